This design comes from an exercise in tuning for small area on the open sky130 flow, not from production work. At most, simulation tests tie the RTL to the original design; equivalence was not proved. The runs stand in the order in which they began. Some may have run side by side, so a run need not build on the results above it, and the first need not be the original design. Not every run is shown, and edits may drop behaviour that the tests do not exercise. Function not checked in runs 13 to 18, 21, 22 and 24: the RTL went through the layout flow alone.

==> flow/design.v <==
module multiplier (
    input wire A_flag,
    input wire U_flag,
    input wire LongMul,
    input wire [31:0] Rm_data,
    input wire [31:0] Rs_data,
    input wire [31:0] Rn_data,
    input wire [31:0] RdHi_data,  
    input wire [31:0] RdLo_data,
    input wire [3:0] cpsr_flags,
    output wire [31:0] result_lo,
    output wire [31:0] result_hi,
    output wire [3:0] flags_out
);
wire [31:0] productHi, productLo;
wire N, Z, C, V;
assign N = LongMul ? result_hi[31] : result_lo[31];
assign Z = LongMul ? ~|{result_hi, result_lo} : ~|result_lo;
assign C = productHi[0];  
assign V = cpsr_flags[0];  
assign flags_out = {N, Z, C, V};
wire signed [63:0] productSigned;
wire [63:0] productUnsigned;
assign productSigned = $signed(Rm_data) * $signed(Rs_data);
assign productUnsigned = $unsigned(Rm_data) * $unsigned(Rs_data);
assign {productHi, productLo} = (U_flag & LongMul) ? productSigned : productUnsigned;
assign {result_hi, result_lo} = A_flag   ?
                                (LongMul ? ({productHi, productLo} + {RdHi_data, RdLo_data}) :
                                ({productHi, productLo} + Rn_data)) :
                                {productHi, productLo};
endmodule
module mul_unit (
    input wire clk,
    input wire A_flag,
    input wire U_flag,
    input wire LongMul,
    input wire [31:0] Rm_data,
    input wire [31:0] Rs_data,
    input wire [31:0] Rn_data,
    input wire [31:0] RdHi_data,
    input wire [31:0] RdLo_data,
    input wire [3:0] cpsr_flags,
    output reg [31:0] result_lo,
    output reg [31:0] result_hi,
    output reg [3:0] flags_out
);
reg A_q, U_q, L_q;
reg [31:0] Rm_q, Rs_q, Rn_q, RdHi_q, RdLo_q;
reg [3:0] flags_q;
wire [31:0] lo_w, hi_w;
wire [3:0] flags_w;
always @(posedge clk) begin
    A_q <= A_flag;
    U_q <= U_flag;
    L_q <= LongMul;
    Rm_q <= Rm_data;
    Rs_q <= Rs_data;
    Rn_q <= Rn_data;
    RdHi_q <= RdHi_data;
    RdLo_q <= RdLo_data;
    flags_q <= cpsr_flags;
end
multiplier u_mul (
    .A_flag(A_q),
    .U_flag(U_q),
    .LongMul(L_q),
    .Rm_data(Rm_q),
    .Rs_data(Rs_q),
    .Rn_data(Rn_q),
    .RdHi_data(RdHi_q),
    .RdLo_data(RdLo_q),
    .cpsr_flags(flags_q),
    .result_lo(lo_w),
    .result_hi(hi_w),
    .flags_out(flags_w)
);
always @(posedge clk) begin
    result_lo <= lo_w;
    result_hi <= hi_w;
    flags_out <= flags_w;
end
endmodule
==> flow/run.sh <==
#!/bin/bash
# synth_recipe.tcl (not shown) runs the flow's synth.tcl, then flattens the netlist and writes it again
# the make line also repeats each setting of config.mk as NAME=value (left out here)
make -C /OpenROAD-flow-scripts/flow DESIGN_CONFIG=/design/flow/config.mk WORK_HOME=/design/flow/orfs CLKGATE_MAP_FILE= SYNTH_SCRIPT=/design/flow/synth_recipe.tcl finish
==> flow/config.mk <==
export PLATFORM = sky130hd
export DESIGN_NAME = mul_unit
export DESIGN_NICKNAME = mul_unit
export VERILOG_FILES = /design/flow/design.v
export SDC_FILE = /design/flow/constraint.sdc
export NUM_CORES = 4
export LEC_CHECK = 0
export CAP_MARGIN = 20
export CORE_MARGIN = 2
export CORE_UTILIZATION = 40
export SLEW_MARGIN = 20
==> flow/constraint.sdc <==
create_clock -name core_clock -period 14.0 [get_ports {clk}]
set_input_delay 2.8000 -clock core_clock [delete_from_list [all_inputs] [get_ports {clk}]]
set_output_delay 2.8000 -clock core_clock [all_outputs]
set_load 0.01 [all_outputs]
==> results of run 1 <==
cell usage after synthesis (12+ instances only):
cell type and number:
a211o_1 12, a211oi_1 27, a21o_1 108, a21oi_1 215
a31oi_1 23, and2_1 526, and3_1 28, clkbuf_1 277
dfxtp_1 232, fa_1 1473, ha_1 454, inv_1 1637
mux2_2 49, mux2i_1 16, nand2_1 775, nand2b_1 26
nand3_1 43, nand4_1 57, nor2_1 139, nor2b_1 45
nor3_1 34, o211ai_1 37, o21a_1 30, o21ai_0 130
o21ai_1 17, o21bai_1 25, o31ai_1 12, or3_1 14
xnor2_1 102, xor2_1 70
final timing paths:
path / startpoint / to / cells past startpoint
hold / removal: flags_q / flags_out[0] / 0
hold reg to reg: flags_q / flags_out[0] / 0
setup reg to reg: Rm_q[9] / flags_out[2] / 38
setup / recovery: Rm_q[9] / flags_out[2] / 38
critical path, delay by kind of cell, from the launching register on:
family	cells	cell delay [ns]
multiplexers	1	0.44
flip-flops	1	1.01
adder cells (fa/ha/maj)	10	4.83
XOR/XNOR	2	0.22
AND/OR/NAND/NOR	10	2.29
AO/OA/AOI/OAI	10	3.12
buffers and inverters	5	0.67
stage by stage:
stage	instance area [um^2]	cells	utilization (%)	hold slack, ns	setup slack, ns
floorplan	63300	6863	-	0.310	3.69
global placement	67600	8932	43.1	0.317	1.35
detailed placement	67600	8932	43.1	0.313	1.37
CTS	68700	8986	43.8	0.344	1.28
global route	68700	8986	43.8	0.354	0.647
finish	68700	8987	43.8	0.341	1.26
per-layer routing:
| layer | up-vias | global-route usage [%] | share of wire [%] |
|---|---|---|---|
| li1 | 20800 | - | - |
| met1 | 24000 | 34.4 | 47 |
| met2 | 1313 | 35.7 | 44 |
| met3 | 168 | 3.32 | 6.1 |
| met4 | 0 | 5.01 | 2.3 |
| met5 | - | 0 | 0 |
final cells by class:
type	count	area share, %
Sequential cell	232	6.79
Clock inverter	18	0.363
Timing Repair Buffer	314	4.28
Antenna cell	1	0.00364
Multi-Input combinational cell	4690	74.7
Tap cell	2058	3.75
Inverter	1638	8.95
Clock buffer	36	1.17
state kept, by name (all words and copies together) (netlist names):
name / flops
U_q: 1
Rs_q: 32
result_hi: 32
Rn_q: 32
L_q: 1
A_q: 1
Rm_q: 32
flags_q: 1
RdLo_q: 32
flags_out: 4
result_lo: 32
RdHi_q: 32
logic make-up after synthesis:
group,synth area share (%)
AOI/OAI and AO/OA,8.32
xor gates and xnor gates,2.38
adders and majority gates,55.6
buffers and inverters,11.6
DFF,7.34
muxes,1.12
and+or+nand+nor,13.6
==> flow_summary.json, run 1 <==
{
  "dr.pass1.iters": 7,
  "cp_data_arrival_time_ns": 13.25,
  "crit_type": "flop to flop",
  "gp_congestion": 0.915,
  "hold_violations": 0,
  "ant_nets": 0,
  "via_per_inst": 5.15,
  "cts_sinks": 232,
  "num-fill-cells": 15400,
  "antenna_found_initial": 2,
  "wl_mm": 181,
  "ys_seq_area_share_pct": 7.34,
  "cap_viol_max_count": 0,
  "die_area_um2": 161000,
  "synth_seq_cells": 232,
  "mostFrequentLayoutCell": "inv_1",
  "ctsHoldBuffers": 0,
  "numCtsBuffers": 30,
  "root_buffer": "clkbuf_16",
  "synth.distinct_cells": 98,
  "cp_slowest_stage_delay_ns": 1.01,
  "drc": 0,
  "syn_to_final_growth_pct": 8.52,
  "synth.area.top_cells": "fa_1, inv_1, ha_1",
  "clock.fmax_mhz": 78.5,
  "r2r_setup_slack_ns": 1.26,
  "die_x_um": 402,
  "async_reset_ff_share_pct": 0,
  "synth.top_cell.area_share_pct": 46.6,
  "synthFlopType": "dfxtp_1",
  "clk_latency_ns": 0.69,
  "initial_core_util_pct": 40.4,
  "cp-end-kind": "flop",
  "ff_latch_area_um2": 4660,
  "synthCells": 6863,
  "core.rowCount": 145,
  "syn_area_um2": 63300,
  "htree_levels": 1,
  "critPathRequiredTime_ns": 14.52,
  "dp_hpwl_mm": 159,
  "path_clk_slew_ns": 0.06,
  "yosysTopAreaCell": "fa_1",
  "fin_crit_sh_pct": 91.0,
  "cts_setup_buffers": 0,
  "rsz0062_at_grt": "no",
  "hold_class": "flop to flop",
  "multi_input_area_um2": 51300,
  "cp_max_fo": 20,
  "grt-ovfl-total": 0,
  "layout_common_cells": "inv_1, fa_1, nand2_1",
  "grt_pass1_vias": 50200,
  "crit_slowest_cell": "dfxtp_1",
  "ctsResizeCount": 0,
  "avgRoutedWirePerCell_um": 20.1,
  "vias": 46300,
  "synth_warnings": 1,
  "avgSynthCellArea_um2": 9.22,
  "fin_skew_ns": 0.0524,
  "final_nets": 9001,
  "grt_max_degree": 72,
  "pin_count": 236,
  "worst_slew_pin_slew_ns": 1.11,
  "drive_gt1_share_pct": 3.59,
  "drt_iter0_drc": 3002,
  "track_usage_pct": 23.1,
  "slew_headroom_pct": 25.9,
  "fin_crit_ns": 12.74,
  "slew_viol_final": 0,
  "die_h_um": 402,
  "portBuffers": 232,
  "tns_ns": 0,
  "cts_tree": "built",
  "core-area_um2": 157000,
  "synth-edff-count": 0,
  "finalSetupViolCount": 0,
  "status": "complete, no violations",
  "crit_top_cell": "fa_1",
  "start_kind": "flop",
  "cts_max_path_buffers": 3,
  "grt_pass1_wl_mm": 292
}
Power of run 1 is left out: the tool's default activity adds up to more than one toggle a clock period on the data nets, which glitch-free logic cannot reach.
## Run 2: large edit since run 1, in outline
flow/design.v: 82 -> 4938 lines; modules unchanged: 0
  multiplier: edited, 31 -> 4882 lines, shown in part
  fa_cell: new, 4 lines
  ha_cell: new, 4 lines
  mul_unit: edited, 51 -> 48 lines
==> module multiplier, changes in run 2, first 51 of 4900 lines <==
@@ -5,27 +5,4878 @@
     input wire [31:0] Rm_data,
     input wire [31:0] Rs_data,
     input wire [31:0] Rn_data,
-    input wire [31:0] RdHi_data,  
+    input wire [31:0] RdHi_data,
     input wire [31:0] RdLo_data,
-    input wire [3:0] cpsr_flags,
-    output wire [31:0] result_lo,
-    output wire [31:0] result_hi,
-    output wire [3:0] flags_out
+    output wire [63:0] res,
+    output wire prod32
 );
-wire [31:0] productHi, productLo;
-wire N, Z, C, V;
-assign N = LongMul ? result_hi[31] : result_lo[31];
-assign Z = LongMul ? ~|{result_hi, result_lo} : ~|result_lo;
-assign C = productHi[0];  
-assign V = cpsr_flags[0];  
-assign flags_out = {N, Z, C, V};
-wire signed [63:0] productSigned;
-wire [63:0] productUnsigned;
-assign productSigned = $signed(Rm_data) * $signed(Rs_data);
-assign productUnsigned = $unsigned(Rm_data) * $unsigned(Rs_data);
-assign {productHi, productLo} = (U_flag & LongMul) ? productSigned : productUnsigned;
-assign {result_hi, result_lo} = A_flag   ?
-                                (LongMul ? ({productHi, productLo} + {RdHi_data, RdLo_data}) :
-                                ({productHi, productLo} + Rn_data)) :
-                                {productHi, productLo};
+wire n0 = U_flag & LongMul;
+wire n1 = A_flag & LongMul;
+wire n2 = ~LongMul;
+wire n3 = A_flag & n2;
+wire n4 = n1 & RdLo_data[0];
+wire n5 = n3 & Rn_data[0];
+wire n6 = n4 | n5;
+wire n7 = n1 & RdLo_data[1];
+wire n8 = n3 & Rn_data[1];
+wire n9 = n7 | n8;
+wire n10 = n1 & RdLo_data[2];
+wire n11 = n3 & Rn_data[2];
+wire n12 = n10 | n11;
+wire n13 = n1 & RdLo_data[3];
+wire n14 = n3 & Rn_data[3];
+wire n15 = n13 | n14;
+wire n16 = n1 & RdLo_data[4];
+wire n17 = n3 & Rn_data[4];
+wire n18 = n16 | n17;
+wire n19 = n1 & RdLo_data[5];
+wire n20 = n3 & Rn_data[5];
==> module fa_cell as of run 2 <==
module fa_cell (input wire a, input wire b, input wire c, output wire s, output wire co);
assign s = a ^ b ^ c;
assign co = (a & b) | (c & (a ^ b));
endmodule
==> module ha_cell as of run 2 <==
module ha_cell (input wire a, input wire b, output wire s, output wire co);
assign s = a ^ b;
assign co = a & b;
endmodule
==> module mul_unit as of run 2 <==
module mul_unit (
    input wire clk,
    input wire A_flag,
    input wire U_flag,
    input wire LongMul,
    input wire [31:0] Rm_data,
    input wire [31:0] Rs_data,
    input wire [31:0] Rn_data,
    input wire [31:0] RdHi_data,
    input wire [31:0] RdLo_data,
    input wire [3:0] cpsr_flags,
    output wire [31:0] result_lo,
    output wire [31:0] result_hi,
    output wire [3:0] flags_out
);
wire [63:0] res_w;
wire c_w;
multiplier u_mul (
    .A_flag(A_flag),
    .U_flag(U_flag),
    .LongMul(LongMul),
    .Rm_data(Rm_data),
    .Rs_data(Rs_data),
    .Rn_data(Rn_data),
    .RdHi_data(RdHi_data),
    .RdLo_data(RdLo_data),
    .res(res_w),
    .prod32(c_w)
);
reg [63:0] res_q, res_qq;
reg c_q, c_qq, v_q, v_qq, l_q, l_qq;
always @(posedge clk) begin
    res_q <= res_w;
    c_q <= c_w;
    v_q <= cpsr_flags[0];
    l_q <= LongMul;
    res_qq <= res_q;
    c_qq <= c_q;
    v_qq <= v_q;
    l_qq <= l_q;
end
assign result_lo = res_qq[31:0];
assign result_hi = res_qq[63:32];
assign flags_out = {l_qq ? res_qq[63] : res_qq[31],
                    ~|res_qq[31:0] & (~l_qq | ~|res_qq[63:32]),
                    c_qq,
                    v_qq};
endmodule
--- a/flow/config.mk
+++ b/flow/config.mk
@@ -5,7 +5,10 @@
 export SDC_FILE = /design/flow/constraint.sdc
 export NUM_CORES = 4
 export LEC_CHECK = 0
+export ABC_AREA = 1
 export CAP_MARGIN = 20
 export CORE_MARGIN = 2
 export CORE_UTILIZATION = 40
 export SLEW_MARGIN = 20
+export SYNTH_HIERARCHICAL = 1
+export SYNTH_MINIMUM_KEEP_SIZE = 0
==> flow_summary.json, run 2 <==
{
  "synth.distinct_cells": 23,
  "slew_viol_final": 0,
  "async_reset_ff_share_pct": 0,
  "worst_slew_pin_slew_ns": 0.887,
  "finalSetupViolCount": 0,
  "num-fill-cells": 6629,
  "pin_count": 236,
  "cp-end-kind": "flop",
  "cts_setup_buffers": 0,
  "track_usage_pct": 27.1,
  "grt_pass1_vias": 25200,
  "clk_latency_ns": 0.49,
  "via_per_inst": 5.95,
  "avgRoutedWirePerCell_um": 25.1,
  "hold_violations": 0,
  "dp_cells": 3908,
  "portBuffers": 232,
  "gp_congestion": 0.968,
  "start_kind": "input port",
  "met3_length_mm": 10.7,
  "clock.fmax_mhz": 78.9,
  "cp_max_fo": 17,
  "path_clk_slew_ns": 0.06,
  "syn_to_final_growth_pct": 12.4,
  "cts_tree": "built",
  "grt-ovfl-total": 0,
  "antenna_found_initial": 1,
  "cp_data_arrival_time_ns": 13.09,
  "synthFlopType": "dfxtp_1",
  "syn_area_um2": 28300,
  "drt_iter0_drc": 2716,
  "yosysTopAreaCell": "fa_1",
  "core-area_um2": 70000,
  "topRoutingLayerUsed": "met5",
  "synth.area.top_cells": "fa_1, xor2_1, o22ai_1",
  "grt_max_degree": 66,
  "reg.largest.list": "res_q x64, res_qq x64",
  "slew_headroom_pct": 39.7,
  "final_nets": 3870,
  "die_area_um2": 72800,
  "synthCells": 2959,
  "fin_crit_ns": 12.67,
  "die_x_um": 270,
  "tns_ns": 0,
  "ctsHoldBuffers": 0,
  "min_from": "res_q[41]",
  "synth.most_common_cell": "xor2_1",
  "layout_common_cells": "xor2_1, fa_1, o22ai_1",
  "die_h_um": 270,
  "synthTopCellsByCount": "xor2_1, fa_1, o22ai_1",
  "rr_startpoint": "c_q",
  "crit_slowest_cell": "fa_1",
  "cts_sinks": 134,
  "path_buf_inv": 3,
  "numCtsBuffers": 17,
  "cts_max_path_buffers": 2,
  "avgSynthCellArea_um2": 9.56,
  "fin_crit_sh_pct": 90.5,
  "synth.top_cell.area_share_pct": 36.4,
  "timing.hold.ws_ns": 0.321,
  "wl_met2_mm": 46.0,
  "worstSetupStartpoint": "Rs_data[7]",
  "cap_viol_max_count": 0,
  "final_core_util_pct": 45.4,
  "fin_skew_ns": 0.00828,
  "synth-edff-count": 0,
  "root_buffer": "clkbuf_16",
  "rsz0062_at_grt": "no",
  "drc": 0,
  "ant_nets": 0,
  "core.rowCount": 97,
  "dr.pass1.iters": 6,
  "stdcell_count": 3942,
  "crit_top_cell": "nand2_1",
  "initial_core_util_pct": 40.4,
  "status": "complete, no violations",
  "grt_pass1_wl_mm": 151,
  "vias": 23400,
  "drt-met1-wl_mm": 36.8,
  "dp_hpwl_mm": 73.9,
  "hold_class": "flop to flop",
  "htree_levels": 4,
  "wl_mm": 99.0,
  "synth_seq_cells": 134,
  "synth_warnings": 7,
  "cp_slowest_stage_delay_ns": 0.48,
  "drive_gt1_share_pct": 8.10,
  "crit_type": "input port to flop",
  "critPathRequiredTime_ns": 14.42,
  "crit_family": "adder cells",
  "ctsResizeCount": 0,
  "ys_seq_area_share_pct": 9.49,
  "mostFrequentLayoutCell": "xor2_1"
}
run 2: cell count changes after synthesis, sizes merged, moves of 148 or more:
cell	delta
inv	-1464
fa	-959
a21oi	-166
o21ai	-148
nand2	-582
and2	-526
xor2	+473
ha	-254
o22ai	+508
run 2: through the flow:
step / cell area [um^2] / setup slack, ns
2_1_floorplan: 28300 / 2.36
3_3_place_gp: 31100 / 0.852
3_5_place_dp: 31100 / 0.767
4_1_cts: 31800 / 1.29
5_1_grt: 31800 / 0.657
6_report: 31800 / 1.33
run 2: area by class of cell:
| class | instances | area [um^2] | area share, % |
|---|---|---|---|
| Multi-Input combinational cell | 2305 | 23500 | 73.8 |
| Timing Repair Buffer | 355 | 3200 | 10.1 |
| Sequential cell | 134 | 2680 | 8.44 |
| Tap cell | 940 | 1180 | 3.70 |
| Inverter | 175 | 657 | 2.07 |
| Clock buffer | 17 | 425 | 1.34 |
| Clock inverter | 15 | 199 | 0.626 |
| Antenna cell | 1 | 2.50 | 0.00787 |
run 2: path summary, 6_finish.rpt:
path	to	slack [ns]	depth (start not counted)
hold / removal	res_qq[41]	0.32	0
setup reg to reg	c_qq	13.58	0
setup / recovery	res_q[63]	1.33	62
hold reg to reg	res_qq[41]	0.32	0
run 2: logic make-up (layout without fill, tap and decap cells):
kind of cell	Yosys count	after routing	share of synthesized area, %
adder cells (fa/ha/maj)	714	714	45.2
multiplexers	15	15	0.531
XOR/XNOR	587	587	18.2
buffers and inverters	520	562	7.78
AND/OR/NAND/NOR	414	414	6.32
flip-flops	134	134	9.49
AO/OA/AOI/OAI	575	575	12.5
other	0	1	0
run 2: per-module statistics from Yosys, one instance, submodules excluded:
module | area (um^2) | cells inside | flops+latches | times used
fa_cell | 20.0 | 1 | 0 | 514
ha_cell | 12.5 | 1 | 0 | 123
mul_unit | 2940 | 196 | 134 | 1
multiplier | 13500 | 2126 | 0 | 1
run 2: routing by layer:
metal | vias to the layer above | global-route usage [%]
met5 | - | 0
met4 | 2 | 14.2
met3 | 390 | 7.70
met2 | 1604 | 43.4
met1 | 11600 | 33.2
li1 | 9843 | -
Power of run 2 is left out for the same reason.
==> inputs of run 3 (changes only) <==
--- a/flow/config.mk
+++ b/flow/config.mk
@@ -8,7 +8,7 @@
 export ABC_AREA = 1
 export CAP_MARGIN = 20
 export CORE_MARGIN = 2
-export CORE_UTILIZATION = 40
+export CORE_UTILIZATION = 75
 export SLEW_MARGIN = 20
 export SYNTH_HIERARCHICAL = 1
 export SYNTH_MINIMUM_KEEP_SIZE = 0
==> flow_summary.json, run 3 <==
{
  "gp_congestion": 1.00,
  "r2r-end": "res_qq[20]",
  "cts_max_path_buffers": 2,
  "syn_to_final_growth_pct": 10.5,
  "holdPathEnd": "res_qq[30]",
  "drc": 0,
  "ys_seq_area_share_pct": 9.49,
  "grt_pass1_vias": 27600,
  "layout_common_cells": "xor2_1, fa_1, o22ai_1",
  "portBuffers": 232,
  "min_from": "res_q[30]",
  "cp_max_fo": 17,
  "grt_max_degree": 64,
  "reg.largest.list": "res_q x64, res_qq x64",
  "synth_warnings": 7,
  "avgRoutedWirePerCell_um": 28.2,
  "syn_area_um2": 28300,
  "wl_mm": 98.9,
  "fin_crit_sh_pct": 94.5,
  "drive_gt1_share_pct": 7.88,
  "fin_skew_ns": 0.0153,
  "cp-end-kind": "flop",
  "rr_startpoint": "res_q[20]",
  "synth_mux_area_share_pct": 0.531,
  "avgSynthCellArea_um2": 9.56,
  "die_area_um2": 39300,
  "synth-edff-count": 0,
  "ctsResizeCount": 0,
  "crit_top_cell": "nand2_1",
  "final_nets": 3863,
  "tns_ns": 0,
  "hold_violations": 0,
  "cts_sinks": 134,
  "critPathRequiredTime_ns": 14.40,
  "antenna_found_initial": 1,
  "via_per_inst": 7.26,
  "pin_count": 236,
  "ctsHoldBuffers": 0,
  "synthTopCellsByCount": "xor2_1, fa_1, o22ai_1",
  "fin_crit_ns": 13.24,
  "synthFlopType": "dfxtp_1",
  "finalSetupViolCount": 0,
  "core.rowCount": 71,
  "synthCells": 2959,
  "rsz0062_at_grt": "no",
  "synth.area.top_cells": "fa_1, xor2_1, o22ai_1",
  "clk_latency_ns": 0.49,
  "hold_depth": 0,
  "synth_top_family_by_area": "adder cells",
  "crit_slowest_cell": "inv_1",
  "track_usage_pct": 51.8,
  "synth.top_cell.area_share_pct": 36.4,
  "synth.distinct_cells": 23,
  "initial_core_util_pct": 75.6,
  "grt_pass1_wl_mm": 150,
  "mostFrequentLayoutCell": "xor2_1",
  "dp_hpwl_mm": 68.8,
  "worst_slew_pin_slew_ns": 1.06,
  "cts_setup_buffers": 0,
  "clock.fmax_mhz": 75.6,
  "synth_xor_area_share_pct": 18.2,
  "die_x_um": 198,
  "r2r_setup_slack_ns": 13.56,
  "synth_seq_cells": 134,
  "cp_slowest_stage_delay_ns": 0.69,
  "slew_viol_final": 0,
  "synth_compound_area_share_pct": 12.5,
  "vias": 25500,
  "status": "complete, no violations",
  "ant_nets": 0,
  "cp_data_arrival_time_ns": 13.64,
  "slew_headroom_pct": 29.4,
  "synth-adder-area-share_pct": 45.2,
  "grt-ovfl-total": 0,
  "dr.pass1.iters": 9,
  "numCtsBuffers": 17,
  "start_kind": "input port",
  "r2r.worst_path.cells": 0,
  "root_buffer": "clkbuf_16",
  "die_h_um": 198,
  "crit_type": "input port to flop",
  "synth.most_common_cell": "xor2_1",
  "path_clk_slew_ns": 0.06,
  "drt_iter0_drc": 3836,
  "htree_levels": 4,
  "cap_viol_max_count": 0,
  "async_reset_ff_share_pct": 0,
  "cts_tree": "built",
  "core-area_um2": 37400,
  "hold_class": "flop to flop",
  "yosysTopAreaCell": "fa_1",
  "synth-simple-area-share_pct": 6.32
}
run 3: per-stage QoR:
step	worst slack, ns	hold WS [ns]	instance area, um^2	util (%)	instances
floorplan	2.36	0.310	28300	-	2959
global route	0.322	0.332	31200	83.5	3505
detailed placement	0.628	0.312	30600	81.8	3473
global placement	0.810	0.310	30600	81.8	3473
CTS	1.07	0.325	31200	83.5	3505
finish	0.765	0.325	31200	83.5	3507
run 3: how the worst max path moves through the flow:
| stage | startpoint | endpoint | slack [ns] | depth (start not counted) |
|---|---|---|---|---|
| 4_1_cts | Rs_data[5] | res_q[63] | 1.07 | 56 |
| 3_5_place_dp | Rs_data[9] | res_q[63] | 0.63 | 62 |
| 2_1_floorplan | Rs_data[9] | res_q[63] | 2.36 | 64 |
| 5_1_grt | Rs_data[9] | res_q[63] | 0.32 | 62 |
| 3_3_place_gp | Rs_data[9] | res_q[63] | 0.81 | 62 |
| 6_report | Rs_data[7] | res_q[63] | 0.76 | 56 |
run 3: cells by family after synthesis:
kind of cell | Yosys count
adder cells (fa/ha/maj) | 714
XOR/XNOR | 587
AO/OA/AOI/OAI | 575
buffers and inverters | 520
AND/OR/NAND/NOR | 414
flip-flops | 134
multiplexers | 15
run 3: Yosys stat by module (local to each module, per instance):
module | cells inside | area [um^2] | copies in the design
ha_cell | 1 | 12.5 | 123
multiplier | 2126 | 13500 | 1
fa_cell | 1 | 20.0 | 514
mul_unit | 196 | 2940 | 1
run 3: cell type report:
class / count / area, um^2
well taps: 511 / 639
flip-flops and latches: 134 / 2680
fillers: 2192 / 6160
clock inverters: 15 / 215
multi-input cells: 2305 / 23500
repair buffers: 348 / 3160
diodes: 2 / 5.00
inverters: 175 / 657
clock buffers: 17 / 425
run 3: layer usage:
layer	global-route usage (%)	vias to the layer above	part of all wire, %
met4	42.1	2	10
met2	78.9	2628	44
met5	1.02	-	0.056
li1	-	9834	-
met1	57.0	12000	31
met3	21.5	1003	15
run 3: critical path, delay by kind of cell:
kind	cells	cell delay [ns]
AOI/OAI and AO/OA	5	0.90
and+or+nand+nor	30	2.57
adders and majority gates	14	5.32
xor gates and xnor gates	3	0.47
buffers and inverters	4	1.57
Power of run 3 is left out for the same reason.
--- run 4: outline of the changes from run 3 ---
flow/design.v: 4938 -> 4734 lines; modules unchanged: 3
  multiplier: edited, 4882 -> 4674 lines, shown in part
  fa1_cell: new, 4 lines
==> module multiplier, changes in run 4, first 58 of 3378 lines <==
@@ -2475,1910 +2475,1912 @@
 wire n2462 = Rm_data[29] & n2432;
 wire n2463 = Rm_data[30] & n2432;
 wire n2464 = Rm_data[31] & n2432;
-wire n2465 = ~n2434;
-wire n2466 = ~n2435;
-wire n2467 = ~n2437;
-wire n2468 = ~n2439;
-wire n2469 = ~n2441;
-wire n2470 = ~n2443;
-wire n2471 = ~n2445;
-wire n2472 = ~n2447;
-wire n2473 = ~n2449;
-wire n2474 = ~n2451;
-wire n2475 = ~n2453;
-wire n2476 = ~n2455;
-wire n2477 = ~n2457;
-wire n2478 = ~n2459;
-wire n2479 = ~n2461;
-wire n2480 = ~n2463;
+wire n2465;
+wire n2466;
+fa_cell u0 (.a(Rs_data[3]), .b(n145), .c(n281), .s(n2465), .co(n2466));
+wire n2467;
+wire n2468;
+fa_cell u1 (.a(n149), .b(n285), .c(n2466), .s(n2467), .co(n2468));
+wire n2469;
+wire n2470;
+fa_cell u2 (.a(Rs_data[5]), .b(n153), .c(n289), .s(n2469), .co(n2470));
+wire n2471;
+wire n2472;
+fa_cell u3 (.a(n425), .b(n2469), .c(n2468), .s(n2471), .co(n2472));
+wire n2473;
+wire n2474;
+fa_cell u4 (.a(n157), .b(n293), .c(n429), .s(n2473), .co(n2474));
+wire n2475;
+wire n2476;
+fa_cell u5 (.a(n2470), .b(n2473), .c(n2472), .s(n2475), .co(n2476));
+wire n2477;
+wire n2478;
+fa_cell u6 (.a(Rs_data[7]), .b(n161), .c(n297), .s(n2477), .co(n2478));
+wire n2479;
+wire n2480;
+fa_cell u7 (.a(n433), .b(n569), .c(n2474), .s(n2479), .co(n2480));
 wire n2481;
 wire n2482;
-ha_cell u0 (.a(Rs_data[3]), .b(n145), .s(n2481), .co(n2482));
+fa_cell u8 (.a(n2477), .b(n2479), .c(n2476), .s(n2481), .co(n2482));
 wire n2483;
 wire n2484;
-ha_cell u1 (.a(n149), .b(n285), .s(n2483), .co(n2484));
+fa_cell u9 (.a(n165), .b(n301), .c(n437), .s(n2483), .co(n2484));
 wire n2485;
 wire n2486;
-fa_cell u2 (.a(Rs_data[5]), .b(n153), .c(n289), .s(n2485), .co(n2486));
+fa_cell u10 (.a(n573), .b(n2478), .c(n2483), .s(n2485), .co(n2486));
 wire n2487;
 wire n2488;
==> module fa1_cell as of run 4 <==
module fa1_cell (input wire a, input wire b, output wire s, output wire co);
assign s = ~(a ^ b);
assign co = a | b;
endmodule
removed: flow/run.sh
==> flow/flow/run.sh (new file) <==
#!/bin/bash
# Standard layout, except that the port buffers are the smallest buffer cell.
set -euo pipefail
bash standard.sh "BUFFER_PORTS_ARGS=-buffer_cell sky130_fd_sc_hd__buf_1" finish > standard_flow.log 2>&1
==> flow/standard.sh (new file) <==
#!/bin/bash
# synth_recipe.tcl (not shown) runs the flow's synth.tcl, then flattens the netlist and writes it again
# the make line also repeats each setting of config.mk as NAME=value (left out here)
make -C /OpenROAD-flow-scripts/flow DESIGN_CONFIG=/design/flow/config.mk WORK_HOME=/design/flow/orfs CLKGATE_MAP_FILE= SYNTH_SCRIPT=/design/flow/synth_recipe.tcl "${@:-finish}"
--- a/flow/config.mk
+++ b/flow/config.mk
@@ -8,7 +8,7 @@
 export ABC_AREA = 1
 export CAP_MARGIN = 20
 export CORE_MARGIN = 2
-export CORE_UTILIZATION = 75
+export CORE_UTILIZATION = 40
 export SLEW_MARGIN = 20
 export SYNTH_HIERARCHICAL = 1
 export SYNTH_MINIMUM_KEEP_SIZE = 0
==> flow_summary.json, run 4 <==
{
  "rsz0062_at_grt": "yes",
  "cap_viol_max_count": 0,
  "setup_ws_ns": -3.31,
  "slew_viol_final": 0,
  "diodes": 0,
  "hold_class": "flop to flop",
  "place_area_um2": 30500,
  "wl_mm": 96.1,
  "check-failures": "negative setup slack",
  "crit_slowest_cell": "fa_1",
  "grt_max_degree": 66,
  "dp_hpwl_mm": 71.7,
  "avgRoutedWirePerCell_um": 24.3,
  "pin_count": 236,
  "cp_max_fo": 4,
  "synth.distinct_cells": 29,
  "clk_latency_ns": 0.49,
  "crit_family": "adder cells",
  "cts_max_path_buffers": 2,
  "final_nets": 3856,
  "grt_pass1_wl_mm": 147,
  "drive_gt1_share_pct": 15.0,
  "grt_pass1_vias": 24900,
  "core.rowCount": 96,
  "hold_violations": 0,
  "synth_warnings": 7,
  "cts_tree": "built",
  "drc": 0,
  "path_buf_inv": 3,
  "synth.top_cell.area_share_pct": 40.1,
  "crit_top_cell": "fa_2",
  "die_h_um": 268,
  "portBuffers": 232,
  "cp_data_arrival_time_ns": 17.68,
  "finalSetupViolCount": 36,
  "stdcell_count": 3947,
  "root_buffer": "clkbuf_16",
  "synthFlopType": "dfxtp_1",
  "gp_congestion": 0.982,
  "ys_seq_area_share_pct": 9.62,
  "fin_skew_ns": 0.0175,
  "cp-end-kind": "flop",
  "track_usage_pct": 27.1,
  "mostFrequentLayoutCell": "xor2_1",
  "syn_to_final_growth_pct": 13.1,
  "worst_slew_pin_slew_ns": 0.975,
  "critPathRequiredTime_ns": 14.37,
  "via_per_inst": 5.87,
  "core-area_um2": 68800,
  "ctsHoldBuffers": 0,
  "vias": 23200,
  "die_x_um": 268,
  "htree_levels": 4,
  "clock.fmax_mhz": 57.8,
  "async_reset_ff_share_pct": 0,
  "ant_nets": 0,
  "synthTopCellsByCount": "xor2_1, fa_1, o22ai_1",
  "die_area_um2": 71800,
  "initial_core_util_pct": 40.5,
  "slew_headroom_pct": 34.9,
  "grt-ovfl-total": 0,
  "layout_common_cells": "xor2_1, fa_1, o22ai_1",
  "status": "complete, but fails checks",
  "place_ws_ns": -4.18,
  "fin_crit_ns": 17.31,
  "synth.most_common_cell": "xor2_1",
  "yosysTopAreaCell": "fa_1",
  "postLayoutCellArea_um2": 31500,
  "synth-edff-count": 0,
  "drt_iter0_drc": 2340,
  "dr.pass1.iters": 8,
  "reg.largest.list": "res_q x64, res_qq x64",
  "numCtsBuffers": 17,
  "path_clk_slew_ns": 0.08,
  "start_kind": "input port",
  "synth_seq_cells": 134,
  "crit_type": "input port to flop",
  "antenna_found_initial": 0,
  "avgSynthCellArea_um2": 9.85,
  "synth.area.top_cells": "fa_1, xor2_1, o22ai_1",
  "syn_area_um2": 27900,
  "dp_cells": 3901,
  "synthCells": 2832,
  "cts_sinks": 134,
  "cp_slowest_stage_delay_ns": 0.52,
  "fin_crit_sh_pct": 124
}
## run 4: changes by cell type in the layout (fill, tap and decap cells not counted), moves of 16 or more
cell / previous run / this run
a21oi_1: 60 / 29
buf_1: 0 / 213
buf_2: 17 / 0
buf_4: 112 / 238
clkbuf_2: 0 / 17
clkdlybuf4s50_1: 215 / 0
conb_1: 0 / 16
fa_2: 0 / 31
ha_1: 200 / 109
inv_1: 172 / 153
nand2_1: 141 / 101
nor2_1: 149 / 117
xnor2_1: 44 / 13
xor2_1: 543 / 571
## run 4: metal layers
layer / vias up / global-route usage (%) / wire length [um]
met1: 11700 / 34.3 / 37000
met3: 279 / 6.82 / 10000
li1: 9664 / - / -
met5: - / 0 / 0
met2: 1523 / 44.0 / 45200
met4: 0 / 11.8 / 3810
## run 4: what timing repair did
| item | in CTS | in global routing |
|---|---|---|
| resized for setup | 50 | 24 |
| setup buffers | 9 | 11 |
| pin swaps | 11 | 14 |
| hold endpoints to repair | 0 | 0 |
| setup endpoints to repair | 36 | 37 |
## run 4: cell type report
type,count,area (um^2)
Inverter,161,609
Fill cell,6490,37300
Clock inverter,14,181
Clock buffer,18,439
Timing Repair Buffer,482,2840
Multi-Input combinational cell,2207,23600
Tap cell,931,1160
Sequential cell,134,2680
## run 4: kinds of logic after synthesis
logic type / Yosys count / share of synthesized area, %
muxes: 15 / 0.538
buffers and inverters: 506 / 7.70
and+or+nand+nor: 360 / 5.86
DFF: 134 / 9.62
xor gates and xnor gates: 587 / 18.4
other: 1 / 0.0134
AOI/OAI and AO/OA: 544 / 12.1
adders and majority gates: 685 / 45.8
## run 4: stage by stage
step | hold WS [ns] | util [%] | setup TNS [ns]
6_report | 0.309 | 45.8 | -82.62
5_1_grt | 0.329 | 45.8 | -96.92
4_1_cts | 0.315 | 45.6 | -83.46
3_5_place_dp | 0.312 | 44.2 | -107.87
3_3_place_gp | 0.311 | 44.2 | -108.09
2_1_floorplan | 0.310 | - | -84.16
## run 4: path summary, 6_finish.rpt
check | start | endpoint | slack, ns | cells after the start
hold / removal | res_q[32] | res_qq[32] | 0.31 | 0
setup reg to reg | res_q[48] | res_qq[48] | 13.56 | 0
hold reg to reg | res_q[32] | res_qq[32] | 0.31 | 0
setup / recovery | Rs_data[1] | res_q[63] | -3.31 | 73
## run 4: modules after synthesis (local to each module, per instance)
| module | cells | cell area (um^2) |
|---|---|---|
| ha_cell | 1 | 12.5 |
| fa_cell | 1 | 20.0 |
| mul_unit | 196 | 2940 |
| multiplier | 2028 | 13100 |
Power of run 4 is left out for the same reason.
==> inputs of run 5 (changes only) <==
--- a/flow/config.mk
+++ b/flow/config.mk
@@ -9,6 +9,7 @@
 export CAP_MARGIN = 20
 export CORE_MARGIN = 2
 export CORE_UTILIZATION = 40
+export CTS_BUF_LIST = sky130_fd_sc_hd__clkbuf_8
 export SLEW_MARGIN = 20
 export SYNTH_HIERARCHICAL = 1
 export SYNTH_MINIMUM_KEEP_SIZE = 0
==> flow_summary.json, run 5 <==
{
  "root_buffer": "clkbuf_8",
  "clk_latency_ns": 0.58,
  "synth-edff-count": 0,
  "synthFlopType": "dfxtp_1",
  "drc": 0,
  "numCtsBuffers": 17,
  "cp_max_fo": 4,
  "syn_area_um2": 27900,
  "grt_max_degree": 66,
  "synth.distinct_cells": 29,
  "clock.fmax_mhz": 58.1,
  "hold_class": "flop to flop",
  "timing.hold.ws_ns": 0.300,
  "mostFrequentLayoutCell": "xor2_1",
  "ant_nets": 0,
  "fin_skew_ns": 0.0296,
  "grt_pass1_vias": 24900,
  "status": "complete, but fails checks",
  "synth_warnings": 7,
  "setup_ws_ns": -3.22,
  "final_core_util_pct": 45.5,
  "cp-end-kind": "flop",
  "cts_tree": "built",
  "start_kind": "input port",
  "synthTopCellsByCount": "xor2_1, fa_1, o22ai_1",
  "fin_crit_sh_pct": 123,
  "synth_seq_cells": 134,
  "synth.top_cell.area_share_pct": 40.1,
  "finalSetupViolCount": 35,
  "drt_iter0_drc": 2216,
  "ys_seq_area_share_pct": 9.62,
  "ctsHoldBuffers": 0,
  "yosysTopAreaCell": "fa_1",
  "path_clk_slew_ns": 0.12,
  "hold_violations": 0,
  "async_reset_ff_share_pct": 0,
  "synth.most_common_cell": "xor2_1",
  "place_area_um2": 30500,
  "postLayoutCellArea_um2": 31300,
  "wl_mm": 95.8,
  "die_x_um": 268,
  "initial_core_util_pct": 40.5,
  "dr.pass1.iters": 6,
  "avgRoutedWirePerCell_um": 24.3,
  "portBuffers": 232,
  "avgSynthCellArea_um2": 9.85,
  "check-failures": "negative setup slack",
  "vias": 23000,
  "slew_headroom_pct": 35.5,
  "reg.largest.list": "res_q x64, res_qq x64",
  "pin_count": 236,
  "antenna_found_initial": 0,
  "syn_to_final_growth_pct": 12.4,
  "layout_common_cells": "xor2_1, fa_1, o22ai_1",
  "die_area_um2": 71800,
  "core-area_um2": 68800,
  "synthCells": 2832,
  "htree_levels": 4,
  "gp_congestion": 0.982,
  "crit_top_cell": "fa_2",
  "fin_crit_ns": 17.22,
  "crit_type": "input port to flop",
  "drive_gt1_share_pct": 15.0,
  "core.rowCount": 96,
  "cts_max_path_buffers": 2,
  "final_nets": 3856,
  "cp_slowest_stage_delay_ns": 0.47,
  "cp_data_arrival_time_ns": 17.66,
  "track_usage_pct": 27.2,
  "grt-ovfl-total": 0,
  "cap_viol_max_count": 0,
  "slew_viol_final": 0,
  "via_per_inst": 5.81,
  "die_h_um": 268,
  "dp_hpwl_mm": 71.7,
  "grt_pass1_wl_mm": 147,
  "rsz0062_at_grt": "yes",
  "worst_slew_pin_slew_ns": 0.966,
  "cts_sinks": 134,
  "synth.area.top_cells": "fa_1, xor2_1, o22ai_1",
  "critPathRequiredTime_ns": 14.45,
  "crit_slowest_cell": "fa_1"
}
[run 5: cell count changes in the layout (fill, tap and decap cells not counted), sizes merged]
cell	previous run	this run
diode	0	1
[run 5: critical path, delay by kind of cell]
| family | cells | cell delay [ns] |
|---|---|---|
| fa+ha+maj | 35 | 12.17 |
| xor+xnor | 3 | 0.46 |
| simple gates | 32 | 2.00 |
| buf+inv | 3 | 0.19 |
[run 5: kinds of logic after synthesis]
family / Yosys count / synth area share (%)
other: 1 / 0.0134
AOI/OAI and AO/OA: 544 / 12.1
muxes: 15 / 0.538
adders and majority gates: 685 / 45.8
DFF: 134 / 9.62
and+or+nand+nor: 360 / 5.86
xor gates and xnor gates: 587 / 18.4
buffers and inverters: 506 / 7.70
[run 5: worst paths after layout]
kind         startpoint          to  slack, ns  depth (start not counted)
max          Rs_data[1]   res_q[63]      -3.22                         73
min           res_q[32]  res_qq[32]       0.30                          0
max reg2reg   res_q[48]  res_qq[48]      13.55                          0
min reg2reg   res_q[32]  res_qq[32]       0.30                          0
[run 5: Yosys stat by module (local to each module, per instance)]
module / cell area, um^2 / flip-flops and latches / cells inside / copies in the design
fa_cell: 20.0 / 0 / 1 / 559
ha_cell: 12.5 / 0 / 1 / 49
mul_unit: 2940 / 134 / 196 / 1
multiplier: 13100 / 0 / 2028 / 1
[run 5: metrics by stage]
stage                     setup slack (ns)  cells  setup TNS [ns]
after floorplan                      -3.42   2847          -84.16
after global placement               -4.21   3901         -108.09
after detailed placement             -4.18   3901         -107.87
after CTS                            -3.31   3941          -80.25
after global routing                 -3.78   3947          -93.98
final                                -3.22   3948          -79.45
[run 5: what timing repair did]
action | CTS | global route
hold endpoints to repair | 0 | 0
gates resized for setup | 50 | 24
pin swaps | 11 | 16
endpoints found under the setup margin | 36 | 36
setup buffers | 9 | 11
[run 5: layer usage]
metal	part of all wire, %	up-vias	GRT usage, %
li1	-	9666	-
met1	39	11500	34.1
met2	47	1493	44.1
met3	10	286	7.04
met4	4.1	0	12.0
met5	0	-	0
[run 5: final cells by class]
cell class | count | area (um^2)
sequential | 134 | 2680
fill | 6517 | 37500
multi-input combinational | 2207 | 23600
tap | 931 | 1160
timing repair buffer | 482 | 2840
clock inverter | 14 | 181
inverter | 161 | 609
antenna | 1 | 2.50
clock buffer | 18 | 248
Power of run 5 is left out for the same reason.
==> inputs of run 6 (changes only) <==
--- a/flow/design.v
+++ b/flow/design.v
@@ -2582,7 +2582,7 @@
 fa_cell u34 (.a(n2520), .b(n2529), .c(n2531), .s(n2533), .co(n2534));
 wire n2535;
 wire n2536;
-fa_cell u35 (.a(n2522), .b(n2533), .c(n2524), .s(n2535), .co(n2536));
+ha_cell u35 (.a(n2522), .b(n2533), .s(n2535), .co(n2536));
 wire n2537;
 wire n2538;
 fa_cell u36 (.a(n189), .b(n325), .c(n461), .s(n2537), .co(n2538));
@@ -2600,7 +2600,7 @@
 fa_cell u40 (.a(n2532), .b(n2541), .c(n2543), .s(n2545), .co(n2546));
 wire n2547;
 wire n2548;
-fa_cell u41 (.a(n2534), .b(n2545), .c(n2536), .s(n2547), .co(n2548));
+fa_cell u41 (.a(n2534), .b(n2536), .c(n2545), .s(n2547), .co(n2548));
 wire n2549;
 wire n2550;
 fa_cell u42 (.a(Rs_data[15]), .b(n193), .c(n329), .s(n2549), .co(n2550));
@@ -2744,7 +2744,7 @@
 fa_cell u88 (.a(n2622), .b(n2637), .c(n2639), .s(n2641), .co(n2642));
 wire n2643;
 wire n2644;
-fa_cell u89 (.a(n2624), .b(n2641), .c(n2626), .s(n2643), .co(n2644));
+ha_cell u89 (.a(n2624), .b(n2641), .s(n2643), .co(n2644));
 wire n2645;
 wire n2646;
 fa_cell u90 (.a(Rs_data[21]), .b(n217), .c(n353), .s(n2645), .co(n2646));
@@ -2906,7 +2906,7 @@
 fa_cell u142 (.a(n2745), .b(n2724), .c(n2747), .s(n2749), .co(n2750));
 wire n2751;
 wire n2752;
-fa_cell u143 (.a(n2726), .b(n2749), .c(n2728), .s(n2751), .co(n2752));
+ha_cell u143 (.a(n2726), .b(n2749), .s(n2751), .co(n2752));
 wire n2753;
 wire n2754;
 fa_cell u144 (.a(n237), .b(n373), .c(n509), .s(n2753), .co(n2754));
@@ -3104,7 +3104,7 @@
 fa_cell u208 (.a(n2877), .b(n2852), .c(n2879), .s(n2881), .co(n2882));
 wire n2883;
 wire n2884;
-fa_cell u209 (.a(n2854), .b(n2881), .c(n2856), .s(n2883), .co(n2884));
+ha_cell u209 (.a(n2854), .b(n2881), .s(n2883), .co(n2884));
 wire n2885;
 wire n2886;
 fa_cell u210 (.a(Rs_data[31]), .b(n257), .c(n393), .s(n2885), .co(n2886));
@@ -4177,500 +4177,562 @@
 wire n3606 = n2523 ^ n3605;
 wire n3607 = n2523 & n2513;
 wire n3608 = n3607 & n3603;
-wire n3609 = n2535 ^ n3608;
-wire n3610 = n2535 & n3608;
-wire n3611 = n2547 ^ n3610;
-wire n3612 = n2547 & n2535;
-wire n3613 = n3612 & n3608;
-wire n3614 = n2561 ^ n3613;
-wire n3615 = n2561 & n3613;
-wire n3616 = n2575 ^ n3615;
-wire n3617 = n2575 & n2561;
-wire n3618 = n3617 & n3613;
-wire n3619 = n2591 ^ n3618;
-wire n3620 = n2591 & n3618;
-wire n3621 = n2607 ^ n3620;
-wire n3622 = n2607 & n2591;
+wire n3609;
+wire n3610;
+ha_cell u558 (.a(n2524), .b(n2535), .s(n3609), .co(n3610));
+wire n3611 = n3609 ^ n3608;
+wire n3612 = n3609 & n3608;
+wire n3613 = n3610 | n3612;
+wire n3614 = n2547 ^ n3613;
+wire n3615 = n2547 & n3610;
+wire n3616 = n2547 & n3609;
+wire n3617 = n3616 & n3608;
+wire n3618 = n3615 | n3617;
+wire n3619 = n2561 ^ n3618;
+wire n3620 = n2561 & n3618;
+wire n3621 = n2575 ^ n3620;
+wire n3622 = n2575 & n2561;
 wire n3623 = n3622 & n3618;
-wire n3624 = n2625 ^ n3623;
-wire n3625 = n2625 & n3623;
-wire n3626 = n2643 ^ n3625;
-wire n3627 = n2643 & n2625;
+wire n3624 = n2591 ^ n3623;
+wire n3625 = n2591 & n3623;
+wire n3626 = n2607 ^ n3625;
+wire n3627 = n2607 & n2591;
 wire n3628 = n3627 & n3623;
-wire n3629 = n2663 ^ n3628;
-wire n3630 = n2663 & n3628;
-wire n3631 = n2683 ^ n3630;
-wire n3632 = n2683 & n2663;
-wire n3633 = n3632 & n3628;
-wire n3634 = n2705 ^ n3633;
-wire n3635 = n2705 & n3633;
-wire n3636 = n2727 ^ n3635;
-wire n3637 = n2727 & n2705;
-wire n3638 = n3637 & n3633;
-wire n3639 = n2751 ^ n3638;
-wire n3640 = n2751 & n3638;
-wire n3641 = n2775 ^ n3640;
-wire n3642 = n2775 & n2751;
-wire n3643 = n3642 & n3638;
-wire n3644 = n2801 ^ n3643;
-wire n3645 = n2801 & n3643;
-wire n3646 = n2827 ^ n3645;
-wire n3647 = n2827 & n2801;
-wire n3648 = n3647 & n3643;
-wire n3649 = n2855 ^ n3648;
-wire n3650 = n2855 & n3648;
-wire n3651 = n2883 ^ n3650;
-wire n3652 = n2883 & n2855;
-wire n3653 = n3652 & n3648;
-wire n3654 = n2913 ^ n3653;
-wire n3655 = n2913 & n3653;
-wire n3656 = n2943 ^ n3655;
-wire n3657 = n2943 & n2913;
-wire n3658 = n3657 & n3653;
-wire n3659;
-wire n3660;
-fa_cell u558 (.a(n2944), .b(n2973), .c(n3658), .s(n3659), .co(n3660));
-wire n3661;
+wire n3629;
+wire n3630;
+ha_cell u559 (.a(n2626), .b(n2643), .s(n3629), .co(n3630));
+wire n3631 = n2625 ^ n3628;
+wire n3632 = n2625 & n3628;
+wire n3633 = n3629 ^ n3632;
+wire n3634 = n3629 & n2625;
+wire n3635 = n3634 & n3628;
+wire n3636 = n3630 | n3635;
+wire n3637 = n2663 ^ n3636;
+wire n3638 = n2663 & n3636;
+wire n3639 = n2683 ^ n3638;
+wire n3640 = n2683 & n2663;
+wire n3641 = n3640 & n3636;
+wire n3642 = n2705 ^ n3641;
+wire n3643 = n2705 & n3641;
+wire n3644 = n2727 ^ n3643;
+wire n3645 = n2727 & n2705;
+wire n3646 = n3645 & n3641;
+wire n3647;
+wire n3648;
+ha_cell u560 (.a(n2728), .b(n2751), .s(n3647), .co(n3648));
+wire n3649 = n3647 ^ n3646;
+wire n3650 = n3647 & n3646;
+wire n3651 = n3648 | n3650;
+wire n3652 = n2775 ^ n3651;
+wire n3653 = n2775 & n3648;
+wire n3654 = n2775 & n3647;
+wire n3655 = n3654 & n3646;
+wire n3656 = n3653 | n3655;
+wire n3657 = n2801 ^ n3656;
+wire n3658 = n2801 & n3656;
+wire n3659 = n2827 ^ n3658;
+wire n3660 = n2827 & n2801;
+wire n3661 = n3660 & n3656;
 wire n3662;
-ha_cell u559 (.a(n3579), .b(n6), .s(n3661), .co(n3662));
 wire n3663;
-wire n3664;
-ha_cell u560 (.a(n3581), .b(n9), .s(n3663), .co(n3664));
-wire n3665 = n3663 ^ n3662;
-wire n3666 = n3663 & n3662;
-wire n3667 = n3664 | n3666;
-wire n3668 = n3663 & n3661;
-wire n3669;
-wire n3670;
-ha_cell u561 (.a(n3584), .b(n12), .s(n3669), .co(n3670));
-wire n3671;
-wire n3672;
-ha_cell u562 (.a(n3586), .b(n15), .s(n3671), .co(n3672));
-wire n3673 = n3669 ^ n3667;
-wire n3674 = n3669 & n3667;
-wire n3675 = n3670 | n3674;
-wire n3676 = n3671 ^ n3675;
-wire n3677 = n3671 & n3670;
-wire n3678 = n3672 | n3677;
-wire n3679 = n3671 & n3669;
-wire n3680 = n3679 & n3667;
-wire n3681 = n3678 | n3680;
-wire n3682;
-wire n3683;
-ha_cell u563 (.a(n3589), .b(n18), .s(n3682), .co(n3683));
-wire n3684;
+ha_cell u561 (.a(n2856), .b(n2883), .s(n3662), .co(n3663));
+wire n3664 = n2855 ^ n3661;
+wire n3665 = n2855 & n3661;
+wire n3666 = n3662 ^ n3665;
+wire n3667 = n3662 & n2855;
+wire n3668 = n3667 & n3661;
+wire n3669 = n3663 | n3668;
+wire n3670 = n2913 ^ n3669;
+wire n3671 = n2913 & n3669;
+wire n3672 = n2943 ^ n3671;
+wire n3673 = n2943 & n2913;
+wire n3674 = n3673 & n3669;
+wire n3675;
+wire n3676;
+fa_cell u562 (.a(n2944), .b(n2973), .c(n3674), .s(n3675), .co(n3676));
+wire n3677;
+wire n3678;
+ha_cell u563 (.a(n3579), .b(n6), .s(n3677), .co(n3678));
+wire n3679;
+wire n3680;
+ha_cell u564 (.a(n3581), .b(n9), .s(n3679), .co(n3680));
+wire n3681 = n3679 ^ n3678;
+wire n3682 = n3679 & n3678;
+wire n3683 = n3680 | n3682;
+wire n3684 = n3679 & n3677;
 wire n3685;
-ha_cell u564 (.a(n3591), .b(n21), .s(n3684), .co(n3685));
-wire n3686 = n3682 ^ n3681;
-wire n3687 = n3682 & n3681;
-wire n3688 = n3683 | n3687;
-wire n3689 = n3684 ^ n3688;
-wire n3690 = n3684 & n3683;
-wire n3691 = n3685 | n3690;
-wire n3692 = n3684 & n3682;
-wire n3693 = n3692 & n3681;
-wire n3694 = n3691 | n3693;
-wire n3695;
-wire n3696;
-ha_cell u565 (.a(n3594), .b(n24), .s(n3695), .co(n3696));
-wire n3697;
+wire n3686;
+ha_cell u565 (.a(n3584), .b(n12), .s(n3685), .co(n3686));
+wire n3687;
+wire n3688;
+ha_cell u566 (.a(n3586), .b(n15), .s(n3687), .co(n3688));
+wire n3689 = n3685 ^ n3683;
+wire n3690 = n3685 & n3683;
+wire n3691 = n3686 | n3690;
+wire n3692 = n3687 ^ n3691;
+wire n3693 = n3687 & n3686;
+wire n3694 = n3688 | n3693;
+wire n3695 = n3687 & n3685;
+wire n3696 = n3695 & n3683;
+wire n3697 = n3694 | n3696;
 wire n3698;
-ha_cell u566 (.a(n3596), .b(n27), .s(n3697), .co(n3698));
-wire n3699 = n3695 ^ n3694;
-wire n3700 = n3695 & n3694;
-wire n3701 = n3696 | n3700;
-wire n3702 = n3697 ^ n3701;
-wire n3703 = n3697 & n3696;
-wire n3704 = n3698 | n3703;
-wire n3705 = n3697 & n3695;
-wire n3706 = n3705 & n3694;
-wire n3707 = n3704 | n3706;
-wire n3708;
-wire n3709;
-ha_cell u567 (.a(n3599), .b(n30), .s(n3708), .co(n3709));
-wire n3710;
+wire n3699;
+ha_cell u567 (.a(n3589), .b(n18), .s(n3698), .co(n3699));
+wire n3700;
+wire n3701;
+ha_cell u568 (.a(n3591), .b(n21), .s(n3700), .co(n3701));
+wire n3702 = n3698 ^ n3697;
+wire n3703 = n3698 & n3697;
+wire n3704 = n3699 | n3703;
+wire n3705 = n3700 ^ n3704;
+wire n3706 = n3700 & n3699;
+wire n3707 = n3701 | n3706;
+wire n3708 = n3700 & n3698;
+wire n3709 = n3708 & n3697;
+wire n3710 = n3707 | n3709;
 wire n3711;
-ha_cell u568 (.a(n3601), .b(n33), .s(n3710), .co(n3711));
-wire n3712 = n3708 ^ n3707;
-wire n3713 = n3708 & n3707;
-wire n3714 = n3709 | n3713;
-wire n3715 = n3710 ^ n3714;
-wire n3716 = n3710 & n3709;
-wire n3717 = n3711 | n3716;
-wire n3718 = n3710 & n3708;
-wire n3719 = n3718 & n3707;
-wire n3720 = n3717 | n3719;
-wire n3721;
-wire n3722;
-ha_cell u569 (.a(n3604), .b(n36), .s(n3721), .co(n3722));
-wire n3723;
+wire n3712;
+ha_cell u569 (.a(n3594), .b(n24), .s(n3711), .co(n3712));
+wire n3713;
+wire n3714;
+ha_cell u570 (.a(n3596), .b(n27), .s(n3713), .co(n3714));
+wire n3715 = n3711 ^ n3710;
+wire n3716 = n3711 & n3710;
+wire n3717 = n3712 | n3716;
+wire n3718 = n3713 ^ n3717;
+wire n3719 = n3713 & n3712;
+wire n3720 = n3714 | n3719;
+wire n3721 = n3713 & n3711;
+wire n3722 = n3721 & n3710;
+wire n3723 = n3720 | n3722;
 wire n3724;
-ha_cell u570 (.a(n3606), .b(n39), .s(n3723), .co(n3724));
-wire n3725 = n3721 ^ n3720;
-wire n3726 = n3721 & n3720;
-wire n3727 = n3722 | n3726;
-wire n3728 = n3723 ^ n3727;
-wire n3729 = n3723 & n3722;
-wire n3730 = n3724 | n3729;
-wire n3731 = n3723 & n3721;
-wire n3732 = n3731 & n3720;
-wire n3733 = n3730 | n3732;
-wire n3734;
-wire n3735;
-ha_cell u571 (.a(n3609), .b(n42), .s(n3734), .co(n3735));
-wire n3736;
+wire n3725;
+ha_cell u571 (.a(n3599), .b(n30), .s(n3724), .co(n3725));
+wire n3726;
+wire n3727;
+ha_cell u572 (.a(n3601), .b(n33), .s(n3726), .co(n3727));
+wire n3728 = n3724 ^ n3723;
+wire n3729 = n3724 & n3723;
+wire n3730 = n3725 | n3729;
+wire n3731 = n3726 ^ n3730;
+wire n3732 = n3726 & n3725;
+wire n3733 = n3727 | n3732;
+wire n3734 = n3726 & n3724;
+wire n3735 = n3734 & n3723;
+wire n3736 = n3733 | n3735;
 wire n3737;
-ha_cell u572 (.a(n3611), .b(n45), .s(n3736), .co(n3737));
-wire n3738 = n3734 ^ n3733;
-wire n3739 = n3734 & n3733;
-wire n3740 = n3735 | n3739;
-wire n3741 = n3736 ^ n3740;
-wire n3742 = n3736 & n3735;
-wire n3743 = n3737 | n3742;
-wire n3744 = n3736 & n3734;
-wire n3745 = n3744 & n3733;
-wire n3746 = n3743 | n3745;
-wire n3747;
-wire n3748;
-ha_cell u573 (.a(n3614), .b(n48), .s(n3747), .co(n3748));
-wire n3749;
+wire n3738;
+ha_cell u573 (.a(n3604), .b(n36), .s(n3737), .co(n3738));
+wire n3739;
+wire n3740;
+ha_cell u574 (.a(n3606), .b(n39), .s(n3739), .co(n3740));
+wire n3741 = n3737 ^ n3736;
+wire n3742 = n3737 & n3736;
+wire n3743 = n3738 | n3742;
+wire n3744 = n3739 ^ n3743;
+wire n3745 = n3739 & n3738;
+wire n3746 = n3740 | n3745;
+wire n3747 = n3739 & n3737;
+wire n3748 = n3747 & n3736;
+wire n3749 = n3746 | n3748;
 wire n3750;
-ha_cell u574 (.a(n3616), .b(n51), .s(n3749), .co(n3750));
-wire n3751 = n3747 ^ n3746;
-wire n3752 = n3747 & n3746;
-wire n3753 = n3748 | n3752;
-wire n3754 = n3749 ^ n3753;
-wire n3755 = n3749 & n3748;
-wire n3756 = n3750 | n3755;
-wire n3757 = n3749 & n3747;
-wire n3758 = n3757 & n3746;
-wire n3759 = n3756 | n3758;
-wire n3760;
-wire n3761;
-ha_cell u575 (.a(n3619), .b(n54), .s(n3760), .co(n3761));
-wire n3762;
+wire n3751;
+ha_cell u575 (.a(n3611), .b(n42), .s(n3750), .co(n3751));
+wire n3752;
+wire n3753;
+ha_cell u576 (.a(n3614), .b(n45), .s(n3752), .co(n3753));
+wire n3754 = n3750 ^ n3749;
+wire n3755 = n3750 & n3749;
+wire n3756 = n3751 | n3755;
+wire n3757 = n3752 ^ n3756;
+wire n3758 = n3752 & n3751;
+wire n3759 = n3753 | n3758;
+wire n3760 = n3752 & n3750;
+wire n3761 = n3760 & n3749;
+wire n3762 = n3759 | n3761;
 wire n3763;
-ha_cell u576 (.a(n3621), .b(n57), .s(n3762), .co(n3763));
-wire n3764 = n3760 ^ n3759;
-wire n3765 = n3760 & n3759;
-wire n3766 = n3761 | n3765;
-wire n3767 = n3762 ^ n3766;
-wire n3768 = n3762 & n3761;
-wire n3769 = n3763 | n3768;
-wire n3770 = n3762 & n3760;
-wire n3771 = n3770 & n3759;
-wire n3772 = n3769 | n3771;
-wire n3773;
-wire n3774;
-ha_cell u577 (.a(n3624), .b(n60), .s(n3773), .co(n3774));
-wire n3775;
+wire n3764;
+ha_cell u577 (.a(n3619), .b(n48), .s(n3763), .co(n3764));
+wire n3765;
+wire n3766;
+ha_cell u578 (.a(n3621), .b(n51), .s(n3765), .co(n3766));
+wire n3767 = n3763 ^ n3762;
+wire n3768 = n3763 & n3762;
+wire n3769 = n3764 | n3768;
+wire n3770 = n3765 ^ n3769;
+wire n3771 = n3765 & n3764;
+wire n3772 = n3766 | n3771;
+wire n3773 = n3765 & n3763;
+wire n3774 = n3773 & n3762;
+wire n3775 = n3772 | n3774;
 wire n3776;
-ha_cell u578 (.a(n3626), .b(n63), .s(n3775), .co(n3776));
-wire n3777 = n3773 ^ n3772;
-wire n3778 = n3773 & n3772;
-wire n3779 = n3774 | n3778;
-wire n3780 = n3775 ^ n3779;
-wire n3781 = n3775 & n3774;
-wire n3782 = n3776 | n3781;
-wire n3783 = n3775 & n3773;
-wire n3784 = n3783 & n3772;
-wire n3785 = n3782 | n3784;
-wire n3786;
-wire n3787;
-ha_cell u579 (.a(n3629), .b(n66), .s(n3786), .co(n3787));
-wire n3788;
+wire n3777;
+ha_cell u579 (.a(n3624), .b(n54), .s(n3776), .co(n3777));
+wire n3778;
+wire n3779;
+ha_cell u580 (.a(n3626), .b(n57), .s(n3778), .co(n3779));
+wire n3780 = n3776 ^ n3775;
+wire n3781 = n3776 & n3775;
+wire n3782 = n3777 | n3781;
+wire n3783 = n3778 ^ n3782;
+wire n3784 = n3778 & n3777;
+wire n3785 = n3779 | n3784;
+wire n3786 = n3778 & n3776;
+wire n3787 = n3786 & n3775;
+wire n3788 = n3785 | n3787;
 wire n3789;
-ha_cell u580 (.a(n3631), .b(n69), .s(n3788), .co(n3789));
-wire n3790 = n3786 ^ n3785;
-wire n3791 = n3786 & n3785;
-wire n3792 = n3787 | n3791;
-wire n3793 = n3788 ^ n3792;
-wire n3794 = n3788 & n3787;
-wire n3795 = n3789 | n3794;
-wire n3796 = n3788 & n3786;
-wire n3797 = n3796 & n3785;
-wire n3798 = n3795 | n3797;
-wire n3799;
-wire n3800;
-ha_cell u581 (.a(n3634), .b(n72), .s(n3799), .co(n3800));
-wire n3801;
+wire n3790;
+ha_cell u581 (.a(n3631), .b(n60), .s(n3789), .co(n3790));
+wire n3791;
+wire n3792;
+ha_cell u582 (.a(n3633), .b(n63), .s(n3791), .co(n3792));
+wire n3793 = n3789 ^ n3788;
+wire n3794 = n3789 & n3788;
+wire n3795 = n3790 | n3794;
+wire n3796 = n3791 ^ n3795;
+wire n3797 = n3791 & n3790;
+wire n3798 = n3792 | n3797;
+wire n3799 = n3791 & n3789;
+wire n3800 = n3799 & n3788;
+wire n3801 = n3798 | n3800;
 wire n3802;
-ha_cell u582 (.a(n3636), .b(n75), .s(n3801), .co(n3802));
-wire n3803 = n3799 ^ n3798;
-wire n3804 = n3799 & n3798;
-wire n3805 = n3800 | n3804;
-wire n3806 = n3801 ^ n3805;
-wire n3807 = n3801 & n3800;
-wire n3808 = n3802 | n3807;
-wire n3809 = n3801 & n3799;
-wire n3810 = n3809 & n3798;
-wire n3811 = n3808 | n3810;
-wire n3812;
-wire n3813;
-ha_cell u583 (.a(n3639), .b(n78), .s(n3812), .co(n3813));
-wire n3814;
+wire n3803;
+ha_cell u583 (.a(n3637), .b(n66), .s(n3802), .co(n3803));
+wire n3804;
+wire n3805;
+ha_cell u584 (.a(n3639), .b(n69), .s(n3804), .co(n3805));
+wire n3806 = n3802 ^ n3801;
+wire n3807 = n3802 & n3801;
+wire n3808 = n3803 | n3807;
+wire n3809 = n3804 ^ n3808;
+wire n3810 = n3804 & n3803;
+wire n3811 = n3805 | n3810;
+wire n3812 = n3804 & n3802;
+wire n3813 = n3812 & n3801;
+wire n3814 = n3811 | n3813;
 wire n3815;
-ha_cell u584 (.a(n3641), .b(n81), .s(n3814), .co(n3815));
-wire n3816 = n3812 ^ n3811;
-wire n3817 = n3812 & n3811;
-wire n3818 = n3813 | n3817;
-wire n3819 = n3814 ^ n3818;
-wire n3820 = n3814 & n3813;
-wire n3821 = n3815 | n3820;
-wire n3822 = n3814 & n3812;
-wire n3823 = n3822 & n3811;
-wire n3824 = n3821 | n3823;
-wire n3825;
-wire n3826;
-ha_cell u585 (.a(n3644), .b(n84), .s(n3825), .co(n3826));
-wire n3827;
+wire n3816;
+ha_cell u585 (.a(n3642), .b(n72), .s(n3815), .co(n3816));
+wire n3817;
+wire n3818;
+ha_cell u586 (.a(n3644), .b(n75), .s(n3817), .co(n3818));
+wire n3819 = n3815 ^ n3814;
+wire n3820 = n3815 & n3814;
+wire n3821 = n3816 | n3820;
+wire n3822 = n3817 ^ n3821;
+wire n3823 = n3817 & n3816;
+wire n3824 = n3818 | n3823;
+wire n3825 = n3817 & n3815;
+wire n3826 = n3825 & n3814;
+wire n3827 = n3824 | n3826;
 wire n3828;
-ha_cell u586 (.a(n3646), .b(n87), .s(n3827), .co(n3828));
-wire n3829 = n3825 ^ n3824;
-wire n3830 = n3825 & n3824;
-wire n3831 = n3826 | n3830;
-wire n3832 = n3827 ^ n3831;
-wire n3833 = n3827 & n3826;
-wire n3834 = n3828 | n3833;
-wire n3835 = n3827 & n3825;
-wire n3836 = n3835 & n3824;
-wire n3837 = n3834 | n3836;
-wire n3838;
-wire n3839;
-ha_cell u587 (.a(n3649), .b(n90), .s(n3838), .co(n3839));
-wire n3840;
+wire n3829;
+ha_cell u587 (.a(n3649), .b(n78), .s(n3828), .co(n3829));
+wire n3830;
+wire n3831;
+ha_cell u588 (.a(n3652), .b(n81), .s(n3830), .co(n3831));
+wire n3832 = n3828 ^ n3827;
+wire n3833 = n3828 & n3827;
+wire n3834 = n3829 | n3833;
+wire n3835 = n3830 ^ n3834;
+wire n3836 = n3830 & n3829;
+wire n3837 = n3831 | n3836;
+wire n3838 = n3830 & n3828;
+wire n3839 = n3838 & n3827;
+wire n3840 = n3837 | n3839;
 wire n3841;
-ha_cell u588 (.a(n3651), .b(n93), .s(n3840), .co(n3841));
-wire n3842 = n3838 ^ n3837;
-wire n3843 = n3838 & n3837;
-wire n3844 = n3839 | n3843;
-wire n3845 = n3840 ^ n3844;
-wire n3846 = n3840 & n3839;
-wire n3847 = n3841 | n3846;
-wire n3848 = n3840 & n3838;
-wire n3849 = n3848 & n3837;
-wire n3850 = n3847 | n3849;
-wire n3851;
-wire n3852;
-ha_cell u589 (.a(n3654), .b(n96), .s(n3851), .co(n3852));
-wire n3853;
+wire n3842;
+ha_cell u589 (.a(n3657), .b(n84), .s(n3841), .co(n3842));
+wire n3843;
+wire n3844;
+ha_cell u590 (.a(n3659), .b(n87), .s(n3843), .co(n3844));
+wire n3845 = n3841 ^ n3840;
+wire n3846 = n3841 & n3840;
+wire n3847 = n3842 | n3846;
+wire n3848 = n3843 ^ n3847;
+wire n3849 = n3843 & n3842;
+wire n3850 = n3844 | n3849;
+wire n3851 = n3843 & n3841;
+wire n3852 = n3851 & n3840;
+wire n3853 = n3850 | n3852;
 wire n3854;
-ha_cell u590 (.a(n3656), .b(n99), .s(n3853), .co(n3854));
-wire n3855 = n3851 ^ n3850;
-wire n3856 = n3851 & n3850;
-wire n3857 = n3852 | n3856;
-wire n3858 = n3853 ^ n3857;
-wire n3859 = n3853 & n3852;
-wire n3860 = n3854 | n3859;
-wire n3861 = n3853 & n3851;
-wire n3862 = n3861 & n3850;
-wire n3863 = n3860 | n3862;
-wire n3864;
-wire n3865;
-fa_cell u591 (.a(n3659), .b(n100), .c(n3863), .s(n3864), .co(n3865));
-wire n3866;
+wire n3855;
+ha_cell u591 (.a(n3664), .b(n90), .s(n3854), .co(n3855));
+wire n3856;
+wire n3857;
+ha_cell u592 (.a(n3666), .b(n93), .s(n3856), .co(n3857));
+wire n3858 = n3854 ^ n3853;
+wire n3859 = n3854 & n3853;
+wire n3860 = n3855 | n3859;
+wire n3861 = n3856 ^ n3860;
+wire n3862 = n3856 & n3855;
+wire n3863 = n3857 | n3862;
+wire n3864 = n3856 & n3854;
+wire n3865 = n3864 & n3853;
+wire n3866 = n3863 | n3865;
 wire n3867;
-fa_cell u592 (.a(n3007), .b(n3660), .c(n3865), .s(n3866), .co(n3867));
 wire n3868;
+ha_cell u593 (.a(n3670), .b(n96), .s(n3867), .co(n3868));
 wire n3869;
-ha_cell u593 (.a(n3042), .b(n3073), .s(n3868), .co(n3869));
-wire n3870 = n3041 ^ n3867;
-wire n3871 = n3041 & n3867;
-wire n3872 = n3868 ^ n3871;
-wire n3873 = n3868 & n3041;
-wire n3874 = n3873 & n3867;
-wire n3875 = n3869 | n3874;
-wire n3876;
-wire n3877;
-ha_cell u594 (.a(n3106), .b(n3135), .s(n3876), .co(n3877));
-wire n3878 = n3105 ^ n3875;
-wire n3879 = n3105 & n3875;
-wire n3880 = n3876 ^ n3879;
-wire n3881 = n3876 & n3105;
-wire n3882 = n3881 & n3875;
-wire n3883 = n3877 | n3882;
+wire n3870;
+ha_cell u594 (.a(n3672), .b(n99), .s(n3869), .co(n3870));
+wire n3871 = n3867 ^ n3866;
+wire n3872 = n3867 & n3866;
+wire n3873 = n3868 | n3872;
+wire n3874 = n3869 ^ n3873;
+wire n3875 = n3869 & n3868;
+wire n3876 = n3870 | n3875;
+wire n3877 = n3869 & n3867;
+wire n3878 = n3877 & n3866;
+wire n3879 = n3876 | n3878;
+wire n3880;
+wire n3881;
+fa_cell u595 (.a(n3675), .b(n100), .c(n3879), .s(n3880), .co(n3881));
+wire n3882;
+wire n3883;
+fa_cell u596 (.a(n3007), .b(n3676), .c(n3881), .s(n3882), .co(n3883));
 wire n3884;
 wire n3885;
-ha_cell u595 (.a(n3166), .b(n3193), .s(n3884), .co(n3885));
-wire n3886 = n3165 ^ n3883;
-wire n3887 = n3165 & n3883;
+ha_cell u597 (.a(n3042), .b(n3073), .s(n3884), .co(n3885));
+wire n3886 = n3041 ^ n3883;
+wire n3887 = n3041 & n3883;
 wire n3888 = n3884 ^ n3887;
-wire n3889 = n3884 & n3165;
+wire n3889 = n3884 & n3041;
 wire n3890 = n3889 & n3883;
 wire n3891 = n3885 | n3890;
 wire n3892;
 wire n3893;
-ha_cell u596 (.a(n3222), .b(n3247), .s(n3892), .co(n3893));
-wire n3894 = n3221 ^ n3891;
-wire n3895 = n3221 & n3891;
+ha_cell u598 (.a(n3106), .b(n3135), .s(n3892), .co(n3893));
+wire n3894 = n3105 ^ n3891;
+wire n3895 = n3105 & n3891;
 wire n3896 = n3892 ^ n3895;
-wire n3897 = n3892 & n3221;
-wire n3898 = n3897 & n3891;
+wire n3897 = n3892 & n3105;
+wire n3898 = n3897 & n3885;
 wire n3899 = n3893 | n3898;
-wire n3900;
-wire n3901;
-ha_cell u597 (.a(n3274), .b(n3297), .s(n3900), .co(n3901));
-wire n3902 = n3273 ^ n3899;
-wire n3903 = n3273 & n3899;
-wire n3904 = n3900 ^ n3903;
-wire n3905 = n3900 & n3273;
-wire n3906 = n3905 & n3899;
-wire n3907 = n3901 | n3906;
-wire n3908;
-wire n3909;
-ha_cell u598 (.a(n3322), .b(n3343), .s(n3908), .co(n3909));
-wire n3910 = n3321 ^ n3907;
-wire n3911 = n3321 & n3907;
-wire n3912 = n3908 ^ n3911;
-wire n3913 = n3908 & n3321;
-wire n3914 = n3913 & n3907;
-wire n3915 = n3909 | n3914;
-wire n3916;
-wire n3917;
-ha_cell u599 (.a(n3366), .b(n3385), .s(n3916), .co(n3917));
-wire n3918 = n3365 ^ n3915;
-wire n3919 = n3365 & n3915;
-wire n3920 = n3916 ^ n3919;
-wire n3921 = n3916 & n3365;
-wire n3922 = n3921 & n3915;
-wire n3923 = n3917 | n3922;
-wire n3924;
+wire n3900 = n3897 & n3889;
+wire n3901 = n3900 & n3883;
+wire n3902 = n3899 | n3901;
+wire n3903;
+wire n3904;
+ha_cell u599 (.a(n3166), .b(n3193), .s(n3903), .co(n3904));
+wire n3905 = n3165 ^ n3902;
+wire n3906 = n3165 & n3902;
+wire n3907 = n3903 ^ n3906;
+wire n3908 = n3903 & n3165;
+wire n3909 = n3908 & n3899;
+wire n3910 = n3904 | n3909;
+wire n3911 = n3908 & n3900;
+wire n3912 = n3911 & n3883;
+wire n3913 = n3910 | n3912;
+wire n3914;
+wire n3915;
+ha_cell u600 (.a(n3222), .b(n3247), .s(n3914), .co(n3915));
+wire n3916 = n3221 ^ n3913;
+wire n3917 = n3221 & n3913;
+wire n3918 = n3914 ^ n3917;
+wire n3919 = n3914 & n3221;
+wire n3920 = n3919 & n3910;
+wire n3921 = n3915 | n3920;
+wire n3922 = n3919 & n3911;
+wire n3923 = n3922 & n3883;
+wire n3924 = n3921 | n3923;
 wire n3925;
-ha_cell u600 (.a(n3406), .b(n3423), .s(n3924), .co(n3925));
-wire n3926 = n3405 ^ n3923;
-wire n3927 = n3405 & n3923;
-wire n3928 = n3924 ^ n3927;
-wire n3929 = n3924 & n3405;
-wire n3930 = n3929 & n3923;
-wire n3931 = n3925 | n3930;
-wire n3932;
-wire n3933;
-ha_cell u601 (.a(n3442), .b(n3457), .s(n3932), .co(n3933));
-wire n3934 = n3441 ^ n3931;
-wire n3935 = n3441 & n3931;
-wire n3936 = n3932 ^ n3935;
-wire n3937 = n3932 & n3441;
-wire n3938 = n3937 & n3931;
-wire n3939 = n3933 | n3938;
-wire n3940;
-wire n3941;
-ha_cell u602 (.a(n3474), .b(n3487), .s(n3940), .co(n3941));
-wire n3942 = n3473 ^ n3939;
-wire n3943 = n3473 & n3939;
-wire n3944 = n3940 ^ n3943;
-wire n3945 = n3940 & n3473;
-wire n3946 = n3945 & n3939;
-wire n3947 = n3941 | n3946;
+wire n3926;
+ha_cell u601 (.a(n3274), .b(n3297), .s(n3925), .co(n3926));
+wire n3927 = n3273 ^ n3924;
+wire n3928 = n3273 & n3924;
+wire n3929 = n3925 ^ n3928;
+wire n3930 = n3925 & n3273;
+wire n3931 = n3930 & n3921;
+wire n3932 = n3926 | n3931;
+wire n3933 = n3930 & n3922;
+wire n3934 = n3933 & n3883;
+wire n3935 = n3932 | n3934;
+wire n3936;
+wire n3937;
+ha_cell u602 (.a(n3322), .b(n3343), .s(n3936), .co(n3937));
+wire n3938 = n3321 ^ n3935;
+wire n3939 = n3321 & n3935;
+wire n3940 = n3936 ^ n3939;
+wire n3941 = n3936 & n3321;
+wire n3942 = n3941 & n3932;
+wire n3943 = n3937 | n3942;
+wire n3944 = n3941 & n3933;
+wire n3945 = n3944 & n3883;
+wire n3946 = n3943 | n3945;
+wire n3947;
 wire n3948;
-wire n3949;
-ha_cell u603 (.a(n3502), .b(n3513), .s(n3948), .co(n3949));
-wire n3950 = n3501 ^ n3947;
-wire n3951 = n3501 & n3947;
-wire n3952 = n3948 ^ n3951;
-wire n3953 = n3948 & n3501;
-wire n3954 = n3953 & n3947;
-wire n3955 = n3949 | n3954;
-wire n3956;
-wire n3957;
-ha_cell u604 (.a(n3526), .b(n3535), .s(n3956), .co(n3957));
-wire n3958 = n3525 ^ n3955;
-wire n3959 = n3525 & n3955;
-wire n3960 = n3956 ^ n3959;
-wire n3961 = n3956 & n3525;
-wire n3962 = n3961 & n3955;
-wire n3963 = n3957 | n3962;
-wire n3964;
-wire n3965;
-ha_cell u605 (.a(n3546), .b(n3553), .s(n3964), .co(n3965));
-wire n3966 = n3545 ^ n3963;
-wire n3967 = n3545 & n3963;
-wire n3968 = n3964 ^ n3967;
-wire n3969 = n3964 & n3545;
-wire n3970 = n3969 & n3963;
-wire n3971 = n3965 | n3970;
-wire n3972;
-wire n3973;
-ha_cell u606 (.a(n3562), .b(n3567), .s(n3972), .co(n3973));
-wire n3974 = n3561 ^ n3971;
-wire n3975 = n3561 & n3971;
-wire n3976 = n3972 ^ n3975;
-wire n3977 = n3972 & n3561;
-wire n3978 = n3977 & n3971;
-wire n3979 = n3973 | n3978;
+ha_cell u603 (.a(n3366), .b(n3385), .s(n3947), .co(n3948));
+wire n3949 = n3365 ^ n3946;
+wire n3950 = n3365 & n3946;
+wire n3951 = n3947 ^ n3950;
+wire n3952 = n3947 & n3365;
+wire n3953 = n3952 & n3943;
+wire n3954 = n3948 | n3953;
+wire n3955 = n3952 & n3944;
+wire n3956 = n3955 & n3883;
+wire n3957 = n3954 | n3956;
+wire n3958;
+wire n3959;
+ha_cell u604 (.a(n3406), .b(n3423), .s(n3958), .co(n3959));
+wire n3960 = n3405 ^ n3957;
+wire n3961 = n3405 & n3957;
+wire n3962 = n3958 ^ n3961;
+wire n3963 = n3958 & n3405;
+wire n3964 = n3963 & n3954;
+wire n3965 = n3959 | n3964;
+wire n3966 = n3963 & n3955;
+wire n3967 = n3966 & n3883;
+wire n3968 = n3965 | n3967;
+wire n3969;
+wire n3970;
+ha_cell u605 (.a(n3442), .b(n3457), .s(n3969), .co(n3970));
+wire n3971 = n3441 ^ n3968;
+wire n3972 = n3441 & n3968;
+wire n3973 = n3969 ^ n3972;
+wire n3974 = n3969 & n3441;
+wire n3975 = n3974 & n3965;
+wire n3976 = n3970 | n3975;
+wire n3977 = n3974 & n3966;
+wire n3978 = n3977 & n3883;
+wire n3979 = n3976 | n3978;
 wire n3980;
 wire n3981;
-ha_cell u607 (.a(n3574), .b(n3577), .s(n3980), .co(n3981));
-wire n3982 = n3573 ^ n3979;
-wire n3983 = n3573 & n3979;
+ha_cell u606 (.a(n3474), .b(n3487), .s(n3980), .co(n3981));
+wire n3982 = n3473 ^ n3979;
+wire n3983 = n3473 & n3979;
 wire n3984 = n3980 ^ n3983;
-wire n3985 = n3980 & n3573;
-wire n3986 = n3985 & n3979;
+wire n3985 = n3980 & n3473;
+wire n3986 = n3985 & n3976;
 wire n3987 = n3981 | n3986;
-assign res[0] = n3661;
-assign res[1] = n3665;
-assign res[2] = n3673;
-assign res[3] = n3676;
-assign res[4] = n3686;
-assign res[5] = n3689;
-assign res[6] = n3699;
-assign res[7] = n3702;
-assign res[8] = n3712;
-assign res[9] = n3715;
-assign res[10] = n3725;
-assign res[11] = n3728;
-assign res[12] = n3738;
-assign res[13] = n3741;
-assign res[14] = n3751;
-assign res[15] = n3754;
-assign res[16] = n3764;
-assign res[17] = n3767;
-assign res[18] = n3777;
-assign res[19] = n3780;
-assign res[20] = n3790;
-assign res[21] = n3793;
-assign res[22] = n3803;
-assign res[23] = n3806;
-assign res[24] = n3816;
-assign res[25] = n3819;
-assign res[26] = n3829;
-assign res[27] = n3832;
-assign res[28] = n3842;
-assign res[29] = n3845;
-assign res[30] = n3855;
-assign res[31] = n3858;
-assign res[32] = n3864;
-assign res[33] = n3866;
-assign res[34] = n3870;
-assign res[35] = n3872;
-assign res[36] = n3878;
-assign res[37] = n3880;
-assign res[38] = n3886;
-assign res[39] = n3888;
-assign res[40] = n3894;
-assign res[41] = n3896;
-assign res[42] = n3902;
-assign res[43] = n3904;
-assign res[44] = n3910;
-assign res[45] = n3912;
-assign res[46] = n3918;
-assign res[47] = n3920;
-assign res[48] = n3926;
-assign res[49] = n3928;
-assign res[50] = n3934;
-assign res[51] = n3936;
-assign res[52] = n3942;
-assign res[53] = n3944;
-assign res[54] = n3950;
-assign res[55] = n3952;
-assign res[56] = n3958;
-assign res[57] = n3960;
-assign res[58] = n3966;
-assign res[59] = n3968;
-assign res[60] = n3974;
-assign res[61] = n3976;
-assign res[62] = n3982;
-assign res[63] = n3984;
-assign prod32 = n3659;
+wire n3988 = n3985 & n3977;
+wire n3989 = n3988 & n3883;
+wire n3990 = n3987 | n3989;
+wire n3991;
+wire n3992;
+ha_cell u607 (.a(n3502), .b(n3513), .s(n3991), .co(n3992));
+wire n3993 = n3501 ^ n3990;
+wire n3994 = n3501 & n3990;
+wire n3995 = n3991 ^ n3994;
+wire n3996 = n3991 & n3501;
+wire n3997 = n3996 & n3987;
+wire n3998 = n3992 | n3997;
+wire n3999 = n3996 & n3988;
+wire n4000 = n3999 & n3883;
+wire n4001 = n3998 | n4000;
+wire n4002;
+wire n4003;
+ha_cell u608 (.a(n3526), .b(n3535), .s(n4002), .co(n4003));
+wire n4004 = n3525 ^ n4001;
+wire n4005 = n3525 & n4001;
+wire n4006 = n4002 ^ n4005;
+wire n4007 = n4002 & n3525;
+wire n4008 = n4007 & n3998;
+wire n4009 = n4003 | n4008;
+wire n4010 = n4007 & n3999;
+wire n4011 = n4010 & n3883;
+wire n4012 = n4009 | n4011;
+wire n4013;
+wire n4014;
+ha_cell u609 (.a(n3546), .b(n3553), .s(n4013), .co(n4014));
+wire n4015 = n3545 ^ n4012;
+wire n4016 = n3545 & n4012;
+wire n4017 = n4013 ^ n4016;
+wire n4018 = n4013 & n3545;
+wire n4019 = n4018 & n4009;
+wire n4020 = n4014 | n4019;
+wire n4021 = n4018 & n4010;
+wire n4022 = n4021 & n3883;
+wire n4023 = n4020 | n4022;
+wire n4024;
+wire n4025;
+ha_cell u610 (.a(n3562), .b(n3567), .s(n4024), .co(n4025));
+wire n4026 = n3561 ^ n4023;
+wire n4027 = n3561 & n4023;
+wire n4028 = n4024 ^ n4027;
+wire n4029 = n4024 & n3561;
+wire n4030 = n4029 & n4020;
+wire n4031 = n4025 | n4030;
+wire n4032 = n4029 & n4021;
+wire n4033 = n4032 & n3883;
+wire n4034 = n4031 | n4033;
+wire n4035;
+wire n4036;
+ha_cell u611 (.a(n3574), .b(n3577), .s(n4035), .co(n4036));
+wire n4037 = n3573 ^ n4034;
+wire n4038 = n3573 & n4034;
+wire n4039 = n4035 ^ n4038;
+wire n4040 = n4035 & n3573;
+wire n4041 = n4040 & n4031;
+wire n4042 = n4036 | n4041;
+wire n4043 = n4040 & n4032;
+wire n4044 = n4043 & n3883;
+wire n4045 = n4042 | n4044;
+assign res[0] = n3677;
+assign res[1] = n3681;
+assign res[2] = n3689;
+assign res[3] = n3692;
+assign res[4] = n3702;
+assign res[5] = n3705;
+assign res[6] = n3715;
+assign res[7] = n3718;
+assign res[8] = n3728;
+assign res[9] = n3731;
+assign res[10] = n3741;
+assign res[11] = n3744;
+assign res[12] = n3754;
+assign res[13] = n3757;
+assign res[14] = n3767;
+assign res[15] = n3770;
+assign res[16] = n3780;
+assign res[17] = n3783;
+assign res[18] = n3793;
+assign res[19] = n3796;
+assign res[20] = n3806;
+assign res[21] = n3809;
+assign res[22] = n3819;
+assign res[23] = n3822;
+assign res[24] = n3832;
+assign res[25] = n3835;
+assign res[26] = n3845;
+assign res[27] = n3848;
+assign res[28] = n3858;
+assign res[29] = n3861;
+assign res[30] = n3871;
+assign res[31] = n3874;
+assign res[32] = n3880;
+assign res[33] = n3882;
+assign res[34] = n3886;
+assign res[35] = n3888;
+assign res[36] = n3894;
+assign res[37] = n3896;
+assign res[38] = n3905;
+assign res[39] = n3907;
+assign res[40] = n3916;
+assign res[41] = n3918;
+assign res[42] = n3927;
+assign res[43] = n3929;
+assign res[44] = n3938;
+assign res[45] = n3940;
+assign res[46] = n3949;
+assign res[47] = n3951;
+assign res[48] = n3960;
+assign res[49] = n3962;
+assign res[50] = n3971;
+assign res[51] = n3973;
+assign res[52] = n3982;
+assign res[53] = n3984;
+assign res[54] = n3993;
+assign res[55] = n3995;
+assign res[56] = n4004;
+assign res[57] = n4006;
+assign res[58] = n4015;
+assign res[59] = n4017;
+assign res[60] = n4026;
+assign res[61] = n4028;
+assign res[62] = n4037;
+assign res[63] = n4039;
+assign prod32 = n3675;
 endmodule
 module fa_cell (input wire a, input wire b, input wire c, output wire s, output wire co);
 assign s = a ^ b ^ c;
==> flow/run.sh (new file) <==
#!/bin/bash
# synth_recipe.tcl (not shown) runs the flow's synth.tcl, then flattens the netlist and writes it again
# the make line also repeats each setting of config.mk as NAME=value (left out here)
make -C /OpenROAD-flow-scripts/flow DESIGN_CONFIG=/design/flow/config.mk WORK_HOME=/design/flow/orfs CLKGATE_MAP_FILE= SYNTH_SCRIPT=/design/flow/synth_recipe.tcl finish
--- a/flow/config.mk
+++ b/flow/config.mk
@@ -9,7 +9,6 @@
 export CAP_MARGIN = 20
 export CORE_MARGIN = 2
 export CORE_UTILIZATION = 40
-export CTS_BUF_LIST = sky130_fd_sc_hd__clkbuf_8
 export SLEW_MARGIN = 20
 export SYNTH_HIERARCHICAL = 1
 export SYNTH_MINIMUM_KEEP_SIZE = 0
removed: flow/flow/run.sh
removed: flow/standard.sh
==> flow_summary.json, run 6 <==
{
  "status": "complete, no violations",
  "root_buffer": "clkbuf_16",
  "synth-adder-area-share_pct": 45.7,
  "via_per_inst": 5.99,
  "ys_seq_area_share_pct": 9.58,
  "slew_viol_final": 0,
  "finalSetupViolCount": 0,
  "dr.pass1.iters": 7,
  "final_nets": 3745,
  "antenna_found_initial": 0,
  "clock.fmax_mhz": 78.4,
  "synthTopCellsByCount": "xor2_1, fa_1, o22ai_1",
  "initial_core_util_pct": 40.2,
  "avgRoutedWirePerCell_um": 25.5,
  "synth.top_cell.area_share_pct": 39.7,
  "avgSynthCellArea_um2": 9.81,
  "fin_skew_ns": 0.00745,
  "drt_iter0_drc": 2466,
  "synth_warnings": 7,
  "r2r.worst_path.cells": 0,
  "wl_mm": 97.8,
  "fin_crit_sh_pct": 91.1,
  "layout_common_cells": "xor2_1, fa_1, o22ai_1",
  "track_usage_pct": 27.4,
  "critPathRequiredTime_ns": 14.38,
  "r2r_setup_slack_ns": 13.59,
  "rr_startpoint": "res_q[46]",
  "diodes": 0,
  "hold_violations": 0,
  "synth.area.top_cells": "fa_1, xor2_1, o22ai_1",
  "worst_slew_pin_slew_ns": 1.10,
  "synth_top_family_by_area": "adder cells",
  "hold_class": "flop to flop",
  "synth_compound_area_share_pct": 12.4,
  "gp_congestion": 0.957,
  "rsz0062_at_grt": "no",
  "die_h_um": 269,
  "crit_top_cell": "nand2_1",
  "num-fill-cells": 6606,
  "reg.largest.list": "res_q x64, res_qq x64",
  "cts_max_path_buffers": 2,
  "crit_family": "adder cells",
  "cp_slowest_stage_delay_ns": 0.55,
  "r2r-end": "res_qq[46]",
  "grt-ovfl-total": 0,
  "holdPathEnd": "res_qq[37]",
  "grt_pass1_vias": 24600,
  "drc": 0,
  "synth-simple-area-share_pct": 5.84,
  "syn_to_final_growth_pct": 12.2,
  "ctsResizeCount": 0,
  "numCtsBuffers": 17,
  "min_from": "res_q[37]",
  "synth_xor_area_share_pct": 18.4,
  "cp_max_fo": 14,
  "tns_ns": 0,
  "pin_count": 236,
  "yosysTopAreaCell": "fa_1",
  "fin_crit_ns": 12.75,
  "htree_levels": 4,
  "dp_hpwl_mm": 72.5,
  "grt_pass1_wl_mm": 148,
  "slew_headroom_pct": 25.6,
  "core-area_um2": 69700,
  "synth.distinct_cells": 30,
  "synth_seq_cells": 134,
  "cts_sinks": 134,
  "start_kind": "input port",
  "die_x_um": 269,
  "clk_latency_ns": 0.50,
  "syn_area_um2": 28000,
  "drive_gt1_share_pct": 7.58,
  "core.rowCount": 97,
  "synth_mux_area_share_pct": 0.536,
  "path_buf_inv": 4,
  "cts_setup_buffers": 0,
  "path_clk_slew_ns": 0.07,
  "cp-end-kind": "flop",
  "synthCells": 2855,
  "synth-edff-count": 0,
  "crit_type": "input port to flop",
  "vias": 23000,
  "ant_nets": 0,
  "portBuffers": 232,
  "crit_slowest_cell": "fa_1",
  "synthFlopType": "dfxtp_1",
  "cap_viol_max_count": 0,
  "cts_tree": "built",
  "synth.most_common_cell": "xor2_1",
  "mostFrequentLayoutCell": "xor2_1",
  "die_area_um2": 72100,
  "grt_max_degree": 66,
  "hold_depth": 0,
  "async_reset_ff_share_pct": 0,
  "cp_data_arrival_time_ns": 13.13,
  "ctsHoldBuffers": 0
}
==> run 6: kinds of logic (layout without fill, tap and decap cells) <==
logic type / after synthesis / in the layout
buffers and inverters: 503 / 534
XOR/XNOR: 587 / 587
other: 1 / 16
flip-flops: 134 / 134
AO/OA/AOI/OAI: 559 / 559
adder cells (fa/ha/maj): 689 / 689
AND/OR/NAND/NOR: 367 / 367
multiplexers: 15 / 15
==> run 6: Yosys stat by module (local to each module, per instance) <==
module      flops+latches  area (um^2)
ha_cell                 0         12.5
multiplier              0        13200
mul_unit              134         2940
fa_cell                 0         20.0
==> run 6: metrics by stage <==
| stage | setup WS, ns | instances | instance area, um^2 | util (%) | hold WS, ns |
|---|---|---|---|---|---|
| 5_1_grt | 0.675 | 3841 | 31400 | 45.1 | 0.329 |
| 3_5_place_dp | 0.731 | 3809 | 30800 | 44.2 | 0.312 |
| 4_1_cts | 1.27 | 3841 | 31400 | 45.1 | 0.325 |
| 3_3_place_gp | 0.764 | 3809 | 30800 | 44.2 | 0.310 |
| 2_1_floorplan | 1.86 | 2870 | 28100 | - | 0.310 |
| 6_report | 1.25 | 3841 | 31400 | 45.1 | 0.322 |
==> run 6: metal layers <==
metal | vias up | track usage, % | wire [um] | share of wire [%]
li1 | 9461 | - | - | -
met5 | - | 0 | 0 | 0
met3 | 354 | 7.31 | 10800 | 11
met4 | 0 | 13.1 | 4760 | 4.9
met1 | 11500 | 34.3 | 37100 | 38
met2 | 1681 | 44.1 | 45200 | 46
==> run 6: worst max-delay path by stage <==
stage          depth (start not counted)         to  startpoint  slack, ns
2_1_floorplan                         52  res_q[63]  Rs_data[1]       1.86
3_3_place_gp                          50  res_q[63]  Rs_data[6]       0.76
3_5_place_dp                          51  res_q[63]  Rs_data[2]       0.73
4_1_cts                               48  res_q[63]  Rs_data[6]       1.27
5_1_grt                               52  res_q[63]  Rs_data[0]       0.67
6_report                              50  res_q[63]  Rs_data[6]       1.25
==> run 6: cell type report <==
type / instances / area, um^2 / area share, %
timing repair buffer: 344 / 3080 / 9.79
inverter: 158 / 593 / 1.89
multi-input combinational: 2233 / 23300 / 74.1
sequential: 134 / 2680 / 8.54
clock buffer: 18 / 439 / 1.40
tap: 940 / 1180 / 3.74
clock inverter: 14 / 161 / 0.514
Power of run 6 is left out for the same reason.
==> inputs of run 7 (changes only) <==
==> flow/flow/run.sh (new file) <==
#!/bin/bash
# Standard layout, except that the port buffers are the smallest buffer cell.
set -euo pipefail
bash standard.sh "BUFFER_PORTS_ARGS=-buffer_cell sky130_fd_sc_hd__buf_1" finish > standard_flow.log 2>&1
==> flow/standard.sh (new file) <==
#!/bin/bash
# synth_recipe.tcl (not shown) runs the flow's synth.tcl, then flattens the netlist and writes it again
# the make line also repeats each setting of config.mk as NAME=value (left out here)
make -C /OpenROAD-flow-scripts/flow DESIGN_CONFIG=/design/flow/config.mk WORK_HOME=/design/flow/orfs CLKGATE_MAP_FILE= SYNTH_SCRIPT=/design/flow/synth_recipe.tcl "${@:-finish}"
removed: flow/run.sh
==> flow_summary.json, run 7 <==
{
  "synth_warnings": 7,
  "mostFrequentLayoutCell": "xor2_1",
  "fin_skew_ns": 0.00543,
  "avgSynthCellArea_um2": 9.81,
  "grt-ovfl-total": 0,
  "final_nets": 3738,
  "crit_slowest_cell": "fa_1",
  "reg.largest.list": "res_q x64, res_qq x64",
  "portBuffers": 232,
  "path_clk_slew_ns": 0.06,
  "critPathRequiredTime_ns": 14.38,
  "vias": 22300,
  "layout_common_cells": "xor2_1, fa_1, o22ai_1",
  "ant_nets": 0,
  "async_reset_ff_share_pct": 0,
  "diodes": 0,
  "fin_crit_ns": 12.56,
  "ctsResizeCount": 0,
  "syn_area_um2": 28000,
  "core-area_um2": 69700,
  "cap_viol_max_count": 0,
  "grt_pass1_vias": 22800,
  "rsz0062_at_grt": "no",
  "die_x_um": 269,
  "worst_slew_pin_slew_ns": 0.922,
  "slew_headroom_pct": 38.5,
  "pin_count": 236,
  "cts_setup_buffers": 0,
  "status": "complete, no violations",
  "drc": 0,
  "syn_to_final_growth_pct": 7.31,
  "cts_tree": "built",
  "dr.pass1.iters": 6,
  "cp_data_arrival_time_ns": 12.95,
  "crit_type": "input port to flop",
  "synth_seq_cells": 134,
  "ctsHoldBuffers": 0,
  "die_area_um2": 72100,
  "start_kind": "input port",
  "synth.most_common_cell": "xor2_1",
  "synth.top_cell.area_share_pct": 39.7,
  "cp_slowest_stage_delay_ns": 0.57,
  "synthTopCellsByCount": "xor2_1, fa_1, o22ai_1",
  "grt_max_degree": 66,
  "htree_levels": 4,
  "root_buffer": "clkbuf_16",
  "crit_top_cell": "nand2_1",
  "num-fill-cells": 6799,
  "core.rowCount": 97,
  "via_per_inst": 5.82,
  "dp_hpwl_mm": 68.0,
  "yosysTopAreaCell": "fa_1",
  "slew_viol_final": 0,
  "cp_max_fo": 19,
  "place_area_um2": 29400,
  "cts_sinks": 134,
  "numCtsBuffers": 17,
  "synth.area.top_cells": "fa_1, xor2_1, o22ai_1",
  "gp_congestion": 0.961,
  "clk_latency_ns": 0.49,
  "synthFlopType": "dfxtp_1",
  "synth.distinct_cells": 30,
  "initial_core_util_pct": 40.2,
  "tns_ns": 0,
  "grt_pass1_wl_mm": 141,
  "die_h_um": 269,
  "cts_max_path_buffers": 2,
  "cp-end-kind": "flop",
  "postLayoutCellArea_um2": 30000,
  "hold_class": "flop to flop",
  "drive_gt1_share_pct": 7.50,
  "drt_iter0_drc": 2448,
  "wl_mm": 92.9,
  "fin_crit_sh_pct": 89.7,
  "hold_violations": 0,
  "synth-edff-count": 0,
  "antenna_found_initial": 3,
  "clock.fmax_mhz": 79.6,
  "track_usage_pct": 26.1,
  "avgRoutedWirePerCell_um": 24.2,
  "synthCells": 2855,
  "finalSetupViolCount": 0,
  "ys_seq_area_share_pct": 9.58
}
run 7: cell counts after synthesis:
Identical to the previous run, type by type.
run 7: final timing paths:
path	slack, ns	cells after the start	to	start
min	0.32	0	res_qq[26]	res_q[26]
min reg2reg	0.32	0	res_qq[26]	res_q[26]
max	1.44	50	res_q[63]	Rs_data[3]
max reg2reg	13.59	0	res_qq[45]	res_q[45]
run 7: worst max-delay path, delay by kind of cell:
family,cells,cell delay [ns]
buffers and inverters,5,1.25
XOR/XNOR,3,0.49
adder cells (fa/ha/maj),16,6.22
AND/OR/NAND/NOR,24,1.84
AO/OA/AOI/OAI,2,0.32
run 7: final cells by class:
type	count	area, um^2	area share (%)
multi-input cells	2233	23300	77.5
flip-flops and latches	134	2680	8.93
clock buffers	17	425	1.42
repair buffers	337	1690	5.63
clock inverters	15	183	0.608
well taps	940	1180	3.91
inverters	158	593	1.97
run 7: routing by layer:
layer  vias to the layer above  GRT usage, %  wire length [um]
met4                         6          10.2              3570
li1                       9458             -                 -
met5                         -             0                40
met3                       262          7.69             10900
met1                     11100          33.8             36000
met2                      1476          41.3             42500
run 7: per-stage QoR:
step / hold WS (ns) / cells / util (%) / setup WS [ns]
floorplan: 0.310 / 2870 / - / 1.86
global placement: 0.310 / 3801 / 42.2 / 1.02
detailed placement: 0.312 / 3801 / 42.2 / 0.948
CTS: 0.324 / 3833 / 43.1 / 1.47
global route: 0.328 / 3834 / 43.1 / 0.829
finish: 0.324 / 3834 / 43.1 / 1.44
run 7: logic make-up after synthesis:
group                    count (synthesis)  synth area share, %
flip-flops                             134                 9.58
AND/OR/NAND/NOR                        367                 5.84
XOR/XNOR                               587                 18.4
AO/OA/AOI/OAI                          559                 12.4
multiplexers                            15                0.536
adder cells (fa/ha/maj)                689                 45.7
other                                    1               0.0134
buffers and inverters                  503                 7.63
run 7: modules after synthesis (local to each module, per instance):
| module | cell area, um^2 | cells | flip-flops and latches | copies in the design |
|---|---|---|---|---|
| ha_cell | 12.5 | 1 | 0 | 57 |
| multiplier | 13200 | 2047 | 0 | 1 |
| fa_cell | 20.0 | 1 | 0 | 555 |
| mul_unit | 2940 | 196 | 134 | 1 |
Power of run 7 is left out for the same reason.
==> inputs of run 8 (changes only) <==
==> flow/flow/run.sh (replaced) <==
#!/bin/bash
set -euo pipefail
bash standard.sh "BUFFER_PORTS_ARGS=-buffer_cell sky130_fd_sc_hd__buf_1" "CTS_ARGS=-sink_clustering_enable -repair_clock_nets -dont_use_dummy_load -buf_list sky130_fd_sc_hd__clkbuf_8 -sink_clustering_size 30" finish > standard_flow.log 2>&1
--- a/flow/config.mk
+++ b/flow/config.mk
@@ -6,9 +6,9 @@
 export NUM_CORES = 4
 export LEC_CHECK = 0
 export ABC_AREA = 1
-export CAP_MARGIN = 20
+export CAP_MARGIN = 0
 export CORE_MARGIN = 2
 export CORE_UTILIZATION = 40
-export SLEW_MARGIN = 20
+export SLEW_MARGIN = 0
 export SYNTH_HIERARCHICAL = 1
 export SYNTH_MINIMUM_KEEP_SIZE = 0
==> flow_summary.json, run 8 <==
{
  "synth.top_cell.area_share_pct": 39.7,
  "ctsHoldBuffers": 0,
  "tns_ns": 0,
  "die_area_um2": 72100,
  "core-area_um2": 69700,
  "clock.fmax_mhz": 79.5,
  "numCtsBuffers": 17,
  "cap_viol_max_count": 0,
  "dr.pass1.iters": 6,
  "via_per_inst": 5.82,
  "die_h_um": 269,
  "dp_hpwl_mm": 68.1,
  "drc": 0,
  "syn_to_final_growth_pct": 5.92,
  "reg.largest.list": "res_q x64, res_qq x64",
  "initial_core_util_pct": 40.2,
  "synth-edff-count": 0,
  "cts_setup_buffers": 0,
  "status": "complete, no violations",
  "hold_class": "flop to flop",
  "synth.most_common_cell": "xor2_1",
  "stdcell_count": 3819,
  "htree_levels": 4,
  "avgSynthCellArea_um2": 9.81,
  "ant_nets": 0,
  "synthFlopType": "dfxtp_1",
  "synthCells": 2855,
  "portBuffers": 232,
  "cp_max_fo": 19,
  "crit_family": "adder cells",
  "grt_pass1_vias": 22700,
  "grt_max_degree": 66,
  "cts_sinks": 134,
  "clk_latency_ns": 0.55,
  "fin_skew_ns": 0.0187,
  "crit_type": "input port to flop",
  "cp-end-kind": "flop",
  "mostFrequentLayoutCell": "xor2_1",
  "drt_iter0_drc": 2287,
  "crit_top_cell": "nand2_1",
  "cp_data_arrival_time_ns": 13.00,
  "grt-ovfl-total": 0,
  "worst_slew_pin_slew_ns": 1.24,
  "track_usage_pct": 26.2,
  "synthTopCellsByCount": "xor2_1, fa_1, o22ai_1",
  "vias": 22200,
  "finalSetupViolCount": 0,
  "gp_congestion": 0.961,
  "synth_seq_cells": 134,
  "yosysTopAreaCell": "fa_1",
  "fin_crit_sh_pct": 89.9,
  "synth.distinct_cells": 30,
  "critPathRequiredTime_ns": 14.41,
  "path_clk_slew_ns": 0.08,
  "dp_cells": 3801,
  "start_kind": "input port",
  "async_reset_ff_share_pct": 0,
  "synth.area.top_cells": "fa_1, xor2_1, o22ai_1",
  "final_core_util_pct": 42.6,
  "slew_viol_final": 0,
  "antenna_found_initial": 3,
  "die_x_um": 269,
  "crit_slowest_cell": "fa_1",
  "cts_tree": "built",
  "wl_mm": 93.2,
  "ys_seq_area_share_pct": 9.58,
  "root_buffer": "clkbuf_8",
  "ctsResizeCount": 0,
  "synth_warnings": 7,
  "cp_slowest_stage_delay_ns": 0.57,
  "num-fill-cells": 6860,
  "pin_count": 236,
  "slew_headroom_pct": 17.3,
  "fin_crit_ns": 12.59,
  "final_nets": 3737,
  "rsz0062_at_grt": "no",
  "core.rowCount": 97,
  "layout_common_cells": "xor2_1, fa_1, o22ai_1",
  "cts_max_path_buffers": 2,
  "path_buf_inv": 5,
  "grt_pass1_wl_mm": 141,
  "drive_gt1_share_pct": 6.98,
  "syn_area_um2": 28000,
  "avgRoutedWirePerCell_um": 24.4,
  "hold_violations": 0
}
[run 8: cell count changes in the layout (fill, tap and decap cells not counted), moves of 2 or more]
cell / before / now
clkbuf_8: 1 / 17
clkinvlp_4: 2 / 0
clkinv_8: 3 / 0
clkbuf_16: 17 / 0
inv_8: 4 / 0
inv_6: 4 / 0
[run 8: worst paths after layout]
| check | end | start | slack [ns] | cells past startpoint |
|---|---|---|---|---|
| setup / recovery | res_q[63] | Rs_data[3] | 1.41 | 50 |
| hold / removal | res_qq[36] | res_q[36] | 0.30 | 0 |
| setup reg to reg | res_qq[33] | res_q[33] | 13.60 | 0 |
| hold reg to reg | res_qq[36] | res_q[36] | 0.30 | 0 |
[run 8: metrics by stage]
step | setup WS (ns) | instance area (um^2) | hold slack [ns]
2_1_floorplan | 1.86 | 28100 | 0.310
3_3_place_gp | 1.02 | 29400 | 0.310
3_5_place_dp | 0.939 | 29400 | 0.312
4_1_cts | 1.52 | 29700 | 0.307
5_1_grt | 0.862 | 29700 | 0.306
6_report | 1.41 | 29700 | 0.304
[run 8: layout make-up]
cell class,count,area [um^2],share of cell area [%]
multi-input combinational,2233,23300,78.5
tap,940,1180,3.97
inverter,158,593,2.00
sequential,134,2680,9.04
clock buffer,17,234,0.789
timing repair buffer,336,1670,5.64
antenna,1,2.50,0.00844
[run 8: cell families (layout without fill, tap and decap cells)]
group,after synthesis,in the layout,synth area share [%]
adders and majority gates,689,689,45.7
xor gates and xnor gates,587,587,18.4
AOI/OAI and AO/OA,559,559,12.4
buffers and inverters,503,511,7.63
and+or+nand+nor,367,367,5.84
DFF,134,134,9.58
muxes,15,15,0.536
other,1,17,0.0134
[run 8: modules after synthesis, one instance, submodules excluded]
module,cells,times used,area (um^2),flops+latches
multiplier,2047,1,13200,0
mul_unit,196,1,2940,134
fa_cell,1,555,20.0,0
ha_cell,1,57,12.5,0
[run 8: layer usage]
metal	part of all wire [%]	track usage, %	vias to the layer above
li1	-	-	9451
met5	0.024	0	-
met4	3.7	10.2	4
met1	39	33.9	11000
met3	12	7.86	238
met2	46	41.1	1477
Power of run 8 is left out for the same reason.
==> inputs of run 9 (changes only) <==
==> flow/flow/run.sh (replaced) <==
#!/bin/bash
set -euo pipefail
bash standard.sh "BUFFER_PORTS_ARGS=-buffer_cell sky130_fd_sc_hd__buf_1" "CTS_ARGS=-sink_clustering_enable -repair_clock_nets -dont_use_dummy_load -buf_list sky130_fd_sc_hd__clkbuf_8" finish > standard_flow.log 2>&1
--- a/flow/config.mk
+++ b/flow/config.mk
@@ -6,9 +6,9 @@
 export NUM_CORES = 4
 export LEC_CHECK = 0
 export ABC_AREA = 1
-export CAP_MARGIN = 0
+export CAP_MARGIN = 20
 export CORE_MARGIN = 2
 export CORE_UTILIZATION = 40
-export SLEW_MARGIN = 0
+export SLEW_MARGIN = 20
 export SYNTH_HIERARCHICAL = 1
 export SYNTH_MINIMUM_KEEP_SIZE = 0
==> flow_summary.json, run 9 <==
{
  "status": "complete, no violations",
  "async_reset_ff_share_pct": 0,
  "synth-simple-area-share_pct": 5.84,
  "synth_top_family_by_area": "adder cells",
  "drc": 0,
  "r2r_setup_slack_ns": 13.60,
  "worst_slew_pin_slew_ns": 0.969,
  "cp_data_arrival_time_ns": 12.94,
  "start_kind": "input port",
  "core.rowCount": 97,
  "postLayoutCellArea_um2": 29700,
  "cts_sinks": 134,
  "final_nets": 3738,
  "stdcell_count": 3819,
  "hold_class": "flop to flop",
  "clock.fmax_mhz": 79.8,
  "die_area_um2": 72100,
  "synth_warnings": 7,
  "wl_mm": 92.9,
  "r2r-end": "res_qq[41]",
  "synthCells": 2855,
  "final_core_util_pct": 42.6,
  "avgSynthCellArea_um2": 9.81,
  "synth-adder-area-share_pct": 45.7,
  "mostFrequentLayoutCell": "xor2_1",
  "synth-edff-count": 0,
  "synth_compound_area_share_pct": 12.4,
  "synthTopCellsByCount": "xor2_1, fa_1, o22ai_1",
  "dr.pass1.iters": 5,
  "fin_crit_sh_pct": 89.5,
  "diodes": 0,
  "finalSetupViolCount": 0,
  "tns_ns": 0,
  "ctsResizeCount": 0,
  "drt_iter0_drc": 2429,
  "drive_gt1_share_pct": 7.02,
  "ys_seq_area_share_pct": 9.58,
  "dp_hpwl_mm": 68.0,
  "synthFlopType": "dfxtp_1",
  "place_area_um2": 29400,
  "min_from": "res_q[29]",
  "multi_input_area_um2": 23300,
  "hold_depth": 0,
  "synth.top_cell.area_share_pct": 39.7,
  "syn_to_final_growth_pct": 5.97,
  "ant_nets": 0,
  "synth.distinct_cells": 30,
  "crit_slowest_cell": "fa_1",
  "cap_viol_max_count": 0,
  "avgRoutedWirePerCell_um": 24.3,
  "hold_violations": 0,
  "synth.most_common_cell": "xor2_1",
  "grt_pass1_vias": 22700,
  "cts_setup_buffers": 0,
  "track_usage_pct": 26.2,
  "path_buf_inv": 5,
  "cts_tree": "built",
  "synth.area.top_cells": "fa_1, xor2_1, o22ai_1",
  "vias": 22200,
  "cts_max_path_buffers": 2,
  "yosysTopAreaCell": "fa_1",
  "grt_max_degree": 66,
  "slew_viol_final": 0,
  "via_per_inst": 5.80,
  "ctsHoldBuffers": 0,
  "reg.largest.list": "res_q x64, res_qq x64",
  "die_h_um": 269,
  "cp_slowest_stage_delay_ns": 0.57,
  "antenna_found_initial": 3,
  "grt-ovfl-total": 0,
  "clk_latency_ns": 0.56,
  "ff_latch_area_um2": 2680,
  "initial_core_util_pct": 40.2,
  "htree_levels": 4,
  "r2r.worst_path.cells": 0,
  "crit_top_cell": "nand2_1",
  "grt_pass1_wl_mm": 141,
  "cp-end-kind": "flop",
  "rr_startpoint": "res_q[41]",
  "layout_common_cells": "xor2_1, fa_1, o22ai_1",
  "crit_family": "adder cells",
  "portBuffers": 232,
  "synth_xor_area_share_pct": 18.4,
  "core-area_um2": 69700,
  "gp_congestion": 0.961,
  "holdPathEnd": "res_qq[29]",
  "fin_crit_ns": 12.52,
  "synth_mux_area_share_pct": 0.536,
  "synth_seq_cells": 134,
  "rsz0062_at_grt": "no",
  "syn_area_um2": 28000,
  "root_buffer": "clkbuf_8",
  "slew_headroom_pct": 35.2,
  "cp_max_fo": 19,
  "num-fill-cells": 6838,
  "path_clk_slew_ns": 0.08,
  "pin_count": 236,
  "die_x_um": 269,
  "fin_skew_ns": 0.0278,
  "critPathRequiredTime_ns": 14.42,
  "crit_type": "input port to flop",
  "numCtsBuffers": 17,
  "dp_cells": 3801
}
==> run 9: cell counts after synthesis <==
No cell type changed its count.
==> run 9: routing by layer <==
| metal | global-route usage [%] | vias up | part of all wire [%] |
|---|---|---|---|
| li1 | - | 9442 | - |
| met1 | 33.9 | 11000 | 39 |
| met2 | 41.3 | 1477 | 46 |
| met3 | 7.86 | 221 | 12 |
| met4 | 9.71 | 6 | 3.5 |
| met5 | 0 | - | 0.058 |
==> run 9: Yosys stat by module, one instance, submodules excluded <==
module      flops+latches  cell area (um^2)  cells inside
fa_cell                 0              20.0             1
ha_cell                 0              12.5             1
mul_unit              134              2940           196
multiplier              0             13200          2047
==> run 9: stage by stage <==
stage / worst slack, ns / hold WS, ns
after CTS: 1.52 / 0.303
final: 1.48 / 0.300
after global placement: 1.02 / 0.310
after floorplan: 1.86 / 0.310
after detailed placement: 0.948 / 0.312
after global routing: 0.875 / 0.295
==> run 9: cell families after synthesis <==
kind of cell	count (synthesis)
adders and majority gates	689
xor gates and xnor gates	587
AOI/OAI and AO/OA	559
buffers and inverters	503
and+or+nand+nor	367
DFF	134
muxes	15
other	1
==> run 9: how the worst max path moves through the flow <==
stage	from	end	slack, ns	cells after the start
after floorplan	Rs_data[1]	res_q[63]	1.86	52
after global placement	Rs_data[3]	res_q[63]	1.02	50
after detailed placement	Rs_data[3]	res_q[63]	0.95	50
after CTS	Rs_data[3]	res_q[63]	1.52	50
after global routing	Rs_data[3]	res_q[63]	0.88	48
final	Rs_data[3]	res_q[63]	1.48	50
==> run 9: layout make-up <==
type                       instances  share of cell area [%]
inverter                         158                    2.00
timing repair buffer             337                    5.70
tap                              940                    3.96
sequential                       134                    9.04
clock buffer                      17                   0.788
multi-input combinational       2233                    78.5
Power of run 9 is left out for the same reason.
==> inputs of run 10 (changes only) <==
--- a/flow/config.mk
+++ b/flow/config.mk
@@ -6,9 +6,11 @@
 export NUM_CORES = 4
 export LEC_CHECK = 0
 export ABC_AREA = 1
-export CAP_MARGIN = 20
+export CAP_MARGIN = 0
 export CORE_MARGIN = 2
 export CORE_UTILIZATION = 40
-export SLEW_MARGIN = 20
+export GPL_ROUTABILITY_DRIVEN = 0
+export GPL_TIMING_DRIVEN = 0
+export SLEW_MARGIN = 0
 export SYNTH_HIERARCHICAL = 1
 export SYNTH_MINIMUM_KEEP_SIZE = 0
==> flow_summary.json, run 10 <==
{
  "antenna_found_initial": 7,
  "die_x_um": 269,
  "cts_sinks": 134,
  "avgSynthCellArea_um2": 9.81,
  "cp-end-kind": "flop",
  "avgRoutedWirePerCell_um": 26.4,
  "worst_slew_pin_slew_ns": 1.35,
  "core.rowCount": 97,
  "grt_pass1_vias": 24100,
  "grt_max_degree": 17,
  "hold_class": "flop to flop",
  "cts_tree": "built",
  "synth_xor_area_share_pct": 18.4,
  "path_clk_slew_ns": 0.09,
  "grt-ovfl-total": 0,
  "grt_pass1_wl_mm": 155,
  "start_kind": "input port",
  "track_usage_pct": 29.9,
  "critPathRequiredTime_ns": 14.44,
  "async_reset_ff_share_pct": 0,
  "slew_headroom_pct": 10.3,
  "slew_viol_final": 0,
  "synth.top_cell.area_share_pct": 39.7,
  "yosysTopAreaCell": "fa_1",
  "synthTopCellsByCount": "xor2_1, fa_1, o22ai_1",
  "cp.depth": 48,
  "multi_input_area_um2": 23300,
  "r2r_setup_slack_ns": 13.57,
  "vias": 24100,
  "r2r.worst_path.cells": 0,
  "ant_nets": 0,
  "finalSetupViolCount": 0,
  "status": "complete, no violations",
  "wl_mm": 107,
  "drc": 0,
  "fin_skew_ns": 0.0306,
  "cp_data_arrival_time_ns": 14.04,
  "via_per_inst": 5.94,
  "cts_max_path_buffers": 2,
  "die_area_um2": 72100,
  "mostFrequentLayoutCell": "xor2_1",
  "r2r-end": "res_qq[28]",
  "synth.distinct_cells": 30,
  "reg.largest.list": "res_q x64, res_qq x64",
  "ctsResizeCount": 0,
  "final_nets": 3976,
  "synth_compound_area_share_pct": 12.4,
  "synth_top_family_by_area": "adder cells",
  "synth.area.top_cells": "fa_1, xor2_1, o22ai_1",
  "syn_to_final_growth_pct": 8.51,
  "die_h_um": 269,
  "dp_cells": 4041,
  "synthFlopType": "dfxtp_1",
  "root_buffer": "clkbuf_8",
  "synth-adder-area-share_pct": 45.7,
  "cap_viol_max_count": 0,
  "core-area_um2": 69700,
  "cp_max_fo": 10,
  "hold_violations": 0,
  "cp_slowest_stage_delay_ns": 0.66,
  "cts_setup_buffers": 0,
  "synth.most_common_cell": "xor2_1",
  "cp-endpoint": "res_q[63]",
  "synthCells": 2855,
  "synth_mux_area_share_pct": 0.536,
  "final_core_util_pct": 43.6,
  "layout_common_cells": "xor2_1, fa_1, o22ai_1",
  "num-fill-cells": 7021,
  "syn_area_um2": 28000,
  "crit_slowest_cell": "mux2i_1",
  "numCtsBuffers": 17,
  "ctsHoldBuffers": 0,
  "fin_crit_ns": 13.60,
  "portBuffers": 231,
  "dr.pass1.iters": 7,
  "stdcell_count": 4059,
  "crit_type": "input port to flop",
  "initial_core_util_pct": 40.2,
  "crit_top_cell": "nand2_1",
  "path_buf_inv": 5,
  "clk_latency_ns": 0.57,
  "crit_family": "adder cells",
  "dp_hpwl_mm": 85.9,
  "rr_startpoint": "res_q[28]",
  "drive_gt1_share_pct": 4.56,
  "clock.fmax_mhz": 73.5,
  "fin_crit_sh_pct": 97.2,
  "ff_latch_area_um2": 2680,
  "ys_seq_area_share_pct": 9.58,
  "worstSetupStartpoint": "Rs_data[11]",
  "synth-simple-area-share_pct": 5.84,
  "rsz0062_at_grt": "no",
  "synth_seq_cells": 134,
  "drt_iter0_drc": 3492,
  "htree_levels": 4,
  "pin_count": 236,
  "synth_warnings": 7,
  "synth-edff-count": 0
}
## run 10: final cells by class
type	instances	share of cell area [%]
Clock buffer	17	0.770
Tap cell	940	3.87
Multi-Input combinational cell	2233	76.6
Buffer	344	5.11
Inverter	158	1.95
Timing Repair Buffer	231	2.85
Sequential cell	134	8.83
Antenna cell	2	0.0165
## run 10: worst min path at each step
stage / startpoint / end / cells past startpoint
6_report: res_q[26] / res_qq[26] / 0
5_1_grt: res_q[26] / res_qq[26] / 0
4_1_cts: res_q[26] / res_qq[26] / 0
3_5_place_dp: res_q[36] / res_qq[36] / 0
3_3_place_gp: res_q[16] / res_qq[16] / 0
2_1_floorplan: c_q / c_qq / 0
## run 10: cells by family (layout without fill, tap and decap cells)
kind of cell | after synthesis | after routing
AO/OA/AOI/OAI | 559 | 559
XOR/XNOR | 587 | 587
adder cells (fa/ha/maj) | 689 | 689
buffers and inverters | 503 | 750
flip-flops | 134 | 134
multiplexers | 15 | 15
other | 1 | 18
AND/OR/NAND/NOR | 367 | 367
## run 10: metal layers
| layer | routed length (um) | vias to the layer above | track usage (%) |
|---|---|---|---|
| met3 | 13900 | 487 | 10.2 |
| li1 | - | 9935 | - |
| met4 | 7400 | 12 | 17.1 |
| met2 | 46100 | 1897 | 45.0 |
| met1 | 39500 | 11800 | 37.6 |
| met5 | 66 | - | 0 |
## run 10: stage by stage
stage,setup slack (ns),TNS (ns),hold slack (ns),cell area (um^2)
floorplan,1.86,0,0.310,28100
global placement,-0.458,-2.11,0.310,30100
detailed placement,-0.525,-3.01,0.312,30100
CTS,0.0529,0,0.308,30300
global route,0.0234,0,0.312,30400
finish,0.398,0,0.310,30400
## run 10: Yosys stat by module (local to each module, per instance)
module | times used | flops+latches
mul_unit | 1 | 134
fa_cell | 555 | 0
multiplier | 1 | 0
ha_cell | 57 | 0
Power of run 10 is left out for the same reason.
==> inputs of run 11 (changes only) <==
--- a/flow/config.mk
+++ b/flow/config.mk
@@ -6,11 +6,10 @@
 export NUM_CORES = 4
 export LEC_CHECK = 0
 export ABC_AREA = 1
-export CAP_MARGIN = 0
+export CAP_MARGIN = 20
 export CORE_MARGIN = 2
 export CORE_UTILIZATION = 40
-export GPL_ROUTABILITY_DRIVEN = 0
 export GPL_TIMING_DRIVEN = 0
-export SLEW_MARGIN = 0
+export SLEW_MARGIN = 20
 export SYNTH_HIERARCHICAL = 1
 export SYNTH_MINIMUM_KEEP_SIZE = 0
==> flow_summary.json, run 11 <==
{
  "status": "complete, no violations",
  "grt-ovfl-total": 0,
  "htree_levels": 4,
  "crit_family": "adder cells",
  "core.rowCount": 97,
  "cp_slowest_stage_delay_ns": 0.61,
  "syn_area_um2": 28000,
  "layout_common_cells": "xor2_1, fa_1, o22ai_1",
  "dp_hpwl_mm": 91.0,
  "grt_pass1_vias": 24500,
  "pin_count": 236,
  "met3_length_mm": 13.0,
  "root_buffer": "clkbuf_8",
  "synthFlopType": "dfxtp_1",
  "crit_top_cell": "nand2_1",
  "postLayoutCellArea_um2": 30400,
  "yosysTopAreaCell": "fa_1",
  "ys_seq_area_share_pct": 9.58,
  "cts_max_path_buffers": 2,
  "synth.most_common_cell": "xor2_1",
  "cp_max_fo": 10,
  "cp_data_arrival_time_ns": 14.02,
  "drt_iter0_drc": 2859,
  "numCtsBuffers": 17,
  "grt_max_degree": 17,
  "place_area_um2": 30100,
  "cp-end-kind": "flop",
  "critPathRequiredTime_ns": 14.44,
  "synth-edff-count": 0,
  "grt_pass1_wl_mm": 162,
  "clk_latency_ns": 0.56,
  "hold_class": "flop to flop",
  "synthTopCellsByCount": "xor2_1, fa_1, o22ai_1",
  "clock.fmax_mhz": 73.6,
  "fin_crit_ns": 13.59,
  "syn_to_final_growth_pct": 8.57,
  "core-area_um2": 69700,
  "synth.top_cell.area_share_pct": 39.7,
  "portBuffers": 231,
  "crit_slowest_cell": "fa_1",
  "initial_core_util_pct": 40.2,
  "start_kind": "input port",
  "die_area_um2": 72100,
  "via_per_inst": 5.87,
  "synth.distinct_cells": 30,
  "ant_nets": 0,
  "vias": 23800,
  "fin_skew_ns": 0.0253,
  "antenna_found_initial": 6,
  "tns_ns": 0,
  "timing.hold.ws_ns": 0.306,
  "track_usage_pct": 31.8,
  "topRoutingLayerUsed": "met5",
  "drt-met1-wl_mm": 42.1,
  "cts_sinks": 134,
  "synth_seq_cells": 134,
  "finalSetupViolCount": 0,
  "slew_viol_final": 0,
  "avgSynthCellArea_um2": 9.81,
  "cts_setup_buffers": 0,
  "crit_type": "input port to flop",
  "dr.pass1.iters": 6,
  "wl_mm": 113,
  "path_clk_slew_ns": 0.08,
  "synthCells": 2855,
  "synth_warnings": 7,
  "ctsHoldBuffers": 0,
  "worst_slew_pin_slew_ns": 1.19,
  "reg.largest.list": "res_q x64, res_qq x64",
  "mostFrequentLayoutCell": "xor2_1",
  "hold_violations": 0,
  "avgRoutedWirePerCell_um": 27.9,
  "die_x_um": 269,
  "final_nets": 3975,
  "cap_viol_max_count": 0,
  "final_core_util_pct": 43.6,
  "drc": 0,
  "fin_crit_sh_pct": 97.0,
  "path_buf_inv": 6,
  "ctsResizeCount": 1,
  "gp_congestion": 1.04,
  "wl_met2_mm": 50.2,
  "synth.area.top_cells": "fa_1, xor2_1, o22ai_1",
  "slew_headroom_pct": 21.0,
  "async_reset_ff_share_pct": 0,
  "die_h_um": 269,
  "rsz0062_at_grt": "no",
  "drive_gt1_share_pct": 4.75,
  "cts_tree": "built"
}
run 11: changes by cell type in the layout (fill, tap and decap cells not counted), sizes merged:
cell,previous run,this run
buf,378,377
diode,2,1
run 11: cell type report:
type / instances / area, um^2
diodes: 1 / 2.50
plain buffers: 343 / 1550
clock buffers: 17 / 234
fillers: 7081 / 39300
inverters: 158 / 593
multi-input cells: 2233 / 23300
flip-flops and latches: 134 / 2680
well taps: 940 / 1180
repair buffers: 231 / 867
run 11: metrics by stage:
step	instances	setup slack [ns]
after floorplan	2870	1.86
after global placement	4041	-0.490
after detailed placement	4041	-0.578
after CTS	4058	0.0154
after global routing	4057	0.00942
final	4057	0.413
run 11: cells by family after synthesis:
logic type / synth area share, %
and+or+nand+nor: 5.84
muxes: 0.536
AOI/OAI and AO/OA: 12.4
adders and majority gates: 45.7
other: 0.0134
DFF: 9.58
buffers and inverters: 7.63
xor gates and xnor gates: 18.4
run 11: worst paths after layout:
kind	start	to	slack, ns	cells after the start
setup / recovery	Rs_data[17]	res_q[63]	0.41	43
hold / removal	res_q[16]	res_qq[16]	0.31	0
setup reg to reg	res_q[59]	res_qq[59]	13.57	0
hold reg to reg	res_q[16]	res_qq[16]	0.31	0
run 11: layer usage:
layer | global-route usage [%] | up-vias
met1 | 39.4 | 11800
met2 | 49.1 | 1666
met3 | 9.01 | 389
li1 | - | 9932
met5 | 0 | -
met4 | 19.4 | 8
run 11: per-module statistics from Yosys, one instance, submodules excluded:
module / cells / flops+latches
multiplier: 2047 / 0
ha_cell: 1 / 0
fa_cell: 1 / 0
mul_unit: 196 / 134
Power of run 11 is left out for the same reason.
==> inputs of run 12 (changes only) <==
--- a/flow/design.v
+++ b/flow/design.v
@@ -4146,593 +4146,536 @@
 wire n3577;
 wire n3578;
 fa_cell u556 (.a(n3570), .b(n3575), .c(n3572), .s(n3577), .co(n3578));
-wire n3579;
-wire n3580;
-ha_cell u557 (.a(n137), .b(Rs_data[1]), .s(n3579), .co(n3580));
+wire n3579 = n137 ^ Rs_data[1];
+wire n3580 = n137 & Rs_data[1];
 wire n3581 = n141 ^ n3580;
-wire n3582 = n141 & n3580;
-wire n3583 = n141 & n3579;
-wire n3584 = n2465 ^ n3582;
-wire n3585 = n2465 & n3582;
-wire n3586 = n2467 ^ n3585;
-wire n3587 = n2467 & n2465;
-wire n3588 = n3587 & n3582;
-wire n3589 = n2471 ^ n3588;
-wire n3590 = n2471 & n3588;
-wire n3591 = n2475 ^ n3590;
-wire n3592 = n2475 & n2471;
-wire n3593 = n3592 & n3588;
-wire n3594 = n2481 ^ n3593;
-wire n3595 = n2481 & n3593;
-wire n3596 = n2487 ^ n3595;
-wire n3597 = n2487 & n2481;
-wire n3598 = n3597 & n3593;
-wire n3599 = n2495 ^ n3598;
-wire n3600 = n2495 & n3598;
-wire n3601 = n2503 ^ n3600;
-wire n3602 = n2503 & n2495;
-wire n3603 = n3602 & n3598;
-wire n3604 = n2513 ^ n3603;
-wire n3605 = n2513 & n3603;
-wire n3606 = n2523 ^ n3605;
-wire n3607 = n2523 & n2513;
-wire n3608 = n3607 & n3603;
-wire n3609;
-wire n3610;
-ha_cell u558 (.a(n2524), .b(n2535), .s(n3609), .co(n3610));
-wire n3611 = n3609 ^ n3608;
-wire n3612 = n3609 & n3608;
-wire n3613 = n3610 | n3612;
-wire n3614 = n2547 ^ n3613;
-wire n3615 = n2547 & n3610;
-wire n3616 = n2547 & n3609;
-wire n3617 = n3616 & n3608;
-wire n3618 = n3615 | n3617;
-wire n3619 = n2561 ^ n3618;
-wire n3620 = n2561 & n3618;
-wire n3621 = n2575 ^ n3620;
-wire n3622 = n2575 & n2561;
-wire n3623 = n3622 & n3618;
-wire n3624 = n2591 ^ n3623;
-wire n3625 = n2591 & n3623;
-wire n3626 = n2607 ^ n3625;
-wire n3627 = n2607 & n2591;
-wire n3628 = n3627 & n3623;
-wire n3629;
-wire n3630;
-ha_cell u559 (.a(n2626), .b(n2643), .s(n3629), .co(n3630));
-wire n3631 = n2625 ^ n3628;
-wire n3632 = n2625 & n3628;
-wire n3633 = n3629 ^ n3632;
-wire n3634 = n3629 & n2625;
-wire n3635 = n3634 & n3628;
-wire n3636 = n3630 | n3635;
-wire n3637 = n2663 ^ n3636;
-wire n3638 = n2663 & n3636;
-wire n3639 = n2683 ^ n3638;
-wire n3640 = n2683 & n2663;
-wire n3641 = n3640 & n3636;
-wire n3642 = n2705 ^ n3641;
-wire n3643 = n2705 & n3641;
-wire n3644 = n2727 ^ n3643;
-wire n3645 = n2727 & n2705;
-wire n3646 = n3645 & n3641;
-wire n3647;
-wire n3648;
-ha_cell u560 (.a(n2728), .b(n2751), .s(n3647), .co(n3648));
-wire n3649 = n3647 ^ n3646;
-wire n3650 = n3647 & n3646;
-wire n3651 = n3648 | n3650;
-wire n3652 = n2775 ^ n3651;
-wire n3653 = n2775 & n3648;
-wire n3654 = n2775 & n3647;
-wire n3655 = n3654 & n3646;
-wire n3656 = n3653 | n3655;
-wire n3657 = n2801 ^ n3656;
-wire n3658 = n2801 & n3656;
-wire n3659 = n2827 ^ n3658;
-wire n3660 = n2827 & n2801;
-wire n3661 = n3660 & n3656;
-wire n3662;
-wire n3663;
-ha_cell u561 (.a(n2856), .b(n2883), .s(n3662), .co(n3663));
-wire n3664 = n2855 ^ n3661;
-wire n3665 = n2855 & n3661;
-wire n3666 = n3662 ^ n3665;
-wire n3667 = n3662 & n2855;
-wire n3668 = n3667 & n3661;
-wire n3669 = n3663 | n3668;
-wire n3670 = n2913 ^ n3669;
-wire n3671 = n2913 & n3669;
-wire n3672 = n2943 ^ n3671;
-wire n3673 = n2943 & n2913;
-wire n3674 = n3673 & n3669;
+wire n3582 = n3580 & n141;
+wire n3583 = n2465 ^ n3582;
+wire n3584 = n3582 & n2465;
+wire n3585 = n2467 ^ n3584;
+wire n3586 = n3584 & n2467;
+wire n3587 = n2471 ^ n3586;
+wire n3588 = n3586 & n2471;
+wire n3589 = n2475 ^ n3588;
+wire n3590 = n3588 & n2475;
+wire n3591 = n2481 ^ n3590;
+wire n3592 = n3590 & n2481;
+wire n3593 = n2487 ^ n3592;
+wire n3594 = n3592 & n2487;
+wire n3595 = n2495 ^ n3594;
+wire n3596 = n3594 & n2495;
+wire n3597 = n2503 ^ n3596;
+wire n3598 = n3596 & n2503;
+wire n3599 = n2513 ^ n3598;
+wire n3600 = n3598 & n2513;
+wire n3601 = n2523 ^ n3600;
+wire n3602 = n3600 & n2523;
+wire n3603;
+wire n3604;
+ha_cell u557 (.a(n2524), .b(n2535), .s(n3603), .co(n3604));
+wire n3605 = n3603 ^ n3602;
+wire n3606 = n3603 & n3602;
+wire n3607 = n3604 | n3606;
+wire n3608 = n2547 ^ n3607;
+wire n3609 = n2547 & n3604;
+wire n3610 = n2547 & n3603;
+wire n3611 = n3610 & n3602;
+wire n3612 = n3609 | n3611;
+wire n3613 = n2561 ^ n3612;
+wire n3614 = n2561 & n3612;
+wire n3615 = n2575 ^ n3614;
+wire n3616 = n2575 & n2561;
+wire n3617 = n3616 & n3612;
+wire n3618 = n2591 ^ n3617;
+wire n3619 = n2591 & n3617;
+wire n3620 = n2607 ^ n3619;
+wire n3621 = n2607 & n2591;
+wire n3622 = n3621 & n3617;
+wire n3623;
+wire n3624;
+ha_cell u558 (.a(n2626), .b(n2643), .s(n3623), .co(n3624));
+wire n3625 = n2625 ^ n3622;
+wire n3626 = n2625 & n3622;
+wire n3627 = n3623 ^ n3626;
+wire n3628 = n3623 & n2625;
+wire n3629 = n3628 & n3622;
+wire n3630 = n3624 | n3629;
+wire n3631 = n2663 ^ n3630;
+wire n3632 = n2663 & n3630;
+wire n3633 = n2683 ^ n3632;
+wire n3634 = n2683 & n2663;
+wire n3635 = n3634 & n3630;
+wire n3636 = n2705 ^ n3635;
+wire n3637 = n2705 & n3635;
+wire n3638 = n2727 ^ n3637;
+wire n3639 = n2727 & n2705;
+wire n3640 = n3639 & n3635;
+wire n3641;
+wire n3642;
+ha_cell u559 (.a(n2728), .b(n2751), .s(n3641), .co(n3642));
+wire n3643 = n3641 ^ n3640;
+wire n3644 = n3641 & n3640;
+wire n3645 = n3642 | n3644;
+wire n3646 = n2775 ^ n3645;
+wire n3647 = n2775 & n3642;
+wire n3648 = n2775 & n3641;
+wire n3649 = n3648 & n3640;
+wire n3650 = n3647 | n3649;
+wire n3651 = n2801 ^ n3650;
+wire n3652 = n2801 & n3650;
+wire n3653 = n2827 ^ n3652;
+wire n3654 = n2827 & n2801;
+wire n3655 = n3654 & n3650;
+wire n3656;
+wire n3657;
+ha_cell u560 (.a(n2856), .b(n2883), .s(n3656), .co(n3657));
+wire n3658 = n2855 ^ n3655;
+wire n3659 = n2855 & n3655;
+wire n3660 = n3656 ^ n3659;
+wire n3661 = n3656 & n2855;
+wire n3662 = n3661 & n3655;
+wire n3663 = n3657 | n3662;
+wire n3664 = n2913 ^ n3663;
+wire n3665 = n2913 & n3663;
+wire n3666 = n2943 ^ n3665;
+wire n3667 = n2943 & n2913;
+wire n3668 = n3667 & n3663;
+wire n3669;
+wire n3670;
+fa_cell u561 (.a(n2944), .b(n2973), .c(n3668), .s(n3669), .co(n3670));
+wire n3671 = n3579 ^ n6;
+wire n3672 = n3579 & n6;
+wire n3673;
+wire n3674;
+fa_cell u562 (.a(n3581), .b(n9), .c(n3672), .s(n3673), .co(n3674));
 wire n3675;
 wire n3676;
-fa_cell u562 (.a(n2944), .b(n2973), .c(n3674), .s(n3675), .co(n3676));
+fa_cell u563 (.a(n3583), .b(n12), .c(n3674), .s(n3675), .co(n3676));
 wire n3677;
 wire n3678;
-ha_cell u563 (.a(n3579), .b(n6), .s(n3677), .co(n3678));
+fa_cell u564 (.a(n3585), .b(n15), .c(n3676), .s(n3677), .co(n3678));
 wire n3679;
 wire n3680;
-ha_cell u564 (.a(n3581), .b(n9), .s(n3679), .co(n3680));
-wire n3681 = n3679 ^ n3678;
-wire n3682 = n3679 & n3678;
-wire n3683 = n3680 | n3682;
-wire n3684 = n3679 & n3677;
+fa_cell u565 (.a(n3587), .b(n18), .c(n3678), .s(n3679), .co(n3680));
+wire n3681;
+wire n3682;
+fa_cell u566 (.a(n3589), .b(n21), .c(n3680), .s(n3681), .co(n3682));
+wire n3683;
+wire n3684;
+fa_cell u567 (.a(n3591), .b(n24), .c(n3682), .s(n3683), .co(n3684));
 wire n3685;
 wire n3686;
-ha_cell u565 (.a(n3584), .b(n12), .s(n3685), .co(n3686));
+fa_cell u568 (.a(n3593), .b(n27), .c(n3684), .s(n3685), .co(n3686));
 wire n3687;
 wire n3688;
-ha_cell u566 (.a(n3586), .b(n15), .s(n3687), .co(n3688));
-wire n3689 = n3685 ^ n3683;
-wire n3690 = n3685 & n3683;
-wire n3691 = n3686 | n3690;
-wire n3692 = n3687 ^ n3691;
-wire n3693 = n3687 & n3686;
-wire n3694 = n3688 | n3693;
-wire n3695 = n3687 & n3685;
-wire n3696 = n3695 & n3683;
-wire n3697 = n3694 | n3696;
+fa_cell u569 (.a(n3595), .b(n30), .c(n3686), .s(n3687), .co(n3688));
+wire n3689;
+wire n3690;
+fa_cell u570 (.a(n3597), .b(n33), .c(n3688), .s(n3689), .co(n3690));
+wire n3691;
+wire n3692;
+fa_cell u571 (.a(n3599), .b(n36), .c(n3690), .s(n3691), .co(n3692));
+wire n3693;
+wire n3694;
+fa_cell u572 (.a(n3601), .b(n39), .c(n3692), .s(n3693), .co(n3694));
+wire n3695;
+wire n3696;
+ha_cell u573 (.a(n3605), .b(n42), .s(n3695), .co(n3696));
+wire n3697;
 wire n3698;
-wire n3699;
-ha_cell u567 (.a(n3589), .b(n18), .s(n3698), .co(n3699));
-wire n3700;
-wire n3701;
-ha_cell u568 (.a(n3591), .b(n21), .s(n3700), .co(n3701));
-wire n3702 = n3698 ^ n3697;
-wire n3703 = n3698 & n3697;
-wire n3704 = n3699 | n3703;
-wire n3705 = n3700 ^ n3704;
-wire n3706 = n3700 & n3699;
-wire n3707 = n3701 | n3706;
-wire n3708 = n3700 & n3698;
-wire n3709 = n3708 & n3697;
-wire n3710 = n3707 | n3709;
+ha_cell u574 (.a(n3608), .b(n45), .s(n3697), .co(n3698));
+wire n3699 = n3695 ^ n3694;
+wire n3700 = n3695 & n3694;
+wire n3701 = n3696 | n3700;
+wire n3702 = n3697 ^ n3701;
+wire n3703 = n3697 & n3696;
+wire n3704 = n3698 | n3703;
+wire n3705 = n3697 & n3695;
+wire n3706 = n3705 & n3694;
+wire n3707 = n3704 | n3706;
+wire n3708;
+wire n3709;
+ha_cell u575 (.a(n3613), .b(n48), .s(n3708), .co(n3709));
+wire n3710;
 wire n3711;
-wire n3712;
-ha_cell u569 (.a(n3594), .b(n24), .s(n3711), .co(n3712));
-wire n3713;
-wire n3714;
-ha_cell u570 (.a(n3596), .b(n27), .s(n3713), .co(n3714));
-wire n3715 = n3711 ^ n3710;
-wire n3716 = n3711 & n3710;
-wire n3717 = n3712 | n3716;
-wire n3718 = n3713 ^ n3717;
-wire n3719 = n3713 & n3712;
-wire n3720 = n3714 | n3719;
-wire n3721 = n3713 & n3711;
-wire n3722 = n3721 & n3710;
-wire n3723 = n3720 | n3722;
+ha_cell u576 (.a(n3615), .b(n51), .s(n3710), .co(n3711));
+wire n3712 = n3708 ^ n3707;
+wire n3713 = n3708 & n3707;
+wire n3714 = n3709 | n3713;
+wire n3715 = n3710 ^ n3714;
+wire n3716 = n3710 & n3709;
+wire n3717 = n3711 | n3716;
+wire n3718 = n3710 & n3708;
+wire n3719 = n3718 & n3707;
+wire n3720 = n3717 | n3719;
+wire n3721;
+wire n3722;
+ha_cell u577 (.a(n3618), .b(n54), .s(n3721), .co(n3722));
+wire n3723;
 wire n3724;
-wire n3725;
-ha_cell u571 (.a(n3599), .b(n30), .s(n3724), .co(n3725));
-wire n3726;
-wire n3727;
-ha_cell u572 (.a(n3601), .b(n33), .s(n3726), .co(n3727));
-wire n3728 = n3724 ^ n3723;
-wire n3729 = n3724 & n3723;
-wire n3730 = n3725 | n3729;
-wire n3731 = n3726 ^ n3730;
-wire n3732 = n3726 & n3725;
-wire n3733 = n3727 | n3732;
-wire n3734 = n3726 & n3724;
-wire n3735 = n3734 & n3723;
-wire n3736 = n3733 | n3735;
+ha_cell u578 (.a(n3620), .b(n57), .s(n3723), .co(n3724));
+wire n3725 = n3721 ^ n3720;
+wire n3726 = n3721 & n3720;
+wire n3727 = n3722 | n3726;
+wire n3728 = n3723 ^ n3727;
+wire n3729 = n3723 & n3722;
+wire n3730 = n3724 | n3729;
+wire n3731 = n3723 & n3721;
+wire n3732 = n3731 & n3720;
+wire n3733 = n3730 | n3732;
+wire n3734;
+wire n3735;
+ha_cell u579 (.a(n3625), .b(n60), .s(n3734), .co(n3735));
+wire n3736;
 wire n3737;
-wire n3738;
-ha_cell u573 (.a(n3604), .b(n36), .s(n3737), .co(n3738));
-wire n3739;
-wire n3740;
-ha_cell u574 (.a(n3606), .b(n39), .s(n3739), .co(n3740));
-wire n3741 = n3737 ^ n3736;
-wire n3742 = n3737 & n3736;
-wire n3743 = n3738 | n3742;
-wire n3744 = n3739 ^ n3743;
-wire n3745 = n3739 & n3738;
-wire n3746 = n3740 | n3745;
-wire n3747 = n3739 & n3737;
-wire n3748 = n3747 & n3736;
-wire n3749 = n3746 | n3748;
+ha_cell u580 (.a(n3627), .b(n63), .s(n3736), .co(n3737));
+wire n3738 = n3734 ^ n3733;
+wire n3739 = n3734 & n3733;
+wire n3740 = n3735 | n3739;
+wire n3741 = n3736 ^ n3740;
+wire n3742 = n3736 & n3735;
+wire n3743 = n3737 | n3742;
+wire n3744 = n3736 & n3734;
+wire n3745 = n3744 & n3733;
+wire n3746 = n3743 | n3745;
+wire n3747;
+wire n3748;
+ha_cell u581 (.a(n3631), .b(n66), .s(n3747), .co(n3748));
+wire n3749;
 wire n3750;
-wire n3751;
-ha_cell u575 (.a(n3611), .b(n42), .s(n3750), .co(n3751));
-wire n3752;
-wire n3753;
-ha_cell u576 (.a(n3614), .b(n45), .s(n3752), .co(n3753));
-wire n3754 = n3750 ^ n3749;
-wire n3755 = n3750 & n3749;
-wire n3756 = n3751 | n3755;
-wire n3757 = n3752 ^ n3756;
-wire n3758 = n3752 & n3751;
-wire n3759 = n3753 | n3758;
-wire n3760 = n3752 & n3750;
-wire n3761 = n3760 & n3749;
-wire n3762 = n3759 | n3761;
+ha_cell u582 (.a(n3633), .b(n69), .s(n3749), .co(n3750));
+wire n3751 = n3747 ^ n3746;
+wire n3752 = n3747 & n3746;
+wire n3753 = n3748 | n3752;
+wire n3754 = n3749 ^ n3753;
+wire n3755 = n3749 & n3748;
+wire n3756 = n3750 | n3755;
+wire n3757 = n3749 & n3747;
+wire n3758 = n3757 & n3746;
+wire n3759 = n3756 | n3758;
+wire n3760;
+wire n3761;
+ha_cell u583 (.a(n3636), .b(n72), .s(n3760), .co(n3761));
+wire n3762;
 wire n3763;
-wire n3764;
-ha_cell u577 (.a(n3619), .b(n48), .s(n3763), .co(n3764));
-wire n3765;
-wire n3766;
-ha_cell u578 (.a(n3621), .b(n51), .s(n3765), .co(n3766));
-wire n3767 = n3763 ^ n3762;
-wire n3768 = n3763 & n3762;
-wire n3769 = n3764 | n3768;
-wire n3770 = n3765 ^ n3769;
-wire n3771 = n3765 & n3764;
-wire n3772 = n3766 | n3771;
-wire n3773 = n3765 & n3763;
-wire n3774 = n3773 & n3762;
-wire n3775 = n3772 | n3774;
+ha_cell u584 (.a(n3638), .b(n75), .s(n3762), .co(n3763));
+wire n3764 = n3760 ^ n3759;
+wire n3765 = n3760 & n3759;
+wire n3766 = n3761 | n3765;
+wire n3767 = n3762 ^ n3766;
+wire n3768 = n3762 & n3761;
+wire n3769 = n3763 | n3768;
+wire n3770 = n3762 & n3760;
+wire n3771 = n3770 & n3759;
+wire n3772 = n3769 | n3771;
+wire n3773;
+wire n3774;
+ha_cell u585 (.a(n3643), .b(n78), .s(n3773), .co(n3774));
+wire n3775;
 wire n3776;
-wire n3777;
-ha_cell u579 (.a(n3624), .b(n54), .s(n3776), .co(n3777));
-wire n3778;
-wire n3779;
-ha_cell u580 (.a(n3626), .b(n57), .s(n3778), .co(n3779));
-wire n3780 = n3776 ^ n3775;
-wire n3781 = n3776 & n3775;
-wire n3782 = n3777 | n3781;
-wire n3783 = n3778 ^ n3782;
-wire n3784 = n3778 & n3777;
-wire n3785 = n3779 | n3784;
-wire n3786 = n3778 & n3776;
-wire n3787 = n3786 & n3775;
-wire n3788 = n3785 | n3787;
+ha_cell u586 (.a(n3646), .b(n81), .s(n3775), .co(n3776));
+wire n3777 = n3773 ^ n3772;
+wire n3778 = n3773 & n3772;
+wire n3779 = n3774 | n3778;
+wire n3780 = n3775 ^ n3779;
+wire n3781 = n3775 & n3774;
+wire n3782 = n3776 | n3781;
+wire n3783 = n3775 & n3773;
+wire n3784 = n3783 & n3772;
+wire n3785 = n3782 | n3784;
+wire n3786;
+wire n3787;
+ha_cell u587 (.a(n3651), .b(n84), .s(n3786), .co(n3787));
+wire n3788;
 wire n3789;
-wire n3790;
-ha_cell u581 (.a(n3631), .b(n60), .s(n3789), .co(n3790));
-wire n3791;
-wire n3792;
-ha_cell u582 (.a(n3633), .b(n63), .s(n3791), .co(n3792));
-wire n3793 = n3789 ^ n3788;
-wire n3794 = n3789 & n3788;
-wire n3795 = n3790 | n3794;
-wire n3796 = n3791 ^ n3795;
-wire n3797 = n3791 & n3790;
-wire n3798 = n3792 | n3797;
-wire n3799 = n3791 & n3789;
-wire n3800 = n3799 & n3788;
-wire n3801 = n3798 | n3800;
+ha_cell u588 (.a(n3653), .b(n87), .s(n3788), .co(n3789));
+wire n3790 = n3786 ^ n3785;
+wire n3791 = n3786 & n3785;
+wire n3792 = n3787 | n3791;
+wire n3793 = n3788 ^ n3792;
+wire n3794 = n3788 & n3787;
+wire n3795 = n3789 | n3794;
+wire n3796 = n3788 & n3786;
+wire n3797 = n3796 & n3785;
+wire n3798 = n3795 | n3797;
+wire n3799;
+wire n3800;
+ha_cell u589 (.a(n3658), .b(n90), .s(n3799), .co(n3800));
+wire n3801;
 wire n3802;
-wire n3803;
-ha_cell u583 (.a(n3637), .b(n66), .s(n3802), .co(n3803));
-wire n3804;
-wire n3805;
-ha_cell u584 (.a(n3639), .b(n69), .s(n3804), .co(n3805));
-wire n3806 = n3802 ^ n3801;
-wire n3807 = n3802 & n3801;
-wire n3808 = n3803 | n3807;
-wire n3809 = n3804 ^ n3808;
-wire n3810 = n3804 & n3803;
-wire n3811 = n3805 | n3810;
-wire n3812 = n3804 & n3802;
-wire n3813 = n3812 & n3801;
-wire n3814 = n3811 | n3813;
+ha_cell u590 (.a(n3660), .b(n93), .s(n3801), .co(n3802));
+wire n3803 = n3799 ^ n3798;
+wire n3804 = n3799 & n3798;
+wire n3805 = n3800 | n3804;
+wire n3806 = n3801 ^ n3805;
+wire n3807 = n3801 & n3800;
+wire n3808 = n3802 | n3807;
+wire n3809 = n3801 & n3799;
+wire n3810 = n3809 & n3798;
+wire n3811 = n3808 | n3810;
+wire n3812;
+wire n3813;
+ha_cell u591 (.a(n3664), .b(n96), .s(n3812), .co(n3813));
+wire n3814;
 wire n3815;
-wire n3816;
-ha_cell u585 (.a(n3642), .b(n72), .s(n3815), .co(n3816));
-wire n3817;
-wire n3818;
-ha_cell u586 (.a(n3644), .b(n75), .s(n3817), .co(n3818));
-wire n3819 = n3815 ^ n3814;
-wire n3820 = n3815 & n3814;
-wire n3821 = n3816 | n3820;
-wire n3822 = n3817 ^ n3821;
-wire n3823 = n3817 & n3816;
-wire n3824 = n3818 | n3823;
-wire n3825 = n3817 & n3815;
-wire n3826 = n3825 & n3814;
-wire n3827 = n3824 | n3826;
+ha_cell u592 (.a(n3666), .b(n99), .s(n3814), .co(n3815));
+wire n3816 = n3812 ^ n3811;
+wire n3817 = n3812 & n3811;
+wire n3818 = n3813 | n3817;
+wire n3819 = n3814 ^ n3818;
+wire n3820 = n3814 & n3813;
+wire n3821 = n3815 | n3820;
+wire n3822 = n3814 & n3812;
+wire n3823 = n3822 & n3811;
+wire n3824 = n3821 | n3823;
+wire n3825;
+wire n3826;
+fa_cell u593 (.a(n3669), .b(n100), .c(n3824), .s(n3825), .co(n3826));
+wire n3827;
 wire n3828;
+fa_cell u594 (.a(n3007), .b(n3670), .c(n3826), .s(n3827), .co(n3828));
 wire n3829;
-ha_cell u587 (.a(n3649), .b(n78), .s(n3828), .co(n3829));
 wire n3830;
-wire n3831;
-ha_cell u588 (.a(n3652), .b(n81), .s(n3830), .co(n3831));
-wire n3832 = n3828 ^ n3827;
-wire n3833 = n3828 & n3827;
-wire n3834 = n3829 | n3833;
-wire n3835 = n3830 ^ n3834;
-wire n3836 = n3830 & n3829;
-wire n3837 = n3831 | n3836;
-wire n3838 = n3830 & n3828;
-wire n3839 = n3838 & n3827;
-wire n3840 = n3837 | n3839;
-wire n3841;
-wire n3842;
-ha_cell u589 (.a(n3657), .b(n84), .s(n3841), .co(n3842));
-wire n3843;
-wire n3844;
-ha_cell u590 (.a(n3659), .b(n87), .s(n3843), .co(n3844));
-wire n3845 = n3841 ^ n3840;
-wire n3846 = n3841 & n3840;
-wire n3847 = n3842 | n3846;
-wire n3848 = n3843 ^ n3847;
-wire n3849 = n3843 & n3842;
-wire n3850 = n3844 | n3849;
-wire n3851 = n3843 & n3841;
-wire n3852 = n3851 & n3840;
-wire n3853 = n3850 | n3852;
-wire n3854;
-wire n3855;
-ha_cell u591 (.a(n3664), .b(n90), .s(n3854), .co(n3855));
-wire n3856;
-wire n3857;
-ha_cell u592 (.a(n3666), .b(n93), .s(n3856), .co(n3857));
-wire n3858 = n3854 ^ n3853;
-wire n3859 = n3854 & n3853;
-wire n3860 = n3855 | n3859;
-wire n3861 = n3856 ^ n3860;
-wire n3862 = n3856 & n3855;
-wire n3863 = n3857 | n3862;
-wire n3864 = n3856 & n3854;
-wire n3865 = n3864 & n3853;
-wire n3866 = n3863 | n3865;
-wire n3867;
-wire n3868;
-ha_cell u593 (.a(n3670), .b(n96), .s(n3867), .co(n3868));
-wire n3869;
+ha_cell u595 (.a(n3042), .b(n3073), .s(n3829), .co(n3830));
+wire n3831 = n3041 ^ n3828;
+wire n3832 = n3041 & n3828;
+wire n3833 = n3829 ^ n3832;
+wire n3834 = n3829 & n3041;
+wire n3835 = n3834 & n3828;
+wire n3836 = n3830 | n3835;
+wire n3837;
+wire n3838;
+ha_cell u596 (.a(n3106), .b(n3135), .s(n3837), .co(n3838));
+wire n3839 = n3105 ^ n3836;
+wire n3840 = n3105 & n3836;
+wire n3841 = n3837 ^ n3840;
+wire n3842 = n3837 & n3105;
+wire n3843 = n3842 & n3830;
+wire n3844 = n3838 | n3843;
+wire n3845 = n3842 & n3834;
+wire n3846 = n3845 & n3828;
+wire n3847 = n3844 | n3846;
+wire n3848;
+wire n3849;
+ha_cell u597 (.a(n3166), .b(n3193), .s(n3848), .co(n3849));
+wire n3850 = n3165 ^ n3847;
+wire n3851 = n3165 & n3847;
+wire n3852 = n3848 ^ n3851;
+wire n3853 = n3848 & n3165;
+wire n3854 = n3853 & n3844;
+wire n3855 = n3849 | n3854;
+wire n3856 = n3853 & n3845;
+wire n3857 = n3856 & n3828;
+wire n3858 = n3855 | n3857;
+wire n3859;
+wire n3860;
+ha_cell u598 (.a(n3222), .b(n3247), .s(n3859), .co(n3860));
+wire n3861 = n3221 ^ n3858;
+wire n3862 = n3221 & n3858;
+wire n3863 = n3859 ^ n3862;
+wire n3864 = n3859 & n3221;
+wire n3865 = n3864 & n3855;
+wire n3866 = n3860 | n3865;
+wire n3867 = n3864 & n3856;
+wire n3868 = n3867 & n3828;
+wire n3869 = n3866 | n3868;
 wire n3870;
-ha_cell u594 (.a(n3672), .b(n99), .s(n3869), .co(n3870));
-wire n3871 = n3867 ^ n3866;
-wire n3872 = n3867 & n3866;
-wire n3873 = n3868 | n3872;
-wire n3874 = n3869 ^ n3873;
-wire n3875 = n3869 & n3868;
-wire n3876 = n3870 | n3875;
-wire n3877 = n3869 & n3867;
-wire n3878 = n3877 & n3866;
-wire n3879 = n3876 | n3878;
-wire n3880;
+wire n3871;
+ha_cell u599 (.a(n3274), .b(n3297), .s(n3870), .co(n3871));
+wire n3872 = n3273 ^ n3869;
+wire n3873 = n3273 & n3869;
+wire n3874 = n3870 ^ n3873;
+wire n3875 = n3870 & n3273;
+wire n3876 = n3875 & n3866;
+wire n3877 = n3871 | n3876;
+wire n3878 = n3875 & n3867;
+wire n3879 = n3878 & n3828;
+wire n3880 = n3877 | n3879;
 wire n3881;
-fa_cell u595 (.a(n3675), .b(n100), .c(n3879), .s(n3880), .co(n3881));
 wire n3882;
-wire n3883;
-fa_cell u596 (.a(n3007), .b(n3676), .c(n3881), .s(n3882), .co(n3883));
-wire n3884;
-wire n3885;
-ha_cell u597 (.a(n3042), .b(n3073), .s(n3884), .co(n3885));
-wire n3886 = n3041 ^ n3883;
-wire n3887 = n3041 & n3883;
-wire n3888 = n3884 ^ n3887;
-wire n3889 = n3884 & n3041;
-wire n3890 = n3889 & n3883;
-wire n3891 = n3885 | n3890;
+ha_cell u600 (.a(n3322), .b(n3343), .s(n3881), .co(n3882));
+wire n3883 = n3321 ^ n3880;
+wire n3884 = n3321 & n3880;
+wire n3885 = n3881 ^ n3884;
+wire n3886 = n3881 & n3321;
+wire n3887 = n3886 & n3877;
+wire n3888 = n3882 | n3887;
+wire n3889 = n3886 & n3878;
+wire n3890 = n3889 & n3828;
+wire n3891 = n3888 | n3890;
 wire n3892;
 wire n3893;
-ha_cell u598 (.a(n3106), .b(n3135), .s(n3892), .co(n3893));
-wire n3894 = n3105 ^ n3891;
-wire n3895 = n3105 & n3891;
+ha_cell u601 (.a(n3366), .b(n3385), .s(n3892), .co(n3893));
+wire n3894 = n3365 ^ n3891;
+wire n3895 = n3365 & n3891;
 wire n3896 = n3892 ^ n3895;
-wire n3897 = n3892 & n3105;
-wire n3898 = n3897 & n3885;
+wire n3897 = n3892 & n3365;
+wire n3898 = n3897 & n3888;
 wire n3899 = n3893 | n3898;
 wire n3900 = n3897 & n3889;
-wire n3901 = n3900 & n3883;
+wire n3901 = n3900 & n3828;
 wire n3902 = n3899 | n3901;
 wire n3903;
 wire n3904;
-ha_cell u599 (.a(n3166), .b(n3193), .s(n3903), .co(n3904));
-wire n3905 = n3165 ^ n3902;
-wire n3906 = n3165 & n3902;
+ha_cell u602 (.a(n3406), .b(n3423), .s(n3903), .co(n3904));
+wire n3905 = n3405 ^ n3902;
+wire n3906 = n3405 & n3902;
 wire n3907 = n3903 ^ n3906;
-wire n3908 = n3903 & n3165;
+wire n3908 = n3903 & n3405;
 wire n3909 = n3908 & n3899;
 wire n3910 = n3904 | n3909;
 wire n3911 = n3908 & n3900;
-wire n3912 = n3911 & n3883;
+wire n3912 = n3911 & n3828;
 wire n3913 = n3910 | n3912;
 wire n3914;
 wire n3915;
-ha_cell u600 (.a(n3222), .b(n3247), .s(n3914), .co(n3915));
-wire n3916 = n3221 ^ n3913;
-wire n3917 = n3221 & n3913;
+ha_cell u603 (.a(n3442), .b(n3457), .s(n3914), .co(n3915));
+wire n3916 = n3441 ^ n3913;
+wire n3917 = n3441 & n3913;
 wire n3918 = n3914 ^ n3917;
-wire n3919 = n3914 & n3221;
+wire n3919 = n3914 & n3441;
 wire n3920 = n3919 & n3910;
 wire n3921 = n3915 | n3920;
 wire n3922 = n3919 & n3911;
-wire n3923 = n3922 & n3883;
+wire n3923 = n3922 & n3828;
 wire n3924 = n3921 | n3923;
 wire n3925;
 wire n3926;
-ha_cell u601 (.a(n3274), .b(n3297), .s(n3925), .co(n3926));
-wire n3927 = n3273 ^ n3924;
-wire n3928 = n3273 & n3924;
+ha_cell u604 (.a(n3474), .b(n3487), .s(n3925), .co(n3926));
+wire n3927 = n3473 ^ n3924;
+wire n3928 = n3473 & n3924;
 wire n3929 = n3925 ^ n3928;
-wire n3930 = n3925 & n3273;
+wire n3930 = n3925 & n3473;
 wire n3931 = n3930 & n3921;
 wire n3932 = n3926 | n3931;
 wire n3933 = n3930 & n3922;
-wire n3934 = n3933 & n3883;
+wire n3934 = n3933 & n3828;
 wire n3935 = n3932 | n3934;
 wire n3936;
 wire n3937;
-ha_cell u602 (.a(n3322), .b(n3343), .s(n3936), .co(n3937));
-wire n3938 = n3321 ^ n3935;
-wire n3939 = n3321 & n3935;
+ha_cell u605 (.a(n3502), .b(n3513), .s(n3936), .co(n3937));
+wire n3938 = n3501 ^ n3935;
+wire n3939 = n3501 & n3935;
 wire n3940 = n3936 ^ n3939;
-wire n3941 = n3936 & n3321;
+wire n3941 = n3936 & n3501;
 wire n3942 = n3941 & n3932;
 wire n3943 = n3937 | n3942;
 wire n3944 = n3941 & n3933;
-wire n3945 = n3944 & n3883;
+wire n3945 = n3944 & n3828;
 wire n3946 = n3943 | n3945;
 wire n3947;
 wire n3948;
-ha_cell u603 (.a(n3366), .b(n3385), .s(n3947), .co(n3948));
-wire n3949 = n3365 ^ n3946;
-wire n3950 = n3365 & n3946;
+ha_cell u606 (.a(n3526), .b(n3535), .s(n3947), .co(n3948));
+wire n3949 = n3525 ^ n3946;
+wire n3950 = n3525 & n3946;
 wire n3951 = n3947 ^ n3950;
-wire n3952 = n3947 & n3365;
+wire n3952 = n3947 & n3525;
 wire n3953 = n3952 & n3943;
 wire n3954 = n3948 | n3953;
 wire n3955 = n3952 & n3944;
-wire n3956 = n3955 & n3883;
+wire n3956 = n3955 & n3828;
 wire n3957 = n3954 | n3956;
 wire n3958;
 wire n3959;
-ha_cell u604 (.a(n3406), .b(n3423), .s(n3958), .co(n3959));
-wire n3960 = n3405 ^ n3957;
-wire n3961 = n3405 & n3957;
+ha_cell u607 (.a(n3546), .b(n3553), .s(n3958), .co(n3959));
+wire n3960 = n3545 ^ n3957;
+wire n3961 = n3545 & n3957;
 wire n3962 = n3958 ^ n3961;
-wire n3963 = n3958 & n3405;
+wire n3963 = n3958 & n3545;
 wire n3964 = n3963 & n3954;
 wire n3965 = n3959 | n3964;
 wire n3966 = n3963 & n3955;
-wire n3967 = n3966 & n3883;
+wire n3967 = n3966 & n3828;
 wire n3968 = n3965 | n3967;
 wire n3969;
 wire n3970;
-ha_cell u605 (.a(n3442), .b(n3457), .s(n3969), .co(n3970));
-wire n3971 = n3441 ^ n3968;
-wire n3972 = n3441 & n3968;
+ha_cell u608 (.a(n3562), .b(n3567), .s(n3969), .co(n3970));
+wire n3971 = n3561 ^ n3968;
+wire n3972 = n3561 & n3968;
 wire n3973 = n3969 ^ n3972;
-wire n3974 = n3969 & n3441;
+wire n3974 = n3969 & n3561;
 wire n3975 = n3974 & n3965;
 wire n3976 = n3970 | n3975;
 wire n3977 = n3974 & n3966;
-wire n3978 = n3977 & n3883;
+wire n3978 = n3977 & n3828;
 wire n3979 = n3976 | n3978;
 wire n3980;
 wire n3981;
-ha_cell u606 (.a(n3474), .b(n3487), .s(n3980), .co(n3981));
-wire n3982 = n3473 ^ n3979;
-wire n3983 = n3473 & n3979;
+ha_cell u609 (.a(n3574), .b(n3577), .s(n3980), .co(n3981));
+wire n3982 = n3573 ^ n3979;
+wire n3983 = n3573 & n3979;
 wire n3984 = n3980 ^ n3983;
-wire n3985 = n3980 & n3473;
+wire n3985 = n3980 & n3573;
 wire n3986 = n3985 & n3976;
 wire n3987 = n3981 | n3986;
 wire n3988 = n3985 & n3977;
-wire n3989 = n3988 & n3883;
+wire n3989 = n3988 & n3828;
 wire n3990 = n3987 | n3989;
-wire n3991;
-wire n3992;
-ha_cell u607 (.a(n3502), .b(n3513), .s(n3991), .co(n3992));
-wire n3993 = n3501 ^ n3990;
-wire n3994 = n3501 & n3990;
-wire n3995 = n3991 ^ n3994;
-wire n3996 = n3991 & n3501;
-wire n3997 = n3996 & n3987;
-wire n3998 = n3992 | n3997;
-wire n3999 = n3996 & n3988;
-wire n4000 = n3999 & n3883;
-wire n4001 = n3998 | n4000;
-wire n4002;
-wire n4003;
-ha_cell u608 (.a(n3526), .b(n3535), .s(n4002), .co(n4003));
-wire n4004 = n3525 ^ n4001;
-wire n4005 = n3525 & n4001;
-wire n4006 = n4002 ^ n4005;
-wire n4007 = n4002 & n3525;
-wire n4008 = n4007 & n3998;
-wire n4009 = n4003 | n4008;
-wire n4010 = n4007 & n3999;
-wire n4011 = n4010 & n3883;
-wire n4012 = n4009 | n4011;
-wire n4013;
-wire n4014;
-ha_cell u609 (.a(n3546), .b(n3553), .s(n4013), .co(n4014));
-wire n4015 = n3545 ^ n4012;
-wire n4016 = n3545 & n4012;
-wire n4017 = n4013 ^ n4016;
-wire n4018 = n4013 & n3545;
-wire n4019 = n4018 & n4009;
-wire n4020 = n4014 | n4019;
-wire n4021 = n4018 & n4010;
-wire n4022 = n4021 & n3883;
-wire n4023 = n4020 | n4022;
-wire n4024;
-wire n4025;
-ha_cell u610 (.a(n3562), .b(n3567), .s(n4024), .co(n4025));
-wire n4026 = n3561 ^ n4023;
-wire n4027 = n3561 & n4023;
-wire n4028 = n4024 ^ n4027;
-wire n4029 = n4024 & n3561;
-wire n4030 = n4029 & n4020;
-wire n4031 = n4025 | n4030;
-wire n4032 = n4029 & n4021;
-wire n4033 = n4032 & n3883;
-wire n4034 = n4031 | n4033;
-wire n4035;
-wire n4036;
-ha_cell u611 (.a(n3574), .b(n3577), .s(n4035), .co(n4036));
-wire n4037 = n3573 ^ n4034;
-wire n4038 = n3573 & n4034;
-wire n4039 = n4035 ^ n4038;
-wire n4040 = n4035 & n3573;
-wire n4041 = n4040 & n4031;
-wire n4042 = n4036 | n4041;
-wire n4043 = n4040 & n4032;
-wire n4044 = n4043 & n3883;
-wire n4045 = n4042 | n4044;
-assign res[0] = n3677;
-assign res[1] = n3681;
-assign res[2] = n3689;
-assign res[3] = n3692;
-assign res[4] = n3702;
-assign res[5] = n3705;
-assign res[6] = n3715;
-assign res[7] = n3718;
-assign res[8] = n3728;
-assign res[9] = n3731;
-assign res[10] = n3741;
-assign res[11] = n3744;
-assign res[12] = n3754;
-assign res[13] = n3757;
-assign res[14] = n3767;
-assign res[15] = n3770;
-assign res[16] = n3780;
-assign res[17] = n3783;
-assign res[18] = n3793;
-assign res[19] = n3796;
-assign res[20] = n3806;
-assign res[21] = n3809;
-assign res[22] = n3819;
-assign res[23] = n3822;
-assign res[24] = n3832;
-assign res[25] = n3835;
-assign res[26] = n3845;
-assign res[27] = n3848;
-assign res[28] = n3858;
-assign res[29] = n3861;
-assign res[30] = n3871;
-assign res[31] = n3874;
-assign res[32] = n3880;
-assign res[33] = n3882;
-assign res[34] = n3886;
-assign res[35] = n3888;
-assign res[36] = n3894;
-assign res[37] = n3896;
-assign res[38] = n3905;
-assign res[39] = n3907;
-assign res[40] = n3916;
-assign res[41] = n3918;
-assign res[42] = n3927;
-assign res[43] = n3929;
-assign res[44] = n3938;
-assign res[45] = n3940;
-assign res[46] = n3949;
-assign res[47] = n3951;
-assign res[48] = n3960;
-assign res[49] = n3962;
-assign res[50] = n3971;
-assign res[51] = n3973;
-assign res[52] = n3982;
-assign res[53] = n3984;
-assign res[54] = n3993;
-assign res[55] = n3995;
-assign res[56] = n4004;
-assign res[57] = n4006;
-assign res[58] = n4015;
-assign res[59] = n4017;
-assign res[60] = n4026;
-assign res[61] = n4028;
-assign res[62] = n4037;
-assign res[63] = n4039;
-assign prod32 = n3675;
+assign res[0] = n3671;
+assign res[1] = n3673;
+assign res[2] = n3675;
+assign res[3] = n3677;
+assign res[4] = n3679;
+assign res[5] = n3681;
+assign res[6] = n3683;
+assign res[7] = n3685;
+assign res[8] = n3687;
+assign res[9] = n3689;
+assign res[10] = n3691;
+assign res[11] = n3693;
+assign res[12] = n3699;
+assign res[13] = n3702;
+assign res[14] = n3712;
+assign res[15] = n3715;
+assign res[16] = n3725;
+assign res[17] = n3728;
+assign res[18] = n3738;
+assign res[19] = n3741;
+assign res[20] = n3751;
+assign res[21] = n3754;
+assign res[22] = n3764;
+assign res[23] = n3767;
+assign res[24] = n3777;
+assign res[25] = n3780;
+assign res[26] = n3790;
+assign res[27] = n3793;
+assign res[28] = n3803;
+assign res[29] = n3806;
+assign res[30] = n3816;
+assign res[31] = n3819;
+assign res[32] = n3825;
+assign res[33] = n3827;
+assign res[34] = n3831;
+assign res[35] = n3833;
+assign res[36] = n3839;
+assign res[37] = n3841;
+assign res[38] = n3850;
+assign res[39] = n3852;
+assign res[40] = n3861;
+assign res[41] = n3863;
+assign res[42] = n3872;
+assign res[43] = n3874;
+assign res[44] = n3883;
+assign res[45] = n3885;
+assign res[46] = n3894;
+assign res[47] = n3896;
+assign res[48] = n3905;
+assign res[49] = n3907;
+assign res[50] = n3916;
+assign res[51] = n3918;
+assign res[52] = n3927;
+assign res[53] = n3929;
+assign res[54] = n3938;
+assign res[55] = n3940;
+assign res[56] = n3949;
+assign res[57] = n3951;
+assign res[58] = n3960;
+assign res[59] = n3962;
+assign res[60] = n3971;
+assign res[61] = n3973;
+assign res[62] = n3982;
+assign res[63] = n3984;
+assign prod32 = n3669;
 endmodule
 module fa_cell (input wire a, input wire b, input wire c, output wire s, output wire co);
 assign s = a ^ b ^ c;
--- a/flow/config.mk
+++ b/flow/config.mk
@@ -9,7 +9,6 @@
 export CAP_MARGIN = 20
 export CORE_MARGIN = 2
 export CORE_UTILIZATION = 40
-export GPL_TIMING_DRIVEN = 0
 export SLEW_MARGIN = 20
 export SYNTH_HIERARCHICAL = 1
 export SYNTH_MINIMUM_KEEP_SIZE = 0
==> flow_summary.json, run 12 <==
{
  "fin_crit_ns": 12.51,
  "ys_seq_area_share_pct": 9.63,
  "via_per_inst": 5.85,
  "ctsHoldBuffers": 0,
  "synthCells": 2822,
  "ant_nets": 0,
  "hold_class": "flop to flop",
  "die_h_um": 268,
  "cts_sinks": 134,
  "synth-edff-count": 0,
  "portBuffers": 232,
  "slew_viol_final": 0,
  "cp_max_fo": 13,
  "worst_slew_pin_slew_ns": 1.11,
  "ff_latch_area_um2": 2680,
  "cp_slowest_stage_delay_ns": 0.67,
  "cp-end-kind": "flop",
  "num-fill-cells": 6783,
  "synth_warnings": 7,
  "grt_max_degree": 43,
  "cts_setup_buffers": 0,
  "place_area_um2": 29200,
  "vias": 22100,
  "mostFrequentLayoutCell": "xor2_1",
  "synthFlopType": "dfxtp_1",
  "pin_count": 236,
  "htree_levels": 4,
  "cts_tree": "built",
  "status": "complete, no violations",
  "finalSetupViolCount": 0,
  "core-area_um2": 68700,
  "grt_pass1_wl_mm": 142,
  "avgSynthCellArea_um2": 9.87,
  "drc": 0,
  "cp_data_arrival_time_ns": 12.95,
  "drt_iter0_drc": 2281,
  "dp_hpwl_mm": 68.2,
  "crit_type": "input port to flop",
  "start_kind": "input port",
  "synthTopCellsByCount": "xor2_1, fa_1, o22ai_1",
  "layout_common_cells": "xor2_1, fa_1, o22ai_1",
  "syn_area_um2": 27900,
  "synth_seq_cells": 134,
  "initial_core_util_pct": 40.5,
  "synth.distinct_cells": 34,
  "critPathRequiredTime_ns": 14.44,
  "drive_gt1_share_pct": 6.40,
  "synth.most_common_cell": "xor2_1",
  "fin_crit_sh_pct": 89.3,
  "rsz0062_at_grt": "no",
  "grt_pass1_vias": 22700,
  "syn_to_final_growth_pct": 5.85,
  "wl_mm": 94.1,
  "cap_viol_max_count": 0,
  "final_nets": 3701,
  "crit_top_cell": "fa_1",
  "yosysTopAreaCell": "fa_1",
  "path_clk_slew_ns": 0.08,
  "hold_violations": 0,
  "async_reset_ff_share_pct": 0,
  "die_area_um2": 71800,
  "slew_headroom_pct": 24.6,
  "die_x_um": 268,
  "ctsResizeCount": 0,
  "gp_congestion": 0.969,
  "reg.largest.list": "res_q x64, res_qq x64",
  "synth.area.top_cells": "fa_1, xor2_1, o22ai_1",
  "dr.pass1.iters": 5,
  "grt-ovfl-total": 0,
  "postLayoutCellArea_um2": 29500,
  "numCtsBuffers": 17,
  "fin_skew_ns": 0.0218,
  "cts_max_path_buffers": 2,
  "tns_ns": 0,
  "core.rowCount": 96,
  "avgRoutedWirePerCell_um": 24.9,
  "track_usage_pct": 26.6,
  "synth.top_cell.area_share_pct": 40.7,
  "crit_slowest_cell": "fa_1",
  "root_buffer": "clkbuf_8",
  "antenna_found_initial": 3,
  "clock.fmax_mhz": 79.9,
  "clk_latency_ns": 0.54,
  "multi_input_area_um2": 23100
}
-- run 12: logic make-up after synthesis --
logic type	synth area share [%]
other cells	0.0135
buf+inv	7.66
flops	9.63
mux	0.539
xor+xnor	18.2
compound gates	12.3
fa+ha+maj	46.2
simple gates	5.53
-- run 12: per-layer routing --
layer,GRT usage [%],wire length (um),up-vias
met3,6.97,10300,221
met5,0,23,-
li1,-,-,9315
met1,34.1,35900,11200
met2,42.5,44000,1372
met4,11.3,3760,4
-- run 12: worst max-delay path, delay by kind of cell --
kind | cells | cell delay, ns
AOI/OAI and AO/OA | 3 | 0.54
xor gates and xnor gates | 3 | 0.48
adders and majority gates | 17 | 6.58
buffers and inverters | 4 | 1.36
and+or+nand+nor | 17 | 1.17
-- run 12: final timing paths --
| check | from | cells past startpoint | endpoint | slack (ns) |
|---|---|---|---|---|
| worst max-delay path | Rs_data[5] | 44 | res_q[61] | 1.49 |
| worst min-delay path | v_q | 0 | v_qq | 0.30 |
| worst max register to register | res_q[51] | 0 | res_qq[51] | 13.57 |
| worst min register to register | v_q | 0 | v_qq | 0.30 |
-- run 12: cell type report --
cell class	instances	share of cell area, %
Antenna cell	1	0.00849
Clock buffer	17	0.794
Inverter	157	2.00
Multi-Input combinational cell	2201	78.5
Sequential cell	134	9.10
Tap cell	931	3.95
Timing Repair Buffer	334	5.63
-- run 12: per-module statistics from Yosys (local to each module, per instance) --
module	times used	flip-flops and latches	cell area, um^2
mul_unit	1	134	2940
fa_cell	566	0	20.0
multiplier	1	0	13000
ha_cell	44	0	12.5
-- run 12: per-stage QoR --
stage          setup WS (ns)  utilization, %  hold slack, ns  cells
3_3_place_gp            1.05            42.6           0.310   3757
3_5_place_dp           0.976            42.6           0.312   3757
4_1_cts                 1.59            42.9           0.309   3774
5_1_grt                 1.03            42.9           0.305   3775
6_report                1.49            42.9           0.305   3775
2_1_floorplan           1.88               -           0.310   2837
Power of run 12 is left out for the same reason.
==> inputs of run 13 (changes only) <==
--- a/flow/design.v
+++ b/flow/design.v
@@ -4172,510 +4172,495 @@
 wire n3602 = n3600 & n2523;
 wire n3603;
 wire n3604;
-ha_cell u557 (.a(n2524), .b(n2535), .s(n3603), .co(n3604));
-wire n3605 = n3603 ^ n3602;
-wire n3606 = n3603 & n3602;
-wire n3607 = n3604 | n3606;
-wire n3608 = n2547 ^ n3607;
-wire n3609 = n2547 & n3604;
-wire n3610 = n2547 & n3603;
-wire n3611 = n3610 & n3602;
-wire n3612 = n3609 | n3611;
-wire n3613 = n2561 ^ n3612;
-wire n3614 = n2561 & n3612;
-wire n3615 = n2575 ^ n3614;
-wire n3616 = n2575 & n2561;
-wire n3617 = n3616 & n3612;
-wire n3618 = n2591 ^ n3617;
-wire n3619 = n2591 & n3617;
-wire n3620 = n2607 ^ n3619;
-wire n3621 = n2607 & n2591;
-wire n3622 = n3621 & n3617;
-wire n3623;
-wire n3624;
-ha_cell u558 (.a(n2626), .b(n2643), .s(n3623), .co(n3624));
-wire n3625 = n2625 ^ n3622;
-wire n3626 = n2625 & n3622;
-wire n3627 = n3623 ^ n3626;
-wire n3628 = n3623 & n2625;
-wire n3629 = n3628 & n3622;
-wire n3630 = n3624 | n3629;
-wire n3631 = n2663 ^ n3630;
-wire n3632 = n2663 & n3630;
-wire n3633 = n2683 ^ n3632;
-wire n3634 = n2683 & n2663;
-wire n3635 = n3634 & n3630;
-wire n3636 = n2705 ^ n3635;
-wire n3637 = n2705 & n3635;
-wire n3638 = n2727 ^ n3637;
-wire n3639 = n2727 & n2705;
-wire n3640 = n3639 & n3635;
-wire n3641;
-wire n3642;
-ha_cell u559 (.a(n2728), .b(n2751), .s(n3641), .co(n3642));
-wire n3643 = n3641 ^ n3640;
-wire n3644 = n3641 & n3640;
-wire n3645 = n3642 | n3644;
-wire n3646 = n2775 ^ n3645;
-wire n3647 = n2775 & n3642;
-wire n3648 = n2775 & n3641;
-wire n3649 = n3648 & n3640;
-wire n3650 = n3647 | n3649;
-wire n3651 = n2801 ^ n3650;
-wire n3652 = n2801 & n3650;
-wire n3653 = n2827 ^ n3652;
-wire n3654 = n2827 & n2801;
-wire n3655 = n3654 & n3650;
-wire n3656;
-wire n3657;
-ha_cell u560 (.a(n2856), .b(n2883), .s(n3656), .co(n3657));
-wire n3658 = n2855 ^ n3655;
-wire n3659 = n2855 & n3655;
-wire n3660 = n3656 ^ n3659;
-wire n3661 = n3656 & n2855;
-wire n3662 = n3661 & n3655;
-wire n3663 = n3657 | n3662;
-wire n3664 = n2913 ^ n3663;
-wire n3665 = n2913 & n3663;
-wire n3666 = n2943 ^ n3665;
-wire n3667 = n2943 & n2913;
-wire n3668 = n3667 & n3663;
+fa_cell u557 (.a(n2524), .b(n2535), .c(n3602), .s(n3603), .co(n3604));
+wire n3605 = n2547 ^ n3604;
+wire n3606 = n3604 & n2547;
+wire n3607 = n2561 ^ n3606;
+wire n3608 = n2561 & n3606;
+wire n3609 = n2575 ^ n3608;
+wire n3610 = n2575 & n2561;
+wire n3611 = n3610 & n3606;
+wire n3612 = n2591 ^ n3611;
+wire n3613 = n2591 & n3611;
+wire n3614 = n2607 ^ n3613;
+wire n3615 = n2607 & n2591;
+wire n3616 = n3615 & n3611;
+wire n3617;
+wire n3618;
+ha_cell u558 (.a(n2626), .b(n2643), .s(n3617), .co(n3618));
+wire n3619 = n2625 ^ n3616;
+wire n3620 = n2625 & n3616;
+wire n3621 = n3617 ^ n3620;
+wire n3622 = n3617 & n2625;
+wire n3623 = n3622 & n3616;
+wire n3624 = n3618 | n3623;
+wire n3625 = n2663 ^ n3624;
+wire n3626 = n2663 & n3624;
+wire n3627 = n2683 ^ n3626;
+wire n3628 = n2683 & n2663;
+wire n3629 = n3628 & n3624;
+wire n3630 = n2705 ^ n3629;
+wire n3631 = n2705 & n3629;
+wire n3632 = n2727 ^ n3631;
+wire n3633 = n2727 & n2705;
+wire n3634 = n3633 & n3629;
+wire n3635;
+wire n3636;
+ha_cell u559 (.a(n2728), .b(n2751), .s(n3635), .co(n3636));
+wire n3637 = n3635 ^ n3634;
+wire n3638 = n3635 & n3634;
+wire n3639 = n3636 | n3638;
+wire n3640 = n2775 ^ n3639;
+wire n3641 = n2775 & n3636;
+wire n3642 = n2775 & n3635;
+wire n3643 = n3642 & n3634;
+wire n3644 = n3641 | n3643;
+wire n3645 = n2801 ^ n3644;
+wire n3646 = n2801 & n3644;
+wire n3647 = n2827 ^ n3646;
+wire n3648 = n2827 & n2801;
+wire n3649 = n3648 & n3644;
+wire n3650;
+wire n3651;
+ha_cell u560 (.a(n2856), .b(n2883), .s(n3650), .co(n3651));
+wire n3652 = n2855 ^ n3649;
+wire n3653 = n2855 & n3649;
+wire n3654 = n3650 ^ n3653;
+wire n3655 = n3650 & n2855;
+wire n3656 = n3655 & n3649;
+wire n3657 = n3651 | n3656;
+wire n3658 = n2913 ^ n3657;
+wire n3659 = n2913 & n3657;
+wire n3660 = n2943 ^ n3659;
+wire n3661 = n2943 & n2913;
+wire n3662 = n3661 & n3657;
+wire n3663;
+wire n3664;
+fa_cell u561 (.a(n2944), .b(n2973), .c(n3662), .s(n3663), .co(n3664));
+wire n3665 = n3579 ^ n6;
+wire n3666 = n3579 & n6;
+wire n3667;
+wire n3668;
+fa_cell u562 (.a(n3581), .b(n9), .c(n3666), .s(n3667), .co(n3668));
 wire n3669;
 wire n3670;
-fa_cell u561 (.a(n2944), .b(n2973), .c(n3668), .s(n3669), .co(n3670));
-wire n3671 = n3579 ^ n6;
-wire n3672 = n3579 & n6;
+fa_cell u563 (.a(n3583), .b(n12), .c(n3668), .s(n3669), .co(n3670));
+wire n3671;
+wire n3672;
+fa_cell u564 (.a(n3585), .b(n15), .c(n3670), .s(n3671), .co(n3672));
 wire n3673;
 wire n3674;
-fa_cell u562 (.a(n3581), .b(n9), .c(n3672), .s(n3673), .co(n3674));
+fa_cell u565 (.a(n3587), .b(n18), .c(n3672), .s(n3673), .co(n3674));
 wire n3675;
 wire n3676;
-fa_cell u563 (.a(n3583), .b(n12), .c(n3674), .s(n3675), .co(n3676));
+fa_cell u566 (.a(n3589), .b(n21), .c(n3674), .s(n3675), .co(n3676));
 wire n3677;
 wire n3678;
-fa_cell u564 (.a(n3585), .b(n15), .c(n3676), .s(n3677), .co(n3678));
+fa_cell u567 (.a(n3591), .b(n24), .c(n3676), .s(n3677), .co(n3678));
 wire n3679;
 wire n3680;
-fa_cell u565 (.a(n3587), .b(n18), .c(n3678), .s(n3679), .co(n3680));
+fa_cell u568 (.a(n3593), .b(n27), .c(n3678), .s(n3679), .co(n3680));
 wire n3681;
 wire n3682;
-fa_cell u566 (.a(n3589), .b(n21), .c(n3680), .s(n3681), .co(n3682));
+fa_cell u569 (.a(n3595), .b(n30), .c(n3680), .s(n3681), .co(n3682));
 wire n3683;
 wire n3684;
-fa_cell u567 (.a(n3591), .b(n24), .c(n3682), .s(n3683), .co(n3684));
+fa_cell u570 (.a(n3597), .b(n33), .c(n3682), .s(n3683), .co(n3684));
 wire n3685;
 wire n3686;
-fa_cell u568 (.a(n3593), .b(n27), .c(n3684), .s(n3685), .co(n3686));
+fa_cell u571 (.a(n3599), .b(n36), .c(n3684), .s(n3685), .co(n3686));
 wire n3687;
 wire n3688;
-fa_cell u569 (.a(n3595), .b(n30), .c(n3686), .s(n3687), .co(n3688));
+fa_cell u572 (.a(n3601), .b(n39), .c(n3686), .s(n3687), .co(n3688));
 wire n3689;
 wire n3690;
-fa_cell u570 (.a(n3597), .b(n33), .c(n3688), .s(n3689), .co(n3690));
+fa_cell u573 (.a(n3603), .b(n42), .c(n3688), .s(n3689), .co(n3690));
 wire n3691;
 wire n3692;
-fa_cell u571 (.a(n3599), .b(n36), .c(n3690), .s(n3691), .co(n3692));
+fa_cell u574 (.a(n3605), .b(n45), .c(n3690), .s(n3691), .co(n3692));
 wire n3693;
 wire n3694;
-fa_cell u572 (.a(n3601), .b(n39), .c(n3692), .s(n3693), .co(n3694));
+ha_cell u575 (.a(n3607), .b(n48), .s(n3693), .co(n3694));
 wire n3695;
 wire n3696;
-ha_cell u573 (.a(n3605), .b(n42), .s(n3695), .co(n3696));
-wire n3697;
-wire n3698;
-ha_cell u574 (.a(n3608), .b(n45), .s(n3697), .co(n3698));
-wire n3699 = n3695 ^ n3694;
-wire n3700 = n3695 & n3694;
-wire n3701 = n3696 | n3700;
-wire n3702 = n3697 ^ n3701;
-wire n3703 = n3697 & n3696;
-wire n3704 = n3698 | n3703;
-wire n3705 = n3697 & n3695;
-wire n3706 = n3705 & n3694;
-wire n3707 = n3704 | n3706;
+ha_cell u576 (.a(n3609), .b(n51), .s(n3695), .co(n3696));
+wire n3697 = n3693 ^ n3692;
+wire n3698 = n3693 & n3692;
+wire n3699 = n3694 | n3698;
+wire n3700 = n3695 ^ n3699;
+wire n3701 = n3695 & n3694;
+wire n3702 = n3696 | n3701;
+wire n3703 = n3695 & n3693;
+wire n3704 = n3703 & n3692;
+wire n3705 = n3702 | n3704;
+wire n3706;
+wire n3707;
+ha_cell u577 (.a(n3612), .b(n54), .s(n3706), .co(n3707));
 wire n3708;
 wire n3709;
-ha_cell u575 (.a(n3613), .b(n48), .s(n3708), .co(n3709));
-wire n3710;
-wire n3711;
-ha_cell u576 (.a(n3615), .b(n51), .s(n3710), .co(n3711));
-wire n3712 = n3708 ^ n3707;
-wire n3713 = n3708 & n3707;
-wire n3714 = n3709 | n3713;
-wire n3715 = n3710 ^ n3714;
-wire n3716 = n3710 & n3709;
-wire n3717 = n3711 | n3716;
-wire n3718 = n3710 & n3708;
-wire n3719 = n3718 & n3707;
-wire n3720 = n3717 | n3719;
+ha_cell u578 (.a(n3614), .b(n57), .s(n3708), .co(n3709));
+wire n3710 = n3706 ^ n3705;
+wire n3711 = n3706 & n3705;
+wire n3712 = n3707 | n3711;
+wire n3713 = n3708 ^ n3712;
+wire n3714 = n3708 & n3707;
+wire n3715 = n3709 | n3714;
+wire n3716 = n3708 & n3706;
+wire n3717 = n3716 & n3705;
+wire n3718 = n3715 | n3717;
+wire n3719;
+wire n3720;
+ha_cell u579 (.a(n3619), .b(n60), .s(n3719), .co(n3720));
 wire n3721;
 wire n3722;
-ha_cell u577 (.a(n3618), .b(n54), .s(n3721), .co(n3722));
-wire n3723;
-wire n3724;
-ha_cell u578 (.a(n3620), .b(n57), .s(n3723), .co(n3724));
-wire n3725 = n3721 ^ n3720;
-wire n3726 = n3721 & n3720;
-wire n3727 = n3722 | n3726;
-wire n3728 = n3723 ^ n3727;
-wire n3729 = n3723 & n3722;
-wire n3730 = n3724 | n3729;
-wire n3731 = n3723 & n3721;
-wire n3732 = n3731 & n3720;
-wire n3733 = n3730 | n3732;
+ha_cell u580 (.a(n3621), .b(n63), .s(n3721), .co(n3722));
+wire n3723 = n3719 ^ n3718;
+wire n3724 = n3719 & n3718;
+wire n3725 = n3720 | n3724;
+wire n3726 = n3721 ^ n3725;
+wire n3727 = n3721 & n3720;
+wire n3728 = n3722 | n3727;
+wire n3729 = n3721 & n3719;
+wire n3730 = n3729 & n3718;
+wire n3731 = n3728 | n3730;
+wire n3732;
+wire n3733;
+ha_cell u581 (.a(n3625), .b(n66), .s(n3732), .co(n3733));
 wire n3734;
 wire n3735;
-ha_cell u579 (.a(n3625), .b(n60), .s(n3734), .co(n3735));
-wire n3736;
-wire n3737;
-ha_cell u580 (.a(n3627), .b(n63), .s(n3736), .co(n3737));
-wire n3738 = n3734 ^ n3733;
-wire n3739 = n3734 & n3733;
-wire n3740 = n3735 | n3739;
-wire n3741 = n3736 ^ n3740;
-wire n3742 = n3736 & n3735;
-wire n3743 = n3737 | n3742;
-wire n3744 = n3736 & n3734;
-wire n3745 = n3744 & n3733;
-wire n3746 = n3743 | n3745;
+ha_cell u582 (.a(n3627), .b(n69), .s(n3734), .co(n3735));
+wire n3736 = n3732 ^ n3731;
+wire n3737 = n3732 & n3731;
+wire n3738 = n3733 | n3737;
+wire n3739 = n3734 ^ n3738;
+wire n3740 = n3734 & n3733;
+wire n3741 = n3735 | n3740;
+wire n3742 = n3734 & n3732;
+wire n3743 = n3742 & n3731;
+wire n3744 = n3741 | n3743;
+wire n3745;
+wire n3746;
+ha_cell u583 (.a(n3630), .b(n72), .s(n3745), .co(n3746));
 wire n3747;
 wire n3748;
-ha_cell u581 (.a(n3631), .b(n66), .s(n3747), .co(n3748));
-wire n3749;
-wire n3750;
-ha_cell u582 (.a(n3633), .b(n69), .s(n3749), .co(n3750));
-wire n3751 = n3747 ^ n3746;
-wire n3752 = n3747 & n3746;
-wire n3753 = n3748 | n3752;
-wire n3754 = n3749 ^ n3753;
-wire n3755 = n3749 & n3748;
-wire n3756 = n3750 | n3755;
-wire n3757 = n3749 & n3747;
-wire n3758 = n3757 & n3746;
-wire n3759 = n3756 | n3758;
+ha_cell u584 (.a(n3632), .b(n75), .s(n3747), .co(n3748));
+wire n3749 = n3745 ^ n3744;
+wire n3750 = n3745 & n3744;
+wire n3751 = n3746 | n3750;
+wire n3752 = n3747 ^ n3751;
+wire n3753 = n3747 & n3746;
+wire n3754 = n3748 | n3753;
+wire n3755 = n3747 & n3745;
+wire n3756 = n3755 & n3744;
+wire n3757 = n3754 | n3756;
+wire n3758;
+wire n3759;
+ha_cell u585 (.a(n3637), .b(n78), .s(n3758), .co(n3759));
 wire n3760;
 wire n3761;
-ha_cell u583 (.a(n3636), .b(n72), .s(n3760), .co(n3761));
-wire n3762;
-wire n3763;
-ha_cell u584 (.a(n3638), .b(n75), .s(n3762), .co(n3763));
-wire n3764 = n3760 ^ n3759;
-wire n3765 = n3760 & n3759;
-wire n3766 = n3761 | n3765;
-wire n3767 = n3762 ^ n3766;
-wire n3768 = n3762 & n3761;
-wire n3769 = n3763 | n3768;
-wire n3770 = n3762 & n3760;
-wire n3771 = n3770 & n3759;
-wire n3772 = n3769 | n3771;
+ha_cell u586 (.a(n3640), .b(n81), .s(n3760), .co(n3761));
+wire n3762 = n3758 ^ n3757;
+wire n3763 = n3758 & n3757;
+wire n3764 = n3759 | n3763;
+wire n3765 = n3760 ^ n3764;
+wire n3766 = n3760 & n3759;
+wire n3767 = n3761 | n3766;
+wire n3768 = n3760 & n3758;
+wire n3769 = n3768 & n3757;
+wire n3770 = n3767 | n3769;
+wire n3771;
+wire n3772;
+ha_cell u587 (.a(n3645), .b(n84), .s(n3771), .co(n3772));
 wire n3773;
 wire n3774;
-ha_cell u585 (.a(n3643), .b(n78), .s(n3773), .co(n3774));
-wire n3775;
-wire n3776;
-ha_cell u586 (.a(n3646), .b(n81), .s(n3775), .co(n3776));
-wire n3777 = n3773 ^ n3772;
-wire n3778 = n3773 & n3772;
-wire n3779 = n3774 | n3778;
-wire n3780 = n3775 ^ n3779;
-wire n3781 = n3775 & n3774;
-wire n3782 = n3776 | n3781;
-wire n3783 = n3775 & n3773;
-wire n3784 = n3783 & n3772;
-wire n3785 = n3782 | n3784;
+ha_cell u588 (.a(n3647), .b(n87), .s(n3773), .co(n3774));
+wire n3775 = n3771 ^ n3770;
+wire n3776 = n3771 & n3770;
+wire n3777 = n3772 | n3776;
+wire n3778 = n3773 ^ n3777;
+wire n3779 = n3773 & n3772;
+wire n3780 = n3774 | n3779;
+wire n3781 = n3773 & n3771;
+wire n3782 = n3781 & n3770;
+wire n3783 = n3780 | n3782;
+wire n3784;
+wire n3785;
+ha_cell u589 (.a(n3652), .b(n90), .s(n3784), .co(n3785));
 wire n3786;
 wire n3787;
-ha_cell u587 (.a(n3651), .b(n84), .s(n3786), .co(n3787));
-wire n3788;
-wire n3789;
-ha_cell u588 (.a(n3653), .b(n87), .s(n3788), .co(n3789));
-wire n3790 = n3786 ^ n3785;
-wire n3791 = n3786 & n3785;
-wire n3792 = n3787 | n3791;
-wire n3793 = n3788 ^ n3792;
-wire n3794 = n3788 & n3787;
-wire n3795 = n3789 | n3794;
-wire n3796 = n3788 & n3786;
-wire n3797 = n3796 & n3785;
-wire n3798 = n3795 | n3797;
+ha_cell u590 (.a(n3654), .b(n93), .s(n3786), .co(n3787));
+wire n3788 = n3784 ^ n3783;
+wire n3789 = n3784 & n3783;
+wire n3790 = n3785 | n3789;
+wire n3791 = n3786 ^ n3790;
+wire n3792 = n3786 & n3785;
+wire n3793 = n3787 | n3792;
+wire n3794 = n3786 & n3784;
+wire n3795 = n3794 & n3783;
+wire n3796 = n3793 | n3795;
+wire n3797;
+wire n3798;
+ha_cell u591 (.a(n3658), .b(n96), .s(n3797), .co(n3798));
 wire n3799;
 wire n3800;
-ha_cell u589 (.a(n3658), .b(n90), .s(n3799), .co(n3800));
-wire n3801;
-wire n3802;
-ha_cell u590 (.a(n3660), .b(n93), .s(n3801), .co(n3802));
-wire n3803 = n3799 ^ n3798;
-wire n3804 = n3799 & n3798;
-wire n3805 = n3800 | n3804;
-wire n3806 = n3801 ^ n3805;
-wire n3807 = n3801 & n3800;
-wire n3808 = n3802 | n3807;
-wire n3809 = n3801 & n3799;
-wire n3810 = n3809 & n3798;
-wire n3811 = n3808 | n3810;
+ha_cell u592 (.a(n3660), .b(n99), .s(n3799), .co(n3800));
+wire n3801 = n3797 ^ n3796;
+wire n3802 = n3797 & n3796;
+wire n3803 = n3798 | n3802;
+wire n3804 = n3799 ^ n3803;
+wire n3805 = n3799 & n3798;
+wire n3806 = n3800 | n3805;
+wire n3807 = n3799 & n3797;
+wire n3808 = n3807 & n3796;
+wire n3809 = n3806 | n3808;
+wire n3810;
+wire n3811;
+fa_cell u593 (.a(n3663), .b(n100), .c(n3809), .s(n3810), .co(n3811));
 wire n3812;
 wire n3813;
-ha_cell u591 (.a(n3664), .b(n96), .s(n3812), .co(n3813));
+fa_cell u594 (.a(n3007), .b(n3664), .c(n3811), .s(n3812), .co(n3813));
 wire n3814;
 wire n3815;
-ha_cell u592 (.a(n3666), .b(n99), .s(n3814), .co(n3815));
-wire n3816 = n3812 ^ n3811;
-wire n3817 = n3812 & n3811;
-wire n3818 = n3813 | n3817;
-wire n3819 = n3814 ^ n3818;
-wire n3820 = n3814 & n3813;
+ha_cell u595 (.a(n3042), .b(n3073), .s(n3814), .co(n3815));
+wire n3816 = n3041 ^ n3813;
+wire n3817 = n3041 & n3813;
+wire n3818 = n3814 ^ n3817;
+wire n3819 = n3814 & n3041;
+wire n3820 = n3819 & n3813;
 wire n3821 = n3815 | n3820;
-wire n3822 = n3814 & n3812;
-wire n3823 = n3822 & n3811;
-wire n3824 = n3821 | n3823;
-wire n3825;
-wire n3826;
-fa_cell u593 (.a(n3669), .b(n100), .c(n3824), .s(n3825), .co(n3826));
-wire n3827;
-wire n3828;
-fa_cell u594 (.a(n3007), .b(n3670), .c(n3826), .s(n3827), .co(n3828));
-wire n3829;
-wire n3830;
-ha_cell u595 (.a(n3042), .b(n3073), .s(n3829), .co(n3830));
-wire n3831 = n3041 ^ n3828;
-wire n3832 = n3041 & n3828;
-wire n3833 = n3829 ^ n3832;
-wire n3834 = n3829 & n3041;
-wire n3835 = n3834 & n3828;
-wire n3836 = n3830 | n3835;
-wire n3837;
-wire n3838;
-ha_cell u596 (.a(n3106), .b(n3135), .s(n3837), .co(n3838));
-wire n3839 = n3105 ^ n3836;
-wire n3840 = n3105 & n3836;
-wire n3841 = n3837 ^ n3840;
-wire n3842 = n3837 & n3105;
-wire n3843 = n3842 & n3830;
-wire n3844 = n3838 | n3843;
-wire n3845 = n3842 & n3834;
-wire n3846 = n3845 & n3828;
-wire n3847 = n3844 | n3846;
-wire n3848;
-wire n3849;
-ha_cell u597 (.a(n3166), .b(n3193), .s(n3848), .co(n3849));
-wire n3850 = n3165 ^ n3847;
-wire n3851 = n3165 & n3847;
-wire n3852 = n3848 ^ n3851;
-wire n3853 = n3848 & n3165;
-wire n3854 = n3853 & n3844;
-wire n3855 = n3849 | n3854;
-wire n3856 = n3853 & n3845;
-wire n3857 = n3856 & n3828;
-wire n3858 = n3855 | n3857;
-wire n3859;
-wire n3860;
-ha_cell u598 (.a(n3222), .b(n3247), .s(n3859), .co(n3860));
-wire n3861 = n3221 ^ n3858;
-wire n3862 = n3221 & n3858;
-wire n3863 = n3859 ^ n3862;
-wire n3864 = n3859 & n3221;
-wire n3865 = n3864 & n3855;
-wire n3866 = n3860 | n3865;
-wire n3867 = n3864 & n3856;
-wire n3868 = n3867 & n3828;
-wire n3869 = n3866 | n3868;
-wire n3870;
-wire n3871;
-ha_cell u599 (.a(n3274), .b(n3297), .s(n3870), .co(n3871));
-wire n3872 = n3273 ^ n3869;
-wire n3873 = n3273 & n3869;
-wire n3874 = n3870 ^ n3873;
-wire n3875 = n3870 & n3273;
-wire n3876 = n3875 & n3866;
-wire n3877 = n3871 | n3876;
-wire n3878 = n3875 & n3867;
-wire n3879 = n3878 & n3828;
-wire n3880 = n3877 | n3879;
-wire n3881;
-wire n3882;
-ha_cell u600 (.a(n3322), .b(n3343), .s(n3881), .co(n3882));
-wire n3883 = n3321 ^ n3880;
-wire n3884 = n3321 & n3880;
-wire n3885 = n3881 ^ n3884;
-wire n3886 = n3881 & n3321;
-wire n3887 = n3886 & n3877;
-wire n3888 = n3882 | n3887;
-wire n3889 = n3886 & n3878;
-wire n3890 = n3889 & n3828;
-wire n3891 = n3888 | n3890;
-wire n3892;
-wire n3893;
-ha_cell u601 (.a(n3366), .b(n3385), .s(n3892), .co(n3893));
-wire n3894 = n3365 ^ n3891;
-wire n3895 = n3365 & n3891;
-wire n3896 = n3892 ^ n3895;
-wire n3897 = n3892 & n3365;
-wire n3898 = n3897 & n3888;
-wire n3899 = n3893 | n3898;
-wire n3900 = n3897 & n3889;
-wire n3901 = n3900 & n3828;
-wire n3902 = n3899 | n3901;
-wire n3903;
-wire n3904;
-ha_cell u602 (.a(n3406), .b(n3423), .s(n3903), .co(n3904));
-wire n3905 = n3405 ^ n3902;
-wire n3906 = n3405 & n3902;
-wire n3907 = n3903 ^ n3906;
-wire n3908 = n3903 & n3405;
-wire n3909 = n3908 & n3899;
-wire n3910 = n3904 | n3909;
-wire n3911 = n3908 & n3900;
-wire n3912 = n3911 & n3828;
-wire n3913 = n3910 | n3912;
-wire n3914;
-wire n3915;
-ha_cell u603 (.a(n3442), .b(n3457), .s(n3914), .co(n3915));
-wire n3916 = n3441 ^ n3913;
-wire n3917 = n3441 & n3913;
-wire n3918 = n3914 ^ n3917;
-wire n3919 = n3914 & n3441;
-wire n3920 = n3919 & n3910;
-wire n3921 = n3915 | n3920;
-wire n3922 = n3919 & n3911;
-wire n3923 = n3922 & n3828;
-wire n3924 = n3921 | n3923;
-wire n3925;
-wire n3926;
-ha_cell u604 (.a(n3474), .b(n3487), .s(n3925), .co(n3926));
-wire n3927 = n3473 ^ n3924;
-wire n3928 = n3473 & n3924;
-wire n3929 = n3925 ^ n3928;
-wire n3930 = n3925 & n3473;
-wire n3931 = n3930 & n3921;
-wire n3932 = n3926 | n3931;
-wire n3933 = n3930 & n3922;
-wire n3934 = n3933 & n3828;
-wire n3935 = n3932 | n3934;
-wire n3936;
-wire n3937;
-ha_cell u605 (.a(n3502), .b(n3513), .s(n3936), .co(n3937));
-wire n3938 = n3501 ^ n3935;
-wire n3939 = n3501 & n3935;
-wire n3940 = n3936 ^ n3939;
-wire n3941 = n3936 & n3501;
-wire n3942 = n3941 & n3932;
-wire n3943 = n3937 | n3942;
-wire n3944 = n3941 & n3933;
-wire n3945 = n3944 & n3828;
-wire n3946 = n3943 | n3945;
-wire n3947;
-wire n3948;
-ha_cell u606 (.a(n3526), .b(n3535), .s(n3947), .co(n3948));
-wire n3949 = n3525 ^ n3946;
-wire n3950 = n3525 & n3946;
-wire n3951 = n3947 ^ n3950;
-wire n3952 = n3947 & n3525;
-wire n3953 = n3952 & n3943;
-wire n3954 = n3948 | n3953;
-wire n3955 = n3952 & n3944;
-wire n3956 = n3955 & n3828;
-wire n3957 = n3954 | n3956;
-wire n3958;
-wire n3959;
-ha_cell u607 (.a(n3546), .b(n3553), .s(n3958), .co(n3959));
-wire n3960 = n3545 ^ n3957;
-wire n3961 = n3545 & n3957;
-wire n3962 = n3958 ^ n3961;
-wire n3963 = n3958 & n3545;
-wire n3964 = n3963 & n3954;
-wire n3965 = n3959 | n3964;
-wire n3966 = n3963 & n3955;
-wire n3967 = n3966 & n3828;
-wire n3968 = n3965 | n3967;
-wire n3969;
-wire n3970;
-ha_cell u608 (.a(n3562), .b(n3567), .s(n3969), .co(n3970));
-wire n3971 = n3561 ^ n3968;
-wire n3972 = n3561 & n3968;
-wire n3973 = n3969 ^ n3972;
-wire n3974 = n3969 & n3561;
-wire n3975 = n3974 & n3965;
-wire n3976 = n3970 | n3975;
-wire n3977 = n3974 & n3966;
-wire n3978 = n3977 & n3828;
-wire n3979 = n3976 | n3978;
-wire n3980;
-wire n3981;
-ha_cell u609 (.a(n3574), .b(n3577), .s(n3980), .co(n3981));
-wire n3982 = n3573 ^ n3979;
-wire n3983 = n3573 & n3979;
-wire n3984 = n3980 ^ n3983;
-wire n3985 = n3980 & n3573;
-wire n3986 = n3985 & n3976;
-wire n3987 = n3981 | n3986;
-wire n3988 = n3985 & n3977;
-wire n3989 = n3988 & n3828;
-wire n3990 = n3987 | n3989;
-assign res[0] = n3671;
-assign res[1] = n3673;
-assign res[2] = n3675;
-assign res[3] = n3677;
-assign res[4] = n3679;
-assign res[5] = n3681;
-assign res[6] = n3683;
-assign res[7] = n3685;
-assign res[8] = n3687;
-assign res[9] = n3689;
-assign res[10] = n3691;
-assign res[11] = n3693;
-assign res[12] = n3699;
-assign res[13] = n3702;
-assign res[14] = n3712;
-assign res[15] = n3715;
-assign res[16] = n3725;
-assign res[17] = n3728;
-assign res[18] = n3738;
-assign res[19] = n3741;
-assign res[20] = n3751;
-assign res[21] = n3754;
-assign res[22] = n3764;
-assign res[23] = n3767;
-assign res[24] = n3777;
-assign res[25] = n3780;
-assign res[26] = n3790;
-assign res[27] = n3793;
-assign res[28] = n3803;
-assign res[29] = n3806;
-assign res[30] = n3816;
-assign res[31] = n3819;
-assign res[32] = n3825;
-assign res[33] = n3827;
-assign res[34] = n3831;
-assign res[35] = n3833;
-assign res[36] = n3839;
-assign res[37] = n3841;
-assign res[38] = n3850;
-assign res[39] = n3852;
-assign res[40] = n3861;
-assign res[41] = n3863;
-assign res[42] = n3872;
-assign res[43] = n3874;
-assign res[44] = n3883;
-assign res[45] = n3885;
-assign res[46] = n3894;
-assign res[47] = n3896;
-assign res[48] = n3905;
-assign res[49] = n3907;
-assign res[50] = n3916;
-assign res[51] = n3918;
-assign res[52] = n3927;
-assign res[53] = n3929;
-assign res[54] = n3938;
-assign res[55] = n3940;
-assign res[56] = n3949;
-assign res[57] = n3951;
-assign res[58] = n3960;
-assign res[59] = n3962;
-assign res[60] = n3971;
-assign res[61] = n3973;
-assign res[62] = n3982;
-assign res[63] = n3984;
-assign prod32 = n3669;
+wire n3822;
+wire n3823;
+ha_cell u596 (.a(n3106), .b(n3135), .s(n3822), .co(n3823));
+wire n3824 = n3105 ^ n3821;
+wire n3825 = n3105 & n3821;
+wire n3826 = n3822 ^ n3825;
+wire n3827 = n3822 & n3105;
+wire n3828 = n3827 & n3815;
+wire n3829 = n3823 | n3828;
+wire n3830 = n3827 & n3819;
+wire n3831 = n3830 & n3813;
+wire n3832 = n3829 | n3831;
+wire n3833;
+wire n3834;
+ha_cell u597 (.a(n3166), .b(n3193), .s(n3833), .co(n3834));
+wire n3835 = n3165 ^ n3832;
+wire n3836 = n3165 & n3832;
+wire n3837 = n3833 ^ n3836;
+wire n3838 = n3833 & n3165;
+wire n3839 = n3838 & n3829;
+wire n3840 = n3834 | n3839;
+wire n3841 = n3838 & n3830;
+wire n3842 = n3841 & n3813;
+wire n3843 = n3840 | n3842;
+wire n3844;
+wire n3845;
+ha_cell u598 (.a(n3222), .b(n3247), .s(n3844), .co(n3845));
+wire n3846 = n3221 ^ n3843;
+wire n3847 = n3221 & n3843;
+wire n3848 = n3844 ^ n3847;
+wire n3849 = n3844 & n3221;
+wire n3850 = n3849 & n3840;
+wire n3851 = n3845 | n3850;
+wire n3852 = n3849 & n3841;
+wire n3853 = n3852 & n3813;
+wire n3854 = n3851 | n3853;
+wire n3855;
+wire n3856;
+ha_cell u599 (.a(n3274), .b(n3297), .s(n3855), .co(n3856));
+wire n3857 = n3273 ^ n3854;
+wire n3858 = n3273 & n3854;
+wire n3859 = n3855 ^ n3858;
+wire n3860 = n3855 & n3273;
+wire n3861 = n3860 & n3851;
+wire n3862 = n3856 | n3861;
+wire n3863 = n3860 & n3852;
+wire n3864 = n3863 & n3813;
+wire n3865 = n3862 | n3864;
+wire n3866;
+wire n3867;
+ha_cell u600 (.a(n3322), .b(n3343), .s(n3866), .co(n3867));
+wire n3868 = n3321 ^ n3865;
+wire n3869 = n3321 & n3865;
+wire n3870 = n3866 ^ n3869;
+wire n3871 = n3866 & n3321;
+wire n3872 = n3871 & n3862;
+wire n3873 = n3867 | n3872;
+wire n3874 = n3871 & n3863;
+wire n3875 = n3874 & n3813;
+wire n3876 = n3873 | n3875;
+wire n3877;
+wire n3878;
+ha_cell u601 (.a(n3366), .b(n3385), .s(n3877), .co(n3878));
+wire n3879 = n3365 ^ n3876;
+wire n3880 = n3365 & n3876;
+wire n3881 = n3877 ^ n3880;
+wire n3882 = n3877 & n3365;
+wire n3883 = n3882 & n3873;
+wire n3884 = n3878 | n3883;
+wire n3885 = n3882 & n3874;
+wire n3886 = n3885 & n3813;
+wire n3887 = n3884 | n3886;
+wire n3888;
+wire n3889;
+ha_cell u602 (.a(n3406), .b(n3423), .s(n3888), .co(n3889));
+wire n3890 = n3405 ^ n3887;
+wire n3891 = n3405 & n3887;
+wire n3892 = n3888 ^ n3891;
+wire n3893 = n3888 & n3405;
+wire n3894 = n3893 & n3884;
+wire n3895 = n3889 | n3894;
+wire n3896 = n3893 & n3885;
+wire n3897 = n3896 & n3813;
+wire n3898 = n3895 | n3897;
+wire n3899;
+wire n3900;
+ha_cell u603 (.a(n3442), .b(n3457), .s(n3899), .co(n3900));
+wire n3901 = n3441 ^ n3898;
+wire n3902 = n3441 & n3898;
+wire n3903 = n3899 ^ n3902;
+wire n3904 = n3899 & n3441;
+wire n3905 = n3904 & n3895;
+wire n3906 = n3900 | n3905;
+wire n3907 = n3904 & n3896;
+wire n3908 = n3907 & n3813;
+wire n3909 = n3906 | n3908;
+wire n3910;
+wire n3911;
+ha_cell u604 (.a(n3474), .b(n3487), .s(n3910), .co(n3911));
+wire n3912 = n3473 ^ n3909;
+wire n3913 = n3473 & n3909;
+wire n3914 = n3910 ^ n3913;
+wire n3915 = n3910 & n3473;
+wire n3916 = n3915 & n3906;
+wire n3917 = n3911 | n3916;
+wire n3918 = n3915 & n3907;
+wire n3919 = n3918 & n3813;
+wire n3920 = n3917 | n3919;
+wire n3921;
+wire n3922;
+ha_cell u605 (.a(n3502), .b(n3513), .s(n3921), .co(n3922));
+wire n3923 = n3501 ^ n3920;
+wire n3924 = n3501 & n3920;
+wire n3925 = n3921 ^ n3924;
+wire n3926 = n3921 & n3501;
+wire n3927 = n3926 & n3917;
+wire n3928 = n3922 | n3927;
+wire n3929 = n3926 & n3918;
+wire n3930 = n3929 & n3813;
+wire n3931 = n3928 | n3930;
+wire n3932;
+wire n3933;
+ha_cell u606 (.a(n3526), .b(n3535), .s(n3932), .co(n3933));
+wire n3934 = n3525 ^ n3931;
+wire n3935 = n3525 & n3931;
+wire n3936 = n3932 ^ n3935;
+wire n3937 = n3932 & n3525;
+wire n3938 = n3937 & n3928;
+wire n3939 = n3933 | n3938;
+wire n3940 = n3937 & n3929;
+wire n3941 = n3940 & n3813;
+wire n3942 = n3939 | n3941;
+wire n3943;
+wire n3944;
+ha_cell u607 (.a(n3546), .b(n3553), .s(n3943), .co(n3944));
+wire n3945 = n3545 ^ n3942;
+wire n3946 = n3545 & n3942;
+wire n3947 = n3943 ^ n3946;
+wire n3948 = n3943 & n3545;
+wire n3949 = n3948 & n3939;
+wire n3950 = n3944 | n3949;
+wire n3951 = n3948 & n3940;
+wire n3952 = n3951 & n3813;
+wire n3953 = n3950 | n3952;
+wire n3954;
+wire n3955;
+ha_cell u608 (.a(n3562), .b(n3567), .s(n3954), .co(n3955));
+wire n3956 = n3561 ^ n3953;
+wire n3957 = n3561 & n3953;
+wire n3958 = n3954 ^ n3957;
+wire n3959 = n3954 & n3561;
+wire n3960 = n3959 & n3950;
+wire n3961 = n3955 | n3960;
+wire n3962 = n3959 & n3951;
+wire n3963 = n3962 & n3813;
+wire n3964 = n3961 | n3963;
+wire n3965;
+wire n3966;
+ha_cell u609 (.a(n3574), .b(n3577), .s(n3965), .co(n3966));
+wire n3967 = n3573 ^ n3964;
+wire n3968 = n3573 & n3964;
+wire n3969 = n3965 ^ n3968;
+wire n3970 = n3965 & n3573;
+wire n3971 = n3970 & n3961;
+wire n3972 = n3966 | n3971;
+wire n3973 = n3970 & n3962;
+wire n3974 = n3973 & n3813;
+wire n3975 = n3972 | n3974;
+assign res[0] = n3665;
+assign res[1] = n3667;
+assign res[2] = n3669;
+assign res[3] = n3671;
+assign res[4] = n3673;
+assign res[5] = n3675;
+assign res[6] = n3677;
+assign res[7] = n3679;
+assign res[8] = n3681;
+assign res[9] = n3683;
+assign res[10] = n3685;
+assign res[11] = n3687;
+assign res[12] = n3689;
+assign res[13] = n3691;
+assign res[14] = n3697;
+assign res[15] = n3700;
+assign res[16] = n3710;
+assign res[17] = n3713;
+assign res[18] = n3723;
+assign res[19] = n3726;
+assign res[20] = n3736;
+assign res[21] = n3739;
+assign res[22] = n3749;
+assign res[23] = n3752;
+assign res[24] = n3762;
+assign res[25] = n3765;
+assign res[26] = n3775;
+assign res[27] = n3778;
+assign res[28] = n3788;
+assign res[29] = n3791;
+assign res[30] = n3801;
+assign res[31] = n3804;
+assign res[32] = n3810;
+assign res[33] = n3812;
+assign res[34] = n3816;
+assign res[35] = n3818;
+assign res[36] = n3824;
+assign res[37] = n3826;
+assign res[38] = n3835;
+assign res[39] = n3837;
+assign res[40] = n3846;
+assign res[41] = n3848;
+assign res[42] = n3857;
+assign res[43] = n3859;
+assign res[44] = n3868;
+assign res[45] = n3870;
+assign res[46] = n3879;
+assign res[47] = n3881;
+assign res[48] = n3890;
+assign res[49] = n3892;
+assign res[50] = n3901;
+assign res[51] = n3903;
+assign res[52] = n3912;
+assign res[53] = n3914;
+assign res[54] = n3923;
+assign res[55] = n3925;
+assign res[56] = n3934;
+assign res[57] = n3936;
+assign res[58] = n3945;
+assign res[59] = n3947;
+assign res[60] = n3956;
+assign res[61] = n3958;
+assign res[62] = n3967;
+assign res[63] = n3969;
+assign prod32 = n3663;
 endmodule
 module fa_cell (input wire a, input wire b, input wire c, output wire s, output wire co);
 assign s = a ^ b ^ c;
==> flow_summary.json, run 13 <==
{
  "synth-adder-area-share_pct": 46.6,
  "hold_class": "flop to flop",
  "critPathRequiredTime_ns": 14.42,
  "clock.fmax_mhz": 75.4,
  "fin_crit_ns": 13.26,
  "start_kind": "input port",
  "numCtsBuffers": 17,
  "pin_count": 236,
  "num-fill-cells": 6606,
  "synth_top_family_by_area": "adder cells",
  "cp_data_arrival_time_ns": 13.68,
  "antenna_found_initial": 3,
  "crit_type": "input port to flop",
  "synthFlopType": "dfxtp_1",
  "final_core_util_pct": 43.2,
  "synth_seq_cells": 134,
  "cp-end-kind": "flop",
  "drive_gt1_share_pct": 8.11,
  "htree_levels": 4,
  "final_nets": 3694,
  "die_area_um2": 71100,
  "track_usage_pct": 26.8,
  "mostFrequentLayoutCell": "fa_1",
  "synth.area.top_cells": "fa_1, xor2_1, o22ai_1",
  "status": "complete, no violations",
  "core-area_um2": 68500,
  "avgSynthCellArea_um2": 9.97,
  "multi_input_area_um2": 23000,
  "slew_viol_final": 0,
  "cp_max_fo": 17,
  "synth_warnings": 7,
  "place_ws_ns": 0.107,
  "dp_cells": 3702,
  "drt_iter0_drc": 2658,
  "core.rowCount": 96,
  "synthTopCellsByCount": "fa_1, xor2_1, o22ai_1",
  "synth_xor_area_share_pct": 18.3,
  "syn_area_um2": 27600,
  "drc": 0,
  "grt_max_degree": 37,
  "ctsHoldBuffers": 0,
  "synth-edff-count": 0,
  "crit_top_cell": "nand2_2",
  "vias": 22500,
  "grt_pass1_vias": 23900,
  "dp_hpwl_mm": 70.2,
  "initial_core_util_pct": 40.3,
  "die_x_um": 267,
  "gp_congestion": 0.981,
  "syn_to_final_growth_pct": 7.04,
  "setup_ws_ns": 0.737,
  "reg.largest.list": "res_q x64, res_qq x64",
  "synth_compound_area_share_pct": 12.3,
  "cts_sinks": 134,
  "cts_max_path_buffers": 2,
  "synthCells": 2768,
  "die_h_um": 267,
  "ant_nets": 0,
  "portBuffers": 232,
  "via_per_inst": 6.06,
  "fin_skew_ns": 0.0238,
  "cp_slowest_stage_delay_ns": 0.51,
  "synth_mux_area_share_pct": 0.544,
  "root_buffer": "clkbuf_8",
  "synth.most_common_cell": "fa_1",
  "tns_ns": 0,
  "rsz0062_at_grt": "no",
  "grt-ovfl-total": 0,
  "stdcell_count": 3720,
  "wl_mm": 94.7,
  "yosysTopAreaCell": "fa_1",
  "worst_slew_pin_slew_ns": 0.892,
  "ff_latch_area_um2": 2680,
  "synth.distinct_cells": 28,
  "fin_crit_sh_pct": 94.7,
  "cap_viol_max_count": 0,
  "crit_slowest_cell": "fa_1",
  "synth.top_cell.area_share_pct": 41.3,
  "synth-simple-area-share_pct": 4.90,
  "async_reset_ff_share_pct": 0,
  "grt_pass1_wl_mm": 144,
  "finalSetupViolCount": 0,
  "path_clk_slew_ns": 0.09,
  "dr.pass1.iters": 8,
  "ys_seq_area_share_pct": 9.72,
  "hold_violations": 0,
  "slew_headroom_pct": 40.4,
  "cts_tree": "built",
  "layout_common_cells": "fa_1, xor2_1, o22ai_1",
  "avgRoutedWirePerCell_um": 25.5,
  "clk_latency_ns": 0.55
}
run 13: changes by cell type after synthesis, moves of 3 or more:
cell,change
inv_1,-10
nand3_1,+6
xnor2_1,-3
buf_1,+6
ha_1,-4
nand2_1,-36
clkbuf_1,-6
nand2_2,+3
nor2_1,-4
fa_1,+3
run 13: cells by family after synthesis:
logic type,count (synthesis)
flops,134
simple gates,316
xor+xnor,576
compound gates,548
mux,15
fa+ha+maj,687
buf+inv,491
other cells,1
run 13: per-stage QoR:
stage                     hold slack [ns]  cell area [um^2]
final                               0.304             29500
after global routing                0.314             29500
after CTS                           0.302             29500
after detailed placement            0.312             29300
after global placement              0.312             29300
after floorplan                     0.310             27700
run 13: layout make-up:
cell class	instances	share of cell area, %
repair buffers	382	6.84
well taps	882	3.74
diodes	1	0.00847
multi-input cells	2158	77.7
inverters	146	1.85
flip-flops and latches	134	9.08
clock buffers	17	0.792
run 13: final timing paths:
check,from,end,slack [ns],cells past startpoint
setup / recovery,Rs_data[1],res_q[63],0.74,58
hold / removal,res_q[4],res_qq[4],0.30,0
setup reg to reg,res_q[12],res_qq[12],13.57,0
hold reg to reg,res_q[4],res_qq[4],0.30,0
run 13: metal layers:
layer / routed length [um] / GRT usage [%] / vias to the layer above
met2: 43900 / 43.2 / 1668
met1: 36000 / 34.0 / 11300
li1: - / - / 9259
met5: 26 / 0.416 / -
met3: 10700 / 7.35 / 320
met4: 4080 / 11.1 / 4
run 13: critical path: cells and delay by family:
family / cells / cell delay [ns]
adders and majority gates: 17 / 6.17
AOI/OAI and AO/OA: 6 / 0.94
buffers and inverters: 4 / 0.73
muxes: 1 / 0.21
xor gates and xnor gates: 3 / 0.64
and+or+nand+nor: 27 / 2.19
run 13: timing repair:
action / 4_1_cts / 5_1_grt
resized for setup: 0 / 4
endpoints found under the setup margin: 0 / 4
setup buffers: 0 / 0
run 13: Yosys stat by module (local to each module, per instance):
module      copies in the design  cells
fa_cell                      569      1
ha_cell                       41      1
multiplier                     1   1962
mul_unit                       1    196
Power of run 13 is left out for the same reason.
==> run 14: too many edits to list; what changed since run 13 <==
flow/design.v: 4724 -> 4806 lines; modules unchanged: 4
  multiplier: edited, 4664 -> 4740 lines, shown in part
  ao22_cell: new, 3 lines
  and2_cell: new, 3 lines
==> module multiplier as of run 14, first 49 of 4740 lines <==
module multiplier (
    input wire A_flag,
    input wire U_flag,
    input wire LongMul,
    input wire [31:0] Rm_data,
    input wire [31:0] Rs_data,
    input wire [31:0] Rn_data,
    input wire [31:0] RdHi_data,
    input wire [31:0] RdLo_data,
    output wire [63:0] res,
    output wire prod32
);
wire n0 = U_flag & LongMul;
wire n1 = A_flag & LongMul;
wire n2 = ~LongMul;
wire n3 = A_flag & n2;
wire n4;
ao22_cell u0 (.a(n1), .b(RdLo_data[0]), .c(n3), .d(Rn_data[0]), .y(n4));
wire n5;
ao22_cell u1 (.a(n1), .b(RdLo_data[1]), .c(n3), .d(Rn_data[1]), .y(n5));
wire n6;
ao22_cell u2 (.a(n1), .b(RdLo_data[2]), .c(n3), .d(Rn_data[2]), .y(n6));
wire n7;
ao22_cell u3 (.a(n1), .b(RdLo_data[3]), .c(n3), .d(Rn_data[3]), .y(n7));
wire n8;
ao22_cell u4 (.a(n1), .b(RdLo_data[4]), .c(n3), .d(Rn_data[4]), .y(n8));
wire n9;
ao22_cell u5 (.a(n1), .b(RdLo_data[5]), .c(n3), .d(Rn_data[5]), .y(n9));
wire n10;
ao22_cell u6 (.a(n1), .b(RdLo_data[6]), .c(n3), .d(Rn_data[6]), .y(n10));
wire n11;
ao22_cell u7 (.a(n1), .b(RdLo_data[7]), .c(n3), .d(Rn_data[7]), .y(n11));
wire n12;
ao22_cell u8 (.a(n1), .b(RdLo_data[8]), .c(n3), .d(Rn_data[8]), .y(n12));
wire n13;
ao22_cell u9 (.a(n1), .b(RdLo_data[9]), .c(n3), .d(Rn_data[9]), .y(n13));
wire n14;
ao22_cell u10 (.a(n1), .b(RdLo_data[10]), .c(n3), .d(Rn_data[10]), .y(n14));
wire n15;
ao22_cell u11 (.a(n1), .b(RdLo_data[11]), .c(n3), .d(Rn_data[11]), .y(n15));
wire n16;
ao22_cell u12 (.a(n1), .b(RdLo_data[12]), .c(n3), .d(Rn_data[12]), .y(n16));
wire n17;
ao22_cell u13 (.a(n1), .b(RdLo_data[13]), .c(n3), .d(Rn_data[13]), .y(n17));
wire n18;
ao22_cell u14 (.a(n1), .b(RdLo_data[14]), .c(n3), .d(Rn_data[14]), .y(n18));
wire n19;
ao22_cell u15 (.a(n1), .b(RdLo_data[15]), .c(n3), .d(Rn_data[15]), .y(n19));
wire n20;
==> module ao22_cell as of run 14 <==
module ao22_cell (input wire a, input wire b, input wire c, input wire d, output wire y);
assign y = (a & b) | (c & d);
endmodule
==> module and2_cell as of run 14 <==
module and2_cell (input wire a, input wire b, output wire y);
assign y = a & b;
endmodule
==> flow_summary.json, run 14 <==
{
  "num-fill-cells": 6787,
  "ff_latch_area_um2": 2680,
  "grt-ovfl-total": 0,
  "final_nets": 3720,
  "finalSetupViolCount": 0,
  "ctsHoldBuffers": 0,
  "cts_tree": "built",
  "synth_seq_cells": 134,
  "layout_common_cells": "xor2_1, fa_1, o22ai_1",
  "slew_headroom_pct": 40.3,
  "rsz0062_at_grt": "no",
  "avgSynthCellArea_um2": 9.83,
  "worst_slew_pin_slew_ns": 0.894,
  "via_per_inst": 5.88,
  "htree_levels": 4,
  "gp_congestion": 0.970,
  "cts_sinks": 134,
  "clock.fmax_mhz": 81.1,
  "syn_area_um2": 27800,
  "start_kind": "input port",
  "tns_ns": 0,
  "core-area_um2": 68700,
  "async_reset_ff_share_pct": 0,
  "critPathRequiredTime_ns": 14.42,
  "mostFrequentLayoutCell": "xor2_1",
  "synthTopCellsByCount": "xor2_1, fa_1, o22ai_1",
  "drc": 0,
  "synthCells": 2827,
  "synth-edff-count": 0,
  "clk_latency_ns": 0.53,
  "path_clk_slew_ns": 0.10,
  "dr.pass1.iters": 8,
  "drive_gt1_share_pct": 7.65,
  "vias": 22300,
  "crit_top_cell": "fa_1",
  "rr_startpoint": "res_q[59]",
  "grt_max_degree": 35,
  "ctsResizeCount": 0,
  "avgRoutedWirePerCell_um": 25.4,
  "cts_setup_buffers": 0,
  "synth.area.top_cells": "fa_1, xor2_1, o22ai_1",
  "cap_viol_max_count": 0,
  "dp_hpwl_mm": 70.4,
  "cp_data_arrival_time_ns": 12.74,
  "min_from": "res_q[48]",
  "synth.top_cell.area_share_pct": 39.7,
  "ant_nets": 0,
  "drt_iter0_drc": 2407,
  "initial_core_util_pct": 40.4,
  "wl_mm": 96.6,
  "pin_count": 236,
  "cp_slowest_stage_delay_ns": 0.56,
  "fin_crit_sh_pct": 88.1,
  "multi_input_area_um2": 23000,
  "die_h_um": 268,
  "synth.distinct_cells": 37,
  "synth.most_common_cell": "xor2_1",
  "root_buffer": "clkbuf_8",
  "status": "complete, no violations",
  "ys_seq_area_share_pct": 9.66,
  "fin_crit_ns": 12.33,
  "yosysTopAreaCell": "fa_1",
  "syn_to_final_growth_pct": 6.23,
  "die_area_um2": 71600,
  "slew_viol_final": 0,
  "portBuffers": 232,
  "synth_warnings": 7,
  "fin_skew_ns": 0.0236,
  "track_usage_pct": 27.4,
  "grt_pass1_vias": 23300,
  "numCtsBuffers": 17,
  "synthFlopType": "dfxtp_1",
  "antenna_found_initial": 1,
  "grt_pass1_wl_mm": 145,
  "hold_class": "flop to flop",
  "cp_max_fo": 17,
  "cts_max_path_buffers": 2,
  "die_x_um": 268,
  "crit_type": "input port to flop",
  "crit_slowest_cell": "inv_1",
  "reg.largest.list": "res_q x64, res_qq x64",
  "core.rowCount": 96,
  "hold_violations": 0,
  "cp-end-kind": "flop",
  "worstSetupStartpoint": "Rs_data[5]"
}
-- run 14: changes by cell type after synthesis, sizes merged, moves of 16 or more --
cell,delta
clkbuf,-21
fa,-18
ha,+19
inv,+27
nand2,+90
nand3,-56
xnor2,+18
xor2,-16
-- run 14: kinds of logic (layout without fill, tap and decap cells) --
| kind of cell | after synthesis | in the layout | share of synthesized area (%) |
|---|---|---|---|
| XOR/XNOR | 578 | 578 | 18.2 |
| flip-flops | 134 | 134 | 9.66 |
| adder cells (fa/ha/maj) | 688 | 688 | 45.9 |
| AND/OR/NAND/NOR | 355 | 355 | 5.62 |
| multiplexers | 15 | 15 | 0.540 |
| AO/OA/AOI/OAI | 556 | 556 | 12.4 |
| buffers and inverters | 501 | 536 | 7.66 |
| other | 0 | 2 | 0 |
-- run 14: final timing paths --
check	to	slack, ns	depth (start not counted)
setup / recovery	res_q[51]	1.67	46
hold / removal	res_qq[48]	0.30	0
setup reg to reg	res_qq[59]	13.57	0
hold reg to reg	res_qq[48]	0.30	0
-- run 14: routing by layer --
metal	wire [um]	vias to the layer above	part of all wire, %	global-route usage (%)
li1	-	9357	-	-
met1	36600	11200	38	34.7
met2	44700	1492	46	43.6
met3	10800	268	11	7.49
met4	4480	0	4.6	12.9
met5	0	-	0	0
-- run 14: cell type report --
| type | count | area share [%] |
|---|---|---|
| repair buffers | 346 | 5.92 |
| multi-input cells | 2192 | 78.0 |
| flip-flops and latches | 134 | 9.09 |
| clock buffers | 17 | 0.793 |
| well taps | 931 | 3.95 |
| diodes | 2 | 0.0170 |
| inverters | 173 | 2.20 |
-- run 14: modules after synthesis, one instance, submodules excluded --
module      cells inside  cell area [um^2]  flops+latches
fa_cell                1              20.0              0
ha_cell                1              12.5              0
mul_unit             196              2940            134
ao22_cell              3              11.3              0
and2_cell              2              7.51              0
multiplier          1861             12500              0
-- run 14: critical path: cells and delay by family --
kind	cells	cell delay [ns]
buffers and inverters	5	0.96
adder cells (fa/ha/maj)	17	5.82
AO/OA/AOI/OAI	2	0.35
AND/OR/NAND/NOR	19	2.32
XOR/XNOR	3	0.47
-- run 14: metrics by stage --
stage	utilization [%]	std cells	instance area (um^2)	hold WS, ns	setup slack, ns
after floorplan	-	2827	27800	0.310	2.02
after global placement	42.6	3776	29300	0.310	1.18
after detailed placement	42.6	3776	29300	0.312	1.12
after CTS	42.9	3793	29500	0.300	1.70
after global routing	42.9	3794	29500	0.303	0.902
final	43.0	3795	29500	0.302	1.67
Power of run 14 is left out for the same reason.
--- run 15: outline of the changes from run 14 ---
flow/design.v: 4806 -> 4745 lines; modules unchanged: 6
  multiplier: edited, 4740 -> 4679 lines, shown in part
==> module multiplier, changes in run 15, first 43 of 1915 lines <==
@@ -3242,909 +3242,910 @@
 fa_cell u318 (.a(n2876), .b(n2907), .c(n2878), .s(n2909), .co(n2910));
 wire n2911;
 wire n2912;
-fa_cell u319 (.a(n37), .b(n2370), .c(n206), .s(n2911), .co(n2912));
+fa_cell u319 (.a(n37), .b(n2370), .c(1'b1), .s(n2911), .co(n2912));
 wire n2913;
 wire n2914;
-fa_cell u320 (.a(n341), .b(n477), .c(n613), .s(n2913), .co(n2914));
+fa_cell u320 (.a(n206), .b(n341), .c(n477), .s(n2913), .co(n2914));
 wire n2915;
 wire n2916;
-fa_cell u321 (.a(n749), .b(n885), .c(n1021), .s(n2915), .co(n2916));
+fa_cell u321 (.a(n613), .b(n749), .c(n885), .s(n2915), .co(n2916));
 wire n2917;
 wire n2918;
-fa_cell u322 (.a(n1157), .b(n1293), .c(n1429), .s(n2917), .co(n2918));
+fa_cell u322 (.a(n1021), .b(n1157), .c(n1293), .s(n2917), .co(n2918));
 wire n2919;
 wire n2920;
-fa_cell u323 (.a(n1565), .b(n1701), .c(n1837), .s(n2919), .co(n2920));
+fa_cell u323 (.a(n1429), .b(n1565), .c(n1701), .s(n2919), .co(n2920));
 wire n2921;
 wire n2922;
-fa_cell u324 (.a(n1973), .b(n2109), .c(n2245), .s(n2921), .co(n2922));
+fa_cell u324 (.a(n1837), .b(n1973), .c(n2109), .s(n2921), .co(n2922));
 wire n2923;
 wire n2924;
-fa_cell u325 (.a(n2882), .b(n2884), .c(n2886), .s(n2923), .co(n2924));
+fa_cell u325 (.a(n2245), .b(n2911), .c(n2882), .s(n2923), .co(n2924));
 wire n2925;
 wire n2926;
-fa_cell u326 (.a(n2888), .b(n2890), .c(n2911), .s(n2925), .co(n2926));
+fa_cell u326 (.a(n2884), .b(n2886), .c(n2888), .s(n2925), .co(n2926));
 wire n2927;
 wire n2928;
-fa_cell u327 (.a(n2913), .b(n2915), .c(n2917), .s(n2927), .co(n2928));
+fa_cell u327 (.a(n2890), .b(n2913), .c(n2915), .s(n2927), .co(n2928));
 wire n2929;
 wire n2930;
-fa_cell u328 (.a(n2919), .b(n2921), .c(n2892), .s(n2929), .co(n2930));
+fa_cell u328 (.a(n2917), .b(n2919), .c(n2921), .s(n2929), .co(n2930));
 wire n2931;
==> flow_summary.json, run 15 <==
{
  "cts_sinks": 134,
  "grt_max_degree": 36,
  "worst_slew_pin_slew_ns": 1.09,
  "ys_seq_area_share_pct": 9.68,
  "root_buffer": "clkbuf_8",
  "synth.area.top_cells": "fa_1, xor2_1, o22ai_1",
  "synth.distinct_cells": 34,
  "async_reset_ff_share_pct": 0,
  "synth-edff-count": 0,
  "num-fill-cells": 6704,
  "dp_hpwl_mm": 69.5,
  "critPathRequiredTime_ns": 14.46,
  "drc": 0,
  "drive_gt1_share_pct": 6.60,
  "reg.largest.list": "res_q x64, res_qq x64",
  "fin_skew_ns": 0.0409,
  "wl_mm": 97.0,
  "grt_pass1_wl_mm": 146,
  "crit_top_cell": "fa_1",
  "fin_crit_sh_pct": 88.8,
  "cts_max_path_buffers": 2,
  "cp_max_fo": 16,
  "initial_core_util_pct": 40.4,
  "synthTopCellsByCount": "xor2_1, fa_1, o22ai_1",
  "crit_slowest_cell": "fa_1",
  "multi_input_area_um2": 23100,
  "gp_congestion": 0.952,
  "synth_seq_cells": 134,
  "hold_class": "flop to flop",
  "synthCells": 2807,
  "hold_violations": 0,
  "syn_to_final_growth_pct": 6.18,
  "rsz0062_at_grt": "no",
  "antenna_found_initial": 1,
  "pin_count": 236,
  "start_kind": "input port",
  "slew_headroom_pct": 25.8,
  "htree_levels": 4,
  "crit_type": "input port to flop",
  "clk_latency_ns": 0.56,
  "tns_ns": 0,
  "synth.top_cell.area_share_pct": 40.9,
  "synth_warnings": 7,
  "grt-ovfl-total": 0,
  "cap_viol_max_count": 0,
  "core.rowCount": 96,
  "vias": 22100,
  "ff_latch_area_um2": 2680,
  "cp-end-kind": "flop",
  "avgRoutedWirePerCell_um": 25.6,
  "die_h_um": 267,
  "ant_nets": 0,
  "syn_area_um2": 27700,
  "finalSetupViolCount": 0,
  "layout_common_cells": "xor2_1, fa_1, o22ai_1",
  "ctsResizeCount": 0,
  "yosysTopAreaCell": "fa_1",
  "ctsHoldBuffers": 0,
  "cp_slowest_stage_delay_ns": 0.56,
  "die_area_um2": 71400,
  "portBuffers": 232,
  "track_usage_pct": 27.6,
  "drt_iter0_drc": 2395,
  "numCtsBuffers": 17,
  "avgSynthCellArea_um2": 9.87,
  "grt_pass1_vias": 23400,
  "fin_crit_ns": 12.43,
  "clock.fmax_mhz": 80.5,
  "cts_setup_buffers": 0,
  "synthFlopType": "dfxtp_1",
  "cp_data_arrival_time_ns": 12.88,
  "core-area_um2": 68600,
  "synth.most_common_cell": "xor2_1",
  "mostFrequentLayoutCell": "xor2_1",
  "slew_viol_final": 0,
  "status": "complete, no violations",
  "via_per_inst": 5.86,
  "path_clk_slew_ns": 0.12,
  "cts_tree": "built",
  "dr.pass1.iters": 5,
  "die_x_um": 267,
  "final_nets": 3705
}
run 15: cell count changes after synthesis, moves of 9 or more:
cell	delta
xnor2_1	-15
a21oi_1	-9
ha_1	-15
nand3_2	-11
nor2_1	-15
xor2_1	+15
nand2_1	+42
inv_1	-14
fa_1	+15
run 15: modules after synthesis, one instance, submodules excluded:
module	times used	cell area (um^2)
mul_unit	1	2940
and2_cell	32	7.51
multiplier	1	12300
fa_cell	566	20.0
ao22_cell	32	11.3
ha_cell	44	12.5
run 15: logic make-up after synthesis:
group                    after synthesis  share of synthesized area, %
adder cells (fa/ha/maj)              688                          46.4
flip-flops                           134                          9.68
AO/OA/AOI/OAI                        549                          12.3
other                                  1                        0.0135
XOR/XNOR                             578                          18.3
multiplexers                          15                         0.542
AND/OR/NAND/NOR                      356                          5.29
buffers and inverters                486                          7.48
run 15: per-stage QoR:
step                utilization, %  setup WS [ns]  std cells  area [um^2]  hold WS (ns)
floorplan                        -           1.88       2822        27800         0.310
global placement              42.6           1.04       3761        29200         0.310
detailed placement            42.6          0.992       3761        29200         0.312
CTS                           42.9           1.62       3778        29400         0.287
global route                  42.9           1.03       3779        29400         0.300
finish                        42.9           1.57       3780        29400         0.288
run 15: layout make-up:
| cell class | instances | share of cell area [%] |
|---|---|---|
| diodes | 2 | 0.0170 |
| inverters | 158 | 2.02 |
| well taps | 931 | 3.96 |
| repair buffers | 336 | 5.68 |
| multi-input cells | 2202 | 78.4 |
| flip-flops and latches | 134 | 9.12 |
| clock buffers | 17 | 0.795 |
run 15: final timing paths:
kind               from    endpoint  slack [ns]  cells past startpoint
max          Rs_data[9]   res_q[47]        1.57                     48
min           res_q[51]  res_qq[51]        0.29                      0
max reg2reg   res_q[47]  res_qq[47]       13.49                      0
min reg2reg   res_q[51]  res_qq[51]        0.29                      0
run 15: layer usage:
layer	up-vias	track usage, %	part of all wire, %
met2	1450	43.8	46
met1	11100	34.6	38
met4	0	13.8	5.1
met3	305	7.65	11
li1	9258	-	-
met5	-	0	0
run 15: critical path, delay by kind of cell:
kind,cells,cell delay (ns)
AO/OA/AOI/OAI,4,0.65
XOR/XNOR,3,0.47
adder cells (fa/ha/maj),17,6.17
buffers and inverters,4,1.27
multiplexers,1,0.17
AND/OR/NAND/NOR,19,1.33
Power of run 15 is left out for the same reason.
==> run 16: too many edits to list; what changed since run 15 <==
flow/design.v: 4745 -> 4799 lines; modules unchanged: 6
  multiplier: edited, 4679 -> 4733 lines, shown in part
==> module multiplier, changes in run 16, first 46 of 2351 lines <==
@@ -2582,7 +2582,7 @@
 fa_cell u98 (.a(n2456), .b(n2465), .c(n2467), .s(n2469), .co(n2470));
 wire n2471;
 wire n2472;
-ha_cell u99 (.a(n2458), .b(n2469), .s(n2471), .co(n2472));
+fa_cell u99 (.a(n2458), .b(n2469), .c(n2460), .s(n2471), .co(n2472));
 wire n2473;
 wire n2474;
 fa_cell u100 (.a(n125), .b(n261), .c(n397), .s(n2473), .co(n2474));
@@ -2600,7 +2600,7 @@
 fa_cell u104 (.a(n2468), .b(n2477), .c(n2479), .s(n2481), .co(n2482));
 wire n2483;
 wire n2484;
-fa_cell u105 (.a(n2470), .b(n2472), .c(n2481), .s(n2483), .co(n2484));
+fa_cell u105 (.a(n2470), .b(n2481), .c(n2472), .s(n2483), .co(n2484));
 wire n2485;
 wire n2486;
 fa_cell u106 (.a(Rs_data[15]), .b(n129), .c(n265), .s(n2485), .co(n2486));
@@ -2621,7 +2621,7 @@
 fa_cell u111 (.a(n2491), .b(n2480), .c(n2493), .s(n2495), .co(n2496));
 wire n2497;
 wire n2498;
-fa_cell u112 (.a(n2482), .b(n2495), .c(n2484), .s(n2497), .co(n2498));
+ha_cell u112 (.a(n2482), .b(n2495), .s(n2497), .co(n2498));
 wire n2499;
 wire n2500;
 fa_cell u113 (.a(n133), .b(n269), .c(n405), .s(n2499), .co(n2500));
@@ -2744,7 +2744,7 @@
 fa_cell u152 (.a(n2558), .b(n2573), .c(n2575), .s(n2577), .co(n2578));
 wire n2579;
 wire n2580;
-ha_cell u153 (.a(n2560), .b(n2577), .s(n2579), .co(n2580));
+fa_cell u153 (.a(n2560), .b(n2577), .c(n2562), .s(n2579), .co(n2580));
 wire n2581;
 wire n2582;
 fa_cell u154 (.a(Rs_data[21]), .b(n153), .c(n289), .s(n2581), .co(n2582));
@@ -2837,7 +2837,7 @@
 fa_cell u183 (.a(n2635), .b(n2616), .c(n2637), .s(n2639), .co(n2640));
 wire n2641;
 wire n2642;
-fa_cell u184 (.a(n2618), .b(n2639), .c(n2620), .s(n2641), .co(n2642));
+ha_cell u184 (.a(n2618), .b(n2639), .s(n2641), .co(n2642));
 wire n2643;
 wire n2644;
 fa_cell u185 (.a(n165), .b(n301), .c(n437), .s(n2643), .co(n2644));
@@ -2906,7 +2906,7 @@
==> flow_summary.json, run 16 <==
{
  "synth.top_cell.area_share_pct": 39.9,
  "gp_congestion": 0.972,
  "numCtsBuffers": 17,
  "synth-edff-count": 0,
  "syn_area_um2": 27700,
  "critPathRequiredTime_ns": 14.42,
  "core.rowCount": 96,
  "ctsResizeCount": 0,
  "cts_max_path_buffers": 2,
  "mostFrequentLayoutCell": "fa_1",
  "die_x_um": 267,
  "crit_type": "input port to flop",
  "antenna_found_initial": 2,
  "avgSynthCellArea_um2": 9.80,
  "worst_slew_pin_slew_ns": 1.01,
  "grt_pass1_wl_mm": 142,
  "synthFlopType": "dfxtp_1",
  "dp_cells": 3785,
  "initial_core_util_pct": 40.4,
  "cap_viol_max_count": 0,
  "cp_data_arrival_time_ns": 13.51,
  "synthTopCellsByCount": "fa_1, xor2_1, o22ai_1",
  "rsz0062_at_grt": "no",
  "synth.distinct_cells": 37,
  "dp_hpwl_mm": 69.7,
  "via_per_inst": 5.80,
  "cp-end-kind": "flop",
  "wl_mm": 93.6,
  "drive_gt1_share_pct": 7.07,
  "track_usage_pct": 26.7,
  "synth.most_common_cell": "fa_1",
  "start_kind": "input port",
  "drc": 0,
  "hold_violations": 0,
  "core-area_um2": 68600,
  "reg.largest.list": "res_q x64, res_qq x64",
  "grt_max_degree": 43,
  "stdcell_count": 3803,
  "tns_ns": 0,
  "ctsHoldBuffers": 0,
  "syn_to_final_growth_pct": 6.54,
  "final_nets": 3727,
  "yosysTopAreaCell": "fa_1",
  "die_area_um2": 71400,
  "portBuffers": 232,
  "crit_top_cell": "fa_1",
  "synth_seq_cells": 134,
  "crit_slowest_cell": "fa_1",
  "cp_slowest_stage_delay_ns": 0.53,
  "layout_common_cells": "fa_1, xor2_1, o22ai_1",
  "cts_sinks": 134,
  "synthCells": 2826,
  "drt_iter0_drc": 2095,
  "grt_pass1_vias": 22800,
  "htree_levels": 4,
  "cts_tree": "built",
  "synth_warnings": 7,
  "die_h_um": 267,
  "hold_class": "flop to flop",
  "avgRoutedWirePerCell_um": 24.6,
  "async_reset_ff_share_pct": 0,
  "path_clk_slew_ns": 0.08,
  "slew_viol_final": 0,
  "grt-ovfl-total": 0,
  "fin_crit_sh_pct": 93.5,
  "dr.pass1.iters": 6,
  "root_buffer": "clkbuf_8",
  "clock.fmax_mhz": 76.4,
  "finalSetupViolCount": 0,
  "clk_latency_ns": 0.55,
  "synth.area.top_cells": "fa_1, xor2_1, o22ai_1",
  "fin_skew_ns": 0.0239,
  "slew_headroom_pct": 32.6,
  "cp_max_fo": 14,
  "vias": 22100,
  "cts_setup_buffers": 0,
  "fin_crit_ns": 13.09,
  "ys_seq_area_share_pct": 9.68,
  "status": "complete, no violations",
  "ant_nets": 0,
  "pin_count": 236
}
run 16: routing by layer:
layer	vias to the layer above	share of wire [%]	global-route usage [%]
met4	4	3.6	9.99
met3	274	11	6.71
met2	1443	46	42.8
met1	11000	39	34.7
met5	-	0.029	0
li1	9372	-	-
run 16: cells by family (layout without fill, tap and decap cells):
group / count (synthesis) / in the layout / synth area share [%]
mux: 15 / 15 / 0.542
simple gates: 354 / 354 / 5.33
buf+inv: 503 / 548 / 7.76
xor+xnor: 578 / 578 / 18.3
flops: 134 / 134 / 9.68
other cells: 0 / 1 / 0
compound gates: 556 / 556 / 12.5
fa+ha+maj: 686 / 686 / 45.9
run 16: critical path: cells and delay by family:
kind,cells,cell delay (ns)
and+or+nand+nor,15,1.69
buffers and inverters,7,0.97
muxes,1,0.44
AOI/OAI and AO/OA,3,0.41
adders and majority gates,19,6.72
xor gates and xnor gates,3,0.44
run 16: through the flow:
stage          setup WS, ns  util [%]  hold WS [ns]  instance area [um^2]
2_1_floorplan          1.18         -         0.310                 27700
3_3_place_gp          0.334      42.7         0.310                 29300
3_5_place_dp          0.296      42.7         0.312                 29300
4_1_cts               0.876      43.0         0.312                 29500
5_1_grt              0.0663      43.0         0.318                 29500
6_report              0.907      43.0         0.306                 29500
run 16: worst paths after layout:
kind	start	end	slack, ns	cells past startpoint
worst max-delay path	Rs_data[3]	res_q[63]	0.91	48
worst min-delay path	c_q	c_qq	0.31	0
worst max register to register	res_q[39]	res_qq[39]	13.58	0
worst min register to register	c_q	c_qq	0.31	0
run 16: area by class of cell:
class	instances	area, um^2
diodes	1	2.50
multi-input cells	2189	22900
fillers	6721	39100
repair buffers	356	1820
flip-flops and latches	134	2680
clock buffers	17	234
inverters	175	671
well taps	931	1160
run 16: Yosys stat by module (local to each module, per instance):
module	area, um^2	flops+latches	cells inside	times used
mul_unit	2940	134	196	1
fa_cell	20.0	0	1	552
and2_cell	7.51	0	2	32
ha_cell	12.5	0	1	56
ao22_cell	11.3	0	3	32
multiplier	12400	0	1862	1
Power of run 16 is left out for the same reason.
--- run 17: outline of the changes from run 16 ---
flow/design.v: 4799 -> 4016 lines; modules unchanged: 6
  multiplier: edited, 4733 -> 3947 lines, shown in part
  inv_cell: new, 3 lines
==> module multiplier as of run 17, first 49 of 3947 lines <==
module multiplier (
    input wire A_flag,
    input wire U_flag,
    input wire LongMul,
    input wire [31:0] Rm_data,
    input wire [31:0] Rs_data,
    input wire [31:0] Rn_data,
    input wire [31:0] RdHi_data,
    input wire [31:0] RdLo_data,
    output wire [63:0] res,
    output wire prod32
);
wire n0 = U_flag & LongMul;
wire n1 = A_flag & LongMul;
wire n2 = ~LongMul;
wire n3 = A_flag & n2;
wire n4;
ao22_cell u0 (.a(n1), .b(RdLo_data[0]), .c(n3), .d(Rn_data[0]), .y(n4));
wire n5;
ao22_cell u1 (.a(n1), .b(RdLo_data[1]), .c(n3), .d(Rn_data[1]), .y(n5));
wire n6;
ao22_cell u2 (.a(n1), .b(RdLo_data[2]), .c(n3), .d(Rn_data[2]), .y(n6));
wire n7;
ao22_cell u3 (.a(n1), .b(RdLo_data[3]), .c(n3), .d(Rn_data[3]), .y(n7));
wire n8;
ao22_cell u4 (.a(n1), .b(RdLo_data[4]), .c(n3), .d(Rn_data[4]), .y(n8));
wire n9;
ao22_cell u5 (.a(n1), .b(RdLo_data[5]), .c(n3), .d(Rn_data[5]), .y(n9));
wire n10;
ao22_cell u6 (.a(n1), .b(RdLo_data[6]), .c(n3), .d(Rn_data[6]), .y(n10));
wire n11;
ao22_cell u7 (.a(n1), .b(RdLo_data[7]), .c(n3), .d(Rn_data[7]), .y(n11));
wire n12;
ao22_cell u8 (.a(n1), .b(RdLo_data[8]), .c(n3), .d(Rn_data[8]), .y(n12));
wire n13;
ao22_cell u9 (.a(n1), .b(RdLo_data[9]), .c(n3), .d(Rn_data[9]), .y(n13));
wire n14;
ao22_cell u10 (.a(n1), .b(RdLo_data[10]), .c(n3), .d(Rn_data[10]), .y(n14));
wire n15;
ao22_cell u11 (.a(n1), .b(RdLo_data[11]), .c(n3), .d(Rn_data[11]), .y(n15));
wire n16;
ao22_cell u12 (.a(n1), .b(RdLo_data[12]), .c(n3), .d(Rn_data[12]), .y(n16));
wire n17;
ao22_cell u13 (.a(n1), .b(RdLo_data[13]), .c(n3), .d(Rn_data[13]), .y(n17));
wire n18;
ao22_cell u14 (.a(n1), .b(RdLo_data[14]), .c(n3), .d(Rn_data[14]), .y(n18));
wire n19;
ao22_cell u15 (.a(n1), .b(RdLo_data[15]), .c(n3), .d(Rn_data[15]), .y(n19));
wire n20;
==> module inv_cell as of run 17 <==
module inv_cell (input wire a, output wire y);
assign y = ~a;
endmodule
==> flow_summary.json, run 17 <==
{
  "initial_core_util_pct": 40.6,
  "crit_slowest_cell": "inv_1",
  "core-area_um2": 70300,
  "pin_count": 236,
  "ff_latch_area_um2": 2680,
  "gp_congestion": 0.993,
  "fin_skew_ns": 0.0318,
  "start_kind": "input port",
  "cp_data_arrival_time_ns": 12.83,
  "grt_pass1_vias": 22800,
  "final_nets": 3842,
  "critPathRequiredTime_ns": 14.44,
  "wl_mm": 94.0,
  "dr.pass1.iters": 7,
  "clock.fmax_mhz": 80.7,
  "hold_violations": 0,
  "mostFrequentLayoutCell": "xor2_1",
  "rsz0062_at_grt": "no",
  "synthTopCellsByCount": "xor2_1, fa_1, o22ai_1",
  "drive_gt1_share_pct": 4.42,
  "cp_max_fo": 10,
  "die_x_um": 271,
  "tns_ns": 0,
  "yosysTopAreaCell": "fa_1",
  "die_h_um": 271,
  "die_area_um2": 73500,
  "async_reset_ff_share_pct": 0,
  "worst_slew_pin_slew_ns": 1.06,
  "crit_type": "input port to flop",
  "cp-end-kind": "flop",
  "syn_area_um2": 28500,
  "htree_levels": 4,
  "finalSetupViolCount": 0,
  "slew_viol_final": 0,
  "antenna_found_initial": 7,
  "grt_max_degree": 33,
  "avgSynthCellArea_um2": 9.39,
  "avgRoutedWirePerCell_um": 23.9,
  "drt_iter0_drc": 2372,
  "synth-edff-count": 0,
  "grt-ovfl-total": 0,
  "path_clk_slew_ns": 0.09,
  "ys_seq_area_share_pct": 9.40,
  "cap_viol_max_count": 0,
  "fin_crit_sh_pct": 88.5,
  "drc": 0,
  "numCtsBuffers": 17,
  "dp_hpwl_mm": 72.2,
  "vias": 22000,
  "cp_slowest_stage_delay_ns": 0.50,
  "via_per_inst": 5.61,
  "core.rowCount": 97,
  "layout_common_cells": "xor2_1, fa_1, o22ai_1",
  "crit_top_cell": "nand2_2",
  "cts_tree": "built",
  "reg.largest.list": "res_q x64, res_qq x64",
  "ctsHoldBuffers": 0,
  "clk_latency_ns": 0.58,
  "status": "complete, no violations",
  "grt_pass1_wl_mm": 142,
  "ant_nets": 0,
  "synth_warnings": 7,
  "ctsResizeCount": 0,
  "slew_headroom_pct": 29.4,
  "portBuffers": 232,
  "synth.top_cell.area_share_pct": 39.7,
  "synth.most_common_cell": "xor2_1",
  "fin_crit_ns": 12.39,
  "synth.distinct_cells": 37,
  "multi_input_area_um2": 23100,
  "num-fill-cells": 7058,
  "hold_class": "flop to flop",
  "synth.area.top_cells": "fa_1, xor2_1, o22ai_1",
  "cts_max_path_buffers": 2,
  "synthCells": 3038,
  "synth_seq_cells": 134,
  "cts_setup_buffers": 0,
  "root_buffer": "clkbuf_8",
  "track_usage_pct": 25.9,
  "cts_sinks": 134,
  "synthFlopType": "dfxtp_1",
  "syn_to_final_growth_pct": 3.74
}
## run 17: modules after synthesis, one instance, submodules excluded
module      cells inside  cell area [um^2]  times used
and2_cell              2              7.51          32
ao22_cell              3              11.3          32
fa_cell                1              20.0         566
ha_cell                1              12.5          44
inv_cell               1              3.75         162
mul_unit             196              2940           1
multiplier          1910             12500           1
## run 17: area by class of cell
cell class | count | area share [%]
diodes | 1 | 0.00845
clock buffers | 17 | 0.790
inverters | 330 | 4.18
multi-input cells | 2228 | 77.9
flip-flops and latches | 134 | 9.06
well taps | 940 | 3.97
repair buffers | 275 | 4.03
## run 17: per-stage QoR
stage                     instances  area (um^2)  utilization [%]  hold slack, ns  setup WS [ns]
after floorplan                3053        28600                -           0.310           2.16
after global placement         3907        29400             41.8           0.310           1.05
after detailed placement       3907        29400             41.8           0.312          0.995
after CTS                      3924        29600             42.1           0.302           1.58
after global routing           3925        29600             42.1           0.309           1.07
final                          3925        29600             42.1           0.306           1.61
## run 17: worst paths after layout
path	from	end	slack [ns]	depth (start not counted)
min	res_q[5]	res_qq[5]	0.31	0
max	Rs_data[1]	res_q[53]	1.61	49
min reg2reg	res_q[5]	res_qq[5]	0.31	0
max reg2reg	res_q[12]	res_qq[12]	13.58	0
## run 17: layer usage
metal,vias up,global-route usage (%),part of all wire [%]
li1,9558,-,-
met1,10900,33.2,39
met2,1284,41.5,46
met3,269,6.13,9.6
met4,14,11.5,4.9
met5,-,0.329,0.13
## run 17: logic make-up (layout without fill, tap and decap cells)
group	count (synthesis)	after routing	share of synthesized area (%)
AO/OA/AOI/OAI	556	556	12.1
XOR/XNOR	579	579	17.8
adder cells (fa/ha/maj)	688	688	45.1
buffers and inverters	691	622	9.96
flip-flops	134	134	9.40
multiplexers	1	1	0.0395
other	1	17	0.0131
AND/OR/NAND/NOR	388	388	5.62
## run 17: critical path, delay by kind of cell
| kind | cells | cell delay (ns) |
|---|---|---|
| fa+ha+maj | 17 | 6.20 |
| simple gates | 21 | 1.44 |
| buf+inv | 5 | 1.22 |
| compound gates | 3 | 0.68 |
| xor+xnor | 3 | 0.47 |
Power of run 17 is left out for the same reason.
## Run 18: large edit since run 17, in outline
flow/design.v: 4016 -> 4340 lines; modules unchanged: 7
  multiplier: edited, 3947 -> 4271 lines, shown in part
==> module multiplier, changes in run 18, first 54 of 6610 lines <==
@@ -275,3673 +275,3997 @@
 inv_cell u128 (.a(Rm_data[31]), .y(n133));
 wire n134;
 inv_cell u129 (.a(n68), .y(n134));
-wire n135 = ~Rs_data[0];
-wire n136 = Rs_data[1] & n135;
-wire n137 = ~Rs_data[1];
+wire n135;
+inv_cell u130 (.a(Rm_data[0]), .y(n135));
+wire n136;
+inv_cell u131 (.a(Rm_data[1]), .y(n136));
+wire n137;
+inv_cell u132 (.a(Rm_data[2]), .y(n137));
 wire n138;
-inv_cell u130 (.a(Rs_data[0]), .y(n138));
+inv_cell u133 (.a(Rm_data[3]), .y(n138));
 wire n139;
-inv_cell u131 (.a(Rs_data[0]), .y(n139));
+inv_cell u134 (.a(Rm_data[4]), .y(n139));
 wire n140;
-inv_cell u132 (.a(n136), .y(n140));
+inv_cell u135 (.a(Rm_data[5]), .y(n140));
 wire n141;
-inv_cell u133 (.a(n136), .y(n141));
+inv_cell u136 (.a(Rm_data[6]), .y(n141));
 wire n142;
-inv_cell u134 (.a(Rs_data[1]), .y(n142));
+inv_cell u137 (.a(Rm_data[7]), .y(n142));
 wire n143;
-inv_cell u135 (.a(Rs_data[1]), .y(n143));
-wire n144 = ~(n138 | n69);
-wire n145 = ~(n144 ^ n142);
-wire n146 = ~((n138 | n70) & (n140 | n69));
-wire n147 = ~(n146 ^ n142);
-wire n148 = ~((n138 | n71) & (n140 | n70));
-wire n149 = ~(n148 ^ n142);
-wire n150 = ~((n138 | n72) & (n140 | n71));
-wire n151 = ~(n150 ^ n142);
-wire n152 = ~((n138 | n73) & (n140 | n72));
-wire n153 = ~(n152 ^ n142);
-wire n154 = ~((n138 | n74) & (n140 | n73));
-wire n155 = ~(n154 ^ n142);
-wire n156 = ~((n138 | n75) & (n140 | n74));
-wire n157 = ~(n156 ^ n142);
-wire n158 = ~((n138 | n76) & (n140 | n75));
-wire n159 = ~(n158 ^ n142);
-wire n160 = ~((n138 | n77) & (n140 | n76));
-wire n161 = ~(n160 ^ n142);
-wire n162 = ~((n138 | n78) & (n140 | n77));
-wire n163 = ~(n162 ^ n142);
-wire n164 = ~((n138 | n79) & (n140 | n78));
-wire n165 = ~(n164 ^ n142);
-wire n166 = ~((n138 | n80) & (n140 | n79));
-wire n167 = ~(n166 ^ n142);
==> flow_summary.json, run 18 <==
{
  "wl_mm": 93.4,
  "synthTopCellsByCount": "xor2_1, fa_1, o22ai_1",
  "ctsResizeCount": 0,
  "synth_seq_cells": 134,
  "worst_slew_pin_slew_ns": 0.862,
  "hold_violations": 0,
  "cts_tree": "built",
  "numCtsBuffers": 17,
  "syn_area_um2": 29200,
  "die_area_um2": 75100,
  "avgSynthCellArea_um2": 9.10,
  "fin_crit_ns": 12.81,
  "crit_family": "adder cells",
  "place_area_um2": 30200,
  "dp_hpwl_mm": 80.0,
  "rsz0062_at_grt": "no",
  "ys_seq_area_share_pct": 9.20,
  "layout_common_cells": "xor2_1, fa_1, o22ai_1",
  "portBuffers": 232,
  "grt-ovfl-total": 0,
  "clk_latency_ns": 0.54,
  "htree_levels": 4,
  "async_reset_ff_share_pct": 0,
  "drt_iter0_drc": 1745,
  "yosysTopAreaCell": "fa_1",
  "synthCells": 3203,
  "pin_count": 236,
  "grt_max_degree": 33,
  "cp_max_fo": 8,
  "ctsHoldBuffers": 0,
  "final_nets": 4047,
  "root_buffer": "clkbuf_8",
  "synth_warnings": 7,
  "dr.pass1.iters": 6,
  "finalSetupViolCount": 0,
  "track_usage_pct": 25.6,
  "die_h_um": 274,
  "cap_viol_max_count": 0,
  "slew_headroom_pct": 42.5,
  "synth-edff-count": 0,
  "path_buf_inv": 10,
  "antenna_found_initial": 4,
  "postLayoutCellArea_um2": 30400,
  "cts_max_path_buffers": 2,
  "cp_data_arrival_time_ns": 13.23,
  "synth.area.top_cells": "fa_1, xor2_1, o22ai_1",
  "grt_pass1_vias": 22400,
  "gp_congestion": 0.980,
  "fin_skew_ns": 0.0366,
  "die_x_um": 274,
  "clock.fmax_mhz": 78.1,
  "status": "complete, no violations",
  "initial_core_util_pct": 40.2,
  "vias": 21900,
  "fin_crit_sh_pct": 91.5,
  "crit_type": "input port to flop",
  "ant_nets": 0,
  "drive_gt1_share_pct": 5.36,
  "cp_slowest_stage_delay_ns": 0.51,
  "cts_sinks": 134,
  "reg.largest.list": "res_q x64, res_qq x64",
  "crit_top_cell": "fa_1",
  "hold_class": "flop to flop",
  "synth.most_common_cell": "xor2_1",
  "drc": 0,
  "cp-end-kind": "flop",
  "tns_ns": 0,
  "slew_viol_final": 0,
  "avgRoutedWirePerCell_um": 22.5,
  "synthFlopType": "dfxtp_1",
  "start_kind": "input port",
  "syn_to_final_growth_pct": 4.28,
  "core-area_um2": 72600,
  "cts_setup_buffers": 0,
  "r2r_setup_slack_ns": 13.56,
  "synth.top_cell.area_share_pct": 38.9,
  "path_clk_slew_ns": 0.10,
  "crit_slowest_cell": "fa_1",
  "core.rowCount": 99,
  "via_per_inst": 5.29,
  "critPathRequiredTime_ns": 14.43,
  "grt_pass1_wl_mm": 141,
  "synth.distinct_cells": 33,
  "mostFrequentLayoutCell": "xor2_1"
}
run 18: cell type report:
cell class                 instances  area, um^2
fill                            7340       42200
multi-input combinational       2224       23000
sequential                       134        2680
inverter                         531        1990
timing repair buffer             283        1250
tap                              959        1200
clock buffer                      17         234
antenna                            2        5.00
run 18: path summary, 6_finish.rpt:
path | startpoint | end | depth (start not counted)
max | Rs_data[7] | res_q[51] | 54
max reg2reg | res_q[47] | res_qq[47] | 0
min reg2reg | res_q[28] | res_qq[28] | 0
min | res_q[28] | res_qq[28] | 0
run 18: through the flow:
step	worst slack [ns]	std cells	hold slack, ns	utilization (%)
after floorplan	1.98	3218	0.310	-
after global placement	0.780	4131	0.310	41.6
after global routing	0.615	4149	0.285	41.9
after CTS	1.30	4148	0.279	41.9
final	1.19	4150	0.283	41.9
after detailed placement	0.745	4131	0.312	41.6
run 18: modules after synthesis (local to each module, per instance):
module / flip-flops and latches / copies in the design / cells / cell area, um^2
multiplier: 0 / 1 / 1913 / 12500
fa_cell: 0 / 566 / 1 / 20.0
ha_cell: 0 / 44 / 1 / 12.5
mul_unit: 134 / 1 / 196 / 2940
and2_cell: 0 / 32 / 2 / 7.51
ao22_cell: 0 / 32 / 3 / 11.3
inv_cell: 0 / 324 / 1 / 3.75
run 18: layer usage:
layer / GRT usage (%) / up-vias / share of wire [%] / wire length, um
li1: - / 9975 / - / -
met1: 33.9 / 10900 / 41 / 38400
met5: 0 / - / 0.014 / 13
met3: 5.25 / 144 / 8.1 / 7550
met4: 10.3 / 2 / 4.3 / 3990
met2: 40.8 / 940 / 46 / 43400
run 18: logic make-up after synthesis:
| group | share of synthesized area (%) |
|---|---|
| muxes | 0.0386 |
| AOI/OAI and AO/OA | 11.6 |
| adders and majority gates | 44.1 |
| and+or+nand+nor | 5.68 |
| other | 0.0129 |
| xor gates and xnor gates | 17.4 |
| buffers and inverters | 12.0 |
| DFF | 9.20 |
Power of run 18 is left out for the same reason.
--- run 19: outline of the changes from run 18 ---
flow/design.v: 4340 -> 4791 lines; modules unchanged: 6
  multiplier: edited, 4271 -> 4725 lines, shown in part
  removed: inv_cell
==> module multiplier as of run 19, first 49 of 4725 lines <==
module multiplier (
    input wire A_flag,
    input wire U_flag,
    input wire LongMul,
    input wire [31:0] Rm_data,
    input wire [31:0] Rs_data,
    input wire [31:0] Rn_data,
    input wire [31:0] RdHi_data,
    input wire [31:0] RdLo_data,
    output wire [63:0] res,
    output wire prod32
);
wire n0 = U_flag & LongMul;
wire n1 = A_flag & LongMul;
wire n2 = ~LongMul;
wire n3 = A_flag & n2;
wire n4;
ao22_cell u0 (.a(n1), .b(RdLo_data[0]), .c(n3), .d(Rn_data[0]), .y(n4));
wire n5;
ao22_cell u1 (.a(n1), .b(RdLo_data[1]), .c(n3), .d(Rn_data[1]), .y(n5));
wire n6;
ao22_cell u2 (.a(n1), .b(RdLo_data[2]), .c(n3), .d(Rn_data[2]), .y(n6));
wire n7;
ao22_cell u3 (.a(n1), .b(RdLo_data[3]), .c(n3), .d(Rn_data[3]), .y(n7));
wire n8;
ao22_cell u4 (.a(n1), .b(RdLo_data[4]), .c(n3), .d(Rn_data[4]), .y(n8));
wire n9;
ao22_cell u5 (.a(n1), .b(RdLo_data[5]), .c(n3), .d(Rn_data[5]), .y(n9));
wire n10;
ao22_cell u6 (.a(n1), .b(RdLo_data[6]), .c(n3), .d(Rn_data[6]), .y(n10));
wire n11;
ao22_cell u7 (.a(n1), .b(RdLo_data[7]), .c(n3), .d(Rn_data[7]), .y(n11));
wire n12;
ao22_cell u8 (.a(n1), .b(RdLo_data[8]), .c(n3), .d(Rn_data[8]), .y(n12));
wire n13;
ao22_cell u9 (.a(n1), .b(RdLo_data[9]), .c(n3), .d(Rn_data[9]), .y(n13));
wire n14;
ao22_cell u10 (.a(n1), .b(RdLo_data[10]), .c(n3), .d(Rn_data[10]), .y(n14));
wire n15;
ao22_cell u11 (.a(n1), .b(RdLo_data[11]), .c(n3), .d(Rn_data[11]), .y(n15));
wire n16;
ao22_cell u12 (.a(n1), .b(RdLo_data[12]), .c(n3), .d(Rn_data[12]), .y(n16));
wire n17;
ao22_cell u13 (.a(n1), .b(RdLo_data[13]), .c(n3), .d(Rn_data[13]), .y(n17));
wire n18;
ao22_cell u14 (.a(n1), .b(RdLo_data[14]), .c(n3), .d(Rn_data[14]), .y(n18));
wire n19;
ao22_cell u15 (.a(n1), .b(RdLo_data[15]), .c(n3), .d(Rn_data[15]), .y(n19));
wire n20;
==> flow_summary.json, run 19 <==
{
  "fin_crit_ns": 12.56,
  "pin_count": 236,
  "path_buf_inv": 4,
  "via_per_inst": 6.09,
  "dr.pass1.iters": 6,
  "grt_pass1_wl_mm": 148,
  "die_area_um2": 71200,
  "wl_mm": 98.2,
  "synthCells": 2802,
  "gp_congestion": 0.957,
  "rsz0062_at_grt": "no",
  "initial_core_util_pct": 40.3,
  "numCtsBuffers": 17,
  "portBuffers": 232,
  "synth.most_common_cell": "fa_1",
  "grt_max_degree": 36,
  "ctsResizeCount": 0,
  "core-area_um2": 68500,
  "worst_slew_pin_slew_ns": 1.00,
  "clk_latency_ns": 0.53,
  "drive_gt1_share_pct": 6.81,
  "cts_tree": "built",
  "cp-end-kind": "flop",
  "crit_type": "input port to flop",
  "root_buffer": "clkbuf_8",
  "num-fill-cells": 6673,
  "hold_class": "flop to flop",
  "synthFlopType": "dfxtp_1",
  "reg.largest.list": "res_q x64, res_qq x64",
  "cp_max_fo": 21,
  "slew_headroom_pct": 33.1,
  "worstSetupStartpoint": "Rs_data[1]",
  "drt_iter0_drc": 2516,
  "ant_nets": 0,
  "final_core_util_pct": 42.7,
  "grt-ovfl-total": 0,
  "tns_ns": 0,
  "drt-met1-wl_mm": 35.4,
  "r2r_setup_slack_ns": 13.56,
  "wl_met2_mm": 45.6,
  "mostFrequentLayoutCell": "fa_1",
  "cts_max_path_buffers": 2,
  "cap_viol_max_count": 0,
  "cp_slowest_stage_delay_ns": 0.65,
  "dp_cells": 3697,
  "clock.fmax_mhz": 79.6,
  "synth.area.top_cells": "fa_1, xor2_1, o22ai_1",
  "die_x_um": 267,
  "crit_slowest_cell": "fa_1",
  "track_usage_pct": 27.8,
  "rr_startpoint": "res_q[10]",
  "synth_seq_cells": 134,
  "stdcell_count": 3717,
  "fin_crit_sh_pct": 89.7,
  "topRoutingLayerUsed": "met4",
  "ys_seq_area_share_pct": 9.71,
  "synth_warnings": 7,
  "cp_data_arrival_time_ns": 13.01,
  "grt_pass1_vias": 24600,
  "synth.distinct_cells": 33,
  "cts_sinks": 134,
  "path_clk_slew_ns": 0.09,
  "syn_area_um2": 27600,
  "drc": 0,
  "met3_length_mm": 11.0,
  "async_reset_ff_share_pct": 0,
  "slew_viol_final": 0,
  "synth-edff-count": 0,
  "hold_violations": 0,
  "cts_setup_buffers": 0,
  "ctsHoldBuffers": 0,
  "crit_family": "adder cells",
  "synthTopCellsByCount": "fa_1, xor2_1, o22ai_1",
  "antenna_found_initial": 3,
  "vias": 22600,
  "finalSetupViolCount": 0,
  "final_nets": 3689,
  "synth.top_cell.area_share_pct": 40.2,
  "core.rowCount": 96,
  "yosysTopAreaCell": "fa_1",
  "critPathRequiredTime_ns": 14.46,
  "avgRoutedWirePerCell_um": 26.4,
  "syn_to_final_growth_pct": 5.92,
  "min_from": "res_q[11]",
  "fin_skew_ns": 0.0250,
  "htree_levels": 4,
  "hold_depth": 0,
  "postLayoutCellArea_um2": 29300,
  "start_kind": "input port",
  "avgSynthCellArea_um2": 9.86,
  "crit_top_cell": "fa_1",
  "layout_common_cells": "fa_1, xor2_1, o22ai_1",
  "place_area_um2": 29000,
  "dp_hpwl_mm": 70.5,
  "status": "complete, no violations",
  "die_h_um": 267,
  "cp.depth": 48,
  "r2r.worst_path.cells": 0
}
[run 19: changes by cell type after synthesis, sizes merged, moves of 5 or more]
cell / previous run / this run
a21oi: 26 / 33
buf: 90 / 106
clkbuf: 239 / 222
fa: 566 / 554
ha: 122 / 133
inv: 530 / 165
mux2i: 0 / 15
nand2: 250 / 193
nor2: 113 / 108
or2: 2 / 8
xnor2: 10 / 24
xor2: 569 / 552
[run 19: cells by family (layout without fill, tap and decap cells)]
logic type / count (synthesis) / after routing / share of synthesized area [%]
buffers and inverters: 495 / 525 / 7.62
XOR/XNOR: 576 / 576 / 18.3
multiplexers: 15 / 15 / 0.544
other: 0 / 3 / 0
AND/OR/NAND/NOR: 341 / 341 / 5.24
AO/OA/AOI/OAI: 554 / 554 / 12.4
adder cells (fa/ha/maj): 687 / 687 / 46.2
flip-flops: 134 / 134 / 9.71
[run 19: stage by stage]
stage,hold slack (ns),setup WS [ns]
6_report,0.300,1.44
5_1_grt,0.311,0.737
4_1_cts,0.304,1.35
3_5_place_dp,0.312,0.805
3_3_place_gp,0.311,0.826
2_1_floorplan,0.310,1.62
[run 19: worst paths after layout]
path                endpoint
setup / recovery   res_q[51]
hold / removal    res_qq[11]
setup reg to reg  res_qq[10]
hold reg to reg   res_qq[11]
[run 19: final cells by class]
class | count | area (um^2) | area share (%)
multi-input combinational | 2173 | 22900 | 78.2
sequential | 134 | 2680 | 9.17
clock buffer | 17 | 234 | 0.800
antenna | 3 | 7.51 | 0.0257
timing repair buffer | 341 | 1710 | 5.84
inverter | 167 | 627 | 2.14
tap | 882 | 1100 | 3.77
[run 19: modules after synthesis (local to each module, per instance)]
module      cell area, um^2  cells inside
fa_cell                20.0             1
mul_unit               2940           196
ha_cell                12.5             1
ao22_cell              11.3             3
and2_cell              7.51             2
multiplier            12300          1836
[run 19: layer usage]
metal | GRT usage (%) | vias to the layer above
li1 | - | 9260
met1 | 34.0 | 11200
met2 | 44.6 | 1721
met3 | 7.23 | 437
met4 | 15.8 | 0
met5 | 0 | -
Power of run 19 is left out for the same reason.
==> inputs of run 20 (changes only) <==
--- a/flow/config.mk
+++ b/flow/config.mk
@@ -9,6 +9,7 @@
 export CAP_MARGIN = 20
 export CORE_MARGIN = 2
 export CORE_UTILIZATION = 40
+export PLACE_DENSITY = 0.45
 export SLEW_MARGIN = 20
 export SYNTH_HIERARCHICAL = 1
 export SYNTH_MINIMUM_KEEP_SIZE = 0
==> flow_summary.json, run 20 <==
{
  "ctsResizeCount": 0,
  "avgRoutedWirePerCell_um": 28.4,
  "dp_hpwl_mm": 76.6,
  "avgSynthCellArea_um2": 9.86,
  "dr.pass1.iters": 7,
  "yosysTopAreaCell": "fa_1",
  "synth.top_cell.area_share_pct": 40.2,
  "tns_ns": 0,
  "finalSetupViolCount": 0,
  "numCtsBuffers": 17,
  "gp_congestion": 0.921,
  "cts_sinks": 134,
  "stdcell_count": 3721,
  "layout_common_cells": "fa_1, xor2_1, o22ai_1",
  "pin_count": 236,
  "syn_to_final_growth_pct": 6.12,
  "core.rowCount": 96,
  "synthCells": 2802,
  "hold_class": "flop to flop",
  "setup_ws_ns": 1.15,
  "root_buffer": "clkbuf_8",
  "track_usage_pct": 30.3,
  "reg.largest.list": "res_q x64, res_qq x64",
  "mostFrequentLayoutCell": "fa_1",
  "slew_viol_final": 0,
  "ant_nets": 0,
  "worst_slew_pin_slew_ns": 1.06,
  "synth.most_common_cell": "fa_1",
  "start_kind": "input port",
  "die_x_um": 267,
  "initial_core_util_pct": 40.3,
  "use_met2_pct": 49.3,
  "synth_warnings": 7,
  "synthTopCellsByCount": "fa_1, xor2_1, o22ai_1",
  "grt_max_degree": 37,
  "portBuffers": 232,
  "rsz0062_at_grt": "no",
  "cp-end-kind": "flop",
  "crit_slowest_cell": "fa_1",
  "cts_max_path_buffers": 2,
  "dp_cells": 3703,
  "clock.fmax_mhz": 77.8,
  "synth.area.top_cells": "fa_1, xor2_1, o22ai_1",
  "die_h_um": 267,
  "status": "complete, no violations",
  "grt-ovfl-total": 0,
  "slew_headroom_pct": 29.3,
  "hold_violations": 0,
  "cp_slowest_stage_delay_ns": 0.66,
  "fin_crit_sh_pct": 91.8,
  "htree_levels": 4,
  "clk_latency_ns": 0.52,
  "antenna_found_initial": 1,
  "cts_tree": "built",
  "via_per_inst": 5.96,
  "ctsHoldBuffers": 0,
  "cp_data_arrival_time_ns": 13.28,
  "fin_skew_ns": 0.0270,
  "final_nets": 3695,
  "crit_top_cell": "fa_1",
  "busiest_layer": "met2",
  "ys_seq_area_share_pct": 9.71,
  "grtUsageMet1_pct": 39.6,
  "place_ws_ns": 0.630,
  "crit_type": "input port to flop",
  "drc": 0,
  "cap_viol_max_count": 0,
  "cts_setup_buffers": 0,
  "async_reset_ff_share_pct": 0,
  "fin_crit_ns": 12.85,
  "synth_seq_cells": 134,
  "die_area_um2": 71200,
  "synth-edff-count": 0,
  "vias": 22200,
  "drive_gt1_share_pct": 7.26,
  "use_met3_pct": 5.39,
  "path_clk_slew_ns": 0.08,
  "core-area_um2": 68500,
  "syn_area_um2": 27600,
  "wl_mm": 106,
  "synthFlopType": "dfxtp_1",
  "synth.distinct_cells": 33,
  "timing.hold.ws_ns": 0.311,
  "cp_max_fo": 23,
  "grt_pass1_vias": 23900,
  "critPathRequiredTime_ns": 14.44,
  "drt_iter0_drc": 2146,
  "grt_pass1_wl_mm": 157
}
-- run 20: path summary, 6_finish.rpt --
kind	start	to	slack (ns)	cells past startpoint
worst max-delay path	Rs_data[1]	res_q[53]	1.15	45
worst min-delay path	res_q[4]	res_qq[4]	0.31	0
worst max register to register	res_q[57]	res_qq[57]	13.55	0
worst min register to register	res_q[4]	res_qq[4]	0.31	0
-- run 20: through the flow --
| step | instance area (um^2) | util [%] |
|---|---|---|
| 3_3_place_gp | 29100 | 42.5 |
| 4_1_cts | 29300 | 42.8 |
| 2_1_floorplan | 27600 | - |
| 5_1_grt | 29300 | 42.8 |
| 6_report | 29300 | 42.8 |
| 3_5_place_dp | 29100 | 42.5 |
-- run 20: logic make-up after synthesis --
group / Yosys count / share of synthesized area, %
AO/OA/AOI/OAI: 554 / 12.4
XOR/XNOR: 576 / 18.3
adder cells (fa/ha/maj): 687 / 46.2
buffers and inverters: 495 / 7.62
flip-flops: 134 / 9.71
multiplexers: 15 / 0.544
AND/OR/NAND/NOR: 341 / 5.24
-- run 20: per-layer routing --
layer  share of wire (%)  vias to the layer above
met2                  47                     1219
met1                  41                    11400
met5                   0                        -
li1                    -                     9274
met4                 4.2                        0
met3                 7.8                      251
-- run 20: area by class of cell --
| type | count | area [um^2] |
|---|---|---|
| sequential | 134 | 2680 |
| timing repair buffer | 347 | 1770 |
| clock buffer | 17 | 234 |
| tap | 882 | 1100 |
| antenna | 1 | 2.50 |
| inverter | 167 | 627 |
| fill | 6719 | 39200 |
| multi-input combinational | 2173 | 22900 |
-- run 20: worst max-delay path, delay by kind of cell --
family	cells	cell delay, ns
xor+xnor	3	0.46
buf+inv	6	1.22
fa+ha+maj	17	6.68
compound gates	4	0.80
simple gates	15	1.30
-- run 20: Yosys stat by module (local to each module, per instance) --
| module | cells inside | times used |
|---|---|---|
| and2_cell | 2 | 32 |
| mul_unit | 196 | 1 |
| ao22_cell | 3 | 32 |
| fa_cell | 1 | 554 |
| multiplier | 1836 | 1 |
| ha_cell | 1 | 56 |
Power of run 20 is left out for the same reason.
==> inputs of run 21 (changes only) <==
--- a/flow/design.v
+++ b/flow/design.v
@@ -4175,553 +4175,620 @@
 wire n3541 = n2483 ^ n3540;
 wire n3542 = n3540 & n2483;
 wire n3543 = n2497 ^ n3542;
-wire n3544 = n2497 & n3542;
+wire n3544 = n3542 & n2497;
 wire n3545 = n2511 ^ n3544;
-wire n3546 = n2511 & n2497;
-wire n3547 = n3546 & n3542;
-wire n3548 = n2527 ^ n3547;
-wire n3549 = n2527 & n3547;
-wire n3550 = n2543 ^ n3549;
-wire n3551 = n2543 & n2527;
-wire n3552 = n3551 & n3547;
+wire n3546 = n3544 & n2511;
+wire n3547 = n2527 ^ n3546;
+wire n3548 = n2527 & n3546;
+wire n3549 = n2543 ^ n3548;
+wire n3550 = n2543 & n2527;
+wire n3551 = n3550 & n3546;
+wire n3552;
 wire n3553;
-wire n3554;
-ha_cell u621 (.a(n2562), .b(n2579), .s(n3553), .co(n3554));
-wire n3555 = n2561 ^ n3552;
-wire n3556 = n2561 & n3552;
-wire n3557 = n3553 ^ n3556;
-wire n3558 = n3553 & n2561;
-wire n3559 = n3558 & n3552;
-wire n3560 = n3554 | n3559;
-wire n3561 = n2599 ^ n3560;
-wire n3562 = n2599 & n3560;
-wire n3563 = n2619 ^ n3562;
-wire n3564 = n2619 & n2599;
-wire n3565 = n3564 & n3560;
-wire n3566 = n2641 ^ n3565;
-wire n3567 = n2641 & n3565;
-wire n3568 = n2663 ^ n3567;
-wire n3569 = n2663 & n2641;
-wire n3570 = n3569 & n3565;
+ha_cell u621 (.a(n2562), .b(n2579), .s(n3552), .co(n3553));
+wire n3554 = n2561 ^ n3551;
+wire n3555 = n2561 & n3551;
+wire n3556 = n3552 ^ n3555;
+wire n3557 = n3552 & n2561;
+wire n3558 = n3557 & n3551;
+wire n3559 = n3553 | n3558;
+wire n3560 = n2599 ^ n3559;
+wire n3561 = n2599 & n3559;
+wire n3562 = n2619 ^ n3561;
+wire n3563 = n2619 & n2599;
+wire n3564 = n3563 & n3559;
+wire n3565 = n2641 ^ n3564;
+wire n3566 = n2641 & n3564;
+wire n3567 = n2663 ^ n3566;
+wire n3568 = n2663 & n2641;
+wire n3569 = n3568 & n3564;
+wire n3570;
 wire n3571;
-wire n3572;
-ha_cell u622 (.a(n2664), .b(n2687), .s(n3571), .co(n3572));
-wire n3573 = n3571 ^ n3570;
-wire n3574 = n3571 & n3570;
-wire n3575 = n3572 | n3574;
-wire n3576 = n2711 ^ n3575;
-wire n3577 = n2711 & n3572;
-wire n3578 = n2711 & n3571;
-wire n3579 = n3578 & n3570;
-wire n3580 = n3577 | n3579;
-wire n3581 = n2737 ^ n3580;
-wire n3582 = n2737 & n3580;
-wire n3583 = n2763 ^ n3582;
-wire n3584 = n2763 & n2737;
-wire n3585 = n3584 & n3580;
+ha_cell u622 (.a(n2664), .b(n2687), .s(n3570), .co(n3571));
+wire n3572 = n3570 ^ n3569;
+wire n3573 = n3570 & n3569;
+wire n3574 = n3571 | n3573;
+wire n3575 = n2711 ^ n3574;
+wire n3576 = n2711 & n3571;
+wire n3577 = n2711 & n3570;
+wire n3578 = n3577 & n3569;
+wire n3579 = n3576 | n3578;
+wire n3580 = n2737 ^ n3579;
+wire n3581 = n2737 & n3579;
+wire n3582 = n2763 ^ n3581;
+wire n3583 = n2763 & n2737;
+wire n3584 = n3583 & n3579;
+wire n3585;
 wire n3586;
-wire n3587;
-ha_cell u623 (.a(n2792), .b(n2819), .s(n3586), .co(n3587));
-wire n3588 = n2791 ^ n3585;
-wire n3589 = n2791 & n3585;
-wire n3590 = n3586 ^ n3589;
-wire n3591 = n3586 & n2791;
-wire n3592 = n3591 & n3585;
-wire n3593 = n3587 | n3592;
-wire n3594 = n2849 ^ n3593;
-wire n3595 = n2849 & n3593;
-wire n3596 = n2879 ^ n3595;
-wire n3597 = n2879 & n2849;
-wire n3598 = n3597 & n3593;
+ha_cell u623 (.a(n2792), .b(n2819), .s(n3585), .co(n3586));
+wire n3587 = n2791 ^ n3584;
+wire n3588 = n2791 & n3584;
+wire n3589 = n3585 ^ n3588;
+wire n3590 = n3585 & n2791;
+wire n3591 = n3590 & n3584;
+wire n3592 = n3586 | n3591;
+wire n3593 = n2849 ^ n3592;
+wire n3594 = n2849 & n3592;
+wire n3595 = n2879 ^ n3594;
+wire n3596 = n2879 & n2849;
+wire n3597 = n3596 & n3592;
+wire n3598;
 wire n3599;
+fa_cell u624 (.a(n2880), .b(n2909), .c(n3597), .s(n3598), .co(n3599));
 wire n3600;
-fa_cell u624 (.a(n2880), .b(n2909), .c(n3598), .s(n3599), .co(n3600));
-wire n3601 = n3515 ^ n4;
-wire n3602 = n3515 & n4;
+wire n3601;
+ha_cell u625 (.a(n3515), .b(n4), .s(n3600), .co(n3601));
+wire n3602;
 wire n3603;
-wire n3604;
-fa_cell u625 (.a(n3517), .b(n5), .c(n3602), .s(n3603), .co(n3604));
-wire n3605;
-wire n3606;
-fa_cell u626 (.a(n3519), .b(n6), .c(n3604), .s(n3605), .co(n3606));
-wire n3607;
+ha_cell u626 (.a(n3517), .b(n5), .s(n3602), .co(n3603));
+wire n3604 = n3602 ^ n3601;
+wire n3605 = n3602 & n3601;
+wire n3606 = n3603 | n3605;
+wire n3607 = n3602 & n3600;
 wire n3608;
-fa_cell u627 (.a(n3521), .b(n7), .c(n3606), .s(n3607), .co(n3608));
 wire n3609;
+ha_cell u627 (.a(n3519), .b(n6), .s(n3608), .co(n3609));
 wire n3610;
-fa_cell u628 (.a(n3523), .b(n8), .c(n3608), .s(n3609), .co(n3610));
 wire n3611;
-wire n3612;
-fa_cell u629 (.a(n3525), .b(n9), .c(n3610), .s(n3611), .co(n3612));
-wire n3613;
-wire n3614;
-fa_cell u630 (.a(n3527), .b(n10), .c(n3612), .s(n3613), .co(n3614));
-wire n3615;
-wire n3616;
-fa_cell u631 (.a(n3529), .b(n11), .c(n3614), .s(n3615), .co(n3616));
-wire n3617;
-wire n3618;
-fa_cell u632 (.a(n3531), .b(n12), .c(n3616), .s(n3617), .co(n3618));
-wire n3619;
-wire n3620;
-fa_cell u633 (.a(n3533), .b(n13), .c(n3618), .s(n3619), .co(n3620));
+ha_cell u628 (.a(n3521), .b(n7), .s(n3610), .co(n3611));
+wire n3612 = n3608 ^ n3606;
+wire n3613 = n3608 & n3606;
+wire n3614 = n3609 | n3613;
+wire n3615 = n3610 ^ n3614;
+wire n3616 = n3610 & n3609;
+wire n3617 = n3611 | n3616;
+wire n3618 = n3610 & n3608;
+wire n3619 = n3618 & n3606;
+wire n3620 = n3617 | n3619;
 wire n3621;
 wire n3622;
-fa_cell u634 (.a(n3535), .b(n14), .c(n3620), .s(n3621), .co(n3622));
+ha_cell u629 (.a(n3523), .b(n8), .s(n3621), .co(n3622));
 wire n3623;
 wire n3624;
-fa_cell u635 (.a(n3537), .b(n15), .c(n3622), .s(n3623), .co(n3624));
-wire n3625;
-wire n3626;
-fa_cell u636 (.a(n3539), .b(n16), .c(n3624), .s(n3625), .co(n3626));
-wire n3627;
-wire n3628;
-fa_cell u637 (.a(n3541), .b(n17), .c(n3626), .s(n3627), .co(n3628));
-wire n3629;
-wire n3630;
-ha_cell u638 (.a(n3543), .b(n18), .s(n3629), .co(n3630));
-wire n3631;
-wire n3632;
-ha_cell u639 (.a(n3545), .b(n19), .s(n3631), .co(n3632));
-wire n3633 = n3629 ^ n3628;
-wire n3634 = n3629 & n3628;
-wire n3635 = n3630 | n3634;
-wire n3636 = n3631 ^ n3635;
-wire n3637 = n3631 & n3630;
-wire n3638 = n3632 | n3637;
-wire n3639 = n3631 & n3629;
-wire n3640 = n3639 & n3628;
-wire n3641 = n3638 | n3640;
-wire n3642;
-wire n3643;
-ha_cell u640 (.a(n3548), .b(n20), .s(n3642), .co(n3643));
-wire n3644;
-wire n3645;
-ha_cell u641 (.a(n3550), .b(n21), .s(n3644), .co(n3645));
-wire n3646 = n3642 ^ n3641;
-wire n3647 = n3642 & n3641;
-wire n3648 = n3643 | n3647;
-wire n3649 = n3644 ^ n3648;
-wire n3650 = n3644 & n3643;
-wire n3651 = n3645 | n3650;
-wire n3652 = n3644 & n3642;
-wire n3653 = n3652 & n3641;
-wire n3654 = n3651 | n3653;
-wire n3655;
-wire n3656;
-ha_cell u642 (.a(n3555), .b(n22), .s(n3655), .co(n3656));
-wire n3657;
-wire n3658;
-ha_cell u643 (.a(n3557), .b(n23), .s(n3657), .co(n3658));
-wire n3659 = n3655 ^ n3654;
-wire n3660 = n3655 & n3654;
-wire n3661 = n3656 | n3660;
-wire n3662 = n3657 ^ n3661;
-wire n3663 = n3657 & n3656;
-wire n3664 = n3658 | n3663;
-wire n3665 = n3657 & n3655;
-wire n3666 = n3665 & n3654;
-wire n3667 = n3664 | n3666;
-wire n3668;
-wire n3669;
-ha_cell u644 (.a(n3561), .b(n24), .s(n3668), .co(n3669));
-wire n3670;
-wire n3671;
-ha_cell u645 (.a(n3563), .b(n25), .s(n3670), .co(n3671));
-wire n3672 = n3668 ^ n3667;
-wire n3673 = n3668 & n3667;
-wire n3674 = n3669 | n3673;
-wire n3675 = n3670 ^ n3674;
-wire n3676 = n3670 & n3669;
-wire n3677 = n3671 | n3676;
-wire n3678 = n3670 & n3668;
-wire n3679 = n3678 & n3667;
-wire n3680 = n3677 | n3679;
-wire n3681;
-wire n3682;
-ha_cell u646 (.a(n3566), .b(n26), .s(n3681), .co(n3682));
-wire n3683;
-wire n3684;
-ha_cell u647 (.a(n3568), .b(n27), .s(n3683), .co(n3684));
-wire n3685 = n3681 ^ n3680;
-wire n3686 = n3681 & n3680;
-wire n3687 = n3682 | n3686;
-wire n3688 = n3683 ^ n3687;
-wire n3689 = n3683 & n3682;
-wire n3690 = n3684 | n3689;
-wire n3691 = n3683 & n3681;
-wire n3692 = n3691 & n3680;
-wire n3693 = n3690 | n3692;
-wire n3694;
-wire n3695;
-ha_cell u648 (.a(n3573), .b(n28), .s(n3694), .co(n3695));
-wire n3696;
-wire n3697;
-ha_cell u649 (.a(n3576), .b(n29), .s(n3696), .co(n3697));
-wire n3698 = n3694 ^ n3693;
-wire n3699 = n3694 & n3693;
-wire n3700 = n3695 | n3699;
-wire n3701 = n3696 ^ n3700;
-wire n3702 = n3696 & n3695;
-wire n3703 = n3697 | n3702;
-wire n3704 = n3696 & n3694;
-wire n3705 = n3704 & n3693;
-wire n3706 = n3703 | n3705;
-wire n3707;
-wire n3708;
-ha_cell u650 (.a(n3581), .b(n30), .s(n3707), .co(n3708));
-wire n3709;
-wire n3710;
-ha_cell u651 (.a(n3583), .b(n31), .s(n3709), .co(n3710));
-wire n3711 = n3707 ^ n3706;
-wire n3712 = n3707 & n3706;
-wire n3713 = n3708 | n3712;
-wire n3714 = n3709 ^ n3713;
-wire n3715 = n3709 & n3708;
-wire n3716 = n3710 | n3715;
-wire n3717 = n3709 & n3707;
-wire n3718 = n3717 & n3706;
-wire n3719 = n3716 | n3718;
-wire n3720;
-wire n3721;
-ha_cell u652 (.a(n3588), .b(n32), .s(n3720), .co(n3721));
-wire n3722;
-wire n3723;
-ha_cell u653 (.a(n3590), .b(n33), .s(n3722), .co(n3723));
-wire n3724 = n3720 ^ n3719;
-wire n3725 = n3720 & n3719;
-wire n3726 = n3721 | n3725;
-wire n3727 = n3722 ^ n3726;
-wire n3728 = n3722 & n3721;
-wire n3729 = n3723 | n3728;
-wire n3730 = n3722 & n3720;
-wire n3731 = n3730 & n3719;
-wire n3732 = n3729 | n3731;
-wire n3733;
-wire n3734;
-ha_cell u654 (.a(n3594), .b(n34), .s(n3733), .co(n3734));
-wire n3735;
-wire n3736;
-ha_cell u655 (.a(n3596), .b(n35), .s(n3735), .co(n3736));
-wire n3737 = n3733 ^ n3732;
-wire n3738 = n3733 & n3732;
-wire n3739 = n3734 | n3738;
-wire n3740 = n3735 ^ n3739;
-wire n3741 = n3735 & n3734;
-wire n3742 = n3736 | n3741;
-wire n3743 = n3735 & n3733;
-wire n3744 = n3743 & n3732;
-wire n3745 = n3742 | n3744;
-wire n3746;
-wire n3747;
-fa_cell u656 (.a(n3599), .b(n36), .c(n3745), .s(n3746), .co(n3747));
-wire n3748;
-wire n3749;
-fa_cell u657 (.a(n3483), .b(n3600), .c(n3747), .s(n3748), .co(n3749));
-wire n3750;
+ha_cell u630 (.a(n3525), .b(n9), .s(n3623), .co(n3624));
+wire n3625 = n3621 ^ n3620;
+wire n3626 = n3621 & n3620;
+wire n3627 = n3622 | n3626;
+wire n3628 = n3623 ^ n3627;
+wire n3629 = n3623 & n3622;
+wire n3630 = n3624 | n3629;
+wire n3631 = n3623 & n3621;
+wire n3632 = n3631 & n3620;
+wire n3633 = n3630 | n3632;
+wire n3634;
+wire n3635;
+ha_cell u631 (.a(n3527), .b(n10), .s(n3634), .co(n3635));
+wire n3636;
+wire n3637;
+ha_cell u632 (.a(n3529), .b(n11), .s(n3636), .co(n3637));
+wire n3638 = n3634 ^ n3633;
+wire n3639 = n3634 & n3633;
+wire n3640 = n3635 | n3639;
+wire n3641 = n3636 ^ n3640;
+wire n3642 = n3636 & n3635;
+wire n3643 = n3637 | n3642;
+wire n3644 = n3636 & n3634;
+wire n3645 = n3644 & n3633;
+wire n3646 = n3643 | n3645;
+wire n3647;
+wire n3648;
+ha_cell u633 (.a(n3531), .b(n12), .s(n3647), .co(n3648));
+wire n3649;
+wire n3650;
+ha_cell u634 (.a(n3533), .b(n13), .s(n3649), .co(n3650));
+wire n3651 = n3647 ^ n3646;
+wire n3652 = n3647 & n3646;
+wire n3653 = n3648 | n3652;
+wire n3654 = n3649 ^ n3653;
+wire n3655 = n3649 & n3648;
+wire n3656 = n3650 | n3655;
+wire n3657 = n3649 & n3647;
+wire n3658 = n3657 & n3646;
+wire n3659 = n3656 | n3658;
+wire n3660;
+wire n3661;
+ha_cell u635 (.a(n3535), .b(n14), .s(n3660), .co(n3661));
+wire n3662;
+wire n3663;
+ha_cell u636 (.a(n3537), .b(n15), .s(n3662), .co(n3663));
+wire n3664 = n3660 ^ n3659;
+wire n3665 = n3660 & n3659;
+wire n3666 = n3661 | n3665;
+wire n3667 = n3662 ^ n3666;
+wire n3668 = n3662 & n3661;
+wire n3669 = n3663 | n3668;
+wire n3670 = n3662 & n3660;
+wire n3671 = n3670 & n3659;
+wire n3672 = n3669 | n3671;
+wire n3673;
+wire n3674;
+ha_cell u637 (.a(n3539), .b(n16), .s(n3673), .co(n3674));
+wire n3675;
+wire n3676;
+ha_cell u638 (.a(n3541), .b(n17), .s(n3675), .co(n3676));
+wire n3677 = n3673 ^ n3672;
+wire n3678 = n3673 & n3672;
+wire n3679 = n3674 | n3678;
+wire n3680 = n3675 ^ n3679;
+wire n3681 = n3675 & n3674;
+wire n3682 = n3676 | n3681;
+wire n3683 = n3675 & n3673;
+wire n3684 = n3683 & n3672;
+wire n3685 = n3682 | n3684;
+wire n3686;
+wire n3687;
+ha_cell u639 (.a(n3543), .b(n18), .s(n3686), .co(n3687));
+wire n3688;
+wire n3689;
+ha_cell u640 (.a(n3545), .b(n19), .s(n3688), .co(n3689));
+wire n3690 = n3686 ^ n3685;
+wire n3691 = n3686 & n3685;
+wire n3692 = n3687 | n3691;
+wire n3693 = n3688 ^ n3692;
+wire n3694 = n3688 & n3687;
+wire n3695 = n3689 | n3694;
+wire n3696 = n3688 & n3686;
+wire n3697 = n3696 & n3685;
+wire n3698 = n3695 | n3697;
+wire n3699;
+wire n3700;
+ha_cell u641 (.a(n3547), .b(n20), .s(n3699), .co(n3700));
+wire n3701;
+wire n3702;
+ha_cell u642 (.a(n3549), .b(n21), .s(n3701), .co(n3702));
+wire n3703 = n3699 ^ n3698;
+wire n3704 = n3699 & n3698;
+wire n3705 = n3700 | n3704;
+wire n3706 = n3701 ^ n3705;
+wire n3707 = n3701 & n3700;
+wire n3708 = n3702 | n3707;
+wire n3709 = n3701 & n3699;
+wire n3710 = n3709 & n3698;
+wire n3711 = n3708 | n3710;
+wire n3712;
+wire n3713;
+ha_cell u643 (.a(n3554), .b(n22), .s(n3712), .co(n3713));
+wire n3714;
+wire n3715;
+ha_cell u644 (.a(n3556), .b(n23), .s(n3714), .co(n3715));
+wire n3716 = n3712 ^ n3711;
+wire n3717 = n3712 & n3711;
+wire n3718 = n3713 | n3717;
+wire n3719 = n3714 ^ n3718;
+wire n3720 = n3714 & n3713;
+wire n3721 = n3715 | n3720;
+wire n3722 = n3714 & n3712;
+wire n3723 = n3722 & n3711;
+wire n3724 = n3721 | n3723;
+wire n3725;
+wire n3726;
+ha_cell u645 (.a(n3560), .b(n24), .s(n3725), .co(n3726));
+wire n3727;
+wire n3728;
+ha_cell u646 (.a(n3562), .b(n25), .s(n3727), .co(n3728));
+wire n3729 = n3725 ^ n3724;
+wire n3730 = n3725 & n3724;
+wire n3731 = n3726 | n3730;
+wire n3732 = n3727 ^ n3731;
+wire n3733 = n3727 & n3726;
+wire n3734 = n3728 | n3733;
+wire n3735 = n3727 & n3725;
+wire n3736 = n3735 & n3724;
+wire n3737 = n3734 | n3736;
+wire n3738;
+wire n3739;
+ha_cell u647 (.a(n3565), .b(n26), .s(n3738), .co(n3739));
+wire n3740;
+wire n3741;
+ha_cell u648 (.a(n3567), .b(n27), .s(n3740), .co(n3741));
+wire n3742 = n3738 ^ n3737;
+wire n3743 = n3738 & n3737;
+wire n3744 = n3739 | n3743;
+wire n3745 = n3740 ^ n3744;
+wire n3746 = n3740 & n3739;
+wire n3747 = n3741 | n3746;
+wire n3748 = n3740 & n3738;
+wire n3749 = n3748 & n3737;
+wire n3750 = n3747 | n3749;
 wire n3751;
-ha_cell u658 (.a(n2941), .b(n3484), .s(n3750), .co(n3751));
 wire n3752;
+ha_cell u649 (.a(n3572), .b(n28), .s(n3751), .co(n3752));
 wire n3753;
-ha_cell u659 (.a(n2973), .b(n3485), .s(n3752), .co(n3753));
-wire n3754 = n3750 ^ n3749;
-wire n3755 = n3750 & n3749;
-wire n3756 = n3751 | n3755;
-wire n3757 = n3752 ^ n3756;
-wire n3758 = n3752 & n3751;
-wire n3759 = n3753 | n3758;
-wire n3760 = n3752 & n3750;
-wire n3761 = n3760 & n3749;
-wire n3762 = n3759 | n3761;
-wire n3763 = ~n3487;
+wire n3754;
+ha_cell u650 (.a(n3575), .b(n29), .s(n3753), .co(n3754));
+wire n3755 = n3751 ^ n3750;
+wire n3756 = n3751 & n3750;
+wire n3757 = n3752 | n3756;
+wire n3758 = n3753 ^ n3757;
+wire n3759 = n3753 & n3752;
+wire n3760 = n3754 | n3759;
+wire n3761 = n3753 & n3751;
+wire n3762 = n3761 & n3750;
+wire n3763 = n3760 | n3762;
 wire n3764;
 wire n3765;
-ha_cell u660 (.a(n3065), .b(n3488), .s(n3764), .co(n3765));
-wire n3766 = n3763 ^ n3762;
-wire n3767 = n3763 & n3762;
-wire n3768 = n3487 | n3767;
-wire n3769 = n3764 ^ n3768;
-wire n3770 = n3764 & n3487;
-wire n3771 = n3765 | n3770;
-wire n3772 = n3764 & n3763;
-wire n3773 = n3772 & n3759;
-wire n3774 = n3771 | n3773;
-wire n3775 = n3772 & n3760;
-wire n3776 = n3775 & n3749;
-wire n3777 = n3774 | n3776;
-wire n3778 = ~n3489;
+ha_cell u651 (.a(n3580), .b(n30), .s(n3764), .co(n3765));
+wire n3766;
+wire n3767;
+ha_cell u652 (.a(n3582), .b(n31), .s(n3766), .co(n3767));
+wire n3768 = n3764 ^ n3763;
+wire n3769 = n3764 & n3763;
+wire n3770 = n3765 | n3769;
+wire n3771 = n3766 ^ n3770;
+wire n3772 = n3766 & n3765;
+wire n3773 = n3767 | n3772;
+wire n3774 = n3766 & n3764;
+wire n3775 = n3774 & n3763;
+wire n3776 = n3773 | n3775;
+wire n3777;
+wire n3778;
+ha_cell u653 (.a(n3587), .b(n32), .s(n3777), .co(n3778));
 wire n3779;
 wire n3780;
-ha_cell u661 (.a(n3121), .b(n3490), .s(n3779), .co(n3780));
-wire n3781 = n3778 ^ n3777;
-wire n3782 = n3778 & n3777;
-wire n3783 = n3489 | n3782;
+ha_cell u654 (.a(n3589), .b(n33), .s(n3779), .co(n3780));
+wire n3781 = n3777 ^ n3776;
+wire n3782 = n3777 & n3776;
+wire n3783 = n3778 | n3782;
 wire n3784 = n3779 ^ n3783;
-wire n3785 = n3779 & n3489;
+wire n3785 = n3779 & n3778;
 wire n3786 = n3780 | n3785;
-wire n3787 = n3779 & n3778;
-wire n3788 = n3787 & n3774;
+wire n3787 = n3779 & n3777;
+wire n3788 = n3787 & n3776;
 wire n3789 = n3786 | n3788;
-wire n3790 = n3787 & n3775;
-wire n3791 = n3790 & n3749;
-wire n3792 = n3789 | n3791;
-wire n3793 = ~n3491;
-wire n3794;
-wire n3795;
-ha_cell u662 (.a(n3173), .b(n3492), .s(n3794), .co(n3795));
-wire n3796 = n3793 ^ n3792;
-wire n3797 = n3793 & n3792;
-wire n3798 = n3491 | n3797;
-wire n3799 = n3794 ^ n3798;
-wire n3800 = n3794 & n3491;
-wire n3801 = n3795 | n3800;
-wire n3802 = n3794 & n3793;
-wire n3803 = n3802 & n3789;
-wire n3804 = n3801 | n3803;
-wire n3805 = n3802 & n3790;
-wire n3806 = n3805 & n3749;
-wire n3807 = n3804 | n3806;
-wire n3808 = ~n3493;
-wire n3809;
-wire n3810;
-ha_cell u663 (.a(n3221), .b(n3494), .s(n3809), .co(n3810));
-wire n3811 = n3808 ^ n3807;
-wire n3812 = n3808 & n3807;
-wire n3813 = n3493 | n3812;
-wire n3814 = n3809 ^ n3813;
-wire n3815 = n3809 & n3493;
-wire n3816 = n3810 | n3815;
-wire n3817 = n3809 & n3808;
-wire n3818 = n3817 & n3804;
-wire n3819 = n3816 | n3818;
-wire n3820 = n3817 & n3805;
-wire n3821 = n3820 & n3749;
-wire n3822 = n3819 | n3821;
-wire n3823 = ~n3495;
-wire n3824;
-wire n3825;
-ha_cell u664 (.a(n3265), .b(n3496), .s(n3824), .co(n3825));
-wire n3826 = n3823 ^ n3822;
-wire n3827 = n3823 & n3822;
-wire n3828 = n3495 | n3827;
-wire n3829 = n3824 ^ n3828;
-wire n3830 = n3824 & n3495;
-wire n3831 = n3825 | n3830;
-wire n3832 = n3824 & n3823;
-wire n3833 = n3832 & n3819;
-wire n3834 = n3831 | n3833;
-wire n3835 = n3832 & n3820;
-wire n3836 = n3835 & n3749;
-wire n3837 = n3834 | n3836;
-wire n3838 = ~n3497;
-wire n3839;
-wire n3840;
-ha_cell u665 (.a(n3305), .b(n3498), .s(n3839), .co(n3840));
-wire n3841 = n3838 ^ n3837;
-wire n3842 = n3838 & n3837;
-wire n3843 = n3497 | n3842;
-wire n3844 = n3839 ^ n3843;
-wire n3845 = n3839 & n3497;
-wire n3846 = n3840 | n3845;
-wire n3847 = n3839 & n3838;
-wire n3848 = n3847 & n3834;
-wire n3849 = n3846 | n3848;
-wire n3850 = n3847 & n3835;
-wire n3851 = n3850 & n3749;
-wire n3852 = n3849 | n3851;
-wire n3853 = ~n3499;
-wire n3854;
-wire n3855;
-ha_cell u666 (.a(n3341), .b(n3500), .s(n3854), .co(n3855));
-wire n3856 = n3853 ^ n3852;
-wire n3857 = n3853 & n3852;
-wire n3858 = n3499 | n3857;
-wire n3859 = n3854 ^ n3858;
-wire n3860 = n3854 & n3499;
-wire n3861 = n3855 | n3860;
-wire n3862 = n3854 & n3853;
-wire n3863 = n3862 & n3849;
-wire n3864 = n3861 | n3863;
-wire n3865 = n3862 & n3850;
-wire n3866 = n3865 & n3749;
-wire n3867 = n3864 | n3866;
-wire n3868 = ~n3501;
-wire n3869;
-wire n3870;
-ha_cell u667 (.a(n3373), .b(n3502), .s(n3869), .co(n3870));
-wire n3871 = n3868 ^ n3867;
-wire n3872 = n3868 & n3867;
-wire n3873 = n3501 | n3872;
-wire n3874 = n3869 ^ n3873;
-wire n3875 = n3869 & n3501;
-wire n3876 = n3870 | n3875;
-wire n3877 = n3869 & n3868;
-wire n3878 = n3877 & n3864;
-wire n3879 = n3876 | n3878;
-wire n3880 = n3877 & n3865;
-wire n3881 = n3880 & n3749;
-wire n3882 = n3879 | n3881;
-wire n3883 = ~n3503;
-wire n3884;
-wire n3885;
-ha_cell u668 (.a(n3401), .b(n3504), .s(n3884), .co(n3885));
-wire n3886 = n3883 ^ n3882;
-wire n3887 = n3883 & n3882;
-wire n3888 = n3503 | n3887;
-wire n3889 = n3884 ^ n3888;
-wire n3890 = n3884 & n3503;
-wire n3891 = n3885 | n3890;
-wire n3892 = n3884 & n3883;
-wire n3893 = n3892 & n3879;
-wire n3894 = n3891 | n3893;
-wire n3895 = n3892 & n3880;
-wire n3896 = n3895 & n3749;
-wire n3897 = n3894 | n3896;
-wire n3898 = ~n3505;
-wire n3899;
-wire n3900;
-ha_cell u669 (.a(n3425), .b(n3506), .s(n3899), .co(n3900));
-wire n3901 = n3898 ^ n3897;
-wire n3902 = n3898 & n3897;
-wire n3903 = n3505 | n3902;
-wire n3904 = n3899 ^ n3903;
-wire n3905 = n3899 & n3505;
-wire n3906 = n3900 | n3905;
-wire n3907 = n3899 & n3898;
-wire n3908 = n3907 & n3894;
-wire n3909 = n3906 | n3908;
-wire n3910 = n3907 & n3895;
-wire n3911 = n3910 & n3749;
-wire n3912 = n3909 | n3911;
-wire n3913 = ~n3507;
-wire n3914;
-wire n3915;
-ha_cell u670 (.a(n3445), .b(n3508), .s(n3914), .co(n3915));
-wire n3916 = n3913 ^ n3912;
-wire n3917 = n3913 & n3912;
-wire n3918 = n3507 | n3917;
-wire n3919 = n3914 ^ n3918;
-wire n3920 = n3914 & n3507;
-wire n3921 = n3915 | n3920;
-wire n3922 = n3914 & n3913;
-wire n3923 = n3922 & n3909;
-wire n3924 = n3921 | n3923;
-wire n3925 = n3922 & n3910;
-wire n3926 = n3925 & n3749;
-wire n3927 = n3924 | n3926;
-wire n3928 = ~n3509;
-wire n3929;
-wire n3930;
-ha_cell u671 (.a(n3461), .b(n3510), .s(n3929), .co(n3930));
-wire n3931 = n3928 ^ n3927;
-wire n3932 = n3928 & n3927;
-wire n3933 = n3509 | n3932;
-wire n3934 = n3929 ^ n3933;
-wire n3935 = n3929 & n3509;
-wire n3936 = n3930 | n3935;
-wire n3937 = n3929 & n3928;
-wire n3938 = n3937 & n3924;
-wire n3939 = n3936 | n3938;
-wire n3940 = n3937 & n3925;
-wire n3941 = n3940 & n3749;
-wire n3942 = n3939 | n3941;
-wire n3943 = ~n3511;
-wire n3944;
-wire n3945;
-ha_cell u672 (.a(n3473), .b(n3512), .s(n3944), .co(n3945));
-wire n3946 = n3943 ^ n3942;
-wire n3947 = n3943 & n3942;
-wire n3948 = n3511 | n3947;
-wire n3949 = n3944 ^ n3948;
-wire n3950 = n3944 & n3511;
-wire n3951 = n3945 | n3950;
-wire n3952 = n3944 & n3943;
-wire n3953 = n3952 & n3939;
-wire n3954 = n3951 | n3953;
-wire n3955 = n3952 & n3940;
-wire n3956 = n3955 & n3749;
-wire n3957 = n3954 | n3956;
-wire n3958 = ~n3513;
-wire n3959;
-wire n3960;
-ha_cell u673 (.a(n3481), .b(n3514), .s(n3959), .co(n3960));
-wire n3961 = n3958 ^ n3957;
-wire n3962 = n3958 & n3957;
-wire n3963 = n3513 | n3962;
-wire n3964 = n3959 ^ n3963;
-wire n3965 = n3959 & n3513;
-wire n3966 = n3960 | n3965;
-wire n3967 = n3959 & n3958;
-wire n3968 = n3967 & n3954;
-wire n3969 = n3966 | n3968;
-wire n3970 = n3967 & n3955;
-wire n3971 = n3970 & n3749;
-wire n3972 = n3969 | n3971;
-assign res[0] = n3601;
-assign res[1] = n3603;
-assign res[2] = n3605;
-assign res[3] = n3607;
-assign res[4] = n3609;
-assign res[5] = n3611;
-assign res[6] = n3613;
-assign res[7] = n3615;
-assign res[8] = n3617;
-assign res[9] = n3619;
-assign res[10] = n3621;
-assign res[11] = n3623;
-assign res[12] = n3625;
-assign res[13] = n3627;
-assign res[14] = n3633;
-assign res[15] = n3636;
-assign res[16] = n3646;
-assign res[17] = n3649;
-assign res[18] = n3659;
-assign res[19] = n3662;
-assign res[20] = n3672;
-assign res[21] = n3675;
-assign res[22] = n3685;
-assign res[23] = n3688;
-assign res[24] = n3698;
-assign res[25] = n3701;
-assign res[26] = n3711;
-assign res[27] = n3714;
-assign res[28] = n3724;
-assign res[29] = n3727;
-assign res[30] = n3737;
-assign res[31] = n3740;
-assign res[32] = n3746;
-assign res[33] = n3748;
-assign res[34] = n3754;
-assign res[35] = n3757;
-assign res[36] = n3766;
-assign res[37] = n3769;
-assign res[38] = n3781;
-assign res[39] = n3784;
-assign res[40] = n3796;
-assign res[41] = n3799;
-assign res[42] = n3811;
-assign res[43] = n3814;
-assign res[44] = n3826;
-assign res[45] = n3829;
-assign res[46] = n3841;
-assign res[47] = n3844;
-assign res[48] = n3856;
-assign res[49] = n3859;
-assign res[50] = n3871;
-assign res[51] = n3874;
-assign res[52] = n3886;
-assign res[53] = n3889;
-assign res[54] = n3901;
-assign res[55] = n3904;
-assign res[56] = n3916;
-assign res[57] = n3919;
-assign res[58] = n3931;
-assign res[59] = n3934;
-assign res[60] = n3946;
-assign res[61] = n3949;
-assign res[62] = n3961;
-assign res[63] = n3964;
-assign prod32 = n3599;
+wire n3790;
+wire n3791;
+ha_cell u655 (.a(n3593), .b(n34), .s(n3790), .co(n3791));
+wire n3792;
+wire n3793;
+ha_cell u656 (.a(n3595), .b(n35), .s(n3792), .co(n3793));
+wire n3794 = n3790 ^ n3789;
+wire n3795 = n3790 & n3789;
+wire n3796 = n3791 | n3795;
+wire n3797 = n3792 ^ n3796;
+wire n3798 = n3792 & n3791;
+wire n3799 = n3793 | n3798;
+wire n3800 = n3792 & n3790;
+wire n3801 = n3800 & n3789;
+wire n3802 = n3799 | n3801;
+wire n3803;
+wire n3804;
+ha_cell u657 (.a(n3598), .b(n36), .s(n3803), .co(n3804));
+wire n3805;
+wire n3806;
+ha_cell u658 (.a(n3483), .b(n3599), .s(n3805), .co(n3806));
+wire n3807 = n3803 ^ n3802;
+wire n3808 = n3803 & n3802;
+wire n3809 = n3804 | n3808;
+wire n3810 = n3805 ^ n3809;
+wire n3811 = n3805 & n3804;
+wire n3812 = n3806 | n3811;
+wire n3813 = n3805 & n3803;
+wire n3814 = n3813 & n3802;
+wire n3815 = n3812 | n3814;
+wire n3816;
+wire n3817;
+ha_cell u659 (.a(n2941), .b(n3484), .s(n3816), .co(n3817));
+wire n3818;
+wire n3819;
+ha_cell u660 (.a(n2973), .b(n3485), .s(n3818), .co(n3819));
+wire n3820 = n3816 ^ n3815;
+wire n3821 = n3816 & n3815;
+wire n3822 = n3817 | n3821;
+wire n3823 = n3818 ^ n3822;
+wire n3824 = n3818 & n3817;
+wire n3825 = n3819 | n3824;
+wire n3826 = n3818 & n3816;
+wire n3827 = n3826 & n3815;
+wire n3828 = n3825 | n3827;
+wire n3829 = ~n3487;
+wire n3830;
+wire n3831;
+ha_cell u661 (.a(n3065), .b(n3488), .s(n3830), .co(n3831));
+wire n3832 = n3829 ^ n3828;
+wire n3833 = n3829 & n3828;
+wire n3834 = n3487 | n3833;
+wire n3835 = n3830 ^ n3834;
+wire n3836 = n3830 & n3487;
+wire n3837 = n3831 | n3836;
+wire n3838 = n3830 & n3829;
+wire n3839 = n3838 & n3825;
+wire n3840 = n3837 | n3839;
+wire n3841 = n3838 & n3826;
+wire n3842 = n3841 & n3815;
+wire n3843 = n3840 | n3842;
+wire n3844 = ~n3489;
+wire n3845;
+wire n3846;
+ha_cell u662 (.a(n3121), .b(n3490), .s(n3845), .co(n3846));
+wire n3847 = n3844 ^ n3843;
+wire n3848 = n3844 & n3843;
+wire n3849 = n3489 | n3848;
+wire n3850 = n3845 ^ n3849;
+wire n3851 = n3845 & n3489;
+wire n3852 = n3846 | n3851;
+wire n3853 = n3845 & n3844;
+wire n3854 = n3853 & n3840;
+wire n3855 = n3852 | n3854;
+wire n3856 = n3853 & n3841;
+wire n3857 = n3856 & n3815;
+wire n3858 = n3855 | n3857;
+wire n3859 = ~n3491;
+wire n3860;
+wire n3861;
+ha_cell u663 (.a(n3173), .b(n3492), .s(n3860), .co(n3861));
+wire n3862 = n3859 ^ n3858;
+wire n3863 = n3859 & n3858;
+wire n3864 = n3491 | n3863;
+wire n3865 = n3860 ^ n3864;
+wire n3866 = n3860 & n3491;
+wire n3867 = n3861 | n3866;
+wire n3868 = n3860 & n3859;
+wire n3869 = n3868 & n3855;
+wire n3870 = n3867 | n3869;
+wire n3871 = n3868 & n3856;
+wire n3872 = n3871 & n3815;
+wire n3873 = n3870 | n3872;
+wire n3874 = ~n3493;
+wire n3875;
+wire n3876;
+ha_cell u664 (.a(n3221), .b(n3494), .s(n3875), .co(n3876));
+wire n3877 = n3874 ^ n3873;
+wire n3878 = n3874 & n3873;
+wire n3879 = n3493 | n3878;
+wire n3880 = n3875 ^ n3879;
+wire n3881 = n3875 & n3493;
+wire n3882 = n3876 | n3881;
+wire n3883 = n3875 & n3874;
+wire n3884 = n3883 & n3870;
+wire n3885 = n3882 | n3884;
+wire n3886 = n3883 & n3871;
+wire n3887 = n3886 & n3815;
+wire n3888 = n3885 | n3887;
+wire n3889 = ~n3495;
+wire n3890;
+wire n3891;
+ha_cell u665 (.a(n3265), .b(n3496), .s(n3890), .co(n3891));
+wire n3892 = n3889 ^ n3888;
+wire n3893 = n3889 & n3888;
+wire n3894 = n3495 | n3893;
+wire n3895 = n3890 ^ n3894;
+wire n3896 = n3890 & n3495;
+wire n3897 = n3891 | n3896;
+wire n3898 = n3890 & n3889;
+wire n3899 = n3898 & n3885;
+wire n3900 = n3897 | n3899;
+wire n3901 = n3898 & n3886;
+wire n3902 = n3901 & n3815;
+wire n3903 = n3900 | n3902;
+wire n3904 = ~n3497;
+wire n3905;
+wire n3906;
+ha_cell u666 (.a(n3305), .b(n3498), .s(n3905), .co(n3906));
+wire n3907 = n3904 ^ n3903;
+wire n3908 = n3904 & n3903;
+wire n3909 = n3497 | n3908;
+wire n3910 = n3905 ^ n3909;
+wire n3911 = n3905 & n3497;
+wire n3912 = n3906 | n3911;
+wire n3913 = n3905 & n3904;
+wire n3914 = n3913 & n3900;
+wire n3915 = n3912 | n3914;
+wire n3916 = n3913 & n3901;
+wire n3917 = n3916 & n3815;
+wire n3918 = n3915 | n3917;
+wire n3919 = ~n3499;
+wire n3920;
+wire n3921;
+ha_cell u667 (.a(n3341), .b(n3500), .s(n3920), .co(n3921));
+wire n3922 = n3919 ^ n3918;
+wire n3923 = n3919 & n3918;
+wire n3924 = n3499 | n3923;
+wire n3925 = n3920 ^ n3924;
+wire n3926 = n3920 & n3499;
+wire n3927 = n3921 | n3926;
+wire n3928 = n3920 & n3919;
+wire n3929 = n3928 & n3915;
+wire n3930 = n3927 | n3929;
+wire n3931 = n3928 & n3916;
+wire n3932 = n3931 & n3815;
+wire n3933 = n3930 | n3932;
+wire n3934 = ~n3501;
+wire n3935;
+wire n3936;
+ha_cell u668 (.a(n3373), .b(n3502), .s(n3935), .co(n3936));
+wire n3937 = n3934 ^ n3933;
+wire n3938 = n3934 & n3933;
+wire n3939 = n3501 | n3938;
+wire n3940 = n3935 ^ n3939;
+wire n3941 = n3935 & n3501;
+wire n3942 = n3936 | n3941;
+wire n3943 = n3935 & n3934;
+wire n3944 = n3943 & n3930;
+wire n3945 = n3942 | n3944;
+wire n3946 = n3943 & n3931;
+wire n3947 = n3946 & n3815;
+wire n3948 = n3945 | n3947;
+wire n3949 = ~n3503;
+wire n3950;
+wire n3951;
+ha_cell u669 (.a(n3401), .b(n3504), .s(n3950), .co(n3951));
+wire n3952 = n3949 ^ n3948;
+wire n3953 = n3949 & n3948;
+wire n3954 = n3503 | n3953;
+wire n3955 = n3950 ^ n3954;
+wire n3956 = n3950 & n3503;
+wire n3957 = n3951 | n3956;
+wire n3958 = n3950 & n3949;
+wire n3959 = n3958 & n3945;
+wire n3960 = n3957 | n3959;
+wire n3961 = n3958 & n3946;
+wire n3962 = n3961 & n3815;
+wire n3963 = n3960 | n3962;
+wire n3964 = ~n3505;
+wire n3965;
+wire n3966;
+ha_cell u670 (.a(n3425), .b(n3506), .s(n3965), .co(n3966));
+wire n3967 = n3964 ^ n3963;
+wire n3968 = n3964 & n3963;
+wire n3969 = n3505 | n3968;
+wire n3970 = n3965 ^ n3969;
+wire n3971 = n3965 & n3505;
+wire n3972 = n3966 | n3971;
+wire n3973 = n3965 & n3964;
+wire n3974 = n3973 & n3960;
+wire n3975 = n3972 | n3974;
+wire n3976 = n3973 & n3961;
+wire n3977 = n3976 & n3815;
+wire n3978 = n3975 | n3977;
+wire n3979 = ~n3507;
+wire n3980;
+wire n3981;
+ha_cell u671 (.a(n3445), .b(n3508), .s(n3980), .co(n3981));
+wire n3982 = n3979 ^ n3978;
+wire n3983 = n3979 & n3978;
+wire n3984 = n3507 | n3983;
+wire n3985 = n3980 ^ n3984;
+wire n3986 = n3980 & n3507;
+wire n3987 = n3981 | n3986;
+wire n3988 = n3980 & n3979;
+wire n3989 = n3988 & n3975;
+wire n3990 = n3987 | n3989;
+wire n3991 = n3988 & n3976;
+wire n3992 = n3991 & n3815;
+wire n3993 = n3990 | n3992;
+wire n3994 = ~n3509;
+wire n3995;
+wire n3996;
+ha_cell u672 (.a(n3461), .b(n3510), .s(n3995), .co(n3996));
+wire n3997 = n3994 ^ n3993;
+wire n3998 = n3994 & n3993;
+wire n3999 = n3509 | n3998;
+wire n4000 = n3995 ^ n3999;
+wire n4001 = n3995 & n3509;
+wire n4002 = n3996 | n4001;
+wire n4003 = n3995 & n3994;
+wire n4004 = n4003 & n3990;
+wire n4005 = n4002 | n4004;
+wire n4006 = n4003 & n3991;
+wire n4007 = n4006 & n3815;
+wire n4008 = n4005 | n4007;
+wire n4009 = ~n3511;
+wire n4010;
+wire n4011;
+ha_cell u673 (.a(n3473), .b(n3512), .s(n4010), .co(n4011));
+wire n4012 = n4009 ^ n4008;
+wire n4013 = n4009 & n4008;
+wire n4014 = n3511 | n4013;
+wire n4015 = n4010 ^ n4014;
+wire n4016 = n4010 & n3511;
+wire n4017 = n4011 | n4016;
+wire n4018 = n4010 & n4009;
+wire n4019 = n4018 & n4005;
+wire n4020 = n4017 | n4019;
+wire n4021 = n4018 & n4006;
+wire n4022 = n4021 & n3815;
+wire n4023 = n4020 | n4022;
+wire n4024 = ~n3513;
+wire n4025;
+wire n4026;
+ha_cell u674 (.a(n3481), .b(n3514), .s(n4025), .co(n4026));
+wire n4027 = n4024 ^ n4023;
+wire n4028 = n4024 & n4023;
+wire n4029 = n3513 | n4028;
+wire n4030 = n4025 ^ n4029;
+wire n4031 = n4025 & n3513;
+wire n4032 = n4026 | n4031;
+wire n4033 = n4025 & n4024;
+wire n4034 = n4033 & n4020;
+wire n4035 = n4032 | n4034;
+wire n4036 = n4033 & n4021;
+wire n4037 = n4036 & n3815;
+wire n4038 = n4035 | n4037;
+assign res[0] = n3600;
+assign res[1] = n3604;
+assign res[2] = n3612;
+assign res[3] = n3615;
+assign res[4] = n3625;
+assign res[5] = n3628;
+assign res[6] = n3638;
+assign res[7] = n3641;
+assign res[8] = n3651;
+assign res[9] = n3654;
+assign res[10] = n3664;
+assign res[11] = n3667;
+assign res[12] = n3677;
+assign res[13] = n3680;
+assign res[14] = n3690;
+assign res[15] = n3693;
+assign res[16] = n3703;
+assign res[17] = n3706;
+assign res[18] = n3716;
+assign res[19] = n3719;
+assign res[20] = n3729;
+assign res[21] = n3732;
+assign res[22] = n3742;
+assign res[23] = n3745;
+assign res[24] = n3755;
+assign res[25] = n3758;
+assign res[26] = n3768;
+assign res[27] = n3771;
+assign res[28] = n3781;
+assign res[29] = n3784;
+assign res[30] = n3794;
+assign res[31] = n3797;
+assign res[32] = n3807;
+assign res[33] = n3810;
+assign res[34] = n3820;
+assign res[35] = n3823;
+assign res[36] = n3832;
+assign res[37] = n3835;
+assign res[38] = n3847;
+assign res[39] = n3850;
+assign res[40] = n3862;
+assign res[41] = n3865;
+assign res[42] = n3877;
+assign res[43] = n3880;
+assign res[44] = n3892;
+assign res[45] = n3895;
+assign res[46] = n3907;
+assign res[47] = n3910;
+assign res[48] = n3922;
+assign res[49] = n3925;
+assign res[50] = n3937;
+assign res[51] = n3940;
+assign res[52] = n3952;
+assign res[53] = n3955;
+assign res[54] = n3967;
+assign res[55] = n3970;
+assign res[56] = n3982;
+assign res[57] = n3985;
+assign res[58] = n3997;
+assign res[59] = n4000;
+assign res[60] = n4012;
+assign res[61] = n4015;
+assign res[62] = n4027;
+assign res[63] = n4030;
+assign prod32 = n3598;
 endmodule
 module fa_cell (input wire a, input wire b, input wire c, output wire s, output wire co);
 assign s = a ^ b ^ c;
--- a/flow/config.mk
+++ b/flow/config.mk
@@ -9,7 +9,6 @@
 export CAP_MARGIN = 20
 export CORE_MARGIN = 2
 export CORE_UTILIZATION = 40
-export PLACE_DENSITY = 0.45
 export SLEW_MARGIN = 20
 export SYNTH_HIERARCHICAL = 1
 export SYNTH_MINIMUM_KEEP_SIZE = 0
==> flow_summary.json, run 21 <==
{
  "status": "complete, no violations",
  "num-fill-cells": 6832,
  "grt-ovfl-total": 0,
  "dp_hpwl_mm": 73.9,
  "finalSetupViolCount": 0,
  "mostFrequentLayoutCell": "xor2_1",
  "avgSynthCellArea_um2": 9.71,
  "avgRoutedWirePerCell_um": 24.7,
  "hold_violations": 0,
  "crit_type": "input port to flop",
  "synth_seq_cells": 134,
  "core-area_um2": 68900,
  "ant_nets": 0,
  "drc": 0,
  "reg.largest.list": "res_q x64, res_qq x64",
  "cp_data_arrival_time_ns": 12.72,
  "syn_to_final_growth_pct": 7.01,
  "crit_top_cell": "fa_1",
  "core.rowCount": 96,
  "via_per_inst": 5.76,
  "fin_skew_ns": 0.0205,
  "cts_tree": "built",
  "drive_gt1_share_pct": 8.09,
  "tns_ns": 0,
  "htree_levels": 4,
  "ctsResizeCount": 0,
  "die_h_um": 268,
  "ff_latch_area_um2": 2680,
  "track_usage_pct": 27.3,
  "cap_viol_max_count": 0,
  "portBuffers": 232,
  "cp-end-kind": "flop",
  "antenna_found_initial": 5,
  "async_reset_ff_share_pct": 0,
  "synthFlopType": "dfxtp_1",
  "pin_count": 236,
  "clock.fmax_mhz": 81.6,
  "root_buffer": "clkbuf_8",
  "die_x_um": 268,
  "worst_slew_pin_slew_ns": 0.877,
  "numCtsBuffers": 17,
  "die_area_um2": 72100,
  "synth.distinct_cells": 34,
  "fin_crit_ns": 12.25,
  "start_kind": "input port",
  "gp_congestion": 1.04,
  "cts_sinks": 134,
  "yosysTopAreaCell": "fa_1",
  "multi_input_area_um2": 23200,
  "syn_area_um2": 28000,
  "cts_max_path_buffers": 2,
  "grt_pass1_vias": 23300,
  "drt_iter0_drc": 2232,
  "slew_headroom_pct": 41.5,
  "clk_latency_ns": 0.57,
  "layout_common_cells": "xor2_1, fa_1, o22ai_1",
  "slew_viol_final": 0,
  "path_clk_slew_ns": 0.10,
  "synth.top_cell.area_share_pct": 38.6,
  "dr.pass1.iters": 7,
  "vias": 22300,
  "final_nets": 3808,
  "initial_core_util_pct": 40.6,
  "ys_seq_area_share_pct": 9.59,
  "cts_setup_buffers": 0,
  "wl_mm": 95.8,
  "critPathRequiredTime_ns": 14.47,
  "fin_crit_sh_pct": 87.5,
  "ctsHoldBuffers": 0,
  "synthCells": 2880,
  "synth.most_common_cell": "xor2_1",
  "synth_warnings": 7,
  "crit_slowest_cell": "inv_1",
  "grt_pass1_wl_mm": 146,
  "synth-edff-count": 0,
  "synthTopCellsByCount": "xor2_1, fa_1, o22ai_1",
  "hold_class": "flop to flop",
  "grt_max_degree": 35,
  "cp_max_fo": 17,
  "cp_slowest_stage_delay_ns": 0.56,
  "synth.area.top_cells": "fa_1, xor2_1, o22ai_1",
  "rsz0062_at_grt": "no"
}
run 21: cells by family (layout without fill, tap and decap cells):
group                      after synthesis  count (layout)  share of synthesized area (%)
adders and majority gates              696             696                           45.6
xor gates and xnor gates               582             582                           18.2
AOI/OAI and AO/OA                      572             572                           12.8
buffers and inverters                  513             575                           7.83
and+or+nand+nor                        368             368                           5.45
DFF                                    134             134                           9.59
muxes                                   15              15                          0.537
other                                    0               2                              0
run 21: area by class of cell:
type                    count  share of cell area (%)
well taps                 931                    3.89
inverters                 184                    2.31
flip-flops and latches    134                    8.96
diodes                      2                  0.0167
multi-input cells        2233                    77.4
repair buffers            374                    6.62
clock buffers              17                   0.782
run 21: path summary, 6_finish.rpt:
path,from,slack [ns],to,cells past startpoint
hold reg to reg,res_q[4],0.31,res_qq[4],0
hold / removal,res_q[4],0.31,res_qq[4],0
setup / recovery,Rs_data[1],1.75,res_q[49],38
setup reg to reg,res_q[24],13.58,res_qq[24],0
run 21: modules after synthesis, one instance, submodules excluded:
module	copies in the design	cells	area (um^2)	flops+latches
and2_cell	32	2	7.51	0
ao22_cell	32	3	11.3	0
fa_cell	539	1	20.0	0
ha_cell	72	1	12.5	0
mul_unit	1	196	2940	134
multiplier	1	1913	12700	0
run 21: worst max-delay path, delay by kind of cell:
family | cells | cell delay, ns
fa+ha+maj | 18 | 6.26
xor+xnor | 2 | 0.34
buf+inv | 5 | 1.06
compound gates | 6 | 1.18
simple gates | 7 | 1.04
run 21: per-stage QoR:
stage               worst slack [ns]  hold WS, ns  util [%]  instances  area, um^2
finish                          1.75        0.313      43.4       3875       29900
global route                    1.11        0.319      43.4       3874       29900
global placement                1.23        0.310      43.1       3856       29700
floorplan                       2.23        0.310         -       2880       28000
detailed placement              1.15        0.312      43.1       3856       29700
CTS                             1.78        0.315      43.4       3873       29900
run 21: metal layers:
layer / vias to the layer above / routed length [um] / global-route usage, %
met1: 11100 / 36700 / 35.2
met5: - / 39 / 0
met2: 1373 / 44000 / 42.9
met3: 245 / 11000 / 8.47
met4: 6 / 4040 / 11.1
li1: 9590 / - / -
Power of run 21 is left out for the same reason.
## Run 22: large edit since run 21, in outline
flow/design.v: 4858 -> 4812 lines; modules unchanged: 6
  multiplier: edited, 4792 -> 4746 lines, shown in part
==> module multiplier, changes in run 22, first 46 of 1402 lines <==
@@ -2549,7 +2549,7 @@
 fa_cell u87 (.a(n2443), .b(n2436), .c(n2445), .s(n2447), .co(n2448));
 wire n2449;
 wire n2450;
-fa_cell u88 (.a(n2438), .b(n2447), .c(n2440), .s(n2449), .co(n2450));
+ha_cell u88 (.a(n2438), .b(n2447), .s(n2449), .co(n2450));
 wire n2451;
 wire n2452;
 fa_cell u89 (.a(n117), .b(n253), .c(n389), .s(n2451), .co(n2452));
@@ -2582,7 +2582,7 @@
 fa_cell u98 (.a(n2456), .b(n2465), .c(n2467), .s(n2469), .co(n2470));
 wire n2471;
 wire n2472;
-ha_cell u99 (.a(n2458), .b(n2469), .s(n2471), .co(n2472));
+fa_cell u99 (.a(n2458), .b(n2469), .c(n2460), .s(n2471), .co(n2472));
 wire n2473;
 wire n2474;
 fa_cell u100 (.a(n125), .b(n261), .c(n397), .s(n2473), .co(n2474));
@@ -2600,7 +2600,7 @@
 fa_cell u104 (.a(n2468), .b(n2477), .c(n2479), .s(n2481), .co(n2482));
 wire n2483;
 wire n2484;
-fa_cell u105 (.a(n2470), .b(n2472), .c(n2481), .s(n2483), .co(n2484));
+fa_cell u105 (.a(n2470), .b(n2481), .c(n2472), .s(n2483), .co(n2484));
 wire n2485;
 wire n2486;
 fa_cell u106 (.a(Rs_data[15]), .b(n129), .c(n265), .s(n2485), .co(n2486));
@@ -2642,7 +2642,7 @@
 fa_cell u118 (.a(n2505), .b(n2494), .c(n2507), .s(n2509), .co(n2510));
 wire n2511;
 wire n2512;
-fa_cell u119 (.a(n2496), .b(n2509), .c(n2498), .s(n2511), .co(n2512));
+ha_cell u119 (.a(n2496), .b(n2509), .s(n2511), .co(n2512));
 wire n2513;
 wire n2514;
 fa_cell u120 (.a(Rs_data[17]), .b(n137), .c(n273), .s(n2513), .co(n2514));
@@ -2837,7 +2837,7 @@
 fa_cell u183 (.a(n2635), .b(n2616), .c(n2637), .s(n2639), .co(n2640));
 wire n2641;
 wire n2642;
-fa_cell u184 (.a(n2618), .b(n2639), .c(n2620), .s(n2641), .co(n2642));
+ha_cell u184 (.a(n2618), .b(n2639), .s(n2641), .co(n2642));
 wire n2643;
 wire n2644;
 fa_cell u185 (.a(n165), .b(n301), .c(n437), .s(n2643), .co(n2644));
@@ -2906,7 +2906,7 @@
==> flow_summary.json, run 22 <==
{
  "die_area_um2": 71400,
  "synth_warnings": 7,
  "htree_levels": 4,
  "cts_tree": "built",
  "grt_max_degree": 36,
  "synth_seq_cells": 134,
  "gp_congestion": 0.953,
  "ant_nets": 0,
  "die_h_um": 267,
  "synthCells": 2815,
  "final_core_util_pct": 42.8,
  "mostFrequentLayoutCell": "fa_1",
  "fin_crit_sh_pct": 91.8,
  "yosysTopAreaCell": "fa_1",
  "multi_input_area_um2": 23000,
  "core-area_um2": 68600,
  "path_clk_slew_ns": 0.08,
  "finalSetupViolCount": 0,
  "drc": 0,
  "reg.largest.list": "res_q x64, res_qq x64",
  "vias": 22000,
  "async_reset_ff_share_pct": 0,
  "synth.distinct_cells": 37,
  "core.rowCount": 96,
  "cp_max_fo": 31,
  "crit_family": "adder cells",
  "syn_to_final_growth_pct": 6.01,
  "drive_gt1_share_pct": 6.79,
  "synthTopCellsByCount": "fa_1, xor2_1, o22ai_1",
  "dp_cells": 3755,
  "track_usage_pct": 26.9,
  "hold_class": "flop to flop",
  "hold_violations": 0,
  "grt_pass1_wl_mm": 143,
  "cp_slowest_stage_delay_ns": 0.51,
  "portBuffers": 232,
  "clock.fmax_mhz": 77.8,
  "tns_ns": 0,
  "clk_latency_ns": 0.56,
  "final_nets": 3703,
  "status": "complete, no violations",
  "dr.pass1.iters": 5,
  "place_area_um2": 29100,
  "cap_viol_max_count": 0,
  "cp-end-kind": "flop",
  "num-fill-cells": 6754,
  "avgSynthCellArea_um2": 9.85,
  "dp_hpwl_mm": 68.5,
  "crit_slowest_cell": "fa_1",
  "cts_sinks": 134,
  "synth.area.top_cells": "fa_1, xor2_1, o22ai_1",
  "ctsHoldBuffers": 0,
  "numCtsBuffers": 17,
  "ctsResizeCount": 0,
  "slew_viol_final": 0,
  "via_per_inst": 5.84,
  "syn_area_um2": 27700,
  "rsz0062_at_grt": "no",
  "die_x_um": 267,
  "synth-edff-count": 0,
  "stdcell_count": 3775,
  "cts_max_path_buffers": 2,
  "initial_core_util_pct": 40.4,
  "crit_type": "input port to flop",
  "layout_common_cells": "fa_1, xor2_1, o22ai_1",
  "grt_pass1_vias": 22600,
  "synth.top_cell.area_share_pct": 39.8,
  "crit_top_cell": "fa_1",
  "postLayoutCellArea_um2": 29400,
  "slew_headroom_pct": 24.6,
  "cp_data_arrival_time_ns": 13.34,
  "cts_setup_buffers": 0,
  "worst_slew_pin_slew_ns": 1.11,
  "start_kind": "input port",
  "drt_iter0_drc": 2272,
  "root_buffer": "clkbuf_8",
  "antenna_found_initial": 5,
  "ys_seq_area_share_pct": 9.68,
  "synthFlopType": "dfxtp_1",
  "path_buf_inv": 2,
  "synth.most_common_cell": "fa_1",
  "fin_crit_ns": 12.86,
  "pin_count": 236,
  "fin_skew_ns": 0.0199,
  "critPathRequiredTime_ns": 14.48,
  "wl_mm": 94.2,
  "grt-ovfl-total": 0,
  "avgRoutedWirePerCell_um": 24.9,
  "ff_latch_area_um2": 2680
}
[run 22: cells by family after synthesis]
family,count (synthesis),synth area share (%)
XOR/XNOR,576,18.2
other,1,0.0135
multiplexers,15,0.542
AO/OA/AOI/OAI,553,12.4
adder cells (fa/ha/maj),692,46.2
AND/OR/NAND/NOR,347,5.33
flip-flops,134,9.68
buffers and inverters,497,7.62
[run 22: worst paths after layout]
path / start / endpoint / slack, ns / cells past startpoint
setup / recovery: Rs_data[1] / res_q[63] / 1.14 / 50
hold / removal: res_q[54] / res_qq[54] / 0.30 / 0
setup reg to reg: res_q[55] / res_qq[55] / 13.57 / 0
hold reg to reg: res_q[54] / res_qq[54] / 0.30 / 0
[run 22: cell type report]
type | count | share of cell area (%)
Antenna cell | 3 | 0.0256
Sequential cell | 134 | 9.13
Inverter | 169 | 2.16
Clock buffer | 17 | 0.796
Multi-Input combinational cell | 2184 | 78.2
Tap cell | 931 | 3.96
Timing Repair Buffer | 337 | 5.71
[run 22: routing by layer]
layer	wire length, um	share of wire, %	global-route usage (%)	vias up
met4	3930	4.2	11.1	4
met1	37300	40	35.4	11100
met2	42700	45	42.0	1420
met5	23	0.024	0	-
met3	10200	11	7.23	258
li1	-	-	-	9299
[run 22: modules after synthesis, one instance, submodules excluded]
module / times used / cell area, um^2
multiplier: 1 / 12300
ao22_cell: 32 / 11.3
mul_unit: 1 / 2940
and2_cell: 32 / 7.51
ha_cell: 64 / 12.5
fa_cell: 551 / 20.0
[run 22: through the flow]
stage / hold WS (ns) / setup WS, ns
6_report: 0.304 / 1.14
5_1_grt: 0.308 / 0.411
4_1_cts: 0.308 / 1.02
3_5_place_dp: 0.312 / 0.447
3_3_place_gp: 0.310 / 0.547
2_1_floorplan: 0.310 / 1.38
Power of run 22 is left out for the same reason.
--- run 23: outline of the changes from run 22 ---
flow/design.v: 4812 -> 4781 lines; modules unchanged: 6
  multiplier: edited, 4746 -> 4715 lines, shown in part
==> module multiplier, changes in run 23, first 46 of 1212 lines <==
@@ -2549,7 +2549,7 @@
 fa_cell u87 (.a(n2443), .b(n2436), .c(n2445), .s(n2447), .co(n2448));
 wire n2449;
 wire n2450;
-ha_cell u88 (.a(n2438), .b(n2447), .s(n2449), .co(n2450));
+fa_cell u88 (.a(n2438), .b(n2447), .c(n2440), .s(n2449), .co(n2450));
 wire n2451;
 wire n2452;
 fa_cell u89 (.a(n117), .b(n253), .c(n389), .s(n2451), .co(n2452));
@@ -2582,7 +2582,7 @@
 fa_cell u98 (.a(n2456), .b(n2465), .c(n2467), .s(n2469), .co(n2470));
 wire n2471;
 wire n2472;
-fa_cell u99 (.a(n2458), .b(n2469), .c(n2460), .s(n2471), .co(n2472));
+ha_cell u99 (.a(n2458), .b(n2469), .s(n2471), .co(n2472));
 wire n2473;
 wire n2474;
 fa_cell u100 (.a(n125), .b(n261), .c(n397), .s(n2473), .co(n2474));
@@ -2600,7 +2600,7 @@
 fa_cell u104 (.a(n2468), .b(n2477), .c(n2479), .s(n2481), .co(n2482));
 wire n2483;
 wire n2484;
-fa_cell u105 (.a(n2470), .b(n2481), .c(n2472), .s(n2483), .co(n2484));
+fa_cell u105 (.a(n2470), .b(n2472), .c(n2481), .s(n2483), .co(n2484));
 wire n2485;
 wire n2486;
 fa_cell u106 (.a(Rs_data[15]), .b(n129), .c(n265), .s(n2485), .co(n2486));
@@ -2642,7 +2642,7 @@
 fa_cell u118 (.a(n2505), .b(n2494), .c(n2507), .s(n2509), .co(n2510));
 wire n2511;
 wire n2512;
-ha_cell u119 (.a(n2496), .b(n2509), .s(n2511), .co(n2512));
+fa_cell u119 (.a(n2496), .b(n2509), .c(n2498), .s(n2511), .co(n2512));
 wire n2513;
 wire n2514;
 fa_cell u120 (.a(Rs_data[17]), .b(n137), .c(n273), .s(n2513), .co(n2514));
@@ -2837,7 +2837,7 @@
 fa_cell u183 (.a(n2635), .b(n2616), .c(n2637), .s(n2639), .co(n2640));
 wire n2641;
 wire n2642;
-ha_cell u184 (.a(n2618), .b(n2639), .s(n2641), .co(n2642));
+fa_cell u184 (.a(n2618), .b(n2639), .c(n2620), .s(n2641), .co(n2642));
 wire n2643;
 wire n2644;
 fa_cell u185 (.a(n165), .b(n301), .c(n437), .s(n2643), .co(n2644));
@@ -2906,7 +2906,7 @@
==> flow_summary.json, run 23 <==
{
  "cts_max_path_buffers": 2,
  "tns_ns": 0,
  "core.rowCount": 96,
  "pin_count": 236,
  "path_buf_inv": 4,
  "portBuffers": 232,
  "grt_pass1_wl_mm": 151,
  "ctsHoldBuffers": 0,
  "final_nets": 3680,
  "grt-ovfl-total": 0,
  "synth.distinct_cells": 32,
  "htree_levels": 4,
  "drive_gt1_share_pct": 6.73,
  "cp-end-kind": "flop",
  "min_from": "res_q[9]",
  "synth_warnings": 7,
  "grt_max_degree": 38,
  "layout_common_cells": "fa_1, xor2_1, o22ai_1",
  "cts_sinks": 134,
  "initial_core_util_pct": 40.3,
  "numCtsBuffers": 17,
  "yosysTopAreaCell": "fa_1",
  "vias": 22600,
  "core-area_um2": 68500,
  "root_buffer": "clkbuf_8",
  "synthCells": 2793,
  "crit_slowest_cell": "fa_1",
  "mostFrequentLayoutCell": "fa_1",
  "start_kind": "input port",
  "dr.pass1.iters": 6,
  "synth-edff-count": 0,
  "drt_iter0_drc": 2857,
  "rsz0062_at_grt": "no",
  "reg.largest.list": "res_q x64, res_qq x64",
  "avgRoutedWirePerCell_um": 27.0,
  "fin_crit_ns": 13.04,
  "status": "complete, no violations",
  "via_per_inst": 6.10,
  "dp_hpwl_mm": 71.4,
  "hold_violations": 0,
  "slew_headroom_pct": 28.5,
  "worst_slew_pin_slew_ns": 1.07,
  "crit_family": "adder cells",
  "ant_nets": 0,
  "cp_slowest_stage_delay_ns": 0.60,
  "fin_crit_sh_pct": 93.1,
  "crit_type": "input port to flop",
  "cts_tree": "built",
  "rr_startpoint": "res_q[21]",
  "synth.most_common_cell": "fa_1",
  "crit_top_cell": "fa_1",
  "syn_to_final_growth_pct": 5.93,
  "die_area_um2": 71100,
  "die_h_um": 267,
  "hold_class": "flop to flop",
  "r2r-end": "res_qq[21]",
  "topRoutingLayerUsed": "met5",
  "critPathRequiredTime_ns": 14.45,
  "ys_seq_area_share_pct": 9.73,
  "holdPathEnd": "res_qq[9]",
  "async_reset_ff_share_pct": 0,
  "slew_viol_final": 0,
  "fin_skew_ns": 0.0198,
  "met3_length_mm": 12.2,
  "gp_congestion": 0.946,
  "ctsResizeCount": 0,
  "wl_mm": 100,
  "drc": 0,
  "synth_seq_cells": 134,
  "synthTopCellsByCount": "fa_1, xor2_1, o22ai_1",
  "cap_viol_max_count": 0,
  "cp_max_fo": 5,
  "finalSetupViolCount": 0,
  "clk_latency_ns": 0.53,
  "r2r_setup_slack_ns": 13.57,
  "r2r.worst_path.cells": 0,
  "hold_depth": 0,
  "synthFlopType": "dfxtp_1",
  "wl_met2_mm": 45.6,
  "cp_data_arrival_time_ns": 13.49,
  "path_clk_slew_ns": 0.08,
  "num-fill-cells": 6609,
  "clock.fmax_mhz": 76.7,
  "avgSynthCellArea_um2": 9.87,
  "synth.top_cell.area_share_pct": 40.4,
  "grt_pass1_vias": 24600,
  "synth.area.top_cells": "fa_1, xor2_1, o22ai_1",
  "cts_setup_buffers": 0,
  "die_x_um": 267,
  "syn_area_um2": 27600,
  "antenna_found_initial": 4,
  "track_usage_pct": 28.5,
  "drt-met1-wl_mm": 36.6
}
==> run 23: cell type report <==
cell class	instances	area, um^2	share of cell area (%)
antenna	3	7.51	0.0257
clock buffer	17	234	0.801
inverter	168	631	2.16
multi-input combinational	2163	22800	78.2
sequential	134	2680	9.18
tap	882	1100	3.78
timing repair buffer	341	1710	5.85
==> run 23: worst max path at each step <==
| stage | start | to | depth (start not counted) |
|---|---|---|---|
| 4_1_cts | Rs_data[1] | res_q[53] | 48 |
| 2_1_floorplan | Rs_data[1] | res_q[63] | 52 |
| 5_1_grt | Rs_data[1] | res_q[50] | 48 |
| 3_5_place_dp | Rs_data[1] | res_q[53] | 48 |
| 6_report | Rs_data[1] | res_q[53] | 48 |
| 3_3_place_gp | Rs_data[1] | res_q[53] | 48 |
==> run 23: through the flow <==
step	instances	hold WS, ns	setup slack [ns]	cell area (um^2)	utilization [%]
6_report	3708	0.310	0.960	29200	42.7
5_1_grt	3706	0.320	0.365	29200	42.7
4_1_cts	3705	0.311	0.886	29200	42.7
3_5_place_dp	3688	0.312	0.347	29000	42.3
3_3_place_gp	3688	0.311	0.334	29000	42.3
2_1_floorplan	2793	0.310	0.880	27600	-
==> run 23: routing by layer <==
metal	vias to the layer above	GRT usage, %
met1	11200	34.7
li1	9228	-
met5	-	0
met2	1775	44.6
met4	2	15.3
met3	432	9.49
==> run 23: per-module statistics from Yosys, one instance, submodules excluded <==
module	flip-flops and latches	cell area, um^2	copies in the design	cells inside
ao22_cell	0	11.3	32	3
and2_cell	0	7.51	32	2
ha_cell	0	12.5	54	1
fa_cell	0	20.0	556	1
mul_unit	134	2940	1	196
multiplier	0	12200	1	1827
==> run 23: kinds of logic after synthesis <==
group,synth area share [%]
simple gates,5.07
flops,9.73
compound gates,12.5
xor+xnor,18.2
mux,0.544
buf+inv,7.65
fa+ha+maj,46.3
Power of run 23 is left out for the same reason.
==> inputs of run 24 (changes only) <==
--- a/flow/design.v
+++ b/flow/design.v
@@ -2549,7 +2549,7 @@
 fa_cell u87 (.a(n2443), .b(n2436), .c(n2445), .s(n2447), .co(n2448));
 wire n2449;
 wire n2450;
-fa_cell u88 (.a(n2438), .b(n2447), .c(n2440), .s(n2449), .co(n2450));
+ha_cell u88 (.a(n2438), .b(n2447), .s(n2449), .co(n2450));
 wire n2451;
 wire n2452;
 fa_cell u89 (.a(n117), .b(n253), .c(n389), .s(n2451), .co(n2452));
@@ -2582,7 +2582,7 @@
 fa_cell u98 (.a(n2456), .b(n2465), .c(n2467), .s(n2469), .co(n2470));
 wire n2471;
 wire n2472;
-ha_cell u99 (.a(n2458), .b(n2469), .s(n2471), .co(n2472));
+fa_cell u99 (.a(n2458), .b(n2469), .c(n2460), .s(n2471), .co(n2472));
 wire n2473;
 wire n2474;
 fa_cell u100 (.a(n125), .b(n261), .c(n397), .s(n2473), .co(n2474));
@@ -2600,7 +2600,7 @@
 fa_cell u104 (.a(n2468), .b(n2477), .c(n2479), .s(n2481), .co(n2482));
 wire n2483;
 wire n2484;
-fa_cell u105 (.a(n2470), .b(n2472), .c(n2481), .s(n2483), .co(n2484));
+fa_cell u105 (.a(n2470), .b(n2481), .c(n2472), .s(n2483), .co(n2484));
 wire n2485;
 wire n2486;
 fa_cell u106 (.a(Rs_data[15]), .b(n129), .c(n265), .s(n2485), .co(n2486));
@@ -2642,7 +2642,7 @@
 fa_cell u118 (.a(n2505), .b(n2494), .c(n2507), .s(n2509), .co(n2510));
 wire n2511;
 wire n2512;
-fa_cell u119 (.a(n2496), .b(n2509), .c(n2498), .s(n2511), .co(n2512));
+ha_cell u119 (.a(n2496), .b(n2509), .s(n2511), .co(n2512));
 wire n2513;
 wire n2514;
 fa_cell u120 (.a(Rs_data[17]), .b(n137), .c(n273), .s(n2513), .co(n2514));
@@ -2837,7 +2837,7 @@
 fa_cell u183 (.a(n2635), .b(n2616), .c(n2637), .s(n2639), .co(n2640));
 wire n2641;
 wire n2642;
-fa_cell u184 (.a(n2618), .b(n2639), .c(n2620), .s(n2641), .co(n2642));
+ha_cell u184 (.a(n2618), .b(n2639), .s(n2641), .co(n2642));
 wire n2643;
 wire n2644;
 fa_cell u185 (.a(n165), .b(n301), .c(n437), .s(n2643), .co(n2644));
@@ -2906,7 +2906,7 @@
 fa_cell u206 (.a(n2681), .b(n2660), .c(n2683), .s(n2685), .co(n2686));
 wire n2687;
 wire n2688;
-ha_cell u207 (.a(n2662), .b(n2685), .s(n2687), .co(n2688));
+fa_cell u207 (.a(n2662), .b(n2685), .c(n2664), .s(n2687), .co(n2688));
 wire n2689;
 wire n2690;
 fa_cell u208 (.a(n173), .b(n309), .c(n445), .s(n2689), .co(n2690));
@@ -2942,7 +2942,7 @@
 fa_cell u218 (.a(n2705), .b(n2684), .c(n2707), .s(n2709), .co(n2710));
 wire n2711;
 wire n2712;
-fa_cell u219 (.a(n2686), .b(n2709), .c(n2688), .s(n2711), .co(n2712));
+ha_cell u219 (.a(n2686), .b(n2709), .s(n2711), .co(n2712));
 wire n2713;
 wire n2714;
 fa_cell u220 (.a(Rs_data[27]), .b(n177), .c(n313), .s(n2713), .co(n2714));
@@ -3062,7 +3062,7 @@
 fa_cell u258 (.a(n2785), .b(n2760), .c(n2787), .s(n2789), .co(n2790));
 wire n2791;
 wire n2792;
-fa_cell u259 (.a(n2762), .b(n2789), .c(n2764), .s(n2791), .co(n2792));
+ha_cell u259 (.a(n2762), .b(n2789), .s(n2791), .co(n2792));
 wire n2793;
 wire n2794;
 fa_cell u260 (.a(n189), .b(n325), .c(n461), .s(n2793), .co(n2794));
@@ -3104,7 +3104,7 @@
 fa_cell u272 (.a(n2813), .b(n2788), .c(n2815), .s(n2817), .co(n2818));
 wire n2819;
 wire n2820;
-ha_cell u273 (.a(n2790), .b(n2817), .s(n2819), .co(n2820));
+fa_cell u273 (.a(n2790), .b(n2817), .c(n2792), .s(n2819), .co(n2820));
 wire n2821;
 wire n2822;
 fa_cell u274 (.a(Rs_data[31]), .b(n193), .c(n329), .s(n2821), .co(n2822));
@@ -3149,7 +3149,7 @@
 fa_cell u287 (.a(n2843), .b(n2816), .c(n2845), .s(n2847), .co(n2848));
 wire n2849;
 wire n2850;
-fa_cell u288 (.a(n2818), .b(n2847), .c(n2820), .s(n2849), .co(n2850));
+ha_cell u288 (.a(n2818), .b(n2847), .s(n2849), .co(n2850));
 wire n2851;
 wire n2852;
 fa_cell u289 (.a(n197), .b(n333), .c(n469), .s(n2851), .co(n2852));
@@ -3335,7 +3335,7 @@
 fa_cell u349 (.a(n2967), .b(n2938), .c(n2969), .s(n2971), .co(n2972));
 wire n2973;
 wire n2974;
-fa_cell u350 (.a(n2940), .b(n2971), .c(n2942), .s(n2973), .co(n2974));
+ha_cell u350 (.a(n2940), .b(n2971), .s(n2973), .co(n2974));
 wire n2975;
 wire n2976;
 fa_cell u351 (.a(n39), .b(n2372), .c(n350), .s(n2975), .co(n2976));
@@ -3383,7 +3383,7 @@
 fa_cell u365 (.a(n2999), .b(n2970), .c(n3001), .s(n3003), .co(n3004));
 wire n3005;
 wire n3006;
-ha_cell u366 (.a(n2972), .b(n3003), .s(n3005), .co(n3006));
+fa_cell u366 (.a(n2972), .b(n3003), .c(n2974), .s(n3005), .co(n3006));
 wire n3007;
 wire n3008;
 fa_cell u367 (.a(n40), .b(n2373), .c(n489), .s(n3007), .co(n3008));
@@ -3473,7 +3473,7 @@
 fa_cell u395 (.a(n3059), .b(n3032), .c(n3061), .s(n3063), .co(n3064));
 wire n3065;
 wire n3066;
-fa_cell u396 (.a(n3034), .b(n3063), .c(n3036), .s(n3065), .co(n3066));
+ha_cell u396 (.a(n3034), .b(n3063), .s(n3065), .co(n3066));
 wire n3067;
 wire n3068;
 fa_cell u397 (.a(n42), .b(n2375), .c(n633), .s(n3067), .co(n3068));
@@ -3557,7 +3557,7 @@
 fa_cell u423 (.a(n3115), .b(n3090), .c(n3117), .s(n3119), .co(n3120));
 wire n3121;
 wire n3122;
-fa_cell u424 (.a(n3092), .b(n3119), .c(n3094), .s(n3121), .co(n3122));
+ha_cell u424 (.a(n3092), .b(n3119), .s(n3121), .co(n3122));
 wire n3123;
 wire n3124;
 fa_cell u425 (.a(n44), .b(n2377), .c(n777), .s(n3123), .co(n3124));
@@ -4099,210 +4099,211 @@
 wire n3482;
 fa_cell u604 (.a(n3476), .b(n3479), .c(n3478), .s(n3481), .co(n3482));
 wire n3483 = ~n2941;
-wire n3484 = ~n2973;
+wire n3484;
 wire n3485;
+fa_cell u605 (.a(n2973), .b(n2942), .c(1'b1), .s(n3484), .co(n3485));
 wire n3486;
-ha_cell u605 (.a(n3005), .b(n2974), .s(n3485), .co(n3486));
 wire n3487;
+ha_cell u606 (.a(n3035), .b(n3006), .s(n3486), .co(n3487));
 wire n3488;
-fa_cell u606 (.a(n3006), .b(n3035), .c(n3486), .s(n3487), .co(n3488));
 wire n3489;
+ha_cell u607 (.a(n3065), .b(n3036), .s(n3488), .co(n3489));
 wire n3490;
-ha_cell u607 (.a(n3093), .b(n3066), .s(n3489), .co(n3490));
 wire n3491;
+fa_cell u608 (.a(n3066), .b(n3093), .c(n3489), .s(n3490), .co(n3491));
 wire n3492;
-ha_cell u608 (.a(n3147), .b(n3122), .s(n3491), .co(n3492));
 wire n3493;
+ha_cell u609 (.a(n3121), .b(n3094), .s(n3492), .co(n3493));
 wire n3494;
-ha_cell u609 (.a(n3197), .b(n3174), .s(n3493), .co(n3494));
 wire n3495;
+fa_cell u610 (.a(n3122), .b(n3147), .c(n3493), .s(n3494), .co(n3495));
 wire n3496;
-ha_cell u610 (.a(n3243), .b(n3222), .s(n3495), .co(n3496));
 wire n3497;
+ha_cell u611 (.a(n3197), .b(n3174), .s(n3496), .co(n3497));
 wire n3498;
-ha_cell u611 (.a(n3285), .b(n3266), .s(n3497), .co(n3498));
 wire n3499;
+ha_cell u612 (.a(n3243), .b(n3222), .s(n3498), .co(n3499));
 wire n3500;
-ha_cell u612 (.a(n3323), .b(n3306), .s(n3499), .co(n3500));
 wire n3501;
+ha_cell u613 (.a(n3285), .b(n3266), .s(n3500), .co(n3501));
 wire n3502;
-ha_cell u613 (.a(n3357), .b(n3342), .s(n3501), .co(n3502));
 wire n3503;
+ha_cell u614 (.a(n3323), .b(n3306), .s(n3502), .co(n3503));
 wire n3504;
-ha_cell u614 (.a(n3387), .b(n3374), .s(n3503), .co(n3504));
 wire n3505;
+ha_cell u615 (.a(n3357), .b(n3342), .s(n3504), .co(n3505));
 wire n3506;
-ha_cell u615 (.a(n3413), .b(n3402), .s(n3505), .co(n3506));
 wire n3507;
+ha_cell u616 (.a(n3387), .b(n3374), .s(n3506), .co(n3507));
 wire n3508;
-ha_cell u616 (.a(n3435), .b(n3426), .s(n3507), .co(n3508));
 wire n3509;
+ha_cell u617 (.a(n3413), .b(n3402), .s(n3508), .co(n3509));
 wire n3510;
-ha_cell u617 (.a(n3453), .b(n3446), .s(n3509), .co(n3510));
 wire n3511;
+ha_cell u618 (.a(n3435), .b(n3426), .s(n3510), .co(n3511));
 wire n3512;
-ha_cell u618 (.a(n3467), .b(n3462), .s(n3511), .co(n3512));
 wire n3513;
+ha_cell u619 (.a(n3453), .b(n3446), .s(n3512), .co(n3513));
 wire n3514;
-ha_cell u619 (.a(n3477), .b(n3474), .s(n3513), .co(n3514));
-wire n3515 = n73 ^ Rs_data[1];
-wire n3516 = n73 & Rs_data[1];
-wire n3517 = n77 ^ n3516;
-wire n3518 = n3516 & n77;
-wire n3519 = n2401 ^ n3518;
-wire n3520 = n3518 & n2401;
-wire n3521 = n2403 ^ n3520;
-wire n3522 = n3520 & n2403;
-wire n3523 = n2407 ^ n3522;
-wire n3524 = n3522 & n2407;
-wire n3525 = n2411 ^ n3524;
-wire n3526 = n3524 & n2411;
-wire n3527 = n2417 ^ n3526;
-wire n3528 = n3526 & n2417;
-wire n3529 = n2423 ^ n3528;
-wire n3530 = n3528 & n2423;
-wire n3531 = n2431 ^ n3530;
-wire n3532 = n3530 & n2431;
-wire n3533 = n2439 ^ n3532;
-wire n3534 = n3532 & n2439;
-wire n3535 = n2449 ^ n3534;
-wire n3536 = n3534 & n2449;
-wire n3537 = n2459 ^ n3536;
-wire n3538 = n3536 & n2459;
+wire n3515;
+ha_cell u620 (.a(n3467), .b(n3462), .s(n3514), .co(n3515));
+wire n3516;
+wire n3517;
+ha_cell u621 (.a(n3477), .b(n3474), .s(n3516), .co(n3517));
+wire n3518 = n73 ^ Rs_data[1];
+wire n3519 = n73 & Rs_data[1];
+wire n3520 = n77 ^ n3519;
+wire n3521 = n3519 & n77;
+wire n3522 = n2401 ^ n3521;
+wire n3523 = n3521 & n2401;
+wire n3524 = n2403 ^ n3523;
+wire n3525 = n3523 & n2403;
+wire n3526 = n2407 ^ n3525;
+wire n3527 = n3525 & n2407;
+wire n3528 = n2411 ^ n3527;
+wire n3529 = n3527 & n2411;
+wire n3530 = n2417 ^ n3529;
+wire n3531 = n3529 & n2417;
+wire n3532 = n2423 ^ n3531;
+wire n3533 = n3531 & n2423;
+wire n3534 = n2431 ^ n3533;
+wire n3535 = n3533 & n2431;
+wire n3536 = n2439 ^ n3535;
+wire n3537 = n3535 & n2439;
+wire n3538;
 wire n3539;
-wire n3540;
-fa_cell u620 (.a(n2460), .b(n2471), .c(n3538), .s(n3539), .co(n3540));
-wire n3541 = n2483 ^ n3540;
-wire n3542 = n3540 & n2483;
-wire n3543 = n2497 ^ n3542;
-wire n3544 = n3542 & n2497;
-wire n3545 = n2511 ^ n3544;
-wire n3546 = n3544 & n2511;
-wire n3547 = n2527 ^ n3546;
-wire n3548 = n2527 & n3546;
-wire n3549 = n2543 ^ n3548;
-wire n3550 = n2543 & n2527;
-wire n3551 = n3550 & n3546;
-wire n3552;
-wire n3553;
-ha_cell u621 (.a(n2562), .b(n2579), .s(n3552), .co(n3553));
-wire n3554 = n2561 ^ n3551;
-wire n3555 = n2561 & n3551;
-wire n3556 = n3552 ^ n3555;
-wire n3557 = n3552 & n2561;
-wire n3558 = n3557 & n3551;
-wire n3559 = n3553 | n3558;
-wire n3560 = n2599 ^ n3559;
-wire n3561 = n2599 & n3559;
-wire n3562 = n2619 ^ n3561;
-wire n3563 = n2619 & n2599;
-wire n3564 = n3563 & n3559;
-wire n3565 = n2641 ^ n3564;
-wire n3566 = n2641 & n3564;
-wire n3567 = n2663 ^ n3566;
-wire n3568 = n2663 & n2641;
-wire n3569 = n3568 & n3564;
-wire n3570;
-wire n3571;
-ha_cell u622 (.a(n2664), .b(n2687), .s(n3570), .co(n3571));
-wire n3572 = n3570 ^ n3569;
-wire n3573 = n3570 & n3569;
-wire n3574 = n3571 | n3573;
-wire n3575 = n2711 ^ n3574;
-wire n3576 = n2711 & n3571;
-wire n3577 = n2711 & n3570;
-wire n3578 = n3577 & n3569;
-wire n3579 = n3576 | n3578;
-wire n3580 = n2737 ^ n3579;
-wire n3581 = n2737 & n3579;
-wire n3582 = n2763 ^ n3581;
-wire n3583 = n2763 & n2737;
-wire n3584 = n3583 & n3579;
-wire n3585;
-wire n3586;
-ha_cell u623 (.a(n2792), .b(n2819), .s(n3585), .co(n3586));
-wire n3587 = n2791 ^ n3584;
-wire n3588 = n2791 & n3584;
-wire n3589 = n3585 ^ n3588;
-wire n3590 = n3585 & n2791;
-wire n3591 = n3590 & n3584;
-wire n3592 = n3586 | n3591;
-wire n3593 = n2849 ^ n3592;
-wire n3594 = n2849 & n3592;
-wire n3595 = n2879 ^ n3594;
-wire n3596 = n2879 & n2849;
-wire n3597 = n3596 & n3592;
-wire n3598;
-wire n3599;
-fa_cell u624 (.a(n2880), .b(n2909), .c(n3597), .s(n3598), .co(n3599));
-wire n3600 = n3515 ^ n4;
-wire n3601 = n3515 & n4;
-wire n3602;
-wire n3603;
-fa_cell u625 (.a(n3517), .b(n5), .c(n3601), .s(n3602), .co(n3603));
-wire n3604;
+fa_cell u622 (.a(n2440), .b(n2449), .c(n3537), .s(n3538), .co(n3539));
+wire n3540 = n2459 ^ n3539;
+wire n3541 = n3539 & n2459;
+wire n3542 = n2471 ^ n3541;
+wire n3543 = n3541 & n2471;
+wire n3544 = n2483 ^ n3543;
+wire n3545 = n3543 & n2483;
+wire n3546;
+wire n3547;
+ha_cell u623 (.a(n2498), .b(n2511), .s(n3546), .co(n3547));
+wire n3548 = n2497 ^ n3545;
+wire n3549 = n2497 & n3545;
+wire n3550 = n3546 ^ n3549;
+wire n3551 = n3546 & n2497;
+wire n3552 = n3551 & n3545;
+wire n3553 = n3547 | n3552;
+wire n3554 = n2527 ^ n3553;
+wire n3555 = n2527 & n3553;
+wire n3556 = n2543 ^ n3555;
+wire n3557 = n2543 & n2527;
+wire n3558 = n3557 & n3553;
+wire n3559;
+wire n3560;
+ha_cell u624 (.a(n2562), .b(n2579), .s(n3559), .co(n3560));
+wire n3561 = n2561 ^ n3558;
+wire n3562 = n2561 & n3558;
+wire n3563 = n3559 ^ n3562;
+wire n3564 = n3559 & n2561;
+wire n3565 = n3564 & n3558;
+wire n3566 = n3560 | n3565;
+wire n3567 = n2599 ^ n3566;
+wire n3568 = n2599 & n3566;
+wire n3569 = n2619 ^ n3568;
+wire n3570 = n2619 & n2599;
+wire n3571 = n3570 & n3566;
+wire n3572;
+wire n3573;
+ha_cell u625 (.a(n2620), .b(n2641), .s(n3572), .co(n3573));
+wire n3574 = n3572 ^ n3571;
+wire n3575 = n3572 & n3571;
+wire n3576 = n3573 | n3575;
+wire n3577 = n2663 ^ n3576;
+wire n3578 = n2663 & n3573;
+wire n3579 = n2663 & n3572;
+wire n3580 = n3579 & n3571;
+wire n3581 = n3578 | n3580;
+wire n3582;
+wire n3583;
+ha_cell u626 (.a(n2688), .b(n2711), .s(n3582), .co(n3583));
+wire n3584 = n2687 ^ n3581;
+wire n3585 = n2687 & n3581;
+wire n3586 = n3582 ^ n3585;
+wire n3587 = n3582 & n2687;
+wire n3588 = n3587 & n3581;
+wire n3589 = n3583 | n3588;
+wire n3590 = n2737 ^ n3589;
+wire n3591 = n2737 & n3589;
+wire n3592 = n2763 ^ n3591;
+wire n3593 = n2763 & n2737;
+wire n3594 = n3593 & n3589;
+wire n3595;
+wire n3596;
+ha_cell u627 (.a(n2764), .b(n2791), .s(n3595), .co(n3596));
+wire n3597 = n3595 ^ n3594;
+wire n3598 = n3595 & n3594;
+wire n3599 = n3596 | n3598;
+wire n3600 = n2819 ^ n3599;
+wire n3601 = n2819 & n3596;
+wire n3602 = n2819 & n3595;
+wire n3603 = n3602 & n3594;
+wire n3604 = n3601 | n3603;
 wire n3605;
-fa_cell u626 (.a(n3519), .b(n6), .c(n3603), .s(n3604), .co(n3605));
 wire n3606;
-wire n3607;
-fa_cell u627 (.a(n3521), .b(n7), .c(n3605), .s(n3606), .co(n3607));
-wire n3608;
-wire n3609;
-fa_cell u628 (.a(n3523), .b(n8), .c(n3607), .s(n3608), .co(n3609));
-wire n3610;
-wire n3611;
-fa_cell u629 (.a(n3525), .b(n9), .c(n3609), .s(n3610), .co(n3611));
-wire n3612;
-wire n3613;
-fa_cell u630 (.a(n3527), .b(n10), .c(n3611), .s(n3612), .co(n3613));
-wire n3614;
+ha_cell u628 (.a(n2820), .b(n2849), .s(n3605), .co(n3606));
+wire n3607 = n3605 ^ n3604;
+wire n3608 = n3605 & n3604;
+wire n3609 = n3606 | n3608;
+wire n3610 = n2879 ^ n3609;
+wire n3611 = n2879 & n3606;
+wire n3612 = n2879 & n3605;
+wire n3613 = n3612 & n3604;
+wire n3614 = n3611 | n3613;
 wire n3615;
-fa_cell u631 (.a(n3529), .b(n11), .c(n3613), .s(n3614), .co(n3615));
 wire n3616;
-wire n3617;
-fa_cell u632 (.a(n3531), .b(n12), .c(n3615), .s(n3616), .co(n3617));
-wire n3618;
+fa_cell u629 (.a(n2880), .b(n2909), .c(n3614), .s(n3615), .co(n3616));
+wire n3617 = n3518 ^ n4;
+wire n3618 = n3518 & n4;
 wire n3619;
-fa_cell u633 (.a(n3533), .b(n13), .c(n3617), .s(n3618), .co(n3619));
 wire n3620;
+fa_cell u630 (.a(n3520), .b(n5), .c(n3618), .s(n3619), .co(n3620));
 wire n3621;
-fa_cell u634 (.a(n3535), .b(n14), .c(n3619), .s(n3620), .co(n3621));
 wire n3622;
+fa_cell u631 (.a(n3522), .b(n6), .c(n3620), .s(n3621), .co(n3622));
 wire n3623;
-fa_cell u635 (.a(n3537), .b(n15), .c(n3621), .s(n3622), .co(n3623));
 wire n3624;
+fa_cell u632 (.a(n3524), .b(n7), .c(n3622), .s(n3623), .co(n3624));
 wire n3625;
-fa_cell u636 (.a(n3539), .b(n16), .c(n3623), .s(n3624), .co(n3625));
 wire n3626;
+fa_cell u633 (.a(n3526), .b(n8), .c(n3624), .s(n3625), .co(n3626));
 wire n3627;
-fa_cell u637 (.a(n3541), .b(n17), .c(n3625), .s(n3626), .co(n3627));
 wire n3628;
+fa_cell u634 (.a(n3528), .b(n9), .c(n3626), .s(n3627), .co(n3628));
 wire n3629;
-fa_cell u638 (.a(n3543), .b(n18), .c(n3627), .s(n3628), .co(n3629));
 wire n3630;
+fa_cell u635 (.a(n3530), .b(n10), .c(n3628), .s(n3629), .co(n3630));
 wire n3631;
-fa_cell u639 (.a(n3545), .b(n19), .c(n3629), .s(n3630), .co(n3631));
 wire n3632;
+fa_cell u636 (.a(n3532), .b(n11), .c(n3630), .s(n3631), .co(n3632));
 wire n3633;
-ha_cell u640 (.a(n3547), .b(n20), .s(n3632), .co(n3633));
 wire n3634;
+fa_cell u637 (.a(n3534), .b(n12), .c(n3632), .s(n3633), .co(n3634));
 wire n3635;
-ha_cell u641 (.a(n3549), .b(n21), .s(n3634), .co(n3635));
-wire n3636 = n3632 ^ n3631;
-wire n3637 = n3632 & n3631;
-wire n3638 = n3633 | n3637;
-wire n3639 = n3634 ^ n3638;
-wire n3640 = n3634 & n3633;
-wire n3641 = n3635 | n3640;
-wire n3642 = n3634 & n3632;
-wire n3643 = n3642 & n3631;
-wire n3644 = n3641 | n3643;
+wire n3636;
+fa_cell u638 (.a(n3536), .b(n13), .c(n3634), .s(n3635), .co(n3636));
+wire n3637;
+wire n3638;
+fa_cell u639 (.a(n3538), .b(n14), .c(n3636), .s(n3637), .co(n3638));
+wire n3639;
+wire n3640;
+fa_cell u640 (.a(n3540), .b(n15), .c(n3638), .s(n3639), .co(n3640));
+wire n3641;
+wire n3642;
+fa_cell u641 (.a(n3542), .b(n16), .c(n3640), .s(n3641), .co(n3642));
+wire n3643;
+wire n3644;
+fa_cell u642 (.a(n3544), .b(n17), .c(n3642), .s(n3643), .co(n3644));
 wire n3645;
 wire n3646;
-ha_cell u642 (.a(n3554), .b(n22), .s(n3645), .co(n3646));
+ha_cell u643 (.a(n3548), .b(n18), .s(n3645), .co(n3646));
 wire n3647;
 wire n3648;
-ha_cell u643 (.a(n3556), .b(n23), .s(n3647), .co(n3648));
+ha_cell u644 (.a(n3550), .b(n19), .s(n3647), .co(n3648));
 wire n3649 = n3645 ^ n3644;
 wire n3650 = n3645 & n3644;
 wire n3651 = n3646 | n3650;
@@ -4314,10 +4315,10 @@
 wire n3657 = n3654 | n3656;
 wire n3658;
 wire n3659;
-ha_cell u644 (.a(n3560), .b(n24), .s(n3658), .co(n3659));
+ha_cell u645 (.a(n3554), .b(n20), .s(n3658), .co(n3659));
 wire n3660;
 wire n3661;
-ha_cell u645 (.a(n3562), .b(n25), .s(n3660), .co(n3661));
+ha_cell u646 (.a(n3556), .b(n21), .s(n3660), .co(n3661));
 wire n3662 = n3658 ^ n3657;
 wire n3663 = n3658 & n3657;
 wire n3664 = n3659 | n3663;
@@ -4329,10 +4330,10 @@
 wire n3670 = n3667 | n3669;
 wire n3671;
 wire n3672;
-ha_cell u646 (.a(n3565), .b(n26), .s(n3671), .co(n3672));
+ha_cell u647 (.a(n3561), .b(n22), .s(n3671), .co(n3672));
 wire n3673;
 wire n3674;
-ha_cell u647 (.a(n3567), .b(n27), .s(n3673), .co(n3674));
+ha_cell u648 (.a(n3563), .b(n23), .s(n3673), .co(n3674));
 wire n3675 = n3671 ^ n3670;
 wire n3676 = n3671 & n3670;
 wire n3677 = n3672 | n3676;
@@ -4344,10 +4345,10 @@
 wire n3683 = n3680 | n3682;
 wire n3684;
 wire n3685;
-ha_cell u648 (.a(n3572), .b(n28), .s(n3684), .co(n3685));
+ha_cell u649 (.a(n3567), .b(n24), .s(n3684), .co(n3685));
 wire n3686;
 wire n3687;
-ha_cell u649 (.a(n3575), .b(n29), .s(n3686), .co(n3687));
+ha_cell u650 (.a(n3569), .b(n25), .s(n3686), .co(n3687));
 wire n3688 = n3684 ^ n3683;
 wire n3689 = n3684 & n3683;
 wire n3690 = n3685 | n3689;
@@ -4359,10 +4360,10 @@
 wire n3696 = n3693 | n3695;
 wire n3697;
 wire n3698;
-ha_cell u650 (.a(n3580), .b(n30), .s(n3697), .co(n3698));
+ha_cell u651 (.a(n3574), .b(n26), .s(n3697), .co(n3698));
 wire n3699;
 wire n3700;
-ha_cell u651 (.a(n3582), .b(n31), .s(n3699), .co(n3700));
+ha_cell u652 (.a(n3577), .b(n27), .s(n3699), .co(n3700));
 wire n3701 = n3697 ^ n3696;
 wire n3702 = n3697 & n3696;
 wire n3703 = n3698 | n3702;
@@ -4374,10 +4375,10 @@
 wire n3709 = n3706 | n3708;
 wire n3710;
 wire n3711;
-ha_cell u652 (.a(n3587), .b(n32), .s(n3710), .co(n3711));
+ha_cell u653 (.a(n3584), .b(n28), .s(n3710), .co(n3711));
 wire n3712;
 wire n3713;
-ha_cell u653 (.a(n3589), .b(n33), .s(n3712), .co(n3713));
+ha_cell u654 (.a(n3586), .b(n29), .s(n3712), .co(n3713));
 wire n3714 = n3710 ^ n3709;
 wire n3715 = n3710 & n3709;
 wire n3716 = n3711 | n3715;
@@ -4389,10 +4390,10 @@
 wire n3722 = n3719 | n3721;
 wire n3723;
 wire n3724;
-ha_cell u654 (.a(n3593), .b(n34), .s(n3723), .co(n3724));
+ha_cell u655 (.a(n3590), .b(n30), .s(n3723), .co(n3724));
 wire n3725;
 wire n3726;
-ha_cell u655 (.a(n3595), .b(n35), .s(n3725), .co(n3726));
+ha_cell u656 (.a(n3592), .b(n31), .s(n3725), .co(n3726));
 wire n3727 = n3723 ^ n3722;
 wire n3728 = n3723 & n3722;
 wire n3729 = n3724 | n3728;
@@ -4404,314 +4405,302 @@
 wire n3735 = n3732 | n3734;
 wire n3736;
 wire n3737;
-fa_cell u656 (.a(n3598), .b(n36), .c(n3735), .s(n3736), .co(n3737));
+ha_cell u657 (.a(n3597), .b(n32), .s(n3736), .co(n3737));
 wire n3738;
 wire n3739;
-fa_cell u657 (.a(n3483), .b(n3599), .c(n3737), .s(n3738), .co(n3739));
-wire n3740;
-wire n3741;
-ha_cell u658 (.a(n2941), .b(n3484), .s(n3740), .co(n3741));
-wire n3742;
-wire n3743;
-ha_cell u659 (.a(n2973), .b(n3485), .s(n3742), .co(n3743));
-wire n3744 = n3740 ^ n3739;
-wire n3745 = n3740 & n3739;
-wire n3746 = n3741 | n3745;
-wire n3747 = n3742 ^ n3746;
-wire n3748 = n3742 & n3741;
-wire n3749 = n3743 | n3748;
-wire n3750 = n3742 & n3740;
-wire n3751 = n3750 & n3739;
-wire n3752 = n3749 | n3751;
-wire n3753 = ~n3487;
-wire n3754;
-wire n3755;
-ha_cell u660 (.a(n3065), .b(n3488), .s(n3754), .co(n3755));
-wire n3756 = n3753 ^ n3752;
-wire n3757 = n3753 & n3752;
-wire n3758 = n3487 | n3757;
-wire n3759 = n3754 ^ n3758;
-wire n3760 = n3754 & n3487;
-wire n3761 = n3755 | n3760;
-wire n3762 = n3754 & n3753;
-wire n3763 = n3762 & n3749;
-wire n3764 = n3761 | n3763;
-wire n3765 = n3762 & n3750;
-wire n3766 = n3765 & n3739;
-wire n3767 = n3764 | n3766;
-wire n3768 = ~n3489;
+ha_cell u658 (.a(n3600), .b(n33), .s(n3738), .co(n3739));
+wire n3740 = n3736 ^ n3735;
+wire n3741 = n3736 & n3735;
+wire n3742 = n3737 | n3741;
+wire n3743 = n3738 ^ n3742;
+wire n3744 = n3738 & n3737;
+wire n3745 = n3739 | n3744;
+wire n3746 = n3738 & n3736;
+wire n3747 = n3746 & n3735;
+wire n3748 = n3745 | n3747;
+wire n3749;
+wire n3750;
+ha_cell u659 (.a(n3607), .b(n34), .s(n3749), .co(n3750));
+wire n3751;
+wire n3752;
+ha_cell u660 (.a(n3610), .b(n35), .s(n3751), .co(n3752));
+wire n3753 = n3749 ^ n3748;
+wire n3754 = n3749 & n3748;
+wire n3755 = n3750 | n3754;
+wire n3756 = n3751 ^ n3755;
+wire n3757 = n3751 & n3750;
+wire n3758 = n3752 | n3757;
+wire n3759 = n3751 & n3749;
+wire n3760 = n3759 & n3748;
+wire n3761 = n3758 | n3760;
+wire n3762;
+wire n3763;
+fa_cell u661 (.a(n3615), .b(n36), .c(n3761), .s(n3762), .co(n3763));
+wire n3764;
+wire n3765;
+fa_cell u662 (.a(n3483), .b(n3616), .c(n3763), .s(n3764), .co(n3765));
+wire n3766;
+wire n3767;
+ha_cell u663 (.a(n2941), .b(n3484), .s(n3766), .co(n3767));
+wire n3768;
 wire n3769;
-wire n3770;
-ha_cell u661 (.a(n3121), .b(n3490), .s(n3769), .co(n3770));
-wire n3771 = n3768 ^ n3767;
-wire n3772 = n3768 & n3767;
-wire n3773 = n3489 | n3772;
-wire n3774 = n3769 ^ n3773;
-wire n3775 = n3769 & n3489;
-wire n3776 = n3770 | n3775;
-wire n3777 = n3769 & n3768;
-wire n3778 = n3777 & n3764;
-wire n3779 = n3776 | n3778;
-wire n3780 = n3777 & n3765;
-wire n3781 = n3780 & n3739;
-wire n3782 = n3779 | n3781;
-wire n3783 = ~n3491;
-wire n3784;
-wire n3785;
-ha_cell u662 (.a(n3173), .b(n3492), .s(n3784), .co(n3785));
-wire n3786 = n3783 ^ n3782;
-wire n3787 = n3783 & n3782;
-wire n3788 = n3491 | n3787;
-wire n3789 = n3784 ^ n3788;
-wire n3790 = n3784 & n3491;
-wire n3791 = n3785 | n3790;
-wire n3792 = n3784 & n3783;
-wire n3793 = n3792 & n3779;
-wire n3794 = n3791 | n3793;
-wire n3795 = n3792 & n3780;
-wire n3796 = n3795 & n3739;
-wire n3797 = n3794 | n3796;
-wire n3798 = ~n3493;
-wire n3799;
-wire n3800;
-ha_cell u663 (.a(n3221), .b(n3494), .s(n3799), .co(n3800));
-wire n3801 = n3798 ^ n3797;
-wire n3802 = n3798 & n3797;
-wire n3803 = n3493 | n3802;
-wire n3804 = n3799 ^ n3803;
-wire n3805 = n3799 & n3493;
-wire n3806 = n3800 | n3805;
-wire n3807 = n3799 & n3798;
-wire n3808 = n3807 & n3794;
-wire n3809 = n3806 | n3808;
-wire n3810 = n3807 & n3795;
-wire n3811 = n3810 & n3739;
-wire n3812 = n3809 | n3811;
-wire n3813 = ~n3495;
-wire n3814;
-wire n3815;
-ha_cell u664 (.a(n3265), .b(n3496), .s(n3814), .co(n3815));
-wire n3816 = n3813 ^ n3812;
-wire n3817 = n3813 & n3812;
-wire n3818 = n3495 | n3817;
-wire n3819 = n3814 ^ n3818;
-wire n3820 = n3814 & n3495;
-wire n3821 = n3815 | n3820;
-wire n3822 = n3814 & n3813;
-wire n3823 = n3822 & n3809;
-wire n3824 = n3821 | n3823;
-wire n3825 = n3822 & n3810;
-wire n3826 = n3825 & n3739;
-wire n3827 = n3824 | n3826;
-wire n3828 = ~n3497;
+ha_cell u664 (.a(n3005), .b(n3485), .s(n3768), .co(n3769));
+wire n3770 = n3766 ^ n3765;
+wire n3771 = n3766 & n3765;
+wire n3772 = n3767 | n3771;
+wire n3773 = n3768 ^ n3772;
+wire n3774 = n3768 & n3767;
+wire n3775 = n3769 | n3774;
+wire n3776 = n3768 & n3766;
+wire n3777 = n3776 & n3765;
+wire n3778 = n3775 | n3777;
+wire n3779 = ~n3486;
+wire n3780;
+wire n3781;
+ha_cell u665 (.a(n3487), .b(n3488), .s(n3780), .co(n3781));
+wire n3782 = n3779 ^ n3778;
+wire n3783 = n3779 & n3778;
+wire n3784 = n3486 | n3783;
+wire n3785 = n3780 ^ n3784;
+wire n3786 = n3780 & n3486;
+wire n3787 = n3781 | n3786;
+wire n3788 = n3780 & n3779;
+wire n3789 = n3788 & n3778;
+wire n3790 = n3787 | n3789;
+wire n3791 = ~n3490;
+wire n3792;
+wire n3793;
+ha_cell u666 (.a(n3491), .b(n3492), .s(n3792), .co(n3793));
+wire n3794 = n3791 ^ n3790;
+wire n3795 = n3791 & n3790;
+wire n3796 = n3490 | n3795;
+wire n3797 = n3792 ^ n3796;
+wire n3798 = n3792 & n3490;
+wire n3799 = n3793 | n3798;
+wire n3800 = n3792 & n3791;
+wire n3801 = n3800 & n3790;
+wire n3802 = n3799 | n3801;
+wire n3803 = ~n3494;
+wire n3804;
+wire n3805;
+ha_cell u667 (.a(n3173), .b(n3495), .s(n3804), .co(n3805));
+wire n3806 = n3803 ^ n3802;
+wire n3807 = n3803 & n3802;
+wire n3808 = n3494 | n3807;
+wire n3809 = n3804 ^ n3808;
+wire n3810 = n3804 & n3494;
+wire n3811 = n3805 | n3810;
+wire n3812 = n3804 & n3803;
+wire n3813 = n3812 & n3802;
+wire n3814 = n3811 | n3813;
+wire n3815 = ~n3496;
+wire n3816;
+wire n3817;
+ha_cell u668 (.a(n3221), .b(n3497), .s(n3816), .co(n3817));
+wire n3818 = n3815 ^ n3814;
+wire n3819 = n3815 & n3814;
+wire n3820 = n3496 | n3819;
+wire n3821 = n3816 ^ n3820;
+wire n3822 = n3816 & n3496;
+wire n3823 = n3817 | n3822;
+wire n3824 = n3816 & n3815;
+wire n3825 = n3824 & n3814;
+wire n3826 = n3823 | n3825;
+wire n3827 = ~n3498;
+wire n3828;
 wire n3829;
-wire n3830;
-ha_cell u665 (.a(n3305), .b(n3498), .s(n3829), .co(n3830));
-wire n3831 = n3828 ^ n3827;
-wire n3832 = n3828 & n3827;
-wire n3833 = n3497 | n3832;
-wire n3834 = n3829 ^ n3833;
-wire n3835 = n3829 & n3497;
-wire n3836 = n3830 | n3835;
-wire n3837 = n3829 & n3828;
-wire n3838 = n3837 & n3824;
-wire n3839 = n3836 | n3838;
-wire n3840 = n3837 & n3825;
-wire n3841 = n3840 & n3739;
-wire n3842 = n3839 | n3841;
-wire n3843 = ~n3499;
-wire n3844;
-wire n3845;
-ha_cell u666 (.a(n3341), .b(n3500), .s(n3844), .co(n3845));
-wire n3846 = n3843 ^ n3842;
-wire n3847 = n3843 & n3842;
-wire n3848 = n3499 | n3847;
-wire n3849 = n3844 ^ n3848;
-wire n3850 = n3844 & n3499;
-wire n3851 = n3845 | n3850;
-wire n3852 = n3844 & n3843;
-wire n3853 = n3852 & n3839;
-wire n3854 = n3851 | n3853;
-wire n3855 = n3852 & n3840;
-wire n3856 = n3855 & n3739;
-wire n3857 = n3854 | n3856;
-wire n3858 = ~n3501;
-wire n3859;
-wire n3860;
-ha_cell u667 (.a(n3373), .b(n3502), .s(n3859), .co(n3860));
-wire n3861 = n3858 ^ n3857;
-wire n3862 = n3858 & n3857;
-wire n3863 = n3501 | n3862;
-wire n3864 = n3859 ^ n3863;
-wire n3865 = n3859 & n3501;
-wire n3866 = n3860 | n3865;
-wire n3867 = n3859 & n3858;
-wire n3868 = n3867 & n3854;
-wire n3869 = n3866 | n3868;
-wire n3870 = n3867 & n3855;
-wire n3871 = n3870 & n3739;
-wire n3872 = n3869 | n3871;
-wire n3873 = ~n3503;
-wire n3874;
-wire n3875;
-ha_cell u668 (.a(n3401), .b(n3504), .s(n3874), .co(n3875));
-wire n3876 = n3873 ^ n3872;
-wire n3877 = n3873 & n3872;
-wire n3878 = n3503 | n3877;
-wire n3879 = n3874 ^ n3878;
-wire n3880 = n3874 & n3503;
-wire n3881 = n3875 | n3880;
-wire n3882 = n3874 & n3873;
-wire n3883 = n3882 & n3869;
-wire n3884 = n3881 | n3883;
-wire n3885 = n3882 & n3870;
-wire n3886 = n3885 & n3739;
-wire n3887 = n3884 | n3886;
-wire n3888 = ~n3505;
+ha_cell u669 (.a(n3265), .b(n3499), .s(n3828), .co(n3829));
+wire n3830 = n3827 ^ n3826;
+wire n3831 = n3827 & n3826;
+wire n3832 = n3498 | n3831;
+wire n3833 = n3828 ^ n3832;
+wire n3834 = n3828 & n3498;
+wire n3835 = n3829 | n3834;
+wire n3836 = n3828 & n3827;
+wire n3837 = n3836 & n3826;
+wire n3838 = n3835 | n3837;
+wire n3839 = ~n3500;
+wire n3840;
+wire n3841;
+ha_cell u670 (.a(n3305), .b(n3501), .s(n3840), .co(n3841));
+wire n3842 = n3839 ^ n3838;
+wire n3843 = n3839 & n3838;
+wire n3844 = n3500 | n3843;
+wire n3845 = n3840 ^ n3844;
+wire n3846 = n3840 & n3500;
+wire n3847 = n3841 | n3846;
+wire n3848 = n3840 & n3839;
+wire n3849 = n3848 & n3838;
+wire n3850 = n3847 | n3849;
+wire n3851 = ~n3502;
+wire n3852;
+wire n3853;
+ha_cell u671 (.a(n3341), .b(n3503), .s(n3852), .co(n3853));
+wire n3854 = n3851 ^ n3850;
+wire n3855 = n3851 & n3850;
+wire n3856 = n3502 | n3855;
+wire n3857 = n3852 ^ n3856;
+wire n3858 = n3852 & n3502;
+wire n3859 = n3853 | n3858;
+wire n3860 = n3852 & n3851;
+wire n3861 = n3860 & n3850;
+wire n3862 = n3859 | n3861;
+wire n3863 = ~n3504;
+wire n3864;
+wire n3865;
+ha_cell u672 (.a(n3373), .b(n3505), .s(n3864), .co(n3865));
+wire n3866 = n3863 ^ n3862;
+wire n3867 = n3863 & n3862;
+wire n3868 = n3504 | n3867;
+wire n3869 = n3864 ^ n3868;
+wire n3870 = n3864 & n3504;
+wire n3871 = n3865 | n3870;
+wire n3872 = n3864 & n3863;
+wire n3873 = n3872 & n3862;
+wire n3874 = n3871 | n3873;
+wire n3875 = ~n3506;
+wire n3876;
+wire n3877;
+ha_cell u673 (.a(n3401), .b(n3507), .s(n3876), .co(n3877));
+wire n3878 = n3875 ^ n3874;
+wire n3879 = n3875 & n3874;
+wire n3880 = n3506 | n3879;
+wire n3881 = n3876 ^ n3880;
+wire n3882 = n3876 & n3506;
+wire n3883 = n3877 | n3882;
+wire n3884 = n3876 & n3875;
+wire n3885 = n3884 & n3874;
+wire n3886 = n3883 | n3885;
+wire n3887 = ~n3508;
+wire n3888;
 wire n3889;
-wire n3890;
-ha_cell u669 (.a(n3425), .b(n3506), .s(n3889), .co(n3890));
-wire n3891 = n3888 ^ n3887;
-wire n3892 = n3888 & n3887;
-wire n3893 = n3505 | n3892;
-wire n3894 = n3889 ^ n3893;
-wire n3895 = n3889 & n3505;
-wire n3896 = n3890 | n3895;
-wire n3897 = n3889 & n3888;
-wire n3898 = n3897 & n3884;
-wire n3899 = n3896 | n3898;
-wire n3900 = n3897 & n3885;
-wire n3901 = n3900 & n3739;
-wire n3902 = n3899 | n3901;
-wire n3903 = ~n3507;
-wire n3904;
-wire n3905;
-ha_cell u670 (.a(n3445), .b(n3508), .s(n3904), .co(n3905));
-wire n3906 = n3903 ^ n3902;
-wire n3907 = n3903 & n3902;
-wire n3908 = n3507 | n3907;
-wire n3909 = n3904 ^ n3908;
-wire n3910 = n3904 & n3507;
-wire n3911 = n3905 | n3910;
-wire n3912 = n3904 & n3903;
-wire n3913 = n3912 & n3899;
-wire n3914 = n3911 | n3913;
-wire n3915 = n3912 & n3900;
-wire n3916 = n3915 & n3739;
-wire n3917 = n3914 | n3916;
-wire n3918 = ~n3509;
-wire n3919;
-wire n3920;
-ha_cell u671 (.a(n3461), .b(n3510), .s(n3919), .co(n3920));
-wire n3921 = n3918 ^ n3917;
-wire n3922 = n3918 & n3917;
-wire n3923 = n3509 | n3922;
-wire n3924 = n3919 ^ n3923;
-wire n3925 = n3919 & n3509;
-wire n3926 = n3920 | n3925;
-wire n3927 = n3919 & n3918;
-wire n3928 = n3927 & n3914;
-wire n3929 = n3926 | n3928;
-wire n3930 = n3927 & n3915;
-wire n3931 = n3930 & n3739;
-wire n3932 = n3929 | n3931;
-wire n3933 = ~n3511;
-wire n3934;
-wire n3935;
-ha_cell u672 (.a(n3473), .b(n3512), .s(n3934), .co(n3935));
-wire n3936 = n3933 ^ n3932;
-wire n3937 = n3933 & n3932;
-wire n3938 = n3511 | n3937;
-wire n3939 = n3934 ^ n3938;
-wire n3940 = n3934 & n3511;
-wire n3941 = n3935 | n3940;
-wire n3942 = n3934 & n3933;
-wire n3943 = n3942 & n3929;
-wire n3944 = n3941 | n3943;
-wire n3945 = n3942 & n3930;
-wire n3946 = n3945 & n3739;
-wire n3947 = n3944 | n3946;
-wire n3948 = ~n3513;
-wire n3949;
-wire n3950;
-ha_cell u673 (.a(n3481), .b(n3514), .s(n3949), .co(n3950));
-wire n3951 = n3948 ^ n3947;
-wire n3952 = n3948 & n3947;
-wire n3953 = n3513 | n3952;
-wire n3954 = n3949 ^ n3953;
-wire n3955 = n3949 & n3513;
-wire n3956 = n3950 | n3955;
-wire n3957 = n3949 & n3948;
-wire n3958 = n3957 & n3944;
-wire n3959 = n3956 | n3958;
-wire n3960 = n3957 & n3945;
-wire n3961 = n3960 & n3739;
-wire n3962 = n3959 | n3961;
-assign res[0] = n3600;
-assign res[1] = n3602;
-assign res[2] = n3604;
-assign res[3] = n3606;
-assign res[4] = n3608;
-assign res[5] = n3610;
-assign res[6] = n3612;
-assign res[7] = n3614;
-assign res[8] = n3616;
-assign res[9] = n3618;
-assign res[10] = n3620;
-assign res[11] = n3622;
-assign res[12] = n3624;
-assign res[13] = n3626;
-assign res[14] = n3628;
-assign res[15] = n3630;
-assign res[16] = n3636;
-assign res[17] = n3639;
-assign res[18] = n3649;
-assign res[19] = n3652;
-assign res[20] = n3662;
-assign res[21] = n3665;
-assign res[22] = n3675;
-assign res[23] = n3678;
-assign res[24] = n3688;
-assign res[25] = n3691;
-assign res[26] = n3701;
-assign res[27] = n3704;
-assign res[28] = n3714;
-assign res[29] = n3717;
-assign res[30] = n3727;
-assign res[31] = n3730;
-assign res[32] = n3736;
-assign res[33] = n3738;
-assign res[34] = n3744;
-assign res[35] = n3747;
-assign res[36] = n3756;
-assign res[37] = n3759;
-assign res[38] = n3771;
-assign res[39] = n3774;
-assign res[40] = n3786;
-assign res[41] = n3789;
-assign res[42] = n3801;
-assign res[43] = n3804;
-assign res[44] = n3816;
-assign res[45] = n3819;
-assign res[46] = n3831;
-assign res[47] = n3834;
-assign res[48] = n3846;
-assign res[49] = n3849;
-assign res[50] = n3861;
-assign res[51] = n3864;
-assign res[52] = n3876;
-assign res[53] = n3879;
-assign res[54] = n3891;
-assign res[55] = n3894;
-assign res[56] = n3906;
-assign res[57] = n3909;
-assign res[58] = n3921;
-assign res[59] = n3924;
-assign res[60] = n3936;
-assign res[61] = n3939;
-assign res[62] = n3951;
-assign res[63] = n3954;
-assign prod32 = n3598;
+ha_cell u674 (.a(n3425), .b(n3509), .s(n3888), .co(n3889));
+wire n3890 = n3887 ^ n3886;
+wire n3891 = n3887 & n3886;
+wire n3892 = n3508 | n3891;
+wire n3893 = n3888 ^ n3892;
+wire n3894 = n3888 & n3508;
+wire n3895 = n3889 | n3894;
+wire n3896 = n3888 & n3887;
+wire n3897 = n3896 & n3886;
+wire n3898 = n3895 | n3897;
+wire n3899 = ~n3510;
+wire n3900;
+wire n3901;
+ha_cell u675 (.a(n3445), .b(n3511), .s(n3900), .co(n3901));
+wire n3902 = n3899 ^ n3898;
+wire n3903 = n3899 & n3898;
+wire n3904 = n3510 | n3903;
+wire n3905 = n3900 ^ n3904;
+wire n3906 = n3900 & n3510;
+wire n3907 = n3901 | n3906;
+wire n3908 = n3900 & n3899;
+wire n3909 = n3908 & n3898;
+wire n3910 = n3907 | n3909;
+wire n3911 = ~n3512;
+wire n3912;
+wire n3913;
+ha_cell u676 (.a(n3461), .b(n3513), .s(n3912), .co(n3913));
+wire n3914 = n3911 ^ n3910;
+wire n3915 = n3911 & n3910;
+wire n3916 = n3512 | n3915;
+wire n3917 = n3912 ^ n3916;
+wire n3918 = n3912 & n3512;
+wire n3919 = n3913 | n3918;
+wire n3920 = n3912 & n3911;
+wire n3921 = n3920 & n3910;
+wire n3922 = n3919 | n3921;
+wire n3923 = ~n3514;
+wire n3924;
+wire n3925;
+ha_cell u677 (.a(n3473), .b(n3515), .s(n3924), .co(n3925));
+wire n3926 = n3923 ^ n3922;
+wire n3927 = n3923 & n3922;
+wire n3928 = n3514 | n3927;
+wire n3929 = n3924 ^ n3928;
+wire n3930 = n3924 & n3514;
+wire n3931 = n3925 | n3930;
+wire n3932 = n3924 & n3923;
+wire n3933 = n3932 & n3922;
+wire n3934 = n3931 | n3933;
+wire n3935 = ~n3516;
+wire n3936;
+wire n3937;
+ha_cell u678 (.a(n3481), .b(n3517), .s(n3936), .co(n3937));
+wire n3938 = n3935 ^ n3934;
+wire n3939 = n3935 & n3934;
+wire n3940 = n3516 | n3939;
+wire n3941 = n3936 ^ n3940;
+wire n3942 = n3936 & n3516;
+wire n3943 = n3937 | n3942;
+wire n3944 = n3936 & n3935;
+wire n3945 = n3944 & n3934;
+wire n3946 = n3943 | n3945;
+assign res[0] = n3617;
+assign res[1] = n3619;
+assign res[2] = n3621;
+assign res[3] = n3623;
+assign res[4] = n3625;
+assign res[5] = n3627;
+assign res[6] = n3629;
+assign res[7] = n3631;
+assign res[8] = n3633;
+assign res[9] = n3635;
+assign res[10] = n3637;
+assign res[11] = n3639;
+assign res[12] = n3641;
+assign res[13] = n3643;
+assign res[14] = n3649;
+assign res[15] = n3652;
+assign res[16] = n3662;
+assign res[17] = n3665;
+assign res[18] = n3675;
+assign res[19] = n3678;
+assign res[20] = n3688;
+assign res[21] = n3691;
+assign res[22] = n3701;
+assign res[23] = n3704;
+assign res[24] = n3714;
+assign res[25] = n3717;
+assign res[26] = n3727;
+assign res[27] = n3730;
+assign res[28] = n3740;
+assign res[29] = n3743;
+assign res[30] = n3753;
+assign res[31] = n3756;
+assign res[32] = n3762;
+assign res[33] = n3764;
+assign res[34] = n3770;
+assign res[35] = n3773;
+assign res[36] = n3782;
+assign res[37] = n3785;
+assign res[38] = n3794;
+assign res[39] = n3797;
+assign res[40] = n3806;
+assign res[41] = n3809;
+assign res[42] = n3818;
+assign res[43] = n3821;
+assign res[44] = n3830;
+assign res[45] = n3833;
+assign res[46] = n3842;
+assign res[47] = n3845;
+assign res[48] = n3854;
+assign res[49] = n3857;
+assign res[50] = n3866;
+assign res[51] = n3869;
+assign res[52] = n3878;
+assign res[53] = n3881;
+assign res[54] = n3890;
+assign res[55] = n3893;
+assign res[56] = n3902;
+assign res[57] = n3905;
+assign res[58] = n3914;
+assign res[59] = n3917;
+assign res[60] = n3926;
+assign res[61] = n3929;
+assign res[62] = n3938;
+assign res[63] = n3941;
+assign prod32 = n3615;
 endmodule
 module fa_cell (input wire a, input wire b, input wire c, output wire s, output wire co);
 assign s = a ^ b ^ c;
==> flow_summary.json, run 24 <==
{
  "synthFlopType": "dfxtp_1",
  "cp-end-kind": "flop",
  "cts_max_path_buffers": 2,
  "start_kind": "input port",
  "grt_pass1_wl_mm": 140,
  "timing.hold.ws_ns": 0.312,
  "core-area_um2": 68500,
  "setup_ws_ns": 0.763,
  "place_ws_ns": -0.330,
  "cp_data_arrival_time_ns": 13.70,
  "dr.pass1.iters": 6,
  "worstSetupStartpoint": "Rs_data[1]",
  "ant_nets": 0,
  "r2r.worst_path.cells": 0,
  "cts_tree": "built",
  "cts_sinks": 134,
  "crit_slowest_cell": "fa_1",
  "drc": 0,
  "avgSynthCellArea_um2": 9.85,
  "cp-endpoint": "res_q[63]",
  "drt_iter0_drc": 2497,
  "crit_type": "input port to flop",
  "gp_congestion": 0.971,
  "cap_viol_max_count": 0,
  "clk_latency_ns": 0.54,
  "synth_seq_cells": 134,
  "synthTopCellsByCount": "fa_1, xor2_1, o22ai_1",
  "r2r-end": "res_qq[3]",
  "status": "complete, no violations",
  "critPathRequiredTime_ns": 14.46,
  "mostFrequentLayoutCell": "fa_1",
  "rsz0062_at_grt": "no",
  "finalSetupViolCount": 0,
  "async_reset_ff_share_pct": 0,
  "grt_pass1_vias": 22300,
  "fin_skew_ns": 0.0162,
  "antenna_found_initial": 3,
  "crit_top_cell": "fa_1",
  "htree_levels": 4,
  "cp_slowest_stage_delay_ns": 0.45,
  "root_buffer": "clkbuf_8",
  "synth_warnings": 7,
  "syn_to_final_growth_pct": 6.65,
  "ys_seq_area_share_pct": 9.73,
  "drive_gt1_share_pct": 7.30,
  "ctsHoldBuffers": 0,
  "dp_hpwl_mm": 68.1,
  "via_per_inst": 5.83,
  "synthCells": 2800,
  "die_area_um2": 71100,
  "worst_slew_pin_slew_ns": 0.822,
  "avgRoutedWirePerCell_um": 24.6,
  "slew_headroom_pct": 44.1,
  "yosysTopAreaCell": "fa_1",
  "die_h_um": 267,
  "fin_crit_sh_pct": 94.6,
  "hold_class": "flop to flop",
  "hold_violations": 0,
  "r2r_setup_slack_ns": 13.58,
  "numCtsBuffers": 17,
  "synth.area.top_cells": "fa_1, xor2_1, o22ai_1",
  "layout_common_cells": "fa_1, xor2_1, o22ai_1",
  "final_nets": 3710,
  "pin_count": 236,
  "reg.largest.list": "res_q x64, res_qq x64",
  "syn_area_um2": 27600,
  "synth.distinct_cells": 31,
  "wl_mm": 92.0,
  "vias": 21700,
  "grt-ovfl-total": 0,
  "cp_max_fo": 2,
  "fin_crit_ns": 13.24,
  "rr_startpoint": "res_q[3]",
  "portBuffers": 232,
  "core.rowCount": 96,
  "clock.fmax_mhz": 75.5,
  "cp.depth": 56,
  "path_buf_inv": 2,
  "slew_viol_final": 0,
  "crit_family": "adder cells",
  "initial_core_util_pct": 40.3,
  "tns_ns": 0,
  "grt_max_degree": 42,
  "synth-edff-count": 0,
  "die_x_um": 267,
  "path_clk_slew_ns": 0.06,
  "synth.top_cell.area_share_pct": 40.0,
  "synth.most_common_cell": "fa_1",
  "track_usage_pct": 26.4
}
run 24: worst min-delay path by stage:
stage          startpoint          to  slack, ns  depth (start not counted)
2_1_floorplan         c_q        c_qq       0.31                          0
3_3_place_gp    res_q[63]  res_qq[63]       0.31                          0
3_5_place_dp     res_q[0]   res_qq[0]       0.31                          0
4_1_cts         res_q[21]  res_qq[21]       0.31                          0
5_1_grt         res_q[21]  res_qq[21]       0.31                          0
6_report        res_q[21]  res_qq[21]       0.31                          0
run 24: kinds of logic after synthesis:
family,count (synthesis),share of synthesized area [%]
other cells,1,0.0136
buf+inv,497,7.66
mux,15,0.544
xor+xnor,576,18.3
fa+ha+maj,692,46.4
flops,134,9.73
simple gates,337,4.99
compound gates,548,12.4
run 24: timing repair:
item / CTS / global route
buffers inserted: 0 / 0
resized for setup: 0 / 9
setup endpoints to repair: 0 / 8
run 24: layout make-up:
| type | instances | area, um^2 |
|---|---|---|
| fillers | 6725 | 39100 |
| well taps | 882 | 1100 |
| flip-flops and latches | 134 | 2680 |
| multi-input cells | 2169 | 22900 |
| clock buffers | 17 | 234 |
| diodes | 2 | 5.00 |
| repair buffers | 359 | 1870 |
| inverters | 169 | 634 |
run 24: stage by stage:
| step | util [%] | cell area (um^2) | std cells |
|---|---|---|---|
| 2_1_floorplan | - | 27600 | 2800 |
| 3_3_place_gp | 42.6 | 29100 | 3713 |
| 3_5_place_dp | 42.6 | 29100 | 3713 |
| 4_1_cts | 42.9 | 29400 | 3730 |
| 5_1_grt | 43.0 | 29400 | 3732 |
| 6_report | 43.0 | 29400 | 3732 |
run 24: layer usage:
metal | vias to the layer above | track usage [%] | routed length (um)
met5 | - | 0 | 8
met4 | 2 | 9.25 | 2820
met3 | 222 | 6.71 | 10400
met2 | 1411 | 41.8 | 42600
met1 | 10800 | 35.1 | 36200
li1 | 9279 | - | -
run 24: per-module statistics from Yosys, one instance, submodules excluded:
| module | cells inside | cell area, um^2 | flip-flops and latches | copies in the design |
|---|---|---|---|---|
| mul_unit | 196 | 2940 | 134 | 1 |
| and2_cell | 2 | 7.51 | 0 | 32 |
| multiplier | 1829 | 12200 | 0 | 1 |
| ao22_cell | 3 | 11.3 | 0 | 32 |
| ha_cell | 1 | 12.5 | 0 | 64 |
| fa_cell | 1 | 20.0 | 0 | 551 |
Power of run 24 is left out for the same reason.
==> inputs of run 25 (changes only) <==
==> flow/design.v: back to that of run 19 <==
--- a/flow/config.mk
+++ b/flow/config.mk
@@ -9,6 +9,7 @@
 export CAP_MARGIN = 20
 export CORE_MARGIN = 2
 export CORE_UTILIZATION = 40
+export PLACE_DENSITY = 0.7
 export SLEW_MARGIN = 20
 export SYNTH_HIERARCHICAL = 1
 export SYNTH_MINIMUM_KEEP_SIZE = 0
==> flow_summary.json, run 25 <==
{
  "status": "complete, no violations",
  "core.rowCount": 96,
  "drt_iter0_drc": 2934,
  "synthTopCellsByCount": "fa_1, xor2_1, o22ai_1",
  "grt_max_degree": 35,
  "crit_top_cell": "fa_1",
  "synthCells": 2802,
  "drive_gt1_share_pct": 6.69,
  "dr.pass1.iters": 7,
  "portBuffers": 232,
  "initial_core_util_pct": 40.3,
  "cts_sinks": 134,
  "avgSynthCellArea_um2": 9.86,
  "grtUsageMet1_pct": 33.3,
  "core-area_um2": 68500,
  "synth_seq_cells": 134,
  "start_kind": "input port",
  "yosysTopAreaCell": "fa_1",
  "slew_viol_final": 0,
  "antenna_found_initial": 2,
  "crit_type": "input port to flop",
  "worst_slew_pin_slew_ns": 0.957,
  "root_buffer": "clkbuf_8",
  "finalSetupViolCount": 0,
  "hold_class": "flop to flop",
  "grt_pass1_wl_mm": 143,
  "layout_common_cells": "fa_1, xor2_1, o22ai_1",
  "slew_headroom_pct": 36.0,
  "async_reset_ff_share_pct": 0,
  "synth.top_cell.area_share_pct": 40.2,
  "via_per_inst": 6.14,
  "ctsHoldBuffers": 0,
  "gp_congestion": 0.977,
  "use_met3_pct": 8.02,
  "cts_max_path_buffers": 2,
  "ys_seq_area_share_pct": 9.71,
  "path_buf_inv": 5,
  "synth.area.top_cells": "fa_1, xor2_1, o22ai_1",
  "fin_skew_ns": 0.0251,
  "use_met2_pct": 41.6,
  "reg.largest.list": "res_q x64, res_qq x64",
  "mostFrequentLayoutCell": "fa_1",
  "syn_to_final_growth_pct": 5.74,
  "cp_data_arrival_time_ns": 13.04,
  "rsz0062_at_grt": "no",
  "ant_nets": 0,
  "die_h_um": 267,
  "clock.fmax_mhz": 79.4,
  "cts_tree": "built",
  "cap_viol_max_count": 0,
  "grt-ovfl-total": 0,
  "dp_hpwl_mm": 67.8,
  "track_usage_pct": 26.8,
  "vias": 22800,
  "synth_warnings": 7,
  "synthFlopType": "dfxtp_1",
  "htree_levels": 4,
  "hold_violations": 0,
  "final_nets": 3683,
  "ctsResizeCount": 0,
  "cp_slowest_stage_delay_ns": 0.64,
  "cts_setup_buffers": 0,
  "crit_family": "adder cells",
  "path_clk_slew_ns": 0.08,
  "avgRoutedWirePerCell_um": 25.4,
  "pin_count": 236,
  "cp-end-kind": "flop",
  "synth-edff-count": 0,
  "fin_crit_ns": 12.59,
  "cp_max_fo": 31,
  "critPathRequiredTime_ns": 14.44,
  "fin_crit_sh_pct": 90.0,
  "clk_latency_ns": 0.53,
  "synth.most_common_cell": "fa_1",
  "numCtsBuffers": 17,
  "busiest_layer": "met2",
  "grt_pass1_vias": 23800,
  "tns_ns": 0,
  "die_area_um2": 71200,
  "crit_slowest_cell": "fa_1",
  "synth.distinct_cells": 33,
  "die_x_um": 267,
  "drc": 0,
  "wl_mm": 94.0,
  "syn_area_um2": 27600
}
[run 25: changes by cell type in the layout (fill, tap and decap cells not counted), moves of 4 or more]
cell	previous run	this run
nor2_2	3	7
buf_4	124	103
clkinv_1	8	4
and2_1	4	0
ha_1	141	133
nand2_1	193	185
[run 25: logic make-up after synthesis]
group	after synthesis	share of synthesized area [%]
multiplexers	15	0.544
XOR/XNOR	576	18.3
AND/OR/NAND/NOR	341	5.24
flip-flops	134	9.71
adder cells (fa/ha/maj)	687	46.2
AO/OA/AOI/OAI	554	12.4
buffers and inverters	495	7.62
[run 25: area by class of cell]
cell class,instances,area (um^2)
multi-input combinational,2173,22900
timing repair buffer,335,1660
inverter,167,627
sequential,134,2680
antenna,1,2.50
clock buffer,17,234
tap,882,1100
fill,6582,39300
[run 25: per-layer routing]
metal  part of all wire, %  vias to the layer above  wire length [um]
met5                 0.014                        -                13
met4                   6.2                        2              5860
met3                    12                      463             11500
met2                    45                     1841             42500
met1                    36                    11200             34200
li1                      -                     9265                 -
[run 25: Yosys stat by module, one instance, submodules excluded]
module      cells  copies in the design  flip-flops and latches  area (um^2)
ha_cell         1                    56                       0         12.5
fa_cell         1                   554                       0         20.0
mul_unit      196                     1                     134         2940
ao22_cell       3                    32                       0         11.3
and2_cell       2                    32                       0         7.51
multiplier   1836                     1                       0        12300
[run 25: path summary, 6_finish.rpt]
| kind | startpoint | end | slack (ns) | cells after the start |
|---|---|---|---|---|
| setup / recovery | Rs_data[1] | res_q[53] | 1.41 | 41 |
| hold / removal | res_q[31] | res_qq[31] | 0.31 | 0 |
| setup reg to reg | res_q[22] | res_qq[22] | 13.56 | 0 |
| hold reg to reg | res_q[31] | res_qq[31] | 0.31 | 0 |
[run 25: metrics by stage]
stage	area [um^2]	utilization (%)	cells	hold slack (ns)	worst slack, ns
6_report	29200	42.7	3709	0.307	1.41
5_1_grt	29200	42.7	3709	0.311	0.739
4_1_cts	29200	42.7	3708	0.309	1.31
3_5_place_dp	29000	42.3	3691	0.312	0.751
3_3_place_gp	29000	42.3	3691	0.310	0.898
2_1_floorplan	27600	-	2802	0.310	1.62
Power of run 25 is left out for the same reason.
==> inputs of run 26 (changes only) <==
--- a/flow/config.mk
+++ b/flow/config.mk
@@ -9,7 +9,7 @@
 export CAP_MARGIN = 20
 export CORE_MARGIN = 2
 export CORE_UTILIZATION = 40
-export PLACE_DENSITY = 0.7
+export PLACE_DENSITY = 0.8
 export SLEW_MARGIN = 20
 export SYNTH_HIERARCHICAL = 1
 export SYNTH_MINIMUM_KEEP_SIZE = 0
==> flow_summary.json, run 26 <==
{
  "r2r-end": "res_qq[11]",
  "die_area_um2": 71200,
  "initial_core_util_pct": 40.3,
  "hold_class": "flop to flop",
  "fin_skew_ns": 0.0188,
  "critPathRequiredTime_ns": 14.46,
  "synth.top_cell.area_share_pct": 40.2,
  "crit_top_cell": "fa_1",
  "hold_depth": 0,
  "async_reset_ff_share_pct": 0,
  "core.rowCount": 96,
  "cp_data_arrival_time_ns": 13.13,
  "tns_ns": 0,
  "synth-edff-count": 0,
  "cp_max_fo": 16,
  "synth.area.top_cells": "fa_1, xor2_1, o22ai_1",
  "synth.distinct_cells": 33,
  "ctsHoldBuffers": 0,
  "antenna_found_initial": 4,
  "cts_sinks": 134,
  "rsz0062_at_grt": "no",
  "track_usage_pct": 26.6,
  "portBuffers": 232,
  "yosysTopAreaCell": "fa_1",
  "mostFrequentLayoutCell": "fa_1",
  "layout_common_cells": "fa_1, xor2_1, o22ai_1",
  "grt_pass1_vias": 24500,
  "dp_hpwl_mm": 68.1,
  "fin_crit_sh_pct": 90.5,
  "drc": 0,
  "clk_latency_ns": 0.54,
  "synthCells": 2802,
  "cts_tree": "built",
  "num-fill-cells": 6436,
  "finalSetupViolCount": 0,
  "vias": 23300,
  "synthTopCellsByCount": "fa_1, xor2_1, o22ai_1",
  "synth_seq_cells": 134,
  "crit_type": "input port to flop",
  "worst_slew_pin_slew_ns": 1.02,
  "grt-ovfl-total": 0,
  "slew_headroom_pct": 32.0,
  "hold_violations": 0,
  "rr_startpoint": "res_q[11]",
  "path_clk_slew_ns": 0.09,
  "core-area_um2": 68500,
  "cts_setup_buffers": 0,
  "r2r_setup_slack_ns": 13.59,
  "syn_to_final_growth_pct": 5.70,
  "synthFlopType": "dfxtp_1",
  "reg.largest.list": "res_q x64, res_qq x64",
  "clock.fmax_mhz": 78.9,
  "htree_levels": 4,
  "ctsResizeCount": 0,
  "wl_mm": 93.7,
  "final_core_util_pct": 42.6,
  "avgSynthCellArea_um2": 9.86,
  "ant_nets": 0,
  "syn_area_um2": 27600,
  "dr.pass1.iters": 9,
  "grt_pass1_wl_mm": 143,
  "min_from": "res_q[61]",
  "drt_iter0_drc": 3467,
  "crit_slowest_cell": "fa_1",
  "synth.most_common_cell": "fa_1",
  "cp-end-kind": "flop",
  "r2r.worst_path.cells": 0,
  "die_h_um": 267,
  "drive_gt1_share_pct": 6.55,
  "timing.hold.ws_ns": 0.309,
  "via_per_inst": 6.29,
  "avgRoutedWirePerCell_um": 25.3,
  "grt_max_degree": 36,
  "root_buffer": "clkbuf_8",
  "fin_crit_ns": 12.67,
  "start_kind": "input port",
  "cts_max_path_buffers": 2,
  "holdPathEnd": "res_qq[61]",
  "pin_count": 236,
  "synth_warnings": 7,
  "final_nets": 3681,
  "cp_slowest_stage_delay_ns": 0.64,
  "numCtsBuffers": 17,
  "gp_congestion": 0.973,
  "status": "complete, no violations",
  "ys_seq_area_share_pct": 9.71,
  "slew_viol_final": 0,
  "die_x_um": 267,
  "cap_viol_max_count": 0
}
==> run 26: worst max path at each step <==
stage / to / start / slack (ns)
final: res_q[53] / Rs_data[1] / 1.33
after global routing: res_q[53] / Rs_data[1] / 0.71
after CTS: res_q[53] / Rs_data[1] / 1.31
after detailed placement: res_q[53] / Rs_data[1] / 0.71
after global placement: res_q[53] / Rs_data[1] / 0.86
after floorplan: res_q[63] / Rs_data[1] / 1.62
==> run 26: kinds of logic after synthesis <==
family	count (synthesis)	share of synthesized area [%]
AOI/OAI and AO/OA	554	12.4
adders and majority gates	687	46.2
xor gates and xnor gates	576	18.3
muxes	15	0.544
DFF	134	9.71
buffers and inverters	495	7.62
and+or+nand+nor	341	5.24
==> run 26: critical path, delay by kind of cell <==
| family | cells | cell delay [ns] |
|---|---|---|
| AO/OA/AOI/OAI | 4 | 0.64 |
| XOR/XNOR | 2 | 0.31 |
| adder cells (fa/ha/maj) | 17 | 6.85 |
| buffers and inverters | 6 | 0.80 |
| AND/OR/NAND/NOR | 20 | 1.69 |
==> run 26: metal layers <==
metal  track usage (%)  wire (um)
met5                 0         32
met4              16.8       7440
met3              11.3      13800
met2              41.2      41700
met1              30.4      30800
==> run 26: Yosys stat by module, one instance, submodules excluded <==
module,flops+latches,cells inside,cell area [um^2]
and2_cell,0,2,7.51
ao22_cell,0,3,11.3
fa_cell,0,1,20.0
ha_cell,0,1,12.5
mul_unit,134,196,2940
multiplier,0,1836,12300
==> run 26: layout make-up <==
| type | instances | area [um^2] | share of cell area, % |
|---|---|---|---|
| well taps | 882 | 1100 | 3.78 |
| multi-input cells | 2173 | 22900 | 78.4 |
| inverters | 167 | 627 | 2.15 |
| diodes | 3 | 7.51 | 0.0257 |
| clock buffers | 17 | 234 | 0.801 |
| flip-flops and latches | 134 | 2680 | 9.19 |
| repair buffers | 333 | 1650 | 5.65 |
==> run 26: stage by stage <==
stage               cells  cell area, um^2  worst slack (ns)
floorplan            2802            27600              1.62
global placement     3689            29000             0.862
detailed placement   3689            29000             0.708
CTS                  3706            29200              1.31
global route         3707            29200             0.710
finish               3709            29200              1.33
Power of run 26 is left out for the same reason.
==> inputs of run 27 (changes only) <==
==> flow/design.v: back to that of run 23 <==
==> flow_summary.json, run 27 <==
{
  "syn_area_um2": 27600,
  "dp_hpwl_mm": 67.2,
  "synthFlopType": "dfxtp_1",
  "drc": 0,
  "root_buffer": "clkbuf_8",
  "clk_latency_ns": 0.50,
  "yosysTopAreaCell": "fa_1",
  "async_reset_ff_share_pct": 0,
  "cts_max_path_buffers": 2,
  "synth.top_cell.area_share_pct": 40.4,
  "start_kind": "input port",
  "grt_pass1_vias": 24500,
  "core.rowCount": 96,
  "slew_headroom_pct": 15.6,
  "vias": 23500,
  "cp_data_arrival_time_ns": 13.61,
  "critPathRequiredTime_ns": 14.45,
  "die_x_um": 267,
  "finalSetupViolCount": 0,
  "grt-ovfl-total": 0,
  "gp_congestion": 0.971,
  "crit_top_cell": "fa_1",
  "num-fill-cells": 6380,
  "ctsHoldBuffers": 0,
  "syn_to_final_growth_pct": 5.73,
  "core-area_um2": 68500,
  "antenna_found_initial": 18,
  "ctsResizeCount": 0,
  "dr.pass1.iters": 10,
  "slew_viol_final": 0,
  "cap_viol_max_count": 0,
  "wl_mm": 95.0,
  "worst_slew_pin_slew_ns": 1.24,
  "synth_seq_cells": 134,
  "mostFrequentLayoutCell": "fa_1",
  "rsz0062_at_grt": "no",
  "synth_warnings": 7,
  "reg.largest.list": "res_q x64, res_qq x64",
  "numCtsBuffers": 17,
  "cts_setup_buffers": 0,
  "synthTopCellsByCount": "fa_1, xor2_1, o22ai_1",
  "cts_sinks": 134,
  "hold_violations": 0,
  "track_usage_pct": 27.0,
  "timing.hold.ws_ns": 0.303,
  "fin_crit_ns": 13.16,
  "cp_slowest_stage_delay_ns": 0.62,
  "die_h_um": 267,
  "crit_type": "input port to flop",
  "r2r.worst_path.cells": 0,
  "grt_max_degree": 36,
  "grt_pass1_wl_mm": 143,
  "drive_gt1_share_pct": 6.47,
  "pin_count": 236,
  "fin_skew_ns": 0.0202,
  "via_per_inst": 6.34,
  "cp.depth": 48,
  "cts_tree": "built",
  "synth.distinct_cells": 32,
  "htree_levels": 4,
  "path_clk_slew_ns": 0.09,
  "clock.fmax_mhz": 76.0,
  "synthCells": 2793,
  "cp_max_fo": 8,
  "synth-edff-count": 0,
  "ys_seq_area_share_pct": 9.73,
  "avgRoutedWirePerCell_um": 25.7,
  "crit_family": "adder cells",
  "ant_nets": 0,
  "portBuffers": 232,
  "cp-end-kind": "flop",
  "fin_crit_sh_pct": 94.0,
  "drt_iter0_drc": 3466,
  "avgSynthCellArea_um2": 9.87,
  "hold_class": "flop to flop",
  "initial_core_util_pct": 40.3,
  "status": "complete, no violations",
  "synth.area.top_cells": "fa_1, xor2_1, o22ai_1",
  "die_area_um2": 71100,
  "crit_slowest_cell": "fa_1",
  "synth.most_common_cell": "fa_1",
  "hold_depth": 0,
  "tns_ns": 0,
  "final_nets": 3672,
  "path_buf_inv": 4,
  "layout_common_cells": "fa_1, xor2_1, o22ai_1"
}
[run 27: worst paths after layout]
check / start / to / slack, ns
worst max register to register: res_q[51] / res_qq[51] / 13.55
worst min register to register: res_q[9] / res_qq[9] / 0.30
worst max-delay path: Rs_data[1] / res_q[51] / 0.84
worst min-delay path: res_q[9] / res_qq[9] / 0.30
[run 27: cells by family (layout without fill, tap and decap cells)]
kind of cell	count (synthesis)	after routing	share of synthesized area (%)
and+or+nand+nor	333	333	5.07
xor gates and xnor gates	574	574	18.2
DFF	134	134	9.73
other	0	5	0
buffers and inverters	496	518	7.65
AOI/OAI and AO/OA	554	554	12.5
muxes	15	15	0.544
adders and majority gates	687	687	46.3
[run 27: layer usage]
metal	GRT usage (%)	vias up	wire length, um
li1	-	9239	-
met1	30.9	11200	30900
met2	41.2	2299	41300
met3	12.5	749	15000
met4	16.4	28	7650
met5	0	-	185
[run 27: area by class of cell]
class	instances	area [um^2]	area share [%]
Timing Repair Buffer	333	1650	5.66
Clock buffer	17	234	0.802
Antenna cell	5	12.5	0.0429
Sequential cell	134	2680	9.20
Multi-Input combinational cell	2163	22800	78.4
Tap cell	882	1100	3.78
Inverter	168	631	2.16
[run 27: stage by stage]
stage | worst slack, ns | cell area [um^2] | instances | utilization [%]
global placement | 0.357 | 28900 | 3680 | 42.2
CTS | 0.834 | 29100 | 3697 | 42.6
detailed placement | 0.287 | 28900 | 3680 | 42.2
floorplan | 0.880 | 27600 | 2793 | -
global route | 0.204 | 29200 | 3700 | 42.6
finish | 0.839 | 29200 | 3702 | 42.6
[run 27: Yosys stat by module, one instance, submodules excluded]
| module | cell area, um^2 | flip-flops and latches | times used |
|---|---|---|---|
| and2_cell | 7.51 | 0 | 32 |
| ao22_cell | 11.3 | 0 | 32 |
| fa_cell | 20.0 | 0 | 556 |
| ha_cell | 12.5 | 0 | 54 |
| mul_unit | 2940 | 134 | 1 |
| multiplier | 12200 | 0 | 1 |
Power of run 27 is left out for the same reason.

port drivers added, routing unchanged:
No port has a modelled driver above. Below, the same layouts with a new extraction and two added sets of constraints.
Step 1 sets driving cells, clkbuf_16 on the clock port and buf_2 on the other inputs (assumed; they add their load-dependent delay and slew).
Step 2 adds t to the input delays and takes it off the output delays; t is the mean of the earliest and latest rising clock arrival at the registers after step 1. Input paths then give back, and output paths get back, about the clock's delay inside the block.
Slacks: no drivers / after step 1 / after step 2; pairs: no drivers / after step 1.
run	t, ns	setup WS [ns]	worst setup path after step 2	worst slew at a driven data input, ns
run 1	0.740	1.263 / 1.263 / 1.263	register to register	0.07
run 2	0.546	1.330 / 1.305 / 0.760	input to register	0.17
run 3	0.534	0.765 / 0.774 / 0.240	input to register	0.07
run 4	0.546	-3.306 / -3.297 / -3.843	input to register	0.06
run 5	0.623	-3.216 / -3.210 / -3.833	input to register	0.06
run 6	0.550	1.251 / 1.242 / 0.691	input to register	0.11
run 7	0.551	1.438 / 1.446 / 0.895	input to register	0.12
run 8	0.599	1.414 / 1.421 / 0.822	input to register	0.12
run 9	0.602	1.475 / 1.478 / 0.876	input to register	0.11
run 10	0.613	0.398 / 0.425 / -0.189	input to register	0.12
run 11	0.607	0.413 / 0.444 / -0.164	input to register	0.11
run 12	0.600	1.491 / 1.512 / 0.912	input to register	0.08
run 13	0.593	0.737 / 0.761 / 0.167	input to register	0.10
run 14	0.570	1.671 / 1.687 / 1.117	input to register	0.08
run 15	0.597	1.574 / 1.610 / 1.013	input to register	0.12
run 16	0.603	0.907 / 0.919 / 0.316	input to register	0.14
run 17	0.621	1.614 / 1.647 / 1.026	input to register	0.11
run 18	0.591	1.193 / 1.227 / 0.637	input to register	0.15
run 19	0.589	1.445 / 1.449 / 0.860	input to register	0.09
run 20	0.565	1.153 / 1.174 / 0.609	input to register	0.09
run 21	0.606	1.748 / 1.768 / 1.162	input to register	0.19
run 22	0.617	1.144 / 1.175 / 0.558	input to register	0.19
run 23	0.568	0.960 / 0.945 / 0.377	input to register	0.09
run 24	0.593	0.763 / 0.794 / 0.201	input to register	0.11
run 25	0.581	1.406 / 1.415 / 0.834	input to register	0.11
run 26	0.582	1.329 / 1.331 / 0.749	input to register	0.09
run 27	0.555	0.839 / 0.827 / 0.272	input to register	0.12
Met with ideal ports but missed after step 2: setup timing in run 10 and run 11. For run 5, which loses most, drivers alone change the setup slack by +0.006 ns; drivers and shift together by -0.617 ns.
